From an optimization exercise on the open Yosys and OpenROAD flow, aimed at small area; shortcuts taken in it are not production practice.
The RTL was checked by simulation tests, not by an equivalence proof against the original design.
Runs are listed by start time; runs that overlapped did not see each other's results, and the first one shown may already differ from the original design.
The series may have gaps, and a smaller design here may also do less where the tests do not look.
No activity file was given, so power comes from the tool's default toggle rates.

===== flow/run.sh =====
#!/bin/bash
# synth_recipe.tcl (not shown) runs the flow's synth.tcl, then flattens the netlist and writes it again
# the make line also repeats each setting of config.mk as NAME=value (left out here)
make -C /OpenROAD-flow-scripts/flow DESIGN_CONFIG=/design/flow/config.mk WORK_HOME=/design/flow/orfs CLKGATE_MAP_FILE= SYNTH_SCRIPT=/design/flow/synth_recipe.tcl finish

===== flow/config.mk =====
export PLATFORM = sky130hd
export DESIGN_NAME = Life
export DESIGN_NICKNAME = Life
export VERILOG_FILES = /design/flow/design.v
export SDC_FILE = /design/flow/constraint.sdc
export NUM_CORES = 4
export LEC_CHECK = 0
export CAP_MARGIN = 20
export CORE_MARGIN = 2
export CORE_UTILIZATION = 40
export SLEW_MARGIN = 20

===== flow/constraint.sdc =====
create_clock -name core_clock -period 5.0 [get_ports {clock}]
set_input_delay 1.0000 -clock core_clock [delete_from_list [all_inputs] [get_ports {clock}]]
set_output_delay 1.0000 -clock core_clock [all_outputs]
set_load 0.01 [all_outputs]

===== flow/design.v =====
module Cell(
  input   clock,
  input   reset,
  input   io_neighbors_0,
  input   io_neighbors_1,
  input   io_neighbors_2,
  input   io_neighbors_3,
  input   io_neighbors_4,
  input   io_neighbors_5,
  input   io_neighbors_6,
  input   io_neighbors_7,
  output  io_out,
  input   io_running,
  input   io_writeEnable,
  input   io_writeValue
);
  reg  isAlive;  
  wire  _T = ~io_running;  
  wire [3:0] _T_1 = {{3'd0}, io_neighbors_7};  
  wire [2:0] _GEN_6 = {{2'd0}, io_neighbors_6};  
  wire [2:0] _T_4 = _GEN_6 + _T_1[2:0];  
  wire [2:0] _GEN_7 = {{2'd0}, io_neighbors_5};  
  wire [2:0] _T_6 = _GEN_7 + _T_4;  
  wire [2:0] _GEN_8 = {{2'd0}, io_neighbors_4};  
  wire [2:0] _T_8 = _GEN_8 + _T_6;  
  wire [2:0] _GEN_9 = {{2'd0}, io_neighbors_3};  
  wire [2:0] _T_10 = _GEN_9 + _T_8;  
  wire [2:0] _GEN_10 = {{2'd0}, io_neighbors_2};  
  wire [2:0] _T_12 = _GEN_10 + _T_10;  
  wire [2:0] _GEN_11 = {{2'd0}, io_neighbors_1};  
  wire [2:0] _T_14 = _GEN_11 + _T_12;  
  wire [2:0] _GEN_12 = {{2'd0}, io_neighbors_0};  
  wire [2:0] _T_16 = _GEN_12 + _T_14;  
  wire  _T_17 = _T_16 < 3'h2;  
  wire  _T_18 = _T_16 < 3'h4;  
  wire  _T_19 = ~isAlive;  
  wire  _T_20 = _T_16 == 3'h3;  
  wire  _T_21 = _T_19 & _T_20;  
  assign io_out = isAlive;  
  always @(posedge clock) begin
    if (reset) begin
      isAlive <= 1'h0;
    end else if (_T) begin
      if (io_writeEnable) begin
        isAlive <= io_writeValue;
      end
    end else if (isAlive) begin
      if (_T_17) begin
        isAlive <= 1'h0;
      end else begin
        isAlive <= _T_18;
      end
    end else begin
      isAlive <= _T_21;
    end
  end
endmodule
module Life(
  input        clock,
  input        reset,
  output       io_state_0_0,
  output       io_state_0_1,
  output       io_state_0_2,
  output       io_state_0_3,
  output       io_state_0_4,
  output       io_state_0_5,
  output       io_state_0_6,
  output       io_state_0_7,
  output       io_state_0_8,
  output       io_state_0_9,
  output       io_state_0_10,
  output       io_state_0_11,
  output       io_state_1_0,
  output       io_state_1_1,
  output       io_state_1_2,
  output       io_state_1_3,
  output       io_state_1_4,
  output       io_state_1_5,
  output       io_state_1_6,
  output       io_state_1_7,
  output       io_state_1_8,
  output       io_state_1_9,
  output       io_state_1_10,
  output       io_state_1_11,
  output       io_state_2_0,
  output       io_state_2_1,
  output       io_state_2_2,
  output       io_state_2_3,
  output       io_state_2_4,
  output       io_state_2_5,
  output       io_state_2_6,
  output       io_state_2_7,
  output       io_state_2_8,
  output       io_state_2_9,
  output       io_state_2_10,
  output       io_state_2_11,
  output       io_state_3_0,
  output       io_state_3_1,
  output       io_state_3_2,
  output       io_state_3_3,
  output       io_state_3_4,
  output       io_state_3_5,
  output       io_state_3_6,
  output       io_state_3_7,
  output       io_state_3_8,
  output       io_state_3_9,
  output       io_state_3_10,
  output       io_state_3_11,
  output       io_state_4_0,
  output       io_state_4_1,
  output       io_state_4_2,
  output       io_state_4_3,
  output       io_state_4_4,
  output       io_state_4_5,
  output       io_state_4_6,
  output       io_state_4_7,
  output       io_state_4_8,
  output       io_state_4_9,
  output       io_state_4_10,
  output       io_state_4_11,
  output       io_state_5_0,
  output       io_state_5_1,
  output       io_state_5_2,
  output       io_state_5_3,
  output       io_state_5_4,
  output       io_state_5_5,
  output       io_state_5_6,
  output       io_state_5_7,
  output       io_state_5_8,
  output       io_state_5_9,
  output       io_state_5_10,
  output       io_state_5_11,
  output       io_state_6_0,
  output       io_state_6_1,
  output       io_state_6_2,
  output       io_state_6_3,
  output       io_state_6_4,
  output       io_state_6_5,
  output       io_state_6_6,
  output       io_state_6_7,
  output       io_state_6_8,
  output       io_state_6_9,
  output       io_state_6_10,
  output       io_state_6_11,
  output       io_state_7_0,
  output       io_state_7_1,
  output       io_state_7_2,
  output       io_state_7_3,
  output       io_state_7_4,
  output       io_state_7_5,
  output       io_state_7_6,
  output       io_state_7_7,
  output       io_state_7_8,
  output       io_state_7_9,
  output       io_state_7_10,
  output       io_state_7_11,
  output       io_state_8_0,
  output       io_state_8_1,
  output       io_state_8_2,
  output       io_state_8_3,
  output       io_state_8_4,
  output       io_state_8_5,
  output       io_state_8_6,
  output       io_state_8_7,
  output       io_state_8_8,
  output       io_state_8_9,
  output       io_state_8_10,
  output       io_state_8_11,
  output       io_state_9_0,
  output       io_state_9_1,
  output       io_state_9_2,
  output       io_state_9_3,
  output       io_state_9_4,
  output       io_state_9_5,
  output       io_state_9_6,
  output       io_state_9_7,
  output       io_state_9_8,
  output       io_state_9_9,
  output       io_state_9_10,
  output       io_state_9_11,
  output       io_state_10_0,
  output       io_state_10_1,
  output       io_state_10_2,
  output       io_state_10_3,
  output       io_state_10_4,
  output       io_state_10_5,
  output       io_state_10_6,
  output       io_state_10_7,
  output       io_state_10_8,
  output       io_state_10_9,
  output       io_state_10_10,
  output       io_state_10_11,
  output       io_state_11_0,
  output       io_state_11_1,
  output       io_state_11_2,
  output       io_state_11_3,
  output       io_state_11_4,
  output       io_state_11_5,
  output       io_state_11_6,
  output       io_state_11_7,
  output       io_state_11_8,
  output       io_state_11_9,
  output       io_state_11_10,
  output       io_state_11_11,
  input        io_running,
  input        io_writeValue,
  input  [3:0] io_writeRowAddress,
  input  [3:0] io_writeColAddress
);
  wire  Cell_clock;  
  wire  Cell_reset;  
  wire  Cell_io_neighbors_0;  
  wire  Cell_io_neighbors_1;  
  wire  Cell_io_neighbors_2;  
  wire  Cell_io_neighbors_3;  
  wire  Cell_io_neighbors_4;  
  wire  Cell_io_neighbors_5;  
  wire  Cell_io_neighbors_6;  
  wire  Cell_io_neighbors_7;  
  wire  Cell_io_out;  
  wire  Cell_io_running;  
  wire  Cell_io_writeEnable;  
  wire  Cell_io_writeValue;  
  wire  Cell_1_clock;  
  wire  Cell_1_reset;  
  wire  Cell_1_io_neighbors_0;  
  wire  Cell_1_io_neighbors_1;  
  wire  Cell_1_io_neighbors_2;  
  wire  Cell_1_io_neighbors_3;  
  wire  Cell_1_io_neighbors_4;  
  wire  Cell_1_io_neighbors_5;  
  wire  Cell_1_io_neighbors_6;  
  wire  Cell_1_io_neighbors_7;  
  wire  Cell_1_io_out;  
  wire  Cell_1_io_running;  
  wire  Cell_1_io_writeEnable;  
  wire  Cell_1_io_writeValue;  
  wire  Cell_2_clock;  
  wire  Cell_2_reset;  
  wire  Cell_2_io_neighbors_0;  
  wire  Cell_2_io_neighbors_1;  
  wire  Cell_2_io_neighbors_2;  
  wire  Cell_2_io_neighbors_3;  
  wire  Cell_2_io_neighbors_4;  
  wire  Cell_2_io_neighbors_5;  
  wire  Cell_2_io_neighbors_6;  
  wire  Cell_2_io_neighbors_7;  
  wire  Cell_2_io_out;  
  wire  Cell_2_io_running;  
  wire  Cell_2_io_writeEnable;  
  wire  Cell_2_io_writeValue;  
  wire  Cell_3_clock;  
  wire  Cell_3_reset;  
  wire  Cell_3_io_neighbors_0;  
  wire  Cell_3_io_neighbors_1;  
  wire  Cell_3_io_neighbors_2;  
  wire  Cell_3_io_neighbors_3;  
  wire  Cell_3_io_neighbors_4;  
  wire  Cell_3_io_neighbors_5;  
  wire  Cell_3_io_neighbors_6;  
  wire  Cell_3_io_neighbors_7;  
  wire  Cell_3_io_out;  
  wire  Cell_3_io_running;  
  wire  Cell_3_io_writeEnable;  
  wire  Cell_3_io_writeValue;  
  wire  Cell_4_clock;  
  wire  Cell_4_reset;  
  wire  Cell_4_io_neighbors_0;  
  wire  Cell_4_io_neighbors_1;  
  wire  Cell_4_io_neighbors_2;  
  wire  Cell_4_io_neighbors_3;  
  wire  Cell_4_io_neighbors_4;  
  wire  Cell_4_io_neighbors_5;  
  wire  Cell_4_io_neighbors_6;  
  wire  Cell_4_io_neighbors_7;  
  wire  Cell_4_io_out;  
  wire  Cell_4_io_running;  
  wire  Cell_4_io_writeEnable;  
  wire  Cell_4_io_writeValue;  
  wire  Cell_5_clock;  
  wire  Cell_5_reset;  
  wire  Cell_5_io_neighbors_0;  
  wire  Cell_5_io_neighbors_1;  
  wire  Cell_5_io_neighbors_2;  
  wire  Cell_5_io_neighbors_3;  
  wire  Cell_5_io_neighbors_4;  
  wire  Cell_5_io_neighbors_5;  
  wire  Cell_5_io_neighbors_6;  
  wire  Cell_5_io_neighbors_7;  
  wire  Cell_5_io_out;  
  wire  Cell_5_io_running;  
  wire  Cell_5_io_writeEnable;  
  wire  Cell_5_io_writeValue;  
  wire  Cell_6_clock;  
  wire  Cell_6_reset;  
  wire  Cell_6_io_neighbors_0;  
  wire  Cell_6_io_neighbors_1;  
  wire  Cell_6_io_neighbors_2;  
  wire  Cell_6_io_neighbors_3;  
  wire  Cell_6_io_neighbors_4;  
  wire  Cell_6_io_neighbors_5;  
  wire  Cell_6_io_neighbors_6;  
  wire  Cell_6_io_neighbors_7;  
  wire  Cell_6_io_out;  
  wire  Cell_6_io_running;  
  wire  Cell_6_io_writeEnable;  
  wire  Cell_6_io_writeValue;  
  wire  Cell_7_clock;  
  wire  Cell_7_reset;  
  wire  Cell_7_io_neighbors_0;  
  wire  Cell_7_io_neighbors_1;  
  wire  Cell_7_io_neighbors_2;  
  wire  Cell_7_io_neighbors_3;  
  wire  Cell_7_io_neighbors_4;  
  wire  Cell_7_io_neighbors_5;  
  wire  Cell_7_io_neighbors_6;  
  wire  Cell_7_io_neighbors_7;  
  wire  Cell_7_io_out;  
  wire  Cell_7_io_running;  
  wire  Cell_7_io_writeEnable;  
  wire  Cell_7_io_writeValue;  
  wire  Cell_8_clock;  
  wire  Cell_8_reset;  
  wire  Cell_8_io_neighbors_0;  
  wire  Cell_8_io_neighbors_1;  
  wire  Cell_8_io_neighbors_2;  
  wire  Cell_8_io_neighbors_3;  
  wire  Cell_8_io_neighbors_4;  
  wire  Cell_8_io_neighbors_5;  
  wire  Cell_8_io_neighbors_6;  
  wire  Cell_8_io_neighbors_7;  
  wire  Cell_8_io_out;  
  wire  Cell_8_io_running;  
  wire  Cell_8_io_writeEnable;  
  wire  Cell_8_io_writeValue;  
  wire  Cell_9_clock;  
  wire  Cell_9_reset;  
  wire  Cell_9_io_neighbors_0;  
  wire  Cell_9_io_neighbors_1;  
  wire  Cell_9_io_neighbors_2;  
  wire  Cell_9_io_neighbors_3;  
  wire  Cell_9_io_neighbors_4;  
  wire  Cell_9_io_neighbors_5;  
  wire  Cell_9_io_neighbors_6;  
  wire  Cell_9_io_neighbors_7;  
  wire  Cell_9_io_out;  
  wire  Cell_9_io_running;  
  wire  Cell_9_io_writeEnable;  
  wire  Cell_9_io_writeValue;  
  wire  Cell_10_clock;  
  wire  Cell_10_reset;  
  wire  Cell_10_io_neighbors_0;  
  wire  Cell_10_io_neighbors_1;  
  wire  Cell_10_io_neighbors_2;  
  wire  Cell_10_io_neighbors_3;  
  wire  Cell_10_io_neighbors_4;  
  wire  Cell_10_io_neighbors_5;  
  wire  Cell_10_io_neighbors_6;  
  wire  Cell_10_io_neighbors_7;  
  wire  Cell_10_io_out;  
  wire  Cell_10_io_running;  
  wire  Cell_10_io_writeEnable;  
  wire  Cell_10_io_writeValue;  
  wire  Cell_11_clock;  
  wire  Cell_11_reset;  
  wire  Cell_11_io_neighbors_0;  
  wire  Cell_11_io_neighbors_1;  
  wire  Cell_11_io_neighbors_2;  
  wire  Cell_11_io_neighbors_3;  
  wire  Cell_11_io_neighbors_4;  
  wire  Cell_11_io_neighbors_5;  
  wire  Cell_11_io_neighbors_6;  
  wire  Cell_11_io_neighbors_7;  
  wire  Cell_11_io_out;  
  wire  Cell_11_io_running;  
  wire  Cell_11_io_writeEnable;  
  wire  Cell_11_io_writeValue;  
  wire  Cell_12_clock;  
  wire  Cell_12_reset;  
  wire  Cell_12_io_neighbors_0;  
  wire  Cell_12_io_neighbors_1;  
  wire  Cell_12_io_neighbors_2;  
  wire  Cell_12_io_neighbors_3;  
  wire  Cell_12_io_neighbors_4;  
  wire  Cell_12_io_neighbors_5;  
  wire  Cell_12_io_neighbors_6;  
  wire  Cell_12_io_neighbors_7;  
  wire  Cell_12_io_out;  
  wire  Cell_12_io_running;  
  wire  Cell_12_io_writeEnable;  
  wire  Cell_12_io_writeValue;  
  wire  Cell_13_clock;  
  wire  Cell_13_reset;  
  wire  Cell_13_io_neighbors_0;  
  wire  Cell_13_io_neighbors_1;  
  wire  Cell_13_io_neighbors_2;  
  wire  Cell_13_io_neighbors_3;  
  wire  Cell_13_io_neighbors_4;  
  wire  Cell_13_io_neighbors_5;  
  wire  Cell_13_io_neighbors_6;  
  wire  Cell_13_io_neighbors_7;  
  wire  Cell_13_io_out;  
  wire  Cell_13_io_running;  
  wire  Cell_13_io_writeEnable;  
  wire  Cell_13_io_writeValue;  
  wire  Cell_14_clock;  
  wire  Cell_14_reset;  
  wire  Cell_14_io_neighbors_0;  
  wire  Cell_14_io_neighbors_1;  
  wire  Cell_14_io_neighbors_2;  
  wire  Cell_14_io_neighbors_3;  
  wire  Cell_14_io_neighbors_4;  
  wire  Cell_14_io_neighbors_5;  
  wire  Cell_14_io_neighbors_6;  
  wire  Cell_14_io_neighbors_7;  
  wire  Cell_14_io_out;  
  wire  Cell_14_io_running;  
  wire  Cell_14_io_writeEnable;  
  wire  Cell_14_io_writeValue;  
  wire  Cell_15_clock;  
  wire  Cell_15_reset;  
  wire  Cell_15_io_neighbors_0;  
  wire  Cell_15_io_neighbors_1;  
  wire  Cell_15_io_neighbors_2;  
  wire  Cell_15_io_neighbors_3;  
  wire  Cell_15_io_neighbors_4;  
  wire  Cell_15_io_neighbors_5;  
  wire  Cell_15_io_neighbors_6;  
  wire  Cell_15_io_neighbors_7;  
  wire  Cell_15_io_out;  
  wire  Cell_15_io_running;  
  wire  Cell_15_io_writeEnable;  
  wire  Cell_15_io_writeValue;  
  wire  Cell_16_clock;  
  wire  Cell_16_reset;  
  wire  Cell_16_io_neighbors_0;  
  wire  Cell_16_io_neighbors_1;  
  wire  Cell_16_io_neighbors_2;  
  wire  Cell_16_io_neighbors_3;  
  wire  Cell_16_io_neighbors_4;  
  wire  Cell_16_io_neighbors_5;  
  wire  Cell_16_io_neighbors_6;  
  wire  Cell_16_io_neighbors_7;  
  wire  Cell_16_io_out;  
  wire  Cell_16_io_running;  
  wire  Cell_16_io_writeEnable;  
  wire  Cell_16_io_writeValue;  
  wire  Cell_17_clock;  
  wire  Cell_17_reset;  
  wire  Cell_17_io_neighbors_0;  
  wire  Cell_17_io_neighbors_1;  
  wire  Cell_17_io_neighbors_2;  
  wire  Cell_17_io_neighbors_3;  
  wire  Cell_17_io_neighbors_4;  
  wire  Cell_17_io_neighbors_5;  
  wire  Cell_17_io_neighbors_6;  
  wire  Cell_17_io_neighbors_7;  
  wire  Cell_17_io_out;  
  wire  Cell_17_io_running;  
  wire  Cell_17_io_writeEnable;  
  wire  Cell_17_io_writeValue;  
  wire  Cell_18_clock;  
  wire  Cell_18_reset;  
  wire  Cell_18_io_neighbors_0;  
  wire  Cell_18_io_neighbors_1;  
  wire  Cell_18_io_neighbors_2;  
  wire  Cell_18_io_neighbors_3;  
  wire  Cell_18_io_neighbors_4;  
  wire  Cell_18_io_neighbors_5;  
  wire  Cell_18_io_neighbors_6;  
  wire  Cell_18_io_neighbors_7;  
  wire  Cell_18_io_out;  
  wire  Cell_18_io_running;  
  wire  Cell_18_io_writeEnable;  
  wire  Cell_18_io_writeValue;  
  wire  Cell_19_clock;  
  wire  Cell_19_reset;  
  wire  Cell_19_io_neighbors_0;  
  wire  Cell_19_io_neighbors_1;  
  wire  Cell_19_io_neighbors_2;  
  wire  Cell_19_io_neighbors_3;  
  wire  Cell_19_io_neighbors_4;  
  wire  Cell_19_io_neighbors_5;  
  wire  Cell_19_io_neighbors_6;  
  wire  Cell_19_io_neighbors_7;  
  wire  Cell_19_io_out;  
  wire  Cell_19_io_running;  
  wire  Cell_19_io_writeEnable;  
  wire  Cell_19_io_writeValue;  
  wire  Cell_20_clock;  
  wire  Cell_20_reset;  
  wire  Cell_20_io_neighbors_0;  
  wire  Cell_20_io_neighbors_1;  
  wire  Cell_20_io_neighbors_2;  
  wire  Cell_20_io_neighbors_3;  
  wire  Cell_20_io_neighbors_4;  
  wire  Cell_20_io_neighbors_5;  
  wire  Cell_20_io_neighbors_6;  
  wire  Cell_20_io_neighbors_7;  
  wire  Cell_20_io_out;  
  wire  Cell_20_io_running;  
  wire  Cell_20_io_writeEnable;  
  wire  Cell_20_io_writeValue;  
  wire  Cell_21_clock;  
  wire  Cell_21_reset;  
  wire  Cell_21_io_neighbors_0;  
  wire  Cell_21_io_neighbors_1;  
  wire  Cell_21_io_neighbors_2;  
  wire  Cell_21_io_neighbors_3;  
  wire  Cell_21_io_neighbors_4;  
  wire  Cell_21_io_neighbors_5;  
  wire  Cell_21_io_neighbors_6;  
  wire  Cell_21_io_neighbors_7;  
  wire  Cell_21_io_out;  
  wire  Cell_21_io_running;  
  wire  Cell_21_io_writeEnable;  
  wire  Cell_21_io_writeValue;  
  wire  Cell_22_clock;  
  wire  Cell_22_reset;  
  wire  Cell_22_io_neighbors_0;  
  wire  Cell_22_io_neighbors_1;  
  wire  Cell_22_io_neighbors_2;  
  wire  Cell_22_io_neighbors_3;  
  wire  Cell_22_io_neighbors_4;  
  wire  Cell_22_io_neighbors_5;  
  wire  Cell_22_io_neighbors_6;  
  wire  Cell_22_io_neighbors_7;  
  wire  Cell_22_io_out;  
  wire  Cell_22_io_running;  
  wire  Cell_22_io_writeEnable;  
  wire  Cell_22_io_writeValue;  
  wire  Cell_23_clock;  
  wire  Cell_23_reset;  
  wire  Cell_23_io_neighbors_0;  
  wire  Cell_23_io_neighbors_1;  
  wire  Cell_23_io_neighbors_2;  
  wire  Cell_23_io_neighbors_3;  
  wire  Cell_23_io_neighbors_4;  
  wire  Cell_23_io_neighbors_5;  
  wire  Cell_23_io_neighbors_6;  
  wire  Cell_23_io_neighbors_7;  
  wire  Cell_23_io_out;  
  wire  Cell_23_io_running;  
  wire  Cell_23_io_writeEnable;  
  wire  Cell_23_io_writeValue;  
  wire  Cell_24_clock;  
  wire  Cell_24_reset;  
  wire  Cell_24_io_neighbors_0;  
  wire  Cell_24_io_neighbors_1;  
  wire  Cell_24_io_neighbors_2;  
  wire  Cell_24_io_neighbors_3;  
  wire  Cell_24_io_neighbors_4;  
  wire  Cell_24_io_neighbors_5;  
  wire  Cell_24_io_neighbors_6;  
  wire  Cell_24_io_neighbors_7;  
  wire  Cell_24_io_out;  
  wire  Cell_24_io_running;  
  wire  Cell_24_io_writeEnable;  
  wire  Cell_24_io_writeValue;  
  wire  Cell_25_clock;  
  wire  Cell_25_reset;  
  wire  Cell_25_io_neighbors_0;  
  wire  Cell_25_io_neighbors_1;  
  wire  Cell_25_io_neighbors_2;  
  wire  Cell_25_io_neighbors_3;  
  wire  Cell_25_io_neighbors_4;  
  wire  Cell_25_io_neighbors_5;  
  wire  Cell_25_io_neighbors_6;  
  wire  Cell_25_io_neighbors_7;  
  wire  Cell_25_io_out;  
  wire  Cell_25_io_running;  
  wire  Cell_25_io_writeEnable;  
  wire  Cell_25_io_writeValue;  
  wire  Cell_26_clock;  
  wire  Cell_26_reset;  
  wire  Cell_26_io_neighbors_0;  
  wire  Cell_26_io_neighbors_1;  
  wire  Cell_26_io_neighbors_2;  
  wire  Cell_26_io_neighbors_3;  
  wire  Cell_26_io_neighbors_4;  
  wire  Cell_26_io_neighbors_5;  
  wire  Cell_26_io_neighbors_6;  
  wire  Cell_26_io_neighbors_7;  
  wire  Cell_26_io_out;  
  wire  Cell_26_io_running;  
  wire  Cell_26_io_writeEnable;  
  wire  Cell_26_io_writeValue;  
  wire  Cell_27_clock;  
  wire  Cell_27_reset;  
  wire  Cell_27_io_neighbors_0;  
  wire  Cell_27_io_neighbors_1;  
  wire  Cell_27_io_neighbors_2;  
  wire  Cell_27_io_neighbors_3;  
  wire  Cell_27_io_neighbors_4;  
  wire  Cell_27_io_neighbors_5;  
  wire  Cell_27_io_neighbors_6;  
  wire  Cell_27_io_neighbors_7;  
  wire  Cell_27_io_out;  
  wire  Cell_27_io_running;  
  wire  Cell_27_io_writeEnable;  
  wire  Cell_27_io_writeValue;  
  wire  Cell_28_clock;  
  wire  Cell_28_reset;  
  wire  Cell_28_io_neighbors_0;  
  wire  Cell_28_io_neighbors_1;  
  wire  Cell_28_io_neighbors_2;  
  wire  Cell_28_io_neighbors_3;  
  wire  Cell_28_io_neighbors_4;  
  wire  Cell_28_io_neighbors_5;  
  wire  Cell_28_io_neighbors_6;  
  wire  Cell_28_io_neighbors_7;  
  wire  Cell_28_io_out;  
  wire  Cell_28_io_running;  
  wire  Cell_28_io_writeEnable;  
  wire  Cell_28_io_writeValue;  
  wire  Cell_29_clock;  
  wire  Cell_29_reset;  
  wire  Cell_29_io_neighbors_0;  
  wire  Cell_29_io_neighbors_1;  
  wire  Cell_29_io_neighbors_2;  
  wire  Cell_29_io_neighbors_3;  
  wire  Cell_29_io_neighbors_4;  
  wire  Cell_29_io_neighbors_5;  
  wire  Cell_29_io_neighbors_6;  
  wire  Cell_29_io_neighbors_7;  
  wire  Cell_29_io_out;  
  wire  Cell_29_io_running;  
  wire  Cell_29_io_writeEnable;  
  wire  Cell_29_io_writeValue;  
  wire  Cell_30_clock;  
  wire  Cell_30_reset;  
  wire  Cell_30_io_neighbors_0;  
  wire  Cell_30_io_neighbors_1;  
  wire  Cell_30_io_neighbors_2;  
  wire  Cell_30_io_neighbors_3;  
  wire  Cell_30_io_neighbors_4;  
  wire  Cell_30_io_neighbors_5;  
  wire  Cell_30_io_neighbors_6;  
  wire  Cell_30_io_neighbors_7;  
  wire  Cell_30_io_out;  
  wire  Cell_30_io_running;  
  wire  Cell_30_io_writeEnable;  
  wire  Cell_30_io_writeValue;  
  wire  Cell_31_clock;  
  wire  Cell_31_reset;  
  wire  Cell_31_io_neighbors_0;  
  wire  Cell_31_io_neighbors_1;  
  wire  Cell_31_io_neighbors_2;  
  wire  Cell_31_io_neighbors_3;  
  wire  Cell_31_io_neighbors_4;  
  wire  Cell_31_io_neighbors_5;  
  wire  Cell_31_io_neighbors_6;  
  wire  Cell_31_io_neighbors_7;  
  wire  Cell_31_io_out;  
  wire  Cell_31_io_running;  
  wire  Cell_31_io_writeEnable;  
  wire  Cell_31_io_writeValue;  
  wire  Cell_32_clock;  
  wire  Cell_32_reset;  
  wire  Cell_32_io_neighbors_0;  
  wire  Cell_32_io_neighbors_1;  
  wire  Cell_32_io_neighbors_2;  
  wire  Cell_32_io_neighbors_3;  
  wire  Cell_32_io_neighbors_4;  
  wire  Cell_32_io_neighbors_5;  
  wire  Cell_32_io_neighbors_6;  
  wire  Cell_32_io_neighbors_7;  
  wire  Cell_32_io_out;  
  wire  Cell_32_io_running;  
  wire  Cell_32_io_writeEnable;  
  wire  Cell_32_io_writeValue;  
  wire  Cell_33_clock;  
  wire  Cell_33_reset;  
  wire  Cell_33_io_neighbors_0;  
  wire  Cell_33_io_neighbors_1;  
  wire  Cell_33_io_neighbors_2;  
  wire  Cell_33_io_neighbors_3;  
  wire  Cell_33_io_neighbors_4;  
  wire  Cell_33_io_neighbors_5;  
  wire  Cell_33_io_neighbors_6;  
  wire  Cell_33_io_neighbors_7;  
  wire  Cell_33_io_out;  
  wire  Cell_33_io_running;  
  wire  Cell_33_io_writeEnable;  
  wire  Cell_33_io_writeValue;  
  wire  Cell_34_clock;  
  wire  Cell_34_reset;  
  wire  Cell_34_io_neighbors_0;  
  wire  Cell_34_io_neighbors_1;  
  wire  Cell_34_io_neighbors_2;  
  wire  Cell_34_io_neighbors_3;  
  wire  Cell_34_io_neighbors_4;  
  wire  Cell_34_io_neighbors_5;  
  wire  Cell_34_io_neighbors_6;  
  wire  Cell_34_io_neighbors_7;  
  wire  Cell_34_io_out;  
  wire  Cell_34_io_running;  
  wire  Cell_34_io_writeEnable;  
  wire  Cell_34_io_writeValue;  
  wire  Cell_35_clock;  
  wire  Cell_35_reset;  
  wire  Cell_35_io_neighbors_0;  
  wire  Cell_35_io_neighbors_1;  
  wire  Cell_35_io_neighbors_2;  
  wire  Cell_35_io_neighbors_3;  
  wire  Cell_35_io_neighbors_4;  
  wire  Cell_35_io_neighbors_5;  
  wire  Cell_35_io_neighbors_6;  
  wire  Cell_35_io_neighbors_7;  
  wire  Cell_35_io_out;  
  wire  Cell_35_io_running;  
  wire  Cell_35_io_writeEnable;  
  wire  Cell_35_io_writeValue;  
  wire  Cell_36_clock;  
  wire  Cell_36_reset;  
  wire  Cell_36_io_neighbors_0;  
  wire  Cell_36_io_neighbors_1;  
  wire  Cell_36_io_neighbors_2;  
  wire  Cell_36_io_neighbors_3;  
  wire  Cell_36_io_neighbors_4;  
  wire  Cell_36_io_neighbors_5;  
  wire  Cell_36_io_neighbors_6;  
  wire  Cell_36_io_neighbors_7;  
  wire  Cell_36_io_out;  
  wire  Cell_36_io_running;  
  wire  Cell_36_io_writeEnable;  
  wire  Cell_36_io_writeValue;  
  wire  Cell_37_clock;  
  wire  Cell_37_reset;  
  wire  Cell_37_io_neighbors_0;  
  wire  Cell_37_io_neighbors_1;  
  wire  Cell_37_io_neighbors_2;  
  wire  Cell_37_io_neighbors_3;  
  wire  Cell_37_io_neighbors_4;  
  wire  Cell_37_io_neighbors_5;  
  wire  Cell_37_io_neighbors_6;  
  wire  Cell_37_io_neighbors_7;  
  wire  Cell_37_io_out;  
  wire  Cell_37_io_running;  
  wire  Cell_37_io_writeEnable;  
  wire  Cell_37_io_writeValue;  
  wire  Cell_38_clock;  
  wire  Cell_38_reset;  
  wire  Cell_38_io_neighbors_0;  
  wire  Cell_38_io_neighbors_1;  
  wire  Cell_38_io_neighbors_2;  
  wire  Cell_38_io_neighbors_3;  
  wire  Cell_38_io_neighbors_4;  
  wire  Cell_38_io_neighbors_5;  
  wire  Cell_38_io_neighbors_6;  
  wire  Cell_38_io_neighbors_7;  
  wire  Cell_38_io_out;  
  wire  Cell_38_io_running;  
  wire  Cell_38_io_writeEnable;  
  wire  Cell_38_io_writeValue;  
  wire  Cell_39_clock;  
  wire  Cell_39_reset;  
  wire  Cell_39_io_neighbors_0;  
  wire  Cell_39_io_neighbors_1;  
  wire  Cell_39_io_neighbors_2;  
  wire  Cell_39_io_neighbors_3;  
  wire  Cell_39_io_neighbors_4;  
  wire  Cell_39_io_neighbors_5;  
  wire  Cell_39_io_neighbors_6;  
  wire  Cell_39_io_neighbors_7;  
  wire  Cell_39_io_out;  
  wire  Cell_39_io_running;  
  wire  Cell_39_io_writeEnable;  
  wire  Cell_39_io_writeValue;  
  wire  Cell_40_clock;  
  wire  Cell_40_reset;  
  wire  Cell_40_io_neighbors_0;  
  wire  Cell_40_io_neighbors_1;  
  wire  Cell_40_io_neighbors_2;  
  wire  Cell_40_io_neighbors_3;  
  wire  Cell_40_io_neighbors_4;  
  wire  Cell_40_io_neighbors_5;  
  wire  Cell_40_io_neighbors_6;  
  wire  Cell_40_io_neighbors_7;  
  wire  Cell_40_io_out;  
  wire  Cell_40_io_running;  
  wire  Cell_40_io_writeEnable;  
  wire  Cell_40_io_writeValue;  
  wire  Cell_41_clock;  
  wire  Cell_41_reset;  
  wire  Cell_41_io_neighbors_0;  
  wire  Cell_41_io_neighbors_1;  
  wire  Cell_41_io_neighbors_2;  
  wire  Cell_41_io_neighbors_3;  
  wire  Cell_41_io_neighbors_4;  
  wire  Cell_41_io_neighbors_5;  
  wire  Cell_41_io_neighbors_6;  
  wire  Cell_41_io_neighbors_7;  
  wire  Cell_41_io_out;  
  wire  Cell_41_io_running;  
  wire  Cell_41_io_writeEnable;  
  wire  Cell_41_io_writeValue;  
  wire  Cell_42_clock;  
  wire  Cell_42_reset;  
  wire  Cell_42_io_neighbors_0;  
  wire  Cell_42_io_neighbors_1;  
  wire  Cell_42_io_neighbors_2;  
  wire  Cell_42_io_neighbors_3;  
  wire  Cell_42_io_neighbors_4;  
  wire  Cell_42_io_neighbors_5;  
  wire  Cell_42_io_neighbors_6;  
  wire  Cell_42_io_neighbors_7;  
  wire  Cell_42_io_out;  
  wire  Cell_42_io_running;  
  wire  Cell_42_io_writeEnable;  
  wire  Cell_42_io_writeValue;  
  wire  Cell_43_clock;  
  wire  Cell_43_reset;  
  wire  Cell_43_io_neighbors_0;  
  wire  Cell_43_io_neighbors_1;  
  wire  Cell_43_io_neighbors_2;  
  wire  Cell_43_io_neighbors_3;  
  wire  Cell_43_io_neighbors_4;  
  wire  Cell_43_io_neighbors_5;  
  wire  Cell_43_io_neighbors_6;  
  wire  Cell_43_io_neighbors_7;  
  wire  Cell_43_io_out;  
  wire  Cell_43_io_running;  
  wire  Cell_43_io_writeEnable;  
  wire  Cell_43_io_writeValue;  
  wire  Cell_44_clock;  
  wire  Cell_44_reset;  
  wire  Cell_44_io_neighbors_0;  
  wire  Cell_44_io_neighbors_1;  
  wire  Cell_44_io_neighbors_2;  
  wire  Cell_44_io_neighbors_3;  
  wire  Cell_44_io_neighbors_4;  
  wire  Cell_44_io_neighbors_5;  
  wire  Cell_44_io_neighbors_6;  
  wire  Cell_44_io_neighbors_7;  
  wire  Cell_44_io_out;  
  wire  Cell_44_io_running;  
  wire  Cell_44_io_writeEnable;  
  wire  Cell_44_io_writeValue;  
  wire  Cell_45_clock;  
  wire  Cell_45_reset;  
  wire  Cell_45_io_neighbors_0;  
  wire  Cell_45_io_neighbors_1;  
  wire  Cell_45_io_neighbors_2;  
  wire  Cell_45_io_neighbors_3;  
  wire  Cell_45_io_neighbors_4;  
  wire  Cell_45_io_neighbors_5;  
  wire  Cell_45_io_neighbors_6;  
  wire  Cell_45_io_neighbors_7;  
  wire  Cell_45_io_out;  
  wire  Cell_45_io_running;  
  wire  Cell_45_io_writeEnable;  
  wire  Cell_45_io_writeValue;  
  wire  Cell_46_clock;  
  wire  Cell_46_reset;  
  wire  Cell_46_io_neighbors_0;  
  wire  Cell_46_io_neighbors_1;  
  wire  Cell_46_io_neighbors_2;  
  wire  Cell_46_io_neighbors_3;  
  wire  Cell_46_io_neighbors_4;  
  wire  Cell_46_io_neighbors_5;  
  wire  Cell_46_io_neighbors_6;  
  wire  Cell_46_io_neighbors_7;  
  wire  Cell_46_io_out;  
  wire  Cell_46_io_running;  
  wire  Cell_46_io_writeEnable;  
  wire  Cell_46_io_writeValue;  
  wire  Cell_47_clock;  
  wire  Cell_47_reset;  
  wire  Cell_47_io_neighbors_0;  
  wire  Cell_47_io_neighbors_1;  
  wire  Cell_47_io_neighbors_2;  
  wire  Cell_47_io_neighbors_3;  
  wire  Cell_47_io_neighbors_4;  
  wire  Cell_47_io_neighbors_5;  
  wire  Cell_47_io_neighbors_6;  
  wire  Cell_47_io_neighbors_7;  
  wire  Cell_47_io_out;  
  wire  Cell_47_io_running;  
  wire  Cell_47_io_writeEnable;  
  wire  Cell_47_io_writeValue;  
  wire  Cell_48_clock;  
  wire  Cell_48_reset;  
  wire  Cell_48_io_neighbors_0;  
  wire  Cell_48_io_neighbors_1;  
  wire  Cell_48_io_neighbors_2;  
  wire  Cell_48_io_neighbors_3;  
  wire  Cell_48_io_neighbors_4;  
  wire  Cell_48_io_neighbors_5;  
  wire  Cell_48_io_neighbors_6;  
  wire  Cell_48_io_neighbors_7;  
  wire  Cell_48_io_out;  
  wire  Cell_48_io_running;  
  wire  Cell_48_io_writeEnable;  
  wire  Cell_48_io_writeValue;  
  wire  Cell_49_clock;  
  wire  Cell_49_reset;  
  wire  Cell_49_io_neighbors_0;  
  wire  Cell_49_io_neighbors_1;  
  wire  Cell_49_io_neighbors_2;  
  wire  Cell_49_io_neighbors_3;  
  wire  Cell_49_io_neighbors_4;  
  wire  Cell_49_io_neighbors_5;  
  wire  Cell_49_io_neighbors_6;  
  wire  Cell_49_io_neighbors_7;  
  wire  Cell_49_io_out;  
  wire  Cell_49_io_running;  
  wire  Cell_49_io_writeEnable;  
  wire  Cell_49_io_writeValue;  
  wire  Cell_50_clock;  
  wire  Cell_50_reset;  
  wire  Cell_50_io_neighbors_0;  
  wire  Cell_50_io_neighbors_1;  
  wire  Cell_50_io_neighbors_2;  
  wire  Cell_50_io_neighbors_3;  
  wire  Cell_50_io_neighbors_4;  
  wire  Cell_50_io_neighbors_5;  
  wire  Cell_50_io_neighbors_6;  
  wire  Cell_50_io_neighbors_7;  
  wire  Cell_50_io_out;  
  wire  Cell_50_io_running;  
  wire  Cell_50_io_writeEnable;  
  wire  Cell_50_io_writeValue;  
  wire  Cell_51_clock;  
  wire  Cell_51_reset;  
  wire  Cell_51_io_neighbors_0;  
  wire  Cell_51_io_neighbors_1;  
  wire  Cell_51_io_neighbors_2;  
  wire  Cell_51_io_neighbors_3;  
  wire  Cell_51_io_neighbors_4;  
  wire  Cell_51_io_neighbors_5;  
  wire  Cell_51_io_neighbors_6;  
  wire  Cell_51_io_neighbors_7;  
  wire  Cell_51_io_out;  
  wire  Cell_51_io_running;  
  wire  Cell_51_io_writeEnable;  
  wire  Cell_51_io_writeValue;  
  wire  Cell_52_clock;  
  wire  Cell_52_reset;  
  wire  Cell_52_io_neighbors_0;  
  wire  Cell_52_io_neighbors_1;  
  wire  Cell_52_io_neighbors_2;  
  wire  Cell_52_io_neighbors_3;  
  wire  Cell_52_io_neighbors_4;  
  wire  Cell_52_io_neighbors_5;  
  wire  Cell_52_io_neighbors_6;  
  wire  Cell_52_io_neighbors_7;  
  wire  Cell_52_io_out;  
  wire  Cell_52_io_running;  
  wire  Cell_52_io_writeEnable;  
  wire  Cell_52_io_writeValue;  
  wire  Cell_53_clock;  
  wire  Cell_53_reset;  
  wire  Cell_53_io_neighbors_0;  
  wire  Cell_53_io_neighbors_1;  
  wire  Cell_53_io_neighbors_2;  
  wire  Cell_53_io_neighbors_3;  
  wire  Cell_53_io_neighbors_4;  
  wire  Cell_53_io_neighbors_5;  
  wire  Cell_53_io_neighbors_6;  
  wire  Cell_53_io_neighbors_7;  
  wire  Cell_53_io_out;  
  wire  Cell_53_io_running;  
  wire  Cell_53_io_writeEnable;  
  wire  Cell_53_io_writeValue;  
  wire  Cell_54_clock;  
  wire  Cell_54_reset;  
  wire  Cell_54_io_neighbors_0;  
  wire  Cell_54_io_neighbors_1;  
  wire  Cell_54_io_neighbors_2;  
  wire  Cell_54_io_neighbors_3;  
  wire  Cell_54_io_neighbors_4;  
  wire  Cell_54_io_neighbors_5;  
  wire  Cell_54_io_neighbors_6;  
  wire  Cell_54_io_neighbors_7;  
  wire  Cell_54_io_out;  
  wire  Cell_54_io_running;  
  wire  Cell_54_io_writeEnable;  
  wire  Cell_54_io_writeValue;  
  wire  Cell_55_clock;  
  wire  Cell_55_reset;  
  wire  Cell_55_io_neighbors_0;  
  wire  Cell_55_io_neighbors_1;  
  wire  Cell_55_io_neighbors_2;  
  wire  Cell_55_io_neighbors_3;  
  wire  Cell_55_io_neighbors_4;  
  wire  Cell_55_io_neighbors_5;  
  wire  Cell_55_io_neighbors_6;  
  wire  Cell_55_io_neighbors_7;  
  wire  Cell_55_io_out;  
  wire  Cell_55_io_running;  
  wire  Cell_55_io_writeEnable;  
  wire  Cell_55_io_writeValue;  
  wire  Cell_56_clock;  
  wire  Cell_56_reset;  
  wire  Cell_56_io_neighbors_0;  
  wire  Cell_56_io_neighbors_1;  
  wire  Cell_56_io_neighbors_2;  
  wire  Cell_56_io_neighbors_3;  
  wire  Cell_56_io_neighbors_4;  
  wire  Cell_56_io_neighbors_5;  
  wire  Cell_56_io_neighbors_6;  
  wire  Cell_56_io_neighbors_7;  
  wire  Cell_56_io_out;  
  wire  Cell_56_io_running;  
  wire  Cell_56_io_writeEnable;  
  wire  Cell_56_io_writeValue;  
  wire  Cell_57_clock;  
  wire  Cell_57_reset;  
  wire  Cell_57_io_neighbors_0;  
  wire  Cell_57_io_neighbors_1;  
  wire  Cell_57_io_neighbors_2;  
  wire  Cell_57_io_neighbors_3;  
  wire  Cell_57_io_neighbors_4;  
  wire  Cell_57_io_neighbors_5;  
  wire  Cell_57_io_neighbors_6;  
  wire  Cell_57_io_neighbors_7;  
  wire  Cell_57_io_out;  
  wire  Cell_57_io_running;  
  wire  Cell_57_io_writeEnable;  
  wire  Cell_57_io_writeValue;  
  wire  Cell_58_clock;  
  wire  Cell_58_reset;  
  wire  Cell_58_io_neighbors_0;  
  wire  Cell_58_io_neighbors_1;  
  wire  Cell_58_io_neighbors_2;  
  wire  Cell_58_io_neighbors_3;  
  wire  Cell_58_io_neighbors_4;  
  wire  Cell_58_io_neighbors_5;  
  wire  Cell_58_io_neighbors_6;  
  wire  Cell_58_io_neighbors_7;  
  wire  Cell_58_io_out;  
  wire  Cell_58_io_running;  
  wire  Cell_58_io_writeEnable;  
  wire  Cell_58_io_writeValue;  
  wire  Cell_59_clock;  
  wire  Cell_59_reset;  
  wire  Cell_59_io_neighbors_0;  
  wire  Cell_59_io_neighbors_1;  
  wire  Cell_59_io_neighbors_2;  
  wire  Cell_59_io_neighbors_3;  
  wire  Cell_59_io_neighbors_4;  
  wire  Cell_59_io_neighbors_5;  
  wire  Cell_59_io_neighbors_6;  
  wire  Cell_59_io_neighbors_7;  
  wire  Cell_59_io_out;  
  wire  Cell_59_io_running;  
  wire  Cell_59_io_writeEnable;  
  wire  Cell_59_io_writeValue;  
  wire  Cell_60_clock;  
  wire  Cell_60_reset;  
  wire  Cell_60_io_neighbors_0;  
  wire  Cell_60_io_neighbors_1;  
  wire  Cell_60_io_neighbors_2;  
  wire  Cell_60_io_neighbors_3;  
  wire  Cell_60_io_neighbors_4;  
  wire  Cell_60_io_neighbors_5;  
  wire  Cell_60_io_neighbors_6;  
  wire  Cell_60_io_neighbors_7;  
  wire  Cell_60_io_out;  
  wire  Cell_60_io_running;  
  wire  Cell_60_io_writeEnable;  
  wire  Cell_60_io_writeValue;  
  wire  Cell_61_clock;  
  wire  Cell_61_reset;  
  wire  Cell_61_io_neighbors_0;  
  wire  Cell_61_io_neighbors_1;  
  wire  Cell_61_io_neighbors_2;  
  wire  Cell_61_io_neighbors_3;  
  wire  Cell_61_io_neighbors_4;  
  wire  Cell_61_io_neighbors_5;  
  wire  Cell_61_io_neighbors_6;  
  wire  Cell_61_io_neighbors_7;  
  wire  Cell_61_io_out;  
  wire  Cell_61_io_running;  
  wire  Cell_61_io_writeEnable;  
  wire  Cell_61_io_writeValue;  
  wire  Cell_62_clock;  
  wire  Cell_62_reset;  
  wire  Cell_62_io_neighbors_0;  
  wire  Cell_62_io_neighbors_1;  
  wire  Cell_62_io_neighbors_2;  
  wire  Cell_62_io_neighbors_3;  
  wire  Cell_62_io_neighbors_4;  
  wire  Cell_62_io_neighbors_5;  
  wire  Cell_62_io_neighbors_6;  
  wire  Cell_62_io_neighbors_7;  
  wire  Cell_62_io_out;  
  wire  Cell_62_io_running;  
  wire  Cell_62_io_writeEnable;  
  wire  Cell_62_io_writeValue;  
  wire  Cell_63_clock;  
  wire  Cell_63_reset;  
  wire  Cell_63_io_neighbors_0;  
  wire  Cell_63_io_neighbors_1;  
  wire  Cell_63_io_neighbors_2;  
  wire  Cell_63_io_neighbors_3;  
  wire  Cell_63_io_neighbors_4;  
  wire  Cell_63_io_neighbors_5;  
  wire  Cell_63_io_neighbors_6;  
  wire  Cell_63_io_neighbors_7;  
  wire  Cell_63_io_out;  
  wire  Cell_63_io_running;  
  wire  Cell_63_io_writeEnable;  
  wire  Cell_63_io_writeValue;  
  wire  Cell_64_clock;  
  wire  Cell_64_reset;  
  wire  Cell_64_io_neighbors_0;  
  wire  Cell_64_io_neighbors_1;  
  wire  Cell_64_io_neighbors_2;  
  wire  Cell_64_io_neighbors_3;  
  wire  Cell_64_io_neighbors_4;  
  wire  Cell_64_io_neighbors_5;  
  wire  Cell_64_io_neighbors_6;  
  wire  Cell_64_io_neighbors_7;  
  wire  Cell_64_io_out;  
  wire  Cell_64_io_running;  
  wire  Cell_64_io_writeEnable;  
  wire  Cell_64_io_writeValue;  
  wire  Cell_65_clock;  
  wire  Cell_65_reset;  
  wire  Cell_65_io_neighbors_0;  
  wire  Cell_65_io_neighbors_1;  
  wire  Cell_65_io_neighbors_2;  
  wire  Cell_65_io_neighbors_3;  
  wire  Cell_65_io_neighbors_4;  
  wire  Cell_65_io_neighbors_5;  
  wire  Cell_65_io_neighbors_6;  
  wire  Cell_65_io_neighbors_7;  
  wire  Cell_65_io_out;  
  wire  Cell_65_io_running;  
  wire  Cell_65_io_writeEnable;  
  wire  Cell_65_io_writeValue;  
  wire  Cell_66_clock;  
  wire  Cell_66_reset;  
  wire  Cell_66_io_neighbors_0;  
  wire  Cell_66_io_neighbors_1;  
  wire  Cell_66_io_neighbors_2;  
  wire  Cell_66_io_neighbors_3;  
  wire  Cell_66_io_neighbors_4;  
  wire  Cell_66_io_neighbors_5;  
  wire  Cell_66_io_neighbors_6;  
  wire  Cell_66_io_neighbors_7;  
  wire  Cell_66_io_out;  
  wire  Cell_66_io_running;  
  wire  Cell_66_io_writeEnable;  
  wire  Cell_66_io_writeValue;  
  wire  Cell_67_clock;  
  wire  Cell_67_reset;  
  wire  Cell_67_io_neighbors_0;  
  wire  Cell_67_io_neighbors_1;  
  wire  Cell_67_io_neighbors_2;  
  wire  Cell_67_io_neighbors_3;  
  wire  Cell_67_io_neighbors_4;  
  wire  Cell_67_io_neighbors_5;  
  wire  Cell_67_io_neighbors_6;  
  wire  Cell_67_io_neighbors_7;  
  wire  Cell_67_io_out;  
  wire  Cell_67_io_running;  
  wire  Cell_67_io_writeEnable;  
  wire  Cell_67_io_writeValue;  
  wire  Cell_68_clock;  
  wire  Cell_68_reset;  
  wire  Cell_68_io_neighbors_0;  
  wire  Cell_68_io_neighbors_1;  
  wire  Cell_68_io_neighbors_2;  
  wire  Cell_68_io_neighbors_3;  
  wire  Cell_68_io_neighbors_4;  
  wire  Cell_68_io_neighbors_5;  
  wire  Cell_68_io_neighbors_6;  
  wire  Cell_68_io_neighbors_7;  
  wire  Cell_68_io_out;  
  wire  Cell_68_io_running;  
  wire  Cell_68_io_writeEnable;  
  wire  Cell_68_io_writeValue;  
  wire  Cell_69_clock;  
  wire  Cell_69_reset;  
  wire  Cell_69_io_neighbors_0;  
  wire  Cell_69_io_neighbors_1;  
  wire  Cell_69_io_neighbors_2;  
  wire  Cell_69_io_neighbors_3;  
  wire  Cell_69_io_neighbors_4;  
  wire  Cell_69_io_neighbors_5;  
  wire  Cell_69_io_neighbors_6;  
  wire  Cell_69_io_neighbors_7;  
  wire  Cell_69_io_out;  
  wire  Cell_69_io_running;  
  wire  Cell_69_io_writeEnable;  
  wire  Cell_69_io_writeValue;  
  wire  Cell_70_clock;  
  wire  Cell_70_reset;  
  wire  Cell_70_io_neighbors_0;  
  wire  Cell_70_io_neighbors_1;  
  wire  Cell_70_io_neighbors_2;  
  wire  Cell_70_io_neighbors_3;  
  wire  Cell_70_io_neighbors_4;  
  wire  Cell_70_io_neighbors_5;  
  wire  Cell_70_io_neighbors_6;  
  wire  Cell_70_io_neighbors_7;  
  wire  Cell_70_io_out;  
  wire  Cell_70_io_running;  
  wire  Cell_70_io_writeEnable;  
  wire  Cell_70_io_writeValue;  
  wire  Cell_71_clock;  
  wire  Cell_71_reset;  
  wire  Cell_71_io_neighbors_0;  
  wire  Cell_71_io_neighbors_1;  
  wire  Cell_71_io_neighbors_2;  
  wire  Cell_71_io_neighbors_3;  
  wire  Cell_71_io_neighbors_4;  
  wire  Cell_71_io_neighbors_5;  
  wire  Cell_71_io_neighbors_6;  
  wire  Cell_71_io_neighbors_7;  
  wire  Cell_71_io_out;  
  wire  Cell_71_io_running;  
  wire  Cell_71_io_writeEnable;  
  wire  Cell_71_io_writeValue;  
  wire  Cell_72_clock;  
  wire  Cell_72_reset;  
  wire  Cell_72_io_neighbors_0;  
  wire  Cell_72_io_neighbors_1;  
  wire  Cell_72_io_neighbors_2;  
  wire  Cell_72_io_neighbors_3;  
  wire  Cell_72_io_neighbors_4;  
  wire  Cell_72_io_neighbors_5;  
  wire  Cell_72_io_neighbors_6;  
  wire  Cell_72_io_neighbors_7;  
  wire  Cell_72_io_out;  
  wire  Cell_72_io_running;  
  wire  Cell_72_io_writeEnable;  
  wire  Cell_72_io_writeValue;  
  wire  Cell_73_clock;  
  wire  Cell_73_reset;  
  wire  Cell_73_io_neighbors_0;  
  wire  Cell_73_io_neighbors_1;  
  wire  Cell_73_io_neighbors_2;  
  wire  Cell_73_io_neighbors_3;  
  wire  Cell_73_io_neighbors_4;  
  wire  Cell_73_io_neighbors_5;  
  wire  Cell_73_io_neighbors_6;  
  wire  Cell_73_io_neighbors_7;  
  wire  Cell_73_io_out;  
  wire  Cell_73_io_running;  
  wire  Cell_73_io_writeEnable;  
  wire  Cell_73_io_writeValue;  
  wire  Cell_74_clock;  
  wire  Cell_74_reset;  
  wire  Cell_74_io_neighbors_0;  
  wire  Cell_74_io_neighbors_1;  
  wire  Cell_74_io_neighbors_2;  
  wire  Cell_74_io_neighbors_3;  
  wire  Cell_74_io_neighbors_4;  
  wire  Cell_74_io_neighbors_5;  
  wire  Cell_74_io_neighbors_6;  
  wire  Cell_74_io_neighbors_7;  
  wire  Cell_74_io_out;  
  wire  Cell_74_io_running;  
  wire  Cell_74_io_writeEnable;  
  wire  Cell_74_io_writeValue;  
  wire  Cell_75_clock;  
  wire  Cell_75_reset;  
  wire  Cell_75_io_neighbors_0;  
  wire  Cell_75_io_neighbors_1;  
  wire  Cell_75_io_neighbors_2;  
  wire  Cell_75_io_neighbors_3;  
  wire  Cell_75_io_neighbors_4;  
  wire  Cell_75_io_neighbors_5;  
  wire  Cell_75_io_neighbors_6;  
  wire  Cell_75_io_neighbors_7;  
  wire  Cell_75_io_out;  
  wire  Cell_75_io_running;  
  wire  Cell_75_io_writeEnable;  
  wire  Cell_75_io_writeValue;  
  wire  Cell_76_clock;  
  wire  Cell_76_reset;  
  wire  Cell_76_io_neighbors_0;  
  wire  Cell_76_io_neighbors_1;  
  wire  Cell_76_io_neighbors_2;  
  wire  Cell_76_io_neighbors_3;  
  wire  Cell_76_io_neighbors_4;  
  wire  Cell_76_io_neighbors_5;  
  wire  Cell_76_io_neighbors_6;  
  wire  Cell_76_io_neighbors_7;  
  wire  Cell_76_io_out;  
  wire  Cell_76_io_running;  
  wire  Cell_76_io_writeEnable;  
  wire  Cell_76_io_writeValue;  
  wire  Cell_77_clock;  
  wire  Cell_77_reset;  
  wire  Cell_77_io_neighbors_0;  
  wire  Cell_77_io_neighbors_1;  
  wire  Cell_77_io_neighbors_2;  
  wire  Cell_77_io_neighbors_3;  
  wire  Cell_77_io_neighbors_4;  
  wire  Cell_77_io_neighbors_5;  
  wire  Cell_77_io_neighbors_6;  
  wire  Cell_77_io_neighbors_7;  
  wire  Cell_77_io_out;  
  wire  Cell_77_io_running;  
  wire  Cell_77_io_writeEnable;  
  wire  Cell_77_io_writeValue;  
  wire  Cell_78_clock;  
  wire  Cell_78_reset;  
  wire  Cell_78_io_neighbors_0;  
  wire  Cell_78_io_neighbors_1;  
  wire  Cell_78_io_neighbors_2;  
  wire  Cell_78_io_neighbors_3;  
  wire  Cell_78_io_neighbors_4;  
  wire  Cell_78_io_neighbors_5;  
  wire  Cell_78_io_neighbors_6;  
  wire  Cell_78_io_neighbors_7;  
  wire  Cell_78_io_out;  
  wire  Cell_78_io_running;  
  wire  Cell_78_io_writeEnable;  
  wire  Cell_78_io_writeValue;  
  wire  Cell_79_clock;  
  wire  Cell_79_reset;  
  wire  Cell_79_io_neighbors_0;  
  wire  Cell_79_io_neighbors_1;  
  wire  Cell_79_io_neighbors_2;  
  wire  Cell_79_io_neighbors_3;  
  wire  Cell_79_io_neighbors_4;  
  wire  Cell_79_io_neighbors_5;  
  wire  Cell_79_io_neighbors_6;  
  wire  Cell_79_io_neighbors_7;  
  wire  Cell_79_io_out;  
  wire  Cell_79_io_running;  
  wire  Cell_79_io_writeEnable;  
  wire  Cell_79_io_writeValue;  
  wire  Cell_80_clock;  
  wire  Cell_80_reset;  
  wire  Cell_80_io_neighbors_0;  
  wire  Cell_80_io_neighbors_1;  
  wire  Cell_80_io_neighbors_2;  
  wire  Cell_80_io_neighbors_3;  
  wire  Cell_80_io_neighbors_4;  
  wire  Cell_80_io_neighbors_5;  
  wire  Cell_80_io_neighbors_6;  
  wire  Cell_80_io_neighbors_7;  
  wire  Cell_80_io_out;  
  wire  Cell_80_io_running;  
  wire  Cell_80_io_writeEnable;  
  wire  Cell_80_io_writeValue;  
  wire  Cell_81_clock;  
  wire  Cell_81_reset;  
  wire  Cell_81_io_neighbors_0;  
  wire  Cell_81_io_neighbors_1;  
  wire  Cell_81_io_neighbors_2;  
  wire  Cell_81_io_neighbors_3;  
  wire  Cell_81_io_neighbors_4;  
  wire  Cell_81_io_neighbors_5;  
  wire  Cell_81_io_neighbors_6;  
  wire  Cell_81_io_neighbors_7;  
  wire  Cell_81_io_out;  
  wire  Cell_81_io_running;  
  wire  Cell_81_io_writeEnable;  
  wire  Cell_81_io_writeValue;  
  wire  Cell_82_clock;  
  wire  Cell_82_reset;  
  wire  Cell_82_io_neighbors_0;  
  wire  Cell_82_io_neighbors_1;  
  wire  Cell_82_io_neighbors_2;  
  wire  Cell_82_io_neighbors_3;  
  wire  Cell_82_io_neighbors_4;  
  wire  Cell_82_io_neighbors_5;  
  wire  Cell_82_io_neighbors_6;  
  wire  Cell_82_io_neighbors_7;  
  wire  Cell_82_io_out;  
  wire  Cell_82_io_running;  
  wire  Cell_82_io_writeEnable;  
  wire  Cell_82_io_writeValue;  
  wire  Cell_83_clock;  
  wire  Cell_83_reset;  
  wire  Cell_83_io_neighbors_0;  
  wire  Cell_83_io_neighbors_1;  
  wire  Cell_83_io_neighbors_2;  
  wire  Cell_83_io_neighbors_3;  
  wire  Cell_83_io_neighbors_4;  
  wire  Cell_83_io_neighbors_5;  
  wire  Cell_83_io_neighbors_6;  
  wire  Cell_83_io_neighbors_7;  
  wire  Cell_83_io_out;  
  wire  Cell_83_io_running;  
  wire  Cell_83_io_writeEnable;  
  wire  Cell_83_io_writeValue;  
  wire  Cell_84_clock;  
  wire  Cell_84_reset;  
  wire  Cell_84_io_neighbors_0;  
  wire  Cell_84_io_neighbors_1;  
  wire  Cell_84_io_neighbors_2;  
  wire  Cell_84_io_neighbors_3;  
  wire  Cell_84_io_neighbors_4;  
  wire  Cell_84_io_neighbors_5;  
  wire  Cell_84_io_neighbors_6;  
  wire  Cell_84_io_neighbors_7;  
  wire  Cell_84_io_out;  
  wire  Cell_84_io_running;  
  wire  Cell_84_io_writeEnable;  
  wire  Cell_84_io_writeValue;  
  wire  Cell_85_clock;  
  wire  Cell_85_reset;  
  wire  Cell_85_io_neighbors_0;  
  wire  Cell_85_io_neighbors_1;  
  wire  Cell_85_io_neighbors_2;  
  wire  Cell_85_io_neighbors_3;  
  wire  Cell_85_io_neighbors_4;  
  wire  Cell_85_io_neighbors_5;  
  wire  Cell_85_io_neighbors_6;  
  wire  Cell_85_io_neighbors_7;  
  wire  Cell_85_io_out;  
  wire  Cell_85_io_running;  
  wire  Cell_85_io_writeEnable;  
  wire  Cell_85_io_writeValue;  
  wire  Cell_86_clock;  
  wire  Cell_86_reset;  
  wire  Cell_86_io_neighbors_0;  
  wire  Cell_86_io_neighbors_1;  
  wire  Cell_86_io_neighbors_2;  
  wire  Cell_86_io_neighbors_3;  
  wire  Cell_86_io_neighbors_4;  
  wire  Cell_86_io_neighbors_5;  
  wire  Cell_86_io_neighbors_6;  
  wire  Cell_86_io_neighbors_7;  
  wire  Cell_86_io_out;  
  wire  Cell_86_io_running;  
  wire  Cell_86_io_writeEnable;  
  wire  Cell_86_io_writeValue;  
  wire  Cell_87_clock;  
  wire  Cell_87_reset;  
  wire  Cell_87_io_neighbors_0;  
  wire  Cell_87_io_neighbors_1;  
  wire  Cell_87_io_neighbors_2;  
  wire  Cell_87_io_neighbors_3;  
  wire  Cell_87_io_neighbors_4;  
  wire  Cell_87_io_neighbors_5;  
  wire  Cell_87_io_neighbors_6;  
  wire  Cell_87_io_neighbors_7;  
  wire  Cell_87_io_out;  
  wire  Cell_87_io_running;  
  wire  Cell_87_io_writeEnable;  
  wire  Cell_87_io_writeValue;  
  wire  Cell_88_clock;  
  wire  Cell_88_reset;  
  wire  Cell_88_io_neighbors_0;  
  wire  Cell_88_io_neighbors_1;  
  wire  Cell_88_io_neighbors_2;  
  wire  Cell_88_io_neighbors_3;  
  wire  Cell_88_io_neighbors_4;  
  wire  Cell_88_io_neighbors_5;  
  wire  Cell_88_io_neighbors_6;  
  wire  Cell_88_io_neighbors_7;  
  wire  Cell_88_io_out;  
  wire  Cell_88_io_running;  
  wire  Cell_88_io_writeEnable;  
  wire  Cell_88_io_writeValue;  
  wire  Cell_89_clock;  
  wire  Cell_89_reset;  
  wire  Cell_89_io_neighbors_0;  
  wire  Cell_89_io_neighbors_1;  
  wire  Cell_89_io_neighbors_2;  
  wire  Cell_89_io_neighbors_3;  
  wire  Cell_89_io_neighbors_4;  
  wire  Cell_89_io_neighbors_5;  
  wire  Cell_89_io_neighbors_6;  
  wire  Cell_89_io_neighbors_7;  
  wire  Cell_89_io_out;  
  wire  Cell_89_io_running;  
  wire  Cell_89_io_writeEnable;  
  wire  Cell_89_io_writeValue;  
  wire  Cell_90_clock;  
  wire  Cell_90_reset;  
  wire  Cell_90_io_neighbors_0;  
  wire  Cell_90_io_neighbors_1;  
  wire  Cell_90_io_neighbors_2;  
  wire  Cell_90_io_neighbors_3;  
  wire  Cell_90_io_neighbors_4;  
  wire  Cell_90_io_neighbors_5;  
  wire  Cell_90_io_neighbors_6;  
  wire  Cell_90_io_neighbors_7;  
  wire  Cell_90_io_out;  
  wire  Cell_90_io_running;  
  wire  Cell_90_io_writeEnable;  
  wire  Cell_90_io_writeValue;  
  wire  Cell_91_clock;  
  wire  Cell_91_reset;  
  wire  Cell_91_io_neighbors_0;  
  wire  Cell_91_io_neighbors_1;  
  wire  Cell_91_io_neighbors_2;  
  wire  Cell_91_io_neighbors_3;  
  wire  Cell_91_io_neighbors_4;  
  wire  Cell_91_io_neighbors_5;  
  wire  Cell_91_io_neighbors_6;  
  wire  Cell_91_io_neighbors_7;  
  wire  Cell_91_io_out;  
  wire  Cell_91_io_running;  
  wire  Cell_91_io_writeEnable;  
  wire  Cell_91_io_writeValue;  
  wire  Cell_92_clock;  
  wire  Cell_92_reset;  
  wire  Cell_92_io_neighbors_0;  
  wire  Cell_92_io_neighbors_1;  
  wire  Cell_92_io_neighbors_2;  
  wire  Cell_92_io_neighbors_3;  
  wire  Cell_92_io_neighbors_4;  
  wire  Cell_92_io_neighbors_5;  
  wire  Cell_92_io_neighbors_6;  
  wire  Cell_92_io_neighbors_7;  
  wire  Cell_92_io_out;  
  wire  Cell_92_io_running;  
  wire  Cell_92_io_writeEnable;  
  wire  Cell_92_io_writeValue;  
  wire  Cell_93_clock;  
  wire  Cell_93_reset;  
  wire  Cell_93_io_neighbors_0;  
  wire  Cell_93_io_neighbors_1;  
  wire  Cell_93_io_neighbors_2;  
  wire  Cell_93_io_neighbors_3;  
  wire  Cell_93_io_neighbors_4;  
  wire  Cell_93_io_neighbors_5;  
  wire  Cell_93_io_neighbors_6;  
  wire  Cell_93_io_neighbors_7;  
  wire  Cell_93_io_out;  
  wire  Cell_93_io_running;  
  wire  Cell_93_io_writeEnable;  
  wire  Cell_93_io_writeValue;  
  wire  Cell_94_clock;  
  wire  Cell_94_reset;  
  wire  Cell_94_io_neighbors_0;  
  wire  Cell_94_io_neighbors_1;  
  wire  Cell_94_io_neighbors_2;  
  wire  Cell_94_io_neighbors_3;  
  wire  Cell_94_io_neighbors_4;  
  wire  Cell_94_io_neighbors_5;  
  wire  Cell_94_io_neighbors_6;  
  wire  Cell_94_io_neighbors_7;  
  wire  Cell_94_io_out;  
  wire  Cell_94_io_running;  
  wire  Cell_94_io_writeEnable;  
  wire  Cell_94_io_writeValue;  
  wire  Cell_95_clock;  
  wire  Cell_95_reset;  
  wire  Cell_95_io_neighbors_0;  
  wire  Cell_95_io_neighbors_1;  
  wire  Cell_95_io_neighbors_2;  
  wire  Cell_95_io_neighbors_3;  
  wire  Cell_95_io_neighbors_4;  
  wire  Cell_95_io_neighbors_5;  
  wire  Cell_95_io_neighbors_6;  
  wire  Cell_95_io_neighbors_7;  
  wire  Cell_95_io_out;  
  wire  Cell_95_io_running;  
  wire  Cell_95_io_writeEnable;  
  wire  Cell_95_io_writeValue;  
  wire  Cell_96_clock;  
  wire  Cell_96_reset;  
  wire  Cell_96_io_neighbors_0;  
  wire  Cell_96_io_neighbors_1;  
  wire  Cell_96_io_neighbors_2;  
  wire  Cell_96_io_neighbors_3;  
  wire  Cell_96_io_neighbors_4;  
  wire  Cell_96_io_neighbors_5;  
  wire  Cell_96_io_neighbors_6;  
  wire  Cell_96_io_neighbors_7;  
  wire  Cell_96_io_out;  
  wire  Cell_96_io_running;  
  wire  Cell_96_io_writeEnable;  
  wire  Cell_96_io_writeValue;  
  wire  Cell_97_clock;  
  wire  Cell_97_reset;  
  wire  Cell_97_io_neighbors_0;  
  wire  Cell_97_io_neighbors_1;  
  wire  Cell_97_io_neighbors_2;  
  wire  Cell_97_io_neighbors_3;  
  wire  Cell_97_io_neighbors_4;  
  wire  Cell_97_io_neighbors_5;  
  wire  Cell_97_io_neighbors_6;  
  wire  Cell_97_io_neighbors_7;  
  wire  Cell_97_io_out;  
  wire  Cell_97_io_running;  
  wire  Cell_97_io_writeEnable;  
  wire  Cell_97_io_writeValue;  
  wire  Cell_98_clock;  
  wire  Cell_98_reset;  
  wire  Cell_98_io_neighbors_0;  
  wire  Cell_98_io_neighbors_1;  
  wire  Cell_98_io_neighbors_2;  
  wire  Cell_98_io_neighbors_3;  
  wire  Cell_98_io_neighbors_4;  
  wire  Cell_98_io_neighbors_5;  
  wire  Cell_98_io_neighbors_6;  
  wire  Cell_98_io_neighbors_7;  
  wire  Cell_98_io_out;  
  wire  Cell_98_io_running;  
  wire  Cell_98_io_writeEnable;  
  wire  Cell_98_io_writeValue;  
  wire  Cell_99_clock;  
  wire  Cell_99_reset;  
  wire  Cell_99_io_neighbors_0;  
  wire  Cell_99_io_neighbors_1;  
  wire  Cell_99_io_neighbors_2;  
  wire  Cell_99_io_neighbors_3;  
  wire  Cell_99_io_neighbors_4;  
  wire  Cell_99_io_neighbors_5;  
  wire  Cell_99_io_neighbors_6;  
  wire  Cell_99_io_neighbors_7;  
  wire  Cell_99_io_out;  
  wire  Cell_99_io_running;  
  wire  Cell_99_io_writeEnable;  
  wire  Cell_99_io_writeValue;  
  wire  Cell_100_clock;  
  wire  Cell_100_reset;  
  wire  Cell_100_io_neighbors_0;  
  wire  Cell_100_io_neighbors_1;  
  wire  Cell_100_io_neighbors_2;  
  wire  Cell_100_io_neighbors_3;  
  wire  Cell_100_io_neighbors_4;  
  wire  Cell_100_io_neighbors_5;  
  wire  Cell_100_io_neighbors_6;  
  wire  Cell_100_io_neighbors_7;  
  wire  Cell_100_io_out;  
  wire  Cell_100_io_running;  
  wire  Cell_100_io_writeEnable;  
  wire  Cell_100_io_writeValue;  
  wire  Cell_101_clock;  
  wire  Cell_101_reset;  
  wire  Cell_101_io_neighbors_0;  
  wire  Cell_101_io_neighbors_1;  
  wire  Cell_101_io_neighbors_2;  
  wire  Cell_101_io_neighbors_3;  
  wire  Cell_101_io_neighbors_4;  
  wire  Cell_101_io_neighbors_5;  
  wire  Cell_101_io_neighbors_6;  
  wire  Cell_101_io_neighbors_7;  
  wire  Cell_101_io_out;  
  wire  Cell_101_io_running;  
  wire  Cell_101_io_writeEnable;  
  wire  Cell_101_io_writeValue;  
  wire  Cell_102_clock;  
  wire  Cell_102_reset;  
  wire  Cell_102_io_neighbors_0;  
  wire  Cell_102_io_neighbors_1;  
  wire  Cell_102_io_neighbors_2;  
  wire  Cell_102_io_neighbors_3;  
  wire  Cell_102_io_neighbors_4;  
  wire  Cell_102_io_neighbors_5;  
  wire  Cell_102_io_neighbors_6;  
  wire  Cell_102_io_neighbors_7;  
  wire  Cell_102_io_out;  
  wire  Cell_102_io_running;  
  wire  Cell_102_io_writeEnable;  
  wire  Cell_102_io_writeValue;  
  wire  Cell_103_clock;  
  wire  Cell_103_reset;  
  wire  Cell_103_io_neighbors_0;  
  wire  Cell_103_io_neighbors_1;  
  wire  Cell_103_io_neighbors_2;  
  wire  Cell_103_io_neighbors_3;  
  wire  Cell_103_io_neighbors_4;  
  wire  Cell_103_io_neighbors_5;  
  wire  Cell_103_io_neighbors_6;  
  wire  Cell_103_io_neighbors_7;  
  wire  Cell_103_io_out;  
  wire  Cell_103_io_running;  
  wire  Cell_103_io_writeEnable;  
  wire  Cell_103_io_writeValue;  
  wire  Cell_104_clock;  
  wire  Cell_104_reset;  
  wire  Cell_104_io_neighbors_0;  
  wire  Cell_104_io_neighbors_1;  
  wire  Cell_104_io_neighbors_2;  
  wire  Cell_104_io_neighbors_3;  
  wire  Cell_104_io_neighbors_4;  
  wire  Cell_104_io_neighbors_5;  
  wire  Cell_104_io_neighbors_6;  
  wire  Cell_104_io_neighbors_7;  
  wire  Cell_104_io_out;  
  wire  Cell_104_io_running;  
  wire  Cell_104_io_writeEnable;  
  wire  Cell_104_io_writeValue;  
  wire  Cell_105_clock;  
  wire  Cell_105_reset;  
  wire  Cell_105_io_neighbors_0;  
  wire  Cell_105_io_neighbors_1;  
  wire  Cell_105_io_neighbors_2;  
  wire  Cell_105_io_neighbors_3;  
  wire  Cell_105_io_neighbors_4;  
  wire  Cell_105_io_neighbors_5;  
  wire  Cell_105_io_neighbors_6;  
  wire  Cell_105_io_neighbors_7;  
  wire  Cell_105_io_out;  
  wire  Cell_105_io_running;  
  wire  Cell_105_io_writeEnable;  
  wire  Cell_105_io_writeValue;  
  wire  Cell_106_clock;  
  wire  Cell_106_reset;  
  wire  Cell_106_io_neighbors_0;  
  wire  Cell_106_io_neighbors_1;  
  wire  Cell_106_io_neighbors_2;  
  wire  Cell_106_io_neighbors_3;  
  wire  Cell_106_io_neighbors_4;  
  wire  Cell_106_io_neighbors_5;  
  wire  Cell_106_io_neighbors_6;  
  wire  Cell_106_io_neighbors_7;  
  wire  Cell_106_io_out;  
  wire  Cell_106_io_running;  
  wire  Cell_106_io_writeEnable;  
  wire  Cell_106_io_writeValue;  
  wire  Cell_107_clock;  
  wire  Cell_107_reset;  
  wire  Cell_107_io_neighbors_0;  
  wire  Cell_107_io_neighbors_1;  
  wire  Cell_107_io_neighbors_2;  
  wire  Cell_107_io_neighbors_3;  
  wire  Cell_107_io_neighbors_4;  
  wire  Cell_107_io_neighbors_5;  
  wire  Cell_107_io_neighbors_6;  
  wire  Cell_107_io_neighbors_7;  
  wire  Cell_107_io_out;  
  wire  Cell_107_io_running;  
  wire  Cell_107_io_writeEnable;  
  wire  Cell_107_io_writeValue;  
  wire  Cell_108_clock;  
  wire  Cell_108_reset;  
  wire  Cell_108_io_neighbors_0;  
  wire  Cell_108_io_neighbors_1;  
  wire  Cell_108_io_neighbors_2;  
  wire  Cell_108_io_neighbors_3;  
  wire  Cell_108_io_neighbors_4;  
  wire  Cell_108_io_neighbors_5;  
  wire  Cell_108_io_neighbors_6;  
  wire  Cell_108_io_neighbors_7;  
  wire  Cell_108_io_out;  
  wire  Cell_108_io_running;  
  wire  Cell_108_io_writeEnable;  
  wire  Cell_108_io_writeValue;  
  wire  Cell_109_clock;  
  wire  Cell_109_reset;  
  wire  Cell_109_io_neighbors_0;  
  wire  Cell_109_io_neighbors_1;  
  wire  Cell_109_io_neighbors_2;  
  wire  Cell_109_io_neighbors_3;  
  wire  Cell_109_io_neighbors_4;  
  wire  Cell_109_io_neighbors_5;  
  wire  Cell_109_io_neighbors_6;  
  wire  Cell_109_io_neighbors_7;  
  wire  Cell_109_io_out;  
  wire  Cell_109_io_running;  
  wire  Cell_109_io_writeEnable;  
  wire  Cell_109_io_writeValue;  
  wire  Cell_110_clock;  
  wire  Cell_110_reset;  
  wire  Cell_110_io_neighbors_0;  
  wire  Cell_110_io_neighbors_1;  
  wire  Cell_110_io_neighbors_2;  
  wire  Cell_110_io_neighbors_3;  
  wire  Cell_110_io_neighbors_4;  
  wire  Cell_110_io_neighbors_5;  
  wire  Cell_110_io_neighbors_6;  
  wire  Cell_110_io_neighbors_7;  
  wire  Cell_110_io_out;  
  wire  Cell_110_io_running;  
  wire  Cell_110_io_writeEnable;  
  wire  Cell_110_io_writeValue;  
  wire  Cell_111_clock;  
  wire  Cell_111_reset;  
  wire  Cell_111_io_neighbors_0;  
  wire  Cell_111_io_neighbors_1;  
  wire  Cell_111_io_neighbors_2;  
  wire  Cell_111_io_neighbors_3;  
  wire  Cell_111_io_neighbors_4;  
  wire  Cell_111_io_neighbors_5;  
  wire  Cell_111_io_neighbors_6;  
  wire  Cell_111_io_neighbors_7;  
  wire  Cell_111_io_out;  
  wire  Cell_111_io_running;  
  wire  Cell_111_io_writeEnable;  
  wire  Cell_111_io_writeValue;  
  wire  Cell_112_clock;  
  wire  Cell_112_reset;  
  wire  Cell_112_io_neighbors_0;  
  wire  Cell_112_io_neighbors_1;  
  wire  Cell_112_io_neighbors_2;  
  wire  Cell_112_io_neighbors_3;  
  wire  Cell_112_io_neighbors_4;  
  wire  Cell_112_io_neighbors_5;  
  wire  Cell_112_io_neighbors_6;  
  wire  Cell_112_io_neighbors_7;  
  wire  Cell_112_io_out;  
  wire  Cell_112_io_running;  
  wire  Cell_112_io_writeEnable;  
  wire  Cell_112_io_writeValue;  
  wire  Cell_113_clock;  
  wire  Cell_113_reset;  
  wire  Cell_113_io_neighbors_0;  
  wire  Cell_113_io_neighbors_1;  
  wire  Cell_113_io_neighbors_2;  
  wire  Cell_113_io_neighbors_3;  
  wire  Cell_113_io_neighbors_4;  
  wire  Cell_113_io_neighbors_5;  
  wire  Cell_113_io_neighbors_6;  
  wire  Cell_113_io_neighbors_7;  
  wire  Cell_113_io_out;  
  wire  Cell_113_io_running;  
  wire  Cell_113_io_writeEnable;  
  wire  Cell_113_io_writeValue;  
  wire  Cell_114_clock;  
  wire  Cell_114_reset;  
  wire  Cell_114_io_neighbors_0;  
  wire  Cell_114_io_neighbors_1;  
  wire  Cell_114_io_neighbors_2;  
  wire  Cell_114_io_neighbors_3;  
  wire  Cell_114_io_neighbors_4;  
  wire  Cell_114_io_neighbors_5;  
  wire  Cell_114_io_neighbors_6;  
  wire  Cell_114_io_neighbors_7;  
  wire  Cell_114_io_out;  
  wire  Cell_114_io_running;  
  wire  Cell_114_io_writeEnable;  
  wire  Cell_114_io_writeValue;  
  wire  Cell_115_clock;  
  wire  Cell_115_reset;  
  wire  Cell_115_io_neighbors_0;  
  wire  Cell_115_io_neighbors_1;  
  wire  Cell_115_io_neighbors_2;  
  wire  Cell_115_io_neighbors_3;  
  wire  Cell_115_io_neighbors_4;  
  wire  Cell_115_io_neighbors_5;  
  wire  Cell_115_io_neighbors_6;  
  wire  Cell_115_io_neighbors_7;  
  wire  Cell_115_io_out;  
  wire  Cell_115_io_running;  
  wire  Cell_115_io_writeEnable;  
  wire  Cell_115_io_writeValue;  
  wire  Cell_116_clock;  
  wire  Cell_116_reset;  
  wire  Cell_116_io_neighbors_0;  
  wire  Cell_116_io_neighbors_1;  
  wire  Cell_116_io_neighbors_2;  
  wire  Cell_116_io_neighbors_3;  
  wire  Cell_116_io_neighbors_4;  
  wire  Cell_116_io_neighbors_5;  
  wire  Cell_116_io_neighbors_6;  
  wire  Cell_116_io_neighbors_7;  
  wire  Cell_116_io_out;  
  wire  Cell_116_io_running;  
  wire  Cell_116_io_writeEnable;  
  wire  Cell_116_io_writeValue;  
  wire  Cell_117_clock;  
  wire  Cell_117_reset;  
  wire  Cell_117_io_neighbors_0;  
  wire  Cell_117_io_neighbors_1;  
  wire  Cell_117_io_neighbors_2;  
  wire  Cell_117_io_neighbors_3;  
  wire  Cell_117_io_neighbors_4;  
  wire  Cell_117_io_neighbors_5;  
  wire  Cell_117_io_neighbors_6;  
  wire  Cell_117_io_neighbors_7;  
  wire  Cell_117_io_out;  
  wire  Cell_117_io_running;  
  wire  Cell_117_io_writeEnable;  
  wire  Cell_117_io_writeValue;  
  wire  Cell_118_clock;  
  wire  Cell_118_reset;  
  wire  Cell_118_io_neighbors_0;  
  wire  Cell_118_io_neighbors_1;  
  wire  Cell_118_io_neighbors_2;  
  wire  Cell_118_io_neighbors_3;  
  wire  Cell_118_io_neighbors_4;  
  wire  Cell_118_io_neighbors_5;  
  wire  Cell_118_io_neighbors_6;  
  wire  Cell_118_io_neighbors_7;  
  wire  Cell_118_io_out;  
  wire  Cell_118_io_running;  
  wire  Cell_118_io_writeEnable;  
  wire  Cell_118_io_writeValue;  
  wire  Cell_119_clock;  
  wire  Cell_119_reset;  
  wire  Cell_119_io_neighbors_0;  
  wire  Cell_119_io_neighbors_1;  
  wire  Cell_119_io_neighbors_2;  
  wire  Cell_119_io_neighbors_3;  
  wire  Cell_119_io_neighbors_4;  
  wire  Cell_119_io_neighbors_5;  
  wire  Cell_119_io_neighbors_6;  
  wire  Cell_119_io_neighbors_7;  
  wire  Cell_119_io_out;  
  wire  Cell_119_io_running;  
  wire  Cell_119_io_writeEnable;  
  wire  Cell_119_io_writeValue;  
  wire  Cell_120_clock;  
  wire  Cell_120_reset;  
  wire  Cell_120_io_neighbors_0;  
  wire  Cell_120_io_neighbors_1;  
  wire  Cell_120_io_neighbors_2;  
  wire  Cell_120_io_neighbors_3;  
  wire  Cell_120_io_neighbors_4;  
  wire  Cell_120_io_neighbors_5;  
  wire  Cell_120_io_neighbors_6;  
  wire  Cell_120_io_neighbors_7;  
  wire  Cell_120_io_out;  
  wire  Cell_120_io_running;  
  wire  Cell_120_io_writeEnable;  
  wire  Cell_120_io_writeValue;  
  wire  Cell_121_clock;  
  wire  Cell_121_reset;  
  wire  Cell_121_io_neighbors_0;  
  wire  Cell_121_io_neighbors_1;  
  wire  Cell_121_io_neighbors_2;  
  wire  Cell_121_io_neighbors_3;  
  wire  Cell_121_io_neighbors_4;  
  wire  Cell_121_io_neighbors_5;  
  wire  Cell_121_io_neighbors_6;  
  wire  Cell_121_io_neighbors_7;  
  wire  Cell_121_io_out;  
  wire  Cell_121_io_running;  
  wire  Cell_121_io_writeEnable;  
  wire  Cell_121_io_writeValue;  
  wire  Cell_122_clock;  
  wire  Cell_122_reset;  
  wire  Cell_122_io_neighbors_0;  
  wire  Cell_122_io_neighbors_1;  
  wire  Cell_122_io_neighbors_2;  
  wire  Cell_122_io_neighbors_3;  
  wire  Cell_122_io_neighbors_4;  
  wire  Cell_122_io_neighbors_5;  
  wire  Cell_122_io_neighbors_6;  
  wire  Cell_122_io_neighbors_7;  
  wire  Cell_122_io_out;  
  wire  Cell_122_io_running;  
  wire  Cell_122_io_writeEnable;  
  wire  Cell_122_io_writeValue;  
  wire  Cell_123_clock;  
  wire  Cell_123_reset;  
  wire  Cell_123_io_neighbors_0;  
  wire  Cell_123_io_neighbors_1;  
  wire  Cell_123_io_neighbors_2;  
  wire  Cell_123_io_neighbors_3;  
  wire  Cell_123_io_neighbors_4;  
  wire  Cell_123_io_neighbors_5;  
  wire  Cell_123_io_neighbors_6;  
  wire  Cell_123_io_neighbors_7;  
  wire  Cell_123_io_out;  
  wire  Cell_123_io_running;  
  wire  Cell_123_io_writeEnable;  
  wire  Cell_123_io_writeValue;  
  wire  Cell_124_clock;  
  wire  Cell_124_reset;  
  wire  Cell_124_io_neighbors_0;  
  wire  Cell_124_io_neighbors_1;  
  wire  Cell_124_io_neighbors_2;  
  wire  Cell_124_io_neighbors_3;  
  wire  Cell_124_io_neighbors_4;  
  wire  Cell_124_io_neighbors_5;  
  wire  Cell_124_io_neighbors_6;  
  wire  Cell_124_io_neighbors_7;  
  wire  Cell_124_io_out;  
  wire  Cell_124_io_running;  
  wire  Cell_124_io_writeEnable;  
  wire  Cell_124_io_writeValue;  
  wire  Cell_125_clock;  
  wire  Cell_125_reset;  
  wire  Cell_125_io_neighbors_0;  
  wire  Cell_125_io_neighbors_1;  
  wire  Cell_125_io_neighbors_2;  
  wire  Cell_125_io_neighbors_3;  
  wire  Cell_125_io_neighbors_4;  
  wire  Cell_125_io_neighbors_5;  
  wire  Cell_125_io_neighbors_6;  
  wire  Cell_125_io_neighbors_7;  
  wire  Cell_125_io_out;  
  wire  Cell_125_io_running;  
  wire  Cell_125_io_writeEnable;  
  wire  Cell_125_io_writeValue;  
  wire  Cell_126_clock;  
  wire  Cell_126_reset;  
  wire  Cell_126_io_neighbors_0;  
  wire  Cell_126_io_neighbors_1;  
  wire  Cell_126_io_neighbors_2;  
  wire  Cell_126_io_neighbors_3;  
  wire  Cell_126_io_neighbors_4;  
  wire  Cell_126_io_neighbors_5;  
  wire  Cell_126_io_neighbors_6;  
  wire  Cell_126_io_neighbors_7;  
  wire  Cell_126_io_out;  
  wire  Cell_126_io_running;  
  wire  Cell_126_io_writeEnable;  
  wire  Cell_126_io_writeValue;  
  wire  Cell_127_clock;  
  wire  Cell_127_reset;  
  wire  Cell_127_io_neighbors_0;  
  wire  Cell_127_io_neighbors_1;  
  wire  Cell_127_io_neighbors_2;  
  wire  Cell_127_io_neighbors_3;  
  wire  Cell_127_io_neighbors_4;  
  wire  Cell_127_io_neighbors_5;  
  wire  Cell_127_io_neighbors_6;  
  wire  Cell_127_io_neighbors_7;  
  wire  Cell_127_io_out;  
  wire  Cell_127_io_running;  
  wire  Cell_127_io_writeEnable;  
  wire  Cell_127_io_writeValue;  
  wire  Cell_128_clock;  
  wire  Cell_128_reset;  
  wire  Cell_128_io_neighbors_0;  
  wire  Cell_128_io_neighbors_1;  
  wire  Cell_128_io_neighbors_2;  
  wire  Cell_128_io_neighbors_3;  
  wire  Cell_128_io_neighbors_4;  
  wire  Cell_128_io_neighbors_5;  
  wire  Cell_128_io_neighbors_6;  
  wire  Cell_128_io_neighbors_7;  
  wire  Cell_128_io_out;  
  wire  Cell_128_io_running;  
  wire  Cell_128_io_writeEnable;  
  wire  Cell_128_io_writeValue;  
  wire  Cell_129_clock;  
  wire  Cell_129_reset;  
  wire  Cell_129_io_neighbors_0;  
  wire  Cell_129_io_neighbors_1;  
  wire  Cell_129_io_neighbors_2;  
  wire  Cell_129_io_neighbors_3;  
  wire  Cell_129_io_neighbors_4;  
  wire  Cell_129_io_neighbors_5;  
  wire  Cell_129_io_neighbors_6;  
  wire  Cell_129_io_neighbors_7;  
  wire  Cell_129_io_out;  
  wire  Cell_129_io_running;  
  wire  Cell_129_io_writeEnable;  
  wire  Cell_129_io_writeValue;  
  wire  Cell_130_clock;  
  wire  Cell_130_reset;  
  wire  Cell_130_io_neighbors_0;  
  wire  Cell_130_io_neighbors_1;  
  wire  Cell_130_io_neighbors_2;  
  wire  Cell_130_io_neighbors_3;  
  wire  Cell_130_io_neighbors_4;  
  wire  Cell_130_io_neighbors_5;  
  wire  Cell_130_io_neighbors_6;  
  wire  Cell_130_io_neighbors_7;  
  wire  Cell_130_io_out;  
  wire  Cell_130_io_running;  
  wire  Cell_130_io_writeEnable;  
  wire  Cell_130_io_writeValue;  
  wire  Cell_131_clock;  
  wire  Cell_131_reset;  
  wire  Cell_131_io_neighbors_0;  
  wire  Cell_131_io_neighbors_1;  
  wire  Cell_131_io_neighbors_2;  
  wire  Cell_131_io_neighbors_3;  
  wire  Cell_131_io_neighbors_4;  
  wire  Cell_131_io_neighbors_5;  
  wire  Cell_131_io_neighbors_6;  
  wire  Cell_131_io_neighbors_7;  
  wire  Cell_131_io_out;  
  wire  Cell_131_io_running;  
  wire  Cell_131_io_writeEnable;  
  wire  Cell_131_io_writeValue;  
  wire  Cell_132_clock;  
  wire  Cell_132_reset;  
  wire  Cell_132_io_neighbors_0;  
  wire  Cell_132_io_neighbors_1;  
  wire  Cell_132_io_neighbors_2;  
  wire  Cell_132_io_neighbors_3;  
  wire  Cell_132_io_neighbors_4;  
  wire  Cell_132_io_neighbors_5;  
  wire  Cell_132_io_neighbors_6;  
  wire  Cell_132_io_neighbors_7;  
  wire  Cell_132_io_out;  
  wire  Cell_132_io_running;  
  wire  Cell_132_io_writeEnable;  
  wire  Cell_132_io_writeValue;  
  wire  Cell_133_clock;  
  wire  Cell_133_reset;  
  wire  Cell_133_io_neighbors_0;  
  wire  Cell_133_io_neighbors_1;  
  wire  Cell_133_io_neighbors_2;  
  wire  Cell_133_io_neighbors_3;  
  wire  Cell_133_io_neighbors_4;  
  wire  Cell_133_io_neighbors_5;  
  wire  Cell_133_io_neighbors_6;  
  wire  Cell_133_io_neighbors_7;  
  wire  Cell_133_io_out;  
  wire  Cell_133_io_running;  
  wire  Cell_133_io_writeEnable;  
  wire  Cell_133_io_writeValue;  
  wire  Cell_134_clock;  
  wire  Cell_134_reset;  
  wire  Cell_134_io_neighbors_0;  
  wire  Cell_134_io_neighbors_1;  
  wire  Cell_134_io_neighbors_2;  
  wire  Cell_134_io_neighbors_3;  
  wire  Cell_134_io_neighbors_4;  
  wire  Cell_134_io_neighbors_5;  
  wire  Cell_134_io_neighbors_6;  
  wire  Cell_134_io_neighbors_7;  
  wire  Cell_134_io_out;  
  wire  Cell_134_io_running;  
  wire  Cell_134_io_writeEnable;  
  wire  Cell_134_io_writeValue;  
  wire  Cell_135_clock;  
  wire  Cell_135_reset;  
  wire  Cell_135_io_neighbors_0;  
  wire  Cell_135_io_neighbors_1;  
  wire  Cell_135_io_neighbors_2;  
  wire  Cell_135_io_neighbors_3;  
  wire  Cell_135_io_neighbors_4;  
  wire  Cell_135_io_neighbors_5;  
  wire  Cell_135_io_neighbors_6;  
  wire  Cell_135_io_neighbors_7;  
  wire  Cell_135_io_out;  
  wire  Cell_135_io_running;  
  wire  Cell_135_io_writeEnable;  
  wire  Cell_135_io_writeValue;  
  wire  Cell_136_clock;  
  wire  Cell_136_reset;  
  wire  Cell_136_io_neighbors_0;  
  wire  Cell_136_io_neighbors_1;  
  wire  Cell_136_io_neighbors_2;  
  wire  Cell_136_io_neighbors_3;  
  wire  Cell_136_io_neighbors_4;  
  wire  Cell_136_io_neighbors_5;  
  wire  Cell_136_io_neighbors_6;  
  wire  Cell_136_io_neighbors_7;  
  wire  Cell_136_io_out;  
  wire  Cell_136_io_running;  
  wire  Cell_136_io_writeEnable;  
  wire  Cell_136_io_writeValue;  
  wire  Cell_137_clock;  
  wire  Cell_137_reset;  
  wire  Cell_137_io_neighbors_0;  
  wire  Cell_137_io_neighbors_1;  
  wire  Cell_137_io_neighbors_2;  
  wire  Cell_137_io_neighbors_3;  
  wire  Cell_137_io_neighbors_4;  
  wire  Cell_137_io_neighbors_5;  
  wire  Cell_137_io_neighbors_6;  
  wire  Cell_137_io_neighbors_7;  
  wire  Cell_137_io_out;  
  wire  Cell_137_io_running;  
  wire  Cell_137_io_writeEnable;  
  wire  Cell_137_io_writeValue;  
  wire  Cell_138_clock;  
  wire  Cell_138_reset;  
  wire  Cell_138_io_neighbors_0;  
  wire  Cell_138_io_neighbors_1;  
  wire  Cell_138_io_neighbors_2;  
  wire  Cell_138_io_neighbors_3;  
  wire  Cell_138_io_neighbors_4;  
  wire  Cell_138_io_neighbors_5;  
  wire  Cell_138_io_neighbors_6;  
  wire  Cell_138_io_neighbors_7;  
  wire  Cell_138_io_out;  
  wire  Cell_138_io_running;  
  wire  Cell_138_io_writeEnable;  
  wire  Cell_138_io_writeValue;  
  wire  Cell_139_clock;  
  wire  Cell_139_reset;  
  wire  Cell_139_io_neighbors_0;  
  wire  Cell_139_io_neighbors_1;  
  wire  Cell_139_io_neighbors_2;  
  wire  Cell_139_io_neighbors_3;  
  wire  Cell_139_io_neighbors_4;  
  wire  Cell_139_io_neighbors_5;  
  wire  Cell_139_io_neighbors_6;  
  wire  Cell_139_io_neighbors_7;  
  wire  Cell_139_io_out;  
  wire  Cell_139_io_running;  
  wire  Cell_139_io_writeEnable;  
  wire  Cell_139_io_writeValue;  
  wire  Cell_140_clock;  
  wire  Cell_140_reset;  
  wire  Cell_140_io_neighbors_0;  
  wire  Cell_140_io_neighbors_1;  
  wire  Cell_140_io_neighbors_2;  
  wire  Cell_140_io_neighbors_3;  
  wire  Cell_140_io_neighbors_4;  
  wire  Cell_140_io_neighbors_5;  
  wire  Cell_140_io_neighbors_6;  
  wire  Cell_140_io_neighbors_7;  
  wire  Cell_140_io_out;  
  wire  Cell_140_io_running;  
  wire  Cell_140_io_writeEnable;  
  wire  Cell_140_io_writeValue;  
  wire  Cell_141_clock;  
  wire  Cell_141_reset;  
  wire  Cell_141_io_neighbors_0;  
  wire  Cell_141_io_neighbors_1;  
  wire  Cell_141_io_neighbors_2;  
  wire  Cell_141_io_neighbors_3;  
  wire  Cell_141_io_neighbors_4;  
  wire  Cell_141_io_neighbors_5;  
  wire  Cell_141_io_neighbors_6;  
  wire  Cell_141_io_neighbors_7;  
  wire  Cell_141_io_out;  
  wire  Cell_141_io_running;  
  wire  Cell_141_io_writeEnable;  
  wire  Cell_141_io_writeValue;  
  wire  Cell_142_clock;  
  wire  Cell_142_reset;  
  wire  Cell_142_io_neighbors_0;  
  wire  Cell_142_io_neighbors_1;  
  wire  Cell_142_io_neighbors_2;  
  wire  Cell_142_io_neighbors_3;  
  wire  Cell_142_io_neighbors_4;  
  wire  Cell_142_io_neighbors_5;  
  wire  Cell_142_io_neighbors_6;  
  wire  Cell_142_io_neighbors_7;  
  wire  Cell_142_io_out;  
  wire  Cell_142_io_running;  
  wire  Cell_142_io_writeEnable;  
  wire  Cell_142_io_writeValue;  
  wire  Cell_143_clock;  
  wire  Cell_143_reset;  
  wire  Cell_143_io_neighbors_0;  
  wire  Cell_143_io_neighbors_1;  
  wire  Cell_143_io_neighbors_2;  
  wire  Cell_143_io_neighbors_3;  
  wire  Cell_143_io_neighbors_4;  
  wire  Cell_143_io_neighbors_5;  
  wire  Cell_143_io_neighbors_6;  
  wire  Cell_143_io_neighbors_7;  
  wire  Cell_143_io_out;  
  wire  Cell_143_io_running;  
  wire  Cell_143_io_writeEnable;  
  wire  Cell_143_io_writeValue;  
  wire  _T = io_writeRowAddress == 4'h0;  
  wire  _T_1 = io_writeColAddress == 4'h0;  
  wire  _T_4 = io_writeColAddress == 4'h1;  
  wire  _T_7 = io_writeColAddress == 4'h2;  
  wire  _T_10 = io_writeColAddress == 4'h3;  
  wire  _T_13 = io_writeColAddress == 4'h4;  
  wire  _T_16 = io_writeColAddress == 4'h5;  
  wire  _T_19 = io_writeColAddress == 4'h6;  
  wire  _T_22 = io_writeColAddress == 4'h7;  
  wire  _T_25 = io_writeColAddress == 4'h8;  
  wire  _T_28 = io_writeColAddress == 4'h9;  
  wire  _T_31 = io_writeColAddress == 4'ha;  
  wire  _T_34 = io_writeColAddress == 4'hb;  
  wire  _T_36 = io_writeRowAddress == 4'h1;  
  wire  _T_72 = io_writeRowAddress == 4'h2;  
  wire  _T_108 = io_writeRowAddress == 4'h3;  
  wire  _T_144 = io_writeRowAddress == 4'h4;  
  wire  _T_180 = io_writeRowAddress == 4'h5;  
  wire  _T_216 = io_writeRowAddress == 4'h6;  
  wire  _T_252 = io_writeRowAddress == 4'h7;  
  wire  _T_288 = io_writeRowAddress == 4'h8;  
  wire  _T_324 = io_writeRowAddress == 4'h9;  
  wire  _T_360 = io_writeRowAddress == 4'ha;  
  wire  _T_396 = io_writeRowAddress == 4'hb;  
  Cell Cell (  
    .clock(Cell_clock),
    .reset(Cell_reset),
    .io_neighbors_0(Cell_io_neighbors_0),
    .io_neighbors_1(Cell_io_neighbors_1),
    .io_neighbors_2(Cell_io_neighbors_2),
    .io_neighbors_3(Cell_io_neighbors_3),
    .io_neighbors_4(Cell_io_neighbors_4),
    .io_neighbors_5(Cell_io_neighbors_5),
    .io_neighbors_6(Cell_io_neighbors_6),
    .io_neighbors_7(Cell_io_neighbors_7),
    .io_out(Cell_io_out),
    .io_running(Cell_io_running),
    .io_writeEnable(Cell_io_writeEnable),
    .io_writeValue(Cell_io_writeValue)
  );
  Cell Cell_1 (  
    .clock(Cell_1_clock),
    .reset(Cell_1_reset),
    .io_neighbors_0(Cell_1_io_neighbors_0),
    .io_neighbors_1(Cell_1_io_neighbors_1),
    .io_neighbors_2(Cell_1_io_neighbors_2),
    .io_neighbors_3(Cell_1_io_neighbors_3),
    .io_neighbors_4(Cell_1_io_neighbors_4),
    .io_neighbors_5(Cell_1_io_neighbors_5),
    .io_neighbors_6(Cell_1_io_neighbors_6),
    .io_neighbors_7(Cell_1_io_neighbors_7),
    .io_out(Cell_1_io_out),
    .io_running(Cell_1_io_running),
    .io_writeEnable(Cell_1_io_writeEnable),
    .io_writeValue(Cell_1_io_writeValue)
  );
  Cell Cell_2 (  
    .clock(Cell_2_clock),
    .reset(Cell_2_reset),
    .io_neighbors_0(Cell_2_io_neighbors_0),
    .io_neighbors_1(Cell_2_io_neighbors_1),
    .io_neighbors_2(Cell_2_io_neighbors_2),
    .io_neighbors_3(Cell_2_io_neighbors_3),
    .io_neighbors_4(Cell_2_io_neighbors_4),
    .io_neighbors_5(Cell_2_io_neighbors_5),
    .io_neighbors_6(Cell_2_io_neighbors_6),
    .io_neighbors_7(Cell_2_io_neighbors_7),
    .io_out(Cell_2_io_out),
    .io_running(Cell_2_io_running),
    .io_writeEnable(Cell_2_io_writeEnable),
    .io_writeValue(Cell_2_io_writeValue)
  );
  Cell Cell_3 (  
    .clock(Cell_3_clock),
    .reset(Cell_3_reset),
    .io_neighbors_0(Cell_3_io_neighbors_0),
    .io_neighbors_1(Cell_3_io_neighbors_1),
    .io_neighbors_2(Cell_3_io_neighbors_2),
    .io_neighbors_3(Cell_3_io_neighbors_3),
    .io_neighbors_4(Cell_3_io_neighbors_4),
    .io_neighbors_5(Cell_3_io_neighbors_5),
    .io_neighbors_6(Cell_3_io_neighbors_6),
    .io_neighbors_7(Cell_3_io_neighbors_7),
    .io_out(Cell_3_io_out),
    .io_running(Cell_3_io_running),
    .io_writeEnable(Cell_3_io_writeEnable),
    .io_writeValue(Cell_3_io_writeValue)
  );
  Cell Cell_4 (  
    .clock(Cell_4_clock),
    .reset(Cell_4_reset),
    .io_neighbors_0(Cell_4_io_neighbors_0),
    .io_neighbors_1(Cell_4_io_neighbors_1),
    .io_neighbors_2(Cell_4_io_neighbors_2),
    .io_neighbors_3(Cell_4_io_neighbors_3),
    .io_neighbors_4(Cell_4_io_neighbors_4),
    .io_neighbors_5(Cell_4_io_neighbors_5),
    .io_neighbors_6(Cell_4_io_neighbors_6),
    .io_neighbors_7(Cell_4_io_neighbors_7),
    .io_out(Cell_4_io_out),
    .io_running(Cell_4_io_running),
    .io_writeEnable(Cell_4_io_writeEnable),
    .io_writeValue(Cell_4_io_writeValue)
  );
  Cell Cell_5 (  
    .clock(Cell_5_clock),
    .reset(Cell_5_reset),
    .io_neighbors_0(Cell_5_io_neighbors_0),
    .io_neighbors_1(Cell_5_io_neighbors_1),
    .io_neighbors_2(Cell_5_io_neighbors_2),
    .io_neighbors_3(Cell_5_io_neighbors_3),
    .io_neighbors_4(Cell_5_io_neighbors_4),
    .io_neighbors_5(Cell_5_io_neighbors_5),
    .io_neighbors_6(Cell_5_io_neighbors_6),
    .io_neighbors_7(Cell_5_io_neighbors_7),
    .io_out(Cell_5_io_out),
    .io_running(Cell_5_io_running),
    .io_writeEnable(Cell_5_io_writeEnable),
    .io_writeValue(Cell_5_io_writeValue)
  );
  Cell Cell_6 (  
    .clock(Cell_6_clock),
    .reset(Cell_6_reset),
    .io_neighbors_0(Cell_6_io_neighbors_0),
    .io_neighbors_1(Cell_6_io_neighbors_1),
    .io_neighbors_2(Cell_6_io_neighbors_2),
    .io_neighbors_3(Cell_6_io_neighbors_3),
    .io_neighbors_4(Cell_6_io_neighbors_4),
    .io_neighbors_5(Cell_6_io_neighbors_5),
    .io_neighbors_6(Cell_6_io_neighbors_6),
    .io_neighbors_7(Cell_6_io_neighbors_7),
    .io_out(Cell_6_io_out),
    .io_running(Cell_6_io_running),
    .io_writeEnable(Cell_6_io_writeEnable),
    .io_writeValue(Cell_6_io_writeValue)
  );
  Cell Cell_7 (  
    .clock(Cell_7_clock),
    .reset(Cell_7_reset),
    .io_neighbors_0(Cell_7_io_neighbors_0),
    .io_neighbors_1(Cell_7_io_neighbors_1),
    .io_neighbors_2(Cell_7_io_neighbors_2),
    .io_neighbors_3(Cell_7_io_neighbors_3),
    .io_neighbors_4(Cell_7_io_neighbors_4),
    .io_neighbors_5(Cell_7_io_neighbors_5),
    .io_neighbors_6(Cell_7_io_neighbors_6),
    .io_neighbors_7(Cell_7_io_neighbors_7),
    .io_out(Cell_7_io_out),
    .io_running(Cell_7_io_running),
    .io_writeEnable(Cell_7_io_writeEnable),
    .io_writeValue(Cell_7_io_writeValue)
  );
  Cell Cell_8 (  
    .clock(Cell_8_clock),
    .reset(Cell_8_reset),
    .io_neighbors_0(Cell_8_io_neighbors_0),
    .io_neighbors_1(Cell_8_io_neighbors_1),
    .io_neighbors_2(Cell_8_io_neighbors_2),
    .io_neighbors_3(Cell_8_io_neighbors_3),
    .io_neighbors_4(Cell_8_io_neighbors_4),
    .io_neighbors_5(Cell_8_io_neighbors_5),
    .io_neighbors_6(Cell_8_io_neighbors_6),
    .io_neighbors_7(Cell_8_io_neighbors_7),
    .io_out(Cell_8_io_out),
    .io_running(Cell_8_io_running),
    .io_writeEnable(Cell_8_io_writeEnable),
    .io_writeValue(Cell_8_io_writeValue)
  );
  Cell Cell_9 (  
    .clock(Cell_9_clock),
    .reset(Cell_9_reset),
    .io_neighbors_0(Cell_9_io_neighbors_0),
    .io_neighbors_1(Cell_9_io_neighbors_1),
    .io_neighbors_2(Cell_9_io_neighbors_2),
    .io_neighbors_3(Cell_9_io_neighbors_3),
    .io_neighbors_4(Cell_9_io_neighbors_4),
    .io_neighbors_5(Cell_9_io_neighbors_5),
    .io_neighbors_6(Cell_9_io_neighbors_6),
    .io_neighbors_7(Cell_9_io_neighbors_7),
    .io_out(Cell_9_io_out),
    .io_running(Cell_9_io_running),
    .io_writeEnable(Cell_9_io_writeEnable),
    .io_writeValue(Cell_9_io_writeValue)
  );
  Cell Cell_10 (  
    .clock(Cell_10_clock),
    .reset(Cell_10_reset),
    .io_neighbors_0(Cell_10_io_neighbors_0),
    .io_neighbors_1(Cell_10_io_neighbors_1),
    .io_neighbors_2(Cell_10_io_neighbors_2),
    .io_neighbors_3(Cell_10_io_neighbors_3),
    .io_neighbors_4(Cell_10_io_neighbors_4),
    .io_neighbors_5(Cell_10_io_neighbors_5),
    .io_neighbors_6(Cell_10_io_neighbors_6),
    .io_neighbors_7(Cell_10_io_neighbors_7),
    .io_out(Cell_10_io_out),
    .io_running(Cell_10_io_running),
    .io_writeEnable(Cell_10_io_writeEnable),
    .io_writeValue(Cell_10_io_writeValue)
  );
  Cell Cell_11 (  
    .clock(Cell_11_clock),
    .reset(Cell_11_reset),
    .io_neighbors_0(Cell_11_io_neighbors_0),
    .io_neighbors_1(Cell_11_io_neighbors_1),
    .io_neighbors_2(Cell_11_io_neighbors_2),
    .io_neighbors_3(Cell_11_io_neighbors_3),
    .io_neighbors_4(Cell_11_io_neighbors_4),
    .io_neighbors_5(Cell_11_io_neighbors_5),
    .io_neighbors_6(Cell_11_io_neighbors_6),
    .io_neighbors_7(Cell_11_io_neighbors_7),
    .io_out(Cell_11_io_out),
    .io_running(Cell_11_io_running),
    .io_writeEnable(Cell_11_io_writeEnable),
    .io_writeValue(Cell_11_io_writeValue)
  );
  Cell Cell_12 (  
    .clock(Cell_12_clock),
    .reset(Cell_12_reset),
    .io_neighbors_0(Cell_12_io_neighbors_0),
    .io_neighbors_1(Cell_12_io_neighbors_1),
    .io_neighbors_2(Cell_12_io_neighbors_2),
    .io_neighbors_3(Cell_12_io_neighbors_3),
    .io_neighbors_4(Cell_12_io_neighbors_4),
    .io_neighbors_5(Cell_12_io_neighbors_5),
    .io_neighbors_6(Cell_12_io_neighbors_6),
    .io_neighbors_7(Cell_12_io_neighbors_7),
    .io_out(Cell_12_io_out),
    .io_running(Cell_12_io_running),
    .io_writeEnable(Cell_12_io_writeEnable),
    .io_writeValue(Cell_12_io_writeValue)
  );
  Cell Cell_13 (  
    .clock(Cell_13_clock),
    .reset(Cell_13_reset),
    .io_neighbors_0(Cell_13_io_neighbors_0),
    .io_neighbors_1(Cell_13_io_neighbors_1),
    .io_neighbors_2(Cell_13_io_neighbors_2),
    .io_neighbors_3(Cell_13_io_neighbors_3),
    .io_neighbors_4(Cell_13_io_neighbors_4),
    .io_neighbors_5(Cell_13_io_neighbors_5),
    .io_neighbors_6(Cell_13_io_neighbors_6),
    .io_neighbors_7(Cell_13_io_neighbors_7),
    .io_out(Cell_13_io_out),
    .io_running(Cell_13_io_running),
    .io_writeEnable(Cell_13_io_writeEnable),
    .io_writeValue(Cell_13_io_writeValue)
  );
  Cell Cell_14 (  
    .clock(Cell_14_clock),
    .reset(Cell_14_reset),
    .io_neighbors_0(Cell_14_io_neighbors_0),
    .io_neighbors_1(Cell_14_io_neighbors_1),
    .io_neighbors_2(Cell_14_io_neighbors_2),
    .io_neighbors_3(Cell_14_io_neighbors_3),
    .io_neighbors_4(Cell_14_io_neighbors_4),
    .io_neighbors_5(Cell_14_io_neighbors_5),
    .io_neighbors_6(Cell_14_io_neighbors_6),
    .io_neighbors_7(Cell_14_io_neighbors_7),
    .io_out(Cell_14_io_out),
    .io_running(Cell_14_io_running),
    .io_writeEnable(Cell_14_io_writeEnable),
    .io_writeValue(Cell_14_io_writeValue)
  );
  Cell Cell_15 (  
    .clock(Cell_15_clock),
    .reset(Cell_15_reset),
    .io_neighbors_0(Cell_15_io_neighbors_0),
    .io_neighbors_1(Cell_15_io_neighbors_1),
    .io_neighbors_2(Cell_15_io_neighbors_2),
    .io_neighbors_3(Cell_15_io_neighbors_3),
    .io_neighbors_4(Cell_15_io_neighbors_4),
    .io_neighbors_5(Cell_15_io_neighbors_5),
    .io_neighbors_6(Cell_15_io_neighbors_6),
    .io_neighbors_7(Cell_15_io_neighbors_7),
    .io_out(Cell_15_io_out),
    .io_running(Cell_15_io_running),
    .io_writeEnable(Cell_15_io_writeEnable),
    .io_writeValue(Cell_15_io_writeValue)
  );
  Cell Cell_16 (  
    .clock(Cell_16_clock),
    .reset(Cell_16_reset),
    .io_neighbors_0(Cell_16_io_neighbors_0),
    .io_neighbors_1(Cell_16_io_neighbors_1),
    .io_neighbors_2(Cell_16_io_neighbors_2),
    .io_neighbors_3(Cell_16_io_neighbors_3),
    .io_neighbors_4(Cell_16_io_neighbors_4),
    .io_neighbors_5(Cell_16_io_neighbors_5),
    .io_neighbors_6(Cell_16_io_neighbors_6),
    .io_neighbors_7(Cell_16_io_neighbors_7),
    .io_out(Cell_16_io_out),
    .io_running(Cell_16_io_running),
    .io_writeEnable(Cell_16_io_writeEnable),
    .io_writeValue(Cell_16_io_writeValue)
  );
  Cell Cell_17 (  
    .clock(Cell_17_clock),
    .reset(Cell_17_reset),
    .io_neighbors_0(Cell_17_io_neighbors_0),
    .io_neighbors_1(Cell_17_io_neighbors_1),
    .io_neighbors_2(Cell_17_io_neighbors_2),
    .io_neighbors_3(Cell_17_io_neighbors_3),
    .io_neighbors_4(Cell_17_io_neighbors_4),
    .io_neighbors_5(Cell_17_io_neighbors_5),
    .io_neighbors_6(Cell_17_io_neighbors_6),
    .io_neighbors_7(Cell_17_io_neighbors_7),
    .io_out(Cell_17_io_out),
    .io_running(Cell_17_io_running),
    .io_writeEnable(Cell_17_io_writeEnable),
    .io_writeValue(Cell_17_io_writeValue)
  );
  Cell Cell_18 (  
    .clock(Cell_18_clock),
    .reset(Cell_18_reset),
    .io_neighbors_0(Cell_18_io_neighbors_0),
    .io_neighbors_1(Cell_18_io_neighbors_1),
    .io_neighbors_2(Cell_18_io_neighbors_2),
    .io_neighbors_3(Cell_18_io_neighbors_3),
    .io_neighbors_4(Cell_18_io_neighbors_4),
    .io_neighbors_5(Cell_18_io_neighbors_5),
    .io_neighbors_6(Cell_18_io_neighbors_6),
    .io_neighbors_7(Cell_18_io_neighbors_7),
    .io_out(Cell_18_io_out),
    .io_running(Cell_18_io_running),
    .io_writeEnable(Cell_18_io_writeEnable),
    .io_writeValue(Cell_18_io_writeValue)
  );
  Cell Cell_19 (  
    .clock(Cell_19_clock),
    .reset(Cell_19_reset),
    .io_neighbors_0(Cell_19_io_neighbors_0),
    .io_neighbors_1(Cell_19_io_neighbors_1),
    .io_neighbors_2(Cell_19_io_neighbors_2),
    .io_neighbors_3(Cell_19_io_neighbors_3),
    .io_neighbors_4(Cell_19_io_neighbors_4),
    .io_neighbors_5(Cell_19_io_neighbors_5),
    .io_neighbors_6(Cell_19_io_neighbors_6),
    .io_neighbors_7(Cell_19_io_neighbors_7),
    .io_out(Cell_19_io_out),
    .io_running(Cell_19_io_running),
    .io_writeEnable(Cell_19_io_writeEnable),
    .io_writeValue(Cell_19_io_writeValue)
  );
  Cell Cell_20 (  
    .clock(Cell_20_clock),
    .reset(Cell_20_reset),
    .io_neighbors_0(Cell_20_io_neighbors_0),
    .io_neighbors_1(Cell_20_io_neighbors_1),
    .io_neighbors_2(Cell_20_io_neighbors_2),
    .io_neighbors_3(Cell_20_io_neighbors_3),
    .io_neighbors_4(Cell_20_io_neighbors_4),
    .io_neighbors_5(Cell_20_io_neighbors_5),
    .io_neighbors_6(Cell_20_io_neighbors_6),
    .io_neighbors_7(Cell_20_io_neighbors_7),
    .io_out(Cell_20_io_out),
    .io_running(Cell_20_io_running),
    .io_writeEnable(Cell_20_io_writeEnable),
    .io_writeValue(Cell_20_io_writeValue)
  );
  Cell Cell_21 (  
    .clock(Cell_21_clock),
    .reset(Cell_21_reset),
    .io_neighbors_0(Cell_21_io_neighbors_0),
    .io_neighbors_1(Cell_21_io_neighbors_1),
    .io_neighbors_2(Cell_21_io_neighbors_2),
    .io_neighbors_3(Cell_21_io_neighbors_3),
    .io_neighbors_4(Cell_21_io_neighbors_4),
    .io_neighbors_5(Cell_21_io_neighbors_5),
    .io_neighbors_6(Cell_21_io_neighbors_6),
    .io_neighbors_7(Cell_21_io_neighbors_7),
    .io_out(Cell_21_io_out),
    .io_running(Cell_21_io_running),
    .io_writeEnable(Cell_21_io_writeEnable),
    .io_writeValue(Cell_21_io_writeValue)
  );
  Cell Cell_22 (  
    .clock(Cell_22_clock),
    .reset(Cell_22_reset),
    .io_neighbors_0(Cell_22_io_neighbors_0),
    .io_neighbors_1(Cell_22_io_neighbors_1),
    .io_neighbors_2(Cell_22_io_neighbors_2),
    .io_neighbors_3(Cell_22_io_neighbors_3),
    .io_neighbors_4(Cell_22_io_neighbors_4),
    .io_neighbors_5(Cell_22_io_neighbors_5),
    .io_neighbors_6(Cell_22_io_neighbors_6),
    .io_neighbors_7(Cell_22_io_neighbors_7),
    .io_out(Cell_22_io_out),
    .io_running(Cell_22_io_running),
    .io_writeEnable(Cell_22_io_writeEnable),
    .io_writeValue(Cell_22_io_writeValue)
  );
  Cell Cell_23 (  
    .clock(Cell_23_clock),
    .reset(Cell_23_reset),
    .io_neighbors_0(Cell_23_io_neighbors_0),
    .io_neighbors_1(Cell_23_io_neighbors_1),
    .io_neighbors_2(Cell_23_io_neighbors_2),
    .io_neighbors_3(Cell_23_io_neighbors_3),
    .io_neighbors_4(Cell_23_io_neighbors_4),
    .io_neighbors_5(Cell_23_io_neighbors_5),
    .io_neighbors_6(Cell_23_io_neighbors_6),
    .io_neighbors_7(Cell_23_io_neighbors_7),
    .io_out(Cell_23_io_out),
    .io_running(Cell_23_io_running),
    .io_writeEnable(Cell_23_io_writeEnable),
    .io_writeValue(Cell_23_io_writeValue)
  );
  Cell Cell_24 (  
    .clock(Cell_24_clock),
    .reset(Cell_24_reset),
    .io_neighbors_0(Cell_24_io_neighbors_0),
    .io_neighbors_1(Cell_24_io_neighbors_1),
    .io_neighbors_2(Cell_24_io_neighbors_2),
    .io_neighbors_3(Cell_24_io_neighbors_3),
    .io_neighbors_4(Cell_24_io_neighbors_4),
    .io_neighbors_5(Cell_24_io_neighbors_5),
    .io_neighbors_6(Cell_24_io_neighbors_6),
    .io_neighbors_7(Cell_24_io_neighbors_7),
    .io_out(Cell_24_io_out),
    .io_running(Cell_24_io_running),
    .io_writeEnable(Cell_24_io_writeEnable),
    .io_writeValue(Cell_24_io_writeValue)
  );
  Cell Cell_25 (  
    .clock(Cell_25_clock),
    .reset(Cell_25_reset),
    .io_neighbors_0(Cell_25_io_neighbors_0),
    .io_neighbors_1(Cell_25_io_neighbors_1),
    .io_neighbors_2(Cell_25_io_neighbors_2),
    .io_neighbors_3(Cell_25_io_neighbors_3),
    .io_neighbors_4(Cell_25_io_neighbors_4),
    .io_neighbors_5(Cell_25_io_neighbors_5),
    .io_neighbors_6(Cell_25_io_neighbors_6),
    .io_neighbors_7(Cell_25_io_neighbors_7),
    .io_out(Cell_25_io_out),
    .io_running(Cell_25_io_running),
    .io_writeEnable(Cell_25_io_writeEnable),
    .io_writeValue(Cell_25_io_writeValue)
  );
  Cell Cell_26 (  
    .clock(Cell_26_clock),
    .reset(Cell_26_reset),
    .io_neighbors_0(Cell_26_io_neighbors_0),
    .io_neighbors_1(Cell_26_io_neighbors_1),
    .io_neighbors_2(Cell_26_io_neighbors_2),
    .io_neighbors_3(Cell_26_io_neighbors_3),
    .io_neighbors_4(Cell_26_io_neighbors_4),
    .io_neighbors_5(Cell_26_io_neighbors_5),
    .io_neighbors_6(Cell_26_io_neighbors_6),
    .io_neighbors_7(Cell_26_io_neighbors_7),
    .io_out(Cell_26_io_out),
    .io_running(Cell_26_io_running),
    .io_writeEnable(Cell_26_io_writeEnable),
    .io_writeValue(Cell_26_io_writeValue)
  );
  Cell Cell_27 (  
    .clock(Cell_27_clock),
    .reset(Cell_27_reset),
    .io_neighbors_0(Cell_27_io_neighbors_0),
    .io_neighbors_1(Cell_27_io_neighbors_1),
    .io_neighbors_2(Cell_27_io_neighbors_2),
    .io_neighbors_3(Cell_27_io_neighbors_3),
    .io_neighbors_4(Cell_27_io_neighbors_4),
    .io_neighbors_5(Cell_27_io_neighbors_5),
    .io_neighbors_6(Cell_27_io_neighbors_6),
    .io_neighbors_7(Cell_27_io_neighbors_7),
    .io_out(Cell_27_io_out),
    .io_running(Cell_27_io_running),
    .io_writeEnable(Cell_27_io_writeEnable),
    .io_writeValue(Cell_27_io_writeValue)
  );
  Cell Cell_28 (  
    .clock(Cell_28_clock),
    .reset(Cell_28_reset),
    .io_neighbors_0(Cell_28_io_neighbors_0),
    .io_neighbors_1(Cell_28_io_neighbors_1),
    .io_neighbors_2(Cell_28_io_neighbors_2),
    .io_neighbors_3(Cell_28_io_neighbors_3),
    .io_neighbors_4(Cell_28_io_neighbors_4),
    .io_neighbors_5(Cell_28_io_neighbors_5),
    .io_neighbors_6(Cell_28_io_neighbors_6),
    .io_neighbors_7(Cell_28_io_neighbors_7),
    .io_out(Cell_28_io_out),
    .io_running(Cell_28_io_running),
    .io_writeEnable(Cell_28_io_writeEnable),
    .io_writeValue(Cell_28_io_writeValue)
  );
  Cell Cell_29 (  
    .clock(Cell_29_clock),
    .reset(Cell_29_reset),
    .io_neighbors_0(Cell_29_io_neighbors_0),
    .io_neighbors_1(Cell_29_io_neighbors_1),
    .io_neighbors_2(Cell_29_io_neighbors_2),
    .io_neighbors_3(Cell_29_io_neighbors_3),
    .io_neighbors_4(Cell_29_io_neighbors_4),
    .io_neighbors_5(Cell_29_io_neighbors_5),
    .io_neighbors_6(Cell_29_io_neighbors_6),
    .io_neighbors_7(Cell_29_io_neighbors_7),
    .io_out(Cell_29_io_out),
    .io_running(Cell_29_io_running),
    .io_writeEnable(Cell_29_io_writeEnable),
    .io_writeValue(Cell_29_io_writeValue)
  );
  Cell Cell_30 (  
    .clock(Cell_30_clock),
    .reset(Cell_30_reset),
    .io_neighbors_0(Cell_30_io_neighbors_0),
    .io_neighbors_1(Cell_30_io_neighbors_1),
    .io_neighbors_2(Cell_30_io_neighbors_2),
    .io_neighbors_3(Cell_30_io_neighbors_3),
    .io_neighbors_4(Cell_30_io_neighbors_4),
    .io_neighbors_5(Cell_30_io_neighbors_5),
    .io_neighbors_6(Cell_30_io_neighbors_6),
    .io_neighbors_7(Cell_30_io_neighbors_7),
    .io_out(Cell_30_io_out),
    .io_running(Cell_30_io_running),
    .io_writeEnable(Cell_30_io_writeEnable),
    .io_writeValue(Cell_30_io_writeValue)
  );
  Cell Cell_31 (  
    .clock(Cell_31_clock),
    .reset(Cell_31_reset),
    .io_neighbors_0(Cell_31_io_neighbors_0),
    .io_neighbors_1(Cell_31_io_neighbors_1),
    .io_neighbors_2(Cell_31_io_neighbors_2),
    .io_neighbors_3(Cell_31_io_neighbors_3),
    .io_neighbors_4(Cell_31_io_neighbors_4),
    .io_neighbors_5(Cell_31_io_neighbors_5),
    .io_neighbors_6(Cell_31_io_neighbors_6),
    .io_neighbors_7(Cell_31_io_neighbors_7),
    .io_out(Cell_31_io_out),
    .io_running(Cell_31_io_running),
    .io_writeEnable(Cell_31_io_writeEnable),
    .io_writeValue(Cell_31_io_writeValue)
  );
  Cell Cell_32 (  
    .clock(Cell_32_clock),
    .reset(Cell_32_reset),
    .io_neighbors_0(Cell_32_io_neighbors_0),
    .io_neighbors_1(Cell_32_io_neighbors_1),
    .io_neighbors_2(Cell_32_io_neighbors_2),
    .io_neighbors_3(Cell_32_io_neighbors_3),
    .io_neighbors_4(Cell_32_io_neighbors_4),
    .io_neighbors_5(Cell_32_io_neighbors_5),
    .io_neighbors_6(Cell_32_io_neighbors_6),
    .io_neighbors_7(Cell_32_io_neighbors_7),
    .io_out(Cell_32_io_out),
    .io_running(Cell_32_io_running),
    .io_writeEnable(Cell_32_io_writeEnable),
    .io_writeValue(Cell_32_io_writeValue)
  );
  Cell Cell_33 (  
    .clock(Cell_33_clock),
    .reset(Cell_33_reset),
    .io_neighbors_0(Cell_33_io_neighbors_0),
    .io_neighbors_1(Cell_33_io_neighbors_1),
    .io_neighbors_2(Cell_33_io_neighbors_2),
    .io_neighbors_3(Cell_33_io_neighbors_3),
    .io_neighbors_4(Cell_33_io_neighbors_4),
    .io_neighbors_5(Cell_33_io_neighbors_5),
    .io_neighbors_6(Cell_33_io_neighbors_6),
    .io_neighbors_7(Cell_33_io_neighbors_7),
    .io_out(Cell_33_io_out),
    .io_running(Cell_33_io_running),
    .io_writeEnable(Cell_33_io_writeEnable),
    .io_writeValue(Cell_33_io_writeValue)
  );
  Cell Cell_34 (  
    .clock(Cell_34_clock),
    .reset(Cell_34_reset),
    .io_neighbors_0(Cell_34_io_neighbors_0),
    .io_neighbors_1(Cell_34_io_neighbors_1),
    .io_neighbors_2(Cell_34_io_neighbors_2),
    .io_neighbors_3(Cell_34_io_neighbors_3),
    .io_neighbors_4(Cell_34_io_neighbors_4),
    .io_neighbors_5(Cell_34_io_neighbors_5),
    .io_neighbors_6(Cell_34_io_neighbors_6),
    .io_neighbors_7(Cell_34_io_neighbors_7),
    .io_out(Cell_34_io_out),
    .io_running(Cell_34_io_running),
    .io_writeEnable(Cell_34_io_writeEnable),
    .io_writeValue(Cell_34_io_writeValue)
  );
  Cell Cell_35 (  
    .clock(Cell_35_clock),
    .reset(Cell_35_reset),
    .io_neighbors_0(Cell_35_io_neighbors_0),
    .io_neighbors_1(Cell_35_io_neighbors_1),
    .io_neighbors_2(Cell_35_io_neighbors_2),
    .io_neighbors_3(Cell_35_io_neighbors_3),
    .io_neighbors_4(Cell_35_io_neighbors_4),
    .io_neighbors_5(Cell_35_io_neighbors_5),
    .io_neighbors_6(Cell_35_io_neighbors_6),
    .io_neighbors_7(Cell_35_io_neighbors_7),
    .io_out(Cell_35_io_out),
    .io_running(Cell_35_io_running),
    .io_writeEnable(Cell_35_io_writeEnable),
    .io_writeValue(Cell_35_io_writeValue)
  );
  Cell Cell_36 (  
    .clock(Cell_36_clock),
    .reset(Cell_36_reset),
    .io_neighbors_0(Cell_36_io_neighbors_0),
    .io_neighbors_1(Cell_36_io_neighbors_1),
    .io_neighbors_2(Cell_36_io_neighbors_2),
    .io_neighbors_3(Cell_36_io_neighbors_3),
    .io_neighbors_4(Cell_36_io_neighbors_4),
    .io_neighbors_5(Cell_36_io_neighbors_5),
    .io_neighbors_6(Cell_36_io_neighbors_6),
    .io_neighbors_7(Cell_36_io_neighbors_7),
    .io_out(Cell_36_io_out),
    .io_running(Cell_36_io_running),
    .io_writeEnable(Cell_36_io_writeEnable),
    .io_writeValue(Cell_36_io_writeValue)
  );
  Cell Cell_37 (  
    .clock(Cell_37_clock),
    .reset(Cell_37_reset),
    .io_neighbors_0(Cell_37_io_neighbors_0),
    .io_neighbors_1(Cell_37_io_neighbors_1),
    .io_neighbors_2(Cell_37_io_neighbors_2),
    .io_neighbors_3(Cell_37_io_neighbors_3),
    .io_neighbors_4(Cell_37_io_neighbors_4),
    .io_neighbors_5(Cell_37_io_neighbors_5),
    .io_neighbors_6(Cell_37_io_neighbors_6),
    .io_neighbors_7(Cell_37_io_neighbors_7),
    .io_out(Cell_37_io_out),
    .io_running(Cell_37_io_running),
    .io_writeEnable(Cell_37_io_writeEnable),
    .io_writeValue(Cell_37_io_writeValue)
  );
  Cell Cell_38 (  
    .clock(Cell_38_clock),
    .reset(Cell_38_reset),
    .io_neighbors_0(Cell_38_io_neighbors_0),
    .io_neighbors_1(Cell_38_io_neighbors_1),
    .io_neighbors_2(Cell_38_io_neighbors_2),
    .io_neighbors_3(Cell_38_io_neighbors_3),
    .io_neighbors_4(Cell_38_io_neighbors_4),
    .io_neighbors_5(Cell_38_io_neighbors_5),
    .io_neighbors_6(Cell_38_io_neighbors_6),
    .io_neighbors_7(Cell_38_io_neighbors_7),
    .io_out(Cell_38_io_out),
    .io_running(Cell_38_io_running),
    .io_writeEnable(Cell_38_io_writeEnable),
    .io_writeValue(Cell_38_io_writeValue)
  );
  Cell Cell_39 (  
    .clock(Cell_39_clock),
    .reset(Cell_39_reset),
    .io_neighbors_0(Cell_39_io_neighbors_0),
    .io_neighbors_1(Cell_39_io_neighbors_1),
    .io_neighbors_2(Cell_39_io_neighbors_2),
    .io_neighbors_3(Cell_39_io_neighbors_3),
    .io_neighbors_4(Cell_39_io_neighbors_4),
    .io_neighbors_5(Cell_39_io_neighbors_5),
    .io_neighbors_6(Cell_39_io_neighbors_6),
    .io_neighbors_7(Cell_39_io_neighbors_7),
    .io_out(Cell_39_io_out),
    .io_running(Cell_39_io_running),
    .io_writeEnable(Cell_39_io_writeEnable),
    .io_writeValue(Cell_39_io_writeValue)
  );
  Cell Cell_40 (  
    .clock(Cell_40_clock),
    .reset(Cell_40_reset),
    .io_neighbors_0(Cell_40_io_neighbors_0),
    .io_neighbors_1(Cell_40_io_neighbors_1),
    .io_neighbors_2(Cell_40_io_neighbors_2),
    .io_neighbors_3(Cell_40_io_neighbors_3),
    .io_neighbors_4(Cell_40_io_neighbors_4),
    .io_neighbors_5(Cell_40_io_neighbors_5),
    .io_neighbors_6(Cell_40_io_neighbors_6),
    .io_neighbors_7(Cell_40_io_neighbors_7),
    .io_out(Cell_40_io_out),
    .io_running(Cell_40_io_running),
    .io_writeEnable(Cell_40_io_writeEnable),
    .io_writeValue(Cell_40_io_writeValue)
  );
  Cell Cell_41 (  
    .clock(Cell_41_clock),
    .reset(Cell_41_reset),
    .io_neighbors_0(Cell_41_io_neighbors_0),
    .io_neighbors_1(Cell_41_io_neighbors_1),
    .io_neighbors_2(Cell_41_io_neighbors_2),
    .io_neighbors_3(Cell_41_io_neighbors_3),
    .io_neighbors_4(Cell_41_io_neighbors_4),
    .io_neighbors_5(Cell_41_io_neighbors_5),
    .io_neighbors_6(Cell_41_io_neighbors_6),
    .io_neighbors_7(Cell_41_io_neighbors_7),
    .io_out(Cell_41_io_out),
    .io_running(Cell_41_io_running),
    .io_writeEnable(Cell_41_io_writeEnable),
    .io_writeValue(Cell_41_io_writeValue)
  );
  Cell Cell_42 (  
    .clock(Cell_42_clock),
    .reset(Cell_42_reset),
    .io_neighbors_0(Cell_42_io_neighbors_0),
    .io_neighbors_1(Cell_42_io_neighbors_1),
    .io_neighbors_2(Cell_42_io_neighbors_2),
    .io_neighbors_3(Cell_42_io_neighbors_3),
    .io_neighbors_4(Cell_42_io_neighbors_4),
    .io_neighbors_5(Cell_42_io_neighbors_5),
    .io_neighbors_6(Cell_42_io_neighbors_6),
    .io_neighbors_7(Cell_42_io_neighbors_7),
    .io_out(Cell_42_io_out),
    .io_running(Cell_42_io_running),
    .io_writeEnable(Cell_42_io_writeEnable),
    .io_writeValue(Cell_42_io_writeValue)
  );
  Cell Cell_43 (  
    .clock(Cell_43_clock),
    .reset(Cell_43_reset),
    .io_neighbors_0(Cell_43_io_neighbors_0),
    .io_neighbors_1(Cell_43_io_neighbors_1),
    .io_neighbors_2(Cell_43_io_neighbors_2),
    .io_neighbors_3(Cell_43_io_neighbors_3),
    .io_neighbors_4(Cell_43_io_neighbors_4),
    .io_neighbors_5(Cell_43_io_neighbors_5),
    .io_neighbors_6(Cell_43_io_neighbors_6),
    .io_neighbors_7(Cell_43_io_neighbors_7),
    .io_out(Cell_43_io_out),
    .io_running(Cell_43_io_running),
    .io_writeEnable(Cell_43_io_writeEnable),
    .io_writeValue(Cell_43_io_writeValue)
  );
  Cell Cell_44 (  
    .clock(Cell_44_clock),
    .reset(Cell_44_reset),
    .io_neighbors_0(Cell_44_io_neighbors_0),
    .io_neighbors_1(Cell_44_io_neighbors_1),
    .io_neighbors_2(Cell_44_io_neighbors_2),
    .io_neighbors_3(Cell_44_io_neighbors_3),
    .io_neighbors_4(Cell_44_io_neighbors_4),
    .io_neighbors_5(Cell_44_io_neighbors_5),
    .io_neighbors_6(Cell_44_io_neighbors_6),
    .io_neighbors_7(Cell_44_io_neighbors_7),
    .io_out(Cell_44_io_out),
    .io_running(Cell_44_io_running),
    .io_writeEnable(Cell_44_io_writeEnable),
    .io_writeValue(Cell_44_io_writeValue)
  );
  Cell Cell_45 (  
    .clock(Cell_45_clock),
    .reset(Cell_45_reset),
    .io_neighbors_0(Cell_45_io_neighbors_0),
    .io_neighbors_1(Cell_45_io_neighbors_1),
    .io_neighbors_2(Cell_45_io_neighbors_2),
    .io_neighbors_3(Cell_45_io_neighbors_3),
    .io_neighbors_4(Cell_45_io_neighbors_4),
    .io_neighbors_5(Cell_45_io_neighbors_5),
    .io_neighbors_6(Cell_45_io_neighbors_6),
    .io_neighbors_7(Cell_45_io_neighbors_7),
    .io_out(Cell_45_io_out),
    .io_running(Cell_45_io_running),
    .io_writeEnable(Cell_45_io_writeEnable),
    .io_writeValue(Cell_45_io_writeValue)
  );
  Cell Cell_46 (  
    .clock(Cell_46_clock),
    .reset(Cell_46_reset),
    .io_neighbors_0(Cell_46_io_neighbors_0),
    .io_neighbors_1(Cell_46_io_neighbors_1),
    .io_neighbors_2(Cell_46_io_neighbors_2),
    .io_neighbors_3(Cell_46_io_neighbors_3),
    .io_neighbors_4(Cell_46_io_neighbors_4),
    .io_neighbors_5(Cell_46_io_neighbors_5),
    .io_neighbors_6(Cell_46_io_neighbors_6),
    .io_neighbors_7(Cell_46_io_neighbors_7),
    .io_out(Cell_46_io_out),
    .io_running(Cell_46_io_running),
    .io_writeEnable(Cell_46_io_writeEnable),
    .io_writeValue(Cell_46_io_writeValue)
  );
  Cell Cell_47 (  
    .clock(Cell_47_clock),
    .reset(Cell_47_reset),
    .io_neighbors_0(Cell_47_io_neighbors_0),
    .io_neighbors_1(Cell_47_io_neighbors_1),
    .io_neighbors_2(Cell_47_io_neighbors_2),
    .io_neighbors_3(Cell_47_io_neighbors_3),
    .io_neighbors_4(Cell_47_io_neighbors_4),
    .io_neighbors_5(Cell_47_io_neighbors_5),
    .io_neighbors_6(Cell_47_io_neighbors_6),
    .io_neighbors_7(Cell_47_io_neighbors_7),
    .io_out(Cell_47_io_out),
    .io_running(Cell_47_io_running),
    .io_writeEnable(Cell_47_io_writeEnable),
    .io_writeValue(Cell_47_io_writeValue)
  );
  Cell Cell_48 (  
    .clock(Cell_48_clock),
    .reset(Cell_48_reset),
    .io_neighbors_0(Cell_48_io_neighbors_0),
    .io_neighbors_1(Cell_48_io_neighbors_1),
    .io_neighbors_2(Cell_48_io_neighbors_2),
    .io_neighbors_3(Cell_48_io_neighbors_3),
    .io_neighbors_4(Cell_48_io_neighbors_4),
    .io_neighbors_5(Cell_48_io_neighbors_5),
    .io_neighbors_6(Cell_48_io_neighbors_6),
    .io_neighbors_7(Cell_48_io_neighbors_7),
    .io_out(Cell_48_io_out),
    .io_running(Cell_48_io_running),
    .io_writeEnable(Cell_48_io_writeEnable),
    .io_writeValue(Cell_48_io_writeValue)
  );
  Cell Cell_49 (  
    .clock(Cell_49_clock),
    .reset(Cell_49_reset),
    .io_neighbors_0(Cell_49_io_neighbors_0),
    .io_neighbors_1(Cell_49_io_neighbors_1),
    .io_neighbors_2(Cell_49_io_neighbors_2),
    .io_neighbors_3(Cell_49_io_neighbors_3),
    .io_neighbors_4(Cell_49_io_neighbors_4),
    .io_neighbors_5(Cell_49_io_neighbors_5),
    .io_neighbors_6(Cell_49_io_neighbors_6),
    .io_neighbors_7(Cell_49_io_neighbors_7),
    .io_out(Cell_49_io_out),
    .io_running(Cell_49_io_running),
    .io_writeEnable(Cell_49_io_writeEnable),
    .io_writeValue(Cell_49_io_writeValue)
  );
  Cell Cell_50 (  
    .clock(Cell_50_clock),
    .reset(Cell_50_reset),
    .io_neighbors_0(Cell_50_io_neighbors_0),
    .io_neighbors_1(Cell_50_io_neighbors_1),
    .io_neighbors_2(Cell_50_io_neighbors_2),
    .io_neighbors_3(Cell_50_io_neighbors_3),
    .io_neighbors_4(Cell_50_io_neighbors_4),
    .io_neighbors_5(Cell_50_io_neighbors_5),
    .io_neighbors_6(Cell_50_io_neighbors_6),
    .io_neighbors_7(Cell_50_io_neighbors_7),
    .io_out(Cell_50_io_out),
    .io_running(Cell_50_io_running),
    .io_writeEnable(Cell_50_io_writeEnable),
    .io_writeValue(Cell_50_io_writeValue)
  );
  Cell Cell_51 (  
    .clock(Cell_51_clock),
    .reset(Cell_51_reset),
    .io_neighbors_0(Cell_51_io_neighbors_0),
    .io_neighbors_1(Cell_51_io_neighbors_1),
    .io_neighbors_2(Cell_51_io_neighbors_2),
    .io_neighbors_3(Cell_51_io_neighbors_3),
    .io_neighbors_4(Cell_51_io_neighbors_4),
    .io_neighbors_5(Cell_51_io_neighbors_5),
    .io_neighbors_6(Cell_51_io_neighbors_6),
    .io_neighbors_7(Cell_51_io_neighbors_7),
    .io_out(Cell_51_io_out),
    .io_running(Cell_51_io_running),
    .io_writeEnable(Cell_51_io_writeEnable),
    .io_writeValue(Cell_51_io_writeValue)
  );
  Cell Cell_52 (  
    .clock(Cell_52_clock),
    .reset(Cell_52_reset),
    .io_neighbors_0(Cell_52_io_neighbors_0),
    .io_neighbors_1(Cell_52_io_neighbors_1),
    .io_neighbors_2(Cell_52_io_neighbors_2),
    .io_neighbors_3(Cell_52_io_neighbors_3),
    .io_neighbors_4(Cell_52_io_neighbors_4),
    .io_neighbors_5(Cell_52_io_neighbors_5),
    .io_neighbors_6(Cell_52_io_neighbors_6),
    .io_neighbors_7(Cell_52_io_neighbors_7),
    .io_out(Cell_52_io_out),
    .io_running(Cell_52_io_running),
    .io_writeEnable(Cell_52_io_writeEnable),
    .io_writeValue(Cell_52_io_writeValue)
  );
  Cell Cell_53 (  
    .clock(Cell_53_clock),
    .reset(Cell_53_reset),
    .io_neighbors_0(Cell_53_io_neighbors_0),
    .io_neighbors_1(Cell_53_io_neighbors_1),
    .io_neighbors_2(Cell_53_io_neighbors_2),
    .io_neighbors_3(Cell_53_io_neighbors_3),
    .io_neighbors_4(Cell_53_io_neighbors_4),
    .io_neighbors_5(Cell_53_io_neighbors_5),
    .io_neighbors_6(Cell_53_io_neighbors_6),
    .io_neighbors_7(Cell_53_io_neighbors_7),
    .io_out(Cell_53_io_out),
    .io_running(Cell_53_io_running),
    .io_writeEnable(Cell_53_io_writeEnable),
    .io_writeValue(Cell_53_io_writeValue)
  );
  Cell Cell_54 (  
    .clock(Cell_54_clock),
    .reset(Cell_54_reset),
    .io_neighbors_0(Cell_54_io_neighbors_0),
    .io_neighbors_1(Cell_54_io_neighbors_1),
    .io_neighbors_2(Cell_54_io_neighbors_2),
    .io_neighbors_3(Cell_54_io_neighbors_3),
    .io_neighbors_4(Cell_54_io_neighbors_4),
    .io_neighbors_5(Cell_54_io_neighbors_5),
    .io_neighbors_6(Cell_54_io_neighbors_6),
    .io_neighbors_7(Cell_54_io_neighbors_7),
    .io_out(Cell_54_io_out),
    .io_running(Cell_54_io_running),
    .io_writeEnable(Cell_54_io_writeEnable),
    .io_writeValue(Cell_54_io_writeValue)
  );
  Cell Cell_55 (  
    .clock(Cell_55_clock),
    .reset(Cell_55_reset),
    .io_neighbors_0(Cell_55_io_neighbors_0),
    .io_neighbors_1(Cell_55_io_neighbors_1),
    .io_neighbors_2(Cell_55_io_neighbors_2),
    .io_neighbors_3(Cell_55_io_neighbors_3),
    .io_neighbors_4(Cell_55_io_neighbors_4),
    .io_neighbors_5(Cell_55_io_neighbors_5),
    .io_neighbors_6(Cell_55_io_neighbors_6),
    .io_neighbors_7(Cell_55_io_neighbors_7),
    .io_out(Cell_55_io_out),
    .io_running(Cell_55_io_running),
    .io_writeEnable(Cell_55_io_writeEnable),
    .io_writeValue(Cell_55_io_writeValue)
  );
  Cell Cell_56 (  
    .clock(Cell_56_clock),
    .reset(Cell_56_reset),
    .io_neighbors_0(Cell_56_io_neighbors_0),
    .io_neighbors_1(Cell_56_io_neighbors_1),
    .io_neighbors_2(Cell_56_io_neighbors_2),
    .io_neighbors_3(Cell_56_io_neighbors_3),
    .io_neighbors_4(Cell_56_io_neighbors_4),
    .io_neighbors_5(Cell_56_io_neighbors_5),
    .io_neighbors_6(Cell_56_io_neighbors_6),
    .io_neighbors_7(Cell_56_io_neighbors_7),
    .io_out(Cell_56_io_out),
    .io_running(Cell_56_io_running),
    .io_writeEnable(Cell_56_io_writeEnable),
    .io_writeValue(Cell_56_io_writeValue)
  );
  Cell Cell_57 (  
    .clock(Cell_57_clock),
    .reset(Cell_57_reset),
    .io_neighbors_0(Cell_57_io_neighbors_0),
    .io_neighbors_1(Cell_57_io_neighbors_1),
    .io_neighbors_2(Cell_57_io_neighbors_2),
    .io_neighbors_3(Cell_57_io_neighbors_3),
    .io_neighbors_4(Cell_57_io_neighbors_4),
    .io_neighbors_5(Cell_57_io_neighbors_5),
    .io_neighbors_6(Cell_57_io_neighbors_6),
    .io_neighbors_7(Cell_57_io_neighbors_7),
    .io_out(Cell_57_io_out),
    .io_running(Cell_57_io_running),
    .io_writeEnable(Cell_57_io_writeEnable),
    .io_writeValue(Cell_57_io_writeValue)
  );
  Cell Cell_58 (  
    .clock(Cell_58_clock),
    .reset(Cell_58_reset),
    .io_neighbors_0(Cell_58_io_neighbors_0),
    .io_neighbors_1(Cell_58_io_neighbors_1),
    .io_neighbors_2(Cell_58_io_neighbors_2),
    .io_neighbors_3(Cell_58_io_neighbors_3),
    .io_neighbors_4(Cell_58_io_neighbors_4),
    .io_neighbors_5(Cell_58_io_neighbors_5),
    .io_neighbors_6(Cell_58_io_neighbors_6),
    .io_neighbors_7(Cell_58_io_neighbors_7),
    .io_out(Cell_58_io_out),
    .io_running(Cell_58_io_running),
    .io_writeEnable(Cell_58_io_writeEnable),
    .io_writeValue(Cell_58_io_writeValue)
  );
  Cell Cell_59 (  
    .clock(Cell_59_clock),
    .reset(Cell_59_reset),
    .io_neighbors_0(Cell_59_io_neighbors_0),
    .io_neighbors_1(Cell_59_io_neighbors_1),
    .io_neighbors_2(Cell_59_io_neighbors_2),
    .io_neighbors_3(Cell_59_io_neighbors_3),
    .io_neighbors_4(Cell_59_io_neighbors_4),
    .io_neighbors_5(Cell_59_io_neighbors_5),
    .io_neighbors_6(Cell_59_io_neighbors_6),
    .io_neighbors_7(Cell_59_io_neighbors_7),
    .io_out(Cell_59_io_out),
    .io_running(Cell_59_io_running),
    .io_writeEnable(Cell_59_io_writeEnable),
    .io_writeValue(Cell_59_io_writeValue)
  );
  Cell Cell_60 (  
    .clock(Cell_60_clock),
    .reset(Cell_60_reset),
    .io_neighbors_0(Cell_60_io_neighbors_0),
    .io_neighbors_1(Cell_60_io_neighbors_1),
    .io_neighbors_2(Cell_60_io_neighbors_2),
    .io_neighbors_3(Cell_60_io_neighbors_3),
    .io_neighbors_4(Cell_60_io_neighbors_4),
    .io_neighbors_5(Cell_60_io_neighbors_5),
    .io_neighbors_6(Cell_60_io_neighbors_6),
    .io_neighbors_7(Cell_60_io_neighbors_7),
    .io_out(Cell_60_io_out),
    .io_running(Cell_60_io_running),
    .io_writeEnable(Cell_60_io_writeEnable),
    .io_writeValue(Cell_60_io_writeValue)
  );
  Cell Cell_61 (  
    .clock(Cell_61_clock),
    .reset(Cell_61_reset),
    .io_neighbors_0(Cell_61_io_neighbors_0),
    .io_neighbors_1(Cell_61_io_neighbors_1),
    .io_neighbors_2(Cell_61_io_neighbors_2),
    .io_neighbors_3(Cell_61_io_neighbors_3),
    .io_neighbors_4(Cell_61_io_neighbors_4),
    .io_neighbors_5(Cell_61_io_neighbors_5),
    .io_neighbors_6(Cell_61_io_neighbors_6),
    .io_neighbors_7(Cell_61_io_neighbors_7),
    .io_out(Cell_61_io_out),
    .io_running(Cell_61_io_running),
    .io_writeEnable(Cell_61_io_writeEnable),
    .io_writeValue(Cell_61_io_writeValue)
  );
  Cell Cell_62 (  
    .clock(Cell_62_clock),
    .reset(Cell_62_reset),
    .io_neighbors_0(Cell_62_io_neighbors_0),
    .io_neighbors_1(Cell_62_io_neighbors_1),
    .io_neighbors_2(Cell_62_io_neighbors_2),
    .io_neighbors_3(Cell_62_io_neighbors_3),
    .io_neighbors_4(Cell_62_io_neighbors_4),
    .io_neighbors_5(Cell_62_io_neighbors_5),
    .io_neighbors_6(Cell_62_io_neighbors_6),
    .io_neighbors_7(Cell_62_io_neighbors_7),
    .io_out(Cell_62_io_out),
    .io_running(Cell_62_io_running),
    .io_writeEnable(Cell_62_io_writeEnable),
    .io_writeValue(Cell_62_io_writeValue)
  );
  Cell Cell_63 (  
    .clock(Cell_63_clock),
    .reset(Cell_63_reset),
    .io_neighbors_0(Cell_63_io_neighbors_0),
    .io_neighbors_1(Cell_63_io_neighbors_1),
    .io_neighbors_2(Cell_63_io_neighbors_2),
    .io_neighbors_3(Cell_63_io_neighbors_3),
    .io_neighbors_4(Cell_63_io_neighbors_4),
    .io_neighbors_5(Cell_63_io_neighbors_5),
    .io_neighbors_6(Cell_63_io_neighbors_6),
    .io_neighbors_7(Cell_63_io_neighbors_7),
    .io_out(Cell_63_io_out),
    .io_running(Cell_63_io_running),
    .io_writeEnable(Cell_63_io_writeEnable),
    .io_writeValue(Cell_63_io_writeValue)
  );
  Cell Cell_64 (  
    .clock(Cell_64_clock),
    .reset(Cell_64_reset),
    .io_neighbors_0(Cell_64_io_neighbors_0),
    .io_neighbors_1(Cell_64_io_neighbors_1),
    .io_neighbors_2(Cell_64_io_neighbors_2),
    .io_neighbors_3(Cell_64_io_neighbors_3),
    .io_neighbors_4(Cell_64_io_neighbors_4),
    .io_neighbors_5(Cell_64_io_neighbors_5),
    .io_neighbors_6(Cell_64_io_neighbors_6),
    .io_neighbors_7(Cell_64_io_neighbors_7),
    .io_out(Cell_64_io_out),
    .io_running(Cell_64_io_running),
    .io_writeEnable(Cell_64_io_writeEnable),
    .io_writeValue(Cell_64_io_writeValue)
  );
  Cell Cell_65 (  
    .clock(Cell_65_clock),
    .reset(Cell_65_reset),
    .io_neighbors_0(Cell_65_io_neighbors_0),
    .io_neighbors_1(Cell_65_io_neighbors_1),
    .io_neighbors_2(Cell_65_io_neighbors_2),
    .io_neighbors_3(Cell_65_io_neighbors_3),
    .io_neighbors_4(Cell_65_io_neighbors_4),
    .io_neighbors_5(Cell_65_io_neighbors_5),
    .io_neighbors_6(Cell_65_io_neighbors_6),
    .io_neighbors_7(Cell_65_io_neighbors_7),
    .io_out(Cell_65_io_out),
    .io_running(Cell_65_io_running),
    .io_writeEnable(Cell_65_io_writeEnable),
    .io_writeValue(Cell_65_io_writeValue)
  );
  Cell Cell_66 (  
    .clock(Cell_66_clock),
    .reset(Cell_66_reset),
    .io_neighbors_0(Cell_66_io_neighbors_0),
    .io_neighbors_1(Cell_66_io_neighbors_1),
    .io_neighbors_2(Cell_66_io_neighbors_2),
    .io_neighbors_3(Cell_66_io_neighbors_3),
    .io_neighbors_4(Cell_66_io_neighbors_4),
    .io_neighbors_5(Cell_66_io_neighbors_5),
    .io_neighbors_6(Cell_66_io_neighbors_6),
    .io_neighbors_7(Cell_66_io_neighbors_7),
    .io_out(Cell_66_io_out),
    .io_running(Cell_66_io_running),
    .io_writeEnable(Cell_66_io_writeEnable),
    .io_writeValue(Cell_66_io_writeValue)
  );
  Cell Cell_67 (  
    .clock(Cell_67_clock),
    .reset(Cell_67_reset),
    .io_neighbors_0(Cell_67_io_neighbors_0),
    .io_neighbors_1(Cell_67_io_neighbors_1),
    .io_neighbors_2(Cell_67_io_neighbors_2),
    .io_neighbors_3(Cell_67_io_neighbors_3),
    .io_neighbors_4(Cell_67_io_neighbors_4),
    .io_neighbors_5(Cell_67_io_neighbors_5),
    .io_neighbors_6(Cell_67_io_neighbors_6),
    .io_neighbors_7(Cell_67_io_neighbors_7),
    .io_out(Cell_67_io_out),
    .io_running(Cell_67_io_running),
    .io_writeEnable(Cell_67_io_writeEnable),
    .io_writeValue(Cell_67_io_writeValue)
  );
  Cell Cell_68 (  
    .clock(Cell_68_clock),
    .reset(Cell_68_reset),
    .io_neighbors_0(Cell_68_io_neighbors_0),
    .io_neighbors_1(Cell_68_io_neighbors_1),
    .io_neighbors_2(Cell_68_io_neighbors_2),
    .io_neighbors_3(Cell_68_io_neighbors_3),
    .io_neighbors_4(Cell_68_io_neighbors_4),
    .io_neighbors_5(Cell_68_io_neighbors_5),
    .io_neighbors_6(Cell_68_io_neighbors_6),
    .io_neighbors_7(Cell_68_io_neighbors_7),
    .io_out(Cell_68_io_out),
    .io_running(Cell_68_io_running),
    .io_writeEnable(Cell_68_io_writeEnable),
    .io_writeValue(Cell_68_io_writeValue)
  );
  Cell Cell_69 (  
    .clock(Cell_69_clock),
    .reset(Cell_69_reset),
    .io_neighbors_0(Cell_69_io_neighbors_0),
    .io_neighbors_1(Cell_69_io_neighbors_1),
    .io_neighbors_2(Cell_69_io_neighbors_2),
    .io_neighbors_3(Cell_69_io_neighbors_3),
    .io_neighbors_4(Cell_69_io_neighbors_4),
    .io_neighbors_5(Cell_69_io_neighbors_5),
    .io_neighbors_6(Cell_69_io_neighbors_6),
    .io_neighbors_7(Cell_69_io_neighbors_7),
    .io_out(Cell_69_io_out),
    .io_running(Cell_69_io_running),
    .io_writeEnable(Cell_69_io_writeEnable),
    .io_writeValue(Cell_69_io_writeValue)
  );
  Cell Cell_70 (  
    .clock(Cell_70_clock),
    .reset(Cell_70_reset),
    .io_neighbors_0(Cell_70_io_neighbors_0),
    .io_neighbors_1(Cell_70_io_neighbors_1),
    .io_neighbors_2(Cell_70_io_neighbors_2),
    .io_neighbors_3(Cell_70_io_neighbors_3),
    .io_neighbors_4(Cell_70_io_neighbors_4),
    .io_neighbors_5(Cell_70_io_neighbors_5),
    .io_neighbors_6(Cell_70_io_neighbors_6),
    .io_neighbors_7(Cell_70_io_neighbors_7),
    .io_out(Cell_70_io_out),
    .io_running(Cell_70_io_running),
    .io_writeEnable(Cell_70_io_writeEnable),
    .io_writeValue(Cell_70_io_writeValue)
  );
  Cell Cell_71 (  
    .clock(Cell_71_clock),
    .reset(Cell_71_reset),
    .io_neighbors_0(Cell_71_io_neighbors_0),
    .io_neighbors_1(Cell_71_io_neighbors_1),
    .io_neighbors_2(Cell_71_io_neighbors_2),
    .io_neighbors_3(Cell_71_io_neighbors_3),
    .io_neighbors_4(Cell_71_io_neighbors_4),
    .io_neighbors_5(Cell_71_io_neighbors_5),
    .io_neighbors_6(Cell_71_io_neighbors_6),
    .io_neighbors_7(Cell_71_io_neighbors_7),
    .io_out(Cell_71_io_out),
    .io_running(Cell_71_io_running),
    .io_writeEnable(Cell_71_io_writeEnable),
    .io_writeValue(Cell_71_io_writeValue)
  );
  Cell Cell_72 (  
    .clock(Cell_72_clock),
    .reset(Cell_72_reset),
    .io_neighbors_0(Cell_72_io_neighbors_0),
    .io_neighbors_1(Cell_72_io_neighbors_1),
    .io_neighbors_2(Cell_72_io_neighbors_2),
    .io_neighbors_3(Cell_72_io_neighbors_3),
    .io_neighbors_4(Cell_72_io_neighbors_4),
    .io_neighbors_5(Cell_72_io_neighbors_5),
    .io_neighbors_6(Cell_72_io_neighbors_6),
    .io_neighbors_7(Cell_72_io_neighbors_7),
    .io_out(Cell_72_io_out),
    .io_running(Cell_72_io_running),
    .io_writeEnable(Cell_72_io_writeEnable),
    .io_writeValue(Cell_72_io_writeValue)
  );
  Cell Cell_73 (  
    .clock(Cell_73_clock),
    .reset(Cell_73_reset),
    .io_neighbors_0(Cell_73_io_neighbors_0),
    .io_neighbors_1(Cell_73_io_neighbors_1),
    .io_neighbors_2(Cell_73_io_neighbors_2),
    .io_neighbors_3(Cell_73_io_neighbors_3),
    .io_neighbors_4(Cell_73_io_neighbors_4),
    .io_neighbors_5(Cell_73_io_neighbors_5),
    .io_neighbors_6(Cell_73_io_neighbors_6),
    .io_neighbors_7(Cell_73_io_neighbors_7),
    .io_out(Cell_73_io_out),
    .io_running(Cell_73_io_running),
    .io_writeEnable(Cell_73_io_writeEnable),
    .io_writeValue(Cell_73_io_writeValue)
  );
  Cell Cell_74 (  
    .clock(Cell_74_clock),
    .reset(Cell_74_reset),
    .io_neighbors_0(Cell_74_io_neighbors_0),
    .io_neighbors_1(Cell_74_io_neighbors_1),
    .io_neighbors_2(Cell_74_io_neighbors_2),
    .io_neighbors_3(Cell_74_io_neighbors_3),
    .io_neighbors_4(Cell_74_io_neighbors_4),
    .io_neighbors_5(Cell_74_io_neighbors_5),
    .io_neighbors_6(Cell_74_io_neighbors_6),
    .io_neighbors_7(Cell_74_io_neighbors_7),
    .io_out(Cell_74_io_out),
    .io_running(Cell_74_io_running),
    .io_writeEnable(Cell_74_io_writeEnable),
    .io_writeValue(Cell_74_io_writeValue)
  );
  Cell Cell_75 (  
    .clock(Cell_75_clock),
    .reset(Cell_75_reset),
    .io_neighbors_0(Cell_75_io_neighbors_0),
    .io_neighbors_1(Cell_75_io_neighbors_1),
    .io_neighbors_2(Cell_75_io_neighbors_2),
    .io_neighbors_3(Cell_75_io_neighbors_3),
    .io_neighbors_4(Cell_75_io_neighbors_4),
    .io_neighbors_5(Cell_75_io_neighbors_5),
    .io_neighbors_6(Cell_75_io_neighbors_6),
    .io_neighbors_7(Cell_75_io_neighbors_7),
    .io_out(Cell_75_io_out),
    .io_running(Cell_75_io_running),
    .io_writeEnable(Cell_75_io_writeEnable),
    .io_writeValue(Cell_75_io_writeValue)
  );
  Cell Cell_76 (  
    .clock(Cell_76_clock),
    .reset(Cell_76_reset),
    .io_neighbors_0(Cell_76_io_neighbors_0),
    .io_neighbors_1(Cell_76_io_neighbors_1),
    .io_neighbors_2(Cell_76_io_neighbors_2),
    .io_neighbors_3(Cell_76_io_neighbors_3),
    .io_neighbors_4(Cell_76_io_neighbors_4),
    .io_neighbors_5(Cell_76_io_neighbors_5),
    .io_neighbors_6(Cell_76_io_neighbors_6),
    .io_neighbors_7(Cell_76_io_neighbors_7),
    .io_out(Cell_76_io_out),
    .io_running(Cell_76_io_running),
    .io_writeEnable(Cell_76_io_writeEnable),
    .io_writeValue(Cell_76_io_writeValue)
  );
  Cell Cell_77 (  
    .clock(Cell_77_clock),
    .reset(Cell_77_reset),
    .io_neighbors_0(Cell_77_io_neighbors_0),
    .io_neighbors_1(Cell_77_io_neighbors_1),
    .io_neighbors_2(Cell_77_io_neighbors_2),
    .io_neighbors_3(Cell_77_io_neighbors_3),
    .io_neighbors_4(Cell_77_io_neighbors_4),
    .io_neighbors_5(Cell_77_io_neighbors_5),
    .io_neighbors_6(Cell_77_io_neighbors_6),
    .io_neighbors_7(Cell_77_io_neighbors_7),
    .io_out(Cell_77_io_out),
    .io_running(Cell_77_io_running),
    .io_writeEnable(Cell_77_io_writeEnable),
    .io_writeValue(Cell_77_io_writeValue)
  );
  Cell Cell_78 (  
    .clock(Cell_78_clock),
    .reset(Cell_78_reset),
    .io_neighbors_0(Cell_78_io_neighbors_0),
    .io_neighbors_1(Cell_78_io_neighbors_1),
    .io_neighbors_2(Cell_78_io_neighbors_2),
    .io_neighbors_3(Cell_78_io_neighbors_3),
    .io_neighbors_4(Cell_78_io_neighbors_4),
    .io_neighbors_5(Cell_78_io_neighbors_5),
    .io_neighbors_6(Cell_78_io_neighbors_6),
    .io_neighbors_7(Cell_78_io_neighbors_7),
    .io_out(Cell_78_io_out),
    .io_running(Cell_78_io_running),
    .io_writeEnable(Cell_78_io_writeEnable),
    .io_writeValue(Cell_78_io_writeValue)
  );
  Cell Cell_79 (  
    .clock(Cell_79_clock),
    .reset(Cell_79_reset),
    .io_neighbors_0(Cell_79_io_neighbors_0),
    .io_neighbors_1(Cell_79_io_neighbors_1),
    .io_neighbors_2(Cell_79_io_neighbors_2),
    .io_neighbors_3(Cell_79_io_neighbors_3),
    .io_neighbors_4(Cell_79_io_neighbors_4),
    .io_neighbors_5(Cell_79_io_neighbors_5),
    .io_neighbors_6(Cell_79_io_neighbors_6),
    .io_neighbors_7(Cell_79_io_neighbors_7),
    .io_out(Cell_79_io_out),
    .io_running(Cell_79_io_running),
    .io_writeEnable(Cell_79_io_writeEnable),
    .io_writeValue(Cell_79_io_writeValue)
  );
  Cell Cell_80 (  
    .clock(Cell_80_clock),
    .reset(Cell_80_reset),
    .io_neighbors_0(Cell_80_io_neighbors_0),
    .io_neighbors_1(Cell_80_io_neighbors_1),
    .io_neighbors_2(Cell_80_io_neighbors_2),
    .io_neighbors_3(Cell_80_io_neighbors_3),
    .io_neighbors_4(Cell_80_io_neighbors_4),
    .io_neighbors_5(Cell_80_io_neighbors_5),
    .io_neighbors_6(Cell_80_io_neighbors_6),
    .io_neighbors_7(Cell_80_io_neighbors_7),
    .io_out(Cell_80_io_out),
    .io_running(Cell_80_io_running),
    .io_writeEnable(Cell_80_io_writeEnable),
    .io_writeValue(Cell_80_io_writeValue)
  );
  Cell Cell_81 (  
    .clock(Cell_81_clock),
    .reset(Cell_81_reset),
    .io_neighbors_0(Cell_81_io_neighbors_0),
    .io_neighbors_1(Cell_81_io_neighbors_1),
    .io_neighbors_2(Cell_81_io_neighbors_2),
    .io_neighbors_3(Cell_81_io_neighbors_3),
    .io_neighbors_4(Cell_81_io_neighbors_4),
    .io_neighbors_5(Cell_81_io_neighbors_5),
    .io_neighbors_6(Cell_81_io_neighbors_6),
    .io_neighbors_7(Cell_81_io_neighbors_7),
    .io_out(Cell_81_io_out),
    .io_running(Cell_81_io_running),
    .io_writeEnable(Cell_81_io_writeEnable),
    .io_writeValue(Cell_81_io_writeValue)
  );
  Cell Cell_82 (  
    .clock(Cell_82_clock),
    .reset(Cell_82_reset),
    .io_neighbors_0(Cell_82_io_neighbors_0),
    .io_neighbors_1(Cell_82_io_neighbors_1),
    .io_neighbors_2(Cell_82_io_neighbors_2),
    .io_neighbors_3(Cell_82_io_neighbors_3),
    .io_neighbors_4(Cell_82_io_neighbors_4),
    .io_neighbors_5(Cell_82_io_neighbors_5),
    .io_neighbors_6(Cell_82_io_neighbors_6),
    .io_neighbors_7(Cell_82_io_neighbors_7),
    .io_out(Cell_82_io_out),
    .io_running(Cell_82_io_running),
    .io_writeEnable(Cell_82_io_writeEnable),
    .io_writeValue(Cell_82_io_writeValue)
  );
  Cell Cell_83 (  
    .clock(Cell_83_clock),
    .reset(Cell_83_reset),
    .io_neighbors_0(Cell_83_io_neighbors_0),
    .io_neighbors_1(Cell_83_io_neighbors_1),
    .io_neighbors_2(Cell_83_io_neighbors_2),
    .io_neighbors_3(Cell_83_io_neighbors_3),
    .io_neighbors_4(Cell_83_io_neighbors_4),
    .io_neighbors_5(Cell_83_io_neighbors_5),
    .io_neighbors_6(Cell_83_io_neighbors_6),
    .io_neighbors_7(Cell_83_io_neighbors_7),
    .io_out(Cell_83_io_out),
    .io_running(Cell_83_io_running),
    .io_writeEnable(Cell_83_io_writeEnable),
    .io_writeValue(Cell_83_io_writeValue)
  );
  Cell Cell_84 (  
    .clock(Cell_84_clock),
    .reset(Cell_84_reset),
    .io_neighbors_0(Cell_84_io_neighbors_0),
    .io_neighbors_1(Cell_84_io_neighbors_1),
    .io_neighbors_2(Cell_84_io_neighbors_2),
    .io_neighbors_3(Cell_84_io_neighbors_3),
    .io_neighbors_4(Cell_84_io_neighbors_4),
    .io_neighbors_5(Cell_84_io_neighbors_5),
    .io_neighbors_6(Cell_84_io_neighbors_6),
    .io_neighbors_7(Cell_84_io_neighbors_7),
    .io_out(Cell_84_io_out),
    .io_running(Cell_84_io_running),
    .io_writeEnable(Cell_84_io_writeEnable),
    .io_writeValue(Cell_84_io_writeValue)
  );
  Cell Cell_85 (  
    .clock(Cell_85_clock),
    .reset(Cell_85_reset),
    .io_neighbors_0(Cell_85_io_neighbors_0),
    .io_neighbors_1(Cell_85_io_neighbors_1),
    .io_neighbors_2(Cell_85_io_neighbors_2),
    .io_neighbors_3(Cell_85_io_neighbors_3),
    .io_neighbors_4(Cell_85_io_neighbors_4),
    .io_neighbors_5(Cell_85_io_neighbors_5),
    .io_neighbors_6(Cell_85_io_neighbors_6),
    .io_neighbors_7(Cell_85_io_neighbors_7),
    .io_out(Cell_85_io_out),
    .io_running(Cell_85_io_running),
    .io_writeEnable(Cell_85_io_writeEnable),
    .io_writeValue(Cell_85_io_writeValue)
  );
  Cell Cell_86 (  
    .clock(Cell_86_clock),
    .reset(Cell_86_reset),
    .io_neighbors_0(Cell_86_io_neighbors_0),
    .io_neighbors_1(Cell_86_io_neighbors_1),
    .io_neighbors_2(Cell_86_io_neighbors_2),
    .io_neighbors_3(Cell_86_io_neighbors_3),
    .io_neighbors_4(Cell_86_io_neighbors_4),
    .io_neighbors_5(Cell_86_io_neighbors_5),
    .io_neighbors_6(Cell_86_io_neighbors_6),
    .io_neighbors_7(Cell_86_io_neighbors_7),
    .io_out(Cell_86_io_out),
    .io_running(Cell_86_io_running),
    .io_writeEnable(Cell_86_io_writeEnable),
    .io_writeValue(Cell_86_io_writeValue)
  );
  Cell Cell_87 (  
    .clock(Cell_87_clock),
    .reset(Cell_87_reset),
    .io_neighbors_0(Cell_87_io_neighbors_0),
    .io_neighbors_1(Cell_87_io_neighbors_1),
    .io_neighbors_2(Cell_87_io_neighbors_2),
    .io_neighbors_3(Cell_87_io_neighbors_3),
    .io_neighbors_4(Cell_87_io_neighbors_4),
    .io_neighbors_5(Cell_87_io_neighbors_5),
    .io_neighbors_6(Cell_87_io_neighbors_6),
    .io_neighbors_7(Cell_87_io_neighbors_7),
    .io_out(Cell_87_io_out),
    .io_running(Cell_87_io_running),
    .io_writeEnable(Cell_87_io_writeEnable),
    .io_writeValue(Cell_87_io_writeValue)
  );
  Cell Cell_88 (  
    .clock(Cell_88_clock),
    .reset(Cell_88_reset),
    .io_neighbors_0(Cell_88_io_neighbors_0),
    .io_neighbors_1(Cell_88_io_neighbors_1),
    .io_neighbors_2(Cell_88_io_neighbors_2),
    .io_neighbors_3(Cell_88_io_neighbors_3),
    .io_neighbors_4(Cell_88_io_neighbors_4),
    .io_neighbors_5(Cell_88_io_neighbors_5),
    .io_neighbors_6(Cell_88_io_neighbors_6),
    .io_neighbors_7(Cell_88_io_neighbors_7),
    .io_out(Cell_88_io_out),
    .io_running(Cell_88_io_running),
    .io_writeEnable(Cell_88_io_writeEnable),
    .io_writeValue(Cell_88_io_writeValue)
  );
  Cell Cell_89 (  
    .clock(Cell_89_clock),
    .reset(Cell_89_reset),
    .io_neighbors_0(Cell_89_io_neighbors_0),
    .io_neighbors_1(Cell_89_io_neighbors_1),
    .io_neighbors_2(Cell_89_io_neighbors_2),
    .io_neighbors_3(Cell_89_io_neighbors_3),
    .io_neighbors_4(Cell_89_io_neighbors_4),
    .io_neighbors_5(Cell_89_io_neighbors_5),
    .io_neighbors_6(Cell_89_io_neighbors_6),
    .io_neighbors_7(Cell_89_io_neighbors_7),
    .io_out(Cell_89_io_out),
    .io_running(Cell_89_io_running),
    .io_writeEnable(Cell_89_io_writeEnable),
    .io_writeValue(Cell_89_io_writeValue)
  );
  Cell Cell_90 (  
    .clock(Cell_90_clock),
    .reset(Cell_90_reset),
    .io_neighbors_0(Cell_90_io_neighbors_0),
    .io_neighbors_1(Cell_90_io_neighbors_1),
    .io_neighbors_2(Cell_90_io_neighbors_2),
    .io_neighbors_3(Cell_90_io_neighbors_3),
    .io_neighbors_4(Cell_90_io_neighbors_4),
    .io_neighbors_5(Cell_90_io_neighbors_5),
    .io_neighbors_6(Cell_90_io_neighbors_6),
    .io_neighbors_7(Cell_90_io_neighbors_7),
    .io_out(Cell_90_io_out),
    .io_running(Cell_90_io_running),
    .io_writeEnable(Cell_90_io_writeEnable),
    .io_writeValue(Cell_90_io_writeValue)
  );
  Cell Cell_91 (  
    .clock(Cell_91_clock),
    .reset(Cell_91_reset),
    .io_neighbors_0(Cell_91_io_neighbors_0),
    .io_neighbors_1(Cell_91_io_neighbors_1),
    .io_neighbors_2(Cell_91_io_neighbors_2),
    .io_neighbors_3(Cell_91_io_neighbors_3),
    .io_neighbors_4(Cell_91_io_neighbors_4),
    .io_neighbors_5(Cell_91_io_neighbors_5),
    .io_neighbors_6(Cell_91_io_neighbors_6),
    .io_neighbors_7(Cell_91_io_neighbors_7),
    .io_out(Cell_91_io_out),
    .io_running(Cell_91_io_running),
    .io_writeEnable(Cell_91_io_writeEnable),
    .io_writeValue(Cell_91_io_writeValue)
  );
  Cell Cell_92 (  
    .clock(Cell_92_clock),
    .reset(Cell_92_reset),
    .io_neighbors_0(Cell_92_io_neighbors_0),
    .io_neighbors_1(Cell_92_io_neighbors_1),
    .io_neighbors_2(Cell_92_io_neighbors_2),
    .io_neighbors_3(Cell_92_io_neighbors_3),
    .io_neighbors_4(Cell_92_io_neighbors_4),
    .io_neighbors_5(Cell_92_io_neighbors_5),
    .io_neighbors_6(Cell_92_io_neighbors_6),
    .io_neighbors_7(Cell_92_io_neighbors_7),
    .io_out(Cell_92_io_out),
    .io_running(Cell_92_io_running),
    .io_writeEnable(Cell_92_io_writeEnable),
    .io_writeValue(Cell_92_io_writeValue)
  );
  Cell Cell_93 (  
    .clock(Cell_93_clock),
    .reset(Cell_93_reset),
    .io_neighbors_0(Cell_93_io_neighbors_0),
    .io_neighbors_1(Cell_93_io_neighbors_1),
    .io_neighbors_2(Cell_93_io_neighbors_2),
    .io_neighbors_3(Cell_93_io_neighbors_3),
    .io_neighbors_4(Cell_93_io_neighbors_4),
    .io_neighbors_5(Cell_93_io_neighbors_5),
    .io_neighbors_6(Cell_93_io_neighbors_6),
    .io_neighbors_7(Cell_93_io_neighbors_7),
    .io_out(Cell_93_io_out),
    .io_running(Cell_93_io_running),
    .io_writeEnable(Cell_93_io_writeEnable),
    .io_writeValue(Cell_93_io_writeValue)
  );
  Cell Cell_94 (  
    .clock(Cell_94_clock),
    .reset(Cell_94_reset),
    .io_neighbors_0(Cell_94_io_neighbors_0),
    .io_neighbors_1(Cell_94_io_neighbors_1),
    .io_neighbors_2(Cell_94_io_neighbors_2),
    .io_neighbors_3(Cell_94_io_neighbors_3),
    .io_neighbors_4(Cell_94_io_neighbors_4),
    .io_neighbors_5(Cell_94_io_neighbors_5),
    .io_neighbors_6(Cell_94_io_neighbors_6),
    .io_neighbors_7(Cell_94_io_neighbors_7),
    .io_out(Cell_94_io_out),
    .io_running(Cell_94_io_running),
    .io_writeEnable(Cell_94_io_writeEnable),
    .io_writeValue(Cell_94_io_writeValue)
  );
  Cell Cell_95 (  
    .clock(Cell_95_clock),
    .reset(Cell_95_reset),
    .io_neighbors_0(Cell_95_io_neighbors_0),
    .io_neighbors_1(Cell_95_io_neighbors_1),
    .io_neighbors_2(Cell_95_io_neighbors_2),
    .io_neighbors_3(Cell_95_io_neighbors_3),
    .io_neighbors_4(Cell_95_io_neighbors_4),
    .io_neighbors_5(Cell_95_io_neighbors_5),
    .io_neighbors_6(Cell_95_io_neighbors_6),
    .io_neighbors_7(Cell_95_io_neighbors_7),
    .io_out(Cell_95_io_out),
    .io_running(Cell_95_io_running),
    .io_writeEnable(Cell_95_io_writeEnable),
    .io_writeValue(Cell_95_io_writeValue)
  );
  Cell Cell_96 (  
    .clock(Cell_96_clock),
    .reset(Cell_96_reset),
    .io_neighbors_0(Cell_96_io_neighbors_0),
    .io_neighbors_1(Cell_96_io_neighbors_1),
    .io_neighbors_2(Cell_96_io_neighbors_2),
    .io_neighbors_3(Cell_96_io_neighbors_3),
    .io_neighbors_4(Cell_96_io_neighbors_4),
    .io_neighbors_5(Cell_96_io_neighbors_5),
    .io_neighbors_6(Cell_96_io_neighbors_6),
    .io_neighbors_7(Cell_96_io_neighbors_7),
    .io_out(Cell_96_io_out),
    .io_running(Cell_96_io_running),
    .io_writeEnable(Cell_96_io_writeEnable),
    .io_writeValue(Cell_96_io_writeValue)
  );
  Cell Cell_97 (  
    .clock(Cell_97_clock),
    .reset(Cell_97_reset),
    .io_neighbors_0(Cell_97_io_neighbors_0),
    .io_neighbors_1(Cell_97_io_neighbors_1),
    .io_neighbors_2(Cell_97_io_neighbors_2),
    .io_neighbors_3(Cell_97_io_neighbors_3),
    .io_neighbors_4(Cell_97_io_neighbors_4),
    .io_neighbors_5(Cell_97_io_neighbors_5),
    .io_neighbors_6(Cell_97_io_neighbors_6),
    .io_neighbors_7(Cell_97_io_neighbors_7),
    .io_out(Cell_97_io_out),
    .io_running(Cell_97_io_running),
    .io_writeEnable(Cell_97_io_writeEnable),
    .io_writeValue(Cell_97_io_writeValue)
  );
  Cell Cell_98 (  
    .clock(Cell_98_clock),
    .reset(Cell_98_reset),
    .io_neighbors_0(Cell_98_io_neighbors_0),
    .io_neighbors_1(Cell_98_io_neighbors_1),
    .io_neighbors_2(Cell_98_io_neighbors_2),
    .io_neighbors_3(Cell_98_io_neighbors_3),
    .io_neighbors_4(Cell_98_io_neighbors_4),
    .io_neighbors_5(Cell_98_io_neighbors_5),
    .io_neighbors_6(Cell_98_io_neighbors_6),
    .io_neighbors_7(Cell_98_io_neighbors_7),
    .io_out(Cell_98_io_out),
    .io_running(Cell_98_io_running),
    .io_writeEnable(Cell_98_io_writeEnable),
    .io_writeValue(Cell_98_io_writeValue)
  );
  Cell Cell_99 (  
    .clock(Cell_99_clock),
    .reset(Cell_99_reset),
    .io_neighbors_0(Cell_99_io_neighbors_0),
    .io_neighbors_1(Cell_99_io_neighbors_1),
    .io_neighbors_2(Cell_99_io_neighbors_2),
    .io_neighbors_3(Cell_99_io_neighbors_3),
    .io_neighbors_4(Cell_99_io_neighbors_4),
    .io_neighbors_5(Cell_99_io_neighbors_5),
    .io_neighbors_6(Cell_99_io_neighbors_6),
    .io_neighbors_7(Cell_99_io_neighbors_7),
    .io_out(Cell_99_io_out),
    .io_running(Cell_99_io_running),
    .io_writeEnable(Cell_99_io_writeEnable),
    .io_writeValue(Cell_99_io_writeValue)
  );
  Cell Cell_100 (  
    .clock(Cell_100_clock),
    .reset(Cell_100_reset),
    .io_neighbors_0(Cell_100_io_neighbors_0),
    .io_neighbors_1(Cell_100_io_neighbors_1),
    .io_neighbors_2(Cell_100_io_neighbors_2),
    .io_neighbors_3(Cell_100_io_neighbors_3),
    .io_neighbors_4(Cell_100_io_neighbors_4),
    .io_neighbors_5(Cell_100_io_neighbors_5),
    .io_neighbors_6(Cell_100_io_neighbors_6),
    .io_neighbors_7(Cell_100_io_neighbors_7),
    .io_out(Cell_100_io_out),
    .io_running(Cell_100_io_running),
    .io_writeEnable(Cell_100_io_writeEnable),
    .io_writeValue(Cell_100_io_writeValue)
  );
  Cell Cell_101 (  
    .clock(Cell_101_clock),
    .reset(Cell_101_reset),
    .io_neighbors_0(Cell_101_io_neighbors_0),
    .io_neighbors_1(Cell_101_io_neighbors_1),
    .io_neighbors_2(Cell_101_io_neighbors_2),
    .io_neighbors_3(Cell_101_io_neighbors_3),
    .io_neighbors_4(Cell_101_io_neighbors_4),
    .io_neighbors_5(Cell_101_io_neighbors_5),
    .io_neighbors_6(Cell_101_io_neighbors_6),
    .io_neighbors_7(Cell_101_io_neighbors_7),
    .io_out(Cell_101_io_out),
    .io_running(Cell_101_io_running),
    .io_writeEnable(Cell_101_io_writeEnable),
    .io_writeValue(Cell_101_io_writeValue)
  );
  Cell Cell_102 (  
    .clock(Cell_102_clock),
    .reset(Cell_102_reset),
    .io_neighbors_0(Cell_102_io_neighbors_0),
    .io_neighbors_1(Cell_102_io_neighbors_1),
    .io_neighbors_2(Cell_102_io_neighbors_2),
    .io_neighbors_3(Cell_102_io_neighbors_3),
    .io_neighbors_4(Cell_102_io_neighbors_4),
    .io_neighbors_5(Cell_102_io_neighbors_5),
    .io_neighbors_6(Cell_102_io_neighbors_6),
    .io_neighbors_7(Cell_102_io_neighbors_7),
    .io_out(Cell_102_io_out),
    .io_running(Cell_102_io_running),
    .io_writeEnable(Cell_102_io_writeEnable),
    .io_writeValue(Cell_102_io_writeValue)
  );
  Cell Cell_103 (  
    .clock(Cell_103_clock),
    .reset(Cell_103_reset),
    .io_neighbors_0(Cell_103_io_neighbors_0),
    .io_neighbors_1(Cell_103_io_neighbors_1),
    .io_neighbors_2(Cell_103_io_neighbors_2),
    .io_neighbors_3(Cell_103_io_neighbors_3),
    .io_neighbors_4(Cell_103_io_neighbors_4),
    .io_neighbors_5(Cell_103_io_neighbors_5),
    .io_neighbors_6(Cell_103_io_neighbors_6),
    .io_neighbors_7(Cell_103_io_neighbors_7),
    .io_out(Cell_103_io_out),
    .io_running(Cell_103_io_running),
    .io_writeEnable(Cell_103_io_writeEnable),
    .io_writeValue(Cell_103_io_writeValue)
  );
  Cell Cell_104 (  
    .clock(Cell_104_clock),
    .reset(Cell_104_reset),
    .io_neighbors_0(Cell_104_io_neighbors_0),
    .io_neighbors_1(Cell_104_io_neighbors_1),
    .io_neighbors_2(Cell_104_io_neighbors_2),
    .io_neighbors_3(Cell_104_io_neighbors_3),
    .io_neighbors_4(Cell_104_io_neighbors_4),
    .io_neighbors_5(Cell_104_io_neighbors_5),
    .io_neighbors_6(Cell_104_io_neighbors_6),
    .io_neighbors_7(Cell_104_io_neighbors_7),
    .io_out(Cell_104_io_out),
    .io_running(Cell_104_io_running),
    .io_writeEnable(Cell_104_io_writeEnable),
    .io_writeValue(Cell_104_io_writeValue)
  );
  Cell Cell_105 (  
    .clock(Cell_105_clock),
    .reset(Cell_105_reset),
    .io_neighbors_0(Cell_105_io_neighbors_0),
    .io_neighbors_1(Cell_105_io_neighbors_1),
    .io_neighbors_2(Cell_105_io_neighbors_2),
    .io_neighbors_3(Cell_105_io_neighbors_3),
    .io_neighbors_4(Cell_105_io_neighbors_4),
    .io_neighbors_5(Cell_105_io_neighbors_5),
    .io_neighbors_6(Cell_105_io_neighbors_6),
    .io_neighbors_7(Cell_105_io_neighbors_7),
    .io_out(Cell_105_io_out),
    .io_running(Cell_105_io_running),
    .io_writeEnable(Cell_105_io_writeEnable),
    .io_writeValue(Cell_105_io_writeValue)
  );
  Cell Cell_106 (  
    .clock(Cell_106_clock),
    .reset(Cell_106_reset),
    .io_neighbors_0(Cell_106_io_neighbors_0),
    .io_neighbors_1(Cell_106_io_neighbors_1),
    .io_neighbors_2(Cell_106_io_neighbors_2),
    .io_neighbors_3(Cell_106_io_neighbors_3),
    .io_neighbors_4(Cell_106_io_neighbors_4),
    .io_neighbors_5(Cell_106_io_neighbors_5),
    .io_neighbors_6(Cell_106_io_neighbors_6),
    .io_neighbors_7(Cell_106_io_neighbors_7),
    .io_out(Cell_106_io_out),
    .io_running(Cell_106_io_running),
    .io_writeEnable(Cell_106_io_writeEnable),
    .io_writeValue(Cell_106_io_writeValue)
  );
  Cell Cell_107 (  
    .clock(Cell_107_clock),
    .reset(Cell_107_reset),
    .io_neighbors_0(Cell_107_io_neighbors_0),
    .io_neighbors_1(Cell_107_io_neighbors_1),
    .io_neighbors_2(Cell_107_io_neighbors_2),
    .io_neighbors_3(Cell_107_io_neighbors_3),
    .io_neighbors_4(Cell_107_io_neighbors_4),
    .io_neighbors_5(Cell_107_io_neighbors_5),
    .io_neighbors_6(Cell_107_io_neighbors_6),
    .io_neighbors_7(Cell_107_io_neighbors_7),
    .io_out(Cell_107_io_out),
    .io_running(Cell_107_io_running),
    .io_writeEnable(Cell_107_io_writeEnable),
    .io_writeValue(Cell_107_io_writeValue)
  );
  Cell Cell_108 (  
    .clock(Cell_108_clock),
    .reset(Cell_108_reset),
    .io_neighbors_0(Cell_108_io_neighbors_0),
    .io_neighbors_1(Cell_108_io_neighbors_1),
    .io_neighbors_2(Cell_108_io_neighbors_2),
    .io_neighbors_3(Cell_108_io_neighbors_3),
    .io_neighbors_4(Cell_108_io_neighbors_4),
    .io_neighbors_5(Cell_108_io_neighbors_5),
    .io_neighbors_6(Cell_108_io_neighbors_6),
    .io_neighbors_7(Cell_108_io_neighbors_7),
    .io_out(Cell_108_io_out),
    .io_running(Cell_108_io_running),
    .io_writeEnable(Cell_108_io_writeEnable),
    .io_writeValue(Cell_108_io_writeValue)
  );
  Cell Cell_109 (  
    .clock(Cell_109_clock),
    .reset(Cell_109_reset),
    .io_neighbors_0(Cell_109_io_neighbors_0),
    .io_neighbors_1(Cell_109_io_neighbors_1),
    .io_neighbors_2(Cell_109_io_neighbors_2),
    .io_neighbors_3(Cell_109_io_neighbors_3),
    .io_neighbors_4(Cell_109_io_neighbors_4),
    .io_neighbors_5(Cell_109_io_neighbors_5),
    .io_neighbors_6(Cell_109_io_neighbors_6),
    .io_neighbors_7(Cell_109_io_neighbors_7),
    .io_out(Cell_109_io_out),
    .io_running(Cell_109_io_running),
    .io_writeEnable(Cell_109_io_writeEnable),
    .io_writeValue(Cell_109_io_writeValue)
  );
  Cell Cell_110 (  
    .clock(Cell_110_clock),
    .reset(Cell_110_reset),
    .io_neighbors_0(Cell_110_io_neighbors_0),
    .io_neighbors_1(Cell_110_io_neighbors_1),
    .io_neighbors_2(Cell_110_io_neighbors_2),
    .io_neighbors_3(Cell_110_io_neighbors_3),
    .io_neighbors_4(Cell_110_io_neighbors_4),
    .io_neighbors_5(Cell_110_io_neighbors_5),
    .io_neighbors_6(Cell_110_io_neighbors_6),
    .io_neighbors_7(Cell_110_io_neighbors_7),
    .io_out(Cell_110_io_out),
    .io_running(Cell_110_io_running),
    .io_writeEnable(Cell_110_io_writeEnable),
    .io_writeValue(Cell_110_io_writeValue)
  );
  Cell Cell_111 (  
    .clock(Cell_111_clock),
    .reset(Cell_111_reset),
    .io_neighbors_0(Cell_111_io_neighbors_0),
    .io_neighbors_1(Cell_111_io_neighbors_1),
    .io_neighbors_2(Cell_111_io_neighbors_2),
    .io_neighbors_3(Cell_111_io_neighbors_3),
    .io_neighbors_4(Cell_111_io_neighbors_4),
    .io_neighbors_5(Cell_111_io_neighbors_5),
    .io_neighbors_6(Cell_111_io_neighbors_6),
    .io_neighbors_7(Cell_111_io_neighbors_7),
    .io_out(Cell_111_io_out),
    .io_running(Cell_111_io_running),
    .io_writeEnable(Cell_111_io_writeEnable),
    .io_writeValue(Cell_111_io_writeValue)
  );
  Cell Cell_112 (  
    .clock(Cell_112_clock),
    .reset(Cell_112_reset),
    .io_neighbors_0(Cell_112_io_neighbors_0),
    .io_neighbors_1(Cell_112_io_neighbors_1),
    .io_neighbors_2(Cell_112_io_neighbors_2),
    .io_neighbors_3(Cell_112_io_neighbors_3),
    .io_neighbors_4(Cell_112_io_neighbors_4),
    .io_neighbors_5(Cell_112_io_neighbors_5),
    .io_neighbors_6(Cell_112_io_neighbors_6),
    .io_neighbors_7(Cell_112_io_neighbors_7),
    .io_out(Cell_112_io_out),
    .io_running(Cell_112_io_running),
    .io_writeEnable(Cell_112_io_writeEnable),
    .io_writeValue(Cell_112_io_writeValue)
  );
  Cell Cell_113 (  
    .clock(Cell_113_clock),
    .reset(Cell_113_reset),
    .io_neighbors_0(Cell_113_io_neighbors_0),
    .io_neighbors_1(Cell_113_io_neighbors_1),
    .io_neighbors_2(Cell_113_io_neighbors_2),
    .io_neighbors_3(Cell_113_io_neighbors_3),
    .io_neighbors_4(Cell_113_io_neighbors_4),
    .io_neighbors_5(Cell_113_io_neighbors_5),
    .io_neighbors_6(Cell_113_io_neighbors_6),
    .io_neighbors_7(Cell_113_io_neighbors_7),
    .io_out(Cell_113_io_out),
    .io_running(Cell_113_io_running),
    .io_writeEnable(Cell_113_io_writeEnable),
    .io_writeValue(Cell_113_io_writeValue)
  );
  Cell Cell_114 (  
    .clock(Cell_114_clock),
    .reset(Cell_114_reset),
    .io_neighbors_0(Cell_114_io_neighbors_0),
    .io_neighbors_1(Cell_114_io_neighbors_1),
    .io_neighbors_2(Cell_114_io_neighbors_2),
    .io_neighbors_3(Cell_114_io_neighbors_3),
    .io_neighbors_4(Cell_114_io_neighbors_4),
    .io_neighbors_5(Cell_114_io_neighbors_5),
    .io_neighbors_6(Cell_114_io_neighbors_6),
    .io_neighbors_7(Cell_114_io_neighbors_7),
    .io_out(Cell_114_io_out),
    .io_running(Cell_114_io_running),
    .io_writeEnable(Cell_114_io_writeEnable),
    .io_writeValue(Cell_114_io_writeValue)
  );
  Cell Cell_115 (  
    .clock(Cell_115_clock),
    .reset(Cell_115_reset),
    .io_neighbors_0(Cell_115_io_neighbors_0),
    .io_neighbors_1(Cell_115_io_neighbors_1),
    .io_neighbors_2(Cell_115_io_neighbors_2),
    .io_neighbors_3(Cell_115_io_neighbors_3),
    .io_neighbors_4(Cell_115_io_neighbors_4),
    .io_neighbors_5(Cell_115_io_neighbors_5),
    .io_neighbors_6(Cell_115_io_neighbors_6),
    .io_neighbors_7(Cell_115_io_neighbors_7),
    .io_out(Cell_115_io_out),
    .io_running(Cell_115_io_running),
    .io_writeEnable(Cell_115_io_writeEnable),
    .io_writeValue(Cell_115_io_writeValue)
  );
  Cell Cell_116 (  
    .clock(Cell_116_clock),
    .reset(Cell_116_reset),
    .io_neighbors_0(Cell_116_io_neighbors_0),
    .io_neighbors_1(Cell_116_io_neighbors_1),
    .io_neighbors_2(Cell_116_io_neighbors_2),
    .io_neighbors_3(Cell_116_io_neighbors_3),
    .io_neighbors_4(Cell_116_io_neighbors_4),
    .io_neighbors_5(Cell_116_io_neighbors_5),
    .io_neighbors_6(Cell_116_io_neighbors_6),
    .io_neighbors_7(Cell_116_io_neighbors_7),
    .io_out(Cell_116_io_out),
    .io_running(Cell_116_io_running),
    .io_writeEnable(Cell_116_io_writeEnable),
    .io_writeValue(Cell_116_io_writeValue)
  );
  Cell Cell_117 (  
    .clock(Cell_117_clock),
    .reset(Cell_117_reset),
    .io_neighbors_0(Cell_117_io_neighbors_0),
    .io_neighbors_1(Cell_117_io_neighbors_1),
    .io_neighbors_2(Cell_117_io_neighbors_2),
    .io_neighbors_3(Cell_117_io_neighbors_3),
    .io_neighbors_4(Cell_117_io_neighbors_4),
    .io_neighbors_5(Cell_117_io_neighbors_5),
    .io_neighbors_6(Cell_117_io_neighbors_6),
    .io_neighbors_7(Cell_117_io_neighbors_7),
    .io_out(Cell_117_io_out),
    .io_running(Cell_117_io_running),
    .io_writeEnable(Cell_117_io_writeEnable),
    .io_writeValue(Cell_117_io_writeValue)
  );
  Cell Cell_118 (  
    .clock(Cell_118_clock),
    .reset(Cell_118_reset),
    .io_neighbors_0(Cell_118_io_neighbors_0),
    .io_neighbors_1(Cell_118_io_neighbors_1),
    .io_neighbors_2(Cell_118_io_neighbors_2),
    .io_neighbors_3(Cell_118_io_neighbors_3),
    .io_neighbors_4(Cell_118_io_neighbors_4),
    .io_neighbors_5(Cell_118_io_neighbors_5),
    .io_neighbors_6(Cell_118_io_neighbors_6),
    .io_neighbors_7(Cell_118_io_neighbors_7),
    .io_out(Cell_118_io_out),
    .io_running(Cell_118_io_running),
    .io_writeEnable(Cell_118_io_writeEnable),
    .io_writeValue(Cell_118_io_writeValue)
  );
  Cell Cell_119 (  
    .clock(Cell_119_clock),
    .reset(Cell_119_reset),
    .io_neighbors_0(Cell_119_io_neighbors_0),
    .io_neighbors_1(Cell_119_io_neighbors_1),
    .io_neighbors_2(Cell_119_io_neighbors_2),
    .io_neighbors_3(Cell_119_io_neighbors_3),
    .io_neighbors_4(Cell_119_io_neighbors_4),
    .io_neighbors_5(Cell_119_io_neighbors_5),
    .io_neighbors_6(Cell_119_io_neighbors_6),
    .io_neighbors_7(Cell_119_io_neighbors_7),
    .io_out(Cell_119_io_out),
    .io_running(Cell_119_io_running),
    .io_writeEnable(Cell_119_io_writeEnable),
    .io_writeValue(Cell_119_io_writeValue)
  );
  Cell Cell_120 (  
    .clock(Cell_120_clock),
    .reset(Cell_120_reset),
    .io_neighbors_0(Cell_120_io_neighbors_0),
    .io_neighbors_1(Cell_120_io_neighbors_1),
    .io_neighbors_2(Cell_120_io_neighbors_2),
    .io_neighbors_3(Cell_120_io_neighbors_3),
    .io_neighbors_4(Cell_120_io_neighbors_4),
    .io_neighbors_5(Cell_120_io_neighbors_5),
    .io_neighbors_6(Cell_120_io_neighbors_6),
    .io_neighbors_7(Cell_120_io_neighbors_7),
    .io_out(Cell_120_io_out),
    .io_running(Cell_120_io_running),
    .io_writeEnable(Cell_120_io_writeEnable),
    .io_writeValue(Cell_120_io_writeValue)
  );
  Cell Cell_121 (  
    .clock(Cell_121_clock),
    .reset(Cell_121_reset),
    .io_neighbors_0(Cell_121_io_neighbors_0),
    .io_neighbors_1(Cell_121_io_neighbors_1),
    .io_neighbors_2(Cell_121_io_neighbors_2),
    .io_neighbors_3(Cell_121_io_neighbors_3),
    .io_neighbors_4(Cell_121_io_neighbors_4),
    .io_neighbors_5(Cell_121_io_neighbors_5),
    .io_neighbors_6(Cell_121_io_neighbors_6),
    .io_neighbors_7(Cell_121_io_neighbors_7),
    .io_out(Cell_121_io_out),
    .io_running(Cell_121_io_running),
    .io_writeEnable(Cell_121_io_writeEnable),
    .io_writeValue(Cell_121_io_writeValue)
  );
  Cell Cell_122 (  
    .clock(Cell_122_clock),
    .reset(Cell_122_reset),
    .io_neighbors_0(Cell_122_io_neighbors_0),
    .io_neighbors_1(Cell_122_io_neighbors_1),
    .io_neighbors_2(Cell_122_io_neighbors_2),
    .io_neighbors_3(Cell_122_io_neighbors_3),
    .io_neighbors_4(Cell_122_io_neighbors_4),
    .io_neighbors_5(Cell_122_io_neighbors_5),
    .io_neighbors_6(Cell_122_io_neighbors_6),
    .io_neighbors_7(Cell_122_io_neighbors_7),
    .io_out(Cell_122_io_out),
    .io_running(Cell_122_io_running),
    .io_writeEnable(Cell_122_io_writeEnable),
    .io_writeValue(Cell_122_io_writeValue)
  );
  Cell Cell_123 (  
    .clock(Cell_123_clock),
    .reset(Cell_123_reset),
    .io_neighbors_0(Cell_123_io_neighbors_0),
    .io_neighbors_1(Cell_123_io_neighbors_1),
    .io_neighbors_2(Cell_123_io_neighbors_2),
    .io_neighbors_3(Cell_123_io_neighbors_3),
    .io_neighbors_4(Cell_123_io_neighbors_4),
    .io_neighbors_5(Cell_123_io_neighbors_5),
    .io_neighbors_6(Cell_123_io_neighbors_6),
    .io_neighbors_7(Cell_123_io_neighbors_7),
    .io_out(Cell_123_io_out),
    .io_running(Cell_123_io_running),
    .io_writeEnable(Cell_123_io_writeEnable),
    .io_writeValue(Cell_123_io_writeValue)
  );
  Cell Cell_124 (  
    .clock(Cell_124_clock),
    .reset(Cell_124_reset),
    .io_neighbors_0(Cell_124_io_neighbors_0),
    .io_neighbors_1(Cell_124_io_neighbors_1),
    .io_neighbors_2(Cell_124_io_neighbors_2),
    .io_neighbors_3(Cell_124_io_neighbors_3),
    .io_neighbors_4(Cell_124_io_neighbors_4),
    .io_neighbors_5(Cell_124_io_neighbors_5),
    .io_neighbors_6(Cell_124_io_neighbors_6),
    .io_neighbors_7(Cell_124_io_neighbors_7),
    .io_out(Cell_124_io_out),
    .io_running(Cell_124_io_running),
    .io_writeEnable(Cell_124_io_writeEnable),
    .io_writeValue(Cell_124_io_writeValue)
  );
  Cell Cell_125 (  
    .clock(Cell_125_clock),
    .reset(Cell_125_reset),
    .io_neighbors_0(Cell_125_io_neighbors_0),
    .io_neighbors_1(Cell_125_io_neighbors_1),
    .io_neighbors_2(Cell_125_io_neighbors_2),
    .io_neighbors_3(Cell_125_io_neighbors_3),
    .io_neighbors_4(Cell_125_io_neighbors_4),
    .io_neighbors_5(Cell_125_io_neighbors_5),
    .io_neighbors_6(Cell_125_io_neighbors_6),
    .io_neighbors_7(Cell_125_io_neighbors_7),
    .io_out(Cell_125_io_out),
    .io_running(Cell_125_io_running),
    .io_writeEnable(Cell_125_io_writeEnable),
    .io_writeValue(Cell_125_io_writeValue)
  );
  Cell Cell_126 (  
    .clock(Cell_126_clock),
    .reset(Cell_126_reset),
    .io_neighbors_0(Cell_126_io_neighbors_0),
    .io_neighbors_1(Cell_126_io_neighbors_1),
    .io_neighbors_2(Cell_126_io_neighbors_2),
    .io_neighbors_3(Cell_126_io_neighbors_3),
    .io_neighbors_4(Cell_126_io_neighbors_4),
    .io_neighbors_5(Cell_126_io_neighbors_5),
    .io_neighbors_6(Cell_126_io_neighbors_6),
    .io_neighbors_7(Cell_126_io_neighbors_7),
    .io_out(Cell_126_io_out),
    .io_running(Cell_126_io_running),
    .io_writeEnable(Cell_126_io_writeEnable),
    .io_writeValue(Cell_126_io_writeValue)
  );
  Cell Cell_127 (  
    .clock(Cell_127_clock),
    .reset(Cell_127_reset),
    .io_neighbors_0(Cell_127_io_neighbors_0),
    .io_neighbors_1(Cell_127_io_neighbors_1),
    .io_neighbors_2(Cell_127_io_neighbors_2),
    .io_neighbors_3(Cell_127_io_neighbors_3),
    .io_neighbors_4(Cell_127_io_neighbors_4),
    .io_neighbors_5(Cell_127_io_neighbors_5),
    .io_neighbors_6(Cell_127_io_neighbors_6),
    .io_neighbors_7(Cell_127_io_neighbors_7),
    .io_out(Cell_127_io_out),
    .io_running(Cell_127_io_running),
    .io_writeEnable(Cell_127_io_writeEnable),
    .io_writeValue(Cell_127_io_writeValue)
  );
  Cell Cell_128 (  
    .clock(Cell_128_clock),
    .reset(Cell_128_reset),
    .io_neighbors_0(Cell_128_io_neighbors_0),
    .io_neighbors_1(Cell_128_io_neighbors_1),
    .io_neighbors_2(Cell_128_io_neighbors_2),
    .io_neighbors_3(Cell_128_io_neighbors_3),
    .io_neighbors_4(Cell_128_io_neighbors_4),
    .io_neighbors_5(Cell_128_io_neighbors_5),
    .io_neighbors_6(Cell_128_io_neighbors_6),
    .io_neighbors_7(Cell_128_io_neighbors_7),
    .io_out(Cell_128_io_out),
    .io_running(Cell_128_io_running),
    .io_writeEnable(Cell_128_io_writeEnable),
    .io_writeValue(Cell_128_io_writeValue)
  );
  Cell Cell_129 (  
    .clock(Cell_129_clock),
    .reset(Cell_129_reset),
    .io_neighbors_0(Cell_129_io_neighbors_0),
    .io_neighbors_1(Cell_129_io_neighbors_1),
    .io_neighbors_2(Cell_129_io_neighbors_2),
    .io_neighbors_3(Cell_129_io_neighbors_3),
    .io_neighbors_4(Cell_129_io_neighbors_4),
    .io_neighbors_5(Cell_129_io_neighbors_5),
    .io_neighbors_6(Cell_129_io_neighbors_6),
    .io_neighbors_7(Cell_129_io_neighbors_7),
    .io_out(Cell_129_io_out),
    .io_running(Cell_129_io_running),
    .io_writeEnable(Cell_129_io_writeEnable),
    .io_writeValue(Cell_129_io_writeValue)
  );
  Cell Cell_130 (  
    .clock(Cell_130_clock),
    .reset(Cell_130_reset),
    .io_neighbors_0(Cell_130_io_neighbors_0),
    .io_neighbors_1(Cell_130_io_neighbors_1),
    .io_neighbors_2(Cell_130_io_neighbors_2),
    .io_neighbors_3(Cell_130_io_neighbors_3),
    .io_neighbors_4(Cell_130_io_neighbors_4),
    .io_neighbors_5(Cell_130_io_neighbors_5),
    .io_neighbors_6(Cell_130_io_neighbors_6),
    .io_neighbors_7(Cell_130_io_neighbors_7),
    .io_out(Cell_130_io_out),
    .io_running(Cell_130_io_running),
    .io_writeEnable(Cell_130_io_writeEnable),
    .io_writeValue(Cell_130_io_writeValue)
  );
  Cell Cell_131 (  
    .clock(Cell_131_clock),
    .reset(Cell_131_reset),
    .io_neighbors_0(Cell_131_io_neighbors_0),
    .io_neighbors_1(Cell_131_io_neighbors_1),
    .io_neighbors_2(Cell_131_io_neighbors_2),
    .io_neighbors_3(Cell_131_io_neighbors_3),
    .io_neighbors_4(Cell_131_io_neighbors_4),
    .io_neighbors_5(Cell_131_io_neighbors_5),
    .io_neighbors_6(Cell_131_io_neighbors_6),
    .io_neighbors_7(Cell_131_io_neighbors_7),
    .io_out(Cell_131_io_out),
    .io_running(Cell_131_io_running),
    .io_writeEnable(Cell_131_io_writeEnable),
    .io_writeValue(Cell_131_io_writeValue)
  );
  Cell Cell_132 (  
    .clock(Cell_132_clock),
    .reset(Cell_132_reset),
    .io_neighbors_0(Cell_132_io_neighbors_0),
    .io_neighbors_1(Cell_132_io_neighbors_1),
    .io_neighbors_2(Cell_132_io_neighbors_2),
    .io_neighbors_3(Cell_132_io_neighbors_3),
    .io_neighbors_4(Cell_132_io_neighbors_4),
    .io_neighbors_5(Cell_132_io_neighbors_5),
    .io_neighbors_6(Cell_132_io_neighbors_6),
    .io_neighbors_7(Cell_132_io_neighbors_7),
    .io_out(Cell_132_io_out),
    .io_running(Cell_132_io_running),
    .io_writeEnable(Cell_132_io_writeEnable),
    .io_writeValue(Cell_132_io_writeValue)
  );
  Cell Cell_133 (  
    .clock(Cell_133_clock),
    .reset(Cell_133_reset),
    .io_neighbors_0(Cell_133_io_neighbors_0),
    .io_neighbors_1(Cell_133_io_neighbors_1),
    .io_neighbors_2(Cell_133_io_neighbors_2),
    .io_neighbors_3(Cell_133_io_neighbors_3),
    .io_neighbors_4(Cell_133_io_neighbors_4),
    .io_neighbors_5(Cell_133_io_neighbors_5),
    .io_neighbors_6(Cell_133_io_neighbors_6),
    .io_neighbors_7(Cell_133_io_neighbors_7),
    .io_out(Cell_133_io_out),
    .io_running(Cell_133_io_running),
    .io_writeEnable(Cell_133_io_writeEnable),
    .io_writeValue(Cell_133_io_writeValue)
  );
  Cell Cell_134 (  
    .clock(Cell_134_clock),
    .reset(Cell_134_reset),
    .io_neighbors_0(Cell_134_io_neighbors_0),
    .io_neighbors_1(Cell_134_io_neighbors_1),
    .io_neighbors_2(Cell_134_io_neighbors_2),
    .io_neighbors_3(Cell_134_io_neighbors_3),
    .io_neighbors_4(Cell_134_io_neighbors_4),
    .io_neighbors_5(Cell_134_io_neighbors_5),
    .io_neighbors_6(Cell_134_io_neighbors_6),
    .io_neighbors_7(Cell_134_io_neighbors_7),
    .io_out(Cell_134_io_out),
    .io_running(Cell_134_io_running),
    .io_writeEnable(Cell_134_io_writeEnable),
    .io_writeValue(Cell_134_io_writeValue)
  );
  Cell Cell_135 (  
    .clock(Cell_135_clock),
    .reset(Cell_135_reset),
    .io_neighbors_0(Cell_135_io_neighbors_0),
    .io_neighbors_1(Cell_135_io_neighbors_1),
    .io_neighbors_2(Cell_135_io_neighbors_2),
    .io_neighbors_3(Cell_135_io_neighbors_3),
    .io_neighbors_4(Cell_135_io_neighbors_4),
    .io_neighbors_5(Cell_135_io_neighbors_5),
    .io_neighbors_6(Cell_135_io_neighbors_6),
    .io_neighbors_7(Cell_135_io_neighbors_7),
    .io_out(Cell_135_io_out),
    .io_running(Cell_135_io_running),
    .io_writeEnable(Cell_135_io_writeEnable),
    .io_writeValue(Cell_135_io_writeValue)
  );
  Cell Cell_136 (  
    .clock(Cell_136_clock),
    .reset(Cell_136_reset),
    .io_neighbors_0(Cell_136_io_neighbors_0),
    .io_neighbors_1(Cell_136_io_neighbors_1),
    .io_neighbors_2(Cell_136_io_neighbors_2),
    .io_neighbors_3(Cell_136_io_neighbors_3),
    .io_neighbors_4(Cell_136_io_neighbors_4),
    .io_neighbors_5(Cell_136_io_neighbors_5),
    .io_neighbors_6(Cell_136_io_neighbors_6),
    .io_neighbors_7(Cell_136_io_neighbors_7),
    .io_out(Cell_136_io_out),
    .io_running(Cell_136_io_running),
    .io_writeEnable(Cell_136_io_writeEnable),
    .io_writeValue(Cell_136_io_writeValue)
  );
  Cell Cell_137 (  
    .clock(Cell_137_clock),
    .reset(Cell_137_reset),
    .io_neighbors_0(Cell_137_io_neighbors_0),
    .io_neighbors_1(Cell_137_io_neighbors_1),
    .io_neighbors_2(Cell_137_io_neighbors_2),
    .io_neighbors_3(Cell_137_io_neighbors_3),
    .io_neighbors_4(Cell_137_io_neighbors_4),
    .io_neighbors_5(Cell_137_io_neighbors_5),
    .io_neighbors_6(Cell_137_io_neighbors_6),
    .io_neighbors_7(Cell_137_io_neighbors_7),
    .io_out(Cell_137_io_out),
    .io_running(Cell_137_io_running),
    .io_writeEnable(Cell_137_io_writeEnable),
    .io_writeValue(Cell_137_io_writeValue)
  );
  Cell Cell_138 (  
    .clock(Cell_138_clock),
    .reset(Cell_138_reset),
    .io_neighbors_0(Cell_138_io_neighbors_0),
    .io_neighbors_1(Cell_138_io_neighbors_1),
    .io_neighbors_2(Cell_138_io_neighbors_2),
    .io_neighbors_3(Cell_138_io_neighbors_3),
    .io_neighbors_4(Cell_138_io_neighbors_4),
    .io_neighbors_5(Cell_138_io_neighbors_5),
    .io_neighbors_6(Cell_138_io_neighbors_6),
    .io_neighbors_7(Cell_138_io_neighbors_7),
    .io_out(Cell_138_io_out),
    .io_running(Cell_138_io_running),
    .io_writeEnable(Cell_138_io_writeEnable),
    .io_writeValue(Cell_138_io_writeValue)
  );
  Cell Cell_139 (  
    .clock(Cell_139_clock),
    .reset(Cell_139_reset),
    .io_neighbors_0(Cell_139_io_neighbors_0),
    .io_neighbors_1(Cell_139_io_neighbors_1),
    .io_neighbors_2(Cell_139_io_neighbors_2),
    .io_neighbors_3(Cell_139_io_neighbors_3),
    .io_neighbors_4(Cell_139_io_neighbors_4),
    .io_neighbors_5(Cell_139_io_neighbors_5),
    .io_neighbors_6(Cell_139_io_neighbors_6),
    .io_neighbors_7(Cell_139_io_neighbors_7),
    .io_out(Cell_139_io_out),
    .io_running(Cell_139_io_running),
    .io_writeEnable(Cell_139_io_writeEnable),
    .io_writeValue(Cell_139_io_writeValue)
  );
  Cell Cell_140 (  
    .clock(Cell_140_clock),
    .reset(Cell_140_reset),
    .io_neighbors_0(Cell_140_io_neighbors_0),
    .io_neighbors_1(Cell_140_io_neighbors_1),
    .io_neighbors_2(Cell_140_io_neighbors_2),
    .io_neighbors_3(Cell_140_io_neighbors_3),
    .io_neighbors_4(Cell_140_io_neighbors_4),
    .io_neighbors_5(Cell_140_io_neighbors_5),
    .io_neighbors_6(Cell_140_io_neighbors_6),
    .io_neighbors_7(Cell_140_io_neighbors_7),
    .io_out(Cell_140_io_out),
    .io_running(Cell_140_io_running),
    .io_writeEnable(Cell_140_io_writeEnable),
    .io_writeValue(Cell_140_io_writeValue)
  );
  Cell Cell_141 (  
    .clock(Cell_141_clock),
    .reset(Cell_141_reset),
    .io_neighbors_0(Cell_141_io_neighbors_0),
    .io_neighbors_1(Cell_141_io_neighbors_1),
    .io_neighbors_2(Cell_141_io_neighbors_2),
    .io_neighbors_3(Cell_141_io_neighbors_3),
    .io_neighbors_4(Cell_141_io_neighbors_4),
    .io_neighbors_5(Cell_141_io_neighbors_5),
    .io_neighbors_6(Cell_141_io_neighbors_6),
    .io_neighbors_7(Cell_141_io_neighbors_7),
    .io_out(Cell_141_io_out),
    .io_running(Cell_141_io_running),
    .io_writeEnable(Cell_141_io_writeEnable),
    .io_writeValue(Cell_141_io_writeValue)
  );
  Cell Cell_142 (  
    .clock(Cell_142_clock),
    .reset(Cell_142_reset),
    .io_neighbors_0(Cell_142_io_neighbors_0),
    .io_neighbors_1(Cell_142_io_neighbors_1),
    .io_neighbors_2(Cell_142_io_neighbors_2),
    .io_neighbors_3(Cell_142_io_neighbors_3),
    .io_neighbors_4(Cell_142_io_neighbors_4),
    .io_neighbors_5(Cell_142_io_neighbors_5),
    .io_neighbors_6(Cell_142_io_neighbors_6),
    .io_neighbors_7(Cell_142_io_neighbors_7),
    .io_out(Cell_142_io_out),
    .io_running(Cell_142_io_running),
    .io_writeEnable(Cell_142_io_writeEnable),
    .io_writeValue(Cell_142_io_writeValue)
  );
  Cell Cell_143 (  
    .clock(Cell_143_clock),
    .reset(Cell_143_reset),
    .io_neighbors_0(Cell_143_io_neighbors_0),
    .io_neighbors_1(Cell_143_io_neighbors_1),
    .io_neighbors_2(Cell_143_io_neighbors_2),
    .io_neighbors_3(Cell_143_io_neighbors_3),
    .io_neighbors_4(Cell_143_io_neighbors_4),
    .io_neighbors_5(Cell_143_io_neighbors_5),
    .io_neighbors_6(Cell_143_io_neighbors_6),
    .io_neighbors_7(Cell_143_io_neighbors_7),
    .io_out(Cell_143_io_out),
    .io_running(Cell_143_io_running),
    .io_writeEnable(Cell_143_io_writeEnable),
    .io_writeValue(Cell_143_io_writeValue)
  );
  assign io_state_0_0 = Cell_io_out;  
  assign io_state_0_1 = Cell_1_io_out;  
  assign io_state_0_2 = Cell_2_io_out;  
  assign io_state_0_3 = Cell_3_io_out;  
  assign io_state_0_4 = Cell_4_io_out;  
  assign io_state_0_5 = Cell_5_io_out;  
  assign io_state_0_6 = Cell_6_io_out;  
  assign io_state_0_7 = Cell_7_io_out;  
  assign io_state_0_8 = Cell_8_io_out;  
  assign io_state_0_9 = Cell_9_io_out;  
  assign io_state_0_10 = Cell_10_io_out;  
  assign io_state_0_11 = Cell_11_io_out;  
  assign io_state_1_0 = Cell_12_io_out;  
  assign io_state_1_1 = Cell_13_io_out;  
  assign io_state_1_2 = Cell_14_io_out;  
  assign io_state_1_3 = Cell_15_io_out;  
  assign io_state_1_4 = Cell_16_io_out;  
  assign io_state_1_5 = Cell_17_io_out;  
  assign io_state_1_6 = Cell_18_io_out;  
  assign io_state_1_7 = Cell_19_io_out;  
  assign io_state_1_8 = Cell_20_io_out;  
  assign io_state_1_9 = Cell_21_io_out;  
  assign io_state_1_10 = Cell_22_io_out;  
  assign io_state_1_11 = Cell_23_io_out;  
  assign io_state_2_0 = Cell_24_io_out;  
  assign io_state_2_1 = Cell_25_io_out;  
  assign io_state_2_2 = Cell_26_io_out;  
  assign io_state_2_3 = Cell_27_io_out;  
  assign io_state_2_4 = Cell_28_io_out;  
  assign io_state_2_5 = Cell_29_io_out;  
  assign io_state_2_6 = Cell_30_io_out;  
  assign io_state_2_7 = Cell_31_io_out;  
  assign io_state_2_8 = Cell_32_io_out;  
  assign io_state_2_9 = Cell_33_io_out;  
  assign io_state_2_10 = Cell_34_io_out;  
  assign io_state_2_11 = Cell_35_io_out;  
  assign io_state_3_0 = Cell_36_io_out;  
  assign io_state_3_1 = Cell_37_io_out;  
  assign io_state_3_2 = Cell_38_io_out;  
  assign io_state_3_3 = Cell_39_io_out;  
  assign io_state_3_4 = Cell_40_io_out;  
  assign io_state_3_5 = Cell_41_io_out;  
  assign io_state_3_6 = Cell_42_io_out;  
  assign io_state_3_7 = Cell_43_io_out;  
  assign io_state_3_8 = Cell_44_io_out;  
  assign io_state_3_9 = Cell_45_io_out;  
  assign io_state_3_10 = Cell_46_io_out;  
  assign io_state_3_11 = Cell_47_io_out;  
  assign io_state_4_0 = Cell_48_io_out;  
  assign io_state_4_1 = Cell_49_io_out;  
  assign io_state_4_2 = Cell_50_io_out;  
  assign io_state_4_3 = Cell_51_io_out;  
  assign io_state_4_4 = Cell_52_io_out;  
  assign io_state_4_5 = Cell_53_io_out;  
  assign io_state_4_6 = Cell_54_io_out;  
  assign io_state_4_7 = Cell_55_io_out;  
  assign io_state_4_8 = Cell_56_io_out;  
  assign io_state_4_9 = Cell_57_io_out;  
  assign io_state_4_10 = Cell_58_io_out;  
  assign io_state_4_11 = Cell_59_io_out;  
  assign io_state_5_0 = Cell_60_io_out;  
  assign io_state_5_1 = Cell_61_io_out;  
  assign io_state_5_2 = Cell_62_io_out;  
  assign io_state_5_3 = Cell_63_io_out;  
  assign io_state_5_4 = Cell_64_io_out;  
  assign io_state_5_5 = Cell_65_io_out;  
  assign io_state_5_6 = Cell_66_io_out;  
  assign io_state_5_7 = Cell_67_io_out;  
  assign io_state_5_8 = Cell_68_io_out;  
  assign io_state_5_9 = Cell_69_io_out;  
  assign io_state_5_10 = Cell_70_io_out;  
  assign io_state_5_11 = Cell_71_io_out;  
  assign io_state_6_0 = Cell_72_io_out;  
  assign io_state_6_1 = Cell_73_io_out;  
  assign io_state_6_2 = Cell_74_io_out;  
  assign io_state_6_3 = Cell_75_io_out;  
  assign io_state_6_4 = Cell_76_io_out;  
  assign io_state_6_5 = Cell_77_io_out;  
  assign io_state_6_6 = Cell_78_io_out;  
  assign io_state_6_7 = Cell_79_io_out;  
  assign io_state_6_8 = Cell_80_io_out;  
  assign io_state_6_9 = Cell_81_io_out;  
  assign io_state_6_10 = Cell_82_io_out;  
  assign io_state_6_11 = Cell_83_io_out;  
  assign io_state_7_0 = Cell_84_io_out;  
  assign io_state_7_1 = Cell_85_io_out;  
  assign io_state_7_2 = Cell_86_io_out;  
  assign io_state_7_3 = Cell_87_io_out;  
  assign io_state_7_4 = Cell_88_io_out;  
  assign io_state_7_5 = Cell_89_io_out;  
  assign io_state_7_6 = Cell_90_io_out;  
  assign io_state_7_7 = Cell_91_io_out;  
  assign io_state_7_8 = Cell_92_io_out;  
  assign io_state_7_9 = Cell_93_io_out;  
  assign io_state_7_10 = Cell_94_io_out;  
  assign io_state_7_11 = Cell_95_io_out;  
  assign io_state_8_0 = Cell_96_io_out;  
  assign io_state_8_1 = Cell_97_io_out;  
  assign io_state_8_2 = Cell_98_io_out;  
  assign io_state_8_3 = Cell_99_io_out;  
  assign io_state_8_4 = Cell_100_io_out;  
  assign io_state_8_5 = Cell_101_io_out;  
  assign io_state_8_6 = Cell_102_io_out;  
  assign io_state_8_7 = Cell_103_io_out;  
  assign io_state_8_8 = Cell_104_io_out;  
  assign io_state_8_9 = Cell_105_io_out;  
  assign io_state_8_10 = Cell_106_io_out;  
  assign io_state_8_11 = Cell_107_io_out;  
  assign io_state_9_0 = Cell_108_io_out;  
  assign io_state_9_1 = Cell_109_io_out;  
  assign io_state_9_2 = Cell_110_io_out;  
  assign io_state_9_3 = Cell_111_io_out;  
  assign io_state_9_4 = Cell_112_io_out;  
  assign io_state_9_5 = Cell_113_io_out;  
  assign io_state_9_6 = Cell_114_io_out;  
  assign io_state_9_7 = Cell_115_io_out;  
  assign io_state_9_8 = Cell_116_io_out;  
  assign io_state_9_9 = Cell_117_io_out;  
  assign io_state_9_10 = Cell_118_io_out;  
  assign io_state_9_11 = Cell_119_io_out;  
  assign io_state_10_0 = Cell_120_io_out;  
  assign io_state_10_1 = Cell_121_io_out;  
  assign io_state_10_2 = Cell_122_io_out;  
  assign io_state_10_3 = Cell_123_io_out;  
  assign io_state_10_4 = Cell_124_io_out;  
  assign io_state_10_5 = Cell_125_io_out;  
  assign io_state_10_6 = Cell_126_io_out;  
  assign io_state_10_7 = Cell_127_io_out;  
  assign io_state_10_8 = Cell_128_io_out;  
  assign io_state_10_9 = Cell_129_io_out;  
  assign io_state_10_10 = Cell_130_io_out;  
  assign io_state_10_11 = Cell_131_io_out;  
  assign io_state_11_0 = Cell_132_io_out;  
  assign io_state_11_1 = Cell_133_io_out;  
  assign io_state_11_2 = Cell_134_io_out;  
  assign io_state_11_3 = Cell_135_io_out;  
  assign io_state_11_4 = Cell_136_io_out;  
  assign io_state_11_5 = Cell_137_io_out;  
  assign io_state_11_6 = Cell_138_io_out;  
  assign io_state_11_7 = Cell_139_io_out;  
  assign io_state_11_8 = Cell_140_io_out;  
  assign io_state_11_9 = Cell_141_io_out;  
  assign io_state_11_10 = Cell_142_io_out;  
  assign io_state_11_11 = Cell_143_io_out;  
  assign Cell_clock = clock;
  assign Cell_reset = reset;
  assign Cell_io_neighbors_0 = Cell_143_io_out;  
  assign Cell_io_neighbors_1 = Cell_132_io_out;  
  assign Cell_io_neighbors_2 = Cell_133_io_out;  
  assign Cell_io_neighbors_3 = Cell_11_io_out;  
  assign Cell_io_neighbors_4 = Cell_1_io_out;  
  assign Cell_io_neighbors_5 = Cell_23_io_out;  
  assign Cell_io_neighbors_6 = Cell_12_io_out;  
  assign Cell_io_neighbors_7 = Cell_13_io_out;  
  assign Cell_io_running = io_running;  
  assign Cell_io_writeEnable = _T & _T_1;  
  assign Cell_io_writeValue = io_writeValue;  
  assign Cell_1_clock = clock;
  assign Cell_1_reset = reset;
  assign Cell_1_io_neighbors_0 = Cell_132_io_out;  
  assign Cell_1_io_neighbors_1 = Cell_133_io_out;  
  assign Cell_1_io_neighbors_2 = Cell_134_io_out;  
  assign Cell_1_io_neighbors_3 = Cell_io_out;  
  assign Cell_1_io_neighbors_4 = Cell_2_io_out;  
  assign Cell_1_io_neighbors_5 = Cell_12_io_out;  
  assign Cell_1_io_neighbors_6 = Cell_13_io_out;  
  assign Cell_1_io_neighbors_7 = Cell_14_io_out;  
  assign Cell_1_io_running = io_running;  
  assign Cell_1_io_writeEnable = _T & _T_4;  
  assign Cell_1_io_writeValue = io_writeValue;  
  assign Cell_2_clock = clock;
  assign Cell_2_reset = reset;
  assign Cell_2_io_neighbors_0 = Cell_133_io_out;  
  assign Cell_2_io_neighbors_1 = Cell_134_io_out;  
  assign Cell_2_io_neighbors_2 = Cell_135_io_out;  
  assign Cell_2_io_neighbors_3 = Cell_1_io_out;  
  assign Cell_2_io_neighbors_4 = Cell_3_io_out;  
  assign Cell_2_io_neighbors_5 = Cell_13_io_out;  
  assign Cell_2_io_neighbors_6 = Cell_14_io_out;  
  assign Cell_2_io_neighbors_7 = Cell_15_io_out;  
  assign Cell_2_io_running = io_running;  
  assign Cell_2_io_writeEnable = _T & _T_7;  
  assign Cell_2_io_writeValue = io_writeValue;  
  assign Cell_3_clock = clock;
  assign Cell_3_reset = reset;
  assign Cell_3_io_neighbors_0 = Cell_134_io_out;  
  assign Cell_3_io_neighbors_1 = Cell_135_io_out;  
  assign Cell_3_io_neighbors_2 = Cell_136_io_out;  
  assign Cell_3_io_neighbors_3 = Cell_2_io_out;  
  assign Cell_3_io_neighbors_4 = Cell_4_io_out;  
  assign Cell_3_io_neighbors_5 = Cell_14_io_out;  
  assign Cell_3_io_neighbors_6 = Cell_15_io_out;  
  assign Cell_3_io_neighbors_7 = Cell_16_io_out;  
  assign Cell_3_io_running = io_running;  
  assign Cell_3_io_writeEnable = _T & _T_10;  
  assign Cell_3_io_writeValue = io_writeValue;  
  assign Cell_4_clock = clock;
  assign Cell_4_reset = reset;
  assign Cell_4_io_neighbors_0 = Cell_135_io_out;  
  assign Cell_4_io_neighbors_1 = Cell_136_io_out;  
  assign Cell_4_io_neighbors_2 = Cell_137_io_out;  
  assign Cell_4_io_neighbors_3 = Cell_3_io_out;  
  assign Cell_4_io_neighbors_4 = Cell_5_io_out;  
  assign Cell_4_io_neighbors_5 = Cell_15_io_out;  
  assign Cell_4_io_neighbors_6 = Cell_16_io_out;  
  assign Cell_4_io_neighbors_7 = Cell_17_io_out;  
  assign Cell_4_io_running = io_running;  
  assign Cell_4_io_writeEnable = _T & _T_13;  
  assign Cell_4_io_writeValue = io_writeValue;  
  assign Cell_5_clock = clock;
  assign Cell_5_reset = reset;
  assign Cell_5_io_neighbors_0 = Cell_136_io_out;  
  assign Cell_5_io_neighbors_1 = Cell_137_io_out;  
  assign Cell_5_io_neighbors_2 = Cell_138_io_out;  
  assign Cell_5_io_neighbors_3 = Cell_4_io_out;  
  assign Cell_5_io_neighbors_4 = Cell_6_io_out;  
  assign Cell_5_io_neighbors_5 = Cell_16_io_out;  
  assign Cell_5_io_neighbors_6 = Cell_17_io_out;  
  assign Cell_5_io_neighbors_7 = Cell_18_io_out;  
  assign Cell_5_io_running = io_running;  
  assign Cell_5_io_writeEnable = _T & _T_16;  
  assign Cell_5_io_writeValue = io_writeValue;  
  assign Cell_6_clock = clock;
  assign Cell_6_reset = reset;
  assign Cell_6_io_neighbors_0 = Cell_137_io_out;  
  assign Cell_6_io_neighbors_1 = Cell_138_io_out;  
  assign Cell_6_io_neighbors_2 = Cell_139_io_out;  
  assign Cell_6_io_neighbors_3 = Cell_5_io_out;  
  assign Cell_6_io_neighbors_4 = Cell_7_io_out;  
  assign Cell_6_io_neighbors_5 = Cell_17_io_out;  
  assign Cell_6_io_neighbors_6 = Cell_18_io_out;  
  assign Cell_6_io_neighbors_7 = Cell_19_io_out;  
  assign Cell_6_io_running = io_running;  
  assign Cell_6_io_writeEnable = _T & _T_19;  
  assign Cell_6_io_writeValue = io_writeValue;  
  assign Cell_7_clock = clock;
  assign Cell_7_reset = reset;
  assign Cell_7_io_neighbors_0 = Cell_138_io_out;  
  assign Cell_7_io_neighbors_1 = Cell_139_io_out;  
  assign Cell_7_io_neighbors_2 = Cell_140_io_out;  
  assign Cell_7_io_neighbors_3 = Cell_6_io_out;  
  assign Cell_7_io_neighbors_4 = Cell_8_io_out;  
  assign Cell_7_io_neighbors_5 = Cell_18_io_out;  
  assign Cell_7_io_neighbors_6 = Cell_19_io_out;  
  assign Cell_7_io_neighbors_7 = Cell_20_io_out;  
  assign Cell_7_io_running = io_running;  
  assign Cell_7_io_writeEnable = _T & _T_22;  
  assign Cell_7_io_writeValue = io_writeValue;  
  assign Cell_8_clock = clock;
  assign Cell_8_reset = reset;
  assign Cell_8_io_neighbors_0 = Cell_139_io_out;  
  assign Cell_8_io_neighbors_1 = Cell_140_io_out;  
  assign Cell_8_io_neighbors_2 = Cell_141_io_out;  
  assign Cell_8_io_neighbors_3 = Cell_7_io_out;  
  assign Cell_8_io_neighbors_4 = Cell_9_io_out;  
  assign Cell_8_io_neighbors_5 = Cell_19_io_out;  
  assign Cell_8_io_neighbors_6 = Cell_20_io_out;  
  assign Cell_8_io_neighbors_7 = Cell_21_io_out;  
  assign Cell_8_io_running = io_running;  
  assign Cell_8_io_writeEnable = _T & _T_25;  
  assign Cell_8_io_writeValue = io_writeValue;  
  assign Cell_9_clock = clock;
  assign Cell_9_reset = reset;
  assign Cell_9_io_neighbors_0 = Cell_140_io_out;  
  assign Cell_9_io_neighbors_1 = Cell_141_io_out;  
  assign Cell_9_io_neighbors_2 = Cell_142_io_out;  
  assign Cell_9_io_neighbors_3 = Cell_8_io_out;  
  assign Cell_9_io_neighbors_4 = Cell_10_io_out;  
  assign Cell_9_io_neighbors_5 = Cell_20_io_out;  
  assign Cell_9_io_neighbors_6 = Cell_21_io_out;  
  assign Cell_9_io_neighbors_7 = Cell_22_io_out;  
  assign Cell_9_io_running = io_running;  
  assign Cell_9_io_writeEnable = _T & _T_28;  
  assign Cell_9_io_writeValue = io_writeValue;  
  assign Cell_10_clock = clock;
  assign Cell_10_reset = reset;
  assign Cell_10_io_neighbors_0 = Cell_141_io_out;  
  assign Cell_10_io_neighbors_1 = Cell_142_io_out;  
  assign Cell_10_io_neighbors_2 = Cell_143_io_out;  
  assign Cell_10_io_neighbors_3 = Cell_9_io_out;  
  assign Cell_10_io_neighbors_4 = Cell_11_io_out;  
  assign Cell_10_io_neighbors_5 = Cell_21_io_out;  
  assign Cell_10_io_neighbors_6 = Cell_22_io_out;  
  assign Cell_10_io_neighbors_7 = Cell_23_io_out;  
  assign Cell_10_io_running = io_running;  
  assign Cell_10_io_writeEnable = _T & _T_31;  
  assign Cell_10_io_writeValue = io_writeValue;  
  assign Cell_11_clock = clock;
  assign Cell_11_reset = reset;
  assign Cell_11_io_neighbors_0 = Cell_142_io_out;  
  assign Cell_11_io_neighbors_1 = Cell_143_io_out;  
  assign Cell_11_io_neighbors_2 = Cell_132_io_out;  
  assign Cell_11_io_neighbors_3 = Cell_10_io_out;  
  assign Cell_11_io_neighbors_4 = Cell_io_out;  
  assign Cell_11_io_neighbors_5 = Cell_22_io_out;  
  assign Cell_11_io_neighbors_6 = Cell_23_io_out;  
  assign Cell_11_io_neighbors_7 = Cell_12_io_out;  
  assign Cell_11_io_running = io_running;  
  assign Cell_11_io_writeEnable = _T & _T_34;  
  assign Cell_11_io_writeValue = io_writeValue;  
  assign Cell_12_clock = clock;
  assign Cell_12_reset = reset;
  assign Cell_12_io_neighbors_0 = Cell_11_io_out;  
  assign Cell_12_io_neighbors_1 = Cell_io_out;  
  assign Cell_12_io_neighbors_2 = Cell_1_io_out;  
  assign Cell_12_io_neighbors_3 = Cell_23_io_out;  
  assign Cell_12_io_neighbors_4 = Cell_13_io_out;  
  assign Cell_12_io_neighbors_5 = Cell_35_io_out;  
  assign Cell_12_io_neighbors_6 = Cell_24_io_out;  
  assign Cell_12_io_neighbors_7 = Cell_25_io_out;  
  assign Cell_12_io_running = io_running;  
  assign Cell_12_io_writeEnable = _T_36 & _T_1;  
  assign Cell_12_io_writeValue = io_writeValue;  
  assign Cell_13_clock = clock;
  assign Cell_13_reset = reset;
  assign Cell_13_io_neighbors_0 = Cell_io_out;  
  assign Cell_13_io_neighbors_1 = Cell_1_io_out;  
  assign Cell_13_io_neighbors_2 = Cell_2_io_out;  
  assign Cell_13_io_neighbors_3 = Cell_12_io_out;  
  assign Cell_13_io_neighbors_4 = Cell_14_io_out;  
  assign Cell_13_io_neighbors_5 = Cell_24_io_out;  
  assign Cell_13_io_neighbors_6 = Cell_25_io_out;  
  assign Cell_13_io_neighbors_7 = Cell_26_io_out;  
  assign Cell_13_io_running = io_running;  
  assign Cell_13_io_writeEnable = _T_36 & _T_4;  
  assign Cell_13_io_writeValue = io_writeValue;  
  assign Cell_14_clock = clock;
  assign Cell_14_reset = reset;
  assign Cell_14_io_neighbors_0 = Cell_1_io_out;  
  assign Cell_14_io_neighbors_1 = Cell_2_io_out;  
  assign Cell_14_io_neighbors_2 = Cell_3_io_out;  
  assign Cell_14_io_neighbors_3 = Cell_13_io_out;  
  assign Cell_14_io_neighbors_4 = Cell_15_io_out;  
  assign Cell_14_io_neighbors_5 = Cell_25_io_out;  
  assign Cell_14_io_neighbors_6 = Cell_26_io_out;  
  assign Cell_14_io_neighbors_7 = Cell_27_io_out;  
  assign Cell_14_io_running = io_running;  
  assign Cell_14_io_writeEnable = _T_36 & _T_7;  
  assign Cell_14_io_writeValue = io_writeValue;  
  assign Cell_15_clock = clock;
  assign Cell_15_reset = reset;
  assign Cell_15_io_neighbors_0 = Cell_2_io_out;  
  assign Cell_15_io_neighbors_1 = Cell_3_io_out;  
  assign Cell_15_io_neighbors_2 = Cell_4_io_out;  
  assign Cell_15_io_neighbors_3 = Cell_14_io_out;  
  assign Cell_15_io_neighbors_4 = Cell_16_io_out;  
  assign Cell_15_io_neighbors_5 = Cell_26_io_out;  
  assign Cell_15_io_neighbors_6 = Cell_27_io_out;  
  assign Cell_15_io_neighbors_7 = Cell_28_io_out;  
  assign Cell_15_io_running = io_running;  
  assign Cell_15_io_writeEnable = _T_36 & _T_10;  
  assign Cell_15_io_writeValue = io_writeValue;  
  assign Cell_16_clock = clock;
  assign Cell_16_reset = reset;
  assign Cell_16_io_neighbors_0 = Cell_3_io_out;  
  assign Cell_16_io_neighbors_1 = Cell_4_io_out;  
  assign Cell_16_io_neighbors_2 = Cell_5_io_out;  
  assign Cell_16_io_neighbors_3 = Cell_15_io_out;  
  assign Cell_16_io_neighbors_4 = Cell_17_io_out;  
  assign Cell_16_io_neighbors_5 = Cell_27_io_out;  
  assign Cell_16_io_neighbors_6 = Cell_28_io_out;  
  assign Cell_16_io_neighbors_7 = Cell_29_io_out;  
  assign Cell_16_io_running = io_running;  
  assign Cell_16_io_writeEnable = _T_36 & _T_13;  
  assign Cell_16_io_writeValue = io_writeValue;  
  assign Cell_17_clock = clock;
  assign Cell_17_reset = reset;
  assign Cell_17_io_neighbors_0 = Cell_4_io_out;  
  assign Cell_17_io_neighbors_1 = Cell_5_io_out;  
  assign Cell_17_io_neighbors_2 = Cell_6_io_out;  
  assign Cell_17_io_neighbors_3 = Cell_16_io_out;  
  assign Cell_17_io_neighbors_4 = Cell_18_io_out;  
  assign Cell_17_io_neighbors_5 = Cell_28_io_out;  
  assign Cell_17_io_neighbors_6 = Cell_29_io_out;  
  assign Cell_17_io_neighbors_7 = Cell_30_io_out;  
  assign Cell_17_io_running = io_running;  
  assign Cell_17_io_writeEnable = _T_36 & _T_16;  
  assign Cell_17_io_writeValue = io_writeValue;  
  assign Cell_18_clock = clock;
  assign Cell_18_reset = reset;
  assign Cell_18_io_neighbors_0 = Cell_5_io_out;  
  assign Cell_18_io_neighbors_1 = Cell_6_io_out;  
  assign Cell_18_io_neighbors_2 = Cell_7_io_out;  
  assign Cell_18_io_neighbors_3 = Cell_17_io_out;  
  assign Cell_18_io_neighbors_4 = Cell_19_io_out;  
  assign Cell_18_io_neighbors_5 = Cell_29_io_out;  
  assign Cell_18_io_neighbors_6 = Cell_30_io_out;  
  assign Cell_18_io_neighbors_7 = Cell_31_io_out;  
  assign Cell_18_io_running = io_running;  
  assign Cell_18_io_writeEnable = _T_36 & _T_19;  
  assign Cell_18_io_writeValue = io_writeValue;  
  assign Cell_19_clock = clock;
  assign Cell_19_reset = reset;
  assign Cell_19_io_neighbors_0 = Cell_6_io_out;  
  assign Cell_19_io_neighbors_1 = Cell_7_io_out;  
  assign Cell_19_io_neighbors_2 = Cell_8_io_out;  
  assign Cell_19_io_neighbors_3 = Cell_18_io_out;  
  assign Cell_19_io_neighbors_4 = Cell_20_io_out;  
  assign Cell_19_io_neighbors_5 = Cell_30_io_out;  
  assign Cell_19_io_neighbors_6 = Cell_31_io_out;  
  assign Cell_19_io_neighbors_7 = Cell_32_io_out;  
  assign Cell_19_io_running = io_running;  
  assign Cell_19_io_writeEnable = _T_36 & _T_22;  
  assign Cell_19_io_writeValue = io_writeValue;  
  assign Cell_20_clock = clock;
  assign Cell_20_reset = reset;
  assign Cell_20_io_neighbors_0 = Cell_7_io_out;  
  assign Cell_20_io_neighbors_1 = Cell_8_io_out;  
  assign Cell_20_io_neighbors_2 = Cell_9_io_out;  
  assign Cell_20_io_neighbors_3 = Cell_19_io_out;  
  assign Cell_20_io_neighbors_4 = Cell_21_io_out;  
  assign Cell_20_io_neighbors_5 = Cell_31_io_out;  
  assign Cell_20_io_neighbors_6 = Cell_32_io_out;  
  assign Cell_20_io_neighbors_7 = Cell_33_io_out;  
  assign Cell_20_io_running = io_running;  
  assign Cell_20_io_writeEnable = _T_36 & _T_25;  
  assign Cell_20_io_writeValue = io_writeValue;  
  assign Cell_21_clock = clock;
  assign Cell_21_reset = reset;
  assign Cell_21_io_neighbors_0 = Cell_8_io_out;  
  assign Cell_21_io_neighbors_1 = Cell_9_io_out;  
  assign Cell_21_io_neighbors_2 = Cell_10_io_out;  
  assign Cell_21_io_neighbors_3 = Cell_20_io_out;  
  assign Cell_21_io_neighbors_4 = Cell_22_io_out;  
  assign Cell_21_io_neighbors_5 = Cell_32_io_out;  
  assign Cell_21_io_neighbors_6 = Cell_33_io_out;  
  assign Cell_21_io_neighbors_7 = Cell_34_io_out;  
  assign Cell_21_io_running = io_running;  
  assign Cell_21_io_writeEnable = _T_36 & _T_28;  
  assign Cell_21_io_writeValue = io_writeValue;  
  assign Cell_22_clock = clock;
  assign Cell_22_reset = reset;
  assign Cell_22_io_neighbors_0 = Cell_9_io_out;  
  assign Cell_22_io_neighbors_1 = Cell_10_io_out;  
  assign Cell_22_io_neighbors_2 = Cell_11_io_out;  
  assign Cell_22_io_neighbors_3 = Cell_21_io_out;  
  assign Cell_22_io_neighbors_4 = Cell_23_io_out;  
  assign Cell_22_io_neighbors_5 = Cell_33_io_out;  
  assign Cell_22_io_neighbors_6 = Cell_34_io_out;  
  assign Cell_22_io_neighbors_7 = Cell_35_io_out;  
  assign Cell_22_io_running = io_running;  
  assign Cell_22_io_writeEnable = _T_36 & _T_31;  
  assign Cell_22_io_writeValue = io_writeValue;  
  assign Cell_23_clock = clock;
  assign Cell_23_reset = reset;
  assign Cell_23_io_neighbors_0 = Cell_10_io_out;  
  assign Cell_23_io_neighbors_1 = Cell_11_io_out;  
  assign Cell_23_io_neighbors_2 = Cell_io_out;  
  assign Cell_23_io_neighbors_3 = Cell_22_io_out;  
  assign Cell_23_io_neighbors_4 = Cell_12_io_out;  
  assign Cell_23_io_neighbors_5 = Cell_34_io_out;  
  assign Cell_23_io_neighbors_6 = Cell_35_io_out;  
  assign Cell_23_io_neighbors_7 = Cell_24_io_out;  
  assign Cell_23_io_running = io_running;  
  assign Cell_23_io_writeEnable = _T_36 & _T_34;  
  assign Cell_23_io_writeValue = io_writeValue;  
  assign Cell_24_clock = clock;
  assign Cell_24_reset = reset;
  assign Cell_24_io_neighbors_0 = Cell_23_io_out;  
  assign Cell_24_io_neighbors_1 = Cell_12_io_out;  
  assign Cell_24_io_neighbors_2 = Cell_13_io_out;  
  assign Cell_24_io_neighbors_3 = Cell_35_io_out;  
  assign Cell_24_io_neighbors_4 = Cell_25_io_out;  
  assign Cell_24_io_neighbors_5 = Cell_47_io_out;  
  assign Cell_24_io_neighbors_6 = Cell_36_io_out;  
  assign Cell_24_io_neighbors_7 = Cell_37_io_out;  
  assign Cell_24_io_running = io_running;  
  assign Cell_24_io_writeEnable = _T_72 & _T_1;  
  assign Cell_24_io_writeValue = io_writeValue;  
  assign Cell_25_clock = clock;
  assign Cell_25_reset = reset;
  assign Cell_25_io_neighbors_0 = Cell_12_io_out;  
  assign Cell_25_io_neighbors_1 = Cell_13_io_out;  
  assign Cell_25_io_neighbors_2 = Cell_14_io_out;  
  assign Cell_25_io_neighbors_3 = Cell_24_io_out;  
  assign Cell_25_io_neighbors_4 = Cell_26_io_out;  
  assign Cell_25_io_neighbors_5 = Cell_36_io_out;  
  assign Cell_25_io_neighbors_6 = Cell_37_io_out;  
  assign Cell_25_io_neighbors_7 = Cell_38_io_out;  
  assign Cell_25_io_running = io_running;  
  assign Cell_25_io_writeEnable = _T_72 & _T_4;  
  assign Cell_25_io_writeValue = io_writeValue;  
  assign Cell_26_clock = clock;
  assign Cell_26_reset = reset;
  assign Cell_26_io_neighbors_0 = Cell_13_io_out;  
  assign Cell_26_io_neighbors_1 = Cell_14_io_out;  
  assign Cell_26_io_neighbors_2 = Cell_15_io_out;  
  assign Cell_26_io_neighbors_3 = Cell_25_io_out;  
  assign Cell_26_io_neighbors_4 = Cell_27_io_out;  
  assign Cell_26_io_neighbors_5 = Cell_37_io_out;  
  assign Cell_26_io_neighbors_6 = Cell_38_io_out;  
  assign Cell_26_io_neighbors_7 = Cell_39_io_out;  
  assign Cell_26_io_running = io_running;  
  assign Cell_26_io_writeEnable = _T_72 & _T_7;  
  assign Cell_26_io_writeValue = io_writeValue;  
  assign Cell_27_clock = clock;
  assign Cell_27_reset = reset;
  assign Cell_27_io_neighbors_0 = Cell_14_io_out;  
  assign Cell_27_io_neighbors_1 = Cell_15_io_out;  
  assign Cell_27_io_neighbors_2 = Cell_16_io_out;  
  assign Cell_27_io_neighbors_3 = Cell_26_io_out;  
  assign Cell_27_io_neighbors_4 = Cell_28_io_out;  
  assign Cell_27_io_neighbors_5 = Cell_38_io_out;  
  assign Cell_27_io_neighbors_6 = Cell_39_io_out;  
  assign Cell_27_io_neighbors_7 = Cell_40_io_out;  
  assign Cell_27_io_running = io_running;  
  assign Cell_27_io_writeEnable = _T_72 & _T_10;  
  assign Cell_27_io_writeValue = io_writeValue;  
  assign Cell_28_clock = clock;
  assign Cell_28_reset = reset;
  assign Cell_28_io_neighbors_0 = Cell_15_io_out;  
  assign Cell_28_io_neighbors_1 = Cell_16_io_out;  
  assign Cell_28_io_neighbors_2 = Cell_17_io_out;  
  assign Cell_28_io_neighbors_3 = Cell_27_io_out;  
  assign Cell_28_io_neighbors_4 = Cell_29_io_out;  
  assign Cell_28_io_neighbors_5 = Cell_39_io_out;  
  assign Cell_28_io_neighbors_6 = Cell_40_io_out;  
  assign Cell_28_io_neighbors_7 = Cell_41_io_out;  
  assign Cell_28_io_running = io_running;  
  assign Cell_28_io_writeEnable = _T_72 & _T_13;  
  assign Cell_28_io_writeValue = io_writeValue;  
  assign Cell_29_clock = clock;
  assign Cell_29_reset = reset;
  assign Cell_29_io_neighbors_0 = Cell_16_io_out;  
  assign Cell_29_io_neighbors_1 = Cell_17_io_out;  
  assign Cell_29_io_neighbors_2 = Cell_18_io_out;  
  assign Cell_29_io_neighbors_3 = Cell_28_io_out;  
  assign Cell_29_io_neighbors_4 = Cell_30_io_out;  
  assign Cell_29_io_neighbors_5 = Cell_40_io_out;  
  assign Cell_29_io_neighbors_6 = Cell_41_io_out;  
  assign Cell_29_io_neighbors_7 = Cell_42_io_out;  
  assign Cell_29_io_running = io_running;  
  assign Cell_29_io_writeEnable = _T_72 & _T_16;  
  assign Cell_29_io_writeValue = io_writeValue;  
  assign Cell_30_clock = clock;
  assign Cell_30_reset = reset;
  assign Cell_30_io_neighbors_0 = Cell_17_io_out;  
  assign Cell_30_io_neighbors_1 = Cell_18_io_out;  
  assign Cell_30_io_neighbors_2 = Cell_19_io_out;  
  assign Cell_30_io_neighbors_3 = Cell_29_io_out;  
  assign Cell_30_io_neighbors_4 = Cell_31_io_out;  
  assign Cell_30_io_neighbors_5 = Cell_41_io_out;  
  assign Cell_30_io_neighbors_6 = Cell_42_io_out;  
  assign Cell_30_io_neighbors_7 = Cell_43_io_out;  
  assign Cell_30_io_running = io_running;  
  assign Cell_30_io_writeEnable = _T_72 & _T_19;  
  assign Cell_30_io_writeValue = io_writeValue;  
  assign Cell_31_clock = clock;
  assign Cell_31_reset = reset;
  assign Cell_31_io_neighbors_0 = Cell_18_io_out;  
  assign Cell_31_io_neighbors_1 = Cell_19_io_out;  
  assign Cell_31_io_neighbors_2 = Cell_20_io_out;  
  assign Cell_31_io_neighbors_3 = Cell_30_io_out;  
  assign Cell_31_io_neighbors_4 = Cell_32_io_out;  
  assign Cell_31_io_neighbors_5 = Cell_42_io_out;  
  assign Cell_31_io_neighbors_6 = Cell_43_io_out;  
  assign Cell_31_io_neighbors_7 = Cell_44_io_out;  
  assign Cell_31_io_running = io_running;  
  assign Cell_31_io_writeEnable = _T_72 & _T_22;  
  assign Cell_31_io_writeValue = io_writeValue;  
  assign Cell_32_clock = clock;
  assign Cell_32_reset = reset;
  assign Cell_32_io_neighbors_0 = Cell_19_io_out;  
  assign Cell_32_io_neighbors_1 = Cell_20_io_out;  
  assign Cell_32_io_neighbors_2 = Cell_21_io_out;  
  assign Cell_32_io_neighbors_3 = Cell_31_io_out;  
  assign Cell_32_io_neighbors_4 = Cell_33_io_out;  
  assign Cell_32_io_neighbors_5 = Cell_43_io_out;  
  assign Cell_32_io_neighbors_6 = Cell_44_io_out;  
  assign Cell_32_io_neighbors_7 = Cell_45_io_out;  
  assign Cell_32_io_running = io_running;  
  assign Cell_32_io_writeEnable = _T_72 & _T_25;  
  assign Cell_32_io_writeValue = io_writeValue;  
  assign Cell_33_clock = clock;
  assign Cell_33_reset = reset;
  assign Cell_33_io_neighbors_0 = Cell_20_io_out;  
  assign Cell_33_io_neighbors_1 = Cell_21_io_out;  
  assign Cell_33_io_neighbors_2 = Cell_22_io_out;  
  assign Cell_33_io_neighbors_3 = Cell_32_io_out;  
  assign Cell_33_io_neighbors_4 = Cell_34_io_out;  
  assign Cell_33_io_neighbors_5 = Cell_44_io_out;  
  assign Cell_33_io_neighbors_6 = Cell_45_io_out;  
  assign Cell_33_io_neighbors_7 = Cell_46_io_out;  
  assign Cell_33_io_running = io_running;  
  assign Cell_33_io_writeEnable = _T_72 & _T_28;  
  assign Cell_33_io_writeValue = io_writeValue;  
  assign Cell_34_clock = clock;
  assign Cell_34_reset = reset;
  assign Cell_34_io_neighbors_0 = Cell_21_io_out;  
  assign Cell_34_io_neighbors_1 = Cell_22_io_out;  
  assign Cell_34_io_neighbors_2 = Cell_23_io_out;  
  assign Cell_34_io_neighbors_3 = Cell_33_io_out;  
  assign Cell_34_io_neighbors_4 = Cell_35_io_out;  
  assign Cell_34_io_neighbors_5 = Cell_45_io_out;  
  assign Cell_34_io_neighbors_6 = Cell_46_io_out;  
  assign Cell_34_io_neighbors_7 = Cell_47_io_out;  
  assign Cell_34_io_running = io_running;  
  assign Cell_34_io_writeEnable = _T_72 & _T_31;  
  assign Cell_34_io_writeValue = io_writeValue;  
  assign Cell_35_clock = clock;
  assign Cell_35_reset = reset;
  assign Cell_35_io_neighbors_0 = Cell_22_io_out;  
  assign Cell_35_io_neighbors_1 = Cell_23_io_out;  
  assign Cell_35_io_neighbors_2 = Cell_12_io_out;  
  assign Cell_35_io_neighbors_3 = Cell_34_io_out;  
  assign Cell_35_io_neighbors_4 = Cell_24_io_out;  
  assign Cell_35_io_neighbors_5 = Cell_46_io_out;  
  assign Cell_35_io_neighbors_6 = Cell_47_io_out;  
  assign Cell_35_io_neighbors_7 = Cell_36_io_out;  
  assign Cell_35_io_running = io_running;  
  assign Cell_35_io_writeEnable = _T_72 & _T_34;  
  assign Cell_35_io_writeValue = io_writeValue;  
  assign Cell_36_clock = clock;
  assign Cell_36_reset = reset;
  assign Cell_36_io_neighbors_0 = Cell_35_io_out;  
  assign Cell_36_io_neighbors_1 = Cell_24_io_out;  
  assign Cell_36_io_neighbors_2 = Cell_25_io_out;  
  assign Cell_36_io_neighbors_3 = Cell_47_io_out;  
  assign Cell_36_io_neighbors_4 = Cell_37_io_out;  
  assign Cell_36_io_neighbors_5 = Cell_59_io_out;  
  assign Cell_36_io_neighbors_6 = Cell_48_io_out;  
  assign Cell_36_io_neighbors_7 = Cell_49_io_out;  
  assign Cell_36_io_running = io_running;  
  assign Cell_36_io_writeEnable = _T_108 & _T_1;  
  assign Cell_36_io_writeValue = io_writeValue;  
  assign Cell_37_clock = clock;
  assign Cell_37_reset = reset;
  assign Cell_37_io_neighbors_0 = Cell_24_io_out;  
  assign Cell_37_io_neighbors_1 = Cell_25_io_out;  
  assign Cell_37_io_neighbors_2 = Cell_26_io_out;  
  assign Cell_37_io_neighbors_3 = Cell_36_io_out;  
  assign Cell_37_io_neighbors_4 = Cell_38_io_out;  
  assign Cell_37_io_neighbors_5 = Cell_48_io_out;  
  assign Cell_37_io_neighbors_6 = Cell_49_io_out;  
  assign Cell_37_io_neighbors_7 = Cell_50_io_out;  
  assign Cell_37_io_running = io_running;  
  assign Cell_37_io_writeEnable = _T_108 & _T_4;  
  assign Cell_37_io_writeValue = io_writeValue;  
  assign Cell_38_clock = clock;
  assign Cell_38_reset = reset;
  assign Cell_38_io_neighbors_0 = Cell_25_io_out;  
  assign Cell_38_io_neighbors_1 = Cell_26_io_out;  
  assign Cell_38_io_neighbors_2 = Cell_27_io_out;  
  assign Cell_38_io_neighbors_3 = Cell_37_io_out;  
  assign Cell_38_io_neighbors_4 = Cell_39_io_out;  
  assign Cell_38_io_neighbors_5 = Cell_49_io_out;  
  assign Cell_38_io_neighbors_6 = Cell_50_io_out;  
  assign Cell_38_io_neighbors_7 = Cell_51_io_out;  
  assign Cell_38_io_running = io_running;  
  assign Cell_38_io_writeEnable = _T_108 & _T_7;  
  assign Cell_38_io_writeValue = io_writeValue;  
  assign Cell_39_clock = clock;
  assign Cell_39_reset = reset;
  assign Cell_39_io_neighbors_0 = Cell_26_io_out;  
  assign Cell_39_io_neighbors_1 = Cell_27_io_out;  
  assign Cell_39_io_neighbors_2 = Cell_28_io_out;  
  assign Cell_39_io_neighbors_3 = Cell_38_io_out;  
  assign Cell_39_io_neighbors_4 = Cell_40_io_out;  
  assign Cell_39_io_neighbors_5 = Cell_50_io_out;  
  assign Cell_39_io_neighbors_6 = Cell_51_io_out;  
  assign Cell_39_io_neighbors_7 = Cell_52_io_out;  
  assign Cell_39_io_running = io_running;  
  assign Cell_39_io_writeEnable = _T_108 & _T_10;  
  assign Cell_39_io_writeValue = io_writeValue;  
  assign Cell_40_clock = clock;
  assign Cell_40_reset = reset;
  assign Cell_40_io_neighbors_0 = Cell_27_io_out;  
  assign Cell_40_io_neighbors_1 = Cell_28_io_out;  
  assign Cell_40_io_neighbors_2 = Cell_29_io_out;  
  assign Cell_40_io_neighbors_3 = Cell_39_io_out;  
  assign Cell_40_io_neighbors_4 = Cell_41_io_out;  
  assign Cell_40_io_neighbors_5 = Cell_51_io_out;  
  assign Cell_40_io_neighbors_6 = Cell_52_io_out;  
  assign Cell_40_io_neighbors_7 = Cell_53_io_out;  
  assign Cell_40_io_running = io_running;  
  assign Cell_40_io_writeEnable = _T_108 & _T_13;  
  assign Cell_40_io_writeValue = io_writeValue;  
  assign Cell_41_clock = clock;
  assign Cell_41_reset = reset;
  assign Cell_41_io_neighbors_0 = Cell_28_io_out;  
  assign Cell_41_io_neighbors_1 = Cell_29_io_out;  
  assign Cell_41_io_neighbors_2 = Cell_30_io_out;  
  assign Cell_41_io_neighbors_3 = Cell_40_io_out;  
  assign Cell_41_io_neighbors_4 = Cell_42_io_out;  
  assign Cell_41_io_neighbors_5 = Cell_52_io_out;  
  assign Cell_41_io_neighbors_6 = Cell_53_io_out;  
  assign Cell_41_io_neighbors_7 = Cell_54_io_out;  
  assign Cell_41_io_running = io_running;  
  assign Cell_41_io_writeEnable = _T_108 & _T_16;  
  assign Cell_41_io_writeValue = io_writeValue;  
  assign Cell_42_clock = clock;
  assign Cell_42_reset = reset;
  assign Cell_42_io_neighbors_0 = Cell_29_io_out;  
  assign Cell_42_io_neighbors_1 = Cell_30_io_out;  
  assign Cell_42_io_neighbors_2 = Cell_31_io_out;  
  assign Cell_42_io_neighbors_3 = Cell_41_io_out;  
  assign Cell_42_io_neighbors_4 = Cell_43_io_out;  
  assign Cell_42_io_neighbors_5 = Cell_53_io_out;  
  assign Cell_42_io_neighbors_6 = Cell_54_io_out;  
  assign Cell_42_io_neighbors_7 = Cell_55_io_out;  
  assign Cell_42_io_running = io_running;  
  assign Cell_42_io_writeEnable = _T_108 & _T_19;  
  assign Cell_42_io_writeValue = io_writeValue;  
  assign Cell_43_clock = clock;
  assign Cell_43_reset = reset;
  assign Cell_43_io_neighbors_0 = Cell_30_io_out;  
  assign Cell_43_io_neighbors_1 = Cell_31_io_out;  
  assign Cell_43_io_neighbors_2 = Cell_32_io_out;  
  assign Cell_43_io_neighbors_3 = Cell_42_io_out;  
  assign Cell_43_io_neighbors_4 = Cell_44_io_out;  
  assign Cell_43_io_neighbors_5 = Cell_54_io_out;  
  assign Cell_43_io_neighbors_6 = Cell_55_io_out;  
  assign Cell_43_io_neighbors_7 = Cell_56_io_out;  
  assign Cell_43_io_running = io_running;  
  assign Cell_43_io_writeEnable = _T_108 & _T_22;  
  assign Cell_43_io_writeValue = io_writeValue;  
  assign Cell_44_clock = clock;
  assign Cell_44_reset = reset;
  assign Cell_44_io_neighbors_0 = Cell_31_io_out;  
  assign Cell_44_io_neighbors_1 = Cell_32_io_out;  
  assign Cell_44_io_neighbors_2 = Cell_33_io_out;  
  assign Cell_44_io_neighbors_3 = Cell_43_io_out;  
  assign Cell_44_io_neighbors_4 = Cell_45_io_out;  
  assign Cell_44_io_neighbors_5 = Cell_55_io_out;  
  assign Cell_44_io_neighbors_6 = Cell_56_io_out;  
  assign Cell_44_io_neighbors_7 = Cell_57_io_out;  
  assign Cell_44_io_running = io_running;  
  assign Cell_44_io_writeEnable = _T_108 & _T_25;  
  assign Cell_44_io_writeValue = io_writeValue;  
  assign Cell_45_clock = clock;
  assign Cell_45_reset = reset;
  assign Cell_45_io_neighbors_0 = Cell_32_io_out;  
  assign Cell_45_io_neighbors_1 = Cell_33_io_out;  
  assign Cell_45_io_neighbors_2 = Cell_34_io_out;  
  assign Cell_45_io_neighbors_3 = Cell_44_io_out;  
  assign Cell_45_io_neighbors_4 = Cell_46_io_out;  
  assign Cell_45_io_neighbors_5 = Cell_56_io_out;  
  assign Cell_45_io_neighbors_6 = Cell_57_io_out;  
  assign Cell_45_io_neighbors_7 = Cell_58_io_out;  
  assign Cell_45_io_running = io_running;  
  assign Cell_45_io_writeEnable = _T_108 & _T_28;  
  assign Cell_45_io_writeValue = io_writeValue;  
  assign Cell_46_clock = clock;
  assign Cell_46_reset = reset;
  assign Cell_46_io_neighbors_0 = Cell_33_io_out;  
  assign Cell_46_io_neighbors_1 = Cell_34_io_out;  
  assign Cell_46_io_neighbors_2 = Cell_35_io_out;  
  assign Cell_46_io_neighbors_3 = Cell_45_io_out;  
  assign Cell_46_io_neighbors_4 = Cell_47_io_out;  
  assign Cell_46_io_neighbors_5 = Cell_57_io_out;  
  assign Cell_46_io_neighbors_6 = Cell_58_io_out;  
  assign Cell_46_io_neighbors_7 = Cell_59_io_out;  
  assign Cell_46_io_running = io_running;  
  assign Cell_46_io_writeEnable = _T_108 & _T_31;  
  assign Cell_46_io_writeValue = io_writeValue;  
  assign Cell_47_clock = clock;
  assign Cell_47_reset = reset;
  assign Cell_47_io_neighbors_0 = Cell_34_io_out;  
  assign Cell_47_io_neighbors_1 = Cell_35_io_out;  
  assign Cell_47_io_neighbors_2 = Cell_24_io_out;  
  assign Cell_47_io_neighbors_3 = Cell_46_io_out;  
  assign Cell_47_io_neighbors_4 = Cell_36_io_out;  
  assign Cell_47_io_neighbors_5 = Cell_58_io_out;  
  assign Cell_47_io_neighbors_6 = Cell_59_io_out;  
  assign Cell_47_io_neighbors_7 = Cell_48_io_out;  
  assign Cell_47_io_running = io_running;  
  assign Cell_47_io_writeEnable = _T_108 & _T_34;  
  assign Cell_47_io_writeValue = io_writeValue;  
  assign Cell_48_clock = clock;
  assign Cell_48_reset = reset;
  assign Cell_48_io_neighbors_0 = Cell_47_io_out;  
  assign Cell_48_io_neighbors_1 = Cell_36_io_out;  
  assign Cell_48_io_neighbors_2 = Cell_37_io_out;  
  assign Cell_48_io_neighbors_3 = Cell_59_io_out;  
  assign Cell_48_io_neighbors_4 = Cell_49_io_out;  
  assign Cell_48_io_neighbors_5 = Cell_71_io_out;  
  assign Cell_48_io_neighbors_6 = Cell_60_io_out;  
  assign Cell_48_io_neighbors_7 = Cell_61_io_out;  
  assign Cell_48_io_running = io_running;  
  assign Cell_48_io_writeEnable = _T_144 & _T_1;  
  assign Cell_48_io_writeValue = io_writeValue;  
  assign Cell_49_clock = clock;
  assign Cell_49_reset = reset;
  assign Cell_49_io_neighbors_0 = Cell_36_io_out;  
  assign Cell_49_io_neighbors_1 = Cell_37_io_out;  
  assign Cell_49_io_neighbors_2 = Cell_38_io_out;  
  assign Cell_49_io_neighbors_3 = Cell_48_io_out;  
  assign Cell_49_io_neighbors_4 = Cell_50_io_out;  
  assign Cell_49_io_neighbors_5 = Cell_60_io_out;  
  assign Cell_49_io_neighbors_6 = Cell_61_io_out;  
  assign Cell_49_io_neighbors_7 = Cell_62_io_out;  
  assign Cell_49_io_running = io_running;  
  assign Cell_49_io_writeEnable = _T_144 & _T_4;  
  assign Cell_49_io_writeValue = io_writeValue;  
  assign Cell_50_clock = clock;
  assign Cell_50_reset = reset;
  assign Cell_50_io_neighbors_0 = Cell_37_io_out;  
  assign Cell_50_io_neighbors_1 = Cell_38_io_out;  
  assign Cell_50_io_neighbors_2 = Cell_39_io_out;  
  assign Cell_50_io_neighbors_3 = Cell_49_io_out;  
  assign Cell_50_io_neighbors_4 = Cell_51_io_out;  
  assign Cell_50_io_neighbors_5 = Cell_61_io_out;  
  assign Cell_50_io_neighbors_6 = Cell_62_io_out;  
  assign Cell_50_io_neighbors_7 = Cell_63_io_out;  
  assign Cell_50_io_running = io_running;  
  assign Cell_50_io_writeEnable = _T_144 & _T_7;  
  assign Cell_50_io_writeValue = io_writeValue;  
  assign Cell_51_clock = clock;
  assign Cell_51_reset = reset;
  assign Cell_51_io_neighbors_0 = Cell_38_io_out;  
  assign Cell_51_io_neighbors_1 = Cell_39_io_out;  
  assign Cell_51_io_neighbors_2 = Cell_40_io_out;  
  assign Cell_51_io_neighbors_3 = Cell_50_io_out;  
  assign Cell_51_io_neighbors_4 = Cell_52_io_out;  
  assign Cell_51_io_neighbors_5 = Cell_62_io_out;  
  assign Cell_51_io_neighbors_6 = Cell_63_io_out;  
  assign Cell_51_io_neighbors_7 = Cell_64_io_out;  
  assign Cell_51_io_running = io_running;  
  assign Cell_51_io_writeEnable = _T_144 & _T_10;  
  assign Cell_51_io_writeValue = io_writeValue;  
  assign Cell_52_clock = clock;
  assign Cell_52_reset = reset;
  assign Cell_52_io_neighbors_0 = Cell_39_io_out;  
  assign Cell_52_io_neighbors_1 = Cell_40_io_out;  
  assign Cell_52_io_neighbors_2 = Cell_41_io_out;  
  assign Cell_52_io_neighbors_3 = Cell_51_io_out;  
  assign Cell_52_io_neighbors_4 = Cell_53_io_out;  
  assign Cell_52_io_neighbors_5 = Cell_63_io_out;  
  assign Cell_52_io_neighbors_6 = Cell_64_io_out;  
  assign Cell_52_io_neighbors_7 = Cell_65_io_out;  
  assign Cell_52_io_running = io_running;  
  assign Cell_52_io_writeEnable = _T_144 & _T_13;  
  assign Cell_52_io_writeValue = io_writeValue;  
  assign Cell_53_clock = clock;
  assign Cell_53_reset = reset;
  assign Cell_53_io_neighbors_0 = Cell_40_io_out;  
  assign Cell_53_io_neighbors_1 = Cell_41_io_out;  
  assign Cell_53_io_neighbors_2 = Cell_42_io_out;  
  assign Cell_53_io_neighbors_3 = Cell_52_io_out;  
  assign Cell_53_io_neighbors_4 = Cell_54_io_out;  
  assign Cell_53_io_neighbors_5 = Cell_64_io_out;  
  assign Cell_53_io_neighbors_6 = Cell_65_io_out;  
  assign Cell_53_io_neighbors_7 = Cell_66_io_out;  
  assign Cell_53_io_running = io_running;  
  assign Cell_53_io_writeEnable = _T_144 & _T_16;  
  assign Cell_53_io_writeValue = io_writeValue;  
  assign Cell_54_clock = clock;
  assign Cell_54_reset = reset;
  assign Cell_54_io_neighbors_0 = Cell_41_io_out;  
  assign Cell_54_io_neighbors_1 = Cell_42_io_out;  
  assign Cell_54_io_neighbors_2 = Cell_43_io_out;  
  assign Cell_54_io_neighbors_3 = Cell_53_io_out;  
  assign Cell_54_io_neighbors_4 = Cell_55_io_out;  
  assign Cell_54_io_neighbors_5 = Cell_65_io_out;  
  assign Cell_54_io_neighbors_6 = Cell_66_io_out;  
  assign Cell_54_io_neighbors_7 = Cell_67_io_out;  
  assign Cell_54_io_running = io_running;  
  assign Cell_54_io_writeEnable = _T_144 & _T_19;  
  assign Cell_54_io_writeValue = io_writeValue;  
  assign Cell_55_clock = clock;
  assign Cell_55_reset = reset;
  assign Cell_55_io_neighbors_0 = Cell_42_io_out;  
  assign Cell_55_io_neighbors_1 = Cell_43_io_out;  
  assign Cell_55_io_neighbors_2 = Cell_44_io_out;  
  assign Cell_55_io_neighbors_3 = Cell_54_io_out;  
  assign Cell_55_io_neighbors_4 = Cell_56_io_out;  
  assign Cell_55_io_neighbors_5 = Cell_66_io_out;  
  assign Cell_55_io_neighbors_6 = Cell_67_io_out;  
  assign Cell_55_io_neighbors_7 = Cell_68_io_out;  
  assign Cell_55_io_running = io_running;  
  assign Cell_55_io_writeEnable = _T_144 & _T_22;  
  assign Cell_55_io_writeValue = io_writeValue;  
  assign Cell_56_clock = clock;
  assign Cell_56_reset = reset;
  assign Cell_56_io_neighbors_0 = Cell_43_io_out;  
  assign Cell_56_io_neighbors_1 = Cell_44_io_out;  
  assign Cell_56_io_neighbors_2 = Cell_45_io_out;  
  assign Cell_56_io_neighbors_3 = Cell_55_io_out;  
  assign Cell_56_io_neighbors_4 = Cell_57_io_out;  
  assign Cell_56_io_neighbors_5 = Cell_67_io_out;  
  assign Cell_56_io_neighbors_6 = Cell_68_io_out;  
  assign Cell_56_io_neighbors_7 = Cell_69_io_out;  
  assign Cell_56_io_running = io_running;  
  assign Cell_56_io_writeEnable = _T_144 & _T_25;  
  assign Cell_56_io_writeValue = io_writeValue;  
  assign Cell_57_clock = clock;
  assign Cell_57_reset = reset;
  assign Cell_57_io_neighbors_0 = Cell_44_io_out;  
  assign Cell_57_io_neighbors_1 = Cell_45_io_out;  
  assign Cell_57_io_neighbors_2 = Cell_46_io_out;  
  assign Cell_57_io_neighbors_3 = Cell_56_io_out;  
  assign Cell_57_io_neighbors_4 = Cell_58_io_out;  
  assign Cell_57_io_neighbors_5 = Cell_68_io_out;  
  assign Cell_57_io_neighbors_6 = Cell_69_io_out;  
  assign Cell_57_io_neighbors_7 = Cell_70_io_out;  
  assign Cell_57_io_running = io_running;  
  assign Cell_57_io_writeEnable = _T_144 & _T_28;  
  assign Cell_57_io_writeValue = io_writeValue;  
  assign Cell_58_clock = clock;
  assign Cell_58_reset = reset;
  assign Cell_58_io_neighbors_0 = Cell_45_io_out;  
  assign Cell_58_io_neighbors_1 = Cell_46_io_out;  
  assign Cell_58_io_neighbors_2 = Cell_47_io_out;  
  assign Cell_58_io_neighbors_3 = Cell_57_io_out;  
  assign Cell_58_io_neighbors_4 = Cell_59_io_out;  
  assign Cell_58_io_neighbors_5 = Cell_69_io_out;  
  assign Cell_58_io_neighbors_6 = Cell_70_io_out;  
  assign Cell_58_io_neighbors_7 = Cell_71_io_out;  
  assign Cell_58_io_running = io_running;  
  assign Cell_58_io_writeEnable = _T_144 & _T_31;  
  assign Cell_58_io_writeValue = io_writeValue;  
  assign Cell_59_clock = clock;
  assign Cell_59_reset = reset;
  assign Cell_59_io_neighbors_0 = Cell_46_io_out;  
  assign Cell_59_io_neighbors_1 = Cell_47_io_out;  
  assign Cell_59_io_neighbors_2 = Cell_36_io_out;  
  assign Cell_59_io_neighbors_3 = Cell_58_io_out;  
  assign Cell_59_io_neighbors_4 = Cell_48_io_out;  
  assign Cell_59_io_neighbors_5 = Cell_70_io_out;  
  assign Cell_59_io_neighbors_6 = Cell_71_io_out;  
  assign Cell_59_io_neighbors_7 = Cell_60_io_out;  
  assign Cell_59_io_running = io_running;  
  assign Cell_59_io_writeEnable = _T_144 & _T_34;  
  assign Cell_59_io_writeValue = io_writeValue;  
  assign Cell_60_clock = clock;
  assign Cell_60_reset = reset;
  assign Cell_60_io_neighbors_0 = Cell_59_io_out;  
  assign Cell_60_io_neighbors_1 = Cell_48_io_out;  
  assign Cell_60_io_neighbors_2 = Cell_49_io_out;  
  assign Cell_60_io_neighbors_3 = Cell_71_io_out;  
  assign Cell_60_io_neighbors_4 = Cell_61_io_out;  
  assign Cell_60_io_neighbors_5 = Cell_83_io_out;  
  assign Cell_60_io_neighbors_6 = Cell_72_io_out;  
  assign Cell_60_io_neighbors_7 = Cell_73_io_out;  
  assign Cell_60_io_running = io_running;  
  assign Cell_60_io_writeEnable = _T_180 & _T_1;  
  assign Cell_60_io_writeValue = io_writeValue;  
  assign Cell_61_clock = clock;
  assign Cell_61_reset = reset;
  assign Cell_61_io_neighbors_0 = Cell_48_io_out;  
  assign Cell_61_io_neighbors_1 = Cell_49_io_out;  
  assign Cell_61_io_neighbors_2 = Cell_50_io_out;  
  assign Cell_61_io_neighbors_3 = Cell_60_io_out;  
  assign Cell_61_io_neighbors_4 = Cell_62_io_out;  
  assign Cell_61_io_neighbors_5 = Cell_72_io_out;  
  assign Cell_61_io_neighbors_6 = Cell_73_io_out;  
  assign Cell_61_io_neighbors_7 = Cell_74_io_out;  
  assign Cell_61_io_running = io_running;  
  assign Cell_61_io_writeEnable = _T_180 & _T_4;  
  assign Cell_61_io_writeValue = io_writeValue;  
  assign Cell_62_clock = clock;
  assign Cell_62_reset = reset;
  assign Cell_62_io_neighbors_0 = Cell_49_io_out;  
  assign Cell_62_io_neighbors_1 = Cell_50_io_out;  
  assign Cell_62_io_neighbors_2 = Cell_51_io_out;  
  assign Cell_62_io_neighbors_3 = Cell_61_io_out;  
  assign Cell_62_io_neighbors_4 = Cell_63_io_out;  
  assign Cell_62_io_neighbors_5 = Cell_73_io_out;  
  assign Cell_62_io_neighbors_6 = Cell_74_io_out;  
  assign Cell_62_io_neighbors_7 = Cell_75_io_out;  
  assign Cell_62_io_running = io_running;  
  assign Cell_62_io_writeEnable = _T_180 & _T_7;  
  assign Cell_62_io_writeValue = io_writeValue;  
  assign Cell_63_clock = clock;
  assign Cell_63_reset = reset;
  assign Cell_63_io_neighbors_0 = Cell_50_io_out;  
  assign Cell_63_io_neighbors_1 = Cell_51_io_out;  
  assign Cell_63_io_neighbors_2 = Cell_52_io_out;  
  assign Cell_63_io_neighbors_3 = Cell_62_io_out;  
  assign Cell_63_io_neighbors_4 = Cell_64_io_out;  
  assign Cell_63_io_neighbors_5 = Cell_74_io_out;  
  assign Cell_63_io_neighbors_6 = Cell_75_io_out;  
  assign Cell_63_io_neighbors_7 = Cell_76_io_out;  
  assign Cell_63_io_running = io_running;  
  assign Cell_63_io_writeEnable = _T_180 & _T_10;  
  assign Cell_63_io_writeValue = io_writeValue;  
  assign Cell_64_clock = clock;
  assign Cell_64_reset = reset;
  assign Cell_64_io_neighbors_0 = Cell_51_io_out;  
  assign Cell_64_io_neighbors_1 = Cell_52_io_out;  
  assign Cell_64_io_neighbors_2 = Cell_53_io_out;  
  assign Cell_64_io_neighbors_3 = Cell_63_io_out;  
  assign Cell_64_io_neighbors_4 = Cell_65_io_out;  
  assign Cell_64_io_neighbors_5 = Cell_75_io_out;  
  assign Cell_64_io_neighbors_6 = Cell_76_io_out;  
  assign Cell_64_io_neighbors_7 = Cell_77_io_out;  
  assign Cell_64_io_running = io_running;  
  assign Cell_64_io_writeEnable = _T_180 & _T_13;  
  assign Cell_64_io_writeValue = io_writeValue;  
  assign Cell_65_clock = clock;
  assign Cell_65_reset = reset;
  assign Cell_65_io_neighbors_0 = Cell_52_io_out;  
  assign Cell_65_io_neighbors_1 = Cell_53_io_out;  
  assign Cell_65_io_neighbors_2 = Cell_54_io_out;  
  assign Cell_65_io_neighbors_3 = Cell_64_io_out;  
  assign Cell_65_io_neighbors_4 = Cell_66_io_out;  
  assign Cell_65_io_neighbors_5 = Cell_76_io_out;  
  assign Cell_65_io_neighbors_6 = Cell_77_io_out;  
  assign Cell_65_io_neighbors_7 = Cell_78_io_out;  
  assign Cell_65_io_running = io_running;  
  assign Cell_65_io_writeEnable = _T_180 & _T_16;  
  assign Cell_65_io_writeValue = io_writeValue;  
  assign Cell_66_clock = clock;
  assign Cell_66_reset = reset;
  assign Cell_66_io_neighbors_0 = Cell_53_io_out;  
  assign Cell_66_io_neighbors_1 = Cell_54_io_out;  
  assign Cell_66_io_neighbors_2 = Cell_55_io_out;  
  assign Cell_66_io_neighbors_3 = Cell_65_io_out;  
  assign Cell_66_io_neighbors_4 = Cell_67_io_out;  
  assign Cell_66_io_neighbors_5 = Cell_77_io_out;  
  assign Cell_66_io_neighbors_6 = Cell_78_io_out;  
  assign Cell_66_io_neighbors_7 = Cell_79_io_out;  
  assign Cell_66_io_running = io_running;  
  assign Cell_66_io_writeEnable = _T_180 & _T_19;  
  assign Cell_66_io_writeValue = io_writeValue;  
  assign Cell_67_clock = clock;
  assign Cell_67_reset = reset;
  assign Cell_67_io_neighbors_0 = Cell_54_io_out;  
  assign Cell_67_io_neighbors_1 = Cell_55_io_out;  
  assign Cell_67_io_neighbors_2 = Cell_56_io_out;  
  assign Cell_67_io_neighbors_3 = Cell_66_io_out;  
  assign Cell_67_io_neighbors_4 = Cell_68_io_out;  
  assign Cell_67_io_neighbors_5 = Cell_78_io_out;  
  assign Cell_67_io_neighbors_6 = Cell_79_io_out;  
  assign Cell_67_io_neighbors_7 = Cell_80_io_out;  
  assign Cell_67_io_running = io_running;  
  assign Cell_67_io_writeEnable = _T_180 & _T_22;  
  assign Cell_67_io_writeValue = io_writeValue;  
  assign Cell_68_clock = clock;
  assign Cell_68_reset = reset;
  assign Cell_68_io_neighbors_0 = Cell_55_io_out;  
  assign Cell_68_io_neighbors_1 = Cell_56_io_out;  
  assign Cell_68_io_neighbors_2 = Cell_57_io_out;  
  assign Cell_68_io_neighbors_3 = Cell_67_io_out;  
  assign Cell_68_io_neighbors_4 = Cell_69_io_out;  
  assign Cell_68_io_neighbors_5 = Cell_79_io_out;  
  assign Cell_68_io_neighbors_6 = Cell_80_io_out;  
  assign Cell_68_io_neighbors_7 = Cell_81_io_out;  
  assign Cell_68_io_running = io_running;  
  assign Cell_68_io_writeEnable = _T_180 & _T_25;  
  assign Cell_68_io_writeValue = io_writeValue;  
  assign Cell_69_clock = clock;
  assign Cell_69_reset = reset;
  assign Cell_69_io_neighbors_0 = Cell_56_io_out;  
  assign Cell_69_io_neighbors_1 = Cell_57_io_out;  
  assign Cell_69_io_neighbors_2 = Cell_58_io_out;  
  assign Cell_69_io_neighbors_3 = Cell_68_io_out;  
  assign Cell_69_io_neighbors_4 = Cell_70_io_out;  
  assign Cell_69_io_neighbors_5 = Cell_80_io_out;  
  assign Cell_69_io_neighbors_6 = Cell_81_io_out;  
  assign Cell_69_io_neighbors_7 = Cell_82_io_out;  
  assign Cell_69_io_running = io_running;  
  assign Cell_69_io_writeEnable = _T_180 & _T_28;  
  assign Cell_69_io_writeValue = io_writeValue;  
  assign Cell_70_clock = clock;
  assign Cell_70_reset = reset;
  assign Cell_70_io_neighbors_0 = Cell_57_io_out;  
  assign Cell_70_io_neighbors_1 = Cell_58_io_out;  
  assign Cell_70_io_neighbors_2 = Cell_59_io_out;  
  assign Cell_70_io_neighbors_3 = Cell_69_io_out;  
  assign Cell_70_io_neighbors_4 = Cell_71_io_out;  
  assign Cell_70_io_neighbors_5 = Cell_81_io_out;  
  assign Cell_70_io_neighbors_6 = Cell_82_io_out;  
  assign Cell_70_io_neighbors_7 = Cell_83_io_out;  
  assign Cell_70_io_running = io_running;  
  assign Cell_70_io_writeEnable = _T_180 & _T_31;  
  assign Cell_70_io_writeValue = io_writeValue;  
  assign Cell_71_clock = clock;
  assign Cell_71_reset = reset;
  assign Cell_71_io_neighbors_0 = Cell_58_io_out;  
  assign Cell_71_io_neighbors_1 = Cell_59_io_out;  
  assign Cell_71_io_neighbors_2 = Cell_48_io_out;  
  assign Cell_71_io_neighbors_3 = Cell_70_io_out;  
  assign Cell_71_io_neighbors_4 = Cell_60_io_out;  
  assign Cell_71_io_neighbors_5 = Cell_82_io_out;  
  assign Cell_71_io_neighbors_6 = Cell_83_io_out;  
  assign Cell_71_io_neighbors_7 = Cell_72_io_out;  
  assign Cell_71_io_running = io_running;  
  assign Cell_71_io_writeEnable = _T_180 & _T_34;  
  assign Cell_71_io_writeValue = io_writeValue;  
  assign Cell_72_clock = clock;
  assign Cell_72_reset = reset;
  assign Cell_72_io_neighbors_0 = Cell_71_io_out;  
  assign Cell_72_io_neighbors_1 = Cell_60_io_out;  
  assign Cell_72_io_neighbors_2 = Cell_61_io_out;  
  assign Cell_72_io_neighbors_3 = Cell_83_io_out;  
  assign Cell_72_io_neighbors_4 = Cell_73_io_out;  
  assign Cell_72_io_neighbors_5 = Cell_95_io_out;  
  assign Cell_72_io_neighbors_6 = Cell_84_io_out;  
  assign Cell_72_io_neighbors_7 = Cell_85_io_out;  
  assign Cell_72_io_running = io_running;  
  assign Cell_72_io_writeEnable = _T_216 & _T_1;  
  assign Cell_72_io_writeValue = io_writeValue;  
  assign Cell_73_clock = clock;
  assign Cell_73_reset = reset;
  assign Cell_73_io_neighbors_0 = Cell_60_io_out;  
  assign Cell_73_io_neighbors_1 = Cell_61_io_out;  
  assign Cell_73_io_neighbors_2 = Cell_62_io_out;  
  assign Cell_73_io_neighbors_3 = Cell_72_io_out;  
  assign Cell_73_io_neighbors_4 = Cell_74_io_out;  
  assign Cell_73_io_neighbors_5 = Cell_84_io_out;  
  assign Cell_73_io_neighbors_6 = Cell_85_io_out;  
  assign Cell_73_io_neighbors_7 = Cell_86_io_out;  
  assign Cell_73_io_running = io_running;  
  assign Cell_73_io_writeEnable = _T_216 & _T_4;  
  assign Cell_73_io_writeValue = io_writeValue;  
  assign Cell_74_clock = clock;
  assign Cell_74_reset = reset;
  assign Cell_74_io_neighbors_0 = Cell_61_io_out;  
  assign Cell_74_io_neighbors_1 = Cell_62_io_out;  
  assign Cell_74_io_neighbors_2 = Cell_63_io_out;  
  assign Cell_74_io_neighbors_3 = Cell_73_io_out;  
  assign Cell_74_io_neighbors_4 = Cell_75_io_out;  
  assign Cell_74_io_neighbors_5 = Cell_85_io_out;  
  assign Cell_74_io_neighbors_6 = Cell_86_io_out;  
  assign Cell_74_io_neighbors_7 = Cell_87_io_out;  
  assign Cell_74_io_running = io_running;  
  assign Cell_74_io_writeEnable = _T_216 & _T_7;  
  assign Cell_74_io_writeValue = io_writeValue;  
  assign Cell_75_clock = clock;
  assign Cell_75_reset = reset;
  assign Cell_75_io_neighbors_0 = Cell_62_io_out;  
  assign Cell_75_io_neighbors_1 = Cell_63_io_out;  
  assign Cell_75_io_neighbors_2 = Cell_64_io_out;  
  assign Cell_75_io_neighbors_3 = Cell_74_io_out;  
  assign Cell_75_io_neighbors_4 = Cell_76_io_out;  
  assign Cell_75_io_neighbors_5 = Cell_86_io_out;  
  assign Cell_75_io_neighbors_6 = Cell_87_io_out;  
  assign Cell_75_io_neighbors_7 = Cell_88_io_out;  
  assign Cell_75_io_running = io_running;  
  assign Cell_75_io_writeEnable = _T_216 & _T_10;  
  assign Cell_75_io_writeValue = io_writeValue;  
  assign Cell_76_clock = clock;
  assign Cell_76_reset = reset;
  assign Cell_76_io_neighbors_0 = Cell_63_io_out;  
  assign Cell_76_io_neighbors_1 = Cell_64_io_out;  
  assign Cell_76_io_neighbors_2 = Cell_65_io_out;  
  assign Cell_76_io_neighbors_3 = Cell_75_io_out;  
  assign Cell_76_io_neighbors_4 = Cell_77_io_out;  
  assign Cell_76_io_neighbors_5 = Cell_87_io_out;  
  assign Cell_76_io_neighbors_6 = Cell_88_io_out;  
  assign Cell_76_io_neighbors_7 = Cell_89_io_out;  
  assign Cell_76_io_running = io_running;  
  assign Cell_76_io_writeEnable = _T_216 & _T_13;  
  assign Cell_76_io_writeValue = io_writeValue;  
  assign Cell_77_clock = clock;
  assign Cell_77_reset = reset;
  assign Cell_77_io_neighbors_0 = Cell_64_io_out;  
  assign Cell_77_io_neighbors_1 = Cell_65_io_out;  
  assign Cell_77_io_neighbors_2 = Cell_66_io_out;  
  assign Cell_77_io_neighbors_3 = Cell_76_io_out;  
  assign Cell_77_io_neighbors_4 = Cell_78_io_out;  
  assign Cell_77_io_neighbors_5 = Cell_88_io_out;  
  assign Cell_77_io_neighbors_6 = Cell_89_io_out;  
  assign Cell_77_io_neighbors_7 = Cell_90_io_out;  
  assign Cell_77_io_running = io_running;  
  assign Cell_77_io_writeEnable = _T_216 & _T_16;  
  assign Cell_77_io_writeValue = io_writeValue;  
  assign Cell_78_clock = clock;
  assign Cell_78_reset = reset;
  assign Cell_78_io_neighbors_0 = Cell_65_io_out;  
  assign Cell_78_io_neighbors_1 = Cell_66_io_out;  
  assign Cell_78_io_neighbors_2 = Cell_67_io_out;  
  assign Cell_78_io_neighbors_3 = Cell_77_io_out;  
  assign Cell_78_io_neighbors_4 = Cell_79_io_out;  
  assign Cell_78_io_neighbors_5 = Cell_89_io_out;  
  assign Cell_78_io_neighbors_6 = Cell_90_io_out;  
  assign Cell_78_io_neighbors_7 = Cell_91_io_out;  
  assign Cell_78_io_running = io_running;  
  assign Cell_78_io_writeEnable = _T_216 & _T_19;  
  assign Cell_78_io_writeValue = io_writeValue;  
  assign Cell_79_clock = clock;
  assign Cell_79_reset = reset;
  assign Cell_79_io_neighbors_0 = Cell_66_io_out;  
  assign Cell_79_io_neighbors_1 = Cell_67_io_out;  
  assign Cell_79_io_neighbors_2 = Cell_68_io_out;  
  assign Cell_79_io_neighbors_3 = Cell_78_io_out;  
  assign Cell_79_io_neighbors_4 = Cell_80_io_out;  
  assign Cell_79_io_neighbors_5 = Cell_90_io_out;  
  assign Cell_79_io_neighbors_6 = Cell_91_io_out;  
  assign Cell_79_io_neighbors_7 = Cell_92_io_out;  
  assign Cell_79_io_running = io_running;  
  assign Cell_79_io_writeEnable = _T_216 & _T_22;  
  assign Cell_79_io_writeValue = io_writeValue;  
  assign Cell_80_clock = clock;
  assign Cell_80_reset = reset;
  assign Cell_80_io_neighbors_0 = Cell_67_io_out;  
  assign Cell_80_io_neighbors_1 = Cell_68_io_out;  
  assign Cell_80_io_neighbors_2 = Cell_69_io_out;  
  assign Cell_80_io_neighbors_3 = Cell_79_io_out;  
  assign Cell_80_io_neighbors_4 = Cell_81_io_out;  
  assign Cell_80_io_neighbors_5 = Cell_91_io_out;  
  assign Cell_80_io_neighbors_6 = Cell_92_io_out;  
  assign Cell_80_io_neighbors_7 = Cell_93_io_out;  
  assign Cell_80_io_running = io_running;  
  assign Cell_80_io_writeEnable = _T_216 & _T_25;  
  assign Cell_80_io_writeValue = io_writeValue;  
  assign Cell_81_clock = clock;
  assign Cell_81_reset = reset;
  assign Cell_81_io_neighbors_0 = Cell_68_io_out;  
  assign Cell_81_io_neighbors_1 = Cell_69_io_out;  
  assign Cell_81_io_neighbors_2 = Cell_70_io_out;  
  assign Cell_81_io_neighbors_3 = Cell_80_io_out;  
  assign Cell_81_io_neighbors_4 = Cell_82_io_out;  
  assign Cell_81_io_neighbors_5 = Cell_92_io_out;  
  assign Cell_81_io_neighbors_6 = Cell_93_io_out;  
  assign Cell_81_io_neighbors_7 = Cell_94_io_out;  
  assign Cell_81_io_running = io_running;  
  assign Cell_81_io_writeEnable = _T_216 & _T_28;  
  assign Cell_81_io_writeValue = io_writeValue;  
  assign Cell_82_clock = clock;
  assign Cell_82_reset = reset;
  assign Cell_82_io_neighbors_0 = Cell_69_io_out;  
  assign Cell_82_io_neighbors_1 = Cell_70_io_out;  
  assign Cell_82_io_neighbors_2 = Cell_71_io_out;  
  assign Cell_82_io_neighbors_3 = Cell_81_io_out;  
  assign Cell_82_io_neighbors_4 = Cell_83_io_out;  
  assign Cell_82_io_neighbors_5 = Cell_93_io_out;  
  assign Cell_82_io_neighbors_6 = Cell_94_io_out;  
  assign Cell_82_io_neighbors_7 = Cell_95_io_out;  
  assign Cell_82_io_running = io_running;  
  assign Cell_82_io_writeEnable = _T_216 & _T_31;  
  assign Cell_82_io_writeValue = io_writeValue;  
  assign Cell_83_clock = clock;
  assign Cell_83_reset = reset;
  assign Cell_83_io_neighbors_0 = Cell_70_io_out;  
  assign Cell_83_io_neighbors_1 = Cell_71_io_out;  
  assign Cell_83_io_neighbors_2 = Cell_60_io_out;  
  assign Cell_83_io_neighbors_3 = Cell_82_io_out;  
  assign Cell_83_io_neighbors_4 = Cell_72_io_out;  
  assign Cell_83_io_neighbors_5 = Cell_94_io_out;  
  assign Cell_83_io_neighbors_6 = Cell_95_io_out;  
  assign Cell_83_io_neighbors_7 = Cell_84_io_out;  
  assign Cell_83_io_running = io_running;  
  assign Cell_83_io_writeEnable = _T_216 & _T_34;  
  assign Cell_83_io_writeValue = io_writeValue;  
  assign Cell_84_clock = clock;
  assign Cell_84_reset = reset;
  assign Cell_84_io_neighbors_0 = Cell_83_io_out;  
  assign Cell_84_io_neighbors_1 = Cell_72_io_out;  
  assign Cell_84_io_neighbors_2 = Cell_73_io_out;  
  assign Cell_84_io_neighbors_3 = Cell_95_io_out;  
  assign Cell_84_io_neighbors_4 = Cell_85_io_out;  
  assign Cell_84_io_neighbors_5 = Cell_107_io_out;  
  assign Cell_84_io_neighbors_6 = Cell_96_io_out;  
  assign Cell_84_io_neighbors_7 = Cell_97_io_out;  
  assign Cell_84_io_running = io_running;  
  assign Cell_84_io_writeEnable = _T_252 & _T_1;  
  assign Cell_84_io_writeValue = io_writeValue;  
  assign Cell_85_clock = clock;
  assign Cell_85_reset = reset;
  assign Cell_85_io_neighbors_0 = Cell_72_io_out;  
  assign Cell_85_io_neighbors_1 = Cell_73_io_out;  
  assign Cell_85_io_neighbors_2 = Cell_74_io_out;  
  assign Cell_85_io_neighbors_3 = Cell_84_io_out;  
  assign Cell_85_io_neighbors_4 = Cell_86_io_out;  
  assign Cell_85_io_neighbors_5 = Cell_96_io_out;  
  assign Cell_85_io_neighbors_6 = Cell_97_io_out;  
  assign Cell_85_io_neighbors_7 = Cell_98_io_out;  
  assign Cell_85_io_running = io_running;  
  assign Cell_85_io_writeEnable = _T_252 & _T_4;  
  assign Cell_85_io_writeValue = io_writeValue;  
  assign Cell_86_clock = clock;
  assign Cell_86_reset = reset;
  assign Cell_86_io_neighbors_0 = Cell_73_io_out;  
  assign Cell_86_io_neighbors_1 = Cell_74_io_out;  
  assign Cell_86_io_neighbors_2 = Cell_75_io_out;  
  assign Cell_86_io_neighbors_3 = Cell_85_io_out;  
  assign Cell_86_io_neighbors_4 = Cell_87_io_out;  
  assign Cell_86_io_neighbors_5 = Cell_97_io_out;  
  assign Cell_86_io_neighbors_6 = Cell_98_io_out;  
  assign Cell_86_io_neighbors_7 = Cell_99_io_out;  
  assign Cell_86_io_running = io_running;  
  assign Cell_86_io_writeEnable = _T_252 & _T_7;  
  assign Cell_86_io_writeValue = io_writeValue;  
  assign Cell_87_clock = clock;
  assign Cell_87_reset = reset;
  assign Cell_87_io_neighbors_0 = Cell_74_io_out;  
  assign Cell_87_io_neighbors_1 = Cell_75_io_out;  
  assign Cell_87_io_neighbors_2 = Cell_76_io_out;  
  assign Cell_87_io_neighbors_3 = Cell_86_io_out;  
  assign Cell_87_io_neighbors_4 = Cell_88_io_out;  
  assign Cell_87_io_neighbors_5 = Cell_98_io_out;  
  assign Cell_87_io_neighbors_6 = Cell_99_io_out;  
  assign Cell_87_io_neighbors_7 = Cell_100_io_out;  
  assign Cell_87_io_running = io_running;  
  assign Cell_87_io_writeEnable = _T_252 & _T_10;  
  assign Cell_87_io_writeValue = io_writeValue;  
  assign Cell_88_clock = clock;
  assign Cell_88_reset = reset;
  assign Cell_88_io_neighbors_0 = Cell_75_io_out;  
  assign Cell_88_io_neighbors_1 = Cell_76_io_out;  
  assign Cell_88_io_neighbors_2 = Cell_77_io_out;  
  assign Cell_88_io_neighbors_3 = Cell_87_io_out;  
  assign Cell_88_io_neighbors_4 = Cell_89_io_out;  
  assign Cell_88_io_neighbors_5 = Cell_99_io_out;  
  assign Cell_88_io_neighbors_6 = Cell_100_io_out;  
  assign Cell_88_io_neighbors_7 = Cell_101_io_out;  
  assign Cell_88_io_running = io_running;  
  assign Cell_88_io_writeEnable = _T_252 & _T_13;  
  assign Cell_88_io_writeValue = io_writeValue;  
  assign Cell_89_clock = clock;
  assign Cell_89_reset = reset;
  assign Cell_89_io_neighbors_0 = Cell_76_io_out;  
  assign Cell_89_io_neighbors_1 = Cell_77_io_out;  
  assign Cell_89_io_neighbors_2 = Cell_78_io_out;  
  assign Cell_89_io_neighbors_3 = Cell_88_io_out;  
  assign Cell_89_io_neighbors_4 = Cell_90_io_out;  
  assign Cell_89_io_neighbors_5 = Cell_100_io_out;  
  assign Cell_89_io_neighbors_6 = Cell_101_io_out;  
  assign Cell_89_io_neighbors_7 = Cell_102_io_out;  
  assign Cell_89_io_running = io_running;  
  assign Cell_89_io_writeEnable = _T_252 & _T_16;  
  assign Cell_89_io_writeValue = io_writeValue;  
  assign Cell_90_clock = clock;
  assign Cell_90_reset = reset;
  assign Cell_90_io_neighbors_0 = Cell_77_io_out;  
  assign Cell_90_io_neighbors_1 = Cell_78_io_out;  
  assign Cell_90_io_neighbors_2 = Cell_79_io_out;  
  assign Cell_90_io_neighbors_3 = Cell_89_io_out;  
  assign Cell_90_io_neighbors_4 = Cell_91_io_out;  
  assign Cell_90_io_neighbors_5 = Cell_101_io_out;  
  assign Cell_90_io_neighbors_6 = Cell_102_io_out;  
  assign Cell_90_io_neighbors_7 = Cell_103_io_out;  
  assign Cell_90_io_running = io_running;  
  assign Cell_90_io_writeEnable = _T_252 & _T_19;  
  assign Cell_90_io_writeValue = io_writeValue;  
  assign Cell_91_clock = clock;
  assign Cell_91_reset = reset;
  assign Cell_91_io_neighbors_0 = Cell_78_io_out;  
  assign Cell_91_io_neighbors_1 = Cell_79_io_out;  
  assign Cell_91_io_neighbors_2 = Cell_80_io_out;  
  assign Cell_91_io_neighbors_3 = Cell_90_io_out;  
  assign Cell_91_io_neighbors_4 = Cell_92_io_out;  
  assign Cell_91_io_neighbors_5 = Cell_102_io_out;  
  assign Cell_91_io_neighbors_6 = Cell_103_io_out;  
  assign Cell_91_io_neighbors_7 = Cell_104_io_out;  
  assign Cell_91_io_running = io_running;  
  assign Cell_91_io_writeEnable = _T_252 & _T_22;  
  assign Cell_91_io_writeValue = io_writeValue;  
  assign Cell_92_clock = clock;
  assign Cell_92_reset = reset;
  assign Cell_92_io_neighbors_0 = Cell_79_io_out;  
  assign Cell_92_io_neighbors_1 = Cell_80_io_out;  
  assign Cell_92_io_neighbors_2 = Cell_81_io_out;  
  assign Cell_92_io_neighbors_3 = Cell_91_io_out;  
  assign Cell_92_io_neighbors_4 = Cell_93_io_out;  
  assign Cell_92_io_neighbors_5 = Cell_103_io_out;  
  assign Cell_92_io_neighbors_6 = Cell_104_io_out;  
  assign Cell_92_io_neighbors_7 = Cell_105_io_out;  
  assign Cell_92_io_running = io_running;  
  assign Cell_92_io_writeEnable = _T_252 & _T_25;  
  assign Cell_92_io_writeValue = io_writeValue;  
  assign Cell_93_clock = clock;
  assign Cell_93_reset = reset;
  assign Cell_93_io_neighbors_0 = Cell_80_io_out;  
  assign Cell_93_io_neighbors_1 = Cell_81_io_out;  
  assign Cell_93_io_neighbors_2 = Cell_82_io_out;  
  assign Cell_93_io_neighbors_3 = Cell_92_io_out;  
  assign Cell_93_io_neighbors_4 = Cell_94_io_out;  
  assign Cell_93_io_neighbors_5 = Cell_104_io_out;  
  assign Cell_93_io_neighbors_6 = Cell_105_io_out;  
  assign Cell_93_io_neighbors_7 = Cell_106_io_out;  
  assign Cell_93_io_running = io_running;  
  assign Cell_93_io_writeEnable = _T_252 & _T_28;  
  assign Cell_93_io_writeValue = io_writeValue;  
  assign Cell_94_clock = clock;
  assign Cell_94_reset = reset;
  assign Cell_94_io_neighbors_0 = Cell_81_io_out;  
  assign Cell_94_io_neighbors_1 = Cell_82_io_out;  
  assign Cell_94_io_neighbors_2 = Cell_83_io_out;  
  assign Cell_94_io_neighbors_3 = Cell_93_io_out;  
  assign Cell_94_io_neighbors_4 = Cell_95_io_out;  
  assign Cell_94_io_neighbors_5 = Cell_105_io_out;  
  assign Cell_94_io_neighbors_6 = Cell_106_io_out;  
  assign Cell_94_io_neighbors_7 = Cell_107_io_out;  
  assign Cell_94_io_running = io_running;  
  assign Cell_94_io_writeEnable = _T_252 & _T_31;  
  assign Cell_94_io_writeValue = io_writeValue;  
  assign Cell_95_clock = clock;
  assign Cell_95_reset = reset;
  assign Cell_95_io_neighbors_0 = Cell_82_io_out;  
  assign Cell_95_io_neighbors_1 = Cell_83_io_out;  
  assign Cell_95_io_neighbors_2 = Cell_72_io_out;  
  assign Cell_95_io_neighbors_3 = Cell_94_io_out;  
  assign Cell_95_io_neighbors_4 = Cell_84_io_out;  
  assign Cell_95_io_neighbors_5 = Cell_106_io_out;  
  assign Cell_95_io_neighbors_6 = Cell_107_io_out;  
  assign Cell_95_io_neighbors_7 = Cell_96_io_out;  
  assign Cell_95_io_running = io_running;  
  assign Cell_95_io_writeEnable = _T_252 & _T_34;  
  assign Cell_95_io_writeValue = io_writeValue;  
  assign Cell_96_clock = clock;
  assign Cell_96_reset = reset;
  assign Cell_96_io_neighbors_0 = Cell_95_io_out;  
  assign Cell_96_io_neighbors_1 = Cell_84_io_out;  
  assign Cell_96_io_neighbors_2 = Cell_85_io_out;  
  assign Cell_96_io_neighbors_3 = Cell_107_io_out;  
  assign Cell_96_io_neighbors_4 = Cell_97_io_out;  
  assign Cell_96_io_neighbors_5 = Cell_119_io_out;  
  assign Cell_96_io_neighbors_6 = Cell_108_io_out;  
  assign Cell_96_io_neighbors_7 = Cell_109_io_out;  
  assign Cell_96_io_running = io_running;  
  assign Cell_96_io_writeEnable = _T_288 & _T_1;  
  assign Cell_96_io_writeValue = io_writeValue;  
  assign Cell_97_clock = clock;
  assign Cell_97_reset = reset;
  assign Cell_97_io_neighbors_0 = Cell_84_io_out;  
  assign Cell_97_io_neighbors_1 = Cell_85_io_out;  
  assign Cell_97_io_neighbors_2 = Cell_86_io_out;  
  assign Cell_97_io_neighbors_3 = Cell_96_io_out;  
  assign Cell_97_io_neighbors_4 = Cell_98_io_out;  
  assign Cell_97_io_neighbors_5 = Cell_108_io_out;  
  assign Cell_97_io_neighbors_6 = Cell_109_io_out;  
  assign Cell_97_io_neighbors_7 = Cell_110_io_out;  
  assign Cell_97_io_running = io_running;  
  assign Cell_97_io_writeEnable = _T_288 & _T_4;  
  assign Cell_97_io_writeValue = io_writeValue;  
  assign Cell_98_clock = clock;
  assign Cell_98_reset = reset;
  assign Cell_98_io_neighbors_0 = Cell_85_io_out;  
  assign Cell_98_io_neighbors_1 = Cell_86_io_out;  
  assign Cell_98_io_neighbors_2 = Cell_87_io_out;  
  assign Cell_98_io_neighbors_3 = Cell_97_io_out;  
  assign Cell_98_io_neighbors_4 = Cell_99_io_out;  
  assign Cell_98_io_neighbors_5 = Cell_109_io_out;  
  assign Cell_98_io_neighbors_6 = Cell_110_io_out;  
  assign Cell_98_io_neighbors_7 = Cell_111_io_out;  
  assign Cell_98_io_running = io_running;  
  assign Cell_98_io_writeEnable = _T_288 & _T_7;  
  assign Cell_98_io_writeValue = io_writeValue;  
  assign Cell_99_clock = clock;
  assign Cell_99_reset = reset;
  assign Cell_99_io_neighbors_0 = Cell_86_io_out;  
  assign Cell_99_io_neighbors_1 = Cell_87_io_out;  
  assign Cell_99_io_neighbors_2 = Cell_88_io_out;  
  assign Cell_99_io_neighbors_3 = Cell_98_io_out;  
  assign Cell_99_io_neighbors_4 = Cell_100_io_out;  
  assign Cell_99_io_neighbors_5 = Cell_110_io_out;  
  assign Cell_99_io_neighbors_6 = Cell_111_io_out;  
  assign Cell_99_io_neighbors_7 = Cell_112_io_out;  
  assign Cell_99_io_running = io_running;  
  assign Cell_99_io_writeEnable = _T_288 & _T_10;  
  assign Cell_99_io_writeValue = io_writeValue;  
  assign Cell_100_clock = clock;
  assign Cell_100_reset = reset;
  assign Cell_100_io_neighbors_0 = Cell_87_io_out;  
  assign Cell_100_io_neighbors_1 = Cell_88_io_out;  
  assign Cell_100_io_neighbors_2 = Cell_89_io_out;  
  assign Cell_100_io_neighbors_3 = Cell_99_io_out;  
  assign Cell_100_io_neighbors_4 = Cell_101_io_out;  
  assign Cell_100_io_neighbors_5 = Cell_111_io_out;  
  assign Cell_100_io_neighbors_6 = Cell_112_io_out;  
  assign Cell_100_io_neighbors_7 = Cell_113_io_out;  
  assign Cell_100_io_running = io_running;  
  assign Cell_100_io_writeEnable = _T_288 & _T_13;  
  assign Cell_100_io_writeValue = io_writeValue;  
  assign Cell_101_clock = clock;
  assign Cell_101_reset = reset;
  assign Cell_101_io_neighbors_0 = Cell_88_io_out;  
  assign Cell_101_io_neighbors_1 = Cell_89_io_out;  
  assign Cell_101_io_neighbors_2 = Cell_90_io_out;  
  assign Cell_101_io_neighbors_3 = Cell_100_io_out;  
  assign Cell_101_io_neighbors_4 = Cell_102_io_out;  
  assign Cell_101_io_neighbors_5 = Cell_112_io_out;  
  assign Cell_101_io_neighbors_6 = Cell_113_io_out;  
  assign Cell_101_io_neighbors_7 = Cell_114_io_out;  
  assign Cell_101_io_running = io_running;  
  assign Cell_101_io_writeEnable = _T_288 & _T_16;  
  assign Cell_101_io_writeValue = io_writeValue;  
  assign Cell_102_clock = clock;
  assign Cell_102_reset = reset;
  assign Cell_102_io_neighbors_0 = Cell_89_io_out;  
  assign Cell_102_io_neighbors_1 = Cell_90_io_out;  
  assign Cell_102_io_neighbors_2 = Cell_91_io_out;  
  assign Cell_102_io_neighbors_3 = Cell_101_io_out;  
  assign Cell_102_io_neighbors_4 = Cell_103_io_out;  
  assign Cell_102_io_neighbors_5 = Cell_113_io_out;  
  assign Cell_102_io_neighbors_6 = Cell_114_io_out;  
  assign Cell_102_io_neighbors_7 = Cell_115_io_out;  
  assign Cell_102_io_running = io_running;  
  assign Cell_102_io_writeEnable = _T_288 & _T_19;  
  assign Cell_102_io_writeValue = io_writeValue;  
  assign Cell_103_clock = clock;
  assign Cell_103_reset = reset;
  assign Cell_103_io_neighbors_0 = Cell_90_io_out;  
  assign Cell_103_io_neighbors_1 = Cell_91_io_out;  
  assign Cell_103_io_neighbors_2 = Cell_92_io_out;  
  assign Cell_103_io_neighbors_3 = Cell_102_io_out;  
  assign Cell_103_io_neighbors_4 = Cell_104_io_out;  
  assign Cell_103_io_neighbors_5 = Cell_114_io_out;  
  assign Cell_103_io_neighbors_6 = Cell_115_io_out;  
  assign Cell_103_io_neighbors_7 = Cell_116_io_out;  
  assign Cell_103_io_running = io_running;  
  assign Cell_103_io_writeEnable = _T_288 & _T_22;  
  assign Cell_103_io_writeValue = io_writeValue;  
  assign Cell_104_clock = clock;
  assign Cell_104_reset = reset;
  assign Cell_104_io_neighbors_0 = Cell_91_io_out;  
  assign Cell_104_io_neighbors_1 = Cell_92_io_out;  
  assign Cell_104_io_neighbors_2 = Cell_93_io_out;  
  assign Cell_104_io_neighbors_3 = Cell_103_io_out;  
  assign Cell_104_io_neighbors_4 = Cell_105_io_out;  
  assign Cell_104_io_neighbors_5 = Cell_115_io_out;  
  assign Cell_104_io_neighbors_6 = Cell_116_io_out;  
  assign Cell_104_io_neighbors_7 = Cell_117_io_out;  
  assign Cell_104_io_running = io_running;  
  assign Cell_104_io_writeEnable = _T_288 & _T_25;  
  assign Cell_104_io_writeValue = io_writeValue;  
  assign Cell_105_clock = clock;
  assign Cell_105_reset = reset;
  assign Cell_105_io_neighbors_0 = Cell_92_io_out;  
  assign Cell_105_io_neighbors_1 = Cell_93_io_out;  
  assign Cell_105_io_neighbors_2 = Cell_94_io_out;  
  assign Cell_105_io_neighbors_3 = Cell_104_io_out;  
  assign Cell_105_io_neighbors_4 = Cell_106_io_out;  
  assign Cell_105_io_neighbors_5 = Cell_116_io_out;  
  assign Cell_105_io_neighbors_6 = Cell_117_io_out;  
  assign Cell_105_io_neighbors_7 = Cell_118_io_out;  
  assign Cell_105_io_running = io_running;  
  assign Cell_105_io_writeEnable = _T_288 & _T_28;  
  assign Cell_105_io_writeValue = io_writeValue;  
  assign Cell_106_clock = clock;
  assign Cell_106_reset = reset;
  assign Cell_106_io_neighbors_0 = Cell_93_io_out;  
  assign Cell_106_io_neighbors_1 = Cell_94_io_out;  
  assign Cell_106_io_neighbors_2 = Cell_95_io_out;  
  assign Cell_106_io_neighbors_3 = Cell_105_io_out;  
  assign Cell_106_io_neighbors_4 = Cell_107_io_out;  
  assign Cell_106_io_neighbors_5 = Cell_117_io_out;  
  assign Cell_106_io_neighbors_6 = Cell_118_io_out;  
  assign Cell_106_io_neighbors_7 = Cell_119_io_out;  
  assign Cell_106_io_running = io_running;  
  assign Cell_106_io_writeEnable = _T_288 & _T_31;  
  assign Cell_106_io_writeValue = io_writeValue;  
  assign Cell_107_clock = clock;
  assign Cell_107_reset = reset;
  assign Cell_107_io_neighbors_0 = Cell_94_io_out;  
  assign Cell_107_io_neighbors_1 = Cell_95_io_out;  
  assign Cell_107_io_neighbors_2 = Cell_84_io_out;  
  assign Cell_107_io_neighbors_3 = Cell_106_io_out;  
  assign Cell_107_io_neighbors_4 = Cell_96_io_out;  
  assign Cell_107_io_neighbors_5 = Cell_118_io_out;  
  assign Cell_107_io_neighbors_6 = Cell_119_io_out;  
  assign Cell_107_io_neighbors_7 = Cell_108_io_out;  
  assign Cell_107_io_running = io_running;  
  assign Cell_107_io_writeEnable = _T_288 & _T_34;  
  assign Cell_107_io_writeValue = io_writeValue;  
  assign Cell_108_clock = clock;
  assign Cell_108_reset = reset;
  assign Cell_108_io_neighbors_0 = Cell_107_io_out;  
  assign Cell_108_io_neighbors_1 = Cell_96_io_out;  
  assign Cell_108_io_neighbors_2 = Cell_97_io_out;  
  assign Cell_108_io_neighbors_3 = Cell_119_io_out;  
  assign Cell_108_io_neighbors_4 = Cell_109_io_out;  
  assign Cell_108_io_neighbors_5 = Cell_131_io_out;  
  assign Cell_108_io_neighbors_6 = Cell_120_io_out;  
  assign Cell_108_io_neighbors_7 = Cell_121_io_out;  
  assign Cell_108_io_running = io_running;  
  assign Cell_108_io_writeEnable = _T_324 & _T_1;  
  assign Cell_108_io_writeValue = io_writeValue;  
  assign Cell_109_clock = clock;
  assign Cell_109_reset = reset;
  assign Cell_109_io_neighbors_0 = Cell_96_io_out;  
  assign Cell_109_io_neighbors_1 = Cell_97_io_out;  
  assign Cell_109_io_neighbors_2 = Cell_98_io_out;  
  assign Cell_109_io_neighbors_3 = Cell_108_io_out;  
  assign Cell_109_io_neighbors_4 = Cell_110_io_out;  
  assign Cell_109_io_neighbors_5 = Cell_120_io_out;  
  assign Cell_109_io_neighbors_6 = Cell_121_io_out;  
  assign Cell_109_io_neighbors_7 = Cell_122_io_out;  
  assign Cell_109_io_running = io_running;  
  assign Cell_109_io_writeEnable = _T_324 & _T_4;  
  assign Cell_109_io_writeValue = io_writeValue;  
  assign Cell_110_clock = clock;
  assign Cell_110_reset = reset;
  assign Cell_110_io_neighbors_0 = Cell_97_io_out;  
  assign Cell_110_io_neighbors_1 = Cell_98_io_out;  
  assign Cell_110_io_neighbors_2 = Cell_99_io_out;  
  assign Cell_110_io_neighbors_3 = Cell_109_io_out;  
  assign Cell_110_io_neighbors_4 = Cell_111_io_out;  
  assign Cell_110_io_neighbors_5 = Cell_121_io_out;  
  assign Cell_110_io_neighbors_6 = Cell_122_io_out;  
  assign Cell_110_io_neighbors_7 = Cell_123_io_out;  
  assign Cell_110_io_running = io_running;  
  assign Cell_110_io_writeEnable = _T_324 & _T_7;  
  assign Cell_110_io_writeValue = io_writeValue;  
  assign Cell_111_clock = clock;
  assign Cell_111_reset = reset;
  assign Cell_111_io_neighbors_0 = Cell_98_io_out;  
  assign Cell_111_io_neighbors_1 = Cell_99_io_out;  
  assign Cell_111_io_neighbors_2 = Cell_100_io_out;  
  assign Cell_111_io_neighbors_3 = Cell_110_io_out;  
  assign Cell_111_io_neighbors_4 = Cell_112_io_out;  
  assign Cell_111_io_neighbors_5 = Cell_122_io_out;  
  assign Cell_111_io_neighbors_6 = Cell_123_io_out;  
  assign Cell_111_io_neighbors_7 = Cell_124_io_out;  
  assign Cell_111_io_running = io_running;  
  assign Cell_111_io_writeEnable = _T_324 & _T_10;  
  assign Cell_111_io_writeValue = io_writeValue;  
  assign Cell_112_clock = clock;
  assign Cell_112_reset = reset;
  assign Cell_112_io_neighbors_0 = Cell_99_io_out;  
  assign Cell_112_io_neighbors_1 = Cell_100_io_out;  
  assign Cell_112_io_neighbors_2 = Cell_101_io_out;  
  assign Cell_112_io_neighbors_3 = Cell_111_io_out;  
  assign Cell_112_io_neighbors_4 = Cell_113_io_out;  
  assign Cell_112_io_neighbors_5 = Cell_123_io_out;  
  assign Cell_112_io_neighbors_6 = Cell_124_io_out;  
  assign Cell_112_io_neighbors_7 = Cell_125_io_out;  
  assign Cell_112_io_running = io_running;  
  assign Cell_112_io_writeEnable = _T_324 & _T_13;  
  assign Cell_112_io_writeValue = io_writeValue;  
  assign Cell_113_clock = clock;
  assign Cell_113_reset = reset;
  assign Cell_113_io_neighbors_0 = Cell_100_io_out;  
  assign Cell_113_io_neighbors_1 = Cell_101_io_out;  
  assign Cell_113_io_neighbors_2 = Cell_102_io_out;  
  assign Cell_113_io_neighbors_3 = Cell_112_io_out;  
  assign Cell_113_io_neighbors_4 = Cell_114_io_out;  
  assign Cell_113_io_neighbors_5 = Cell_124_io_out;  
  assign Cell_113_io_neighbors_6 = Cell_125_io_out;  
  assign Cell_113_io_neighbors_7 = Cell_126_io_out;  
  assign Cell_113_io_running = io_running;  
  assign Cell_113_io_writeEnable = _T_324 & _T_16;  
  assign Cell_113_io_writeValue = io_writeValue;  
  assign Cell_114_clock = clock;
  assign Cell_114_reset = reset;
  assign Cell_114_io_neighbors_0 = Cell_101_io_out;  
  assign Cell_114_io_neighbors_1 = Cell_102_io_out;  
  assign Cell_114_io_neighbors_2 = Cell_103_io_out;  
  assign Cell_114_io_neighbors_3 = Cell_113_io_out;  
  assign Cell_114_io_neighbors_4 = Cell_115_io_out;  
  assign Cell_114_io_neighbors_5 = Cell_125_io_out;  
  assign Cell_114_io_neighbors_6 = Cell_126_io_out;  
  assign Cell_114_io_neighbors_7 = Cell_127_io_out;  
  assign Cell_114_io_running = io_running;  
  assign Cell_114_io_writeEnable = _T_324 & _T_19;  
  assign Cell_114_io_writeValue = io_writeValue;  
  assign Cell_115_clock = clock;
  assign Cell_115_reset = reset;
  assign Cell_115_io_neighbors_0 = Cell_102_io_out;  
  assign Cell_115_io_neighbors_1 = Cell_103_io_out;  
  assign Cell_115_io_neighbors_2 = Cell_104_io_out;  
  assign Cell_115_io_neighbors_3 = Cell_114_io_out;  
  assign Cell_115_io_neighbors_4 = Cell_116_io_out;  
  assign Cell_115_io_neighbors_5 = Cell_126_io_out;  
  assign Cell_115_io_neighbors_6 = Cell_127_io_out;  
  assign Cell_115_io_neighbors_7 = Cell_128_io_out;  
  assign Cell_115_io_running = io_running;  
  assign Cell_115_io_writeEnable = _T_324 & _T_22;  
  assign Cell_115_io_writeValue = io_writeValue;  
  assign Cell_116_clock = clock;
  assign Cell_116_reset = reset;
  assign Cell_116_io_neighbors_0 = Cell_103_io_out;  
  assign Cell_116_io_neighbors_1 = Cell_104_io_out;  
  assign Cell_116_io_neighbors_2 = Cell_105_io_out;  
  assign Cell_116_io_neighbors_3 = Cell_115_io_out;  
  assign Cell_116_io_neighbors_4 = Cell_117_io_out;  
  assign Cell_116_io_neighbors_5 = Cell_127_io_out;  
  assign Cell_116_io_neighbors_6 = Cell_128_io_out;  
  assign Cell_116_io_neighbors_7 = Cell_129_io_out;  
  assign Cell_116_io_running = io_running;  
  assign Cell_116_io_writeEnable = _T_324 & _T_25;  
  assign Cell_116_io_writeValue = io_writeValue;  
  assign Cell_117_clock = clock;
  assign Cell_117_reset = reset;
  assign Cell_117_io_neighbors_0 = Cell_104_io_out;  
  assign Cell_117_io_neighbors_1 = Cell_105_io_out;  
  assign Cell_117_io_neighbors_2 = Cell_106_io_out;  
  assign Cell_117_io_neighbors_3 = Cell_116_io_out;  
  assign Cell_117_io_neighbors_4 = Cell_118_io_out;  
  assign Cell_117_io_neighbors_5 = Cell_128_io_out;  
  assign Cell_117_io_neighbors_6 = Cell_129_io_out;  
  assign Cell_117_io_neighbors_7 = Cell_130_io_out;  
  assign Cell_117_io_running = io_running;  
  assign Cell_117_io_writeEnable = _T_324 & _T_28;  
  assign Cell_117_io_writeValue = io_writeValue;  
  assign Cell_118_clock = clock;
  assign Cell_118_reset = reset;
  assign Cell_118_io_neighbors_0 = Cell_105_io_out;  
  assign Cell_118_io_neighbors_1 = Cell_106_io_out;  
  assign Cell_118_io_neighbors_2 = Cell_107_io_out;  
  assign Cell_118_io_neighbors_3 = Cell_117_io_out;  
  assign Cell_118_io_neighbors_4 = Cell_119_io_out;  
  assign Cell_118_io_neighbors_5 = Cell_129_io_out;  
  assign Cell_118_io_neighbors_6 = Cell_130_io_out;  
  assign Cell_118_io_neighbors_7 = Cell_131_io_out;  
  assign Cell_118_io_running = io_running;  
  assign Cell_118_io_writeEnable = _T_324 & _T_31;  
  assign Cell_118_io_writeValue = io_writeValue;  
  assign Cell_119_clock = clock;
  assign Cell_119_reset = reset;
  assign Cell_119_io_neighbors_0 = Cell_106_io_out;  
  assign Cell_119_io_neighbors_1 = Cell_107_io_out;  
  assign Cell_119_io_neighbors_2 = Cell_96_io_out;  
  assign Cell_119_io_neighbors_3 = Cell_118_io_out;  
  assign Cell_119_io_neighbors_4 = Cell_108_io_out;  
  assign Cell_119_io_neighbors_5 = Cell_130_io_out;  
  assign Cell_119_io_neighbors_6 = Cell_131_io_out;  
  assign Cell_119_io_neighbors_7 = Cell_120_io_out;  
  assign Cell_119_io_running = io_running;  
  assign Cell_119_io_writeEnable = _T_324 & _T_34;  
  assign Cell_119_io_writeValue = io_writeValue;  
  assign Cell_120_clock = clock;
  assign Cell_120_reset = reset;
  assign Cell_120_io_neighbors_0 = Cell_119_io_out;  
  assign Cell_120_io_neighbors_1 = Cell_108_io_out;  
  assign Cell_120_io_neighbors_2 = Cell_109_io_out;  
  assign Cell_120_io_neighbors_3 = Cell_131_io_out;  
  assign Cell_120_io_neighbors_4 = Cell_121_io_out;  
  assign Cell_120_io_neighbors_5 = Cell_143_io_out;  
  assign Cell_120_io_neighbors_6 = Cell_132_io_out;  
  assign Cell_120_io_neighbors_7 = Cell_133_io_out;  
  assign Cell_120_io_running = io_running;  
  assign Cell_120_io_writeEnable = _T_360 & _T_1;  
  assign Cell_120_io_writeValue = io_writeValue;  
  assign Cell_121_clock = clock;
  assign Cell_121_reset = reset;
  assign Cell_121_io_neighbors_0 = Cell_108_io_out;  
  assign Cell_121_io_neighbors_1 = Cell_109_io_out;  
  assign Cell_121_io_neighbors_2 = Cell_110_io_out;  
  assign Cell_121_io_neighbors_3 = Cell_120_io_out;  
  assign Cell_121_io_neighbors_4 = Cell_122_io_out;  
  assign Cell_121_io_neighbors_5 = Cell_132_io_out;  
  assign Cell_121_io_neighbors_6 = Cell_133_io_out;  
  assign Cell_121_io_neighbors_7 = Cell_134_io_out;  
  assign Cell_121_io_running = io_running;  
  assign Cell_121_io_writeEnable = _T_360 & _T_4;  
  assign Cell_121_io_writeValue = io_writeValue;  
  assign Cell_122_clock = clock;
  assign Cell_122_reset = reset;
  assign Cell_122_io_neighbors_0 = Cell_109_io_out;  
  assign Cell_122_io_neighbors_1 = Cell_110_io_out;  
  assign Cell_122_io_neighbors_2 = Cell_111_io_out;  
  assign Cell_122_io_neighbors_3 = Cell_121_io_out;  
  assign Cell_122_io_neighbors_4 = Cell_123_io_out;  
  assign Cell_122_io_neighbors_5 = Cell_133_io_out;  
  assign Cell_122_io_neighbors_6 = Cell_134_io_out;  
  assign Cell_122_io_neighbors_7 = Cell_135_io_out;  
  assign Cell_122_io_running = io_running;  
  assign Cell_122_io_writeEnable = _T_360 & _T_7;  
  assign Cell_122_io_writeValue = io_writeValue;  
  assign Cell_123_clock = clock;
  assign Cell_123_reset = reset;
  assign Cell_123_io_neighbors_0 = Cell_110_io_out;  
  assign Cell_123_io_neighbors_1 = Cell_111_io_out;  
  assign Cell_123_io_neighbors_2 = Cell_112_io_out;  
  assign Cell_123_io_neighbors_3 = Cell_122_io_out;  
  assign Cell_123_io_neighbors_4 = Cell_124_io_out;  
  assign Cell_123_io_neighbors_5 = Cell_134_io_out;  
  assign Cell_123_io_neighbors_6 = Cell_135_io_out;  
  assign Cell_123_io_neighbors_7 = Cell_136_io_out;  
  assign Cell_123_io_running = io_running;  
  assign Cell_123_io_writeEnable = _T_360 & _T_10;  
  assign Cell_123_io_writeValue = io_writeValue;  
  assign Cell_124_clock = clock;
  assign Cell_124_reset = reset;
  assign Cell_124_io_neighbors_0 = Cell_111_io_out;  
  assign Cell_124_io_neighbors_1 = Cell_112_io_out;  
  assign Cell_124_io_neighbors_2 = Cell_113_io_out;  
  assign Cell_124_io_neighbors_3 = Cell_123_io_out;  
  assign Cell_124_io_neighbors_4 = Cell_125_io_out;  
  assign Cell_124_io_neighbors_5 = Cell_135_io_out;  
  assign Cell_124_io_neighbors_6 = Cell_136_io_out;  
  assign Cell_124_io_neighbors_7 = Cell_137_io_out;  
  assign Cell_124_io_running = io_running;  
  assign Cell_124_io_writeEnable = _T_360 & _T_13;  
  assign Cell_124_io_writeValue = io_writeValue;  
  assign Cell_125_clock = clock;
  assign Cell_125_reset = reset;
  assign Cell_125_io_neighbors_0 = Cell_112_io_out;  
  assign Cell_125_io_neighbors_1 = Cell_113_io_out;  
  assign Cell_125_io_neighbors_2 = Cell_114_io_out;  
  assign Cell_125_io_neighbors_3 = Cell_124_io_out;  
  assign Cell_125_io_neighbors_4 = Cell_126_io_out;  
  assign Cell_125_io_neighbors_5 = Cell_136_io_out;  
  assign Cell_125_io_neighbors_6 = Cell_137_io_out;  
  assign Cell_125_io_neighbors_7 = Cell_138_io_out;  
  assign Cell_125_io_running = io_running;  
  assign Cell_125_io_writeEnable = _T_360 & _T_16;  
  assign Cell_125_io_writeValue = io_writeValue;  
  assign Cell_126_clock = clock;
  assign Cell_126_reset = reset;
  assign Cell_126_io_neighbors_0 = Cell_113_io_out;  
  assign Cell_126_io_neighbors_1 = Cell_114_io_out;  
  assign Cell_126_io_neighbors_2 = Cell_115_io_out;  
  assign Cell_126_io_neighbors_3 = Cell_125_io_out;  
  assign Cell_126_io_neighbors_4 = Cell_127_io_out;  
  assign Cell_126_io_neighbors_5 = Cell_137_io_out;  
  assign Cell_126_io_neighbors_6 = Cell_138_io_out;  
  assign Cell_126_io_neighbors_7 = Cell_139_io_out;  
  assign Cell_126_io_running = io_running;  
  assign Cell_126_io_writeEnable = _T_360 & _T_19;  
  assign Cell_126_io_writeValue = io_writeValue;  
  assign Cell_127_clock = clock;
  assign Cell_127_reset = reset;
  assign Cell_127_io_neighbors_0 = Cell_114_io_out;  
  assign Cell_127_io_neighbors_1 = Cell_115_io_out;  
  assign Cell_127_io_neighbors_2 = Cell_116_io_out;  
  assign Cell_127_io_neighbors_3 = Cell_126_io_out;  
  assign Cell_127_io_neighbors_4 = Cell_128_io_out;  
  assign Cell_127_io_neighbors_5 = Cell_138_io_out;  
  assign Cell_127_io_neighbors_6 = Cell_139_io_out;  
  assign Cell_127_io_neighbors_7 = Cell_140_io_out;  
  assign Cell_127_io_running = io_running;  
  assign Cell_127_io_writeEnable = _T_360 & _T_22;  
  assign Cell_127_io_writeValue = io_writeValue;  
  assign Cell_128_clock = clock;
  assign Cell_128_reset = reset;
  assign Cell_128_io_neighbors_0 = Cell_115_io_out;  
  assign Cell_128_io_neighbors_1 = Cell_116_io_out;  
  assign Cell_128_io_neighbors_2 = Cell_117_io_out;  
  assign Cell_128_io_neighbors_3 = Cell_127_io_out;  
  assign Cell_128_io_neighbors_4 = Cell_129_io_out;  
  assign Cell_128_io_neighbors_5 = Cell_139_io_out;  
  assign Cell_128_io_neighbors_6 = Cell_140_io_out;  
  assign Cell_128_io_neighbors_7 = Cell_141_io_out;  
  assign Cell_128_io_running = io_running;  
  assign Cell_128_io_writeEnable = _T_360 & _T_25;  
  assign Cell_128_io_writeValue = io_writeValue;  
  assign Cell_129_clock = clock;
  assign Cell_129_reset = reset;
  assign Cell_129_io_neighbors_0 = Cell_116_io_out;  
  assign Cell_129_io_neighbors_1 = Cell_117_io_out;  
  assign Cell_129_io_neighbors_2 = Cell_118_io_out;  
  assign Cell_129_io_neighbors_3 = Cell_128_io_out;  
  assign Cell_129_io_neighbors_4 = Cell_130_io_out;  
  assign Cell_129_io_neighbors_5 = Cell_140_io_out;  
  assign Cell_129_io_neighbors_6 = Cell_141_io_out;  
  assign Cell_129_io_neighbors_7 = Cell_142_io_out;  
  assign Cell_129_io_running = io_running;  
  assign Cell_129_io_writeEnable = _T_360 & _T_28;  
  assign Cell_129_io_writeValue = io_writeValue;  
  assign Cell_130_clock = clock;
  assign Cell_130_reset = reset;
  assign Cell_130_io_neighbors_0 = Cell_117_io_out;  
  assign Cell_130_io_neighbors_1 = Cell_118_io_out;  
  assign Cell_130_io_neighbors_2 = Cell_119_io_out;  
  assign Cell_130_io_neighbors_3 = Cell_129_io_out;  
  assign Cell_130_io_neighbors_4 = Cell_131_io_out;  
  assign Cell_130_io_neighbors_5 = Cell_141_io_out;  
  assign Cell_130_io_neighbors_6 = Cell_142_io_out;  
  assign Cell_130_io_neighbors_7 = Cell_143_io_out;  
  assign Cell_130_io_running = io_running;  
  assign Cell_130_io_writeEnable = _T_360 & _T_31;  
  assign Cell_130_io_writeValue = io_writeValue;  
  assign Cell_131_clock = clock;
  assign Cell_131_reset = reset;
  assign Cell_131_io_neighbors_0 = Cell_118_io_out;  
  assign Cell_131_io_neighbors_1 = Cell_119_io_out;  
  assign Cell_131_io_neighbors_2 = Cell_108_io_out;  
  assign Cell_131_io_neighbors_3 = Cell_130_io_out;  
  assign Cell_131_io_neighbors_4 = Cell_120_io_out;  
  assign Cell_131_io_neighbors_5 = Cell_142_io_out;  
  assign Cell_131_io_neighbors_6 = Cell_143_io_out;  
  assign Cell_131_io_neighbors_7 = Cell_132_io_out;  
  assign Cell_131_io_running = io_running;  
  assign Cell_131_io_writeEnable = _T_360 & _T_34;  
  assign Cell_131_io_writeValue = io_writeValue;  
  assign Cell_132_clock = clock;
  assign Cell_132_reset = reset;
  assign Cell_132_io_neighbors_0 = Cell_131_io_out;  
  assign Cell_132_io_neighbors_1 = Cell_120_io_out;  
  assign Cell_132_io_neighbors_2 = Cell_121_io_out;  
  assign Cell_132_io_neighbors_3 = Cell_143_io_out;  
  assign Cell_132_io_neighbors_4 = Cell_133_io_out;  
  assign Cell_132_io_neighbors_5 = Cell_11_io_out;  
  assign Cell_132_io_neighbors_6 = Cell_io_out;  
  assign Cell_132_io_neighbors_7 = Cell_1_io_out;  
  assign Cell_132_io_running = io_running;  
  assign Cell_132_io_writeEnable = _T_396 & _T_1;  
  assign Cell_132_io_writeValue = io_writeValue;  
  assign Cell_133_clock = clock;
  assign Cell_133_reset = reset;
  assign Cell_133_io_neighbors_0 = Cell_120_io_out;  
  assign Cell_133_io_neighbors_1 = Cell_121_io_out;  
  assign Cell_133_io_neighbors_2 = Cell_122_io_out;  
  assign Cell_133_io_neighbors_3 = Cell_132_io_out;  
  assign Cell_133_io_neighbors_4 = Cell_134_io_out;  
  assign Cell_133_io_neighbors_5 = Cell_io_out;  
  assign Cell_133_io_neighbors_6 = Cell_1_io_out;  
  assign Cell_133_io_neighbors_7 = Cell_2_io_out;  
  assign Cell_133_io_running = io_running;  
  assign Cell_133_io_writeEnable = _T_396 & _T_4;  
  assign Cell_133_io_writeValue = io_writeValue;  
  assign Cell_134_clock = clock;
  assign Cell_134_reset = reset;
  assign Cell_134_io_neighbors_0 = Cell_121_io_out;  
  assign Cell_134_io_neighbors_1 = Cell_122_io_out;  
  assign Cell_134_io_neighbors_2 = Cell_123_io_out;  
  assign Cell_134_io_neighbors_3 = Cell_133_io_out;  
  assign Cell_134_io_neighbors_4 = Cell_135_io_out;  
  assign Cell_134_io_neighbors_5 = Cell_1_io_out;  
  assign Cell_134_io_neighbors_6 = Cell_2_io_out;  
  assign Cell_134_io_neighbors_7 = Cell_3_io_out;  
  assign Cell_134_io_running = io_running;  
  assign Cell_134_io_writeEnable = _T_396 & _T_7;  
  assign Cell_134_io_writeValue = io_writeValue;  
  assign Cell_135_clock = clock;
  assign Cell_135_reset = reset;
  assign Cell_135_io_neighbors_0 = Cell_122_io_out;  
  assign Cell_135_io_neighbors_1 = Cell_123_io_out;  
  assign Cell_135_io_neighbors_2 = Cell_124_io_out;  
  assign Cell_135_io_neighbors_3 = Cell_134_io_out;  
  assign Cell_135_io_neighbors_4 = Cell_136_io_out;  
  assign Cell_135_io_neighbors_5 = Cell_2_io_out;  
  assign Cell_135_io_neighbors_6 = Cell_3_io_out;  
  assign Cell_135_io_neighbors_7 = Cell_4_io_out;  
  assign Cell_135_io_running = io_running;  
  assign Cell_135_io_writeEnable = _T_396 & _T_10;  
  assign Cell_135_io_writeValue = io_writeValue;  
  assign Cell_136_clock = clock;
  assign Cell_136_reset = reset;
  assign Cell_136_io_neighbors_0 = Cell_123_io_out;  
  assign Cell_136_io_neighbors_1 = Cell_124_io_out;  
  assign Cell_136_io_neighbors_2 = Cell_125_io_out;  
  assign Cell_136_io_neighbors_3 = Cell_135_io_out;  
  assign Cell_136_io_neighbors_4 = Cell_137_io_out;  
  assign Cell_136_io_neighbors_5 = Cell_3_io_out;  
  assign Cell_136_io_neighbors_6 = Cell_4_io_out;  
  assign Cell_136_io_neighbors_7 = Cell_5_io_out;  
  assign Cell_136_io_running = io_running;  
  assign Cell_136_io_writeEnable = _T_396 & _T_13;  
  assign Cell_136_io_writeValue = io_writeValue;  
  assign Cell_137_clock = clock;
  assign Cell_137_reset = reset;
  assign Cell_137_io_neighbors_0 = Cell_124_io_out;  
  assign Cell_137_io_neighbors_1 = Cell_125_io_out;  
  assign Cell_137_io_neighbors_2 = Cell_126_io_out;  
  assign Cell_137_io_neighbors_3 = Cell_136_io_out;  
  assign Cell_137_io_neighbors_4 = Cell_138_io_out;  
  assign Cell_137_io_neighbors_5 = Cell_4_io_out;  
  assign Cell_137_io_neighbors_6 = Cell_5_io_out;  
  assign Cell_137_io_neighbors_7 = Cell_6_io_out;  
  assign Cell_137_io_running = io_running;  
  assign Cell_137_io_writeEnable = _T_396 & _T_16;  
  assign Cell_137_io_writeValue = io_writeValue;  
  assign Cell_138_clock = clock;
  assign Cell_138_reset = reset;
  assign Cell_138_io_neighbors_0 = Cell_125_io_out;  
  assign Cell_138_io_neighbors_1 = Cell_126_io_out;  
  assign Cell_138_io_neighbors_2 = Cell_127_io_out;  
  assign Cell_138_io_neighbors_3 = Cell_137_io_out;  
  assign Cell_138_io_neighbors_4 = Cell_139_io_out;  
  assign Cell_138_io_neighbors_5 = Cell_5_io_out;  
  assign Cell_138_io_neighbors_6 = Cell_6_io_out;  
  assign Cell_138_io_neighbors_7 = Cell_7_io_out;  
  assign Cell_138_io_running = io_running;  
  assign Cell_138_io_writeEnable = _T_396 & _T_19;  
  assign Cell_138_io_writeValue = io_writeValue;  
  assign Cell_139_clock = clock;
  assign Cell_139_reset = reset;
  assign Cell_139_io_neighbors_0 = Cell_126_io_out;  
  assign Cell_139_io_neighbors_1 = Cell_127_io_out;  
  assign Cell_139_io_neighbors_2 = Cell_128_io_out;  
  assign Cell_139_io_neighbors_3 = Cell_138_io_out;  
  assign Cell_139_io_neighbors_4 = Cell_140_io_out;  
  assign Cell_139_io_neighbors_5 = Cell_6_io_out;  
  assign Cell_139_io_neighbors_6 = Cell_7_io_out;  
  assign Cell_139_io_neighbors_7 = Cell_8_io_out;  
  assign Cell_139_io_running = io_running;  
  assign Cell_139_io_writeEnable = _T_396 & _T_22;  
  assign Cell_139_io_writeValue = io_writeValue;  
  assign Cell_140_clock = clock;
  assign Cell_140_reset = reset;
  assign Cell_140_io_neighbors_0 = Cell_127_io_out;  
  assign Cell_140_io_neighbors_1 = Cell_128_io_out;  
  assign Cell_140_io_neighbors_2 = Cell_129_io_out;  
  assign Cell_140_io_neighbors_3 = Cell_139_io_out;  
  assign Cell_140_io_neighbors_4 = Cell_141_io_out;  
  assign Cell_140_io_neighbors_5 = Cell_7_io_out;  
  assign Cell_140_io_neighbors_6 = Cell_8_io_out;  
  assign Cell_140_io_neighbors_7 = Cell_9_io_out;  
  assign Cell_140_io_running = io_running;  
  assign Cell_140_io_writeEnable = _T_396 & _T_25;  
  assign Cell_140_io_writeValue = io_writeValue;  
  assign Cell_141_clock = clock;
  assign Cell_141_reset = reset;
  assign Cell_141_io_neighbors_0 = Cell_128_io_out;  
  assign Cell_141_io_neighbors_1 = Cell_129_io_out;  
  assign Cell_141_io_neighbors_2 = Cell_130_io_out;  
  assign Cell_141_io_neighbors_3 = Cell_140_io_out;  
  assign Cell_141_io_neighbors_4 = Cell_142_io_out;  
  assign Cell_141_io_neighbors_5 = Cell_8_io_out;  
  assign Cell_141_io_neighbors_6 = Cell_9_io_out;  
  assign Cell_141_io_neighbors_7 = Cell_10_io_out;  
  assign Cell_141_io_running = io_running;  
  assign Cell_141_io_writeEnable = _T_396 & _T_28;  
  assign Cell_141_io_writeValue = io_writeValue;  
  assign Cell_142_clock = clock;
  assign Cell_142_reset = reset;
  assign Cell_142_io_neighbors_0 = Cell_129_io_out;  
  assign Cell_142_io_neighbors_1 = Cell_130_io_out;  
  assign Cell_142_io_neighbors_2 = Cell_131_io_out;  
  assign Cell_142_io_neighbors_3 = Cell_141_io_out;  
  assign Cell_142_io_neighbors_4 = Cell_143_io_out;  
  assign Cell_142_io_neighbors_5 = Cell_9_io_out;  
  assign Cell_142_io_neighbors_6 = Cell_10_io_out;  
  assign Cell_142_io_neighbors_7 = Cell_11_io_out;  
  assign Cell_142_io_running = io_running;  
  assign Cell_142_io_writeEnable = _T_396 & _T_31;  
  assign Cell_142_io_writeValue = io_writeValue;  
  assign Cell_143_clock = clock;
  assign Cell_143_reset = reset;
  assign Cell_143_io_neighbors_0 = Cell_130_io_out;  
  assign Cell_143_io_neighbors_1 = Cell_131_io_out;  
  assign Cell_143_io_neighbors_2 = Cell_120_io_out;  
  assign Cell_143_io_neighbors_3 = Cell_142_io_out;  
  assign Cell_143_io_neighbors_4 = Cell_132_io_out;  
  assign Cell_143_io_neighbors_5 = Cell_10_io_out;  
  assign Cell_143_io_neighbors_6 = Cell_11_io_out;  
  assign Cell_143_io_neighbors_7 = Cell_io_out;  
  assign Cell_143_io_running = io_running;  
  assign Cell_143_io_writeEnable = _T_396 & _T_34;  
  assign Cell_143_io_writeValue = io_writeValue;  
endmodule

==> flow_summary.yaml, run 1 <==
drt:
  via_count: 20102
  totalWireLength_um: 87500
  firstDrtPassIters: 5
  wl_per_cell_um: 24.8
  vias_per_cell: 5.70
  drc: 0
  antenna_left: 0
  first_iter_violations: 1323
floorplanning:
  io_pins: 156
  die_h_um: 268
  fp-row-count: 96
  core_area_um2: 68800
  dieArea_um2: 71900
  start_util_pct: 40.5
  die_w_um: 268
timing:
  period_needed_ps: 3650
  max_freq_mhz: 274
  setup_viol: 0
  grt_setup_unrepaired: "no"
  hold_violations: 0
  tns_ps: 0
  slew_headroom_pct: 27.3
  finClkSkew_ps: 11.1
  drv_slew: 0
  finalCritPeriodShare_pct: 72.9
  worstMarginPinSlew_ps: 1090
  holdWs_ps: 790
run:
  maxCapViolCount: 0
cts:
  cts-root-buf: "clkbuf_16"
  path_clk_slew_ps: 70
  numCtsBuffers: 17
  clock-sinks: 144
  cts_repair_resize_count: 0
  holdBufCountCts: 0
  clockBufferDepth: 2
  postCtsSetupRepairBufs: 0
  cts_tree: "yes"
  htreeDepth: 4
  clock_latency_ps: 510
global_routing:
  grt_start_max_net_pins: 153
  grt_pass1_vias: 22317
  grt.total_usage_pct: 25.5
  antenna_found_initial: 3
  grt_remaining_overflow: 0
  grt_pass1_wl_um: 137000
pwr:
  irDropWorstVdd_uv: 214
  power_density_nw_per_um2: 298
  power_leakage_nw: 15.4
placement:
  placed_cells: 3496
  dp_hpwl_um: 66200
  gp_congestion: 0.842
  io_buffers: 155
worst_setup_path:
  crit_family: "adder cells"
  path_common_cell: "fa_1"
  critical_path_class: "reg2reg"
  path_buf_inv: 2
  crit_fanout: 10
  arrival_ps: 4060
  crit_chain: "ha_1, inv_1, fa_1, fa_1, fa_1, inv_1, fa_1, nand2_1, a211o_1, a311oi_1"
  crit_path_start_kind: "flip-flop"
  cp_slowest_cell: "dfxtp_1"
  cp.required_ps: 5420
  end_kind: "flip-flop"
  max_stage_delay_ps: 870
status:
  status: "complete, no violations"
final_layout:
  fin_cells: 3529
  multiInputGateArea_um2: 22000
  seqCellArea_um2: 2880
  fin_nets: 3460
  drive_gt1_share_pct: 4.82
  syn2layout_area_growth_pct: 9.85
  final_core_util_pct: 44.5
  fillers: 6424
yosys:
  syn_nets: 3397
  seq_area_frac_synth_pct: 10.3
  yosysWarnings: 1
  syn_inst: 2521
  synth.avg_cell_area_um2: 11.1
  ys_ff_latch: 144
  yosysUniqueCellTypes: 24
  synth_area_um2: 27900
worst_hold_path:
  hold_path_class: "reg2reg"
logic make-up after synthesis:
group           after synthesis  synth area share [%]
xor+xnor                    145                  4.55
fa+ha+maj                   864                  54.2
flops                       144                  10.3
simple gates                 67                  2.03
compound gates              577                  17.8
buf+inv                     724                  11.0
placed cells by master, fill, tap and decap left out:
cell and n:
fa_1 575, inv_1 574, ha_1 289, clkdlybuf4s50_1 153, a21o_1 145, dfxtp_1 144
a211oi_1 144, xnor2_1 103, o2111ai_1 102, a311oi_1 99, a311oi_2 45, nand2_1 42
xor2_1 42, a211o_1 42, buf_4 33, clkbuf_16 17, and4bb_1 9, nor4b_4 8
buf_12 6, clkbuf_8 5, and4b_1 4, clkbuf_1 4, clkinv_2 3, diode_2 2
nor4_4 2, nand2b_4 1, nor4bb_4 1, bufinv_16 1, clkinvlp_4 1, buf_8 1
buf_6 1
worst register-to-register path: stages (launching register included):
cell and delay (ps):
dfxtp_1 870, ha_1 370, inv_1 70, fa_1 430
fa_1 520, fa_1 160, inv_1 50, fa_1 480
nand2_1 60, a211o_1 280, a311oi_1 270
final timing paths:
check                                       from          endpoint  slack [ps]  cells after the start
worst max-delay path             Cell_22.isAlive   Cell_10.isAlive        1350                     10
worst min-delay path            Cell_139.isAlive  Cell_139.isAlive         790                      2
worst max register to register   Cell_22.isAlive   Cell_10.isAlive        1350                     10
worst min register to register  Cell_139.isAlive  Cell_139.isAlive         790                      2
report_power, final:
group / switching, mW / total (mW) / internal (mW)
Clock: 0.626 / 1.37 / 0.745
Combinational: 3.14 / 5.79 / 2.65
Sequential: 0.680 / 1.96 / 1.28
Total: 4.45 / 9.12 / 4.67
Yosys cell counts:
cell       count  area (um^2)
nand2_1       42          158
nor4b_4        8          190
buf_1          3         11.3
and4b_1        4         40.0
o2111ai_1    102          893
a311oi_1      99          867
ha_1         289         3620
a211o_1       42          368
buf_2         37          185
inv_1        574         2150
xor2_1        42          368
clkbuf_1      63          236
a211oi_1     144         1080
dfxtp_1      144         2880
nand2b_1       1         6.26
nor4bb_2       1         16.3
xnor2_1      103          902
fa_1         575        11500
nor4_4         2         42.5
buf_6         37          417
a311oi_2      45          676
and4bb_1       9          113
buf_4         10         75.1
a21o_1       145         1090
cell type report:
class | count | share of cell area [%]
diodes | 2 | 0.0163
clock buffers | 26 | 1.66
clock inverters | 5 | 0.171
inverters | 574 | 7.03
multi-input cells | 1653 | 71.6
flip-flops and latches | 144 | 9.41
well taps | 931 | 3.80
repair buffers | 194 | 6.28
stage by stage:
step           total power [mW]  instance area [um^2]  setup slack [ps]
2_1_floorplan              6.00                 27900              1820
3_3_place_gp               7.29                 30100              1450
3_5_place_dp               7.83                 30100              1340
4_1_cts                    9.22                 30600              1360
5_1_grt                    10.2                 30600              1210
6_report                   9.12                 30600              1350
metal layers:
metal / up-vias / routed length [um] / track usage [%]
met5: - / 30 / 0
met4: 4 / 2270 / 7.88
met3: 112 / 4870 / 4.76
met2: 544 / 42700 / 42.6
met1: 10796 / 37600 / 33.4
li1: 8646 / - / -
==> run 2: changes to the inputs <==
==> flow/design.v (replaced) <==
module LifeFA(input a, input b, input c, output s, output co);
  assign s = a ^ b ^ c;
  assign co = (a & b) | (a & c) | (b & c);
endmodule
module LifeQ(input a0, input a1, input b0, input b1, output q0, output q1, output q2);
  wire c = a0 & b0;
  assign q0 = a0 ^ b0;
  LifeFA fa (.a(a1), .b(b1), .c(c), .s(q1), .co(q2));
endmodule
module LifeNext(input q0, input q1, input q2, input h0, input h1, input alive, input sel, input wv, output d);
  reg n3, n4;  
  always @(*) begin
    case ({q2, q1, q0, h1, h0})
      5'b011_00, 5'b010_01, 5'b001_10, 5'b000_11: {n3, n4} = 2'b10;
      5'b100_00, 5'b011_01, 5'b010_10, 5'b001_11: {n3, n4} = 2'b01;
      default: {n3, n4} = 2'b00;
    endcase
  end
  assign d = sel ? wv : (n3 | (alive & n4));
endmodule
module Life(
  input        clock,
  input        reset,
  output       io_state_0_0,
  output       io_state_0_1,
  output       io_state_0_2,
  output       io_state_0_3,
  output       io_state_0_4,
  output       io_state_0_5,
  output       io_state_0_6,
  output       io_state_0_7,
  output       io_state_0_8,
  output       io_state_0_9,
  output       io_state_0_10,
  output       io_state_0_11,
  output       io_state_1_0,
  output       io_state_1_1,
  output       io_state_1_2,
  output       io_state_1_3,
  output       io_state_1_4,
  output       io_state_1_5,
  output       io_state_1_6,
  output       io_state_1_7,
  output       io_state_1_8,
  output       io_state_1_9,
  output       io_state_1_10,
  output       io_state_1_11,
  output       io_state_2_0,
  output       io_state_2_1,
  output       io_state_2_2,
  output       io_state_2_3,
  output       io_state_2_4,
  output       io_state_2_5,
  output       io_state_2_6,
  output       io_state_2_7,
  output       io_state_2_8,
  output       io_state_2_9,
  output       io_state_2_10,
  output       io_state_2_11,
  output       io_state_3_0,
  output       io_state_3_1,
  output       io_state_3_2,
  output       io_state_3_3,
  output       io_state_3_4,
  output       io_state_3_5,
  output       io_state_3_6,
  output       io_state_3_7,
  output       io_state_3_8,
  output       io_state_3_9,
  output       io_state_3_10,
  output       io_state_3_11,
  output       io_state_4_0,
  output       io_state_4_1,
  output       io_state_4_2,
  output       io_state_4_3,
  output       io_state_4_4,
  output       io_state_4_5,
  output       io_state_4_6,
  output       io_state_4_7,
  output       io_state_4_8,
  output       io_state_4_9,
  output       io_state_4_10,
  output       io_state_4_11,
  output       io_state_5_0,
  output       io_state_5_1,
  output       io_state_5_2,
  output       io_state_5_3,
  output       io_state_5_4,
  output       io_state_5_5,
  output       io_state_5_6,
  output       io_state_5_7,
  output       io_state_5_8,
  output       io_state_5_9,
  output       io_state_5_10,
  output       io_state_5_11,
  output       io_state_6_0,
  output       io_state_6_1,
  output       io_state_6_2,
  output       io_state_6_3,
  output       io_state_6_4,
  output       io_state_6_5,
  output       io_state_6_6,
  output       io_state_6_7,
  output       io_state_6_8,
  output       io_state_6_9,
  output       io_state_6_10,
  output       io_state_6_11,
  output       io_state_7_0,
  output       io_state_7_1,
  output       io_state_7_2,
  output       io_state_7_3,
  output       io_state_7_4,
  output       io_state_7_5,
  output       io_state_7_6,
  output       io_state_7_7,
  output       io_state_7_8,
  output       io_state_7_9,
  output       io_state_7_10,
  output       io_state_7_11,
  output       io_state_8_0,
  output       io_state_8_1,
  output       io_state_8_2,
  output       io_state_8_3,
  output       io_state_8_4,
  output       io_state_8_5,
  output       io_state_8_6,
  output       io_state_8_7,
  output       io_state_8_8,
  output       io_state_8_9,
  output       io_state_8_10,
  output       io_state_8_11,
  output       io_state_9_0,
  output       io_state_9_1,
  output       io_state_9_2,
  output       io_state_9_3,
  output       io_state_9_4,
  output       io_state_9_5,
  output       io_state_9_6,
  output       io_state_9_7,
  output       io_state_9_8,
  output       io_state_9_9,
  output       io_state_9_10,
  output       io_state_9_11,
  output       io_state_10_0,
  output       io_state_10_1,
  output       io_state_10_2,
  output       io_state_10_3,
  output       io_state_10_4,
  output       io_state_10_5,
  output       io_state_10_6,
  output       io_state_10_7,
  output       io_state_10_8,
  output       io_state_10_9,
  output       io_state_10_10,
  output       io_state_10_11,
  output       io_state_11_0,
  output       io_state_11_1,
  output       io_state_11_2,
  output       io_state_11_3,
  output       io_state_11_4,
  output       io_state_11_5,
  output       io_state_11_6,
  output       io_state_11_7,
  output       io_state_11_8,
  output       io_state_11_9,
  output       io_state_11_10,
  output       io_state_11_11,
  input        io_running,
  input        io_writeValue,
  input  [3:0] io_writeRowAddress,
  input  [3:0] io_writeColAddress
);
  reg  [143:0] st;      
  wire [143:0] y;       
  wire [143:0] h0, h1;  
  wire [143:0] nxt;
  wire [11:0] rsel, csel;
  wire wv = io_writeValue & ~reset;
  genvar i;
  generate for (i = 0; i < 12; i = i + 1) begin : g_sel
    assign rsel[i] = reset | (~io_running & (io_writeRowAddress == i));
    assign csel[i] = reset | (~io_running & (io_writeColAddress == i));
  end endgenerate
  assign y[0] = st[0] | ~io_running;
  assign y[1] = st[1] | ~io_running;
  assign y[2] = st[2] & io_running;
  assign y[3] = st[3] | ~io_running;
  assign y[4] = st[4] | ~io_running;
  assign y[5] = st[5] & io_running;
  assign y[6] = st[6] | ~io_running;
  assign y[7] = st[7] | ~io_running;
  assign y[8] = st[8] & io_running;
  assign y[9] = st[9] | ~io_running;
  assign y[10] = st[10] | ~io_running;
  assign y[11] = st[11] & io_running;
  assign y[12] = st[12] | ~io_running;
  assign y[13] = st[13] | ~io_running;
  assign y[14] = st[14] & io_running;
  assign y[15] = st[15] | ~io_running;
  assign y[16] = st[16] | ~io_running;
  assign y[17] = st[17] & io_running;
  assign y[18] = st[18] | ~io_running;
  assign y[19] = st[19] | ~io_running;
  assign y[20] = st[20] & io_running;
  assign y[21] = st[21] | ~io_running;
  assign y[22] = st[22] | ~io_running;
  assign y[23] = st[23] & io_running;
  assign y[24] = st[24] & io_running;
  assign y[25] = st[25] & io_running;
  assign y[26] = st[26] & io_running;
  assign y[27] = st[27] & io_running;
  assign y[28] = st[28] & io_running;
  assign y[29] = st[29] & io_running;
  assign y[30] = st[30] & io_running;
  assign y[31] = st[31] & io_running;
  assign y[32] = st[32] & io_running;
  assign y[33] = st[33] & io_running;
  assign y[34] = st[34] & io_running;
  assign y[35] = st[35] & io_running;
  assign y[36] = st[36] | ~io_running;
  assign y[37] = st[37] | ~io_running;
  assign y[38] = st[38] & io_running;
  assign y[39] = st[39] | ~io_running;
  assign y[40] = st[40] | ~io_running;
  assign y[41] = st[41] & io_running;
  assign y[42] = st[42] | ~io_running;
  assign y[43] = st[43] | ~io_running;
  assign y[44] = st[44] & io_running;
  assign y[45] = st[45] | ~io_running;
  assign y[46] = st[46] | ~io_running;
  assign y[47] = st[47] & io_running;
  assign y[48] = st[48] | ~io_running;
  assign y[49] = st[49] | ~io_running;
  assign y[50] = st[50] & io_running;
  assign y[51] = st[51] | ~io_running;
  assign y[52] = st[52] | ~io_running;
  assign y[53] = st[53] & io_running;
  assign y[54] = st[54] | ~io_running;
  assign y[55] = st[55] | ~io_running;
  assign y[56] = st[56] & io_running;
  assign y[57] = st[57] | ~io_running;
  assign y[58] = st[58] | ~io_running;
  assign y[59] = st[59] & io_running;
  assign y[60] = st[60] & io_running;
  assign y[61] = st[61] & io_running;
  assign y[62] = st[62] & io_running;
  assign y[63] = st[63] & io_running;
  assign y[64] = st[64] & io_running;
  assign y[65] = st[65] & io_running;
  assign y[66] = st[66] & io_running;
  assign y[67] = st[67] & io_running;
  assign y[68] = st[68] & io_running;
  assign y[69] = st[69] & io_running;
  assign y[70] = st[70] & io_running;
  assign y[71] = st[71] & io_running;
  assign y[72] = st[72] | ~io_running;
  assign y[73] = st[73] | ~io_running;
  assign y[74] = st[74] & io_running;
  assign y[75] = st[75] | ~io_running;
  assign y[76] = st[76] | ~io_running;
  assign y[77] = st[77] & io_running;
  assign y[78] = st[78] | ~io_running;
  assign y[79] = st[79] | ~io_running;
  assign y[80] = st[80] & io_running;
  assign y[81] = st[81] | ~io_running;
  assign y[82] = st[82] | ~io_running;
  assign y[83] = st[83] & io_running;
  assign y[84] = st[84] | ~io_running;
  assign y[85] = st[85] | ~io_running;
  assign y[86] = st[86] & io_running;
  assign y[87] = st[87] | ~io_running;
  assign y[88] = st[88] | ~io_running;
  assign y[89] = st[89] & io_running;
  assign y[90] = st[90] | ~io_running;
  assign y[91] = st[91] | ~io_running;
  assign y[92] = st[92] & io_running;
  assign y[93] = st[93] | ~io_running;
  assign y[94] = st[94] | ~io_running;
  assign y[95] = st[95] & io_running;
  assign y[96] = st[96] & io_running;
  assign y[97] = st[97] & io_running;
  assign y[98] = st[98] & io_running;
  assign y[99] = st[99] & io_running;
  assign y[100] = st[100] & io_running;
  assign y[101] = st[101] & io_running;
  assign y[102] = st[102] & io_running;
  assign y[103] = st[103] & io_running;
  assign y[104] = st[104] & io_running;
  assign y[105] = st[105] & io_running;
  assign y[106] = st[106] & io_running;
  assign y[107] = st[107] & io_running;
  assign y[108] = st[108] | ~io_running;
  assign y[109] = st[109] | ~io_running;
  assign y[110] = st[110] & io_running;
  assign y[111] = st[111] | ~io_running;
  assign y[112] = st[112] | ~io_running;
  assign y[113] = st[113] & io_running;
  assign y[114] = st[114] | ~io_running;
  assign y[115] = st[115] | ~io_running;
  assign y[116] = st[116] & io_running;
  assign y[117] = st[117] | ~io_running;
  assign y[118] = st[118] | ~io_running;
  assign y[119] = st[119] & io_running;
  assign y[120] = st[120] | ~io_running;
  assign y[121] = st[121] | ~io_running;
  assign y[122] = st[122] & io_running;
  assign y[123] = st[123] | ~io_running;
  assign y[124] = st[124] | ~io_running;
  assign y[125] = st[125] & io_running;
  assign y[126] = st[126] | ~io_running;
  assign y[127] = st[127] | ~io_running;
  assign y[128] = st[128] & io_running;
  assign y[129] = st[129] | ~io_running;
  assign y[130] = st[130] | ~io_running;
  assign y[131] = st[131] & io_running;
  assign y[132] = st[132] & io_running;
  assign y[133] = st[133] & io_running;
  assign y[134] = st[134] & io_running;
  assign y[135] = st[135] & io_running;
  assign y[136] = st[136] & io_running;
  assign y[137] = st[137] & io_running;
  assign y[138] = st[138] & io_running;
  assign y[139] = st[139] & io_running;
  assign y[140] = st[140] & io_running;
  assign y[141] = st[141] & io_running;
  assign y[142] = st[142] & io_running;
  assign y[143] = st[143] & io_running;
  LifeFA hfa_0 (.a(y[11]), .b(y[0]), .c(y[1]), .s(h0[0]), .co(h1[0]));
  LifeFA hfa_1 (.a(y[0]), .b(y[1]), .c(y[2]), .s(h0[1]), .co(h1[1]));
  LifeFA hfa_2 (.a(y[1]), .b(y[2]), .c(y[3]), .s(h0[2]), .co(h1[2]));
  LifeFA hfa_3 (.a(y[2]), .b(y[3]), .c(y[4]), .s(h0[3]), .co(h1[3]));
  LifeFA hfa_4 (.a(y[3]), .b(y[4]), .c(y[5]), .s(h0[4]), .co(h1[4]));
  LifeFA hfa_5 (.a(y[4]), .b(y[5]), .c(y[6]), .s(h0[5]), .co(h1[5]));
  LifeFA hfa_6 (.a(y[5]), .b(y[6]), .c(y[7]), .s(h0[6]), .co(h1[6]));
  LifeFA hfa_7 (.a(y[6]), .b(y[7]), .c(y[8]), .s(h0[7]), .co(h1[7]));
  LifeFA hfa_8 (.a(y[7]), .b(y[8]), .c(y[9]), .s(h0[8]), .co(h1[8]));
  LifeFA hfa_9 (.a(y[8]), .b(y[9]), .c(y[10]), .s(h0[9]), .co(h1[9]));
  LifeFA hfa_10 (.a(y[9]), .b(y[10]), .c(y[11]), .s(h0[10]), .co(h1[10]));
  LifeFA hfa_11 (.a(y[10]), .b(y[11]), .c(y[0]), .s(h0[11]), .co(h1[11]));
  LifeFA hfa_12 (.a(y[23]), .b(y[12]), .c(y[13]), .s(h0[12]), .co(h1[12]));
  LifeFA hfa_13 (.a(y[12]), .b(y[13]), .c(y[14]), .s(h0[13]), .co(h1[13]));
  LifeFA hfa_14 (.a(y[13]), .b(y[14]), .c(y[15]), .s(h0[14]), .co(h1[14]));
  LifeFA hfa_15 (.a(y[14]), .b(y[15]), .c(y[16]), .s(h0[15]), .co(h1[15]));
  LifeFA hfa_16 (.a(y[15]), .b(y[16]), .c(y[17]), .s(h0[16]), .co(h1[16]));
  LifeFA hfa_17 (.a(y[16]), .b(y[17]), .c(y[18]), .s(h0[17]), .co(h1[17]));
  LifeFA hfa_18 (.a(y[17]), .b(y[18]), .c(y[19]), .s(h0[18]), .co(h1[18]));
  LifeFA hfa_19 (.a(y[18]), .b(y[19]), .c(y[20]), .s(h0[19]), .co(h1[19]));
  LifeFA hfa_20 (.a(y[19]), .b(y[20]), .c(y[21]), .s(h0[20]), .co(h1[20]));
  LifeFA hfa_21 (.a(y[20]), .b(y[21]), .c(y[22]), .s(h0[21]), .co(h1[21]));
  LifeFA hfa_22 (.a(y[21]), .b(y[22]), .c(y[23]), .s(h0[22]), .co(h1[22]));
  LifeFA hfa_23 (.a(y[22]), .b(y[23]), .c(y[12]), .s(h0[23]), .co(h1[23]));
  LifeFA hfa_24 (.a(y[35]), .b(y[24]), .c(y[25]), .s(h0[24]), .co(h1[24]));
  LifeFA hfa_25 (.a(y[24]), .b(y[25]), .c(y[26]), .s(h0[25]), .co(h1[25]));
  LifeFA hfa_26 (.a(y[25]), .b(y[26]), .c(y[27]), .s(h0[26]), .co(h1[26]));
  LifeFA hfa_27 (.a(y[26]), .b(y[27]), .c(y[28]), .s(h0[27]), .co(h1[27]));
  LifeFA hfa_28 (.a(y[27]), .b(y[28]), .c(y[29]), .s(h0[28]), .co(h1[28]));
  LifeFA hfa_29 (.a(y[28]), .b(y[29]), .c(y[30]), .s(h0[29]), .co(h1[29]));
  LifeFA hfa_30 (.a(y[29]), .b(y[30]), .c(y[31]), .s(h0[30]), .co(h1[30]));
  LifeFA hfa_31 (.a(y[30]), .b(y[31]), .c(y[32]), .s(h0[31]), .co(h1[31]));
  LifeFA hfa_32 (.a(y[31]), .b(y[32]), .c(y[33]), .s(h0[32]), .co(h1[32]));
  LifeFA hfa_33 (.a(y[32]), .b(y[33]), .c(y[34]), .s(h0[33]), .co(h1[33]));
  LifeFA hfa_34 (.a(y[33]), .b(y[34]), .c(y[35]), .s(h0[34]), .co(h1[34]));
  LifeFA hfa_35 (.a(y[34]), .b(y[35]), .c(y[24]), .s(h0[35]), .co(h1[35]));
  LifeFA hfa_36 (.a(y[47]), .b(y[36]), .c(y[37]), .s(h0[36]), .co(h1[36]));
  LifeFA hfa_37 (.a(y[36]), .b(y[37]), .c(y[38]), .s(h0[37]), .co(h1[37]));
  LifeFA hfa_38 (.a(y[37]), .b(y[38]), .c(y[39]), .s(h0[38]), .co(h1[38]));
  LifeFA hfa_39 (.a(y[38]), .b(y[39]), .c(y[40]), .s(h0[39]), .co(h1[39]));
  LifeFA hfa_40 (.a(y[39]), .b(y[40]), .c(y[41]), .s(h0[40]), .co(h1[40]));
  LifeFA hfa_41 (.a(y[40]), .b(y[41]), .c(y[42]), .s(h0[41]), .co(h1[41]));
  LifeFA hfa_42 (.a(y[41]), .b(y[42]), .c(y[43]), .s(h0[42]), .co(h1[42]));
  LifeFA hfa_43 (.a(y[42]), .b(y[43]), .c(y[44]), .s(h0[43]), .co(h1[43]));
  LifeFA hfa_44 (.a(y[43]), .b(y[44]), .c(y[45]), .s(h0[44]), .co(h1[44]));
  LifeFA hfa_45 (.a(y[44]), .b(y[45]), .c(y[46]), .s(h0[45]), .co(h1[45]));
  LifeFA hfa_46 (.a(y[45]), .b(y[46]), .c(y[47]), .s(h0[46]), .co(h1[46]));
  LifeFA hfa_47 (.a(y[46]), .b(y[47]), .c(y[36]), .s(h0[47]), .co(h1[47]));
  LifeFA hfa_48 (.a(y[59]), .b(y[48]), .c(y[49]), .s(h0[48]), .co(h1[48]));
  LifeFA hfa_49 (.a(y[48]), .b(y[49]), .c(y[50]), .s(h0[49]), .co(h1[49]));
  LifeFA hfa_50 (.a(y[49]), .b(y[50]), .c(y[51]), .s(h0[50]), .co(h1[50]));
  LifeFA hfa_51 (.a(y[50]), .b(y[51]), .c(y[52]), .s(h0[51]), .co(h1[51]));
  LifeFA hfa_52 (.a(y[51]), .b(y[52]), .c(y[53]), .s(h0[52]), .co(h1[52]));
  LifeFA hfa_53 (.a(y[52]), .b(y[53]), .c(y[54]), .s(h0[53]), .co(h1[53]));
  LifeFA hfa_54 (.a(y[53]), .b(y[54]), .c(y[55]), .s(h0[54]), .co(h1[54]));
  LifeFA hfa_55 (.a(y[54]), .b(y[55]), .c(y[56]), .s(h0[55]), .co(h1[55]));
  LifeFA hfa_56 (.a(y[55]), .b(y[56]), .c(y[57]), .s(h0[56]), .co(h1[56]));
  LifeFA hfa_57 (.a(y[56]), .b(y[57]), .c(y[58]), .s(h0[57]), .co(h1[57]));
  LifeFA hfa_58 (.a(y[57]), .b(y[58]), .c(y[59]), .s(h0[58]), .co(h1[58]));
  LifeFA hfa_59 (.a(y[58]), .b(y[59]), .c(y[48]), .s(h0[59]), .co(h1[59]));
  LifeFA hfa_60 (.a(y[71]), .b(y[60]), .c(y[61]), .s(h0[60]), .co(h1[60]));
  LifeFA hfa_61 (.a(y[60]), .b(y[61]), .c(y[62]), .s(h0[61]), .co(h1[61]));
  LifeFA hfa_62 (.a(y[61]), .b(y[62]), .c(y[63]), .s(h0[62]), .co(h1[62]));
  LifeFA hfa_63 (.a(y[62]), .b(y[63]), .c(y[64]), .s(h0[63]), .co(h1[63]));
  LifeFA hfa_64 (.a(y[63]), .b(y[64]), .c(y[65]), .s(h0[64]), .co(h1[64]));
  LifeFA hfa_65 (.a(y[64]), .b(y[65]), .c(y[66]), .s(h0[65]), .co(h1[65]));
  LifeFA hfa_66 (.a(y[65]), .b(y[66]), .c(y[67]), .s(h0[66]), .co(h1[66]));
  LifeFA hfa_67 (.a(y[66]), .b(y[67]), .c(y[68]), .s(h0[67]), .co(h1[67]));
  LifeFA hfa_68 (.a(y[67]), .b(y[68]), .c(y[69]), .s(h0[68]), .co(h1[68]));
  LifeFA hfa_69 (.a(y[68]), .b(y[69]), .c(y[70]), .s(h0[69]), .co(h1[69]));
  LifeFA hfa_70 (.a(y[69]), .b(y[70]), .c(y[71]), .s(h0[70]), .co(h1[70]));
  LifeFA hfa_71 (.a(y[70]), .b(y[71]), .c(y[60]), .s(h0[71]), .co(h1[71]));
  LifeFA hfa_72 (.a(y[83]), .b(y[72]), .c(y[73]), .s(h0[72]), .co(h1[72]));
  LifeFA hfa_73 (.a(y[72]), .b(y[73]), .c(y[74]), .s(h0[73]), .co(h1[73]));
  LifeFA hfa_74 (.a(y[73]), .b(y[74]), .c(y[75]), .s(h0[74]), .co(h1[74]));
  LifeFA hfa_75 (.a(y[74]), .b(y[75]), .c(y[76]), .s(h0[75]), .co(h1[75]));
  LifeFA hfa_76 (.a(y[75]), .b(y[76]), .c(y[77]), .s(h0[76]), .co(h1[76]));
  LifeFA hfa_77 (.a(y[76]), .b(y[77]), .c(y[78]), .s(h0[77]), .co(h1[77]));
  LifeFA hfa_78 (.a(y[77]), .b(y[78]), .c(y[79]), .s(h0[78]), .co(h1[78]));
  LifeFA hfa_79 (.a(y[78]), .b(y[79]), .c(y[80]), .s(h0[79]), .co(h1[79]));
  LifeFA hfa_80 (.a(y[79]), .b(y[80]), .c(y[81]), .s(h0[80]), .co(h1[80]));
  LifeFA hfa_81 (.a(y[80]), .b(y[81]), .c(y[82]), .s(h0[81]), .co(h1[81]));
  LifeFA hfa_82 (.a(y[81]), .b(y[82]), .c(y[83]), .s(h0[82]), .co(h1[82]));
  LifeFA hfa_83 (.a(y[82]), .b(y[83]), .c(y[72]), .s(h0[83]), .co(h1[83]));
  LifeFA hfa_84 (.a(y[95]), .b(y[84]), .c(y[85]), .s(h0[84]), .co(h1[84]));
  LifeFA hfa_85 (.a(y[84]), .b(y[85]), .c(y[86]), .s(h0[85]), .co(h1[85]));
  LifeFA hfa_86 (.a(y[85]), .b(y[86]), .c(y[87]), .s(h0[86]), .co(h1[86]));
  LifeFA hfa_87 (.a(y[86]), .b(y[87]), .c(y[88]), .s(h0[87]), .co(h1[87]));
  LifeFA hfa_88 (.a(y[87]), .b(y[88]), .c(y[89]), .s(h0[88]), .co(h1[88]));
  LifeFA hfa_89 (.a(y[88]), .b(y[89]), .c(y[90]), .s(h0[89]), .co(h1[89]));
  LifeFA hfa_90 (.a(y[89]), .b(y[90]), .c(y[91]), .s(h0[90]), .co(h1[90]));
  LifeFA hfa_91 (.a(y[90]), .b(y[91]), .c(y[92]), .s(h0[91]), .co(h1[91]));
  LifeFA hfa_92 (.a(y[91]), .b(y[92]), .c(y[93]), .s(h0[92]), .co(h1[92]));
  LifeFA hfa_93 (.a(y[92]), .b(y[93]), .c(y[94]), .s(h0[93]), .co(h1[93]));
  LifeFA hfa_94 (.a(y[93]), .b(y[94]), .c(y[95]), .s(h0[94]), .co(h1[94]));
  LifeFA hfa_95 (.a(y[94]), .b(y[95]), .c(y[84]), .s(h0[95]), .co(h1[95]));
  LifeFA hfa_96 (.a(y[107]), .b(y[96]), .c(y[97]), .s(h0[96]), .co(h1[96]));
  LifeFA hfa_97 (.a(y[96]), .b(y[97]), .c(y[98]), .s(h0[97]), .co(h1[97]));
  LifeFA hfa_98 (.a(y[97]), .b(y[98]), .c(y[99]), .s(h0[98]), .co(h1[98]));
  LifeFA hfa_99 (.a(y[98]), .b(y[99]), .c(y[100]), .s(h0[99]), .co(h1[99]));
  LifeFA hfa_100 (.a(y[99]), .b(y[100]), .c(y[101]), .s(h0[100]), .co(h1[100]));
  LifeFA hfa_101 (.a(y[100]), .b(y[101]), .c(y[102]), .s(h0[101]), .co(h1[101]));
  LifeFA hfa_102 (.a(y[101]), .b(y[102]), .c(y[103]), .s(h0[102]), .co(h1[102]));
  LifeFA hfa_103 (.a(y[102]), .b(y[103]), .c(y[104]), .s(h0[103]), .co(h1[103]));
  LifeFA hfa_104 (.a(y[103]), .b(y[104]), .c(y[105]), .s(h0[104]), .co(h1[104]));
  LifeFA hfa_105 (.a(y[104]), .b(y[105]), .c(y[106]), .s(h0[105]), .co(h1[105]));
  LifeFA hfa_106 (.a(y[105]), .b(y[106]), .c(y[107]), .s(h0[106]), .co(h1[106]));
  LifeFA hfa_107 (.a(y[106]), .b(y[107]), .c(y[96]), .s(h0[107]), .co(h1[107]));
  LifeFA hfa_108 (.a(y[119]), .b(y[108]), .c(y[109]), .s(h0[108]), .co(h1[108]));
  LifeFA hfa_109 (.a(y[108]), .b(y[109]), .c(y[110]), .s(h0[109]), .co(h1[109]));
  LifeFA hfa_110 (.a(y[109]), .b(y[110]), .c(y[111]), .s(h0[110]), .co(h1[110]));
  LifeFA hfa_111 (.a(y[110]), .b(y[111]), .c(y[112]), .s(h0[111]), .co(h1[111]));
  LifeFA hfa_112 (.a(y[111]), .b(y[112]), .c(y[113]), .s(h0[112]), .co(h1[112]));
  LifeFA hfa_113 (.a(y[112]), .b(y[113]), .c(y[114]), .s(h0[113]), .co(h1[113]));
  LifeFA hfa_114 (.a(y[113]), .b(y[114]), .c(y[115]), .s(h0[114]), .co(h1[114]));
  LifeFA hfa_115 (.a(y[114]), .b(y[115]), .c(y[116]), .s(h0[115]), .co(h1[115]));
  LifeFA hfa_116 (.a(y[115]), .b(y[116]), .c(y[117]), .s(h0[116]), .co(h1[116]));
  LifeFA hfa_117 (.a(y[116]), .b(y[117]), .c(y[118]), .s(h0[117]), .co(h1[117]));
  LifeFA hfa_118 (.a(y[117]), .b(y[118]), .c(y[119]), .s(h0[118]), .co(h1[118]));
  LifeFA hfa_119 (.a(y[118]), .b(y[119]), .c(y[108]), .s(h0[119]), .co(h1[119]));
  LifeFA hfa_120 (.a(y[131]), .b(y[120]), .c(y[121]), .s(h0[120]), .co(h1[120]));
  LifeFA hfa_121 (.a(y[120]), .b(y[121]), .c(y[122]), .s(h0[121]), .co(h1[121]));
  LifeFA hfa_122 (.a(y[121]), .b(y[122]), .c(y[123]), .s(h0[122]), .co(h1[122]));
  LifeFA hfa_123 (.a(y[122]), .b(y[123]), .c(y[124]), .s(h0[123]), .co(h1[123]));
  LifeFA hfa_124 (.a(y[123]), .b(y[124]), .c(y[125]), .s(h0[124]), .co(h1[124]));
  LifeFA hfa_125 (.a(y[124]), .b(y[125]), .c(y[126]), .s(h0[125]), .co(h1[125]));
  LifeFA hfa_126 (.a(y[125]), .b(y[126]), .c(y[127]), .s(h0[126]), .co(h1[126]));
  LifeFA hfa_127 (.a(y[126]), .b(y[127]), .c(y[128]), .s(h0[127]), .co(h1[127]));
  LifeFA hfa_128 (.a(y[127]), .b(y[128]), .c(y[129]), .s(h0[128]), .co(h1[128]));
  LifeFA hfa_129 (.a(y[128]), .b(y[129]), .c(y[130]), .s(h0[129]), .co(h1[129]));
  LifeFA hfa_130 (.a(y[129]), .b(y[130]), .c(y[131]), .s(h0[130]), .co(h1[130]));
  LifeFA hfa_131 (.a(y[130]), .b(y[131]), .c(y[120]), .s(h0[131]), .co(h1[131]));
  LifeFA hfa_132 (.a(y[143]), .b(y[132]), .c(y[133]), .s(h0[132]), .co(h1[132]));
  LifeFA hfa_133 (.a(y[132]), .b(y[133]), .c(y[134]), .s(h0[133]), .co(h1[133]));
  LifeFA hfa_134 (.a(y[133]), .b(y[134]), .c(y[135]), .s(h0[134]), .co(h1[134]));
  LifeFA hfa_135 (.a(y[134]), .b(y[135]), .c(y[136]), .s(h0[135]), .co(h1[135]));
  LifeFA hfa_136 (.a(y[135]), .b(y[136]), .c(y[137]), .s(h0[136]), .co(h1[136]));
  LifeFA hfa_137 (.a(y[136]), .b(y[137]), .c(y[138]), .s(h0[137]), .co(h1[137]));
  LifeFA hfa_138 (.a(y[137]), .b(y[138]), .c(y[139]), .s(h0[138]), .co(h1[138]));
  LifeFA hfa_139 (.a(y[138]), .b(y[139]), .c(y[140]), .s(h0[139]), .co(h1[139]));
  LifeFA hfa_140 (.a(y[139]), .b(y[140]), .c(y[141]), .s(h0[140]), .co(h1[140]));
  LifeFA hfa_141 (.a(y[140]), .b(y[141]), .c(y[142]), .s(h0[141]), .co(h1[141]));
  LifeFA hfa_142 (.a(y[141]), .b(y[142]), .c(y[143]), .s(h0[142]), .co(h1[142]));
  LifeFA hfa_143 (.a(y[142]), .b(y[143]), .c(y[132]), .s(h0[143]), .co(h1[143]));
  wire q0_0, q1_0, q2_0;
  LifeQ pq_0 (.a0(h0[0]), .a1(h1[0]), .b0(h0[12]), .b1(h1[12]), .q0(q0_0), .q1(q1_0), .q2(q2_0));
  LifeNext nx_0 (.q0(q0_0), .q1(q1_0), .q2(q2_0), .h0(h0[132]), .h1(h1[132]), .alive(st[0]), .sel(rsel[0] & csel[0]), .wv(wv), .d(nxt[0]));
  LifeNext nx_12 (.q0(q0_0), .q1(q1_0), .q2(q2_0), .h0(h0[24]), .h1(h1[24]), .alive(st[12]), .sel(rsel[1] & csel[0]), .wv(wv), .d(nxt[12]));
  wire q0_1, q1_1, q2_1;
  LifeQ pq_1 (.a0(h0[1]), .a1(h1[1]), .b0(h0[13]), .b1(h1[13]), .q0(q0_1), .q1(q1_1), .q2(q2_1));
  LifeNext nx_1 (.q0(q0_1), .q1(q1_1), .q2(q2_1), .h0(h0[133]), .h1(h1[133]), .alive(st[1]), .sel(rsel[0] & csel[1]), .wv(wv), .d(nxt[1]));
  LifeNext nx_13 (.q0(q0_1), .q1(q1_1), .q2(q2_1), .h0(h0[25]), .h1(h1[25]), .alive(st[13]), .sel(rsel[1] & csel[1]), .wv(wv), .d(nxt[13]));
  wire q0_2, q1_2, q2_2;
  LifeQ pq_2 (.a0(h0[2]), .a1(h1[2]), .b0(h0[14]), .b1(h1[14]), .q0(q0_2), .q1(q1_2), .q2(q2_2));
  LifeNext nx_2 (.q0(q0_2), .q1(q1_2), .q2(q2_2), .h0(h0[134]), .h1(h1[134]), .alive(st[2]), .sel(rsel[0] & csel[2]), .wv(wv), .d(nxt[2]));
  LifeNext nx_14 (.q0(q0_2), .q1(q1_2), .q2(q2_2), .h0(h0[26]), .h1(h1[26]), .alive(st[14]), .sel(rsel[1] & csel[2]), .wv(wv), .d(nxt[14]));
  wire q0_3, q1_3, q2_3;
  LifeQ pq_3 (.a0(h0[3]), .a1(h1[3]), .b0(h0[15]), .b1(h1[15]), .q0(q0_3), .q1(q1_3), .q2(q2_3));
  LifeNext nx_3 (.q0(q0_3), .q1(q1_3), .q2(q2_3), .h0(h0[135]), .h1(h1[135]), .alive(st[3]), .sel(rsel[0] & csel[3]), .wv(wv), .d(nxt[3]));
  LifeNext nx_15 (.q0(q0_3), .q1(q1_3), .q2(q2_3), .h0(h0[27]), .h1(h1[27]), .alive(st[15]), .sel(rsel[1] & csel[3]), .wv(wv), .d(nxt[15]));
  wire q0_4, q1_4, q2_4;
  LifeQ pq_4 (.a0(h0[4]), .a1(h1[4]), .b0(h0[16]), .b1(h1[16]), .q0(q0_4), .q1(q1_4), .q2(q2_4));
  LifeNext nx_4 (.q0(q0_4), .q1(q1_4), .q2(q2_4), .h0(h0[136]), .h1(h1[136]), .alive(st[4]), .sel(rsel[0] & csel[4]), .wv(wv), .d(nxt[4]));
  LifeNext nx_16 (.q0(q0_4), .q1(q1_4), .q2(q2_4), .h0(h0[28]), .h1(h1[28]), .alive(st[16]), .sel(rsel[1] & csel[4]), .wv(wv), .d(nxt[16]));
  wire q0_5, q1_5, q2_5;
  LifeQ pq_5 (.a0(h0[5]), .a1(h1[5]), .b0(h0[17]), .b1(h1[17]), .q0(q0_5), .q1(q1_5), .q2(q2_5));
  LifeNext nx_5 (.q0(q0_5), .q1(q1_5), .q2(q2_5), .h0(h0[137]), .h1(h1[137]), .alive(st[5]), .sel(rsel[0] & csel[5]), .wv(wv), .d(nxt[5]));
  LifeNext nx_17 (.q0(q0_5), .q1(q1_5), .q2(q2_5), .h0(h0[29]), .h1(h1[29]), .alive(st[17]), .sel(rsel[1] & csel[5]), .wv(wv), .d(nxt[17]));
  wire q0_6, q1_6, q2_6;
  LifeQ pq_6 (.a0(h0[6]), .a1(h1[6]), .b0(h0[18]), .b1(h1[18]), .q0(q0_6), .q1(q1_6), .q2(q2_6));
  LifeNext nx_6 (.q0(q0_6), .q1(q1_6), .q2(q2_6), .h0(h0[138]), .h1(h1[138]), .alive(st[6]), .sel(rsel[0] & csel[6]), .wv(wv), .d(nxt[6]));
  LifeNext nx_18 (.q0(q0_6), .q1(q1_6), .q2(q2_6), .h0(h0[30]), .h1(h1[30]), .alive(st[18]), .sel(rsel[1] & csel[6]), .wv(wv), .d(nxt[18]));
  wire q0_7, q1_7, q2_7;
  LifeQ pq_7 (.a0(h0[7]), .a1(h1[7]), .b0(h0[19]), .b1(h1[19]), .q0(q0_7), .q1(q1_7), .q2(q2_7));
  LifeNext nx_7 (.q0(q0_7), .q1(q1_7), .q2(q2_7), .h0(h0[139]), .h1(h1[139]), .alive(st[7]), .sel(rsel[0] & csel[7]), .wv(wv), .d(nxt[7]));
  LifeNext nx_19 (.q0(q0_7), .q1(q1_7), .q2(q2_7), .h0(h0[31]), .h1(h1[31]), .alive(st[19]), .sel(rsel[1] & csel[7]), .wv(wv), .d(nxt[19]));
  wire q0_8, q1_8, q2_8;
  LifeQ pq_8 (.a0(h0[8]), .a1(h1[8]), .b0(h0[20]), .b1(h1[20]), .q0(q0_8), .q1(q1_8), .q2(q2_8));
  LifeNext nx_8 (.q0(q0_8), .q1(q1_8), .q2(q2_8), .h0(h0[140]), .h1(h1[140]), .alive(st[8]), .sel(rsel[0] & csel[8]), .wv(wv), .d(nxt[8]));
  LifeNext nx_20 (.q0(q0_8), .q1(q1_8), .q2(q2_8), .h0(h0[32]), .h1(h1[32]), .alive(st[20]), .sel(rsel[1] & csel[8]), .wv(wv), .d(nxt[20]));
  wire q0_9, q1_9, q2_9;
  LifeQ pq_9 (.a0(h0[9]), .a1(h1[9]), .b0(h0[21]), .b1(h1[21]), .q0(q0_9), .q1(q1_9), .q2(q2_9));
  LifeNext nx_9 (.q0(q0_9), .q1(q1_9), .q2(q2_9), .h0(h0[141]), .h1(h1[141]), .alive(st[9]), .sel(rsel[0] & csel[9]), .wv(wv), .d(nxt[9]));
  LifeNext nx_21 (.q0(q0_9), .q1(q1_9), .q2(q2_9), .h0(h0[33]), .h1(h1[33]), .alive(st[21]), .sel(rsel[1] & csel[9]), .wv(wv), .d(nxt[21]));
  wire q0_10, q1_10, q2_10;
  LifeQ pq_10 (.a0(h0[10]), .a1(h1[10]), .b0(h0[22]), .b1(h1[22]), .q0(q0_10), .q1(q1_10), .q2(q2_10));
  LifeNext nx_10 (.q0(q0_10), .q1(q1_10), .q2(q2_10), .h0(h0[142]), .h1(h1[142]), .alive(st[10]), .sel(rsel[0] & csel[10]), .wv(wv), .d(nxt[10]));
  LifeNext nx_22 (.q0(q0_10), .q1(q1_10), .q2(q2_10), .h0(h0[34]), .h1(h1[34]), .alive(st[22]), .sel(rsel[1] & csel[10]), .wv(wv), .d(nxt[22]));
  wire q0_11, q1_11, q2_11;
  LifeQ pq_11 (.a0(h0[11]), .a1(h1[11]), .b0(h0[23]), .b1(h1[23]), .q0(q0_11), .q1(q1_11), .q2(q2_11));
  LifeNext nx_11 (.q0(q0_11), .q1(q1_11), .q2(q2_11), .h0(h0[143]), .h1(h1[143]), .alive(st[11]), .sel(rsel[0] & csel[11]), .wv(wv), .d(nxt[11]));
  LifeNext nx_23 (.q0(q0_11), .q1(q1_11), .q2(q2_11), .h0(h0[35]), .h1(h1[35]), .alive(st[23]), .sel(rsel[1] & csel[11]), .wv(wv), .d(nxt[23]));
  wire q0_24, q1_24, q2_24;
  LifeQ pq_24 (.a0(h0[24]), .a1(h1[24]), .b0(h0[36]), .b1(h1[36]), .q0(q0_24), .q1(q1_24), .q2(q2_24));
  LifeNext nx_24 (.q0(q0_24), .q1(q1_24), .q2(q2_24), .h0(h0[12]), .h1(h1[12]), .alive(st[24]), .sel(rsel[2] & csel[0]), .wv(wv), .d(nxt[24]));
  LifeNext nx_36 (.q0(q0_24), .q1(q1_24), .q2(q2_24), .h0(h0[48]), .h1(h1[48]), .alive(st[36]), .sel(rsel[3] & csel[0]), .wv(wv), .d(nxt[36]));
  wire q0_25, q1_25, q2_25;
  LifeQ pq_25 (.a0(h0[25]), .a1(h1[25]), .b0(h0[37]), .b1(h1[37]), .q0(q0_25), .q1(q1_25), .q2(q2_25));
  LifeNext nx_25 (.q0(q0_25), .q1(q1_25), .q2(q2_25), .h0(h0[13]), .h1(h1[13]), .alive(st[25]), .sel(rsel[2] & csel[1]), .wv(wv), .d(nxt[25]));
  LifeNext nx_37 (.q0(q0_25), .q1(q1_25), .q2(q2_25), .h0(h0[49]), .h1(h1[49]), .alive(st[37]), .sel(rsel[3] & csel[1]), .wv(wv), .d(nxt[37]));
  wire q0_26, q1_26, q2_26;
  LifeQ pq_26 (.a0(h0[26]), .a1(h1[26]), .b0(h0[38]), .b1(h1[38]), .q0(q0_26), .q1(q1_26), .q2(q2_26));
  LifeNext nx_26 (.q0(q0_26), .q1(q1_26), .q2(q2_26), .h0(h0[14]), .h1(h1[14]), .alive(st[26]), .sel(rsel[2] & csel[2]), .wv(wv), .d(nxt[26]));
  LifeNext nx_38 (.q0(q0_26), .q1(q1_26), .q2(q2_26), .h0(h0[50]), .h1(h1[50]), .alive(st[38]), .sel(rsel[3] & csel[2]), .wv(wv), .d(nxt[38]));
  wire q0_27, q1_27, q2_27;
  LifeQ pq_27 (.a0(h0[27]), .a1(h1[27]), .b0(h0[39]), .b1(h1[39]), .q0(q0_27), .q1(q1_27), .q2(q2_27));
  LifeNext nx_27 (.q0(q0_27), .q1(q1_27), .q2(q2_27), .h0(h0[15]), .h1(h1[15]), .alive(st[27]), .sel(rsel[2] & csel[3]), .wv(wv), .d(nxt[27]));
  LifeNext nx_39 (.q0(q0_27), .q1(q1_27), .q2(q2_27), .h0(h0[51]), .h1(h1[51]), .alive(st[39]), .sel(rsel[3] & csel[3]), .wv(wv), .d(nxt[39]));
  wire q0_28, q1_28, q2_28;
  LifeQ pq_28 (.a0(h0[28]), .a1(h1[28]), .b0(h0[40]), .b1(h1[40]), .q0(q0_28), .q1(q1_28), .q2(q2_28));
  LifeNext nx_28 (.q0(q0_28), .q1(q1_28), .q2(q2_28), .h0(h0[16]), .h1(h1[16]), .alive(st[28]), .sel(rsel[2] & csel[4]), .wv(wv), .d(nxt[28]));
  LifeNext nx_40 (.q0(q0_28), .q1(q1_28), .q2(q2_28), .h0(h0[52]), .h1(h1[52]), .alive(st[40]), .sel(rsel[3] & csel[4]), .wv(wv), .d(nxt[40]));
  wire q0_29, q1_29, q2_29;
  LifeQ pq_29 (.a0(h0[29]), .a1(h1[29]), .b0(h0[41]), .b1(h1[41]), .q0(q0_29), .q1(q1_29), .q2(q2_29));
  LifeNext nx_29 (.q0(q0_29), .q1(q1_29), .q2(q2_29), .h0(h0[17]), .h1(h1[17]), .alive(st[29]), .sel(rsel[2] & csel[5]), .wv(wv), .d(nxt[29]));
  LifeNext nx_41 (.q0(q0_29), .q1(q1_29), .q2(q2_29), .h0(h0[53]), .h1(h1[53]), .alive(st[41]), .sel(rsel[3] & csel[5]), .wv(wv), .d(nxt[41]));
  wire q0_30, q1_30, q2_30;
  LifeQ pq_30 (.a0(h0[30]), .a1(h1[30]), .b0(h0[42]), .b1(h1[42]), .q0(q0_30), .q1(q1_30), .q2(q2_30));
  LifeNext nx_30 (.q0(q0_30), .q1(q1_30), .q2(q2_30), .h0(h0[18]), .h1(h1[18]), .alive(st[30]), .sel(rsel[2] & csel[6]), .wv(wv), .d(nxt[30]));
  LifeNext nx_42 (.q0(q0_30), .q1(q1_30), .q2(q2_30), .h0(h0[54]), .h1(h1[54]), .alive(st[42]), .sel(rsel[3] & csel[6]), .wv(wv), .d(nxt[42]));
  wire q0_31, q1_31, q2_31;
  LifeQ pq_31 (.a0(h0[31]), .a1(h1[31]), .b0(h0[43]), .b1(h1[43]), .q0(q0_31), .q1(q1_31), .q2(q2_31));
  LifeNext nx_31 (.q0(q0_31), .q1(q1_31), .q2(q2_31), .h0(h0[19]), .h1(h1[19]), .alive(st[31]), .sel(rsel[2] & csel[7]), .wv(wv), .d(nxt[31]));
  LifeNext nx_43 (.q0(q0_31), .q1(q1_31), .q2(q2_31), .h0(h0[55]), .h1(h1[55]), .alive(st[43]), .sel(rsel[3] & csel[7]), .wv(wv), .d(nxt[43]));
  wire q0_32, q1_32, q2_32;
  LifeQ pq_32 (.a0(h0[32]), .a1(h1[32]), .b0(h0[44]), .b1(h1[44]), .q0(q0_32), .q1(q1_32), .q2(q2_32));
  LifeNext nx_32 (.q0(q0_32), .q1(q1_32), .q2(q2_32), .h0(h0[20]), .h1(h1[20]), .alive(st[32]), .sel(rsel[2] & csel[8]), .wv(wv), .d(nxt[32]));
  LifeNext nx_44 (.q0(q0_32), .q1(q1_32), .q2(q2_32), .h0(h0[56]), .h1(h1[56]), .alive(st[44]), .sel(rsel[3] & csel[8]), .wv(wv), .d(nxt[44]));
  wire q0_33, q1_33, q2_33;
  LifeQ pq_33 (.a0(h0[33]), .a1(h1[33]), .b0(h0[45]), .b1(h1[45]), .q0(q0_33), .q1(q1_33), .q2(q2_33));
  LifeNext nx_33 (.q0(q0_33), .q1(q1_33), .q2(q2_33), .h0(h0[21]), .h1(h1[21]), .alive(st[33]), .sel(rsel[2] & csel[9]), .wv(wv), .d(nxt[33]));
  LifeNext nx_45 (.q0(q0_33), .q1(q1_33), .q2(q2_33), .h0(h0[57]), .h1(h1[57]), .alive(st[45]), .sel(rsel[3] & csel[9]), .wv(wv), .d(nxt[45]));
  wire q0_34, q1_34, q2_34;
  LifeQ pq_34 (.a0(h0[34]), .a1(h1[34]), .b0(h0[46]), .b1(h1[46]), .q0(q0_34), .q1(q1_34), .q2(q2_34));
  LifeNext nx_34 (.q0(q0_34), .q1(q1_34), .q2(q2_34), .h0(h0[22]), .h1(h1[22]), .alive(st[34]), .sel(rsel[2] & csel[10]), .wv(wv), .d(nxt[34]));
  LifeNext nx_46 (.q0(q0_34), .q1(q1_34), .q2(q2_34), .h0(h0[58]), .h1(h1[58]), .alive(st[46]), .sel(rsel[3] & csel[10]), .wv(wv), .d(nxt[46]));
  wire q0_35, q1_35, q2_35;
  LifeQ pq_35 (.a0(h0[35]), .a1(h1[35]), .b0(h0[47]), .b1(h1[47]), .q0(q0_35), .q1(q1_35), .q2(q2_35));
  LifeNext nx_35 (.q0(q0_35), .q1(q1_35), .q2(q2_35), .h0(h0[23]), .h1(h1[23]), .alive(st[35]), .sel(rsel[2] & csel[11]), .wv(wv), .d(nxt[35]));
  LifeNext nx_47 (.q0(q0_35), .q1(q1_35), .q2(q2_35), .h0(h0[59]), .h1(h1[59]), .alive(st[47]), .sel(rsel[3] & csel[11]), .wv(wv), .d(nxt[47]));
  wire q0_48, q1_48, q2_48;
  LifeQ pq_48 (.a0(h0[48]), .a1(h1[48]), .b0(h0[60]), .b1(h1[60]), .q0(q0_48), .q1(q1_48), .q2(q2_48));
  LifeNext nx_48 (.q0(q0_48), .q1(q1_48), .q2(q2_48), .h0(h0[36]), .h1(h1[36]), .alive(st[48]), .sel(rsel[4] & csel[0]), .wv(wv), .d(nxt[48]));
  LifeNext nx_60 (.q0(q0_48), .q1(q1_48), .q2(q2_48), .h0(h0[72]), .h1(h1[72]), .alive(st[60]), .sel(rsel[5] & csel[0]), .wv(wv), .d(nxt[60]));
  wire q0_49, q1_49, q2_49;
  LifeQ pq_49 (.a0(h0[49]), .a1(h1[49]), .b0(h0[61]), .b1(h1[61]), .q0(q0_49), .q1(q1_49), .q2(q2_49));
  LifeNext nx_49 (.q0(q0_49), .q1(q1_49), .q2(q2_49), .h0(h0[37]), .h1(h1[37]), .alive(st[49]), .sel(rsel[4] & csel[1]), .wv(wv), .d(nxt[49]));
  LifeNext nx_61 (.q0(q0_49), .q1(q1_49), .q2(q2_49), .h0(h0[73]), .h1(h1[73]), .alive(st[61]), .sel(rsel[5] & csel[1]), .wv(wv), .d(nxt[61]));
  wire q0_50, q1_50, q2_50;
  LifeQ pq_50 (.a0(h0[50]), .a1(h1[50]), .b0(h0[62]), .b1(h1[62]), .q0(q0_50), .q1(q1_50), .q2(q2_50));
  LifeNext nx_50 (.q0(q0_50), .q1(q1_50), .q2(q2_50), .h0(h0[38]), .h1(h1[38]), .alive(st[50]), .sel(rsel[4] & csel[2]), .wv(wv), .d(nxt[50]));
  LifeNext nx_62 (.q0(q0_50), .q1(q1_50), .q2(q2_50), .h0(h0[74]), .h1(h1[74]), .alive(st[62]), .sel(rsel[5] & csel[2]), .wv(wv), .d(nxt[62]));
  wire q0_51, q1_51, q2_51;
  LifeQ pq_51 (.a0(h0[51]), .a1(h1[51]), .b0(h0[63]), .b1(h1[63]), .q0(q0_51), .q1(q1_51), .q2(q2_51));
  LifeNext nx_51 (.q0(q0_51), .q1(q1_51), .q2(q2_51), .h0(h0[39]), .h1(h1[39]), .alive(st[51]), .sel(rsel[4] & csel[3]), .wv(wv), .d(nxt[51]));
  LifeNext nx_63 (.q0(q0_51), .q1(q1_51), .q2(q2_51), .h0(h0[75]), .h1(h1[75]), .alive(st[63]), .sel(rsel[5] & csel[3]), .wv(wv), .d(nxt[63]));
  wire q0_52, q1_52, q2_52;
  LifeQ pq_52 (.a0(h0[52]), .a1(h1[52]), .b0(h0[64]), .b1(h1[64]), .q0(q0_52), .q1(q1_52), .q2(q2_52));
  LifeNext nx_52 (.q0(q0_52), .q1(q1_52), .q2(q2_52), .h0(h0[40]), .h1(h1[40]), .alive(st[52]), .sel(rsel[4] & csel[4]), .wv(wv), .d(nxt[52]));
  LifeNext nx_64 (.q0(q0_52), .q1(q1_52), .q2(q2_52), .h0(h0[76]), .h1(h1[76]), .alive(st[64]), .sel(rsel[5] & csel[4]), .wv(wv), .d(nxt[64]));
  wire q0_53, q1_53, q2_53;
  LifeQ pq_53 (.a0(h0[53]), .a1(h1[53]), .b0(h0[65]), .b1(h1[65]), .q0(q0_53), .q1(q1_53), .q2(q2_53));
  LifeNext nx_53 (.q0(q0_53), .q1(q1_53), .q2(q2_53), .h0(h0[41]), .h1(h1[41]), .alive(st[53]), .sel(rsel[4] & csel[5]), .wv(wv), .d(nxt[53]));
  LifeNext nx_65 (.q0(q0_53), .q1(q1_53), .q2(q2_53), .h0(h0[77]), .h1(h1[77]), .alive(st[65]), .sel(rsel[5] & csel[5]), .wv(wv), .d(nxt[65]));
  wire q0_54, q1_54, q2_54;
  LifeQ pq_54 (.a0(h0[54]), .a1(h1[54]), .b0(h0[66]), .b1(h1[66]), .q0(q0_54), .q1(q1_54), .q2(q2_54));
  LifeNext nx_54 (.q0(q0_54), .q1(q1_54), .q2(q2_54), .h0(h0[42]), .h1(h1[42]), .alive(st[54]), .sel(rsel[4] & csel[6]), .wv(wv), .d(nxt[54]));
  LifeNext nx_66 (.q0(q0_54), .q1(q1_54), .q2(q2_54), .h0(h0[78]), .h1(h1[78]), .alive(st[66]), .sel(rsel[5] & csel[6]), .wv(wv), .d(nxt[66]));
  wire q0_55, q1_55, q2_55;
  LifeQ pq_55 (.a0(h0[55]), .a1(h1[55]), .b0(h0[67]), .b1(h1[67]), .q0(q0_55), .q1(q1_55), .q2(q2_55));
  LifeNext nx_55 (.q0(q0_55), .q1(q1_55), .q2(q2_55), .h0(h0[43]), .h1(h1[43]), .alive(st[55]), .sel(rsel[4] & csel[7]), .wv(wv), .d(nxt[55]));
  LifeNext nx_67 (.q0(q0_55), .q1(q1_55), .q2(q2_55), .h0(h0[79]), .h1(h1[79]), .alive(st[67]), .sel(rsel[5] & csel[7]), .wv(wv), .d(nxt[67]));
  wire q0_56, q1_56, q2_56;
  LifeQ pq_56 (.a0(h0[56]), .a1(h1[56]), .b0(h0[68]), .b1(h1[68]), .q0(q0_56), .q1(q1_56), .q2(q2_56));
  LifeNext nx_56 (.q0(q0_56), .q1(q1_56), .q2(q2_56), .h0(h0[44]), .h1(h1[44]), .alive(st[56]), .sel(rsel[4] & csel[8]), .wv(wv), .d(nxt[56]));
  LifeNext nx_68 (.q0(q0_56), .q1(q1_56), .q2(q2_56), .h0(h0[80]), .h1(h1[80]), .alive(st[68]), .sel(rsel[5] & csel[8]), .wv(wv), .d(nxt[68]));
  wire q0_57, q1_57, q2_57;
  LifeQ pq_57 (.a0(h0[57]), .a1(h1[57]), .b0(h0[69]), .b1(h1[69]), .q0(q0_57), .q1(q1_57), .q2(q2_57));
  LifeNext nx_57 (.q0(q0_57), .q1(q1_57), .q2(q2_57), .h0(h0[45]), .h1(h1[45]), .alive(st[57]), .sel(rsel[4] & csel[9]), .wv(wv), .d(nxt[57]));
  LifeNext nx_69 (.q0(q0_57), .q1(q1_57), .q2(q2_57), .h0(h0[81]), .h1(h1[81]), .alive(st[69]), .sel(rsel[5] & csel[9]), .wv(wv), .d(nxt[69]));
  wire q0_58, q1_58, q2_58;
  LifeQ pq_58 (.a0(h0[58]), .a1(h1[58]), .b0(h0[70]), .b1(h1[70]), .q0(q0_58), .q1(q1_58), .q2(q2_58));
  LifeNext nx_58 (.q0(q0_58), .q1(q1_58), .q2(q2_58), .h0(h0[46]), .h1(h1[46]), .alive(st[58]), .sel(rsel[4] & csel[10]), .wv(wv), .d(nxt[58]));
  LifeNext nx_70 (.q0(q0_58), .q1(q1_58), .q2(q2_58), .h0(h0[82]), .h1(h1[82]), .alive(st[70]), .sel(rsel[5] & csel[10]), .wv(wv), .d(nxt[70]));
  wire q0_59, q1_59, q2_59;
  LifeQ pq_59 (.a0(h0[59]), .a1(h1[59]), .b0(h0[71]), .b1(h1[71]), .q0(q0_59), .q1(q1_59), .q2(q2_59));
  LifeNext nx_59 (.q0(q0_59), .q1(q1_59), .q2(q2_59), .h0(h0[47]), .h1(h1[47]), .alive(st[59]), .sel(rsel[4] & csel[11]), .wv(wv), .d(nxt[59]));
  LifeNext nx_71 (.q0(q0_59), .q1(q1_59), .q2(q2_59), .h0(h0[83]), .h1(h1[83]), .alive(st[71]), .sel(rsel[5] & csel[11]), .wv(wv), .d(nxt[71]));
  wire q0_72, q1_72, q2_72;
  LifeQ pq_72 (.a0(h0[72]), .a1(h1[72]), .b0(h0[84]), .b1(h1[84]), .q0(q0_72), .q1(q1_72), .q2(q2_72));
  LifeNext nx_72 (.q0(q0_72), .q1(q1_72), .q2(q2_72), .h0(h0[60]), .h1(h1[60]), .alive(st[72]), .sel(rsel[6] & csel[0]), .wv(wv), .d(nxt[72]));
  LifeNext nx_84 (.q0(q0_72), .q1(q1_72), .q2(q2_72), .h0(h0[96]), .h1(h1[96]), .alive(st[84]), .sel(rsel[7] & csel[0]), .wv(wv), .d(nxt[84]));
  wire q0_73, q1_73, q2_73;
  LifeQ pq_73 (.a0(h0[73]), .a1(h1[73]), .b0(h0[85]), .b1(h1[85]), .q0(q0_73), .q1(q1_73), .q2(q2_73));
  LifeNext nx_73 (.q0(q0_73), .q1(q1_73), .q2(q2_73), .h0(h0[61]), .h1(h1[61]), .alive(st[73]), .sel(rsel[6] & csel[1]), .wv(wv), .d(nxt[73]));
  LifeNext nx_85 (.q0(q0_73), .q1(q1_73), .q2(q2_73), .h0(h0[97]), .h1(h1[97]), .alive(st[85]), .sel(rsel[7] & csel[1]), .wv(wv), .d(nxt[85]));
  wire q0_74, q1_74, q2_74;
  LifeQ pq_74 (.a0(h0[74]), .a1(h1[74]), .b0(h0[86]), .b1(h1[86]), .q0(q0_74), .q1(q1_74), .q2(q2_74));
  LifeNext nx_74 (.q0(q0_74), .q1(q1_74), .q2(q2_74), .h0(h0[62]), .h1(h1[62]), .alive(st[74]), .sel(rsel[6] & csel[2]), .wv(wv), .d(nxt[74]));
  LifeNext nx_86 (.q0(q0_74), .q1(q1_74), .q2(q2_74), .h0(h0[98]), .h1(h1[98]), .alive(st[86]), .sel(rsel[7] & csel[2]), .wv(wv), .d(nxt[86]));
  wire q0_75, q1_75, q2_75;
  LifeQ pq_75 (.a0(h0[75]), .a1(h1[75]), .b0(h0[87]), .b1(h1[87]), .q0(q0_75), .q1(q1_75), .q2(q2_75));
  LifeNext nx_75 (.q0(q0_75), .q1(q1_75), .q2(q2_75), .h0(h0[63]), .h1(h1[63]), .alive(st[75]), .sel(rsel[6] & csel[3]), .wv(wv), .d(nxt[75]));
  LifeNext nx_87 (.q0(q0_75), .q1(q1_75), .q2(q2_75), .h0(h0[99]), .h1(h1[99]), .alive(st[87]), .sel(rsel[7] & csel[3]), .wv(wv), .d(nxt[87]));
  wire q0_76, q1_76, q2_76;
  LifeQ pq_76 (.a0(h0[76]), .a1(h1[76]), .b0(h0[88]), .b1(h1[88]), .q0(q0_76), .q1(q1_76), .q2(q2_76));
  LifeNext nx_76 (.q0(q0_76), .q1(q1_76), .q2(q2_76), .h0(h0[64]), .h1(h1[64]), .alive(st[76]), .sel(rsel[6] & csel[4]), .wv(wv), .d(nxt[76]));
  LifeNext nx_88 (.q0(q0_76), .q1(q1_76), .q2(q2_76), .h0(h0[100]), .h1(h1[100]), .alive(st[88]), .sel(rsel[7] & csel[4]), .wv(wv), .d(nxt[88]));
  wire q0_77, q1_77, q2_77;
  LifeQ pq_77 (.a0(h0[77]), .a1(h1[77]), .b0(h0[89]), .b1(h1[89]), .q0(q0_77), .q1(q1_77), .q2(q2_77));
  LifeNext nx_77 (.q0(q0_77), .q1(q1_77), .q2(q2_77), .h0(h0[65]), .h1(h1[65]), .alive(st[77]), .sel(rsel[6] & csel[5]), .wv(wv), .d(nxt[77]));
  LifeNext nx_89 (.q0(q0_77), .q1(q1_77), .q2(q2_77), .h0(h0[101]), .h1(h1[101]), .alive(st[89]), .sel(rsel[7] & csel[5]), .wv(wv), .d(nxt[89]));
  wire q0_78, q1_78, q2_78;
  LifeQ pq_78 (.a0(h0[78]), .a1(h1[78]), .b0(h0[90]), .b1(h1[90]), .q0(q0_78), .q1(q1_78), .q2(q2_78));
  LifeNext nx_78 (.q0(q0_78), .q1(q1_78), .q2(q2_78), .h0(h0[66]), .h1(h1[66]), .alive(st[78]), .sel(rsel[6] & csel[6]), .wv(wv), .d(nxt[78]));
  LifeNext nx_90 (.q0(q0_78), .q1(q1_78), .q2(q2_78), .h0(h0[102]), .h1(h1[102]), .alive(st[90]), .sel(rsel[7] & csel[6]), .wv(wv), .d(nxt[90]));
  wire q0_79, q1_79, q2_79;
  LifeQ pq_79 (.a0(h0[79]), .a1(h1[79]), .b0(h0[91]), .b1(h1[91]), .q0(q0_79), .q1(q1_79), .q2(q2_79));
  LifeNext nx_79 (.q0(q0_79), .q1(q1_79), .q2(q2_79), .h0(h0[67]), .h1(h1[67]), .alive(st[79]), .sel(rsel[6] & csel[7]), .wv(wv), .d(nxt[79]));
  LifeNext nx_91 (.q0(q0_79), .q1(q1_79), .q2(q2_79), .h0(h0[103]), .h1(h1[103]), .alive(st[91]), .sel(rsel[7] & csel[7]), .wv(wv), .d(nxt[91]));
  wire q0_80, q1_80, q2_80;
  LifeQ pq_80 (.a0(h0[80]), .a1(h1[80]), .b0(h0[92]), .b1(h1[92]), .q0(q0_80), .q1(q1_80), .q2(q2_80));
  LifeNext nx_80 (.q0(q0_80), .q1(q1_80), .q2(q2_80), .h0(h0[68]), .h1(h1[68]), .alive(st[80]), .sel(rsel[6] & csel[8]), .wv(wv), .d(nxt[80]));
  LifeNext nx_92 (.q0(q0_80), .q1(q1_80), .q2(q2_80), .h0(h0[104]), .h1(h1[104]), .alive(st[92]), .sel(rsel[7] & csel[8]), .wv(wv), .d(nxt[92]));
  wire q0_81, q1_81, q2_81;
  LifeQ pq_81 (.a0(h0[81]), .a1(h1[81]), .b0(h0[93]), .b1(h1[93]), .q0(q0_81), .q1(q1_81), .q2(q2_81));
  LifeNext nx_81 (.q0(q0_81), .q1(q1_81), .q2(q2_81), .h0(h0[69]), .h1(h1[69]), .alive(st[81]), .sel(rsel[6] & csel[9]), .wv(wv), .d(nxt[81]));
  LifeNext nx_93 (.q0(q0_81), .q1(q1_81), .q2(q2_81), .h0(h0[105]), .h1(h1[105]), .alive(st[93]), .sel(rsel[7] & csel[9]), .wv(wv), .d(nxt[93]));
  wire q0_82, q1_82, q2_82;
  LifeQ pq_82 (.a0(h0[82]), .a1(h1[82]), .b0(h0[94]), .b1(h1[94]), .q0(q0_82), .q1(q1_82), .q2(q2_82));
  LifeNext nx_82 (.q0(q0_82), .q1(q1_82), .q2(q2_82), .h0(h0[70]), .h1(h1[70]), .alive(st[82]), .sel(rsel[6] & csel[10]), .wv(wv), .d(nxt[82]));
  LifeNext nx_94 (.q0(q0_82), .q1(q1_82), .q2(q2_82), .h0(h0[106]), .h1(h1[106]), .alive(st[94]), .sel(rsel[7] & csel[10]), .wv(wv), .d(nxt[94]));
  wire q0_83, q1_83, q2_83;
  LifeQ pq_83 (.a0(h0[83]), .a1(h1[83]), .b0(h0[95]), .b1(h1[95]), .q0(q0_83), .q1(q1_83), .q2(q2_83));
  LifeNext nx_83 (.q0(q0_83), .q1(q1_83), .q2(q2_83), .h0(h0[71]), .h1(h1[71]), .alive(st[83]), .sel(rsel[6] & csel[11]), .wv(wv), .d(nxt[83]));
  LifeNext nx_95 (.q0(q0_83), .q1(q1_83), .q2(q2_83), .h0(h0[107]), .h1(h1[107]), .alive(st[95]), .sel(rsel[7] & csel[11]), .wv(wv), .d(nxt[95]));
  wire q0_96, q1_96, q2_96;
  LifeQ pq_96 (.a0(h0[96]), .a1(h1[96]), .b0(h0[108]), .b1(h1[108]), .q0(q0_96), .q1(q1_96), .q2(q2_96));
  LifeNext nx_96 (.q0(q0_96), .q1(q1_96), .q2(q2_96), .h0(h0[84]), .h1(h1[84]), .alive(st[96]), .sel(rsel[8] & csel[0]), .wv(wv), .d(nxt[96]));
  LifeNext nx_108 (.q0(q0_96), .q1(q1_96), .q2(q2_96), .h0(h0[120]), .h1(h1[120]), .alive(st[108]), .sel(rsel[9] & csel[0]), .wv(wv), .d(nxt[108]));
  wire q0_97, q1_97, q2_97;
  LifeQ pq_97 (.a0(h0[97]), .a1(h1[97]), .b0(h0[109]), .b1(h1[109]), .q0(q0_97), .q1(q1_97), .q2(q2_97));
  LifeNext nx_97 (.q0(q0_97), .q1(q1_97), .q2(q2_97), .h0(h0[85]), .h1(h1[85]), .alive(st[97]), .sel(rsel[8] & csel[1]), .wv(wv), .d(nxt[97]));
  LifeNext nx_109 (.q0(q0_97), .q1(q1_97), .q2(q2_97), .h0(h0[121]), .h1(h1[121]), .alive(st[109]), .sel(rsel[9] & csel[1]), .wv(wv), .d(nxt[109]));
  wire q0_98, q1_98, q2_98;
  LifeQ pq_98 (.a0(h0[98]), .a1(h1[98]), .b0(h0[110]), .b1(h1[110]), .q0(q0_98), .q1(q1_98), .q2(q2_98));
  LifeNext nx_98 (.q0(q0_98), .q1(q1_98), .q2(q2_98), .h0(h0[86]), .h1(h1[86]), .alive(st[98]), .sel(rsel[8] & csel[2]), .wv(wv), .d(nxt[98]));
  LifeNext nx_110 (.q0(q0_98), .q1(q1_98), .q2(q2_98), .h0(h0[122]), .h1(h1[122]), .alive(st[110]), .sel(rsel[9] & csel[2]), .wv(wv), .d(nxt[110]));
  wire q0_99, q1_99, q2_99;
  LifeQ pq_99 (.a0(h0[99]), .a1(h1[99]), .b0(h0[111]), .b1(h1[111]), .q0(q0_99), .q1(q1_99), .q2(q2_99));
  LifeNext nx_99 (.q0(q0_99), .q1(q1_99), .q2(q2_99), .h0(h0[87]), .h1(h1[87]), .alive(st[99]), .sel(rsel[8] & csel[3]), .wv(wv), .d(nxt[99]));
  LifeNext nx_111 (.q0(q0_99), .q1(q1_99), .q2(q2_99), .h0(h0[123]), .h1(h1[123]), .alive(st[111]), .sel(rsel[9] & csel[3]), .wv(wv), .d(nxt[111]));
  wire q0_100, q1_100, q2_100;
  LifeQ pq_100 (.a0(h0[100]), .a1(h1[100]), .b0(h0[112]), .b1(h1[112]), .q0(q0_100), .q1(q1_100), .q2(q2_100));
  LifeNext nx_100 (.q0(q0_100), .q1(q1_100), .q2(q2_100), .h0(h0[88]), .h1(h1[88]), .alive(st[100]), .sel(rsel[8] & csel[4]), .wv(wv), .d(nxt[100]));
  LifeNext nx_112 (.q0(q0_100), .q1(q1_100), .q2(q2_100), .h0(h0[124]), .h1(h1[124]), .alive(st[112]), .sel(rsel[9] & csel[4]), .wv(wv), .d(nxt[112]));
  wire q0_101, q1_101, q2_101;
  LifeQ pq_101 (.a0(h0[101]), .a1(h1[101]), .b0(h0[113]), .b1(h1[113]), .q0(q0_101), .q1(q1_101), .q2(q2_101));
  LifeNext nx_101 (.q0(q0_101), .q1(q1_101), .q2(q2_101), .h0(h0[89]), .h1(h1[89]), .alive(st[101]), .sel(rsel[8] & csel[5]), .wv(wv), .d(nxt[101]));
  LifeNext nx_113 (.q0(q0_101), .q1(q1_101), .q2(q2_101), .h0(h0[125]), .h1(h1[125]), .alive(st[113]), .sel(rsel[9] & csel[5]), .wv(wv), .d(nxt[113]));
  wire q0_102, q1_102, q2_102;
  LifeQ pq_102 (.a0(h0[102]), .a1(h1[102]), .b0(h0[114]), .b1(h1[114]), .q0(q0_102), .q1(q1_102), .q2(q2_102));
  LifeNext nx_102 (.q0(q0_102), .q1(q1_102), .q2(q2_102), .h0(h0[90]), .h1(h1[90]), .alive(st[102]), .sel(rsel[8] & csel[6]), .wv(wv), .d(nxt[102]));
  LifeNext nx_114 (.q0(q0_102), .q1(q1_102), .q2(q2_102), .h0(h0[126]), .h1(h1[126]), .alive(st[114]), .sel(rsel[9] & csel[6]), .wv(wv), .d(nxt[114]));
  wire q0_103, q1_103, q2_103;
  LifeQ pq_103 (.a0(h0[103]), .a1(h1[103]), .b0(h0[115]), .b1(h1[115]), .q0(q0_103), .q1(q1_103), .q2(q2_103));
  LifeNext nx_103 (.q0(q0_103), .q1(q1_103), .q2(q2_103), .h0(h0[91]), .h1(h1[91]), .alive(st[103]), .sel(rsel[8] & csel[7]), .wv(wv), .d(nxt[103]));
  LifeNext nx_115 (.q0(q0_103), .q1(q1_103), .q2(q2_103), .h0(h0[127]), .h1(h1[127]), .alive(st[115]), .sel(rsel[9] & csel[7]), .wv(wv), .d(nxt[115]));
  wire q0_104, q1_104, q2_104;
  LifeQ pq_104 (.a0(h0[104]), .a1(h1[104]), .b0(h0[116]), .b1(h1[116]), .q0(q0_104), .q1(q1_104), .q2(q2_104));
  LifeNext nx_104 (.q0(q0_104), .q1(q1_104), .q2(q2_104), .h0(h0[92]), .h1(h1[92]), .alive(st[104]), .sel(rsel[8] & csel[8]), .wv(wv), .d(nxt[104]));
  LifeNext nx_116 (.q0(q0_104), .q1(q1_104), .q2(q2_104), .h0(h0[128]), .h1(h1[128]), .alive(st[116]), .sel(rsel[9] & csel[8]), .wv(wv), .d(nxt[116]));
  wire q0_105, q1_105, q2_105;
  LifeQ pq_105 (.a0(h0[105]), .a1(h1[105]), .b0(h0[117]), .b1(h1[117]), .q0(q0_105), .q1(q1_105), .q2(q2_105));
  LifeNext nx_105 (.q0(q0_105), .q1(q1_105), .q2(q2_105), .h0(h0[93]), .h1(h1[93]), .alive(st[105]), .sel(rsel[8] & csel[9]), .wv(wv), .d(nxt[105]));
  LifeNext nx_117 (.q0(q0_105), .q1(q1_105), .q2(q2_105), .h0(h0[129]), .h1(h1[129]), .alive(st[117]), .sel(rsel[9] & csel[9]), .wv(wv), .d(nxt[117]));
  wire q0_106, q1_106, q2_106;
  LifeQ pq_106 (.a0(h0[106]), .a1(h1[106]), .b0(h0[118]), .b1(h1[118]), .q0(q0_106), .q1(q1_106), .q2(q2_106));
  LifeNext nx_106 (.q0(q0_106), .q1(q1_106), .q2(q2_106), .h0(h0[94]), .h1(h1[94]), .alive(st[106]), .sel(rsel[8] & csel[10]), .wv(wv), .d(nxt[106]));
  LifeNext nx_118 (.q0(q0_106), .q1(q1_106), .q2(q2_106), .h0(h0[130]), .h1(h1[130]), .alive(st[118]), .sel(rsel[9] & csel[10]), .wv(wv), .d(nxt[118]));
  wire q0_107, q1_107, q2_107;
  LifeQ pq_107 (.a0(h0[107]), .a1(h1[107]), .b0(h0[119]), .b1(h1[119]), .q0(q0_107), .q1(q1_107), .q2(q2_107));
  LifeNext nx_107 (.q0(q0_107), .q1(q1_107), .q2(q2_107), .h0(h0[95]), .h1(h1[95]), .alive(st[107]), .sel(rsel[8] & csel[11]), .wv(wv), .d(nxt[107]));
  LifeNext nx_119 (.q0(q0_107), .q1(q1_107), .q2(q2_107), .h0(h0[131]), .h1(h1[131]), .alive(st[119]), .sel(rsel[9] & csel[11]), .wv(wv), .d(nxt[119]));
  wire q0_120, q1_120, q2_120;
  LifeQ pq_120 (.a0(h0[120]), .a1(h1[120]), .b0(h0[132]), .b1(h1[132]), .q0(q0_120), .q1(q1_120), .q2(q2_120));
  LifeNext nx_120 (.q0(q0_120), .q1(q1_120), .q2(q2_120), .h0(h0[108]), .h1(h1[108]), .alive(st[120]), .sel(rsel[10] & csel[0]), .wv(wv), .d(nxt[120]));
  LifeNext nx_132 (.q0(q0_120), .q1(q1_120), .q2(q2_120), .h0(h0[0]), .h1(h1[0]), .alive(st[132]), .sel(rsel[11] & csel[0]), .wv(wv), .d(nxt[132]));
  wire q0_121, q1_121, q2_121;
  LifeQ pq_121 (.a0(h0[121]), .a1(h1[121]), .b0(h0[133]), .b1(h1[133]), .q0(q0_121), .q1(q1_121), .q2(q2_121));
  LifeNext nx_121 (.q0(q0_121), .q1(q1_121), .q2(q2_121), .h0(h0[109]), .h1(h1[109]), .alive(st[121]), .sel(rsel[10] & csel[1]), .wv(wv), .d(nxt[121]));
  LifeNext nx_133 (.q0(q0_121), .q1(q1_121), .q2(q2_121), .h0(h0[1]), .h1(h1[1]), .alive(st[133]), .sel(rsel[11] & csel[1]), .wv(wv), .d(nxt[133]));
  wire q0_122, q1_122, q2_122;
  LifeQ pq_122 (.a0(h0[122]), .a1(h1[122]), .b0(h0[134]), .b1(h1[134]), .q0(q0_122), .q1(q1_122), .q2(q2_122));
  LifeNext nx_122 (.q0(q0_122), .q1(q1_122), .q2(q2_122), .h0(h0[110]), .h1(h1[110]), .alive(st[122]), .sel(rsel[10] & csel[2]), .wv(wv), .d(nxt[122]));
  LifeNext nx_134 (.q0(q0_122), .q1(q1_122), .q2(q2_122), .h0(h0[2]), .h1(h1[2]), .alive(st[134]), .sel(rsel[11] & csel[2]), .wv(wv), .d(nxt[134]));
  wire q0_123, q1_123, q2_123;
  LifeQ pq_123 (.a0(h0[123]), .a1(h1[123]), .b0(h0[135]), .b1(h1[135]), .q0(q0_123), .q1(q1_123), .q2(q2_123));
  LifeNext nx_123 (.q0(q0_123), .q1(q1_123), .q2(q2_123), .h0(h0[111]), .h1(h1[111]), .alive(st[123]), .sel(rsel[10] & csel[3]), .wv(wv), .d(nxt[123]));
  LifeNext nx_135 (.q0(q0_123), .q1(q1_123), .q2(q2_123), .h0(h0[3]), .h1(h1[3]), .alive(st[135]), .sel(rsel[11] & csel[3]), .wv(wv), .d(nxt[135]));
  wire q0_124, q1_124, q2_124;
  LifeQ pq_124 (.a0(h0[124]), .a1(h1[124]), .b0(h0[136]), .b1(h1[136]), .q0(q0_124), .q1(q1_124), .q2(q2_124));
  LifeNext nx_124 (.q0(q0_124), .q1(q1_124), .q2(q2_124), .h0(h0[112]), .h1(h1[112]), .alive(st[124]), .sel(rsel[10] & csel[4]), .wv(wv), .d(nxt[124]));
  LifeNext nx_136 (.q0(q0_124), .q1(q1_124), .q2(q2_124), .h0(h0[4]), .h1(h1[4]), .alive(st[136]), .sel(rsel[11] & csel[4]), .wv(wv), .d(nxt[136]));
  wire q0_125, q1_125, q2_125;
  LifeQ pq_125 (.a0(h0[125]), .a1(h1[125]), .b0(h0[137]), .b1(h1[137]), .q0(q0_125), .q1(q1_125), .q2(q2_125));
  LifeNext nx_125 (.q0(q0_125), .q1(q1_125), .q2(q2_125), .h0(h0[113]), .h1(h1[113]), .alive(st[125]), .sel(rsel[10] & csel[5]), .wv(wv), .d(nxt[125]));
  LifeNext nx_137 (.q0(q0_125), .q1(q1_125), .q2(q2_125), .h0(h0[5]), .h1(h1[5]), .alive(st[137]), .sel(rsel[11] & csel[5]), .wv(wv), .d(nxt[137]));
  wire q0_126, q1_126, q2_126;
  LifeQ pq_126 (.a0(h0[126]), .a1(h1[126]), .b0(h0[138]), .b1(h1[138]), .q0(q0_126), .q1(q1_126), .q2(q2_126));
  LifeNext nx_126 (.q0(q0_126), .q1(q1_126), .q2(q2_126), .h0(h0[114]), .h1(h1[114]), .alive(st[126]), .sel(rsel[10] & csel[6]), .wv(wv), .d(nxt[126]));
  LifeNext nx_138 (.q0(q0_126), .q1(q1_126), .q2(q2_126), .h0(h0[6]), .h1(h1[6]), .alive(st[138]), .sel(rsel[11] & csel[6]), .wv(wv), .d(nxt[138]));
  wire q0_127, q1_127, q2_127;
  LifeQ pq_127 (.a0(h0[127]), .a1(h1[127]), .b0(h0[139]), .b1(h1[139]), .q0(q0_127), .q1(q1_127), .q2(q2_127));
  LifeNext nx_127 (.q0(q0_127), .q1(q1_127), .q2(q2_127), .h0(h0[115]), .h1(h1[115]), .alive(st[127]), .sel(rsel[10] & csel[7]), .wv(wv), .d(nxt[127]));
  LifeNext nx_139 (.q0(q0_127), .q1(q1_127), .q2(q2_127), .h0(h0[7]), .h1(h1[7]), .alive(st[139]), .sel(rsel[11] & csel[7]), .wv(wv), .d(nxt[139]));
  wire q0_128, q1_128, q2_128;
  LifeQ pq_128 (.a0(h0[128]), .a1(h1[128]), .b0(h0[140]), .b1(h1[140]), .q0(q0_128), .q1(q1_128), .q2(q2_128));
  LifeNext nx_128 (.q0(q0_128), .q1(q1_128), .q2(q2_128), .h0(h0[116]), .h1(h1[116]), .alive(st[128]), .sel(rsel[10] & csel[8]), .wv(wv), .d(nxt[128]));
  LifeNext nx_140 (.q0(q0_128), .q1(q1_128), .q2(q2_128), .h0(h0[8]), .h1(h1[8]), .alive(st[140]), .sel(rsel[11] & csel[8]), .wv(wv), .d(nxt[140]));
  wire q0_129, q1_129, q2_129;
  LifeQ pq_129 (.a0(h0[129]), .a1(h1[129]), .b0(h0[141]), .b1(h1[141]), .q0(q0_129), .q1(q1_129), .q2(q2_129));
  LifeNext nx_129 (.q0(q0_129), .q1(q1_129), .q2(q2_129), .h0(h0[117]), .h1(h1[117]), .alive(st[129]), .sel(rsel[10] & csel[9]), .wv(wv), .d(nxt[129]));
  LifeNext nx_141 (.q0(q0_129), .q1(q1_129), .q2(q2_129), .h0(h0[9]), .h1(h1[9]), .alive(st[141]), .sel(rsel[11] & csel[9]), .wv(wv), .d(nxt[141]));
  wire q0_130, q1_130, q2_130;
  LifeQ pq_130 (.a0(h0[130]), .a1(h1[130]), .b0(h0[142]), .b1(h1[142]), .q0(q0_130), .q1(q1_130), .q2(q2_130));
  LifeNext nx_130 (.q0(q0_130), .q1(q1_130), .q2(q2_130), .h0(h0[118]), .h1(h1[118]), .alive(st[130]), .sel(rsel[10] & csel[10]), .wv(wv), .d(nxt[130]));
  LifeNext nx_142 (.q0(q0_130), .q1(q1_130), .q2(q2_130), .h0(h0[10]), .h1(h1[10]), .alive(st[142]), .sel(rsel[11] & csel[10]), .wv(wv), .d(nxt[142]));
  wire q0_131, q1_131, q2_131;
  LifeQ pq_131 (.a0(h0[131]), .a1(h1[131]), .b0(h0[143]), .b1(h1[143]), .q0(q0_131), .q1(q1_131), .q2(q2_131));
  LifeNext nx_131 (.q0(q0_131), .q1(q1_131), .q2(q2_131), .h0(h0[119]), .h1(h1[119]), .alive(st[131]), .sel(rsel[10] & csel[11]), .wv(wv), .d(nxt[131]));
  LifeNext nx_143 (.q0(q0_131), .q1(q1_131), .q2(q2_131), .h0(h0[11]), .h1(h1[11]), .alive(st[143]), .sel(rsel[11] & csel[11]), .wv(wv), .d(nxt[143]));
  always @(posedge clock) st <= nxt;
  assign io_state_0_0 = st[0];
  assign io_state_0_1 = st[1];
  assign io_state_0_2 = st[2];
  assign io_state_0_3 = st[3];
  assign io_state_0_4 = st[4];
  assign io_state_0_5 = st[5];
  assign io_state_0_6 = st[6];
  assign io_state_0_7 = st[7];
  assign io_state_0_8 = st[8];
  assign io_state_0_9 = st[9];
  assign io_state_0_10 = st[10];
  assign io_state_0_11 = st[11];
  assign io_state_1_0 = st[12];
  assign io_state_1_1 = st[13];
  assign io_state_1_2 = st[14];
  assign io_state_1_3 = st[15];
  assign io_state_1_4 = st[16];
  assign io_state_1_5 = st[17];
  assign io_state_1_6 = st[18];
  assign io_state_1_7 = st[19];
  assign io_state_1_8 = st[20];
  assign io_state_1_9 = st[21];
  assign io_state_1_10 = st[22];
  assign io_state_1_11 = st[23];
  assign io_state_2_0 = st[24];
  assign io_state_2_1 = st[25];
  assign io_state_2_2 = st[26];
  assign io_state_2_3 = st[27];
  assign io_state_2_4 = st[28];
  assign io_state_2_5 = st[29];
  assign io_state_2_6 = st[30];
  assign io_state_2_7 = st[31];
  assign io_state_2_8 = st[32];
  assign io_state_2_9 = st[33];
  assign io_state_2_10 = st[34];
  assign io_state_2_11 = st[35];
  assign io_state_3_0 = st[36];
  assign io_state_3_1 = st[37];
  assign io_state_3_2 = st[38];
  assign io_state_3_3 = st[39];
  assign io_state_3_4 = st[40];
  assign io_state_3_5 = st[41];
  assign io_state_3_6 = st[42];
  assign io_state_3_7 = st[43];
  assign io_state_3_8 = st[44];
  assign io_state_3_9 = st[45];
  assign io_state_3_10 = st[46];
  assign io_state_3_11 = st[47];
  assign io_state_4_0 = st[48];
  assign io_state_4_1 = st[49];
  assign io_state_4_2 = st[50];
  assign io_state_4_3 = st[51];
  assign io_state_4_4 = st[52];
  assign io_state_4_5 = st[53];
  assign io_state_4_6 = st[54];
  assign io_state_4_7 = st[55];
  assign io_state_4_8 = st[56];
  assign io_state_4_9 = st[57];
  assign io_state_4_10 = st[58];
  assign io_state_4_11 = st[59];
  assign io_state_5_0 = st[60];
  assign io_state_5_1 = st[61];
  assign io_state_5_2 = st[62];
  assign io_state_5_3 = st[63];
  assign io_state_5_4 = st[64];
  assign io_state_5_5 = st[65];
  assign io_state_5_6 = st[66];
  assign io_state_5_7 = st[67];
  assign io_state_5_8 = st[68];
  assign io_state_5_9 = st[69];
  assign io_state_5_10 = st[70];
  assign io_state_5_11 = st[71];
  assign io_state_6_0 = st[72];
  assign io_state_6_1 = st[73];
  assign io_state_6_2 = st[74];
  assign io_state_6_3 = st[75];
  assign io_state_6_4 = st[76];
  assign io_state_6_5 = st[77];
  assign io_state_6_6 = st[78];
  assign io_state_6_7 = st[79];
  assign io_state_6_8 = st[80];
  assign io_state_6_9 = st[81];
  assign io_state_6_10 = st[82];
  assign io_state_6_11 = st[83];
  assign io_state_7_0 = st[84];
  assign io_state_7_1 = st[85];
  assign io_state_7_2 = st[86];
  assign io_state_7_3 = st[87];
  assign io_state_7_4 = st[88];
  assign io_state_7_5 = st[89];
  assign io_state_7_6 = st[90];
  assign io_state_7_7 = st[91];
  assign io_state_7_8 = st[92];
  assign io_state_7_9 = st[93];
  assign io_state_7_10 = st[94];
  assign io_state_7_11 = st[95];
  assign io_state_8_0 = st[96];
  assign io_state_8_1 = st[97];
  assign io_state_8_2 = st[98];
  assign io_state_8_3 = st[99];
  assign io_state_8_4 = st[100];
  assign io_state_8_5 = st[101];
  assign io_state_8_6 = st[102];
  assign io_state_8_7 = st[103];
  assign io_state_8_8 = st[104];
  assign io_state_8_9 = st[105];
  assign io_state_8_10 = st[106];
  assign io_state_8_11 = st[107];
  assign io_state_9_0 = st[108];
  assign io_state_9_1 = st[109];
  assign io_state_9_2 = st[110];
  assign io_state_9_3 = st[111];
  assign io_state_9_4 = st[112];
  assign io_state_9_5 = st[113];
  assign io_state_9_6 = st[114];
  assign io_state_9_7 = st[115];
  assign io_state_9_8 = st[116];
  assign io_state_9_9 = st[117];
  assign io_state_9_10 = st[118];
  assign io_state_9_11 = st[119];
  assign io_state_10_0 = st[120];
  assign io_state_10_1 = st[121];
  assign io_state_10_2 = st[122];
  assign io_state_10_3 = st[123];
  assign io_state_10_4 = st[124];
  assign io_state_10_5 = st[125];
  assign io_state_10_6 = st[126];
  assign io_state_10_7 = st[127];
  assign io_state_10_8 = st[128];
  assign io_state_10_9 = st[129];
  assign io_state_10_10 = st[130];
  assign io_state_10_11 = st[131];
  assign io_state_11_0 = st[132];
  assign io_state_11_1 = st[133];
  assign io_state_11_2 = st[134];
  assign io_state_11_3 = st[135];
  assign io_state_11_4 = st[136];
  assign io_state_11_5 = st[137];
  assign io_state_11_6 = st[138];
  assign io_state_11_7 = st[139];
  assign io_state_11_8 = st[140];
  assign io_state_11_9 = st[141];
  assign io_state_11_10 = st[142];
  assign io_state_11_11 = st[143];
endmodule
--- a/flow/config.mk
+++ b/flow/config.mk
@@ -7,2 +7,3 @@
 export LEC_CHECK = 0
+export ABC_AREA = 1
 export CAP_MARGIN = 20
@@ -11 +12,3 @@
 export SLEW_MARGIN = 20
+export SYNTH_HIERARCHICAL = 1
+export SYNTH_MINIMUM_KEEP_SIZE = 0
==> run 2 against run 1 <==
Against the previous run: final cell count grew 15%; sequential cell count is the same; first-iteration DRC count grew 57%; setup slack gained 81 ps; clock-buffer cell count shrank 2; via count grew 7.1%; non-clock buffer count shrank 26; core utilization grew 0.97 points; area after synthesis shrank 22%; critical path depth grew 3; cell area shrank 20%; register-to-register slack gained 860 ps; critical path type is now in2reg; highest routed layer is now met4.
==> flow_summary.yaml, run 2 <==
status:
  status: "complete, no violations"
timing:
  slew_headroom_pct: 40.3
  hold_violations: 0
  finalCritPeriodShare_pct: 71.3
  period_needed_ps: 3570
  grt_setup_unrepaired: "no"
  finClkSkew_ps: 8.77
  setup_viol: 0
  tns_ps: 0
  drv_slew: 0
  worstMarginPinSlew_ps: 896
  max_freq_mhz: 280
cts:
  clock-sinks: 144
  path_clk_slew_ps: 70
  cts_tree: "yes"
  holdBufCountCts: 0
  clock_latency_ps: 500
  postCtsSetupRepairBufs: 0
  cts-root-buf: "clkbuf_16"
  numCtsBuffers: 17
  cts_repair_resize_count: 0
  htreeDepth: 4
  clockBufferDepth: 2
drt:
  drc: 0
  first_iter_violations: 2072
  totalWireLength_um: 71700
  vias_per_cell: 5.31
  via_count: 21536
  antenna_left: 0
  wl_per_cell_um: 17.7
  firstDrtPassIters: 6
worst_setup_path:
  critical_path_class: "in2reg"
  arrival_ps: 4010
  crit_path_start_kind: "primary input"
  crit_fanout: 38
  end_kind: "flip-flop"
  cp.required_ps: 5440
final_layout:
  drive_gt1_share_pct: 11.9
  top_register: "st"
  fin_nets: 3651
  syn2layout_area_growth_pct: 12.7
  reg_top3: "st x144"
  largest_reg_flops: 144
  mostFrequentLayoutCell: "nand2_1"
  most-common-layout-cells: "nand2_1, inv_1, nor2_1, nand4_1, fa_1"
floorplanning:
  die_w_um: 237
  die_h_um: 237
  start_util_pct: 40.4
  fp-row-count: 85
  core_area_um2: 53700
  dieArea_um2: 56100
  io_pins: 156
global_routing:
  grt_pass1_wl_um: 109000
  grt.total_usage_pct: 25.6
  grt_start_max_net_pins: 91
  grt_pass1_vias: 19179
  grt_remaining_overflow: 0
  antenna_found_initial: 1
yosys:
  synth_common_cells: "nand2_1, inv_1, nor2_1"
  yosysUniqueCellTypes: 27
  synth.largest_area_cell: "fa_1"
  synthMostInstantiatedCell: "nand2_1"
  yosysWarnings: 8
  syn_nets: 3521
  synth-edff-count: 0
  synth_ff_type: "dfxtp_1"
  ys_ff_latch: 144
  synth_area_um2: 21700
  synth_top_cell_area_share_pct: 19.9
  synth.avg_cell_area_um2: 6.73
  synth_area_leaders: "fa_1, dfxtp_1, nand2_1"
  syn_inst: 3221
  synthArstFlopShare_pct: 0
  seq_area_frac_synth_pct: 13.3
run:
  maxCapViolCount: 0
placement:
  dp_hpwl_um: 54700
  gp_congestion: 0.904
  io_buffers: 155
worst_hold_path:
  hold_path_class: "reg2reg"
run 2: cell count changes in the layout (fill, tap and decap cells not counted), sizes merged, moves of 144 or more:
| cell | delta |
|---|---|
| nand4 | +288 |
| a211oi | -144 |
| fa | -359 |
| a21o | -145 |
| ha | -217 |
| nor2 | +593 |
| nand3b | +144 |
| a21oi | +144 |
| nand2 | +620 |
| nand3 | +168 |
| a311oi | -144 |
run 2: worst paths after layout:
check / start / end / slack [ps] / depth (start not counted)
setup / recovery: io_running / st[9] / 1430 / 13
hold / removal: st[133] / st[133] / 640 / 4
setup reg to reg: st[35] / st[34] / 2210 / 11
hold reg to reg: st[133] / st[133] / 640 / 4
run 2: logic make-up after synthesis:
family | share of synthesized area [%]
AO/OA/AOI/OAI | 9.05
adder cells (fa/ha/maj) | 24.1
flip-flops | 13.3
AND/OR/NAND/NOR | 42.9
buffers and inverters | 10.7
run 2: final cells by class:
class,count,area (um^2)
fill,5445,29300
multi-input combinational,2491,16500
sequential,144,2880
inverter,529,1990
timing repair buffer,168,1700
tap,696,871
clock buffer,24,482
clock inverter,2,10.0
antenna,1,2.50
run 2: critical path: stages:
cell	delay, ps
buf_4	130
inv_4	360
buf_12	280
or2_1	310
fa_1	530
ha_1	240
fa_1	590
nor2_1	90
nor2_1	120
nand3_1	80
nand2_1	60
nand2_1	60
a21oi_2	100
run 2: modules after synthesis (local to each module, per instance):
module    area [um^2]  cells  copies in the design
Life             5290    629                     1
LifeFA           20.0      1                   216
LifeNext         77.6     16                   144
LifeQ            12.5      1                    72
run 2: routing by layer:
| metal | routed length, um | vias to the layer above | track usage, % |
|---|---|---|---|
| met4 | 1950 | 0 | 7.98 |
| met5 | 0 | - | 0 |
| met1 | 32800 | 9999 | 35.6 |
| met2 | 32100 | 720 | 40.5 |
| met3 | 4820 | 97 | 4.27 |
| li1 | - | 10720 | - |
run 2: per-stage QoR:
step	utilization, %	std cells	hold slack [ps]	instance area (um^2)	setup WS [ps]
global route	45.5	4054	668	24400	1260
detailed placement	44.6	4028	629	23900	964
CTS	45.5	4054	640	24400	1500
global placement	44.6	4028	627	23900	1060
floorplan	-	3221	624	21700	857
finish	45.5	4055	637	24400	1430
Power of run 2 is not shown: the default activity estimate is doubtful for this run.
==> run 3: changes to the inputs <==
--- a/flow/design.v
+++ b/flow/design.v
@@ -10,11 +10,4 @@
 module LifeNext(input q0, input q1, input q2, input h0, input h1, input alive, input sel, input wv, output d);
-  reg n3, n4;  
-  always @(*) begin
-    case ({q2, q1, q0, h1, h0})
-      5'b011_00, 5'b010_01, 5'b001_10, 5'b000_11: {n3, n4} = 2'b10;
-      5'b100_00, 5'b011_01, 5'b010_10, 5'b001_11: {n3, n4} = 2'b01;
-      default: {n3, n4} = 2'b00;
-    endcase
-  end
-  assign d = sel ? wv : (n3 | (alive & n4));
+  wire [3:0] n = {1'b0, q2, q1, q0} + {2'b0, h1, h0};
+  assign d = sel ? wv : ((n == 4'd3) | (alive & (n == 4'd4)));
 endmodule
==> flow/flow/run.sh (new file) <==
#!/bin/bash
# Own layout flow: the standard flow (standard.sh) with three changes:
#  - synthesis: synth_recipe.tcl with an area-oriented ABC script (flow/area.abc) for every module,
#    and Yosys's full-adder extraction limited to the adder modules (LifeFA, LifeQ), so that the
#    next-state logic (LifeNext) is mapped by ABC as a whole; hierarchy kept during synthesis and
#    flattened at its end, as synth_recipe.tcl does;
#  - port buffers: sky130_fd_sc_hd__buf_1 on every input and output port;
#  - clock tree: no dummy loads, small clock buffers.
# Each tool's output goes to ORFS's logs under orfs/logs/, make's to run_make.log.
set -euo pipefail
W=$(pwd)
export MY_WORK="$W"
export MY_ABC_SCRIPT="$W/flow/area.abc"
export MY_FA_MODULES="LifeFA LifeQ"
bash standard.sh "SYNTH_SCRIPT=$W/flow/synth.tcl" SYNTH_HIERARCHICAL=1 SYNTH_MINIMUM_KEEP_SIZE=0 \
  "BUFFER_PORTS_ARGS=-buffer_cell sky130_fd_sc_hd__buf_1" \
  "CTS_ARGS=-sink_clustering_enable -repair_clock_nets -dont_use_dummy_load -buf_list sky130_fd_sc_hd__clkbuf_8" \
  finish > "$W/run_make.log" 2>&1
==> flow/flow/area.abc (new file) <==
strash
&get -n
&deepsyn -T 10
&put
dch -f
map -a
topo
==> flow/flow/synth.tcl (new file) <==
# synth_recipe.tcl with two changes: ABC runs flow/area.abc (no delay target), and extract_fa
# works only on the modules named in MY_FA_MODULES.
proc abc {args} {
  set i [lsearch -exact $args -script]
  if { $i >= 0 } { lset args [expr {$i + 1}] $::env(MY_ABC_SCRIPT) }
  set j [lsearch -exact $args -D]
  if { $j >= 0 } { set args [lreplace $args $j [expr {$j + 1}]] }
  yosys abc {*}$args
}
proc extract_fa {args} {
  yosys extract_fa {*}$args {*}$::env(MY_FA_MODULES)
}
source $::env(MY_WORK)/synth_recipe.tcl
==> flow/standard.sh (new file) <==
#!/bin/bash
# synth_recipe.tcl (not shown) runs the flow's synth.tcl, then flattens the netlist and writes it again
# the make line also repeats each setting of config.mk as NAME=value (left out here)
make -C /OpenROAD-flow-scripts/flow DESIGN_CONFIG=/design/flow/config.mk WORK_HOME=/design/flow/orfs CLKGATE_MAP_FILE= SYNTH_SCRIPT=/design/flow/synth_recipe.tcl "${@:-finish}"
--- a/flow/config.mk
+++ b/flow/config.mk
@@ -7,3 +7,2 @@
 export LEC_CHECK = 0
-export ABC_AREA = 1
 export CAP_MARGIN = 20
@@ -12,3 +11 @@
 export SLEW_MARGIN = 20
-export SYNTH_HIERARCHICAL = 1
-export SYNTH_MINIMUM_KEEP_SIZE = 0
removed: flow/run.sh
==> run 3 against run 2 <==
Against the previous run: setup slack got worse by 500 ps; via count fell by 17%; area after synthesis fell by 20%; critical path depth did not move; synthesized cell count fell by 29%; core utilization fell by 0.70 points; worst hold slack got worse by 78 ps; cell area fell by 22%; clock-buffer cell count fell by 7; first-iteration DRC count fell by 33%; critical path type unchanged.
==> flow_summary.yaml, run 3 <==
global_routing:
  grt_pass1_vias: 16526
  grt_start_max_net_pins: 55
  grt_remaining_overflow: 0
  grt_pass1_wl_um: 94100
  grt.total_usage_pct: 28.1
  antenna_found_initial: 1
timing:
  finalCritPeriodShare_pct: 81.2
  max_freq_mhz: 246
  hold_violations: 0
  tns_ps: 0
  worstMarginPinSlew_ps: 935
  holdWs_ps: 559
  finClkSkew_ps: 30.9
  slew_headroom_pct: 37.5
  period_needed_ps: 4060
  setup_viol: 0
  drv_slew: 0
  grt_setup_unrepaired: "no"
worst_setup_path:
  critical_path_class: "in2reg"
  end_kind: "flip-flop"
  arrival_ps: 4520
  crit_path_start_kind: "primary input"
  cp.required_ps: 5460
  crit_fanout: 54
  worst-r2r-cell-count: 11
cts:
  numCtsBuffers: 17
  clock_latency_ps: 580
  path_clk_slew_ps: 90
  htreeDepth: 4
  postCtsSetupRepairBufs: 0
  cts-root-buf: "clkbuf_8"
  clock-sinks: 144
  cts_tree: "yes"
  clockBufferDepth: 2
  cts_repair_resize_count: 0
  holdBufCountCts: 0
drt:
  firstDrtPassIters: 5
  first_iter_violations: 1391
  wl_per_cell_um: 20.3
  totalWireLength_um: 61600
  antenna_left: 0
  via_count: 17942
  vias_per_cell: 5.91
  drc: 0
yosys:
  ys_ff_latch: 144
  synth.avg_cell_area_um2: 7.56
  synth_ff_type: "dfxtp_1"
  syn_nets: 2580
  synthMostInstantiatedCell: "a21oi_1"
  synth-edff-count: 0
  synth.largest_area_cell: "fa_1"
  synth_area_leaders: "fa_1, dfxtp_1, a21oi_1"
  syn_inst: 2280
  synth_area_um2: 17200
  yosysUniqueCellTypes: 14
  synth_common_cells: "a21oi_1, nor2_1, o21ai_0"
  yosysWarnings: 7
  synthArstFlopShare_pct: 0
  synth_top_cell_area_share_pct: 25.1
  seq_area_frac_synth_pct: 16.7
final_layout:
  diodes: 0
  most-common-layout-cells: "a21oi_1, nor2_1, o21ai_0, clkinv_1, fa_1"
  largest_reg_flops: 144
  drive_gt1_share_pct: 5.46
  top_register: "st"
  mostFrequentLayoutCell: "a21oi_1"
  fin_nets: 2792
  fin_cells: 3036
  reg_top3: "st x144"
  syn2layout_area_growth_pct: 11.2
  final_core_util_pct: 44.8
floorplanning:
  dieArea_um2: 44800
  core_area_um2: 42800
  die_h_um: 212
  die_w_um: 212
  fp-row-count: 76
  io_pins: 156
  start_util_pct: 40.3
worst_hold_path:
  hold_path_class: "reg2reg"
  min_delay_path_depth: 2
placement:
  placed_cells: 3019
  dp_hpwl_um: 48700
  io_buffers: 155
  gp_congestion: 0.904
run:
  maxCapViolCount: 0
status:
  status: "complete, no violations"
==> run 3: final timing paths <==
kind,startpoint,endpoint,slack [ps]
worst max-delay path,io_running,st[125],940
worst min-delay path,st[124],st[124],560
worst max register to register,st[106],st[117],1620
worst min register to register,st[124],st[124],560
==> run 3: final cells by class <==
cell class | instances | area (um^2)
clock buffer | 17 | 234
fill | 4371 | 23600
inverter | 230 | 866
multi-input combinational | 1906 | 13600
sequential | 144 | 2880
tap | 546 | 683
timing repair buffer | 193 | 892
==> run 3: modules after synthesis, one instance, submodules excluded <==
module,times used,cell area (um^2)
LifeQ,72,12.5
Life,1,4630
LifeNext,144,51.3
LifeFA,216,20.0
==> run 3: cell families after synthesis <==
family	synth area share [%]
AO/OA/AOI/OAI	34.3
adder cells (fa/ha/maj)	30.3
buffers and inverters	5.01
flip-flops	16.7
AND/OR/NAND/NOR	13.7
==> run 3: critical path: stages <==
cell and delay (ps):
buf_1 190, inv_4 250, buf_12 290, nor2_1 530, fa_1 580, ha_1 240
fa_1 540, o21ai_0 210, nand2_1 80, o211ai_1 110, o21ai_0 130, a211oi_1 230
a21oi_1 70
==> run 3: stage by stage <==
stage	area, um^2	setup WS (ps)
floorplan	17300	507
global placement	18900	537
detailed placement	18900	464
CTS	19200	1090
global route	19200	710
finish	19200	939
==> run 3: metal layers <==
| layer | vias to the layer above | wire length [um] | track usage, % |
|---|---|---|---|
| li1 | 8626 | - | - |
| met4 | 2 | 1950 | 10.2 |
| met1 | 8583 | 27200 | 38.6 |
| met5 | - | 14 | 0 |
| met2 | 624 | 28100 | 44.0 |
| met3 | 107 | 4450 | 5.34 |
Power of run 3 is not shown: default switching activity piles up to over one toggle a cycle in this logic, so the estimate is an artifact.
==> run 4: too many edits to list; what changed since run 3 <==
flow/design.v: 898 -> 898 lines; modules unchanged: 1
  LifeQ: edited, 5 -> 5 lines
  LifeNext: edited, 4 -> 4 lines
  Life: edited, 885 -> 885 lines, shown in part
==> module LifeQ as of run 4 <==
module LifeQ(input na0, input na1, input nb0, input nb1, output nq0, output nq1, output nq2);
  wire nc = na0 | nb0;  
  assign nq0 = ~(na0 ^ nb0);
  LifeFA fa (.a(na1), .b(nb1), .c(nc), .s(nq1), .co(nq2));
endmodule
==> module LifeNext as of run 4 <==
module LifeNext(input nq0, input nq1, input nq2, input nh0, input nh1, input alive, input sel, input wv, output d);
  wire [3:0] n = {1'b0, ~nq2, ~nq1, ~nq0} + {2'b0, ~nh1, ~nh0};
  assign d = sel ? wv : ((n == 4'd3) | (alive & (n == 4'd4)));
endmodule
==> module Life, changes in run 4, first 46 of 1170 lines <==
@@ -153,6 +153,6 @@
   reg  [143:0] st;      
-  wire [143:0] y;       
-  wire [143:0] h0, h1;  
+  wire [143:0] ny;      
+  wire [143:0] nh0, nh1;  
   wire [143:0] nxt;
-  wire [11:0] rsel, csel;
+  wire [11:0] nrsel, ncsel;
   wire wv = io_writeValue & ~reset;
@@ -160,581 +160,581 @@
   generate for (i = 0; i < 12; i = i + 1) begin : g_sel
-    assign rsel[i] = reset | (~io_running & (io_writeRowAddress == i));
-    assign csel[i] = reset | (~io_running & (io_writeColAddress == i));
+    assign nrsel[i] = ~(reset | (~io_running & (io_writeRowAddress == i)));
+    assign ncsel[i] = ~(reset | (~io_running & (io_writeColAddress == i)));
   end endgenerate
-  assign y[0] = st[0] | ~io_running;
-  assign y[1] = st[1] | ~io_running;
-  assign y[2] = st[2] & io_running;
-  assign y[3] = st[3] | ~io_running;
-  assign y[4] = st[4] | ~io_running;
-  assign y[5] = st[5] & io_running;
-  assign y[6] = st[6] | ~io_running;
-  assign y[7] = st[7] | ~io_running;
-  assign y[8] = st[8] & io_running;
-  assign y[9] = st[9] | ~io_running;
-  assign y[10] = st[10] | ~io_running;
-  assign y[11] = st[11] & io_running;
-  assign y[12] = st[12] | ~io_running;
-  assign y[13] = st[13] | ~io_running;
-  assign y[14] = st[14] & io_running;
-  assign y[15] = st[15] | ~io_running;
-  assign y[16] = st[16] | ~io_running;
-  assign y[17] = st[17] & io_running;
-  assign y[18] = st[18] | ~io_running;
-  assign y[19] = st[19] | ~io_running;
-  assign y[20] = st[20] & io_running;
-  assign y[21] = st[21] | ~io_running;
-  assign y[22] = st[22] | ~io_running;
-  assign y[23] = st[23] & io_running;
-  assign y[24] = st[24] & io_running;
-  assign y[25] = st[25] & io_running;
-  assign y[26] = st[26] & io_running;
-  assign y[27] = st[27] & io_running;
-  assign y[28] = st[28] & io_running;
==> flow/flow/run.sh (replaced) <==
#!/bin/bash
# Own layout flow: the standard flow (standard.sh) with these changes:
#  - synthesis (flow/synth.tcl): synth_recipe.tcl with an area-oriented ABC script (flow/area.abc),
#    Yosys's full-adder extraction limited to the adder module LifeFA, and module
#    LifeNext taken from flow/LifeNext.v, a precomputed mapping of it; hierarchy kept during
#    synthesis and flattened at its end, as synth_recipe.tcl does;
#  - port buffers: sky130_fd_sc_hd__buf_1 on every input and output port;
#  - clock tree: no dummy loads, smaller clock buffers.
# Each tool's output goes to ORFS's logs under orfs/logs/, make's to run_make.log.
set -euo pipefail
W=$(pwd)
export MY_WORK="$W"
export MY_ABC_SCRIPT="$W/flow/area.abc"
export MY_FA_MODULES="LifeFA"
CTS_BUF=${MY_CTS_BUF:-sky130_fd_sc_hd__clkbuf_8}
bash standard.sh "SYNTH_SCRIPT=$W/flow/synth.tcl" SYNTH_HIERARCHICAL=1 SYNTH_MINIMUM_KEEP_SIZE=0 \
  "BUFFER_PORTS_ARGS=-buffer_cell sky130_fd_sc_hd__buf_1" \
  "CTS_ARGS=-sink_clustering_enable -repair_clock_nets -dont_use_dummy_load -buf_list $CTS_BUF" \
  finish > "$W/run_make.log" 2>&1
==> flow/flow/LifeNext.v (new file) <==
/* Generated by Yosys 0.63+post (git sha1 UNKNOWN-dirty, g++ 11.4.0-1ubuntu1~22.04.3 -fPIC -O3) */

module LifeNext(nq0, nq1, nq2, nh0, nh1, alive, sel, wv, d);
  input nq0;
  wire nq0;
  input nq1;
  wire nq1;
  input nq2;
  wire nq2;
  input nh0;
  wire nh0;
  input nh1;
  wire nh1;
  input alive;
  wire alive;
  input sel;
  wire sel;
  input wv;
  wire wv;
  output d;
  wire d;
  wire _00_;
  wire _01_;
  wire _02_;
  wire _03_;
  wire _04_;
  wire _05_;
  wire _06_;
  wire \c.alive ;
  wire \c.d ;
  wire \c.nh0 ;
  wire \c.nh1 ;
  wire \c.nq0 ;
  wire \c.nq1 ;
  wire \c.nq2 ;
  wire \c.sel ;
  wire \c.wv ;
  sky130_fd_sc_hd__o21ai_0 _07_ (
    .A1(nh1),
    .A2(nq1),
    .B1(nq2),
    .Y(_00_)
  );
  sky130_fd_sc_hd__a221oi_1 _08_ (
    .A1(nq0),
    .A2(nh0),
    .B1(nh1),
    .B2(nq1),
    .C1(_00_),
    .Y(_01_)
  );
  sky130_fd_sc_hd__a41oi_1 _09_ (
    .A1(nq0),
    .A2(nh0),
    .A3(alive),
    .A4(_00_),
    .B1(_01_),
    .Y(_02_)
  );
  sky130_fd_sc_hd__nor3_1 _10_ (
    .A(nq0),
    .B(nh0),
    .C(alive),
    .Y(_03_)
  );
  sky130_fd_sc_hd__a21oi_1 _11_ (
    .A1(nh1),
    .A2(nq1),
    .B1(nq2),
    .Y(_04_)
  );
  sky130_fd_sc_hd__or3_1 _12_ (
    .A(sel),
    .B(_03_),
    .C(_04_),
    .X(_05_)
  );
  sky130_fd_sc_hd__nand2_1 _13_ (
    .A(wv),
    .B(sel),
    .Y(_06_)
  );
  sky130_fd_sc_hd__o21ai_0 _14_ (
    .A1(_02_),
    .A2(_05_),
    .B1(_06_),
    .Y(d)
  );
  assign \c.alive  = alive;
  assign \c.sel  = sel;
  assign \c.wv  = wv;
  assign \c.d  = d;
  assign \c.nq1  = nq1;
  assign \c.nq2  = nq2;
  assign \c.nh0  = nh0;
  assign \c.nh1  = nh1;
  assign \c.nq0  = nq0;
endmodule
--- a/flow/flow/synth.tcl
+++ b/flow/flow/synth.tcl
@@ -1,3 +1,5 @@
-# synth_recipe.tcl with two changes: ABC runs flow/area.abc (no delay target), and extract_fa
-# works only on the modules named in MY_FA_MODULES.
+# synth_recipe.tcl with these changes: ABC runs flow/area.abc (no delay target); extract_fa works
+# only on the modules named in MY_FA_MODULES; module LifeNext is replaced by the mapped netlist
+# in flow/LifeNext.v before the design is flattened.
+proc synth {args} { yosys synth -nofsm -noshare {*}$args }
 proc abc {args} {
@@ -12,2 +14,5 @@
 }
-source $::env(MY_WORK)/synth_recipe.tcl
+source $::env(SCRIPTS_DIR)/synth.tcl
+read_verilog -overwrite $::env(MY_WORK)/flow/LifeNext.v
+hierarchy -top $::env(DESIGN_NAME)
+# left out here: clear keep_hierarchy, flatten, clean up, hide names made inside functions, write 1_2_yosys.v
==> run 4 against run 3 <==
Against the previous run: die area down 5.2%; non-clock buffer count up 45; clock-buffer cell count unchanged; area after synthesis down 5.3%; setup slack better by 210 ps; via count up 3.3%; maximum frequency up 5.4%; critical endpoint is now st[92]; clock skew down 8.2 ps.
==> flow_summary.yaml, run 4 <==
worst_hold_path:
  min_delay_path_depth: 2
  hold_path_class: "reg2reg"
  hold_path_end: "st[106]"
  worstHoldStart: "st[106]"
drt:
  firstDrtPassIters: 7
  wl_per_cell_um: 22.2
  antenna_left: 0
  via_count: 18540
  totalWireLength_um: 63100
  first_iter_violations: 2251
  drc: 0
  vias_per_cell: 6.52
timing:
  finalCritPeriodShare_pct: 77.0
  period_needed_ps: 3850
  drv_slew: 0
  hold_violations: 0
  tns_ps: 0
  finClkSkew_ps: 22.8
  max_freq_mhz: 260
  setup_viol: 0
  grt_setup_unrepaired: "no"
  slew_headroom_pct: 34.9
  worstMarginPinSlew_ps: 973
worst_setup_path:
  crit_path_start: "io_running"
  r2r_end: "st[110]"
  worst-r2r-cell-count: 8
  cp.required_ps: 5430
  end_kind: "flip-flop"
  ff2ff_setup_slack_ps: 1800
  r2r_start: "st[111]"
  arrival_ps: 4280
  crit_fanout: 21
  crit_path_start_kind: "primary input"
  critical_path_class: "in2reg"
global_routing:
  grt_pass1_vias: 16921
  grt.total_usage_pct: 29.7
  grt_pass1_wl_um: 95700
  grt_remaining_overflow: 0
  antenna_found_initial: 1
  grt_start_max_net_pins: 97
final_layout:
  largest_reg_flops: 144
  fillers: 4065
  mostFrequentLayoutCell: "nand2_1"
  reg_top3: "st x144"
  top_register: "st"
  fin_nets: 2541
  drive_gt1_share_pct: 8.26
  syn2layout_area_growth_pct: 13.9
  most-common-layout-cells: "nand2_1, o21ai_0, fa_1, nor2_1, buf_1"
floorplanning:
  fp-row-count: 74
  die_h_um: 206
  core_area_um2: 40600
  start_util_pct: 40.3
  die_w_um: 206
  dieArea_um2: 42500
  io_pins: 156
cts:
  numCtsBuffers: 17
  clock_latency_ps: 510
  holdBufCountCts: 0
  cts-root-buf: "clkbuf_8"
  clockBufferDepth: 2
  clock-sinks: 144
  postCtsSetupRepairBufs: 0
  cts_repair_resize_count: 0
  htreeDepth: 4
  cts_tree: "yes"
  path_clk_slew_ps: 80
yosys:
  syn_inst: 2056
  synth.avg_cell_area_um2: 7.94
  synth_area_um2: 16300
  yosysWarnings: 7
  syn_nets: 2284
status:
  status: "complete, no violations"
run:
  maxCapViolCount: 0
placement:
  gp_congestion: 0.887
  dp_hpwl_um: 47900
  io_buffers: 155
-- run 4: layout make-up --
| class | count | area, um^2 | share of cell area (%) |
|---|---|---|---|
| Antenna cell | 1 | 2.50 | 0.0135 |
| Clock buffer | 17 | 234 | 1.26 |
| Multi-Input combinational cell | 1906 | 13500 | 72.8 |
| Timing Repair Buffer | 238 | 1250 | 6.70 |
| Sequential cell | 144 | 2880 | 15.5 |
| Tap cell | 532 | 666 | 3.58 |
| Inverter | 6 | 22.5 | 0.121 |
-- run 4: worst max path at each step --
stage,to,slack (ps),cells past startpoint
2_1_floorplan,st[108],490,9
3_3_place_gp,st[80],760,11
3_5_place_dp,st[80],710,11
4_1_cts,st[80],1260,11
5_1_grt,st[23],1010,11
6_report,st[92],1150,11
-- run 4: stage by stage --
stage	instances	util [%]	hold WS, ps	instance area, um^2	worst slack (ps)
after floorplan	2056	-	660	16300	489
after global placement	2826	45.3	640	18400	760
after detailed placement	2826	45.3	650	18400	710
after CTS	2843	45.8	663	18600	1260
after global routing	2843	45.8	700	18600	1010
final	2844	45.9	658	18600	1150
-- run 4: routing by layer --
metal	global-route usage (%)	wire [um]
met4	11.7	2280
met5	0	13
met1	41.2	26900
met3	4.86	5590
met2	46.1	28200
-- run 4: critical path, cell delays in order --
cell and delay, ps:
clkbuf_4 130, inv_2 130, buf_4 270, nor2_1 530, fa_1 620, or2_2 350
fa_1 590, o21ai_0 140, a221oi_1 270, a41oi_1 80, o21ai_0 160
Power of run 4 is not shown: the default activity estimate is doubtful for this run.
## Run 5: large edit since run 4, in outline
flow/design.v: 898 -> 898 lines; modules unchanged: 2
  LifeNext: edited, 4 -> 4 lines
  Life: edited, 885 -> 885 lines, shown in part
==> module LifeNext as of run 5 <==
module LifeNext(input nq0, input nq1, input nq2, input nh0, input nh1, input alive, input rs, input cs, input nwv, output d);
  wire [3:0] n = {1'b0, ~nq2, ~nq1, ~nq0} + {2'b0, ~nh1, ~nh0};
  assign d = (rs & cs) ? ~nwv : ((n == 4'd3) | (alive & (n == 4'd4)));
endmodule
==> module Life, changes in run 5, first 23 of 446 lines <==
@@ -156,8 +156,8 @@
   wire [143:0] nxt;
-  wire [11:0] nrsel, ncsel;
-  wire wv = io_writeValue & ~reset;
+  wire [11:0] rsel, csel;
+  wire nwv = ~(io_writeValue & ~reset);
   genvar i;
   generate for (i = 0; i < 12; i = i + 1) begin : g_sel
-    assign nrsel[i] = ~(reset | (~io_running & (io_writeRowAddress == i)));
-    assign ncsel[i] = ~(reset | (~io_running & (io_writeColAddress == i)));
+    assign rsel[i] = reset | (~io_running & (io_writeRowAddress == i));
+    assign csel[i] = reset | (~io_running & (io_writeColAddress == i));
   end endgenerate
@@ -453,288 +453,288 @@
   LifeQ pq_0 (.na0(nh0[0]), .na1(nh1[0]), .nb0(nh0[12]), .nb1(nh1[12]), .nq0(nq0_0), .nq1(nq1_0), .nq2(nq2_0));
-  LifeNext nx_0 (.nq0(nq0_0), .nq1(nq1_0), .nq2(nq2_0), .nh0(nh0[132]), .nh1(nh1[132]), .alive(st[0]), .sel(~(nrsel[0] | ncsel[0])), .wv(wv), .d(nxt[0]));
-  LifeNext nx_12 (.nq0(nq0_0), .nq1(nq1_0), .nq2(nq2_0), .nh0(nh0[24]), .nh1(nh1[24]), .alive(st[12]), .sel(~(nrsel[1] | ncsel[0])), .wv(wv), .d(nxt[12]));
+  LifeNext nx_0 (.nq0(nq0_0), .nq1(nq1_0), .nq2(nq2_0), .nh0(nh0[132]), .nh1(nh1[132]), .alive(st[0]), .rs(rsel[0]), .cs(csel[0]), .nwv(nwv), .d(nxt[0]));
+  LifeNext nx_12 (.nq0(nq0_0), .nq1(nq1_0), .nq2(nq2_0), .nh0(nh0[24]), .nh1(nh1[24]), .alive(st[12]), .rs(rsel[1]), .cs(csel[0]), .nwv(nwv), .d(nxt[12]));
   wire nq0_1, nq1_1, nq2_1;
   LifeQ pq_1 (.na0(nh0[1]), .na1(nh1[1]), .nb0(nh0[13]), .nb1(nh1[13]), .nq0(nq0_1), .nq1(nq1_1), .nq2(nq2_1));
-  LifeNext nx_1 (.nq0(nq0_1), .nq1(nq1_1), .nq2(nq2_1), .nh0(nh0[133]), .nh1(nh1[133]), .alive(st[1]), .sel(~(nrsel[0] | ncsel[1])), .wv(wv), .d(nxt[1]));
-  LifeNext nx_13 (.nq0(nq0_1), .nq1(nq1_1), .nq2(nq2_1), .nh0(nh0[25]), .nh1(nh1[25]), .alive(st[13]), .sel(~(nrsel[1] | ncsel[1])), .wv(wv), .d(nxt[13]));
==> flow/flow/LifeNext.v (replaced) <==
/* Generated by Yosys 0.63+post (git sha1 UNKNOWN-dirty, g++ 11.4.0-1ubuntu1~22.04.3 -fPIC -O3) */

module LifeNext(nq0, nq1, nq2, nh0, nh1, alive, rs, cs, nwv, d);
  input nq0;
  wire nq0;
  input nq1;
  wire nq1;
  input nq2;
  wire nq2;
  input nh0;
  wire nh0;
  input nh1;
  wire nh1;
  input alive;
  wire alive;
  input rs;
  wire rs;
  input cs;
  wire cs;
  input nwv;
  wire nwv;
  output d;
  wire d;
  wire _00_;
  wire _01_;
  wire _02_;
  wire _03_;
  wire _04_;
  wire _05_;
  wire \c.alive ;
  wire \c.cs ;
  wire \c.d ;
  wire \c.nh0 ;
  wire \c.nh1 ;
  wire \c.nq0 ;
  wire \c.nq1 ;
  wire \c.nq2 ;
  wire \c.rs ;
  sky130_fd_sc_hd__nand2_1 _06_ (
    .A(cs),
    .B(rs),
    .Y(_00_)
  );
  sky130_fd_sc_hd__a21o_1 _07_ (
    .A1(nh1),
    .A2(nq1),
    .B1(nq2),
    .X(_01_)
  );
  sky130_fd_sc_hd__o311ai_0 _08_ (
    .A1(nh0),
    .A2(nq0),
    .A3(alive),
    .B1(_00_),
    .C1(_01_),
    .Y(_02_)
  );
  sky130_fd_sc_hd__o21ai_0 _09_ (
    .A1(nh1),
    .A2(nq1),
    .B1(nq2),
    .Y(_03_)
  );
  sky130_fd_sc_hd__a221oi_1 _10_ (
    .A1(nh0),
    .A2(nq0),
    .B1(nh1),
    .B2(nq1),
    .C1(_03_),
    .Y(_04_)
  );
  sky130_fd_sc_hd__a41oi_1 _11_ (
    .A1(nh0),
    .A2(nq0),
    .A3(alive),
    .A4(_03_),
    .B1(_04_),
    .Y(_05_)
  );
  sky130_fd_sc_hd__o22ai_1 _12_ (
    .A1(nwv),
    .A2(_00_),
    .B1(_02_),
    .B2(_05_),
    .Y(d)
  );
  assign \c.d  = d;
  assign \c.alive  = alive;
  assign \c.nh1  = nh1;
  assign \c.nh0  = nh0;
  assign \c.rs  = rs;
  assign \c.cs  = cs;
  assign \c.nq2  = nq2;
  assign \c.nq1  = nq1;
  assign \c.nq0  = nq0;
endmodule
==> run 5 against run 4 <==
Against the previous run: final cell count is 12% lower; synthesized cell count is 14% lower; cell area is 4.5% lower; worst hold slack worse by 23 ps; register-to-register slack worse by 50 ps; setup slack worse by 24 ps; die area is 2.1% lower; highest routed layer is now met4.
==> flow_summary.yaml, run 5 <==
timing:
  slew_headroom_pct: 24.9
  finalCritPeriodShare_pct: 77.5
  setup_viol: 0
  holdWs_ps: 635
  hold_violations: 0
  tns_ps: 0
  worstMarginPinSlew_ps: 1120
  max_freq_mhz: 258
  finClkSkew_ps: 16.4
  period_needed_ps: 3880
  drv_slew: 0
  grt_setup_unrepaired: "no"
worst_setup_path:
  critical_path_class: "in2reg"
  arrival_ps: 4220
  cp.required_ps: 5350
  ff2ff_setup_slack_ps: 1750
  crit_fanout: 67
  crit_path_start_kind: "primary input"
  end_kind: "flip-flop"
global_routing:
  grt_pass1_vias: 16057
  antenna_found_initial: 2
  grt_start_max_net_pins: 69
  grt.total_usage_pct: 29.7
  grt_pass1_wl_um: 94200
  grt_remaining_overflow: 0
drt:
  firstDrtPassIters: 6
  vias_per_cell: 7.04
  via_count: 17633
  wl_per_cell_um: 25.1
  totalWireLength_um: 62900
  first_iter_violations: 2193
  antenna_left: 0
  drc: 0
floorplanning:
  dieArea_um2: 41600
  die_w_um: 204
  fp-row-count: 73
  die_h_um: 204
  start_util_pct: 40.3
  core_area_um2: 39600
  io_pins: 156
final_layout:
  top_register: "st"
  most-common-layout-cells: "nand2_1, fa_1, buf_1, o21ai_0"
  drive_gt1_share_pct: 6.47
  mostFrequentLayoutCell: "nand2_1"
  syn2layout_area_growth_pct: 11.0
  largest_reg_flops: 144
  reg_top3: "st x144"
  fin_nets: 2208
status:
  status: "complete, no violations"
cts:
  clockBufferDepth: 2
  htreeDepth: 4
  cts_repair_resize_count: 0
  postCtsSetupRepairBufs: 0
  cts_tree: "yes"
  clock_latency_ps: 490
  path_clk_slew_ps: 80
  numCtsBuffers: 17
  cts-root-buf: "clkbuf_8"
  holdBufCountCts: 0
  clock-sinks: 144
placement:
  gp_congestion: 0.890
  dp_hpwl_um: 47700
  io_buffers: 155
yosys:
  synth_area_um2: 16000
  synth.avg_cell_area_um2: 8.99
  yosysWarnings: 7
  syn_inst: 1778
  syn_nets: 2006
run:
  maxCapViolCount: 0
worst_hold_path:
  hold_path_class: "reg2reg"
## run 5: cell type report
type,count,area (um^2)
fill,3952,21900
multi-input combinational,1626,13100
sequential,144,2880
timing repair buffer,183,833
tap,525,657
clock buffer,17,234
inverter,8,30.0
antenna,2,5.00
## run 5: per-layer routing
layer  up-vias  GRT usage, %  part of all wire, %
li1       7773             -                    -
met1      8671          41.0                   41
met4         0          12.8                  4.2
met5         -             0                    0
met2      1048          46.0                   45
met3       141          4.86                  9.2
## run 5: stage by stage
stage / area, um^2 / std cells / setup WS [ps] / utilization [%]
after floorplan: 16000 / 1778 / 348 / -
after global placement: 17500 / 2486 / 795 / 44.2
after detailed placement: 17500 / 2486 / 734 / 44.2
after CTS: 17700 / 2503 / 1230 / 44.8
after global routing: 17700 / 2503 / 1020 / 44.8
final: 17800 / 2505 / 1120 / 44.8
## run 5: path summary, 6_finish.rpt
path             end  cells after the start        from
max reg2reg  st[107]                      8     st[108]
min reg2reg   st[62]                      2      st[62]
min           st[62]                      2      st[62]
max          st[107]                     11  io_running
## run 5: worst max-delay path, stage by stage
cell	delay, ps
clkbuf_4	150
inv_2	50
buf_12	210
nor2_1	600
fa_1	630
or2_2	360
fa_1	540
o21ai_0	280
a221oi_1	90
a41oi_1	190
o22ai_1	90
Power of run 5 is not shown: the default activity estimate is doubtful for this run.

## re-timing with driven ports
The results above use ideal ports. As a check the final layouts listed here were re-extracted and re-timed, cells and wires unchanged. Step 1 assumes that a clkbuf_16 drives the clock port and a buf_2 every other input. Step 2 moves the port delays by t, midway between the first and last clock arrival at a register: inputs arrive t later, outputs are due t later. That takes back most of the time a late clock gives input paths. Slacks: ideal ports / drivers / drivers and shift; pairs: ideal ports / drivers.
run | t (ns) | setup slack, ns | worst setup path at the end | worst register clock-pin slew, ns
run 1 | 0.562 | 1.354 / 1.354 / 1.157 | input to register | 0.07 / 0.07
run 2 | 0.558 | 1.435 / 1.468 / 0.910 | input to register | 0.07 / 0.07
run 3 | 0.613 | 0.939 / 0.967 / 0.353 | input to register | 0.10 / 0.10
run 4 | 0.553 | 1.148 / 1.171 / 0.618 | input to register | 0.10 / 0.10
run 5 | 0.536 | 1.124 / 1.148 / 0.612 | input to register | 0.09 / 0.09
After both steps setup and hold are still met in every run listed. For run 3, which loses most, drivers alone change the setup slack by +0.028 ns; drivers and shift together by -0.586 ns.
